From an optimization exercise on the open Yosys and OpenROAD flow, aimed at small area; shortcuts taken in it are not production practice.
The RTL was checked by simulation tests, not by an equivalence proof against the original design.
Order is by start time. A run may have started before the one above it ended, and the first run may already hold edits.
The series may have gaps, and a smaller design here may also do less where the tests do not look.
Power is estimated from default activity; no workload was simulated.

===== config.mk =====
export PLATFORM = sky130hd
export DESIGN_NAME = ALU
export DESIGN_NICKNAME = ALU
export VERILOG_FILES = /design/flow/design.v
export SDC_FILE = /design/flow/constraint.sdc
export NUM_CORES = 4
export LEC_CHECK = 0
export CAP_MARGIN = 20
export CORE_MARGIN = 2
export CORE_UTILIZATION = 40
export SLEW_MARGIN = 20

===== constraint.sdc =====
create_clock -name core_clock -period 6.0 [get_ports {clk}]
set_input_delay 1.2000 -clock core_clock [delete_from_list [all_inputs] [get_ports {clk}]]
set_output_delay 1.2000 -clock core_clock [all_outputs]
set_load 0.01 [all_outputs]

===== design.v =====
module DFlipFlop(data,clk,q);
input data,clk;
output reg  q;
always@ (posedge clk)
begin
	q <= data;
end
endmodule  
module DFlipFlop2(DATA,clk,OUT);
input[1:0] DATA;
input clk;
output[1:0] OUT;
reg[1:0] OUT;
always @(posedge clk)
begin
	OUT <= DATA;
end
endmodule  
module DFlipFlop2IN(data1,data2,clk,out1,out2);
input data1, data2, clk;
output reg out1, out2;
always @(posedge clk)
begin
	out1 <= data1;
	out2 <= data2;
end
endmodule  
module DFlipFlop3(DATA,clk,OUT);
input[2:0] DATA;
input clk;
output[2:0] OUT;
reg[2:0] OUT;
always @(posedge clk)
begin
	OUT <= DATA;
end
endmodule  
module DFlipFlop4(DATA,clk,OUT);
input[3:0] DATA;
input clk;
output[3:0] OUT;
reg[3:0] OUT;
always @(posedge clk)
begin
	OUT <= DATA;
end
endmodule  
module DFlipFlop4IN(DATA1,DATA2,clk,OUT);
input[1:0] DATA1;
input[1:0] DATA2;
input clk;
output[3:0] OUT;
reg[3:0] OUT;
always @(posedge clk)
begin
	OUT[3:2] <= DATA1;
	OUT[1:0] <= DATA2;
end
endmodule  
module DFlipFlop5(DATA,clk,OUT);
input[4:0] DATA;
input clk;
output[4:0] OUT;
reg[4:0] OUT;
always @(posedge clk)
begin
	OUT <= DATA;
end
endmodule  
module DFlipFlop8IN(DATA1,DATA2,clk,OUT);
input[3:0] DATA1;
input[3:0] DATA2;
input clk;
output[7:0] OUT;
reg[7:0] OUT;
always @(posedge clk)
begin
	OUT[7:4] <= DATA1;
	OUT[3:0] <= DATA2;
end
endmodule  
module DFlipFlop8(DATA,clk,OUT);
input[7:0] DATA;
input clk;
output[7:0] OUT;
reg[7:0] OUT;
always @(posedge clk)
begin
	OUT <= DATA;
end
endmodule  
module DFlipFlop12(DATA,clk,OUT);
input[11:0] DATA;
input clk;
output[11:0] OUT;
reg[11:0] OUT;
always @(posedge clk)
begin
	OUT <= DATA;
end
endmodule  
module DFlipFlop14(DATA,clk,OUT);
input[13:0] DATA;
input clk;
output[13:0] OUT;
reg[13:0] OUT;
always @(posedge clk)
begin
	OUT <= DATA;
end
endmodule  
module DFlipFlop15(DATA,clk,OUT);
input[14:0] DATA;
input clk;
output[14:0] OUT;
reg[14:0] OUT;
always @(posedge clk)
begin
	OUT <= DATA;
end
endmodule  
module DFlipFlop16(DATA,clk,OUT);
input[15:0] DATA;
input clk;
output[15:0] OUT;
reg[15:0] OUT;
always @(posedge clk)
begin
	OUT <= DATA;
end
endmodule  
module DFlipFlop16IN(DATA1,DATA2,clk,OUT);
input[7:0] DATA1;
input[7:0] DATA2;
input clk;
output[15:0] OUT;
reg[15:0] OUT;
always @(posedge clk)
begin
	OUT[15:8] <= DATA1;
	OUT[7:0] <= DATA2;
end
endmodule  
module DFlipFlop23(DATA,clk, OUT);
input [22:0] DATA;
input clk;
output[22:0] OUT;
reg[22:0] OUT;
always @(posedge clk)
begin
	OUT <= DATA;
end
endmodule  
module DFlipFlop24(DATA,clk, OUT);
input [23:0] DATA;
input clk;
output[23:0] OUT;
reg[23:0] OUT;
always @(posedge clk)
begin
	OUT <= DATA;
end
endmodule  
module DFlipFlop32IN(DATA1,DATA2,clk,OUT);
input [15:0] DATA1;
input [15:0] DATA2;
input clk;
output[31:0] OUT;
reg[31:0] OUT;
always @(posedge clk)
begin
	OUT[31:16] <= DATA1;
	OUT[15:0]  <= DATA2;
end
endmodule  
module DFlipFlop32(DATA,clk, OUT);
input [31:0] DATA;
input clk;
output[31:0] OUT;
reg[31:0] OUT;
always @(posedge clk)
begin
	OUT <= DATA;
end
endmodule  
module DFlipFlop63bit(DATA,clk,OUT);
input[62:0] DATA;
input clk;
output[62:0] OUT;
reg[62:0] OUT;
always@ (posedge clk)
begin
	OUT <= DATA;
end
endmodule  
module DFlipFlop64(DATA,clk,OUT);
input[63:0] DATA;
input clk;
output[63:0] OUT;
reg[63:0] OUT;
always@ (posedge clk)
begin
	OUT <= DATA;
end
endmodule  
module delay10_1bit_DFF(in,clk,out);
	input in,clk;
	output out;
	wire level1_FF_OUT;
	DFlipFlop DFF_layer1(in,clk,level1_FF_OUT);
	wire level2_FF_OUT;
	DFlipFlop DFF_layer2(level1_FF_OUT,clk,level2_FF_OUT);
	wire level3_FF_OUT;
	DFlipFlop DFF_layer3(level2_FF_OUT,clk,level3_FF_OUT);
	wire level4_FF_OUT;
	DFlipFlop DFF_layer4(level3_FF_OUT,clk,level4_FF_OUT);
	wire level5_FF_OUT;
	DFlipFlop DFF_layer5(level4_FF_OUT,clk,level5_FF_OUT);
	wire level6_FF_OUT;
	DFlipFlop DFF_layer6(level5_FF_OUT,clk,level6_FF_OUT);
	wire level7_FF_OUT;
	DFlipFlop DFF_layer7(level6_FF_OUT,clk,level7_FF_OUT);
	wire level8_FF_OUT;
	DFlipFlop DFF_layer8(level7_FF_OUT,clk,level8_FF_OUT);
	wire level9_FF_OUT;
	DFlipFlop DFF_layer9(level8_FF_OUT,clk,level9_FF_OUT);
	wire level10_FF_OUT;
	DFlipFlop DFF_layer10(level9_FF_OUT,clk,out);
endmodule
module MUX_2x1(A,select,out);
	input[1:0] A;
	input select;
	output out;
	assign out=A[0]&(~select)|A[1]&select;
endmodule
module MUX2x1(data0,data1,select,out);
	input data0,data1,select;
	output out;
	assign out = data0 & (~select) | data1 & select;
endmodule  
module MUX8bit_2x1(DATA0,DATA1,select,OUT);
	input[7:0] DATA0, DATA1;
	input select;
	output[7:0] OUT;
	MUX2x1 MUX0(DATA0[0],DATA1[0],select,OUT[0]);
	MUX2x1 MUX1(DATA0[1],DATA1[1],select,OUT[1]);
	MUX2x1 MUX2(DATA0[2],DATA1[2],select,OUT[2]);
	MUX2x1 MUX3(DATA0[3],DATA1[3],select,OUT[3]);
	MUX2x1 MUX4(DATA0[4],DATA1[4],select,OUT[4]);
	MUX2x1 MUX5(DATA0[5],DATA1[5],select,OUT[5]);
	MUX2x1 MUX6(DATA0[6],DATA1[6],select,OUT[6]);
	MUX2x1 MUX7(DATA0[7],DATA1[7],select,OUT[7]);
endmodule  
module MUX24bit_2x1(DATA0,DATA1,select,OUT);
	input[23:0] DATA0,DATA1;
	input select;
	output[23:0] OUT;
	MUX2x1 MUX0(DATA0[0],DATA1[0],select,OUT[0]);
	MUX2x1 MUX1(DATA0[1],DATA1[1],select,OUT[1]);
	MUX2x1 MUX2(DATA0[2],DATA1[2],select,OUT[2]);
	MUX2x1 MUX3(DATA0[3],DATA1[3],select,OUT[3]);
	MUX2x1 MUX4(DATA0[4],DATA1[4],select,OUT[4]);
	MUX2x1 MUX5(DATA0[5],DATA1[5],select,OUT[5]);
	MUX2x1 MUX6(DATA0[6],DATA1[6],select,OUT[6]);
	MUX2x1 MUX7(DATA0[7],DATA1[7],select,OUT[7]);
	MUX2x1 MUX8(DATA0[8],DATA1[8],select,OUT[8]);
	MUX2x1 MUX9(DATA0[9],DATA1[9],select,OUT[9]);
	MUX2x1 MUX10(DATA0[10],DATA1[10],select,OUT[10]);
	MUX2x1 MUX11(DATA0[11],DATA1[11],select,OUT[11]);
	MUX2x1 MUX12(DATA0[12],DATA1[12],select,OUT[12]);
	MUX2x1 MUX13(DATA0[13],DATA1[13],select,OUT[13]);
	MUX2x1 MUX14(DATA0[14],DATA1[14],select,OUT[14]);
	MUX2x1 MUX15(DATA0[15],DATA1[15],select,OUT[15]);
	MUX2x1 MUX16(DATA0[16],DATA1[16],select,OUT[16]);
	MUX2x1 MUX17(DATA0[17],DATA1[17],select,OUT[17]);
	MUX2x1 MUX18(DATA0[18],DATA1[18],select,OUT[18]);
	MUX2x1 MUX19(DATA0[19],DATA1[19],select,OUT[19]);
	MUX2x1 MUX20(DATA0[20],DATA1[20],select,OUT[20]);
	MUX2x1 MUX21(DATA0[21],DATA1[21],select,OUT[21]);
	MUX2x1 MUX22(DATA0[22],DATA1[22],select,OUT[22]);
	MUX2x1 MUX23(DATA0[23],DATA1[23],select,OUT[23]);
endmodule  
module MUX32bit_2x1(DATA0,DATA1,select,OUT);
	input[31:0] DATA0,DATA1;
	input select;
	output[31:0] OUT;
	MUX2x1 MUX0(DATA0[0],DATA1[0],select,OUT[0]);
	MUX2x1 MUX1(DATA0[1],DATA1[1],select,OUT[1]);
	MUX2x1 MUX2(DATA0[2],DATA1[2],select,OUT[2]);
	MUX2x1 MUX3(DATA0[3],DATA1[3],select,OUT[3]);
	MUX2x1 MUX4(DATA0[4],DATA1[4],select,OUT[4]);
	MUX2x1 MUX5(DATA0[5],DATA1[5],select,OUT[5]);
	MUX2x1 MUX6(DATA0[6],DATA1[6],select,OUT[6]);
	MUX2x1 MUX7(DATA0[7],DATA1[7],select,OUT[7]);
	MUX2x1 MUX8(DATA0[8],DATA1[8],select,OUT[8]);
	MUX2x1 MUX9(DATA0[9],DATA1[9],select,OUT[9]);
	MUX2x1 MUX10(DATA0[10],DATA1[10],select,OUT[10]);
	MUX2x1 MUX11(DATA0[11],DATA1[11],select,OUT[11]);
	MUX2x1 MUX12(DATA0[12],DATA1[12],select,OUT[12]);
	MUX2x1 MUX13(DATA0[13],DATA1[13],select,OUT[13]);
	MUX2x1 MUX14(DATA0[14],DATA1[14],select,OUT[14]);
	MUX2x1 MUX15(DATA0[15],DATA1[15],select,OUT[15]);
	MUX2x1 MUX16(DATA0[16],DATA1[16],select,OUT[16]);
	MUX2x1 MUX17(DATA0[17],DATA1[17],select,OUT[17]);
	MUX2x1 MUX18(DATA0[18],DATA1[18],select,OUT[18]);
	MUX2x1 MUX19(DATA0[19],DATA1[19],select,OUT[19]);
	MUX2x1 MUX20(DATA0[20],DATA1[20],select,OUT[20]);
	MUX2x1 MUX21(DATA0[21],DATA1[21],select,OUT[21]);
	MUX2x1 MUX22(DATA0[22],DATA1[22],select,OUT[22]);
	MUX2x1 MUX23(DATA0[23],DATA1[23],select,OUT[23]);
	MUX2x1 MUX24(DATA0[24],DATA1[24],select,OUT[24]);
	MUX2x1 MUX25(DATA0[25],DATA1[25],select,OUT[25]);
	MUX2x1 MUX26(DATA0[26],DATA1[26],select,OUT[26]);
	MUX2x1 MUX27(DATA0[27],DATA1[27],select,OUT[27]);
	MUX2x1 MUX28(DATA0[28],DATA1[28],select,OUT[28]);
	MUX2x1 MUX29(DATA0[29],DATA1[29],select,OUT[29]);
	MUX2x1 MUX30(DATA0[30],DATA1[30],select,OUT[30]);
	MUX2x1 MUX31(DATA0[31],DATA1[31],select,OUT[31]);
endmodule  
module MUX_24bitShifter(DATA,shift,OUT);
	input[23:0] DATA;
	input shift;
	output[23:0] OUT;
	MUX2x1 MUX0(DATA[0],DATA[1],shift,OUT[0]);
	MUX2x1 MUX1(DATA[1],DATA[2],shift,OUT[1]);
	MUX2x1 MUX2(DATA[2],DATA[3],shift,OUT[2]);
	MUX2x1 MUX3(DATA[3],DATA[4],shift,OUT[3]);
	MUX2x1 MUX4(DATA[4],DATA[5],shift,OUT[4]);
	MUX2x1 MUX5(DATA[5],DATA[6],shift,OUT[5]);
	MUX2x1 MUX6(DATA[6],DATA[7],shift,OUT[6]);
	MUX2x1 MUX7(DATA[7],DATA[8],shift,OUT[7]);
	MUX2x1 MUX8(DATA[8],DATA[9],shift,OUT[8]);
	MUX2x1 MUX9(DATA[9],DATA[10],shift,OUT[9]);
	MUX2x1 MUX10(DATA[10],DATA[11],shift,OUT[10]);
	MUX2x1 MUX11(DATA[11],DATA[12],shift,OUT[11]);
	MUX2x1 MUX12(DATA[12],DATA[13],shift,OUT[12]);
	MUX2x1 MUX13(DATA[13],DATA[14],shift,OUT[13]);
	MUX2x1 MUX14(DATA[14],DATA[15],shift,OUT[14]);
	MUX2x1 MUX15(DATA[15],DATA[16],shift,OUT[15]);
	MUX2x1 MUX16(DATA[16],DATA[17],shift,OUT[16]);
	MUX2x1 MUX17(DATA[17],DATA[18],shift,OUT[17]);
	MUX2x1 MUX18(DATA[18],DATA[19],shift,OUT[18]);
	MUX2x1 MUX19(DATA[19],DATA[20],shift,OUT[19]);
	MUX2x1 MUX20(DATA[20],DATA[21],shift,OUT[20]);
	MUX2x1 MUX21(DATA[21],DATA[22],shift,OUT[21]);
	MUX2x1 MUX22(DATA[22],DATA[23],shift,OUT[22]);
	MUX2x1 MUX23(DATA[23],0,shift,OUT[23]);
endmodule
module MUX2x1_DFF(data0,data1,select,out,clk);
	input data0,data1,select,clk;
	output out;
	wire mux_out;
	assign mux_out = data0 & (~select) | data1 & select;
	DFlipFlop DFF(mux_out,clk,out);
endmodule  
module MUX4x1(data0,data1,data2,data3,SELECT,out,clk);
	input data0,data1,data2,data3,clk;
	input[1:0] SELECT;
	output out;
	wire level1_MUX0_out,level1_MUX1_out;
	MUX2x1 level1_MUX0(data0,data1,SELECT[0],level1_MUX0_out);
	MUX2x1 level1_MUX1(data2,data3,SELECT[0],level1_MUX1_out);
	MUX2x1 level2_MUX(level1_MUX0_out,level1_MUX1_out,SELECT[1],out);
endmodule  
module MUX64bit_4x1(DATA0,DATA1,DATA2,DATA3,SELECT,OUT,clk);
	input[63:0] DATA0,DATA1,DATA2,DATA3;
	input[1:0] SELECT;
	input clk;
	output[63:0] OUT;
	MUX4x1 MUX0(DATA0[0],DATA1[0],DATA2[0],DATA3[0],SELECT,OUT[0],clk);
	MUX4x1 MUX1(DATA0[1],DATA1[1],DATA2[1],DATA3[1],SELECT,OUT[1],clk);
	MUX4x1 MUX2(DATA0[2],DATA1[2],DATA2[2],DATA3[2],SELECT,OUT[2],clk);
	MUX4x1 MUX3(DATA0[3],DATA1[3],DATA2[3],DATA3[3],SELECT,OUT[3],clk);
	MUX4x1 MUX4(DATA0[4],DATA1[4],DATA2[4],DATA3[4],SELECT,OUT[4],clk);
	MUX4x1 MUX5(DATA0[5],DATA1[5],DATA2[5],DATA3[5],SELECT,OUT[5],clk);
	MUX4x1 MUX6(DATA0[6],DATA1[6],DATA2[6],DATA3[6],SELECT,OUT[6],clk);
	MUX4x1 MUX7(DATA0[7],DATA1[7],DATA2[7],DATA3[7],SELECT,OUT[7],clk);
	MUX4x1 MUX8(DATA0[8],DATA1[8],DATA2[8],DATA3[8],SELECT,OUT[8],clk);
	MUX4x1 MUX9(DATA0[9],DATA1[9],DATA2[9],DATA3[9],SELECT,OUT[9],clk);
	MUX4x1 MUX10(DATA0[10],DATA1[10],DATA2[10],DATA3[10],SELECT,OUT[10],clk);
	MUX4x1 MUX11(DATA0[11],DATA1[11],DATA2[11],DATA3[11],SELECT,OUT[11],clk);
	MUX4x1 MUX12(DATA0[12],DATA1[12],DATA2[12],DATA3[12],SELECT,OUT[12],clk);
	MUX4x1 MUX13(DATA0[13],DATA1[13],DATA2[13],DATA3[13],SELECT,OUT[13],clk);
	MUX4x1 MUX14(DATA0[14],DATA1[14],DATA2[14],DATA3[14],SELECT,OUT[14],clk);
	MUX4x1 MUX15(DATA0[15],DATA1[15],DATA2[15],DATA3[15],SELECT,OUT[15],clk);
	MUX4x1 MUX16(DATA0[16],DATA1[16],DATA2[16],DATA3[16],SELECT,OUT[16],clk);
	MUX4x1 MUX17(DATA0[17],DATA1[17],DATA2[17],DATA3[17],SELECT,OUT[17],clk);
	MUX4x1 MUX18(DATA0[18],DATA1[18],DATA2[18],DATA3[18],SELECT,OUT[18],clk);
	MUX4x1 MUX19(DATA0[19],DATA1[19],DATA2[19],DATA3[19],SELECT,OUT[19],clk);
	MUX4x1 MUX20(DATA0[20],DATA1[20],DATA2[20],DATA3[20],SELECT,OUT[20],clk);
	MUX4x1 MUX21(DATA0[21],DATA1[21],DATA2[21],DATA3[21],SELECT,OUT[21],clk);
	MUX4x1 MUX22(DATA0[22],DATA1[22],DATA2[22],DATA3[22],SELECT,OUT[22],clk);
	MUX4x1 MUX23(DATA0[23],DATA1[23],DATA2[23],DATA3[23],SELECT,OUT[23],clk);
	MUX4x1 MUX24(DATA0[24],DATA1[24],DATA2[24],DATA3[24],SELECT,OUT[24],clk);
	MUX4x1 MUX25(DATA0[25],DATA1[25],DATA2[25],DATA3[25],SELECT,OUT[25],clk);
	MUX4x1 MUX26(DATA0[26],DATA1[26],DATA2[26],DATA3[26],SELECT,OUT[26],clk);
	MUX4x1 MUX27(DATA0[27],DATA1[27],DATA2[27],DATA3[27],SELECT,OUT[27],clk);
	MUX4x1 MUX28(DATA0[28],DATA1[28],DATA2[28],DATA3[28],SELECT,OUT[28],clk);
	MUX4x1 MUX29(DATA0[29],DATA1[29],DATA2[29],DATA3[29],SELECT,OUT[29],clk);
	MUX4x1 MUX30(DATA0[30],DATA1[30],DATA2[30],DATA3[30],SELECT,OUT[30],clk);
	MUX4x1 MUX31(DATA0[31],DATA1[31],DATA2[31],DATA3[31],SELECT,OUT[31],clk);
	MUX4x1 MUX32(DATA0[32],DATA1[32],DATA2[32],DATA3[32],SELECT,OUT[32],clk);
	MUX4x1 MUX33(DATA0[33],DATA1[33],DATA2[33],DATA3[33],SELECT,OUT[33],clk);
	MUX4x1 MUX34(DATA0[34],DATA1[34],DATA2[34],DATA3[34],SELECT,OUT[34],clk);
	MUX4x1 MUX35(DATA0[35],DATA1[35],DATA2[35],DATA3[35],SELECT,OUT[35],clk);
	MUX4x1 MUX36(DATA0[36],DATA1[36],DATA2[36],DATA3[36],SELECT,OUT[36],clk);
	MUX4x1 MUX37(DATA0[37],DATA1[37],DATA2[37],DATA3[37],SELECT,OUT[37],clk);
	MUX4x1 MUX38(DATA0[38],DATA1[38],DATA2[38],DATA3[38],SELECT,OUT[38],clk);
	MUX4x1 MUX39(DATA0[39],DATA1[39],DATA2[39],DATA3[39],SELECT,OUT[39],clk);
	MUX4x1 MUX40(DATA0[40],DATA1[40],DATA2[40],DATA3[40],SELECT,OUT[40],clk);
	MUX4x1 MUX41(DATA0[41],DATA1[41],DATA2[41],DATA3[41],SELECT,OUT[41],clk);
	MUX4x1 MUX42(DATA0[42],DATA1[42],DATA2[42],DATA3[42],SELECT,OUT[42],clk);
	MUX4x1 MUX43(DATA0[43],DATA1[43],DATA2[43],DATA3[43],SELECT,OUT[43],clk);
	MUX4x1 MUX44(DATA0[44],DATA1[44],DATA2[44],DATA3[44],SELECT,OUT[44],clk);
	MUX4x1 MUX45(DATA0[45],DATA1[45],DATA2[45],DATA3[45],SELECT,OUT[45],clk);
	MUX4x1 MUX46(DATA0[46],DATA1[46],DATA2[46],DATA3[46],SELECT,OUT[46],clk);
	MUX4x1 MUX47(DATA0[47],DATA1[47],DATA2[47],DATA3[47],SELECT,OUT[47],clk);
	MUX4x1 MUX48(DATA0[48],DATA1[48],DATA2[48],DATA3[48],SELECT,OUT[48],clk);
	MUX4x1 MUX49(DATA0[49],DATA1[49],DATA2[49],DATA3[49],SELECT,OUT[49],clk);
	MUX4x1 MUX50(DATA0[50],DATA1[50],DATA2[50],DATA3[50],SELECT,OUT[50],clk);
	MUX4x1 MUX51(DATA0[51],DATA1[51],DATA2[51],DATA3[51],SELECT,OUT[51],clk);
	MUX4x1 MUX52(DATA0[52],DATA1[52],DATA2[52],DATA3[52],SELECT,OUT[52],clk);
	MUX4x1 MUX53(DATA0[53],DATA1[53],DATA2[53],DATA3[53],SELECT,OUT[53],clk);
	MUX4x1 MUX54(DATA0[54],DATA1[54],DATA2[54],DATA3[54],SELECT,OUT[54],clk);
	MUX4x1 MUX55(DATA0[55],DATA1[55],DATA2[55],DATA3[55],SELECT,OUT[55],clk);
	MUX4x1 MUX56(DATA0[56],DATA1[56],DATA2[56],DATA3[56],SELECT,OUT[56],clk);
	MUX4x1 MUX57(DATA0[57],DATA1[57],DATA2[57],DATA3[57],SELECT,OUT[57],clk);
	MUX4x1 MUX58(DATA0[58],DATA1[58],DATA2[58],DATA3[58],SELECT,OUT[58],clk);
	MUX4x1 MUX59(DATA0[59],DATA1[59],DATA2[59],DATA3[59],SELECT,OUT[59],clk);
	MUX4x1 MUX60(DATA0[60],DATA1[60],DATA2[60],DATA3[60],SELECT,OUT[60],clk);
	MUX4x1 MUX61(DATA0[61],DATA1[61],DATA2[61],DATA3[61],SELECT,OUT[61],clk);
	MUX4x1 MUX62(DATA0[62],DATA1[62],DATA2[62],DATA3[62],SELECT,OUT[62],clk);
	MUX4x1 MUX63(DATA0[63],DATA1[63],DATA2[63],DATA3[63],SELECT,OUT[63],clk);
endmodule  
module MUX64bit_16x1(DATA0,DATA1,DATA2,DATA3,DATA4,DATA5,DATA6,DATA7,DATA8,DATA9,DATA10,DATA11,DATA12,DATA13,DATA14,DATA15,SELECT,OUT,clk);
	input[63:0] DATA0,DATA1,DATA2,DATA3,DATA4,DATA5,DATA6,DATA7,DATA8,DATA9,DATA10,DATA11,DATA12,DATA13,DATA14,DATA15;
	input[3:0] SELECT;
	input clk;
	output[63:0] OUT;
	wire[63:0] LEVEL1_MUX0_OUT,LEVEL1_MUX1_OUT,LEVEL1_MUX2_OUT,LEVEL1_MUX3_OUT;
  	MUX64bit_4x1 level1_MUX0(DATA0,DATA1,DATA2,DATA3,SELECT[1:0],LEVEL1_MUX0_OUT,clk);
	MUX64bit_4x1 level1_MUX1(DATA4,DATA5,DATA6,DATA7,SELECT[1:0],LEVEL1_MUX1_OUT,clk);
	MUX64bit_4x1 level1_MUX2(DATA8,DATA9,DATA10,DATA11,SELECT[1:0],LEVEL1_MUX2_OUT,clk);
	MUX64bit_4x1 level1_MUX3(DATA12,DATA13,DATA14,DATA15,SELECT[1:0],LEVEL1_MUX3_OUT,clk);
	wire[63:0] LEVEL1_MUX0_FFOUT,LEVEL1_MUX1_FFOUT,LEVEL1_MUX2_FFOUT,LEVEL1_MUX3_FFOUT;
	DFlipFlop64 MUX0_outFF(LEVEL1_MUX0_OUT,clk,LEVEL1_MUX0_FFOUT);
	DFlipFlop64 MUX1_outFF(LEVEL1_MUX1_OUT,clk,LEVEL1_MUX1_FFOUT);
	DFlipFlop64 MUX2_outFF(LEVEL1_MUX2_OUT,clk,LEVEL1_MUX2_FFOUT);
	DFlipFlop64 MUX3_outFF(LEVEL1_MUX3_OUT,clk,LEVEL1_MUX3_FFOUT);
	wire[1:0] LEVEL1_SELECT_FFOUT;
	DFlipFlop2 level1_SELECT_FF(SELECT[3:2],clk,LEVEL1_SELECT_FFOUT);
	MUX64bit_4x1 level2_MUX(LEVEL1_MUX0_FFOUT,LEVEL1_MUX1_FFOUT,LEVEL1_MUX2_FFOUT,LEVEL1_MUX3_FFOUT,LEVEL1_SELECT_FFOUT,OUT,clk);
endmodule  
module blackBox(gL,aL,gR,gOut);
input gL,aL,gR;
output gOut;
assign gOut = gL | (aL&gR);
endmodule
module whiteBox(gL,aL,gR,aR,gOut,aOut);
input gL,aL,gR,aR;
output gOut,aOut;
assign gOut = gL | (aL&gR);
assign aOut = aL&aR;
endmodule
module prefixAdder(X,Y,cin,cout,SUM,clk);
input[31:0] X,Y;
input cin,clk;
output[31:0] SUM;
output cout;
wire[31:0] P,G,A;
assign P = X^Y;
assign G = X&Y;
assign A = P|G;
wire[31:0] carry;
assign carry[0]=cin;
wire[14:0] level01_FFIN_gOutL1;
wire[14:0] level01_FFIN_aOutL1;
blackBox level1_01(G[0],A[0],carry[0],carry[1]);
whiteBox level1_02(G[2],A[2],G[1],A[1],level01_FFIN_gOutL1[0],level01_FFIN_aOutL1[0]);
whiteBox level1_03(G[4],A[4],G[3],A[3],level01_FFIN_gOutL1[1],level01_FFIN_aOutL1[1]);
whiteBox level1_04(G[6],A[6],G[5],A[5],level01_FFIN_gOutL1[2],level01_FFIN_aOutL1[2]);
whiteBox level1_05(G[8],A[8],G[7],A[7],level01_FFIN_gOutL1[3],level01_FFIN_aOutL1[3]);
whiteBox level1_06(G[10],A[10],G[9],A[9],level01_FFIN_gOutL1[4],level01_FFIN_aOutL1[4]);
whiteBox level1_07(G[12],A[12],G[11],A[11],level01_FFIN_gOutL1[5],level01_FFIN_aOutL1[5]);
whiteBox level1_08(G[14],A[14],G[13],A[13],level01_FFIN_gOutL1[6],level01_FFIN_aOutL1[6]);
whiteBox level1_09(G[16],A[16],G[15],A[15],level01_FFIN_gOutL1[7],level01_FFIN_aOutL1[7]);
whiteBox level1_10(G[18],A[18],G[17],A[17],level01_FFIN_gOutL1[8],level01_FFIN_aOutL1[8]);
whiteBox level1_11(G[20],A[20],G[19],A[19],level01_FFIN_gOutL1[9],level01_FFIN_aOutL1[9]);
whiteBox level1_12(G[22],A[22],G[21],A[21],level01_FFIN_gOutL1[10],level01_FFIN_aOutL1[10]);
whiteBox level1_13(G[24],A[24],G[23],A[23],level01_FFIN_gOutL1[11],level01_FFIN_aOutL1[11]);
whiteBox level1_14(G[26],A[26],G[25],A[25],level01_FFIN_gOutL1[12],level01_FFIN_aOutL1[12]);
whiteBox level1_15(G[28],A[28],G[27],A[27],level01_FFIN_gOutL1[13],level01_FFIN_aOutL1[13]);
whiteBox level1_16(G[30],A[30],G[29],A[29],level01_FFIN_gOutL1[14],level01_FFIN_aOutL1[14]);
wire[31:0] level01_PFF_OUT;
DFlipFlop32 layer01_P_FF(P,clk,level01_PFF_OUT);
wire[1:0] level_01_carryFF_OUT;
DFlipFlop2IN layer01_CARRY_FF(carry[1],carry[0],clk,level_01_carryFF_OUT[1],level_01_carryFF_OUT[0]);
wire[31:0] level01_FFOUT_G;
DFlipFlop32 layer01_G_FF(G[31:0],clk,level01_FFOUT_G);
wire[31:0] level01_FFOUT_A;
DFlipFlop32 layer01_A_FF(A[31:0],clk,level01_FFOUT_A);
wire[14:0] level01_FFOUT_gOutL1;
wire[14:0] level01_FFOUT_aOutL1;
DFlipFlop15 layer01_gOutL1_FF(level01_FFIN_gOutL1[14:0],clk,level01_FFOUT_gOutL1[14:0]);
DFlipFlop15 layer01_aOutL1_FF(level01_FFIN_aOutL1[14:0],clk,level01_FFOUT_aOutL1[14:0]);
wire[13:0] level02_FFIN_gOutL2;
wire[13:0] level02_FFIN_aOutL2;
blackBox level2_01(level01_FFOUT_G[1],level01_FFOUT_A[1],level_01_carryFF_OUT[1],carry[2]);
blackBox level2_02(level01_FFOUT_gOutL1[0],level01_FFOUT_aOutL1[0],level_01_carryFF_OUT[1],carry[3]);
whiteBox level2_03(level01_FFOUT_G[5],level01_FFOUT_A[5],level01_FFOUT_gOutL1[1],level01_FFOUT_aOutL1[1],level02_FFIN_gOutL2[0],level02_FFIN_aOutL2[0]);
whiteBox level2_04(level01_FFOUT_gOutL1[2],level01_FFOUT_aOutL1[2],level01_FFOUT_gOutL1[1],level01_FFOUT_aOutL1[1],level02_FFIN_gOutL2[1],level02_FFIN_aOutL2[1]);
whiteBox level2_05(level01_FFOUT_G[9],level01_FFOUT_A[9],level01_FFOUT_gOutL1[3],level01_FFOUT_aOutL1[3],level02_FFIN_gOutL2[2],level02_FFIN_aOutL2[2]);
whiteBox level2_06(level01_FFOUT_gOutL1[4],level01_FFOUT_aOutL1[4],level01_FFOUT_gOutL1[3],level01_FFOUT_aOutL1[3],level02_FFIN_gOutL2[3],level02_FFIN_aOutL2[3]);
whiteBox level2_07(level01_FFOUT_G[13],level01_FFOUT_A[13],level01_FFOUT_gOutL1[5],level01_FFOUT_aOutL1[5],level02_FFIN_gOutL2[4],level02_FFIN_aOutL2[4]);
whiteBox level2_08(level01_FFOUT_gOutL1[6],level01_FFOUT_aOutL1[6],level01_FFOUT_gOutL1[5],level01_FFOUT_aOutL1[5],level02_FFIN_gOutL2[5],level02_FFIN_aOutL2[5]);
whiteBox level2_09(level01_FFOUT_G[17],level01_FFOUT_A[17],level01_FFOUT_gOutL1[7],level01_FFOUT_aOutL1[7],level02_FFIN_gOutL2[6],level02_FFIN_aOutL2[6]);
whiteBox level2_10(level01_FFOUT_gOutL1[8],level01_FFOUT_aOutL1[8],level01_FFOUT_gOutL1[7],level01_FFOUT_aOutL1[7],level02_FFIN_gOutL2[7],level02_FFIN_aOutL2[7]);
whiteBox level2_11(level01_FFOUT_G[21],level01_FFOUT_A[21],level01_FFOUT_gOutL1[9],level01_FFOUT_aOutL1[9],level02_FFIN_gOutL2[8],level02_FFIN_aOutL2[8]);
whiteBox level2_12(level01_FFOUT_gOutL1[10],level01_FFOUT_aOutL1[10],level01_FFOUT_gOutL1[9],level01_FFOUT_aOutL1[9],level02_FFIN_gOutL2[9],level02_FFIN_aOutL2[9]);
whiteBox level2_13(level01_FFOUT_G[25],level01_FFOUT_A[25],level01_FFOUT_gOutL1[11],level01_FFOUT_aOutL1[11],level02_FFIN_gOutL2[10],level02_FFIN_aOutL2[10]);
whiteBox level2_14(level01_FFOUT_gOutL1[12],level01_FFOUT_aOutL1[12],level01_FFOUT_gOutL1[11],level01_FFOUT_aOutL1[11],level02_FFIN_gOutL2[11],level02_FFIN_aOutL2[11]);
whiteBox level2_15(level01_FFOUT_G[29],level01_FFOUT_A[29],level01_FFOUT_gOutL1[13],level01_FFOUT_aOutL1[13],level02_FFIN_gOutL2[12],level02_FFIN_aOutL2[12]);
whiteBox level2_16(level01_FFOUT_gOutL1[14],level01_FFOUT_aOutL1[14],level01_FFOUT_gOutL1[13],level01_FFOUT_aOutL1[13],level02_FFIN_gOutL2[13],level02_FFIN_aOutL2[13]);
wire[31:0] level02_PFF_OUT;
DFlipFlop32 layer02_P_FF(level01_PFF_OUT,clk,level02_PFF_OUT);
wire[3:0] level_02_carryFF_OUT;
DFlipFlop4IN layer02_CARRY_FF(carry[3:2],level_01_carryFF_OUT[1:0],clk,level_02_carryFF_OUT[3:0]);
wire[31:0] level02_FFOUT_G;
DFlipFlop32 layer02_G_FF(level01_FFOUT_G,clk,level02_FFOUT_G);
wire[31:0] level02_FFOUT_A;
DFlipFlop32 layer02_A_FF(level01_FFOUT_A,clk,level02_FFOUT_A);
wire[14:0] level02_FFOUT_gOutL1;
wire[14:0] level02_FFOUT_aOutL1;
DFlipFlop15 layer02_gOutL1_FF(level01_FFOUT_gOutL1[14:0],clk,level02_FFOUT_gOutL1[14:0]);
DFlipFlop15 layer02_aOutL1_FF(level01_FFOUT_aOutL1[14:0],clk,level02_FFOUT_aOutL1[14:0]);
wire[13:0] level02_FFOUT_gOutL2;
wire[13:0] level02_FFOUT_aOutL2;
DFlipFlop14 layer02_gOutL2_FF(level02_FFIN_gOutL2[13:0],clk,level02_FFOUT_gOutL2[13:0]);
DFlipFlop14 layer02_aOutL2_FF(level02_FFIN_aOutL2[13:0],clk,level02_FFOUT_aOutL2[13:0]);
wire[11:0] level03_FFIN_gOutL3;
wire[11:0] level03_FFIN_aOutL3;
blackBox level3_01(level02_FFOUT_G[3],level02_FFOUT_A[3],level_02_carryFF_OUT[3],carry[4]);
blackBox level3_02(level02_FFOUT_gOutL1[1],level02_FFOUT_aOutL1[1],level_02_carryFF_OUT[3],carry[5]);
blackBox level3_03(level02_FFOUT_gOutL2[0],level02_FFOUT_aOutL2[0],level_02_carryFF_OUT[3],carry[6]);
blackBox level3_04(level02_FFOUT_gOutL2[1],level02_FFOUT_aOutL2[1],level_02_carryFF_OUT[3],carry[7]);
whiteBox level3_05(level02_FFOUT_G[11],level02_FFOUT_A[11],level02_FFOUT_gOutL2[3],level02_FFOUT_aOutL2[3],level03_FFIN_gOutL3[0],level03_FFIN_aOutL3[0]);
whiteBox level3_06(level02_FFOUT_gOutL1[5],level02_FFOUT_aOutL1[5],level02_FFOUT_gOutL2[3],level02_FFOUT_aOutL2[3],level03_FFIN_gOutL3[1],level03_FFIN_aOutL3[1]);
whiteBox level3_07(level02_FFOUT_gOutL2[4],level02_FFOUT_aOutL2[4],level02_FFOUT_gOutL2[3],level02_FFOUT_aOutL2[3],level03_FFIN_gOutL3[2],level03_FFIN_aOutL3[2]);
whiteBox level3_08(level02_FFOUT_gOutL2[5],level02_FFOUT_aOutL2[5],level02_FFOUT_gOutL2[3],level02_FFOUT_aOutL2[3],level03_FFIN_gOutL3[3],level03_FFIN_aOutL3[3]);
whiteBox level3_09(level02_FFOUT_G[19],level02_FFOUT_A[19],level02_FFOUT_gOutL2[7],level02_FFOUT_aOutL2[7],level03_FFIN_gOutL3[4],level03_FFIN_aOutL3[4]);
whiteBox level3_10(level02_FFOUT_gOutL1[9],level02_FFOUT_aOutL1[9],level02_FFOUT_gOutL2[7],level02_FFOUT_aOutL2[7],level03_FFIN_gOutL3[5],level03_FFIN_aOutL3[5]);
whiteBox level3_11(level02_FFOUT_gOutL2[8],level02_FFOUT_aOutL2[8],level02_FFOUT_gOutL2[7],level02_FFOUT_aOutL2[7],level03_FFIN_gOutL3[6],level03_FFIN_aOutL3[6]);
whiteBox level3_12(level02_FFOUT_gOutL2[9],level02_FFOUT_aOutL2[9],level02_FFOUT_gOutL2[7],level02_FFOUT_aOutL2[7],level03_FFIN_gOutL3[7],level03_FFIN_aOutL3[7]);
whiteBox level3_13(level02_FFOUT_G[27],level02_FFOUT_A[27],level02_FFOUT_gOutL2[11],level02_FFOUT_aOutL2[11],level03_FFIN_gOutL3[8],level03_FFIN_aOutL3[8]);
whiteBox level3_14(level02_FFOUT_gOutL1[13],level02_FFOUT_aOutL1[13],level02_FFOUT_gOutL2[11],level02_FFOUT_aOutL2[11],level03_FFIN_gOutL3[9],level03_FFIN_aOutL3[9]);
whiteBox level3_15(level02_FFOUT_gOutL2[12],level02_FFOUT_aOutL2[12],level02_FFOUT_gOutL2[11],level02_FFOUT_aOutL2[11],level03_FFIN_gOutL3[10],level03_FFIN_aOutL3[10]);
whiteBox level3_16(level02_FFOUT_gOutL2[13],level02_FFOUT_aOutL2[13],level02_FFOUT_gOutL2[11],level02_FFOUT_aOutL2[11],level03_FFIN_gOutL3[11],level03_FFIN_aOutL3[11]);
wire[31:0] level03_PFF_OUT;
DFlipFlop32 layer03_P_FF(level02_PFF_OUT,clk,level03_PFF_OUT);
wire[7:0] level_03_carryFF_OUT;
DFlipFlop8IN layer03_CARRY_FF(carry[7:4],level_02_carryFF_OUT[3:0],clk,level_03_carryFF_OUT[7:0]);
wire[31:0] level03_FFOUT_G;
DFlipFlop32 layer03_G_FF(level02_FFOUT_G,clk,level03_FFOUT_G);
wire[31:0] level03_FFOUT_A;
DFlipFlop32 layer03_A_FF(level02_FFOUT_A,clk,level03_FFOUT_A);
wire[14:0] level03_FFOUT_gOutL1;
wire[14:0] level03_FFOUT_aOutL1;
DFlipFlop15 layer03_gOutL1_FF(level02_FFOUT_gOutL1[14:0],clk,level03_FFOUT_gOutL1[14:0]);
DFlipFlop15 layer03_aOutL1_FF(level02_FFOUT_aOutL1[14:0],clk,level03_FFOUT_aOutL1[14:0]);
wire[13:0] level03_FFOUT_gOutL2;
wire[13:0] level03_FFOUT_aOutL2;
DFlipFlop14 layer03_gOutL2_FF(level02_FFOUT_gOutL2[13:0],clk,level03_FFOUT_gOutL2[13:0]);
DFlipFlop14 layer03_aOutL2_FF(level02_FFOUT_aOutL2[13:0],clk,level03_FFOUT_aOutL2[13:0]);
wire[11:0] level03_FFOUT_gOutL3;
wire[11:0] level03_FFOUT_aOutL3;
DFlipFlop12 layer03_gOutL3_FF(level03_FFIN_gOutL3[11:0],clk,level03_FFOUT_gOutL3[11:0]);
DFlipFlop12 layer03_aOutL3_FF(level03_FFIN_aOutL3[11:0],clk,level03_FFOUT_aOutL3[11:0]);
wire[7:0] level04_FFIN_gOutL4;
wire[7:0] level04_FFIN_aOutL4;
blackBox level4_01(level03_FFOUT_G[7],level03_FFOUT_A[7],level_03_carryFF_OUT[7],carry[8]);
blackBox level4_02(level03_FFOUT_gOutL1[3],level03_FFOUT_aOutL1[3],level_03_carryFF_OUT[7],carry[9]);
blackBox level4_03(level03_FFOUT_gOutL2[2],level03_FFOUT_aOutL2[2],level_03_carryFF_OUT[7],carry[10]);
blackBox level4_04(level03_FFOUT_gOutL2[3],level03_FFOUT_aOutL2[3],level_03_carryFF_OUT[7],carry[11]);
blackBox level4_05(level03_FFOUT_gOutL3[0],level03_FFOUT_aOutL3[0],level_03_carryFF_OUT[7],carry[12]);
blackBox level4_06(level03_FFOUT_gOutL3[1],level03_FFOUT_aOutL3[1],level_03_carryFF_OUT[7],carry[13]);
blackBox level4_07(level03_FFOUT_gOutL3[2],level03_FFOUT_aOutL3[2],level_03_carryFF_OUT[7],carry[14]);
blackBox level4_08(level03_FFOUT_gOutL3[3],level03_FFOUT_aOutL3[3],level_03_carryFF_OUT[7],carry[15]);
whiteBox level4_09(level03_FFOUT_G[23],level03_FFOUT_A[23],level03_FFOUT_gOutL3[7],level03_FFOUT_aOutL3[7],level04_FFIN_gOutL4[0],level04_FFIN_aOutL4[0]);
whiteBox level4_10(level03_FFOUT_gOutL1[11],level03_FFOUT_aOutL1[11],level03_FFOUT_gOutL3[7],level03_FFOUT_aOutL3[7],level04_FFIN_gOutL4[1],level04_FFIN_aOutL4[1]);
whiteBox level4_11(level03_FFOUT_gOutL2[10],level03_FFOUT_aOutL2[10],level03_FFOUT_gOutL3[7],level03_FFOUT_aOutL3[7],level04_FFIN_gOutL4[2],level04_FFIN_aOutL4[2]);
whiteBox level4_12(level03_FFOUT_gOutL2[11],level03_FFOUT_aOutL2[11],level03_FFOUT_gOutL3[7],level03_FFOUT_aOutL3[7],level04_FFIN_gOutL4[3],level04_FFIN_aOutL4[3]);
whiteBox level4_13(level03_FFOUT_gOutL3[8],level03_FFOUT_aOutL3[8],level03_FFOUT_gOutL3[7],level03_FFOUT_aOutL3[7],level04_FFIN_gOutL4[4],level04_FFIN_aOutL4[4]);
whiteBox level4_14(level03_FFOUT_gOutL3[9],level03_FFOUT_aOutL3[9],level03_FFOUT_gOutL3[7],level03_FFOUT_aOutL3[7],level04_FFIN_gOutL4[5],level04_FFIN_aOutL4[5]);
whiteBox level4_15(level03_FFOUT_gOutL3[10],level03_FFOUT_aOutL3[10],level03_FFOUT_gOutL3[7],level03_FFOUT_aOutL3[7],level04_FFIN_gOutL4[6],level04_FFIN_aOutL4[6]);
whiteBox level4_16(level03_FFOUT_gOutL3[11],level03_FFOUT_aOutL3[11],level03_FFOUT_gOutL3[7],level03_FFOUT_aOutL3[7],level04_FFIN_gOutL4[7],level04_FFIN_aOutL4[7]);
wire[31:0] level04_PFF_OUT;
DFlipFlop32 layer04_P_FF(level03_PFF_OUT,clk,level04_PFF_OUT);
wire[15:0] level_04_carryFF_OUT;
DFlipFlop16IN layer04_CARRY_FF(carry[15:8],level_03_carryFF_OUT[7:0],clk,level_04_carryFF_OUT[15:0]);
wire[31:0] level04_FFOUT_G;
DFlipFlop32 layer04_G_FF(level03_FFOUT_G,clk,level04_FFOUT_G);
wire[31:0] level04_FFOUT_A;
DFlipFlop32 layer04_A_FF(level03_FFOUT_A,clk,level04_FFOUT_A);
wire[14:0] level04_FFOUT_gOutL1;
wire[14:0] level04_FFOUT_aOutL1;
DFlipFlop15 layer04_gOutL1_FF(level03_FFOUT_gOutL1[14:0],clk,level04_FFOUT_gOutL1[14:0]);
DFlipFlop15 layer04_aOutL1_FF(level03_FFOUT_aOutL1[14:0],clk,level04_FFOUT_aOutL1[14:0]);
wire[13:0] level04_FFOUT_gOutL2;
wire[13:0] level04_FFOUT_aOutL2;
DFlipFlop14 layer04_gOutL2_FF(level03_FFOUT_gOutL2[13:0],clk,level04_FFOUT_gOutL2[13:0]);
DFlipFlop14 layer04_aOutL2_FF(level03_FFOUT_aOutL2[13:0],clk,level04_FFOUT_aOutL2[13:0]);
wire[11:0] level04_FFOUT_gOutL3;
wire[11:0] level04_FFOUT_aOutL3;
DFlipFlop12 layer04_gOutL3_FF(level03_FFOUT_gOutL3[11:0],clk,level04_FFOUT_gOutL3[11:0]);
DFlipFlop12 layer04_aOutL3_FF(level03_FFOUT_aOutL3[11:0],clk,level04_FFOUT_aOutL3[11:0]);
wire[7:0] level04_FFOUT_gOutL4;
wire[7:0] level04_FFOUT_aOutL4;
DFlipFlop8 layer04_gOutL4_FF(level04_FFIN_gOutL4[7:0],clk,level04_FFOUT_gOutL4[7:0]);
DFlipFlop8 layer04_aOutL4_FF(level04_FFIN_aOutL4[7:0],clk,level04_FFOUT_aOutL4[7:0]);
blackBox level5_01(level04_FFOUT_G[15],level04_FFOUT_A[15],level_04_carryFF_OUT[15],carry[16]);
blackBox level5_02(level04_FFOUT_gOutL1[7],level04_FFOUT_aOutL1[7],level_04_carryFF_OUT[15],carry[17]);
blackBox level5_03(level04_FFOUT_gOutL2[6],level04_FFOUT_aOutL2[6],level_04_carryFF_OUT[15],carry[18]);
blackBox level5_04(level04_FFOUT_gOutL2[7],level04_FFOUT_aOutL2[7],level_04_carryFF_OUT[15],carry[19]);
blackBox level5_05(level04_FFOUT_gOutL3[4],level04_FFOUT_aOutL3[4],level_04_carryFF_OUT[15],carry[20]);
blackBox level5_06(level04_FFOUT_gOutL3[5],level04_FFOUT_aOutL3[5],level_04_carryFF_OUT[15],carry[21]);
blackBox level5_07(level04_FFOUT_gOutL3[6],level04_FFOUT_aOutL3[6],level_04_carryFF_OUT[15],carry[22]);
blackBox level5_08(level04_FFOUT_gOutL3[7],level04_FFOUT_aOutL3[7],level_04_carryFF_OUT[15],carry[23]);
blackBox level5_09(level04_FFOUT_gOutL4[0],level04_FFOUT_aOutL4[0],level_04_carryFF_OUT[15],carry[24]);
blackBox level5_10(level04_FFOUT_gOutL4[1],level04_FFOUT_aOutL4[1],level_04_carryFF_OUT[15],carry[25]);
blackBox level5_11(level04_FFOUT_gOutL4[2],level04_FFOUT_aOutL4[2],level_04_carryFF_OUT[15],carry[26]);
blackBox level5_12(level04_FFOUT_gOutL4[3],level04_FFOUT_aOutL4[3],level_04_carryFF_OUT[15],carry[27]);
blackBox level5_13(level04_FFOUT_gOutL4[4],level04_FFOUT_aOutL4[4],level_04_carryFF_OUT[15],carry[28]);
blackBox level5_14(level04_FFOUT_gOutL4[5],level04_FFOUT_aOutL4[5],level_04_carryFF_OUT[15],carry[29]);
blackBox level5_15(level04_FFOUT_gOutL4[6],level04_FFOUT_aOutL4[6],level_04_carryFF_OUT[15],carry[30]);
blackBox level5_16(level04_FFOUT_gOutL4[7],level04_FFOUT_aOutL4[7],level_04_carryFF_OUT[15],carry[31]);
wire[31:0] level_05_carry_OUT;
assign level_05_carry_OUT[31:16]= carry[31:16];
assign level_05_carry_OUT[15:0] = level_04_carryFF_OUT[15:0];
blackBox carry_out(level04_FFOUT_G[31],level04_FFOUT_A[31],carry[31],cout);
assign SUM = level04_PFF_OUT^level_05_carry_OUT;
endmodule
module prefixAdder8bit(X,Y,cin,cout,SUM,clk);
	input[7:0] X,Y;
	input cin,clk;
	output[7:0] SUM;
	output cout;
	wire[7:0] P,G,A;
	assign P = X ^ Y;
	assign G = X & Y;
	assign A = X | Y;
	wire[7:0] carry;
	assign carry[0]=cin;
	wire[2:0] level01_FFIN_gOutL1,level01_FFIN_aOutL1;
	blackBox level1_01(G[0],A[0],carry[0],carry[1]);
	whiteBox level1_02(G[2],A[2],G[1],A[1],level01_FFIN_gOutL1[0],level01_FFIN_aOutL1[0]);
	whiteBox level1_03(G[4],A[4],G[3],A[3],level01_FFIN_gOutL1[1],level01_FFIN_aOutL1[1]);
	whiteBox level1_04(G[6],A[6],G[5],A[5],level01_FFIN_gOutL1[2],level01_FFIN_aOutL1[2]);
	wire[7:0] level01_FFOUT_P, level01_FFOUT_G, level01_FFOUT_A;
	DFlipFlop8 level01_P_FF(P,clk,level01_FFOUT_P);
	DFlipFlop8 level01_G_FF(G,clk,level01_FFOUT_G);
	DFlipFlop8 level01_A_FF(A,clk,level01_FFOUT_A);
	wire[1:0] level_01_carryFF_OUT;
	DFlipFlop2IN layer01_CARRY_FF(carry[1],carry[0],clk,level_01_carryFF_OUT[1],level_01_carryFF_OUT[0]);
	wire[2:0] level01_FFOUT_gOutL1, level01_FFOUT_aOutL1;
	DFlipFlop3 layer01_gOutL1_FF(level01_FFIN_gOutL1,clk,level01_FFOUT_gOutL1);
	DFlipFlop3 layer01_aOutL1_FF(level01_FFIN_aOutL1,clk,level01_FFOUT_aOutL1);
	wire[1:0] level02_FFIN_gOutL2, level02_FFIN_aOutL2;
	blackBox level2_01(level01_FFOUT_G[1],level01_FFOUT_A[1],level_01_carryFF_OUT[1],carry[2]);
	blackBox level2_02(level01_FFOUT_gOutL1[0],level01_FFOUT_aOutL1[0],level_01_carryFF_OUT[1],carry[3]);
	whiteBox level2_03(level01_FFOUT_G[5],level01_FFOUT_A[5],level01_FFOUT_gOutL1[1],level01_FFOUT_aOutL1[1],level02_FFIN_gOutL2[0],level02_FFIN_aOutL2[0]);
	whiteBox level2_04(level01_FFOUT_gOutL1[2],level01_FFOUT_aOutL1[2],level01_FFOUT_gOutL1[1],level01_FFOUT_aOutL1[1],level02_FFIN_gOutL2[1],level02_FFIN_aOutL2[1]);
	wire[7:0] level02_FFOUT_P, level02_FFOUT_G, level02_FFOUT_A;
	DFlipFlop8 level02_P_FF(level01_FFOUT_P,clk,level02_FFOUT_P);
	DFlipFlop8 level02_G_FF(level01_FFOUT_G,clk,level02_FFOUT_G);
	DFlipFlop8 level02_A_FF(level01_FFOUT_A,clk,level02_FFOUT_A);
	wire[3:0] level_02_carryFF_OUT;
	DFlipFlop4IN layer02_CARRY_FF(carry[3:2],level_01_carryFF_OUT[1:0],clk,level_02_carryFF_OUT[3:0]);
	wire[2:0] level02_FFOUT_gOutL1, level02_FFOUT_aOutL1;
	DFlipFlop3 layer02_gOutL1_FF(level01_FFOUT_gOutL1,clk,level02_FFOUT_gOutL1);
	DFlipFlop3 layer02_aOutL1_FF(level01_FFOUT_aOutL1,clk,level02_FFOUT_aOutL1);
	wire[1:0] level02_FFOUT_gOutL2, level02_FFOUT_aOutL2;
	DFlipFlop2 layer02_gOutL2_FF(level02_FFIN_gOutL2,clk,level02_FFOUT_gOutL2);
	DFlipFlop2 layer02_aOutL2_FF(level02_FFIN_aOutL2,clk,level02_FFOUT_aOutL2);
	blackBox level3_01(level02_FFOUT_G[3],level02_FFOUT_A[3],level_02_carryFF_OUT[3],carry[4]);
	blackBox level3_02(level02_FFOUT_gOutL1[1],level02_FFOUT_aOutL1[1],level_02_carryFF_OUT[3],carry[5]);
	blackBox level3_03(level02_FFOUT_gOutL2[0],level02_FFOUT_aOutL2[0],level_02_carryFF_OUT[3],carry[6]);
	blackBox level3_04(level02_FFOUT_gOutL2[1],level02_FFOUT_aOutL2[1],level_02_carryFF_OUT[3],carry[7]);
	wire[7:0] level_03_carry_OUT;
	assign level_03_carry_OUT[7:4]=carry[7:4];
	assign level_03_carry_OUT[3:0]=level_02_carryFF_OUT;
	blackBox carry_out(level02_FFOUT_G[7],level02_FFOUT_A[7],carry[7],cout);
	assign SUM = level_03_carry_OUT ^ level02_FFOUT_P;
endmodule  
module prefixAdder64(A,B,cin,cout,SUM,clk);
	input[63:0] A,B;
	input cin,clk;
	output[63:0] SUM;
	output cout;
	wire PA32_LSB_cout;
	wire[31:0] PA32_LSB_SUM;
	prefixAdder PA32_LSB(A[31:0],B[31:0],cin,PA32_LSB_cout,PA32_LSB_SUM,clk);
	wire PA32_MSB_cout0,PA32_MSB_cout1;
	wire[31:0] PA32_MSB_SUM0;
	wire[31:0] PA32_MSB_SUM1;
	prefixAdder PA32_MSB_0(A[63:32],B[63:32],0,PA32_MSB_cout0,PA32_MSB_SUM0,clk);
	prefixAdder PA32_MSB_1(A[63:32],B[63:32],1,PA32_MSB_cout1,PA32_MSB_SUM1,clk);
	wire[31:0] LSB_SUM_OUT,MSB_SUM0_OUT,MSB_SUM1_OUT;
	DFlipFlop32 SUM_LSB_FF(PA32_LSB_SUM,clk,LSB_SUM_OUT);
	DFlipFlop32 SUM_MSB_FF0(PA32_MSB_SUM0,clk,MSB_SUM0_OUT);
	DFlipFlop32 SUM_MSB_FF1(PA32_MSB_SUM1,clk,MSB_SUM1_OUT);
	wire LSB_cout_OUT,MSB_cout0_OUT,MSB_cout1_OUT;
	DFlipFlop cout_LSB_FF(PA32_LSB_cout,clk,LSB_cout_OUT);
	DFlipFlop cout_MSB0_FF(PA32_MSB_cout0,clk,MSB_cout0_OUT);
	DFlipFlop cout_MSB1_FF(PA32_MSB_cout1,clk,MSB_cout1_OUT);
	assign SUM[31:0] = LSB_SUM_OUT;
	MUX32bit_2x1 SUM_SELECT(MSB_SUM0_OUT,MSB_SUM1_OUT,LSB_cout_OUT,SUM[63:32]);
	MUX2x1 cout_Select(MSB_cout0_OUT,MSB_cout1_OUT,LSB_cout_OUT,cout);
endmodule  
module fullAdder(a,b,cin,sum,cout);
	input a, b, cin;
	output cout, sum;
	assign sum = a^b^cin;
	assign cout= (a&b) | (b&cin) | (cin&a);
endmodule  
module CSA63bit(A,B,C,SUM,CARRY);
	input[62:0] A,B,C;
	output[62:0] SUM,CARRY;
	assign CARRY[0]=0;
	fullAdder FA0(A[0],B[0],C[0],SUM[0],CARRY[1]);
	fullAdder FA1(A[1],B[1],C[1],SUM[1],CARRY[2]);
	fullAdder FA2(A[2],B[2],C[2],SUM[2],CARRY[3]);
	fullAdder FA3(A[3],B[3],C[3],SUM[3],CARRY[4]);
	fullAdder FA4(A[4],B[4],C[4],SUM[4],CARRY[5]);
	fullAdder FA5(A[5],B[5],C[5],SUM[5],CARRY[6]);
	fullAdder FA6(A[6],B[6],C[6],SUM[6],CARRY[7]);
	fullAdder FA7(A[7],B[7],C[7],SUM[7],CARRY[8]);
	fullAdder FA8(A[8],B[8],C[8],SUM[8],CARRY[9]);
	fullAdder FA9(A[9],B[9],C[9],SUM[9],CARRY[10]);
	fullAdder FA10(A[10],B[10],C[10],SUM[10],CARRY[11]);
	fullAdder FA11(A[11],B[11],C[11],SUM[11],CARRY[12]);
	fullAdder FA12(A[12],B[12],C[12],SUM[12],CARRY[13]);
	fullAdder FA13(A[13],B[13],C[13],SUM[13],CARRY[14]);
	fullAdder FA14(A[14],B[14],C[14],SUM[14],CARRY[15]);
	fullAdder FA15(A[15],B[15],C[15],SUM[15],CARRY[16]);
	fullAdder FA16(A[16],B[16],C[16],SUM[16],CARRY[17]);
	fullAdder FA17(A[17],B[17],C[17],SUM[17],CARRY[18]);
	fullAdder FA18(A[18],B[18],C[18],SUM[18],CARRY[19]);
	fullAdder FA19(A[19],B[19],C[19],SUM[19],CARRY[20]);
	fullAdder FA20(A[20],B[20],C[20],SUM[20],CARRY[21]);
	fullAdder FA21(A[21],B[21],C[21],SUM[21],CARRY[22]);
	fullAdder FA22(A[22],B[22],C[22],SUM[22],CARRY[23]);
	fullAdder FA23(A[23],B[23],C[23],SUM[23],CARRY[24]);
	fullAdder FA24(A[24],B[24],C[24],SUM[24],CARRY[25]);
	fullAdder FA25(A[25],B[25],C[25],SUM[25],CARRY[26]);
	fullAdder FA26(A[26],B[26],C[26],SUM[26],CARRY[27]);
	fullAdder FA27(A[27],B[27],C[27],SUM[27],CARRY[28]);
	fullAdder FA28(A[28],B[28],C[28],SUM[28],CARRY[29]);
	fullAdder FA29(A[29],B[29],C[29],SUM[29],CARRY[30]);
	fullAdder FA30(A[30],B[30],C[30],SUM[30],CARRY[31]);
	fullAdder FA31(A[31],B[31],C[31],SUM[31],CARRY[32]);
	fullAdder FA32(A[32],B[32],C[32],SUM[32],CARRY[33]);
	fullAdder FA33(A[33],B[33],C[33],SUM[33],CARRY[34]);
	fullAdder FA34(A[34],B[34],C[34],SUM[34],CARRY[35]);
	fullAdder FA35(A[35],B[35],C[35],SUM[35],CARRY[36]);
	fullAdder FA36(A[36],B[36],C[36],SUM[36],CARRY[37]);
	fullAdder FA37(A[37],B[37],C[37],SUM[37],CARRY[38]);
	fullAdder FA38(A[38],B[38],C[38],SUM[38],CARRY[39]);
	fullAdder FA39(A[39],B[39],C[39],SUM[39],CARRY[40]);
	fullAdder FA40(A[40],B[40],C[40],SUM[40],CARRY[41]);
	fullAdder FA41(A[41],B[41],C[41],SUM[41],CARRY[42]);
	fullAdder FA42(A[42],B[42],C[42],SUM[42],CARRY[43]);
	fullAdder FA43(A[43],B[43],C[43],SUM[43],CARRY[44]);
	fullAdder FA44(A[44],B[44],C[44],SUM[44],CARRY[45]);
	fullAdder FA45(A[45],B[45],C[45],SUM[45],CARRY[46]);
	fullAdder FA46(A[46],B[46],C[46],SUM[46],CARRY[47]);
	fullAdder FA47(A[47],B[47],C[47],SUM[47],CARRY[48]);
	fullAdder FA48(A[48],B[48],C[48],SUM[48],CARRY[49]);
	fullAdder FA49(A[49],B[49],C[49],SUM[49],CARRY[50]);
	fullAdder FA50(A[50],B[50],C[50],SUM[50],CARRY[51]);
	fullAdder FA51(A[51],B[51],C[51],SUM[51],CARRY[52]);
	fullAdder FA52(A[52],B[52],C[52],SUM[52],CARRY[53]);
	fullAdder FA53(A[53],B[53],C[53],SUM[53],CARRY[54]);
	fullAdder FA54(A[54],B[54],C[54],SUM[54],CARRY[55]);
	fullAdder FA55(A[55],B[55],C[55],SUM[55],CARRY[56]);
	fullAdder FA56(A[56],B[56],C[56],SUM[56],CARRY[57]);
	fullAdder FA57(A[57],B[57],C[57],SUM[57],CARRY[58]);
	fullAdder FA58(A[58],B[58],C[58],SUM[58],CARRY[59]);
	fullAdder FA59(A[59],B[59],C[59],SUM[59],CARRY[60]);
	fullAdder FA60(A[60],B[60],C[60],SUM[60],CARRY[61]);
	fullAdder FA61(A[61],B[61],C[61],SUM[61],CARRY[62]);
	wire temp;
	fullAdder FA62(A[62],B[62],C[62],SUM[62],temp);
endmodule  
module partialSum(A,b,OUT);
	input[31:0] A;
	input b;
	output[31:0] OUT;
	assign OUT[0] = A[0]&b;
	assign OUT[1] = A[1]&b;
	assign OUT[2] = A[2]&b;
	assign OUT[3] = A[3]&b;
	assign OUT[4] = A[4]&b;
	assign OUT[5] = A[5]&b;
	assign OUT[6] = A[6]&b;
	assign OUT[7] = A[7]&b;
	assign OUT[8] = A[8]&b;
	assign OUT[9] = A[9]&b;
	assign OUT[10] = A[10]&b;
	assign OUT[11] = A[11]&b;
	assign OUT[12] = A[12]&b;
	assign OUT[13] = A[13]&b;
	assign OUT[14] = A[14]&b;
	assign OUT[15] = A[15]&b;
	assign OUT[16] = A[16]&b;
	assign OUT[17] = A[17]&b;
	assign OUT[18] = A[18]&b;
	assign OUT[19] = A[19]&b;
	assign OUT[20] = A[20]&b;
	assign OUT[21] = A[21]&b;
	assign OUT[22] = A[22]&b;
	assign OUT[23] = A[23]&b;
	assign OUT[24] = A[24]&b;
	assign OUT[25] = A[25]&b;
	assign OUT[26] = A[26]&b;
	assign OUT[27] = A[27]&b;
	assign OUT[28] = A[28]&b;
	assign OUT[29] = A[29]&b;
	assign OUT[30] = A[30]&b;
	assign OUT[31] = A[31]&b;
endmodule  
module wallaceMultiplier(A,B,OUT,clk);
	input[31:0] A,B;
	input clk;
	output[63:0] OUT;
	wire[62:0] level1_partial_sum[0:31];
	assign level1_partial_sum[0][62:32]=31'b0;
	assign level1_partial_sum[1][0]=0;
	assign level1_partial_sum[1][62:33]=30'b0;
	assign level1_partial_sum[2][1:0]=2'b0;
	assign level1_partial_sum[2][62:34]=29'b0;
	assign level1_partial_sum[3][2:0]=3'b0;
	assign level1_partial_sum[3][62:35]=28'b0;
	assign level1_partial_sum[4][3:0]=4'b0;
	assign level1_partial_sum[4][62:36]=27'b0;
	assign level1_partial_sum[5][4:0]=5'b0;
	assign level1_partial_sum[5][62:37]=26'b0;
	assign level1_partial_sum[6][5:0]=6'b0;
	assign level1_partial_sum[6][62:38]=25'b0;
	assign level1_partial_sum[7][6:0]=7'b0;
	assign level1_partial_sum[7][62:39]=24'b0;
	assign level1_partial_sum[8][7:0]=8'b0;
	assign level1_partial_sum[8][62:40]=23'b0;
	assign level1_partial_sum[9][8:0]=9'b0;
	assign level1_partial_sum[9][62:41]=22'b0;
	assign level1_partial_sum[10][9:0]=10'b0;
	assign level1_partial_sum[10][62:42]=21'b0;
	assign level1_partial_sum[11][10:0]=11'b0;
	assign level1_partial_sum[11][62:43]=20'b0;
	assign level1_partial_sum[12][11:0]=12'b0;
	assign level1_partial_sum[12][62:44]=19'b0;
	assign level1_partial_sum[13][12:0]=13'b0;
	assign level1_partial_sum[13][62:45]=18'b0;
	assign level1_partial_sum[14][13:0]=14'b0;
	assign level1_partial_sum[14][62:46]=17'b0;
	assign level1_partial_sum[15][14:0]=15'b0;
	assign level1_partial_sum[15][62:47]=16'b0;
	assign level1_partial_sum[16][15:0]=16'b0;
	assign level1_partial_sum[16][62:48]=15'b0;
	assign level1_partial_sum[17][16:0]=17'b0;
	assign level1_partial_sum[17][62:49]=14'b0;
	assign level1_partial_sum[18][17:0]=18'b0;
	assign level1_partial_sum[18][62:50]=13'b0;
	assign level1_partial_sum[19][18:0]=19'b0;
	assign level1_partial_sum[19][62:51]=12'b0;
	assign level1_partial_sum[20][19:0]=20'b0;
	assign level1_partial_sum[20][62:52]=11'b0;
	assign level1_partial_sum[21][20:0]=21'b0;
	assign level1_partial_sum[21][62:53]=10'b0;
	assign level1_partial_sum[22][21:0]=22'b0;
	assign level1_partial_sum[22][62:54]=9'b0;
	assign level1_partial_sum[23][22:0]=23'b0;
	assign level1_partial_sum[23][62:55]=8'b0;
	assign level1_partial_sum[24][23:0]=24'b0;
	assign level1_partial_sum[24][62:56]=7'b0;
	assign level1_partial_sum[25][24:0]=25'b0;
	assign level1_partial_sum[25][62:57]=6'b0;
	assign level1_partial_sum[26][25:0]=26'b0;
	assign level1_partial_sum[26][62:58]=5'b0;
	assign level1_partial_sum[27][26:0]=27'b0;
	assign level1_partial_sum[27][62:59]=4'b0;
	assign level1_partial_sum[28][27:0]=28'b0;
	assign level1_partial_sum[28][62:60]=3'b0;
	assign level1_partial_sum[29][28:0]=29'b0;
	assign level1_partial_sum[29][62:61]=2'b0;
	assign level1_partial_sum[30][29:0]=30'b0;
	assign level1_partial_sum[30][62]=1'b0;
	assign level1_partial_sum[31][30:0]=31'b0;
	partialSum level1_PS0(A,B[0],level1_partial_sum[0][31:0]);
	partialSum level1_PS1(A,B[1],level1_partial_sum[1][32:1]);
	partialSum level1_PS2(A,B[2],level1_partial_sum[2][33:2]);
	partialSum level1_PS3(A,B[3],level1_partial_sum[3][34:3]);
	partialSum level1_PS4(A,B[4],level1_partial_sum[4][35:4]);
	partialSum level1_PS5(A,B[5],level1_partial_sum[5][36:5]);
	partialSum level1_PS6(A,B[6],level1_partial_sum[6][37:6]);
	partialSum level1_PS7(A,B[7],level1_partial_sum[7][38:7]);
	partialSum level1_PS8(A,B[8],level1_partial_sum[8][39:8]);
	partialSum level1_PS9(A,B[9],level1_partial_sum[9][40:9]);
	partialSum level1_PS10(A,B[10],level1_partial_sum[10][41:10]);
	partialSum level1_PS11(A,B[11],level1_partial_sum[11][42:11]);
	partialSum level1_PS12(A,B[12],level1_partial_sum[12][43:12]);
	partialSum level1_PS13(A,B[13],level1_partial_sum[13][44:13]);
	partialSum level1_PS14(A,B[14],level1_partial_sum[14][45:14]);
	partialSum level1_PS15(A,B[15],level1_partial_sum[15][46:15]);
	partialSum level1_PS16(A,B[16],level1_partial_sum[16][47:16]);
	partialSum level1_PS17(A,B[17],level1_partial_sum[17][48:17]);
	partialSum level1_PS18(A,B[18],level1_partial_sum[18][49:18]);
	partialSum level1_PS19(A,B[19],level1_partial_sum[19][50:19]);
	partialSum level1_PS20(A,B[20],level1_partial_sum[20][51:20]);
	partialSum level1_PS21(A,B[21],level1_partial_sum[21][52:21]);
	partialSum level1_PS22(A,B[22],level1_partial_sum[22][53:22]);
	partialSum level1_PS23(A,B[23],level1_partial_sum[23][54:23]);
	partialSum level1_PS24(A,B[24],level1_partial_sum[24][55:24]);
	partialSum level1_PS25(A,B[25],level1_partial_sum[25][56:25]);
	partialSum level1_PS26(A,B[26],level1_partial_sum[26][57:26]);
	partialSum level1_PS27(A,B[27],level1_partial_sum[27][58:27]);
	partialSum level1_PS28(A,B[28],level1_partial_sum[28][59:28]);
	partialSum level1_PS29(A,B[29],level1_partial_sum[29][60:29]);
	partialSum level1_PS30(A,B[30],level1_partial_sum[30][61:30]);
	partialSum level1_PS31(A,B[31],level1_partial_sum[31][62:31]);
	wire[62:0] level1_PS_FFIN[0:21];
	CSA63bit CSA_level1_0(level1_partial_sum[0],level1_partial_sum[1],level1_partial_sum[2],level1_PS_FFIN[0],level1_PS_FFIN[1]);
	CSA63bit CSA_level1_1(level1_partial_sum[3],level1_partial_sum[4],level1_partial_sum[5],level1_PS_FFIN[2],level1_PS_FFIN[3]);
	CSA63bit CSA_level1_2(level1_partial_sum[6],level1_partial_sum[7],level1_partial_sum[8],level1_PS_FFIN[4],level1_PS_FFIN[5]);
	CSA63bit CSA_level1_3(level1_partial_sum[9],level1_partial_sum[10],level1_partial_sum[11],level1_PS_FFIN[6],level1_PS_FFIN[7]);
	CSA63bit CSA_level1_4(level1_partial_sum[12],level1_partial_sum[13],level1_partial_sum[14],level1_PS_FFIN[8],level1_PS_FFIN[9]);
	CSA63bit CSA_level1_5(level1_partial_sum[15],level1_partial_sum[16],level1_partial_sum[17],level1_PS_FFIN[10],level1_PS_FFIN[11]);
	CSA63bit CSA_level1_6(level1_partial_sum[18],level1_partial_sum[19],level1_partial_sum[20],level1_PS_FFIN[12],level1_PS_FFIN[13]);
	CSA63bit CSA_level1_7(level1_partial_sum[21],level1_partial_sum[22],level1_partial_sum[23],level1_PS_FFIN[14],level1_PS_FFIN[15]);
	CSA63bit CSA_level1_8(level1_partial_sum[24],level1_partial_sum[25],level1_partial_sum[26],level1_PS_FFIN[16],level1_PS_FFIN[17]);
	CSA63bit CSA_level1_9(level1_partial_sum[27],level1_partial_sum[28],level1_partial_sum[29],level1_PS_FFIN[18],level1_PS_FFIN[19]);
	assign level1_PS_FFIN[20] = level1_partial_sum[30];
	assign level1_PS_FFIN[21] = level1_partial_sum[31];
	wire[62:0] level1_PS_FFOUT[0:21];
	DFlipFlop63bit level1_PSFF0(level1_PS_FFIN[0],clk,level1_PS_FFOUT[0]);
	DFlipFlop63bit level1_PSFF1(level1_PS_FFIN[1],clk,level1_PS_FFOUT[1]);
	DFlipFlop63bit level1_PSFF2(level1_PS_FFIN[2],clk,level1_PS_FFOUT[2]);
	DFlipFlop63bit level1_PSFF3(level1_PS_FFIN[3],clk,level1_PS_FFOUT[3]);
	DFlipFlop63bit level1_PSFF4(level1_PS_FFIN[4],clk,level1_PS_FFOUT[4]);
	DFlipFlop63bit level1_PSFF5(level1_PS_FFIN[5],clk,level1_PS_FFOUT[5]);
	DFlipFlop63bit level1_PSFF6(level1_PS_FFIN[6],clk,level1_PS_FFOUT[6]);
	DFlipFlop63bit level1_PSFF7(level1_PS_FFIN[7],clk,level1_PS_FFOUT[7]);
	DFlipFlop63bit level1_PSFF8(level1_PS_FFIN[8],clk,level1_PS_FFOUT[8]);
	DFlipFlop63bit level1_PSFF9(level1_PS_FFIN[9],clk,level1_PS_FFOUT[9]);
	DFlipFlop63bit level1_PSFF10(level1_PS_FFIN[10],clk,level1_PS_FFOUT[10]);
	DFlipFlop63bit level1_PSFF11(level1_PS_FFIN[11],clk,level1_PS_FFOUT[11]);
	DFlipFlop63bit level1_PSFF12(level1_PS_FFIN[12],clk,level1_PS_FFOUT[12]);
	DFlipFlop63bit level1_PSFF13(level1_PS_FFIN[13],clk,level1_PS_FFOUT[13]);
	DFlipFlop63bit level1_PSFF14(level1_PS_FFIN[14],clk,level1_PS_FFOUT[14]);
	DFlipFlop63bit level1_PSFF15(level1_PS_FFIN[15],clk,level1_PS_FFOUT[15]);
	DFlipFlop63bit level1_PSFF16(level1_PS_FFIN[16],clk,level1_PS_FFOUT[16]);
	DFlipFlop63bit level1_PSFF17(level1_PS_FFIN[17],clk,level1_PS_FFOUT[17]);
	DFlipFlop63bit level1_PSFF18(level1_PS_FFIN[18],clk,level1_PS_FFOUT[18]);
	DFlipFlop63bit level1_PSFF19(level1_PS_FFIN[19],clk,level1_PS_FFOUT[19]);
	DFlipFlop63bit level1_PSFF20(level1_PS_FFIN[20],clk,level1_PS_FFOUT[20]);
	DFlipFlop63bit level1_PSFF21(level1_PS_FFIN[21],clk,level1_PS_FFOUT[21]);
	wire[62:0] level2_partial_sum[0:14];
	CSA63bit CSA_level2_0(level1_PS_FFOUT[0],level1_PS_FFOUT[1],level1_PS_FFOUT[2],level2_partial_sum[0],level2_partial_sum[1]);
	CSA63bit CSA_level2_1(level1_PS_FFOUT[3],level1_PS_FFOUT[4],level1_PS_FFOUT[5],level2_partial_sum[2],level2_partial_sum[3]);
	CSA63bit CSA_level2_2(level1_PS_FFOUT[6],level1_PS_FFOUT[7],level1_PS_FFOUT[8],level2_partial_sum[4],level2_partial_sum[5]);
	CSA63bit CSA_level2_3(level1_PS_FFOUT[9],level1_PS_FFOUT[10],level1_PS_FFOUT[11],level2_partial_sum[6],level2_partial_sum[7]);
	CSA63bit CSA_level2_4(level1_PS_FFOUT[12],level1_PS_FFOUT[13],level1_PS_FFOUT[14],level2_partial_sum[8],level2_partial_sum[9]);
	CSA63bit CSA_level2_5(level1_PS_FFOUT[15],level1_PS_FFOUT[16],level1_PS_FFOUT[17],level2_partial_sum[10],level2_partial_sum[11]);
	CSA63bit CSA_level2_6(level1_PS_FFOUT[18],level1_PS_FFOUT[19],level1_PS_FFOUT[20],level2_partial_sum[12],level2_partial_sum[13]);
	assign level2_partial_sum[14] = level1_PS_FFOUT[21];
	wire[62:0] level3_partial_sum[0:9];
	CSA63bit CSA_level3_0(level2_partial_sum[0],level2_partial_sum[1],level2_partial_sum[2],level3_partial_sum[0],level3_partial_sum[1]);
	CSA63bit CSA_level3_1(level2_partial_sum[3],level2_partial_sum[4],level2_partial_sum[5],level3_partial_sum[2],level3_partial_sum[3]);
	CSA63bit CSA_level3_2(level2_partial_sum[6],level2_partial_sum[7],level2_partial_sum[8],level3_partial_sum[4],level3_partial_sum[5]);
	CSA63bit CSA_level3_3(level2_partial_sum[9],level2_partial_sum[10],level2_partial_sum[11],level3_partial_sum[6],level3_partial_sum[7]);
	CSA63bit CSA_level3_4(level2_partial_sum[12],level2_partial_sum[13],level2_partial_sum[14],level3_partial_sum[8],level3_partial_sum[9]);
	wire[62:0] level3_PS_FFOUT[0:9];
	DFlipFlop63bit level3_PSFF0(level3_partial_sum[0],clk,level3_PS_FFOUT[0]);
	DFlipFlop63bit level3_PSFF1(level3_partial_sum[1],clk,level3_PS_FFOUT[1]);
	DFlipFlop63bit level3_PSFF2(level3_partial_sum[2],clk,level3_PS_FFOUT[2]);
	DFlipFlop63bit level3_PSFF3(level3_partial_sum[3],clk,level3_PS_FFOUT[3]);
	DFlipFlop63bit level3_PSFF4(level3_partial_sum[4],clk,level3_PS_FFOUT[4]);
	DFlipFlop63bit level3_PSFF5(level3_partial_sum[5],clk,level3_PS_FFOUT[5]);
	DFlipFlop63bit level3_PSFF6(level3_partial_sum[6],clk,level3_PS_FFOUT[6]);
	DFlipFlop63bit level3_PSFF7(level3_partial_sum[7],clk,level3_PS_FFOUT[7]);
	DFlipFlop63bit level3_PSFF8(level3_partial_sum[8],clk,level3_PS_FFOUT[8]);
	DFlipFlop63bit level3_PSFF9(level3_partial_sum[9],clk,level3_PS_FFOUT[9]);
	wire[62:0] level4_partial_sum[0:6];
	CSA63bit CSA_level4_0(level3_PS_FFOUT[0],level3_PS_FFOUT[1],level3_PS_FFOUT[2],level4_partial_sum[0],level4_partial_sum[1]);
	CSA63bit CSA_level4_1(level3_PS_FFOUT[3],level3_PS_FFOUT[4],level3_PS_FFOUT[5],level4_partial_sum[2],level4_partial_sum[3]);
	CSA63bit CSA_level4_2(level3_PS_FFOUT[6],level3_PS_FFOUT[7],level3_PS_FFOUT[8],level4_partial_sum[4],level4_partial_sum[5]);
	assign level4_partial_sum[6] = level3_PS_FFOUT[9];
	wire[62:0] level5_partial_sum[0:4];
	CSA63bit CSA_level5_0(level4_partial_sum[0],level4_partial_sum[1],level4_partial_sum[2],level5_partial_sum[0],level5_partial_sum[1]);
	CSA63bit CSA_level5_1(level4_partial_sum[3],level4_partial_sum[4],level4_partial_sum[5],level5_partial_sum[2],level5_partial_sum[3]);
	assign level5_partial_sum[4] = level4_partial_sum[6];
	wire[62:0] level5_PS_FFOUT[0:4];
	DFlipFlop63bit level5_PSFF0(level5_partial_sum[0],clk,level5_PS_FFOUT[0]);
	DFlipFlop63bit level5_PSFF1(level5_partial_sum[1],clk,level5_PS_FFOUT[1]);
	DFlipFlop63bit level5_PSFF2(level5_partial_sum[2],clk,level5_PS_FFOUT[2]);
	DFlipFlop63bit level5_PSFF3(level5_partial_sum[3],clk,level5_PS_FFOUT[3]);
	DFlipFlop63bit level5_PSFF4(level5_partial_sum[4],clk,level5_PS_FFOUT[4]);
	wire[62:0] level6_partial_sum[0:3];
	CSA63bit CSA_level6_0(level5_PS_FFOUT[0],level5_PS_FFOUT[1],level5_PS_FFOUT[2],level6_partial_sum[0],level6_partial_sum[1]);
	assign level6_partial_sum[2] = level5_PS_FFOUT[3];
	assign level6_partial_sum[3] = level5_PS_FFOUT[4];
	wire[62:0] level7_partial_sum[0:2];
	CSA63bit CSA_level7_0(level6_partial_sum[0],level6_partial_sum[1],level6_partial_sum[2],level7_partial_sum[0],level7_partial_sum[1]);
	assign level7_partial_sum[2] = level6_partial_sum[3];
	wire[62:0] level7_PS_FFOUT[0:2];
	DFlipFlop63bit level7_PSFF0(level7_partial_sum[0],clk,level7_PS_FFOUT[0]);
	DFlipFlop63bit level7_PSFF1(level7_partial_sum[1],clk,level7_PS_FFOUT[1]);
	DFlipFlop63bit level7_PSFF2(level7_partial_sum[2],clk,level7_PS_FFOUT[2]);
	wire[62:0] level8_partial_sum[0:1];
	CSA63bit CSA_level8_0(level7_PS_FFOUT[0],level7_PS_FFOUT[1],level7_PS_FFOUT[2],level8_partial_sum[0],level8_partial_sum[1]);
	wire[63:0] partial_sumA,partial_sumB;
	assign partial_sumA[62:0] = level8_partial_sum[0];
	assign partial_sumB[62:0] = level8_partial_sum[1];
	assign partial_sumA[63] = 0;
	assign partial_sumB[63] = 0;
	wire temp_cout;
	prefixAdder64 PS_finalFF(partial_sumA,partial_sumB,0,temp_cout,OUT,clk);
endmodule  
module Adder_Subtractor(A,B,cin,neg_b,cout,SUM,clk);
	input[31:0] A,B;
	input cin,neg_b,clk;
	output cout;
	output[31:0] SUM;
	wire[31:0] PA_B_IN;
	assign PA_B_IN[0] = B[0] ^ neg_b;
	assign PA_B_IN[1] = B[1] ^ neg_b;
	assign PA_B_IN[2] = B[2] ^ neg_b;
	assign PA_B_IN[3] = B[3] ^ neg_b;
	assign PA_B_IN[4] = B[4] ^ neg_b;
	assign PA_B_IN[5] = B[5] ^ neg_b;
	assign PA_B_IN[6] = B[6] ^ neg_b;
	assign PA_B_IN[7] = B[7] ^ neg_b;
	assign PA_B_IN[8] = B[8] ^ neg_b;
	assign PA_B_IN[9] = B[9] ^ neg_b;
	assign PA_B_IN[10] = B[10] ^ neg_b;
	assign PA_B_IN[11] = B[11] ^ neg_b;
	assign PA_B_IN[12] = B[12] ^ neg_b;
	assign PA_B_IN[13] = B[13] ^ neg_b;
	assign PA_B_IN[14] = B[14] ^ neg_b;
	assign PA_B_IN[15] = B[15] ^ neg_b;
	assign PA_B_IN[16] = B[16] ^ neg_b;
	assign PA_B_IN[17] = B[17] ^ neg_b;
	assign PA_B_IN[18] = B[18] ^ neg_b;
	assign PA_B_IN[19] = B[19] ^ neg_b;
	assign PA_B_IN[20] = B[20] ^ neg_b;
	assign PA_B_IN[21] = B[21] ^ neg_b;
	assign PA_B_IN[22] = B[22] ^ neg_b;
	assign PA_B_IN[23] = B[23] ^ neg_b;
	assign PA_B_IN[24] = B[24] ^ neg_b;
	assign PA_B_IN[25] = B[25] ^ neg_b;
	assign PA_B_IN[26] = B[26] ^ neg_b;
	assign PA_B_IN[27] = B[27] ^ neg_b;
	assign PA_B_IN[28] = B[28] ^ neg_b;
	assign PA_B_IN[29] = B[29] ^ neg_b;
	assign PA_B_IN[30] = B[30] ^ neg_b;
	assign PA_B_IN[31] = B[31] ^ neg_b;
	prefixAdder adder_sub(A,PA_B_IN,cin,cout,SUM,clk);
endmodule  
module priorityEncoder32x5
	(
		IN,  
		OUT,input_valid,	 
		clk
	);
	input[31:0] IN;
	input clk;
	output[4:0] OUT;
	output input_valid;
	wire[15:0] level1_out, level1_FFOUT;
	assign level1_out[0] = IN[0] | IN[1];
	assign level1_out[1] = IN[2] | IN[3];
	assign level1_out[2] = IN[4] | IN[5];
	assign level1_out[3] = IN[6] | IN[7];
	assign level1_out[4] = IN[8] | IN[9];
	assign level1_out[5] = IN[10] | IN[11];
	assign level1_out[6] = IN[12] | IN[13];
	assign level1_out[7] = IN[14] | IN[15];
	assign level1_out[8] = IN[16] | IN[17];
	assign level1_out[9] = IN[18] | IN[19];
	assign level1_out[10] = IN[20] | IN[21];
	assign level1_out[11] = IN[22] | IN[23];
	assign level1_out[12] = IN[24] | IN[25];
	assign level1_out[13] = IN[26] | IN[27];
	assign level1_out[14] = IN[28] | IN[29];
	assign level1_out[15] = IN[30] | IN[31];
	wire[7:0] level2_out, level2_FFOUT;
	assign level2_out[0] = level1_out[0] | level1_out[1];
	assign level2_out[1] = level1_out[2] | level1_out[3];
	assign level2_out[2] = level1_out[4] | level1_out[5];
	assign level2_out[3] = level1_out[6] | level1_out[7];
	assign level2_out[4] = level1_out[8] | level1_out[9];
	assign level2_out[5] = level1_out[10] | level1_out[11];
	assign level2_out[6] = level1_out[12] | level1_out[13];
	assign level2_out[7] = level1_out[14] | level1_out[15];
	wire[3:0] level3_out, level3_FFOUT;
	assign level3_out[0] = level2_out[0] | level2_out[1];
	assign level3_out[1] = level2_out[2] | level2_out[3];
	assign level3_out[2] = level2_out[4] | level2_out[5];
	assign level3_out[3] = level2_out[6] | level2_out[7];
	wire[1:0] level4_out, level4_FFOUT;
	assign level4_out[0] = level3_out[0] | level3_out[1];
	assign level4_out[1] = level3_out[2] | level3_out[3];
	wire[31:0] IN_FFOUT;
	DFlipFlop32 IN_FF(IN,clk,IN_FFOUT);
	DFlipFlop16 level1_FF(level1_out,clk,level1_FFOUT);
	DFlipFlop8 level2_FF(level2_out,clk,level2_FFOUT);
	DFlipFlop4 level3_FF(level3_out,clk,level3_FFOUT);
	DFlipFlop2 level4_FF(level4_out,clk,level4_FFOUT);
	assign input_valid = level4_FFOUT[0] | level4_FFOUT[1];
	assign OUT[4] = ~level4_FFOUT[0] & level4_FFOUT[1];
	assign OUT[3] = (~level3_FFOUT[0] & level3_FFOUT[1]) | (~level4_FFOUT[0] & (~level3_FFOUT[2] & level3_FFOUT[3]));
	assign OUT[2] = (~level2_FFOUT[0] & level2_FFOUT[1]) | (~level3_FFOUT[0] & (~level2_FFOUT[2] & level2_FFOUT[3]))
					| (~level4_FFOUT[0] & ((~level2_FFOUT[4] & level2_FFOUT[5]) | (~level3_FFOUT[2] & ~level2_FFOUT[6] & level2_FFOUT[7])));
	assign OUT[1] = ~level1_FFOUT[0]&level1_FFOUT[1] | ~level2_FFOUT[0]&~level1_FFOUT[2]&level1_FFOUT[3] | 
					~level3_FFOUT[0]&(~level1_FFOUT[4]&level1_FFOUT[5] | ~level2_FFOUT[2]&~level1_FFOUT[6]&level1_FFOUT[7]) |
					~level4_FFOUT[0]&(~level1_FFOUT[8]&level1_FFOUT[9] | ~level2_FFOUT[4]&~level1_FFOUT[10]&level1_FFOUT[11] | 
						~level3_FFOUT[2]&(~level1_FFOUT[12]&level1_FFOUT[13] | ~level2_FFOUT[6]&~level1_FFOUT[14]&level1_FFOUT[15]));
	assign OUT[0] = ~IN_FFOUT[0]&IN_FFOUT[1] | ~level1_FFOUT[0]&~IN_FFOUT[2]&IN_FFOUT[3] | ~level2_FFOUT[0]&(~IN_FFOUT[4]&IN_FFOUT[5] | ~level1_FFOUT[2]&~IN_FFOUT[6]&IN_FFOUT[7]) |
					~level3_FFOUT[0]&(~IN_FFOUT[8]&IN_FFOUT[9] | ~level1_FFOUT[4]&~IN_FFOUT[10]&IN_FFOUT[11] | ~level2_FFOUT[2]&(~IN_FFOUT[12]&IN_FFOUT[13] | ~level1_FFOUT[6]&~IN_FFOUT[14]&IN_FFOUT[15]))
					| ~level4_FFOUT[0]&(~IN_FFOUT[16]&IN_FFOUT[17] | ~level1_FFOUT[8]&~IN_FFOUT[18]&IN_FFOUT[19] | ~level2_FFOUT[4]&(~IN_FFOUT[20]&IN_FFOUT[21] | ~level1_FFOUT[10]&~IN_FFOUT[22]&IN_FFOUT[23]) | 
						~level3_FFOUT[2]&(~IN_FFOUT[24]&IN_FFOUT[25] | ~level1_FFOUT[12]&~IN_FFOUT[26]&IN_FFOUT[27] | ~level2_FFOUT[6]&(~IN_FFOUT[28])&IN_FFOUT[29] | ~level1_FFOUT[14]&~IN_FFOUT[30]&IN_FFOUT[31])); 
endmodule  
module barrelShifterRotator(DATA,AMOUNT,left,rotate,arithmetic,clk,OUT);
	input[31:0] DATA;
	input[4:0] AMOUNT;
	input left,rotate,arithmetic,clk;
	output[31:0] OUT;
	wire[31:0] REV_DATA;
	MUX2x1_DFF DATA_REV31(DATA[31],DATA[0],left,REV_DATA[31],clk);
	MUX2x1_DFF DATA_REV30(DATA[30],DATA[1],left,REV_DATA[30],clk);
	MUX2x1_DFF DATA_REV29(DATA[29],DATA[2],left,REV_DATA[29],clk);
	MUX2x1_DFF DATA_REV28(DATA[28],DATA[3],left,REV_DATA[28],clk);
	MUX2x1_DFF DATA_REV27(DATA[27],DATA[4],left,REV_DATA[27],clk);
	MUX2x1_DFF DATA_REV26(DATA[26],DATA[5],left,REV_DATA[26],clk);
	MUX2x1_DFF DATA_REV25(DATA[25],DATA[6],left,REV_DATA[25],clk);
	MUX2x1_DFF DATA_REV24(DATA[24],DATA[7],left,REV_DATA[24],clk);
	MUX2x1_DFF DATA_REV23(DATA[23],DATA[8],left,REV_DATA[23],clk);
	MUX2x1_DFF DATA_REV22(DATA[22],DATA[9],left,REV_DATA[22],clk);
	MUX2x1_DFF DATA_REV21(DATA[21],DATA[10],left,REV_DATA[21],clk);
	MUX2x1_DFF DATA_REV20(DATA[20],DATA[11],left,REV_DATA[20],clk);
	MUX2x1_DFF DATA_REV19(DATA[19],DATA[12],left,REV_DATA[19],clk);
	MUX2x1_DFF DATA_REV18(DATA[18],DATA[13],left,REV_DATA[18],clk);
	MUX2x1_DFF DATA_REV17(DATA[17],DATA[14],left,REV_DATA[17],clk);
	MUX2x1_DFF DATA_REV16(DATA[16],DATA[15],left,REV_DATA[16],clk);
	MUX2x1_DFF DATA_REV15(DATA[15],DATA[16],left,REV_DATA[15],clk);
	MUX2x1_DFF DATA_REV14(DATA[14],DATA[17],left,REV_DATA[14],clk);
	MUX2x1_DFF DATA_REV13(DATA[13],DATA[18],left,REV_DATA[13],clk);
	MUX2x1_DFF DATA_REV12(DATA[12],DATA[19],left,REV_DATA[12],clk);
	MUX2x1_DFF DATA_REV11(DATA[11],DATA[20],left,REV_DATA[11],clk);
	MUX2x1_DFF DATA_REV10(DATA[10],DATA[21],left,REV_DATA[10],clk);
	MUX2x1_DFF DATA_REV9(DATA[9],DATA[22],left,REV_DATA[9],clk);
	MUX2x1_DFF DATA_REV8(DATA[8],DATA[23],left,REV_DATA[8],clk);
	MUX2x1_DFF DATA_REV7(DATA[7],DATA[24],left,REV_DATA[7],clk);
	MUX2x1_DFF DATA_REV6(DATA[6],DATA[25],left,REV_DATA[6],clk);
	MUX2x1_DFF DATA_REV5(DATA[5],DATA[26],left,REV_DATA[5],clk);
	MUX2x1_DFF DATA_REV4(DATA[4],DATA[27],left,REV_DATA[4],clk);
	MUX2x1_DFF DATA_REV3(DATA[3],DATA[28],left,REV_DATA[3],clk);
	MUX2x1_DFF DATA_REV2(DATA[2],DATA[29],left,REV_DATA[2],clk);
	MUX2x1_DFF DATA_REV1(DATA[1],DATA[30],left,REV_DATA[1],clk);
	MUX2x1_DFF DATA_REV0(DATA[0],DATA[31],left,REV_DATA[0],clk);
	wire sra,REV_level_sOUT;
	assign sra= ~rotate & ~left & arithmetic;
	MUX2x1_DFF REV_level_S(0,DATA[31],sra,REV_level_sOUT,clk);
	wire REV_level_leftOUT,REV_level_rotateOUT,REV_level_arithOUT;
	DFlipFlop REV_level_left(left,clk,REV_level_leftOUT);
	DFlipFlop REV_level_rotate(rotate,clk,REV_level_rotateOUT);
	DFlipFlop REV_level_arith(arithmetic,clk,REV_level_arithOUT);
	wire[4:0] REV_level_amountOUT;
	DFlipFlop5 REV_level_AMOUNTFF(AMOUNT,clk,REV_level_amountOUT);
	wire level1_rotated16OUT[15:0];
	MUX2x1 STAGE1_ROTATE_31(REV_level_sOUT,REV_DATA[15],REV_level_rotateOUT,level1_rotated16OUT[15]);
	MUX2x1 STAGE1_ROTATE_30(REV_level_sOUT,REV_DATA[14],REV_level_rotateOUT,level1_rotated16OUT[14]);
	MUX2x1 STAGE1_ROTATE_29(REV_level_sOUT,REV_DATA[13],REV_level_rotateOUT,level1_rotated16OUT[13]);
	MUX2x1 STAGE1_ROTATE_28(REV_level_sOUT,REV_DATA[12],REV_level_rotateOUT,level1_rotated16OUT[12]);
	MUX2x1 STAGE1_ROTATE_27(REV_level_sOUT,REV_DATA[11],REV_level_rotateOUT,level1_rotated16OUT[11]);
	MUX2x1 STAGE1_ROTATE_26(REV_level_sOUT,REV_DATA[10],REV_level_rotateOUT,level1_rotated16OUT[10]);
	MUX2x1 STAGE1_ROTATE_25(REV_level_sOUT,REV_DATA[9],REV_level_rotateOUT,level1_rotated16OUT[9]);
	MUX2x1 STAGE1_ROTATE_24(REV_level_sOUT,REV_DATA[8],REV_level_rotateOUT,level1_rotated16OUT[8]);
	MUX2x1 STAGE1_ROTATE_23(REV_level_sOUT,REV_DATA[7],REV_level_rotateOUT,level1_rotated16OUT[7]);
	MUX2x1 STAGE1_ROTATE_22(REV_level_sOUT,REV_DATA[6],REV_level_rotateOUT,level1_rotated16OUT[6]);
	MUX2x1 STAGE1_ROTATE_21(REV_level_sOUT,REV_DATA[5],REV_level_rotateOUT,level1_rotated16OUT[5]);
	MUX2x1 STAGE1_ROTATE_20(REV_level_sOUT,REV_DATA[4],REV_level_rotateOUT,level1_rotated16OUT[4]);
	MUX2x1 STAGE1_ROTATE_19(REV_level_sOUT,REV_DATA[3],REV_level_rotateOUT,level1_rotated16OUT[3]);
	MUX2x1 STAGE1_ROTATE_18(REV_level_sOUT,REV_DATA[2],REV_level_rotateOUT,level1_rotated16OUT[2]);
	MUX2x1 STAGE1_ROTATE_17(REV_level_sOUT,REV_DATA[1],REV_level_rotateOUT,level1_rotated16OUT[1]);
	MUX2x1 STAGE1_ROTATE_16(REV_level_sOUT,REV_DATA[0],REV_level_rotateOUT,level1_rotated16OUT[0]);
	wire[31:0] level1_dataOUT;
	MUX2x1_DFF level1_dataOUT31(REV_DATA[31],level1_rotated16OUT[15],REV_level_amountOUT[4],level1_dataOUT[31],clk);
	MUX2x1_DFF level1_dataOUT30(REV_DATA[30],level1_rotated16OUT[14],REV_level_amountOUT[4],level1_dataOUT[30],clk);
	MUX2x1_DFF level1_dataOUT29(REV_DATA[29],level1_rotated16OUT[13],REV_level_amountOUT[4],level1_dataOUT[29],clk);
	MUX2x1_DFF level1_dataOUT28(REV_DATA[28],level1_rotated16OUT[12],REV_level_amountOUT[4],level1_dataOUT[28],clk);
	MUX2x1_DFF level1_dataOUT27(REV_DATA[27],level1_rotated16OUT[11],REV_level_amountOUT[4],level1_dataOUT[27],clk);
	MUX2x1_DFF level1_dataOUT26(REV_DATA[26],level1_rotated16OUT[10],REV_level_amountOUT[4],level1_dataOUT[26],clk);
	MUX2x1_DFF level1_dataOUT25(REV_DATA[25],level1_rotated16OUT[9],REV_level_amountOUT[4],level1_dataOUT[25],clk);
	MUX2x1_DFF level1_dataOUT24(REV_DATA[24],level1_rotated16OUT[8],REV_level_amountOUT[4],level1_dataOUT[24],clk);
	MUX2x1_DFF level1_dataOUT23(REV_DATA[23],level1_rotated16OUT[7],REV_level_amountOUT[4],level1_dataOUT[23],clk);
	MUX2x1_DFF level1_dataOUT22(REV_DATA[22],level1_rotated16OUT[6],REV_level_amountOUT[4],level1_dataOUT[22],clk);
	MUX2x1_DFF level1_dataOUT21(REV_DATA[21],level1_rotated16OUT[5],REV_level_amountOUT[4],level1_dataOUT[21],clk);
	MUX2x1_DFF level1_dataOUT20(REV_DATA[20],level1_rotated16OUT[4],REV_level_amountOUT[4],level1_dataOUT[20],clk);
	MUX2x1_DFF level1_dataOUT19(REV_DATA[19],level1_rotated16OUT[3],REV_level_amountOUT[4],level1_dataOUT[19],clk);
	MUX2x1_DFF level1_dataOUT18(REV_DATA[18],level1_rotated16OUT[2],REV_level_amountOUT[4],level1_dataOUT[18],clk);
	MUX2x1_DFF level1_dataOUT17(REV_DATA[17],level1_rotated16OUT[1],REV_level_amountOUT[4],level1_dataOUT[17],clk);
	MUX2x1_DFF level1_dataOUT16(REV_DATA[16],level1_rotated16OUT[0],REV_level_amountOUT[4],level1_dataOUT[16],clk);
	MUX2x1_DFF level1_dataOUT15(REV_DATA[15],REV_DATA[31],REV_level_amountOUT[4],level1_dataOUT[15],clk);
	MUX2x1_DFF level1_dataOUT14(REV_DATA[14],REV_DATA[30],REV_level_amountOUT[4],level1_dataOUT[14],clk);
	MUX2x1_DFF level1_dataOUT13(REV_DATA[13],REV_DATA[29],REV_level_amountOUT[4],level1_dataOUT[13],clk);
	MUX2x1_DFF level1_dataOUT12(REV_DATA[12],REV_DATA[28],REV_level_amountOUT[4],level1_dataOUT[12],clk);
	MUX2x1_DFF level1_dataOUT11(REV_DATA[11],REV_DATA[27],REV_level_amountOUT[4],level1_dataOUT[11],clk);
	MUX2x1_DFF level1_dataOUT10(REV_DATA[10],REV_DATA[26],REV_level_amountOUT[4],level1_dataOUT[10],clk);
	MUX2x1_DFF level1_dataOUT9(REV_DATA[9],REV_DATA[25],REV_level_amountOUT[4],level1_dataOUT[9],clk);
	MUX2x1_DFF level1_dataOUT8(REV_DATA[8],REV_DATA[24],REV_level_amountOUT[4],level1_dataOUT[8],clk);
	MUX2x1_DFF level1_dataOUT7(REV_DATA[7],REV_DATA[23],REV_level_amountOUT[4],level1_dataOUT[7],clk);
	MUX2x1_DFF level1_dataOUT6(REV_DATA[6],REV_DATA[22],REV_level_amountOUT[4],level1_dataOUT[6],clk);
	MUX2x1_DFF level1_dataOUT5(REV_DATA[5],REV_DATA[21],REV_level_amountOUT[4],level1_dataOUT[5],clk);
	MUX2x1_DFF level1_dataOUT4(REV_DATA[4],REV_DATA[20],REV_level_amountOUT[4],level1_dataOUT[4],clk);
	MUX2x1_DFF level1_dataOUT3(REV_DATA[3],REV_DATA[19],REV_level_amountOUT[4],level1_dataOUT[3],clk);
	MUX2x1_DFF level1_dataOUT2(REV_DATA[2],REV_DATA[18],REV_level_amountOUT[4],level1_dataOUT[2],clk);
	MUX2x1_DFF level1_dataOUT1(REV_DATA[1],REV_DATA[17],REV_level_amountOUT[4],level1_dataOUT[1],clk);
	MUX2x1_DFF level1_dataOUT0(REV_DATA[0],REV_DATA[16],REV_level_amountOUT[4],level1_dataOUT[0],clk);
	wire level1_leftOUT,level1_rotateOUT,level1_arithOUT;
	DFlipFlop level1_left(REV_level_leftOUT,clk,level1_leftOUT);
	DFlipFlop level1_rotate(REV_level_rotateOUT,clk,level1_rotateOUT);
	DFlipFlop level1_arith(REV_level_arithOUT,clk,level1_arithOUT);
	wire[4:0] level1_amountOUT;
	DFlipFlop5 level1_AMOUNTFF(REV_level_amountOUT,clk,level1_amountOUT);
	wire level1_sLeftOUT;
	DFlipFlop level1_sLeftOUTFF(REV_DATA[0],clk,level1_sLeftOUT);
	wire level1_sOUT;
	DFlipFlop level1_sOutFF(REV_level_sOUT,clk,level1_sOUT);
	wire[7:0] level2_rotated8OUT;
	MUX2x1 STAGE2_ROTATE_31(level1_sOUT,level1_dataOUT[7],level1_rotateOUT,level2_rotated8OUT[7]);
	MUX2x1 STAGE2_ROTATE_30(level1_sOUT,level1_dataOUT[6],level1_rotateOUT,level2_rotated8OUT[6]);
	MUX2x1 STAGE2_ROTATE_29(level1_sOUT,level1_dataOUT[5],level1_rotateOUT,level2_rotated8OUT[5]);
	MUX2x1 STAGE2_ROTATE_28(level1_sOUT,level1_dataOUT[4],level1_rotateOUT,level2_rotated8OUT[4]);
	MUX2x1 STAGE2_ROTATE_27(level1_sOUT,level1_dataOUT[3],level1_rotateOUT,level2_rotated8OUT[3]);
	MUX2x1 STAGE2_ROTATE_26(level1_sOUT,level1_dataOUT[2],level1_rotateOUT,level2_rotated8OUT[2]);
	MUX2x1 STAGE2_ROTATE_25(level1_sOUT,level1_dataOUT[1],level1_rotateOUT,level2_rotated8OUT[1]);
	MUX2x1 STAGE2_ROTATE_24(level1_sOUT,level1_dataOUT[0],level1_rotateOUT,level2_rotated8OUT[0]);
	wire[31:0] level2_dataOUT;
	MUX2x1_DFF level2_dataOUT31(level1_dataOUT[31],level2_rotated8OUT[7],level1_amountOUT[3],level2_dataOUT[31],clk);
	MUX2x1_DFF level2_dataOUT30(level1_dataOUT[30],level2_rotated8OUT[6],level1_amountOUT[3],level2_dataOUT[30],clk);
	MUX2x1_DFF level2_dataOUT29(level1_dataOUT[29],level2_rotated8OUT[5],level1_amountOUT[3],level2_dataOUT[29],clk);
	MUX2x1_DFF level2_dataOUT28(level1_dataOUT[28],level2_rotated8OUT[4],level1_amountOUT[3],level2_dataOUT[28],clk);
	MUX2x1_DFF level2_dataOUT27(level1_dataOUT[27],level2_rotated8OUT[3],level1_amountOUT[3],level2_dataOUT[27],clk);
	MUX2x1_DFF level2_dataOUT26(level1_dataOUT[26],level2_rotated8OUT[2],level1_amountOUT[3],level2_dataOUT[26],clk);
	MUX2x1_DFF level2_dataOUT25(level1_dataOUT[25],level2_rotated8OUT[1],level1_amountOUT[3],level2_dataOUT[25],clk);
	MUX2x1_DFF level2_dataOUT24(level1_dataOUT[24],level2_rotated8OUT[0],level1_amountOUT[3],level2_dataOUT[24],clk);
	MUX2x1_DFF level2_dataOUT23(level1_dataOUT[23],level1_dataOUT[31],level1_amountOUT[3],level2_dataOUT[23],clk);
	MUX2x1_DFF level2_dataOUT22(level1_dataOUT[22],level1_dataOUT[30],level1_amountOUT[3],level2_dataOUT[22],clk);
	MUX2x1_DFF level2_dataOUT21(level1_dataOUT[21],level1_dataOUT[29],level1_amountOUT[3],level2_dataOUT[21],clk);
	MUX2x1_DFF level2_dataOUT20(level1_dataOUT[20],level1_dataOUT[28],level1_amountOUT[3],level2_dataOUT[20],clk);
	MUX2x1_DFF level2_dataOUT19(level1_dataOUT[19],level1_dataOUT[27],level1_amountOUT[3],level2_dataOUT[19],clk);
	MUX2x1_DFF level2_dataOUT18(level1_dataOUT[18],level1_dataOUT[26],level1_amountOUT[3],level2_dataOUT[18],clk);
	MUX2x1_DFF level2_dataOUT17(level1_dataOUT[17],level1_dataOUT[25],level1_amountOUT[3],level2_dataOUT[17],clk);
	MUX2x1_DFF level2_dataOUT16(level1_dataOUT[16],level1_dataOUT[24],level1_amountOUT[3],level2_dataOUT[16],clk);
	MUX2x1_DFF level2_dataOUT15(level1_dataOUT[15],level1_dataOUT[23],level1_amountOUT[3],level2_dataOUT[15],clk);
	MUX2x1_DFF level2_dataOUT14(level1_dataOUT[14],level1_dataOUT[22],level1_amountOUT[3],level2_dataOUT[14],clk);
	MUX2x1_DFF level2_dataOUT13(level1_dataOUT[13],level1_dataOUT[21],level1_amountOUT[3],level2_dataOUT[13],clk);
	MUX2x1_DFF level2_dataOUT12(level1_dataOUT[12],level1_dataOUT[20],level1_amountOUT[3],level2_dataOUT[12],clk);
	MUX2x1_DFF level2_dataOUT11(level1_dataOUT[11],level1_dataOUT[19],level1_amountOUT[3],level2_dataOUT[11],clk);
	MUX2x1_DFF level2_dataOUT10(level1_dataOUT[10],level1_dataOUT[18],level1_amountOUT[3],level2_dataOUT[10],clk);
	MUX2x1_DFF level2_dataOUT9(level1_dataOUT[9],level1_dataOUT[17],level1_amountOUT[3],level2_dataOUT[9],clk);
	MUX2x1_DFF level2_dataOUT8(level1_dataOUT[8],level1_dataOUT[16],level1_amountOUT[3],level2_dataOUT[8],clk);
	MUX2x1_DFF level2_dataOUT7(level1_dataOUT[7],level1_dataOUT[15],level1_amountOUT[3],level2_dataOUT[7],clk);
	MUX2x1_DFF level2_dataOUT6(level1_dataOUT[6],level1_dataOUT[14],level1_amountOUT[3],level2_dataOUT[6],clk);
	MUX2x1_DFF level2_dataOUT5(level1_dataOUT[5],level1_dataOUT[13],level1_amountOUT[3],level2_dataOUT[5],clk);
	MUX2x1_DFF level2_dataOUT4(level1_dataOUT[4],level1_dataOUT[12],level1_amountOUT[3],level2_dataOUT[4],clk);
	MUX2x1_DFF level2_dataOUT3(level1_dataOUT[3],level1_dataOUT[11],level1_amountOUT[3],level2_dataOUT[3],clk);
	MUX2x1_DFF level2_dataOUT2(level1_dataOUT[2],level1_dataOUT[10],level1_amountOUT[3],level2_dataOUT[2],clk);
	MUX2x1_DFF level2_dataOUT1(level1_dataOUT[1],level1_dataOUT[9],level1_amountOUT[3],level2_dataOUT[1],clk);
	MUX2x1_DFF level2_dataOUT0(level1_dataOUT[0],level1_dataOUT[8],level1_amountOUT[3],level2_dataOUT[0],clk);
	wire level2_leftOUT,level2_rotateOUT,level2_arithOUT;
	DFlipFlop level2_left(level1_leftOUT,clk,level2_leftOUT);
	DFlipFlop level2_rotate(level1_rotateOUT,clk,level2_rotateOUT);
	DFlipFlop level2_arith(level1_arithOUT,clk,level2_arithOUT);
	wire[4:0] level2_amountOUT;
	DFlipFlop5 level2_AMOUNTFF(level1_amountOUT,clk,level2_amountOUT);
	wire level2_sLeftOUT;
	DFlipFlop level2_sLeftOUTFF(level1_sLeftOUT,clk,level2_sLeftOUT);
	wire level2_sOUT;
	DFlipFlop level2_sOutFF(level1_sOUT,clk,level2_sOUT);
	wire[3:0] level3_rotated4OUT;
	MUX2x1 STAGE3_ROTATE_31(level2_sOUT,level2_dataOUT[3],level2_rotateOUT,level3_rotated4OUT[3]);
	MUX2x1 STAGE3_ROTATE_30(level2_sOUT,level2_dataOUT[2],level2_rotateOUT,level3_rotated4OUT[2]);
	MUX2x1 STAGE3_ROTATE_29(level2_sOUT,level2_dataOUT[1],level2_rotateOUT,level3_rotated4OUT[1]);
	MUX2x1 STAGE3_ROTATE_28(level2_sOUT,level2_dataOUT[0],level2_rotateOUT,level3_rotated4OUT[0]);
	wire[31:0] level3_dataOUT;
	MUX2x1_DFF level3_dataOUT31(level2_dataOUT[31],level3_rotated4OUT[3],level2_amountOUT[2],level3_dataOUT[31],clk);
	MUX2x1_DFF level3_dataOUT30(level2_dataOUT[30],level3_rotated4OUT[2],level2_amountOUT[2],level3_dataOUT[30],clk);
	MUX2x1_DFF level3_dataOUT29(level2_dataOUT[29],level3_rotated4OUT[1],level2_amountOUT[2],level3_dataOUT[29],clk);
	MUX2x1_DFF level3_dataOUT28(level2_dataOUT[28],level3_rotated4OUT[0],level2_amountOUT[2],level3_dataOUT[28],clk);
	MUX2x1_DFF level3_dataOUT27(level2_dataOUT[27],level2_dataOUT[31],level2_amountOUT[2],level3_dataOUT[27],clk);
	MUX2x1_DFF level3_dataOUT26(level2_dataOUT[26],level2_dataOUT[30],level2_amountOUT[2],level3_dataOUT[26],clk);
	MUX2x1_DFF level3_dataOUT25(level2_dataOUT[25],level2_dataOUT[29],level2_amountOUT[2],level3_dataOUT[25],clk);
	MUX2x1_DFF level3_dataOUT24(level2_dataOUT[24],level2_dataOUT[28],level2_amountOUT[2],level3_dataOUT[24],clk);
	MUX2x1_DFF level3_dataOUT23(level2_dataOUT[23],level2_dataOUT[27],level2_amountOUT[2],level3_dataOUT[23],clk);
	MUX2x1_DFF level3_dataOUT22(level2_dataOUT[22],level2_dataOUT[26],level2_amountOUT[2],level3_dataOUT[22],clk);
	MUX2x1_DFF level3_dataOUT21(level2_dataOUT[21],level2_dataOUT[25],level2_amountOUT[2],level3_dataOUT[21],clk);
	MUX2x1_DFF level3_dataOUT20(level2_dataOUT[20],level2_dataOUT[24],level2_amountOUT[2],level3_dataOUT[20],clk);
	MUX2x1_DFF level3_dataOUT19(level2_dataOUT[19],level2_dataOUT[23],level2_amountOUT[2],level3_dataOUT[19],clk);
	MUX2x1_DFF level3_dataOUT18(level2_dataOUT[18],level2_dataOUT[22],level2_amountOUT[2],level3_dataOUT[18],clk);
	MUX2x1_DFF level3_dataOUT17(level2_dataOUT[17],level2_dataOUT[21],level2_amountOUT[2],level3_dataOUT[17],clk);
	MUX2x1_DFF level3_dataOUT16(level2_dataOUT[16],level2_dataOUT[20],level2_amountOUT[2],level3_dataOUT[16],clk);
	MUX2x1_DFF level3_dataOUT15(level2_dataOUT[15],level2_dataOUT[19],level2_amountOUT[2],level3_dataOUT[15],clk);
	MUX2x1_DFF level3_dataOUT14(level2_dataOUT[14],level2_dataOUT[18],level2_amountOUT[2],level3_dataOUT[14],clk);
	MUX2x1_DFF level3_dataOUT13(level2_dataOUT[13],level2_dataOUT[17],level2_amountOUT[2],level3_dataOUT[13],clk);
	MUX2x1_DFF level3_dataOUT12(level2_dataOUT[12],level2_dataOUT[16],level2_amountOUT[2],level3_dataOUT[12],clk);
	MUX2x1_DFF level3_dataOUT11(level2_dataOUT[11],level2_dataOUT[15],level2_amountOUT[2],level3_dataOUT[11],clk);
	MUX2x1_DFF level3_dataOUT10(level2_dataOUT[10],level2_dataOUT[14],level2_amountOUT[2],level3_dataOUT[10],clk);
	MUX2x1_DFF level3_dataOUT9(level2_dataOUT[9],level2_dataOUT[13],level2_amountOUT[2],level3_dataOUT[9],clk);
	MUX2x1_DFF level3_dataOUT8(level2_dataOUT[8],level2_dataOUT[12],level2_amountOUT[2],level3_dataOUT[8],clk);
	MUX2x1_DFF level3_dataOUT7(level2_dataOUT[7],level2_dataOUT[11],level2_amountOUT[2],level3_dataOUT[7],clk);
	MUX2x1_DFF level3_dataOUT6(level2_dataOUT[6],level2_dataOUT[10],level2_amountOUT[2],level3_dataOUT[6],clk);
	MUX2x1_DFF level3_dataOUT5(level2_dataOUT[5],level2_dataOUT[9],level2_amountOUT[2],level3_dataOUT[5],clk);
	MUX2x1_DFF level3_dataOUT4(level2_dataOUT[4],level2_dataOUT[8],level2_amountOUT[2],level3_dataOUT[4],clk);
	MUX2x1_DFF level3_dataOUT3(level2_dataOUT[3],level2_dataOUT[7],level2_amountOUT[2],level3_dataOUT[3],clk);
	MUX2x1_DFF level3_dataOUT2(level2_dataOUT[2],level2_dataOUT[6],level2_amountOUT[2],level3_dataOUT[2],clk);
	MUX2x1_DFF level3_dataOUT1(level2_dataOUT[1],level2_dataOUT[5],level2_amountOUT[2],level3_dataOUT[1],clk);
	MUX2x1_DFF level3_dataOUT0(level2_dataOUT[0],level2_dataOUT[4],level2_amountOUT[2],level3_dataOUT[0],clk);
	wire level3_leftOUT,level3_rotateOUT,level3_arithOUT;
	DFlipFlop level3_left(level2_leftOUT,clk,level3_leftOUT);
	DFlipFlop level3_rotate(level2_rotateOUT,clk,level3_rotateOUT);
	DFlipFlop level3_arith(level2_arithOUT,clk,level3_arithOUT);
	wire[4:0] level3_amountOUT;
	DFlipFlop5 level3_AMOUNTFF(level2_amountOUT,clk,level3_amountOUT);
	wire level3_sLeftOUT;
	DFlipFlop level3_sLeftOUTFF(level2_sLeftOUT,clk,level3_sLeftOUT);
	wire level3_sOUT;
	DFlipFlop level3_sOutFF(level2_sOUT,clk,level3_sOUT);
	wire[1:0] level4_rotated2OUT;
	MUX2x1 STAGE4_ROTATE_31(level3_sOUT,level3_dataOUT[1],level3_rotateOUT,level4_rotated2OUT[1]);
	MUX2x1 STAGE4_ROTATE_30(level3_sOUT,level3_dataOUT[0],level3_rotateOUT,level4_rotated2OUT[0]);
	wire[31:0] level4_dataOUT;
  	MUX2x1_DFF level4_dataOUT31(level3_dataOUT[31],level4_rotated2OUT[1],level3_amountOUT[1],level4_dataOUT[31],clk);
  	MUX2x1_DFF level4_dataOUT30(level3_dataOUT[30],level4_rotated2OUT[0],level3_amountOUT[1],level4_dataOUT[30],clk);
	MUX2x1_DFF level4_dataOUT29(level3_dataOUT[29],level3_dataOUT[31],level3_amountOUT[1],level4_dataOUT[29],clk);
	MUX2x1_DFF level4_dataOUT28(level3_dataOUT[28],level3_dataOUT[30],level3_amountOUT[1],level4_dataOUT[28],clk);
	MUX2x1_DFF level4_dataOUT27(level3_dataOUT[27],level3_dataOUT[29],level3_amountOUT[1],level4_dataOUT[27],clk);
	MUX2x1_DFF level4_dataOUT26(level3_dataOUT[26],level3_dataOUT[28],level3_amountOUT[1],level4_dataOUT[26],clk);
	MUX2x1_DFF level4_dataOUT25(level3_dataOUT[25],level3_dataOUT[27],level3_amountOUT[1],level4_dataOUT[25],clk);
	MUX2x1_DFF level4_dataOUT24(level3_dataOUT[24],level3_dataOUT[26],level3_amountOUT[1],level4_dataOUT[24],clk);
	MUX2x1_DFF level4_dataOUT23(level3_dataOUT[23],level3_dataOUT[25],level3_amountOUT[1],level4_dataOUT[23],clk);
	MUX2x1_DFF level4_dataOUT22(level3_dataOUT[22],level3_dataOUT[24],level3_amountOUT[1],level4_dataOUT[22],clk);
	MUX2x1_DFF level4_dataOUT21(level3_dataOUT[21],level3_dataOUT[23],level3_amountOUT[1],level4_dataOUT[21],clk);
	MUX2x1_DFF level4_dataOUT20(level3_dataOUT[20],level3_dataOUT[22],level3_amountOUT[1],level4_dataOUT[20],clk);
	MUX2x1_DFF level4_dataOUT19(level3_dataOUT[19],level3_dataOUT[21],level3_amountOUT[1],level4_dataOUT[19],clk);
	MUX2x1_DFF level4_dataOUT18(level3_dataOUT[18],level3_dataOUT[20],level3_amountOUT[1],level4_dataOUT[18],clk);
	MUX2x1_DFF level4_dataOUT17(level3_dataOUT[17],level3_dataOUT[19],level3_amountOUT[1],level4_dataOUT[17],clk);
	MUX2x1_DFF level4_dataOUT16(level3_dataOUT[16],level3_dataOUT[18],level3_amountOUT[1],level4_dataOUT[16],clk);
	MUX2x1_DFF level4_dataOUT15(level3_dataOUT[15],level3_dataOUT[17],level3_amountOUT[1],level4_dataOUT[15],clk);
	MUX2x1_DFF level4_dataOUT14(level3_dataOUT[14],level3_dataOUT[16],level3_amountOUT[1],level4_dataOUT[14],clk);
	MUX2x1_DFF level4_dataOUT13(level3_dataOUT[13],level3_dataOUT[15],level3_amountOUT[1],level4_dataOUT[13],clk);
	MUX2x1_DFF level4_dataOUT12(level3_dataOUT[12],level3_dataOUT[14],level3_amountOUT[1],level4_dataOUT[12],clk);
	MUX2x1_DFF level4_dataOUT11(level3_dataOUT[11],level3_dataOUT[13],level3_amountOUT[1],level4_dataOUT[11],clk);
	MUX2x1_DFF level4_dataOUT10(level3_dataOUT[10],level3_dataOUT[12],level3_amountOUT[1],level4_dataOUT[10],clk);
	MUX2x1_DFF level4_dataOUT9(level3_dataOUT[9],level3_dataOUT[11],level3_amountOUT[1],level4_dataOUT[9],clk);
	MUX2x1_DFF level4_dataOUT8(level3_dataOUT[8],level3_dataOUT[10],level3_amountOUT[1],level4_dataOUT[8],clk);
	MUX2x1_DFF level4_dataOUT7(level3_dataOUT[7],level3_dataOUT[9],level3_amountOUT[1],level4_dataOUT[7],clk);
	MUX2x1_DFF level4_dataOUT6(level3_dataOUT[6],level3_dataOUT[8],level3_amountOUT[1],level4_dataOUT[6],clk);
	MUX2x1_DFF level4_dataOUT5(level3_dataOUT[5],level3_dataOUT[7],level3_amountOUT[1],level4_dataOUT[5],clk);
	MUX2x1_DFF level4_dataOUT4(level3_dataOUT[4],level3_dataOUT[6],level3_amountOUT[1],level4_dataOUT[4],clk);
	MUX2x1_DFF level4_dataOUT3(level3_dataOUT[3],level3_dataOUT[5],level3_amountOUT[1],level4_dataOUT[3],clk);
	MUX2x1_DFF level4_dataOUT2(level3_dataOUT[2],level3_dataOUT[4],level3_amountOUT[1],level4_dataOUT[2],clk);
	MUX2x1_DFF level4_dataOUT1(level3_dataOUT[1],level3_dataOUT[3],level3_amountOUT[1],level4_dataOUT[1],clk);
	MUX2x1_DFF level4_dataOUT0(level3_dataOUT[0],level3_dataOUT[2],level3_amountOUT[1],level4_dataOUT[0],clk);
	wire level4_leftOUT,level4_rotateOUT,level4_arithOUT;
	DFlipFlop level4_left(level3_leftOUT,clk,level4_leftOUT);
	DFlipFlop level4_rotate(level3_rotateOUT,clk,level4_rotateOUT);
	DFlipFlop level4_arith(level3_arithOUT,clk,level4_arithOUT);
	wire[4:0] level4_amountOUT;
	DFlipFlop5 level4_AMOUNTFF(level3_amountOUT,clk,level4_amountOUT);
	wire level4_sLeftOUT;
	DFlipFlop level4_sLeftOUTFF(level3_sLeftOUT,clk,level4_sLeftOUT);
	wire level4_sOUT;
	DFlipFlop level4_sOutFF(level3_sOUT,clk,level4_sOUT);
	wire sla;
	assign sla = ~level4_rotateOUT & level4_leftOUT & level4_arithOUT;
	wire level5_rotated1OUT;
	MUX2x1 STAGE5_ROTATE_31(level4_sOUT,level4_dataOUT[0],level4_rotateOUT,level5_rotated1OUT);
	wire[31:0] level5_dataOUT;
	wire level5_dataOUT_L0;
  	MUX2x1_DFF level5_dataOUT31(level4_dataOUT[31],level5_rotated1OUT,level4_amountOUT[0],level5_dataOUT[31],clk);
	MUX2x1_DFF level5_dataOUT30(level4_dataOUT[30],level4_dataOUT[31],level4_amountOUT[0],level5_dataOUT[30],clk);
	MUX2x1_DFF level5_dataOUT29(level4_dataOUT[29],level4_dataOUT[30],level4_amountOUT[0],level5_dataOUT[29],clk);
	MUX2x1_DFF level5_dataOUT28(level4_dataOUT[28],level4_dataOUT[29],level4_amountOUT[0],level5_dataOUT[28],clk);
	MUX2x1_DFF level5_dataOUT27(level4_dataOUT[27],level4_dataOUT[28],level4_amountOUT[0],level5_dataOUT[27],clk);
	MUX2x1_DFF level5_dataOUT26(level4_dataOUT[26],level4_dataOUT[27],level4_amountOUT[0],level5_dataOUT[26],clk);
	MUX2x1_DFF level5_dataOUT25(level4_dataOUT[25],level4_dataOUT[26],level4_amountOUT[0],level5_dataOUT[25],clk);
	MUX2x1_DFF level5_dataOUT24(level4_dataOUT[24],level4_dataOUT[25],level4_amountOUT[0],level5_dataOUT[24],clk);
	MUX2x1_DFF level5_dataOUT23(level4_dataOUT[23],level4_dataOUT[24],level4_amountOUT[0],level5_dataOUT[23],clk);
	MUX2x1_DFF level5_dataOUT22(level4_dataOUT[22],level4_dataOUT[23],level4_amountOUT[0],level5_dataOUT[22],clk);
	MUX2x1_DFF level5_dataOUT21(level4_dataOUT[21],level4_dataOUT[22],level4_amountOUT[0],level5_dataOUT[21],clk);
	MUX2x1_DFF level5_dataOUT20(level4_dataOUT[20],level4_dataOUT[21],level4_amountOUT[0],level5_dataOUT[20],clk);
	MUX2x1_DFF level5_dataOUT19(level4_dataOUT[19],level4_dataOUT[20],level4_amountOUT[0],level5_dataOUT[19],clk);
	MUX2x1_DFF level5_dataOUT18(level4_dataOUT[18],level4_dataOUT[19],level4_amountOUT[0],level5_dataOUT[18],clk);
	MUX2x1_DFF level5_dataOUT17(level4_dataOUT[17],level4_dataOUT[18],level4_amountOUT[0],level5_dataOUT[17],clk);
	MUX2x1_DFF level5_dataOUT16(level4_dataOUT[16],level4_dataOUT[17],level4_amountOUT[0],level5_dataOUT[16],clk);
	MUX2x1_DFF level5_dataOUT15(level4_dataOUT[15],level4_dataOUT[16],level4_amountOUT[0],level5_dataOUT[15],clk);
	MUX2x1_DFF level5_dataOUT14(level4_dataOUT[14],level4_dataOUT[15],level4_amountOUT[0],level5_dataOUT[14],clk);
	MUX2x1_DFF level5_dataOUT13(level4_dataOUT[13],level4_dataOUT[14],level4_amountOUT[0],level5_dataOUT[13],clk);
	MUX2x1_DFF level5_dataOUT12(level4_dataOUT[12],level4_dataOUT[13],level4_amountOUT[0],level5_dataOUT[12],clk);
	MUX2x1_DFF level5_dataOUT11(level4_dataOUT[11],level4_dataOUT[12],level4_amountOUT[0],level5_dataOUT[11],clk);
	MUX2x1_DFF level5_dataOUT10(level4_dataOUT[10],level4_dataOUT[11],level4_amountOUT[0],level5_dataOUT[10],clk);
	MUX2x1_DFF level5_dataOUT9(level4_dataOUT[9],level4_dataOUT[10],level4_amountOUT[0],level5_dataOUT[9],clk);
	MUX2x1_DFF level5_dataOUT8(level4_dataOUT[8],level4_dataOUT[9],level4_amountOUT[0],level5_dataOUT[8],clk);
	MUX2x1_DFF level5_dataOUT7(level4_dataOUT[7],level4_dataOUT[8],level4_amountOUT[0],level5_dataOUT[7],clk);
	MUX2x1_DFF level5_dataOUT6(level4_dataOUT[6],level4_dataOUT[7],level4_amountOUT[0],level5_dataOUT[6],clk);
	MUX2x1_DFF level5_dataOUT5(level4_dataOUT[5],level4_dataOUT[6],level4_amountOUT[0],level5_dataOUT[5],clk);
	MUX2x1_DFF level5_dataOUT4(level4_dataOUT[4],level4_dataOUT[5],level4_amountOUT[0],level5_dataOUT[4],clk);
	MUX2x1_DFF level5_dataOUT3(level4_dataOUT[3],level4_dataOUT[4],level4_amountOUT[0],level5_dataOUT[3],clk);
	MUX2x1_DFF level5_dataOUT2(level4_dataOUT[2],level4_dataOUT[3],level4_amountOUT[0],level5_dataOUT[2],clk);
	MUX2x1_DFF level5_dataOUT1(level4_dataOUT[1],level4_dataOUT[2],level4_amountOUT[0],level5_dataOUT[1],clk);
	MUX2x1 level5_dataOUTL0_FF(level4_dataOUT[0],level4_dataOUT[1],level4_amountOUT[0],level5_dataOUT_L0);
	MUX2x1_DFF level5_dataOUT0(level5_dataOUT_L0,level4_sLeftOUT,sla,level5_dataOUT[0],clk);
	wire level5_leftOUT;
	DFlipFlop level5_left(level4_leftOUT,clk,level5_leftOUT);
	wire[31:0] level_RE_REVERSEOUT;
	MUX2x1 level_RE_REVERSE31(level5_dataOUT[31],level5_dataOUT[0],level5_leftOUT,level_RE_REVERSEOUT[31]);
	MUX2x1 level_RE_REVERSE30(level5_dataOUT[30],level5_dataOUT[1],level5_leftOUT,level_RE_REVERSEOUT[30]);
	MUX2x1 level_RE_REVERSE29(level5_dataOUT[29],level5_dataOUT[2],level5_leftOUT,level_RE_REVERSEOUT[29]);
	MUX2x1 level_RE_REVERSE28(level5_dataOUT[28],level5_dataOUT[3],level5_leftOUT,level_RE_REVERSEOUT[28]);
	MUX2x1 level_RE_REVERSE27(level5_dataOUT[27],level5_dataOUT[4],level5_leftOUT,level_RE_REVERSEOUT[27]);
	MUX2x1 level_RE_REVERSE26(level5_dataOUT[26],level5_dataOUT[5],level5_leftOUT,level_RE_REVERSEOUT[26]);
	MUX2x1 level_RE_REVERSE25(level5_dataOUT[25],level5_dataOUT[6],level5_leftOUT,level_RE_REVERSEOUT[25]);
	MUX2x1 level_RE_REVERSE24(level5_dataOUT[24],level5_dataOUT[7],level5_leftOUT,level_RE_REVERSEOUT[24]);
	MUX2x1 level_RE_REVERSE23(level5_dataOUT[23],level5_dataOUT[8],level5_leftOUT,level_RE_REVERSEOUT[23]);
	MUX2x1 level_RE_REVERSE22(level5_dataOUT[22],level5_dataOUT[9],level5_leftOUT,level_RE_REVERSEOUT[22]);
	MUX2x1 level_RE_REVERSE21(level5_dataOUT[21],level5_dataOUT[10],level5_leftOUT,level_RE_REVERSEOUT[21]);
	MUX2x1 level_RE_REVERSE20(level5_dataOUT[20],level5_dataOUT[11],level5_leftOUT,level_RE_REVERSEOUT[20]);
	MUX2x1 level_RE_REVERSE19(level5_dataOUT[19],level5_dataOUT[12],level5_leftOUT,level_RE_REVERSEOUT[19]);
	MUX2x1 level_RE_REVERSE18(level5_dataOUT[18],level5_dataOUT[13],level5_leftOUT,level_RE_REVERSEOUT[18]);
	MUX2x1 level_RE_REVERSE17(level5_dataOUT[17],level5_dataOUT[14],level5_leftOUT,level_RE_REVERSEOUT[17]);
	MUX2x1 level_RE_REVERSE16(level5_dataOUT[16],level5_dataOUT[15],level5_leftOUT,level_RE_REVERSEOUT[16]);
	MUX2x1 level_RE_REVERSE15(level5_dataOUT[15],level5_dataOUT[16],level5_leftOUT,level_RE_REVERSEOUT[15]);
	MUX2x1 level_RE_REVERSE14(level5_dataOUT[14],level5_dataOUT[17],level5_leftOUT,level_RE_REVERSEOUT[14]);
	MUX2x1 level_RE_REVERSE13(level5_dataOUT[13],level5_dataOUT[18],level5_leftOUT,level_RE_REVERSEOUT[13]);
	MUX2x1 level_RE_REVERSE12(level5_dataOUT[12],level5_dataOUT[19],level5_leftOUT,level_RE_REVERSEOUT[12]);
	MUX2x1 level_RE_REVERSE11(level5_dataOUT[11],level5_dataOUT[20],level5_leftOUT,level_RE_REVERSEOUT[11]);
	MUX2x1 level_RE_REVERSE10(level5_dataOUT[10],level5_dataOUT[21],level5_leftOUT,level_RE_REVERSEOUT[10]);
	MUX2x1 level_RE_REVERSE9(level5_dataOUT[9],level5_dataOUT[22],level5_leftOUT,level_RE_REVERSEOUT[9]);
	MUX2x1 level_RE_REVERSE8(level5_dataOUT[8],level5_dataOUT[23],level5_leftOUT,level_RE_REVERSEOUT[8]);
	MUX2x1 level_RE_REVERSE7(level5_dataOUT[7],level5_dataOUT[24],level5_leftOUT,level_RE_REVERSEOUT[7]);
	MUX2x1 level_RE_REVERSE6(level5_dataOUT[6],level5_dataOUT[25],level5_leftOUT,level_RE_REVERSEOUT[6]);
	MUX2x1 level_RE_REVERSE5(level5_dataOUT[5],level5_dataOUT[26],level5_leftOUT,level_RE_REVERSEOUT[5]);
	MUX2x1 level_RE_REVERSE4(level5_dataOUT[4],level5_dataOUT[27],level5_leftOUT,level_RE_REVERSEOUT[4]);
	MUX2x1 level_RE_REVERSE3(level5_dataOUT[3],level5_dataOUT[28],level5_leftOUT,level_RE_REVERSEOUT[3]);
	MUX2x1 level_RE_REVERSE2(level5_dataOUT[2],level5_dataOUT[29],level5_leftOUT,level_RE_REVERSEOUT[2]);
	MUX2x1 level_RE_REVERSE1(level5_dataOUT[1],level5_dataOUT[30],level5_leftOUT,level_RE_REVERSEOUT[1]);
	MUX2x1 level_RE_REVERSE0(level5_dataOUT[0],level5_dataOUT[31],level5_leftOUT,level_RE_REVERSEOUT[0]);
	assign OUT = level_RE_REVERSEOUT;
endmodule  
module comparator_swap(A,B,OUT_EXPLARGE,OUT_EXPSMALL,clk);
	input[31:0] A,B;
	input clk;
	output[31:0] OUT_EXPLARGE,OUT_EXPSMALL;
	wire[7:0] EXPONENT_SUB_DIFF;
	wire PA_cout_FFIN;
	prefixAdder8bit PA_exp_diff(A[30:23],~B[30:23],1,PA_cout_FFIN,EXPONENT_SUB_DIFF,clk);
	wire PA_cout_FFOUT;
	DFlipFlop exp_cout_FF(PA_cout_FFIN,clk,PA_cout_FFOUT);
	wire[31:0] level1_A_FFOUT,level1_B_FFOUT;
	DFlipFlop32 level1_A_FF(A,clk,level1_A_FFOUT);
	DFlipFlop32 level1_B_FF(B,clk,level1_B_FFOUT);
	wire[31:0] level2_A_FFOUT,level2_B_FFOUT;
	DFlipFlop32 level2_A_FF(level1_A_FFOUT,clk,level2_A_FFOUT);
	DFlipFlop32 level2_B_FF(level1_B_FFOUT,clk,level2_B_FFOUT);
	wire[31:0] level3_A_FFOUT,level3_B_FFOUT;
	DFlipFlop32 level3_A_FF(level2_A_FFOUT,clk,level3_A_FFOUT);
	DFlipFlop32 level3_B_FF(level2_B_FFOUT,clk,level3_B_FFOUT);
	MUX32bit_2x1 MUX_EXPLARGE(level3_A_FFOUT,level3_B_FFOUT,~PA_cout_FFOUT,OUT_EXPLARGE);
	MUX32bit_2x1 MUX_EXPSMALL(level3_A_FFOUT,level3_B_FFOUT,PA_cout_FFOUT,OUT_EXPSMALL);
endmodule  
module exponent_balance(FP_EXPLARGE,FP_EXPSMALL,OUT_A_SIGN,OUT_A_MANTISSA,OUT_B_SIGN,OUT_B_MANTISSA,OUT_EXPONENT,clk);
	input[31:0] FP_EXPLARGE,FP_EXPSMALL;
	input clk;
	output OUT_A_SIGN, OUT_B_SIGN;
	output[23:0] OUT_A_MANTISSA, OUT_B_MANTISSA;
	output[7:0] OUT_EXPONENT;
	wire[7:0] EXPONENT_LARGE, EXPONENT_SMALL;
	assign EXPONENT_LARGE = FP_EXPLARGE[30:23];
	assign EXPONENT_SMALL = FP_EXPSMALL[30:23];
	wire exp_PA_cout;
	wire[7:0] EXP_PA_DIFF;
	prefixAdder8bit PA_exp_diff(EXPONENT_LARGE,~EXPONENT_SMALL,1,exp_PA_cout,EXP_PA_DIFF,clk);
	wire[7:0] EXP_DIFF_FFOUT;
	DFlipFlop8 EXP_DIFF_DFF(EXP_PA_DIFF,clk,EXP_DIFF_FFOUT);
	wire level1_FPA_sign, level1_FPB_sign;
	wire[22:0] level1_FPA_mantissa,level1_FPB_mantissa;
	wire[7:0] level1_FP_exponent;  
	DFlipFlop2IN level1_sign_FF(FP_EXPLARGE[31],FP_EXPSMALL[31],clk,level1_FPA_sign,level1_FPB_sign);
	DFlipFlop23 level1_mantissaA_FF(FP_EXPLARGE[22:0],clk,level1_FPA_mantissa);
	DFlipFlop23 level1_mantissaB_FF(FP_EXPSMALL[22:0],clk,level1_FPB_mantissa);
	DFlipFlop8 level1_exponent_FF(EXPONENT_LARGE,clk,level1_FP_exponent);
	wire level2_FPA_sign, level2_FPB_sign;
	wire[22:0] level2_FPA_mantissa,level2_FPB_mantissa;
	wire[7:0] level2_FP_exponent;  
	DFlipFlop2IN level2_sign_FF(level1_FPA_sign,level1_FPB_sign,clk,level2_FPA_sign,level2_FPB_sign);
	DFlipFlop23 level2_mantissaA_FF(level1_FPA_mantissa,clk,level2_FPA_mantissa);
	DFlipFlop23 level2_mantissaB_FF(level1_FPB_mantissa,clk,level2_FPB_mantissa);
	DFlipFlop8 level2_exponent_FF(level1_FP_exponent,clk,level2_FP_exponent);
	wire level3_FPA_sign, level3_FPB_sign;
	wire[22:0] level3_FPA_mantissa,level3_FPB_mantissa;
	wire[7:0] level3_FP_exponent;  
	DFlipFlop2IN level3_sign_FF(level2_FPA_sign,level2_FPB_sign,clk,level3_FPA_sign,level3_FPB_sign);
	DFlipFlop23 level3_mantissaA_FF(level2_FPA_mantissa,clk,level3_FPA_mantissa);
	DFlipFlop23 level3_mantissaB_FF(level2_FPB_mantissa,clk,level3_FPB_mantissa);
	DFlipFlop8 level3_exponent_FF(level2_FP_exponent,clk,level3_FP_exponent);
	wire is_greater_31=EXP_DIFF_FFOUT[7]|EXP_DIFF_FFOUT[6]|EXP_DIFF_FFOUT[5];
	wire[4:0] shiftAmount;
	assign shiftAmount[0] = EXP_DIFF_FFOUT[0] | is_greater_31;
	assign shiftAmount[1] = EXP_DIFF_FFOUT[1] | is_greater_31;
	assign shiftAmount[2] = EXP_DIFF_FFOUT[2] | is_greater_31;
	assign shiftAmount[3] = EXP_DIFF_FFOUT[3] | is_greater_31;
	assign shiftAmount[4] = EXP_DIFF_FFOUT[4] | is_greater_31;
	wire[31:0] shiftData;
	assign shiftData[31]=1;
	assign shiftData[30:8]=level3_FPB_mantissa;
	assign shiftData[7:0]=8'd0;
	wire[31:0] MANTISSA_SHIFTEDB_FFIN;
	wire[23:0] MANTISSA_SHIFTEDB_FFOUT;
	barrelShifterRotator BSA(shiftData,shiftAmount,0,0,0,clk,MANTISSA_SHIFTEDB_FFIN);
	DFlipFlop24 shifted_EXP_FF(MANTISSA_SHIFTEDB_FFIN[31:8],clk,MANTISSA_SHIFTEDB_FFOUT);
	wire level4_FPA_sign, level4_FPB_sign;
	wire[22:0] level4_FPA_mantissa;
	wire[7:0] level4_FP_exponent;
	DFlipFlop2IN level4_sign_FF(level3_FPA_sign,level3_FPB_sign,clk,level4_FPA_sign,level4_FPB_sign);
	DFlipFlop23 level4_mantissaA_FF(level3_FPA_mantissa,clk,level4_FPA_mantissa);
	DFlipFlop8 level4_exponent_FF(level3_FP_exponent,clk,level4_FP_exponent);
	wire level5_FPA_sign, level5_FPB_sign;
	wire[22:0] level5_FPA_mantissa;
	wire[7:0] level5_FP_exponent;
	DFlipFlop2IN level5_sign_FF(level4_FPA_sign,level4_FPB_sign,clk,level5_FPA_sign,level5_FPB_sign);
	DFlipFlop23 level5_mantissaA_FF(level4_FPA_mantissa,clk,level5_FPA_mantissa);
	DFlipFlop8 level5_exponent_FF(level4_FP_exponent,clk,level5_FP_exponent);
	wire level6_FPA_sign, level6_FPB_sign;
	wire[22:0] level6_FPA_mantissa;
	wire[7:0] level6_FP_exponent;
	DFlipFlop2IN level6_sign_FF(level5_FPA_sign,level5_FPB_sign,clk,level6_FPA_sign,level6_FPB_sign);
	DFlipFlop23 level6_mantissaA_FF(level5_FPA_mantissa,clk,level6_FPA_mantissa);
	DFlipFlop8 level6_exponent_FF(level5_FP_exponent,clk,level6_FP_exponent);
	wire level7_FPA_sign, level7_FPB_sign;
	wire[22:0] level7_FPA_mantissa;
	wire[7:0] level7_FP_exponent;
	DFlipFlop2IN level7_sign_FF(level6_FPA_sign,level6_FPB_sign,clk,level7_FPA_sign,level7_FPB_sign);
	DFlipFlop23 level7_mantissaA_FF(level6_FPA_mantissa,clk,level7_FPA_mantissa);
	DFlipFlop8 level7_exponent_FF(level6_FP_exponent,clk,level7_FP_exponent);
	wire level8_FPA_sign, level8_FPB_sign;
	wire[22:0] level8_FPA_mantissa;
	wire[7:0] level8_FP_exponent;
	DFlipFlop2IN level8_sign_FF(level7_FPA_sign,level7_FPB_sign,clk,level8_FPA_sign,level8_FPB_sign);
	DFlipFlop23 level8_mantissaA_FF(level7_FPA_mantissa,clk,level8_FPA_mantissa);
	DFlipFlop8 level8_exponent_FF(level7_FP_exponent,clk,level8_FP_exponent);
	wire level9_FPA_sign, level9_FPB_sign;
	wire[22:0] level9_FPA_mantissa;
	wire[7:0] level9_FP_exponent;
	DFlipFlop2IN level9_sign_FF(level8_FPA_sign,level8_FPB_sign,clk,level9_FPA_sign,level9_FPB_sign);
	DFlipFlop23 level9_mantissaA_FF(level8_FPA_mantissa,clk,level9_FPA_mantissa);
	DFlipFlop8 level9_exponent_FF(level8_FP_exponent,clk,level9_FP_exponent);
	wire level10_FPA_sign, level10_FPB_sign;
	wire[22:0] level10_FPA_mantissa;
	wire[7:0] level10_FP_exponent;
	DFlipFlop2IN level10_sign_FF(level9_FPA_sign,level9_FPB_sign,clk,level10_FPA_sign,level10_FPB_sign);
	DFlipFlop23 level10_mantissaA_FF(level9_FPA_mantissa,clk,level10_FPA_mantissa);
	DFlipFlop8 level10_exponent_FF(level9_FP_exponent,clk,level10_FP_exponent);
	assign OUT_A_SIGN = level10_FPA_sign;
	assign OUT_B_SIGN = level10_FPB_sign;
	assign OUT_A_MANTISSA[23]=1;
	assign OUT_A_MANTISSA[22:0]=level10_FPA_mantissa;
	assign OUT_B_MANTISSA=MANTISSA_SHIFTEDB_FFOUT;
	assign OUT_EXPONENT=level10_FP_exponent;
endmodule  
module FP_SS_Adder
	(
		SIGN_A,MANTISSA_A,SIGN_B,MANTISSA_B,EXPONENT, 	 
		SUM,
		clk  
	);
	input SIGN_A, SIGN_B, clk;
	input[23:0] MANTISSA_A, MANTISSA_B;
	input[7:0] EXPONENT;
	output[31:0] SUM;
	wire[31:0] PA_IN_MANTISSA, PA_IN_MANTISSB;
	assign PA_IN_MANTISSA[23:0] = MANTISSA_A;
	assign PA_IN_MANTISSA[31:24] = 8'd0;
	assign PA_IN_MANTISSB[23:0] = MANTISSA_B;
	assign PA_IN_MANTISSB[31:24] = 8'd0;
	wire pa_mantissa_cout;
	wire mantissa_cout_ffout;
	wire[31:0] MANTISSA_SUM;
	wire[23:0] MANTISSA_SUM_FFOUT;
	prefixAdder PA_MANTISSA_SUM(PA_IN_MANTISSA,PA_IN_MANTISSB,0,pa_mantissa_cout,MANTISSA_SUM,clk);
	DFlipFlop MANTISSA_COUT_FF(MANTISSA_SUM[24],clk,mantissa_cout_ffout);
	DFlipFlop24 MANTISSA_SUM_FF(MANTISSA_SUM[23:0],clk,MANTISSA_SUM_FFOUT);
	wire[7:0] EXP_PLUS_1;
	wire EXP_PLUS_1_cout;
	prefixAdder8bit EXP_PLUS_1PA(EXPONENT,8'd1,0,EXP_PLUS_1_cout,EXP_PLUS_1,clk);
	wire[7:0] level3_EXP_PLUS1;
	DFlipFlop8 level3_EXP_PLUS_1FF(EXP_PLUS_1,clk,level3_EXP_PLUS1);
	wire[7:0] level4_EXP_PLUS1;
	DFlipFlop8 level4_EXP_PLUS_1FF(level3_EXP_PLUS1,clk,level4_EXP_PLUS1);
	wire[7:0] level5_EXP_PLUS1;
	DFlipFlop8 level5_EXP_PLUS_1FF(level4_EXP_PLUS1,clk,level5_EXP_PLUS1);
	wire[7:0] level1_EXP;
	wire level1_SIGN;
	DFlipFlop8 level1_EXP_FF(EXPONENT,clk,level1_EXP);
	DFlipFlop level1_SIGN_FF(SIGN_A,clk,level1_SIGN);
	wire[7:0] level2_EXP;
	wire level2_SIGN;
	DFlipFlop8 level2_EXP_FF(level1_EXP,clk,level2_EXP);
	DFlipFlop level2_SIGN_FF(level1_SIGN,clk,level2_SIGN);
	wire[7:0] level3_EXP;
	wire level3_SIGN;
	DFlipFlop8 level3_EXP_FF(level2_EXP,clk,level3_EXP);
	DFlipFlop level3_SIGN_FF(level2_SIGN,clk,level3_SIGN);
	wire[7:0] level4_EXP;
	wire level4_SIGN;
	DFlipFlop8 level4_EXP_FF(level3_EXP,clk,level4_EXP);
	DFlipFlop level4_SIGN_FF(level3_SIGN,clk,level4_SIGN);
	wire[7:0] level5_EXP;
	wire level5_SIGN;
	DFlipFlop8 level5_EXP_FF(level4_EXP,clk,level5_EXP);
	DFlipFlop level5_SIGN_FF(level4_SIGN,clk,level5_SIGN);
	wire[23:0] SHIFTED_MANTISSA;
	MUX_24bitShifter MUX_MANTISSA_NORM(MANTISSA_SUM_FFOUT,mantissa_cout_ffout,SHIFTED_MANTISSA);
	assign SUM[22:0] = SHIFTED_MANTISSA[22:0];
	assign SUM[31] = level5_SIGN;
	MUX8bit_2x1 EXP_MUX(level5_EXP,level5_EXP_PLUS1,mantissa_cout_ffout,SUM[30:23]);
endmodule  
module FF_DS_Adder
	(
		SIGN_A,MANTISSA_A,SIGN_B,MANTISSA_B,EXPONENT, 	 
		SUM,	 
		clk
	);
	input SIGN_A,SIGN_B,clk;
	input[23:0] MANTISSA_A,MANTISSA_B;
	input[7:0] EXPONENT;
	output[31:0] SUM;
	wire[31:0] PA_IN_MANTISSA, PA_IN_MANTISSB;
	assign PA_IN_MANTISSA[23:0] = MANTISSA_A;
	assign PA_IN_MANTISSA[31:24]= 8'd0;
	assign PA_IN_MANTISSB[23:0] = MANTISSA_B;
	assign PA_IN_MANTISSB[31:24]= 8'd0;
	wire AgB_cout;
	wire[31:0] MANTISSA_DIFF;
	prefixAdder PA_MANTISSA_COMP(PA_IN_MANTISSA,~PA_IN_MANTISSB,1,AgB_cout,MANTISSA_DIFF,clk);
	wire AgB_cout_FFOUT;
	DFlipFlop AgB_FF(AgB_cout,clk,AgB_cout_FFOUT);
	wire[23:0] level1_MANTISSA,level1_MANTISSB;
	wire level1_SIGNA,level1_SIGNB;
	wire[7:0] level1_EXPONENT;
	DFlipFlop24 level1_MANTISSA_FF(MANTISSA_A,clk,level1_MANTISSA);
	DFlipFlop24 level1_MANTISSB_FF(MANTISSA_B,clk,level1_MANTISSB);
	DFlipFlop2IN level1_SIGN_FF(SIGN_A,SIGN_B,clk,level1_SIGNA,level1_SIGNB);
	DFlipFlop8 level1_EXPONENT_FF(EXPONENT,clk,level1_EXPONENT);
	wire[23:0] level2_MANTISSA,level2_MANTISSB;
	wire level2_SIGNA,level2_SIGNB;
	wire[7:0] level2_EXPONENT;
	DFlipFlop24 level2_MANTISSA_FF(level1_MANTISSA,clk,level2_MANTISSA);
	DFlipFlop24 level2_MANTISSB_FF(level1_MANTISSB,clk,level2_MANTISSB);
	DFlipFlop2IN level2_SIGN_FF(level1_SIGNA,level1_SIGNB,clk,level2_SIGNA,level2_SIGNB);
	DFlipFlop8 level2_EXPONENT_FF(level1_EXPONENT,clk,level2_EXPONENT);
	wire[23:0] level3_MANTISSA,level3_MANTISSB;
	wire level3_SIGNA,level3_SIGNB;
	wire[7:0] level3_EXPONENT;
	DFlipFlop24 level3_MANTISSA_FF(level2_MANTISSA,clk,level3_MANTISSA);
	DFlipFlop24 level3_MANTISSB_FF(level2_MANTISSB,clk,level3_MANTISSB);
	DFlipFlop2IN level3_SIGN_FF(level2_SIGNA,level2_SIGNB,clk,level3_SIGNA,level3_SIGNB);
	DFlipFlop8 level3_EXPONENT_FF(level2_EXPONENT,clk,level3_EXPONENT);
	wire[23:0] level4_MANTISSA,level4_MANTISSB;
	wire level4_SIGNA,level4_SIGNB;
	wire[7:0] level4_EXPONENT;
	DFlipFlop24 level4_MANTISSA_FF(level3_MANTISSA,clk,level4_MANTISSA);
	DFlipFlop24 level4_MANTISSB_FF(level3_MANTISSB,clk,level4_MANTISSB);
	DFlipFlop2IN level4_SIGN_FF(level3_SIGNA,level3_SIGNB,clk,level4_SIGNA,level4_SIGNB);
	DFlipFlop8 level4_EXPONENT_FF(level3_EXPONENT,clk,level4_EXPONENT);
	wire[23:0] level5_MANTISSA,level5_MANTISSB;
	wire level5_SIGNA,level5_SIGNB;
	wire[7:0] level5_EXPONENT;
	DFlipFlop24 level5_MANTISSA_FF(level4_MANTISSA,clk,level5_MANTISSA);
	DFlipFlop24 level5_MANTISSB_FF(level4_MANTISSB,clk,level5_MANTISSB);
	DFlipFlop2IN level5_SIGN_FF(level4_SIGNA,level4_SIGNB,clk,level5_SIGNA,level5_SIGNB);
	DFlipFlop8 level5_EXPONENT_FF(level4_EXPONENT,clk,level5_EXPONENT);
	wire SWAP_SIGN;
	MUX2x1 MUX_SIGN(level5_SIGNB,level5_SIGNA,AgB_cout_FFOUT,SWAP_SIGN);
	wire SIGN_FFOUT;
	DFlipFlop SIGN_FF(SWAP_SIGN,clk,SIGN_FFOUT);
	wire[23:0] SWAP_MANTISSA, SWAP_MANTISSB;
	MUX24bit_2x1 MUX_MANTISSA(level5_MANTISSB,level5_MANTISSA,AgB_cout_FFOUT,SWAP_MANTISSA);
	MUX24bit_2x1 MUX_MANTISSB(level5_MANTISSA,level5_MANTISSB,AgB_cout_FFOUT,SWAP_MANTISSB);
	wire[23:0] MANTISSA_FFOUT, MANTISSB_FFOUT;
	DFlipFlop24 SWAP_MANTISSA_FF(SWAP_MANTISSA,clk,MANTISSA_FFOUT);
	DFlipFlop24 SWAP_MANTISSB_FF(SWAP_MANTISSB,clk,MANTISSB_FFOUT);
	wire[7:0] level6_EXPONENT;
	DFlipFlop8 SWAP_EXPONENT_FF(level5_EXPONENT,clk,level6_EXPONENT);
	wire[31:0] PA1_MANTISSA_IN, PA1_MANTISSB_IN, PA1_MANTISSA_DIFF;
	assign PA1_MANTISSA_IN[7:0] = 8'd0;
	assign PA1_MANTISSA_IN[31:8]  = MANTISSA_FFOUT;
	assign PA1_MANTISSB_IN[7:0] = 8'd0;
	assign PA1_MANTISSB_IN[31:8]  = MANTISSB_FFOUT;
	wire AgB_cout_PA1;
	prefixAdder PA_MANTISSA_DIFF(PA1_MANTISSA_IN,~PA1_MANTISSB_IN,1,AgB_cout_PA1,PA1_MANTISSA_DIFF,clk);
	wire[31:0] MANTISSA_DIFF_FFOUT;
	DFlipFlop32 MANTISSA_DIFF_FF(PA1_MANTISSA_DIFF,clk,MANTISSA_DIFF_FFOUT);
	wire[31:0] level12_MANTISSA_DIFF;
	DFlipFlop32 level12_MANTISSA_FF(MANTISSA_DIFF_FFOUT,clk,level12_MANTISSA_DIFF);
	wire[31:0] level13_MANTISSA_DIFF;
	DFlipFlop32 level13_MANTISSA_FF(level12_MANTISSA_DIFF,clk,level13_MANTISSA_DIFF);
	wire[31:0] MANTISSA_PE_IN;
	assign MANTISSA_PE_IN[0]=MANTISSA_DIFF_FFOUT[31];
	assign MANTISSA_PE_IN[1]=MANTISSA_DIFF_FFOUT[30];
	assign MANTISSA_PE_IN[2]=MANTISSA_DIFF_FFOUT[29];
	assign MANTISSA_PE_IN[3]=MANTISSA_DIFF_FFOUT[28];
	assign MANTISSA_PE_IN[4]=MANTISSA_DIFF_FFOUT[27];
	assign MANTISSA_PE_IN[5]=MANTISSA_DIFF_FFOUT[26];
	assign MANTISSA_PE_IN[6]=MANTISSA_DIFF_FFOUT[25];
	assign MANTISSA_PE_IN[7]=MANTISSA_DIFF_FFOUT[24];
	assign MANTISSA_PE_IN[8]=MANTISSA_DIFF_FFOUT[23];
	assign MANTISSA_PE_IN[9]=MANTISSA_DIFF_FFOUT[22];
	assign MANTISSA_PE_IN[10]=MANTISSA_DIFF_FFOUT[21];
	assign MANTISSA_PE_IN[11]=MANTISSA_DIFF_FFOUT[20];
	assign MANTISSA_PE_IN[12]=MANTISSA_DIFF_FFOUT[19];
	assign MANTISSA_PE_IN[13]=MANTISSA_DIFF_FFOUT[18];
	assign MANTISSA_PE_IN[14]=MANTISSA_DIFF_FFOUT[17];
	assign MANTISSA_PE_IN[15]=MANTISSA_DIFF_FFOUT[16];
	assign MANTISSA_PE_IN[16]=MANTISSA_DIFF_FFOUT[15];
	assign MANTISSA_PE_IN[17]=MANTISSA_DIFF_FFOUT[14];
	assign MANTISSA_PE_IN[18]=MANTISSA_DIFF_FFOUT[13];
	assign MANTISSA_PE_IN[19]=MANTISSA_DIFF_FFOUT[12];
	assign MANTISSA_PE_IN[20]=MANTISSA_DIFF_FFOUT[11];
	assign MANTISSA_PE_IN[21]=MANTISSA_DIFF_FFOUT[10];
	assign MANTISSA_PE_IN[22]=MANTISSA_DIFF_FFOUT[9];
	assign MANTISSA_PE_IN[23]=MANTISSA_DIFF_FFOUT[8];
	assign MANTISSA_PE_IN[24]=MANTISSA_DIFF_FFOUT[7];
	assign MANTISSA_PE_IN[25]=MANTISSA_DIFF_FFOUT[6];
	assign MANTISSA_PE_IN[26]=MANTISSA_DIFF_FFOUT[5];
	assign MANTISSA_PE_IN[27]=MANTISSA_DIFF_FFOUT[4];
	assign MANTISSA_PE_IN[28]=MANTISSA_DIFF_FFOUT[3];
	assign MANTISSA_PE_IN[29]=MANTISSA_DIFF_FFOUT[2];
	assign MANTISSA_PE_IN[30]=MANTISSA_DIFF_FFOUT[1];
	assign MANTISSA_PE_IN[31]=MANTISSA_DIFF_FFOUT[0];
	wire[4:0] MANTISSA_NORMALISER;
	wire PEinput_valid;
	priorityEncoder32x5 PE_MANTISSA_DIFF(MANTISSA_PE_IN,MANTISSA_NORMALISER,PEinput_valid,clk);
	wire[4:0] MANTISSA_NORM_FFOUT;
	DFlipFlop5 MANTISSA_NORM_FF(MANTISSA_NORMALISER,clk,MANTISSA_NORM_FFOUT);
	wire level7_SIGN;
	wire[7:0] level7_EXPONENT;
	DFlipFlop level7_SIGN_FF(SIGN_FFOUT,clk,level7_SIGN);
	DFlipFlop8 level7_EXPONENT_FF(level6_EXPONENT,clk,level7_EXPONENT);
	wire level8_SIGN;
	wire[7:0] level8_EXPONENT;
	DFlipFlop level8_SIGN_FF(level7_SIGN,clk,level8_SIGN);
	DFlipFlop8 level8_EXPONENT_FF(level7_EXPONENT,clk,level8_EXPONENT);
	wire level9_SIGN;
	wire[7:0] level9_EXPONENT;
	DFlipFlop level9_SIGN_FF(level8_SIGN,clk,level9_SIGN);
	DFlipFlop8 level9_EXPONENT_FF(level8_EXPONENT,clk,level9_EXPONENT);
	wire level10_SIGN;
	wire[7:0] level10_EXPONENT;
	DFlipFlop level10_SIGN_FF(level9_SIGN,clk,level10_SIGN);
	DFlipFlop8 level10_EXPONENT_FF(level9_EXPONENT,clk,level10_EXPONENT);
	wire level11_SIGN;
	wire[7:0] level11_EXPONENT;
	DFlipFlop level11_SIGN_FF(level10_SIGN,clk,level11_SIGN);
	DFlipFlop8 level11_EXPONENT_FF(level10_EXPONENT,clk,level11_EXPONENT);
	wire level12_SIGN;
	wire[7:0] level12_EXPONENT;
	DFlipFlop level12_SIGN_FF(level11_SIGN,clk,level12_SIGN);
	DFlipFlop8 level12_EXPONENT_FF(level11_EXPONENT,clk,level12_EXPONENT);
	wire level13_SIGN;
	wire[7:0] level13_EXPONENT;
	DFlipFlop level13_SIGN_FF(level12_SIGN,clk,level13_SIGN);
	DFlipFlop8 level13_EXPONENT_FF(level12_EXPONENT,clk,level13_EXPONENT);
	wire level14_SIGN;
	DFlipFlop level14_SIGN_FF(level13_SIGN,clk,level14_SIGN);
	wire level15_SIGN;
	DFlipFlop level15_SIGN_FF(level14_SIGN,clk,level15_SIGN);
	wire level16_SIGN;
	DFlipFlop level16_SIGN_FF(level15_SIGN,clk,level16_SIGN);
	wire level17_SIGN;
	DFlipFlop level17_SIGN_FF(level16_SIGN,clk,level17_SIGN);
	wire level18_SIGN;
	DFlipFlop level18_SIGN_FF(level17_SIGN,clk,level18_SIGN);
	wire level19_SIGN;
	DFlipFlop level19_SIGN_FF(level18_SIGN,clk,level19_SIGN);
	wire[31:0] SHIFTED_MANTISSA, SHIFT_MANTISSA_FFOUT;
	barrelShifterRotator BS_MANTISSA_SHIFT(level13_MANTISSA_DIFF,MANTISSA_NORM_FFOUT,1,0,0,clk,SHIFTED_MANTISSA);
	wire[7:0] MANTISSA_NORM;
	assign MANTISSA_NORM[4:0]=MANTISSA_NORM_FFOUT;
	assign MANTISSA_NORM[7:5]=3'd0;
	wire[7:0] NORMALISED_EXPONENT;
	wire exponent_norm_cout;
	prefixAdder8bit PA_EXP_NORM(level13_EXPONENT,~MANTISSA_NORM,1,exponent_norm_cout,NORMALISED_EXPONENT,clk);
	wire[7:0] level16_exponent;
	DFlipFlop8 level16_exponentFF(NORMALISED_EXPONENT,clk,level16_exponent);
	wire[7:0] level17_exponent;
	DFlipFlop8 level17_exponentFF(level16_exponent,clk,level17_exponent);
	wire[7:0] level18_exponent;
	DFlipFlop8 level18_exponentFF(level17_exponent,clk,level18_exponent);
	wire[7:0] level19_exponent;
	DFlipFlop8 level19_exponentFF(level18_exponent,clk,level19_exponent);
	assign SUM[31]=level19_SIGN;
	assign SUM[30:23]=level19_exponent;
	assign SUM[22:0]=SHIFTED_MANTISSA[30:8];
endmodule  
module FPA(A,B,SUM,clk);
	input[31:0] A,B;
	input clk;
	output[31:0] SUM;
	wire[31:0] OUT_EXPLARGE,OUT_EXPSMALL;
	comparator_swap comp_swap(A,B,OUT_EXPLARGE,OUT_EXPSMALL,clk);
	wire[31:0] OUT_LARGE_FFOUT, OUT_SMALL_FFOUT;
	DFlipFlop32 OUT_LARGE_FF(OUT_EXPLARGE,clk,OUT_LARGE_FFOUT);
	DFlipFlop32 OUT_SMALL_FF(OUT_EXPSMALL,clk,OUT_SMALL_FFOUT);
	wire OUT_A_SIGN, OUT_B_SIGN;
	wire[23:0] OUT_A_MANTISSA, OUT_B_MANTISSA;
	wire[7:0] OUT_EXPONENT;
	exponent_balance exp_balance(OUT_LARGE_FFOUT,OUT_SMALL_FFOUT,OUT_A_SIGN,OUT_A_MANTISSA,OUT_B_SIGN,OUT_B_MANTISSA,OUT_EXPONENT,clk);
	wire SIGNA_FFOUT,SIGNB_FFOUT;
	wire[23:0] MANTISSA_FFOUT, MANTISSB_FFOUT;
	wire[7:0] EXPONENT_FFOUT;
	DFlipFlop2IN SIGN_FF(OUT_A_SIGN,OUT_B_SIGN,clk,SIGNA_FFOUT,SIGNB_FFOUT);
	DFlipFlop24 MANTISSA_FF(OUT_A_MANTISSA,clk,MANTISSA_FFOUT);
	DFlipFlop24 MANTISSB_FF(OUT_B_MANTISSA,clk,MANTISSB_FFOUT);
	DFlipFlop8 EXPONENT_FF(OUT_EXPONENT,clk,EXPONENT_FFOUT);
	wire[31:0] SUM_SS;
	FP_SS_Adder FPSSAdder(SIGNA_FFOUT,MANTISSA_FFOUT,SIGNB_FFOUT,MANTISSB_FFOUT,EXPONENT_FFOUT,SUM_SS,clk);
	wire[31:0] SUM_SS_FFOUT;
	DFlipFlop32 SUM_SS_FF(SUM_SS,clk,SUM_SS_FFOUT);
	wire[31:0] SUM_DS;
	FF_DS_Adder FPDSAdder(SIGNA_FFOUT,MANTISSA_FFOUT,SIGNB_FFOUT,MANTISSB_FFOUT,EXPONENT_FFOUT,SUM_DS,clk);
	wire[31:0] SUM_DS_FFOUT;
	DFlipFlop32 SUM_DS_FF(SUM_DS,clk,SUM_DS_FFOUT);
	wire sign_xor = SIGNA_FFOUT^SIGNB_FFOUT;
	wire level16_signXOR;
	DFlipFlop level16_signXOR_FF(sign_xor,clk,level16_signXOR);
	wire level17_signXOR;
	DFlipFlop level17_signXOR_FF(level16_signXOR,clk,level17_signXOR);
	wire level18_signXOR;
	DFlipFlop level18_signXOR_FF(level17_signXOR,clk,level18_signXOR);
	wire level19_signXOR;
	DFlipFlop level19_signXOR_FF(level18_signXOR,clk,level19_signXOR);
	wire level20_signXOR;
	DFlipFlop level20_signXOR_FF(level19_signXOR,clk,level20_signXOR);
	wire level21_signXOR;
	DFlipFlop level21_signXOR_FF(level20_signXOR,clk,level21_signXOR);
	wire level22_signXOR;
	DFlipFlop level22_signXOR_FF(level21_signXOR,clk,level22_signXOR);
	wire level23_signXOR;
	DFlipFlop level23_signXOR_FF(level22_signXOR,clk,level23_signXOR);
	wire level24_signXOR;
	DFlipFlop level24_signXOR_FF(level23_signXOR,clk,level24_signXOR);
	wire level25_signXOR;
	DFlipFlop level25_signXOR_FF(level24_signXOR,clk,level25_signXOR);
	wire level26_signXOR;
	DFlipFlop level26_signXOR_FF(level25_signXOR,clk,level26_signXOR);
	wire level27_signXOR;
	DFlipFlop level27_signXOR_FF(level26_signXOR,clk,level27_signXOR);
	wire level28_signXOR;
	DFlipFlop level28_signXOR_FF(level27_signXOR,clk,level28_signXOR);
	wire level29_signXOR;
	DFlipFlop level29_signXOR_FF(level28_signXOR,clk,level29_signXOR);
	wire level30_signXOR;
	DFlipFlop level30_signXOR_FF(level29_signXOR,clk,level30_signXOR);
	wire level31_signXOR;
	DFlipFlop level31_signXOR_FF(level30_signXOR,clk,level31_signXOR);
	wire level32_signXOR;
	DFlipFlop level32_signXOR_FF(level31_signXOR,clk,level32_signXOR);
	wire level33_signXOR;
	DFlipFlop level33_signXOR_FF(level32_signXOR,clk,level33_signXOR);
	wire level34_signXOR;
	DFlipFlop level34_signXOR_FF(level33_signXOR,clk,level34_signXOR);
	wire level35_signXOR;
	DFlipFlop level35_signXOR_FF(level34_signXOR,clk,level35_signXOR);
	wire[31:0] level22_SUM_SS;
	DFlipFlop32 level22_SUMSS_FF(SUM_SS_FFOUT,clk,level22_SUM_SS);
	wire[31:0] level23_SUM_SS;
	DFlipFlop32 level23_SUMSS_FF(level22_SUM_SS,clk,level23_SUM_SS);
	wire[31:0] level24_SUM_SS;
	DFlipFlop32 level24_SUMSS_FF(level23_SUM_SS,clk,level24_SUM_SS);
	wire[31:0] level25_SUM_SS;
	DFlipFlop32 level25_SUMSS_FF(level24_SUM_SS,clk,level25_SUM_SS);
	wire[31:0] level26_SUM_SS;
	DFlipFlop32 level26_SUMSS_FF(level25_SUM_SS,clk,level26_SUM_SS);
	wire[31:0] level27_SUM_SS;
	DFlipFlop32 level27_SUMSS_FF(level26_SUM_SS,clk,level27_SUM_SS);
	wire[31:0] level28_SUM_SS;
	DFlipFlop32 level28_SUMSS_FF(level27_SUM_SS,clk,level28_SUM_SS);
	wire[31:0] level29_SUM_SS;
	DFlipFlop32 level29_SUMSS_FF(level28_SUM_SS,clk,level29_SUM_SS);
	wire[31:0] level30_SUM_SS;
	DFlipFlop32 level30_SUMSS_FF(level29_SUM_SS,clk,level30_SUM_SS);
	wire[31:0] level31_SUM_SS;
	DFlipFlop32 level31_SUMSS_FF(level30_SUM_SS,clk,level31_SUM_SS);
	wire[31:0] level32_SUM_SS;
	DFlipFlop32 level32_SUMSS_FF(level31_SUM_SS,clk,level32_SUM_SS);
	wire[31:0] level33_SUM_SS;
	DFlipFlop32 level33_SUMSS_FF(level32_SUM_SS,clk,level33_SUM_SS);
	wire[31:0] level34_SUM_SS;
	DFlipFlop32 level34_SUMSS_FF(level33_SUM_SS,clk,level34_SUM_SS);
	wire[31:0] level35_SUM_SS;
	DFlipFlop32 level35_SUMSS_FF(level34_SUM_SS,clk,level35_SUM_SS);
	MUX32bit_2x1 MUX_SUM(level35_SUM_SS,SUM_DS_FFOUT,level35_signXOR,SUM);
endmodule  
module FPM(A,B,SUM,clk);
	input[31:0] A,B;
	input clk;
	output[31:0] SUM;
	wire exponentSUM_PA_cout;
	wire[7:0] exponent_SUM_FFIN;
	prefixAdder8bit exponentSUM_PA8(A[30:23],B[30:23],0,exponentSUM_PA_cout,exponent_SUM_FFIN,clk);
	wire[7:0] exponent_SUM_FFOUT;
	DFlipFlop8 exponentSUM_FF(exponent_SUM_FFIN,clk,exponent_SUM_FFOUT);
	wire exp_normalise_cout0, exp_normalise_cout1;
	wire[7:0] exp_normalise0__FFIN, exp_normalise1__FFIN;
	prefixAdder8bit exp_normalisePA_case0(exponent_SUM_FFOUT,8'b10000001,0,exp_normalise_cout0,exp_normalise0__FFIN,clk);
	prefixAdder8bit exp_normalisePA_case1(exponent_SUM_FFOUT,8'b10000001,1,exp_normalise_cout1,exp_normalise1__FFIN,clk);
	wire[7:0] exp_normalise0__FF0OUT, exp_normalise1__FF0OUT;
	DFlipFlop8 expSUM_norm_FF0_level0(exp_normalise0__FFIN,clk,exp_normalise0__FF0OUT);
	DFlipFlop8 expSUM_norm_FF1_level0(exp_normalise1__FFIN,clk,exp_normalise1__FF0OUT);
	wire[7:0] exp_normalise0__FF1OUT, exp_normalise1__FF1OUT;
	DFlipFlop8 expSUM_norm_FF0_level1(exp_normalise0__FF0OUT,clk,exp_normalise0__FF1OUT);
	DFlipFlop8 expSUM_norm_FF1_level1(exp_normalise1__FF0OUT,clk,exp_normalise1__FF1OUT);
	wire[7:0] exp_normalise0__FF2OUT, exp_normalise1__FF2OUT;
	DFlipFlop8 expSUM_norm_FF0_level2(exp_normalise0__FF1OUT,clk,exp_normalise0__FF2OUT);
	DFlipFlop8 expSUM_norm_FF1_level2(exp_normalise1__FF1OUT,clk,exp_normalise1__FF2OUT);
	wire[7:0] exp_normalise0__FF3OUT, exp_normalise1__FF3OUT;
	DFlipFlop8 expSUM_norm_FF0_level3(exp_normalise0__FF2OUT,clk,exp_normalise0__FF3OUT);
	DFlipFlop8 expSUM_norm_FF1_level3(exp_normalise1__FF2OUT,clk,exp_normalise1__FF3OUT);
	wire[7:0] exp_normalise0__FFOUT, exp_normalise1__FFOUT;
	DFlipFlop8 expSUM_norm_FF0(exp_normalise0__FF3OUT,clk,exp_normalise0__FFOUT);
	DFlipFlop8 expSUM_norm_FF1(exp_normalise1__FF3OUT,clk,exp_normalise1__FFOUT);
	wire[31:0] mantissa_A, mantissa_B;
	assign mantissa_A[22:0] = A[22:0];
	assign mantissa_B[22:0] = B[22:0];
	assign mantissa_A[23]=1;
	assign mantissa_B[23]=1;
	assign mantissa_A[31:24] = 8'd0;
	assign mantissa_B[31:24] = 8'd0;
	wire[63:0] mantissa_product_FFIN, mantissa_product_FFOUT;
	wallaceMultiplier mantissas_WM(mantissa_A,mantissa_B,mantissa_product_FFIN,clk);
	DFlipFlop64 mantissa_product_FF(mantissa_product_FFIN,clk,mantissa_product_FFOUT);
	MUX8bit_2x1 MUX_exp_norm(exp_normalise0__FFOUT, exp_normalise1__FFOUT, mantissa_product_FFOUT[47],SUM[30:23]);
	wire[23:0] mantissa_pro_shifted;
	MUX_24bitShifter mantissa_shifter(mantissa_product_FFOUT[46:23],mantissa_product_FFOUT[47],mantissa_pro_shifted);
	assign SUM[22:0] = mantissa_pro_shifted[22:0];
	assign SUM_sign = A[31] ^ B[31];
	delay10_1bit_DFF sign_delay_FFs(SUM_sign,clk,SUM[31]);
endmodule  
module ALU
	(
		A,B,OP_SELECT,
		OUT,
		clk	
	);
	input[31:0] A,B;
	input clk;
	input[3:0] OP_SELECT;
	output[63:0] OUT;
	assign cin = (~OP_SELECT[1]&OP_SELECT[0]) | (OP_SELECT[2]&OP_SELECT[0]) | (~OP_SELECT[3]&OP_SELECT[1]&~OP_SELECT[0]);
	assign neg_b = OP_SELECT[1];
	wire[31:0] SUM;
	Adder_Subtractor add_sub(A,B,cin,neg_b,cout,SUM,clk);
	wire level5_cout;
	wire[31:0] level5_SUM;
	DFlipFlop level5_cout_FF(cout,clk,level5_cout);
	DFlipFlop32 level5_SUM_FF(SUM,clk,level5_SUM);
	wire level6_cout;
	wire[31:0] level6_SUM;
	DFlipFlop level6_cout_FF(level5_cout,clk,level6_cout);
	DFlipFlop32 level6_SUM_FF(level5_SUM,clk,level6_SUM);
	wire level7_cout;
	wire[31:0] level7_SUM;
	DFlipFlop level7_cout_FF(level6_cout,clk,level7_cout);
	DFlipFlop32 level7_SUM_FF(level6_SUM,clk,level7_SUM);
	wire level8_cout;
	wire[31:0] level8_SUM;
	DFlipFlop level8_cout_FF(level7_cout,clk,level8_cout);
	DFlipFlop32 level8_SUM_FF(level7_SUM,clk,level8_SUM);
	wire level9_cout;
	wire[31:0] level9_SUM;
	DFlipFlop level9_cout_FF(level8_cout,clk,level9_cout);
	DFlipFlop32 level9_SUM_FF(level8_SUM,clk,level9_SUM);
	wire level10_cout;
	wire[31:0] level10_SUM;
	DFlipFlop level10_cout_FF(level9_cout,clk,level10_cout);
	DFlipFlop32 level10_SUM_FF(level9_SUM,clk,level10_SUM);
	wire level11_cout;
	wire[31:0] level11_SUM;
	DFlipFlop level11_cout_FF(level10_cout,clk,level11_cout);
	DFlipFlop32 level11_SUM_FF(level10_SUM,clk,level11_SUM);
	wire level12_cout;
	wire[31:0] level12_SUM;
	DFlipFlop level12_cout_FF(level11_cout,clk,level12_cout);
	DFlipFlop32 level12_SUM_FF(level11_SUM,clk,level12_SUM);
	wire level13_cout;
	wire[31:0] level13_SUM;
	DFlipFlop level13_cout_FF(level12_cout,clk,level13_cout);
	DFlipFlop32 level13_SUM_FF(level12_SUM,clk,level13_SUM);
	wire level14_cout;
	wire[31:0] level14_SUM;
	DFlipFlop level14_cout_FF(level13_cout,clk,level14_cout);
	DFlipFlop32 level14_SUM_FF(level13_SUM,clk,level14_SUM);
	wire level15_cout;
	wire[31:0] level15_SUM;
	DFlipFlop level15_cout_FF(level14_cout,clk,level15_cout);
	DFlipFlop32 level15_SUM_FF(level14_SUM,clk,level15_SUM);
	wire level16_cout;
	wire[31:0] level16_SUM;
	DFlipFlop level16_cout_FF(level15_cout,clk,level16_cout);
	DFlipFlop32 level16_SUM_FF(level15_SUM,clk,level16_SUM);
	wire level17_cout;
	wire[31:0] level17_SUM;
	DFlipFlop level17_cout_FF(level16_cout,clk,level17_cout);
	DFlipFlop32 level17_SUM_FF(level16_SUM,clk,level17_SUM);
	wire level18_cout;
	wire[31:0] level18_SUM;
	DFlipFlop level18_cout_FF(level17_cout,clk,level18_cout);
	DFlipFlop32 level18_SUM_FF(level17_SUM,clk,level18_SUM);
	wire level19_cout;
	wire[31:0] level19_SUM;
	DFlipFlop level19_cout_FF(level18_cout,clk,level19_cout);
	DFlipFlop32 level19_SUM_FF(level18_SUM,clk,level19_SUM);
	wire level20_cout;
	wire[31:0] level20_SUM;
	DFlipFlop level20_cout_FF(level19_cout,clk,level20_cout);
	DFlipFlop32 level20_SUM_FF(level19_SUM,clk,level20_SUM);
	wire level21_cout;
	wire[31:0] level21_SUM;
	DFlipFlop level21_cout_FF(level20_cout,clk,level21_cout);
	DFlipFlop32 level21_SUM_FF(level20_SUM,clk,level21_SUM);
	wire level22_cout;
	wire[31:0] level22_SUM;
	DFlipFlop level22_cout_FF(level21_cout,clk,level22_cout);
	DFlipFlop32 level22_SUM_FF(level21_SUM,clk,level22_SUM);
	wire level23_cout;
	wire[31:0] level23_SUM;
	DFlipFlop level23_cout_FF(level22_cout,clk,level23_cout);
	DFlipFlop32 level23_SUM_FF(level22_SUM,clk,level23_SUM);
	wire level24_cout;
	wire[31:0] level24_SUM;
	DFlipFlop level24_cout_FF(level23_cout,clk,level24_cout);
	DFlipFlop32 level24_SUM_FF(level23_SUM,clk,level24_SUM);
	wire level25_cout;
	wire[31:0] level25_SUM;
	DFlipFlop level25_cout_FF(level24_cout,clk,level25_cout);
	DFlipFlop32 level25_SUM_FF(level24_SUM,clk,level25_SUM);
	wire level26_cout;
	wire[31:0] level26_SUM;
	DFlipFlop level26_cout_FF(level25_cout,clk,level26_cout);
	DFlipFlop32 level26_SUM_FF(level25_SUM,clk,level26_SUM);
	wire level27_cout;
	wire[31:0] level27_SUM;
	DFlipFlop level27_cout_FF(level26_cout,clk,level27_cout);
	DFlipFlop32 level27_SUM_FF(level26_SUM,clk,level27_SUM);
	wire level28_cout;
	wire[31:0] level28_SUM;
	DFlipFlop level28_cout_FF(level27_cout,clk,level28_cout);
	DFlipFlop32 level28_SUM_FF(level27_SUM,clk,level28_SUM);
	wire level29_cout;
	wire[31:0] level29_SUM;
	DFlipFlop level29_cout_FF(level28_cout,clk,level29_cout);
	DFlipFlop32 level29_SUM_FF(level28_SUM,clk,level29_SUM);
	wire level30_cout;
	wire[31:0] level30_SUM;
	DFlipFlop level30_cout_FF(level29_cout,clk,level30_cout);
	DFlipFlop32 level30_SUM_FF(level29_SUM,clk,level30_SUM);
	wire level31_cout;
	wire[31:0] level31_SUM;
	DFlipFlop level31_cout_FF(level30_cout,clk,level31_cout);
	DFlipFlop32 level31_SUM_FF(level30_SUM,clk,level31_SUM);
	wire level32_cout;
	wire[31:0] level32_SUM;
	DFlipFlop level32_cout_FF(level31_cout,clk,level32_cout);
	DFlipFlop32 level32_SUM_FF(level31_SUM,clk,level32_SUM);
	wire level33_cout;
	wire[31:0] level33_SUM;
	DFlipFlop level33_cout_FF(level32_cout,clk,level33_cout);
	DFlipFlop32 level33_SUM_FF(level32_SUM,clk,level33_SUM);
	wire level34_cout;
	wire[31:0] level34_SUM;
	DFlipFlop level34_cout_FF(level33_cout,clk,level34_cout);
	DFlipFlop32 level34_SUM_FF(level33_SUM,clk,level34_SUM);
	wire level35_cout;
	wire[31:0] level35_SUM;
	DFlipFlop level35_cout_FF(level34_cout,clk,level35_cout);
	DFlipFlop32 level35_SUM_FF(level34_SUM,clk,level35_SUM);
	wire level36_cout;
	wire[31:0] level36_SUM;
	DFlipFlop level36_cout_FF(level35_cout,clk,level36_cout);
	DFlipFlop32 level36_SUM_FF(level35_SUM,clk,level36_SUM);
	wire[63:0] PRODUCT;
	wallaceMultiplier WMultiplier(A,B,PRODUCT,clk);
	wire[63:0] level10_PRODUCT;
	DFlipFlop64 level10_PRODUCT_FF(PRODUCT,clk,level10_PRODUCT);
	wire[63:0] level11_PRODUCT;
	DFlipFlop64 level11_PRODUCT_FF(level10_PRODUCT,clk,level11_PRODUCT);
	wire[63:0] level12_PRODUCT;
	DFlipFlop64 level12_PRODUCT_FF(level11_PRODUCT,clk,level12_PRODUCT);
	wire[63:0] level13_PRODUCT;
	DFlipFlop64 level13_PRODUCT_FF(level12_PRODUCT,clk,level13_PRODUCT);
	wire[63:0] level14_PRODUCT;
	DFlipFlop64 level14_PRODUCT_FF(level13_PRODUCT,clk,level14_PRODUCT);
	wire[63:0] level15_PRODUCT;
	DFlipFlop64 level15_PRODUCT_FF(level14_PRODUCT,clk,level15_PRODUCT);
	wire[63:0] level16_PRODUCT;
	DFlipFlop64 level16_PRODUCT_FF(level15_PRODUCT,clk,level16_PRODUCT);
	wire[63:0] level17_PRODUCT;
	DFlipFlop64 level17_PRODUCT_FF(level16_PRODUCT,clk,level17_PRODUCT);
	wire[63:0] level18_PRODUCT;
	DFlipFlop64 level18_PRODUCT_FF(level17_PRODUCT,clk,level18_PRODUCT);
	wire[63:0] level19_PRODUCT;
	DFlipFlop64 level19_PRODUCT_FF(level18_PRODUCT,clk,level19_PRODUCT);
	wire[63:0] level20_PRODUCT;
	DFlipFlop64 level20_PRODUCT_FF(level19_PRODUCT,clk,level20_PRODUCT);
	wire[63:0] level21_PRODUCT;
	DFlipFlop64 level21_PRODUCT_FF(level20_PRODUCT,clk,level21_PRODUCT);
	wire[63:0] level22_PRODUCT;
	DFlipFlop64 level22_PRODUCT_FF(level21_PRODUCT,clk,level22_PRODUCT);
	wire[63:0] level23_PRODUCT;
	DFlipFlop64 level23_PRODUCT_FF(level22_PRODUCT,clk,level23_PRODUCT);
	wire[63:0] level24_PRODUCT;
	DFlipFlop64 level24_PRODUCT_FF(level23_PRODUCT,clk,level24_PRODUCT);
	wire[63:0] level25_PRODUCT;
	DFlipFlop64 level25_PRODUCT_FF(level24_PRODUCT,clk,level25_PRODUCT);
	wire[63:0] level26_PRODUCT;
	DFlipFlop64 level26_PRODUCT_FF(level25_PRODUCT,clk,level26_PRODUCT);
	wire[63:0] level27_PRODUCT;
	DFlipFlop64 level27_PRODUCT_FF(level26_PRODUCT,clk,level27_PRODUCT);
	wire[63:0] level28_PRODUCT;
	DFlipFlop64 level28_PRODUCT_FF(level27_PRODUCT,clk,level28_PRODUCT);
	wire[63:0] level29_PRODUCT;
	DFlipFlop64 level29_PRODUCT_FF(level28_PRODUCT,clk,level29_PRODUCT);
	wire[63:0] level30_PRODUCT;
	DFlipFlop64 level30_PRODUCT_FF(level29_PRODUCT,clk,level30_PRODUCT);
	wire[63:0] level31_PRODUCT;
	DFlipFlop64 level31_PRODUCT_FF(level30_PRODUCT,clk,level31_PRODUCT);
	wire[63:0] level32_PRODUCT;
	DFlipFlop64 level32_PRODUCT_FF(level31_PRODUCT,clk,level32_PRODUCT);
	wire[63:0] level33_PRODUCT;
	DFlipFlop64 level33_PRODUCT_FF(level32_PRODUCT,clk,level33_PRODUCT);
	wire[63:0] level34_PRODUCT;
	DFlipFlop64 level34_PRODUCT_FF(level33_PRODUCT,clk,level34_PRODUCT);
	wire[63:0] level35_PRODUCT;
	DFlipFlop64 level35_PRODUCT_FF(level34_PRODUCT,clk,level35_PRODUCT);
	wire[63:0] level36_PRODUCT;
	DFlipFlop64 level36_PRODUCT_FF(level35_PRODUCT,clk,level36_PRODUCT);
	wire[31:0] FPA_B_IN;
	assign FPA_B_IN[31] = B[31] ^ neg_b;
	assign FPA_B_IN[30:0] = B[30:0];
	wire[31:0] FPA_SUM, FPA_SUM_FFOUT;
	FPA fpa(A,FPA_B_IN,FPA_SUM,clk);
	DFlipFlop32 FPA_SUM_FF(FPA_SUM,clk,FPA_SUM_FFOUT);
	wire[31:0] FPM_PRODUCT;
	FPM fpm(A,B,FPM_PRODUCT,clk);
	wire[31:0] level11_FPM_PRO;
	DFlipFlop32 level11_FPMPRO_FF(FPM_PRODUCT,clk,level11_FPM_PRO);
	wire[31:0] level12_FPM_PRO;
	DFlipFlop32 level12_FPMPRO_FF(level11_FPM_PRO,clk,level12_FPM_PRO);
	wire[31:0] level13_FPM_PRO;
	DFlipFlop32 level13_FPMPRO_FF(level12_FPM_PRO,clk,level13_FPM_PRO);
	wire[31:0] level14_FPM_PRO;
	DFlipFlop32 level14_FPMPRO_FF(level13_FPM_PRO,clk,level14_FPM_PRO);
	wire[31:0] level15_FPM_PRO;
	DFlipFlop32 level15_FPMPRO_FF(level14_FPM_PRO,clk,level15_FPM_PRO);
	wire[31:0] level16_FPM_PRO;
	DFlipFlop32 level16_FPMPRO_FF(level15_FPM_PRO,clk,level16_FPM_PRO);
	wire[31:0] level17_FPM_PRO;
	DFlipFlop32 level17_FPMPRO_FF(level16_FPM_PRO,clk,level17_FPM_PRO);
	wire[31:0] level18_FPM_PRO;
	DFlipFlop32 level18_FPMPRO_FF(level17_FPM_PRO,clk,level18_FPM_PRO);
	wire[31:0] level19_FPM_PRO;
	DFlipFlop32 level19_FPMPRO_FF(level18_FPM_PRO,clk,level19_FPM_PRO);
	wire[31:0] level20_FPM_PRO;
	DFlipFlop32 level20_FPMPRO_FF(level19_FPM_PRO,clk,level20_FPM_PRO);
	wire[31:0] level21_FPM_PRO;
	DFlipFlop32 level21_FPMPRO_FF(level20_FPM_PRO,clk,level21_FPM_PRO);
	wire[31:0] level22_FPM_PRO;
	DFlipFlop32 level22_FPMPRO_FF(level21_FPM_PRO,clk,level22_FPM_PRO);
	wire[31:0] level23_FPM_PRO;
	DFlipFlop32 level23_FPMPRO_FF(level22_FPM_PRO,clk,level23_FPM_PRO);
	wire[31:0] level24_FPM_PRO;
	DFlipFlop32 level24_FPMPRO_FF(level23_FPM_PRO,clk,level24_FPM_PRO);
	wire[31:0] level25_FPM_PRO;
	DFlipFlop32 level25_FPMPRO_FF(level24_FPM_PRO,clk,level25_FPM_PRO);
	wire[31:0] level26_FPM_PRO;
	DFlipFlop32 level26_FPMPRO_FF(level25_FPM_PRO,clk,level26_FPM_PRO);
	wire[31:0] level27_FPM_PRO;
	DFlipFlop32 level27_FPMPRO_FF(level26_FPM_PRO,clk,level27_FPM_PRO);
	wire[31:0] level28_FPM_PRO;
	DFlipFlop32 level28_FPMPRO_FF(level27_FPM_PRO,clk,level28_FPM_PRO);
	wire[31:0] level29_FPM_PRO;
	DFlipFlop32 level29_FPMPRO_FF(level28_FPM_PRO,clk,level29_FPM_PRO);
	wire[31:0] level30_FPM_PRO;
	DFlipFlop32 level30_FPMPRO_FF(level29_FPM_PRO,clk,level30_FPM_PRO);
	wire[31:0] level31_FPM_PRO;
	DFlipFlop32 level31_FPMPRO_FF(level30_FPM_PRO,clk,level31_FPM_PRO);
	wire[31:0] level32_FPM_PRO;
	DFlipFlop32 level32_FPMPRO_FF(level31_FPM_PRO,clk,level32_FPM_PRO);
	wire[31:0] level33_FPM_PRO;
	DFlipFlop32 level33_FPMPRO_FF(level32_FPM_PRO,clk,level33_FPM_PRO);
	wire[31:0] level34_FPM_PRO;
	DFlipFlop32 level34_FPMPRO_FF(level33_FPM_PRO,clk,level34_FPM_PRO);
	wire[31:0] level35_FPM_PRO;
	DFlipFlop32 level35_FPMPRO_FF(level34_FPM_PRO,clk,level35_FPM_PRO);
	wire[31:0] level36_FPM_PRO;
	DFlipFlop32 level36_FPMPRO_FF(level35_FPM_PRO,clk,level36_FPM_PRO);
	wire[31:0] AND, OR, XOR, NAND, NOR, XNOR;
	assign AND  = A &  B;
	assign OR   = A |  B;
	assign XOR  = A ^  B;
	assign NAND = ~(A & B);
	assign NOR  = ~(A | B);
	assign XNOR = A ^~ B;
	wire[31:0] level1_AND,level1_OR,level1_XOR,level1_NAND,level1_NOR,level1_XNOR;
	DFlipFlop32 level1_AND_FF(AND,clk,level1_AND);
	DFlipFlop32 level1_OR_FF(OR,clk,level1_OR);
	DFlipFlop32 level1_XOR_FF(XOR,clk,level1_XOR);
	DFlipFlop32 level1_NAND_FF(NAND,clk,level1_NAND);
	DFlipFlop32 level1_NOR_FF(NOR,clk,level1_NOR);
	DFlipFlop32 level1_XNOR_FF(XNOR,clk,level1_XNOR);
	wire[31:0] level2_AND,level2_OR,level2_XOR,level2_NAND,level2_NOR,level2_XNOR;
	DFlipFlop32 level2_AND_FF(level1_AND,clk,level2_AND);
	DFlipFlop32 level2_OR_FF(level1_OR,clk,level2_OR);
	DFlipFlop32 level2_XOR_FF(level1_XOR,clk,level2_XOR);
	DFlipFlop32 level2_NAND_FF(level1_NAND,clk,level2_NAND);
	DFlipFlop32 level2_NOR_FF(level1_NOR,clk,level2_NOR);
	DFlipFlop32 level2_XNOR_FF(level1_XNOR,clk,level2_XNOR);
	wire[31:0] level3_AND,level3_OR,level3_XOR,level3_NAND,level3_NOR,level3_XNOR;
	DFlipFlop32 level3_AND_FF(level2_AND,clk,level3_AND);
	DFlipFlop32 level3_OR_FF(level2_OR,clk,level3_OR);
	DFlipFlop32 level3_XOR_FF(level2_XOR,clk,level3_XOR);
	DFlipFlop32 level3_NAND_FF(level2_NAND,clk,level3_NAND);
	DFlipFlop32 level3_NOR_FF(level2_NOR,clk,level3_NOR);
	DFlipFlop32 level3_XNOR_FF(level2_XNOR,clk,level3_XNOR);
	wire[31:0] level4_AND,level4_OR,level4_XOR,level4_NAND,level4_NOR,level4_XNOR;
	DFlipFlop32 level4_AND_FF(level3_AND,clk,level4_AND);
	DFlipFlop32 level4_OR_FF(level3_OR,clk,level4_OR);
	DFlipFlop32 level4_XOR_FF(level3_XOR,clk,level4_XOR);
	DFlipFlop32 level4_NAND_FF(level3_NAND,clk,level4_NAND);
	DFlipFlop32 level4_NOR_FF(level3_NOR,clk,level4_NOR);
	DFlipFlop32 level4_XNOR_FF(level3_XNOR,clk,level4_XNOR);
	wire[31:0] level5_AND,level5_OR,level5_XOR,level5_NAND,level5_NOR,level5_XNOR;
	DFlipFlop32 level5_AND_FF(level4_AND,clk,level5_AND);
	DFlipFlop32 level5_OR_FF(level4_OR,clk,level5_OR);
	DFlipFlop32 level5_XOR_FF(level4_XOR,clk,level5_XOR);
	DFlipFlop32 level5_NAND_FF(level4_NAND,clk,level5_NAND);
	DFlipFlop32 level5_NOR_FF(level4_NOR,clk,level5_NOR);
	DFlipFlop32 level5_XNOR_FF(level4_XNOR,clk,level5_XNOR);
	wire[31:0] level6_AND,level6_OR,level6_XOR,level6_NAND,level6_NOR,level6_XNOR;
	DFlipFlop32 level6_AND_FF(level5_AND,clk,level6_AND);
	DFlipFlop32 level6_OR_FF(level5_OR,clk,level6_OR);
	DFlipFlop32 level6_XOR_FF(level5_XOR,clk,level6_XOR);
	DFlipFlop32 level6_NAND_FF(level5_NAND,clk,level6_NAND);
	DFlipFlop32 level6_NOR_FF(level5_NOR,clk,level6_NOR);
	DFlipFlop32 level6_XNOR_FF(level5_XNOR,clk,level6_XNOR);
	wire[31:0] level7_AND,level7_OR,level7_XOR,level7_NAND,level7_NOR,level7_XNOR;
	DFlipFlop32 level7_AND_FF(level6_AND,clk,level7_AND);
	DFlipFlop32 level7_OR_FF(level6_OR,clk,level7_OR);
	DFlipFlop32 level7_XOR_FF(level6_XOR,clk,level7_XOR);
	DFlipFlop32 level7_NAND_FF(level6_NAND,clk,level7_NAND);
	DFlipFlop32 level7_NOR_FF(level6_NOR,clk,level7_NOR);
	DFlipFlop32 level7_XNOR_FF(level6_XNOR,clk,level7_XNOR);
	wire[31:0] level8_AND,level8_OR,level8_XOR,level8_NAND,level8_NOR,level8_XNOR;
	DFlipFlop32 level8_AND_FF(level7_AND,clk,level8_AND);
	DFlipFlop32 level8_OR_FF(level7_OR,clk,level8_OR);
	DFlipFlop32 level8_XOR_FF(level7_XOR,clk,level8_XOR);
	DFlipFlop32 level8_NAND_FF(level7_NAND,clk,level8_NAND);
	DFlipFlop32 level8_NOR_FF(level7_NOR,clk,level8_NOR);
	DFlipFlop32 level8_XNOR_FF(level7_XNOR,clk,level8_XNOR);
	wire[31:0] level9_AND,level9_OR,level9_XOR,level9_NAND,level9_NOR,level9_XNOR;
	DFlipFlop32 level9_AND_FF(level8_AND,clk,level9_AND);
	DFlipFlop32 level9_OR_FF(level8_OR,clk,level9_OR);
	DFlipFlop32 level9_XOR_FF(level8_XOR,clk,level9_XOR);
	DFlipFlop32 level9_NAND_FF(level8_NAND,clk,level9_NAND);
	DFlipFlop32 level9_NOR_FF(level8_NOR,clk,level9_NOR);
	DFlipFlop32 level9_XNOR_FF(level8_XNOR,clk,level9_XNOR);
	wire[31:0] level10_AND,level10_OR,level10_XOR,level10_NAND,level10_NOR,level10_XNOR;
	DFlipFlop32 level10_AND_FF(level9_AND,clk,level10_AND);
	DFlipFlop32 level10_OR_FF(level9_OR,clk,level10_OR);
	DFlipFlop32 level10_XOR_FF(level9_XOR,clk,level10_XOR);
	DFlipFlop32 level10_NAND_FF(level9_NAND,clk,level10_NAND);
	DFlipFlop32 level10_NOR_FF(level9_NOR,clk,level10_NOR);
	DFlipFlop32 level10_XNOR_FF(level9_XNOR,clk,level10_XNOR);
	wire[31:0] level11_AND,level11_OR,level11_XOR,level11_NAND,level11_NOR,level11_XNOR;
	DFlipFlop32 level11_AND_FF(level10_AND,clk,level11_AND);
	DFlipFlop32 level11_OR_FF(level10_OR,clk,level11_OR);
	DFlipFlop32 level11_XOR_FF(level10_XOR,clk,level11_XOR);
	DFlipFlop32 level11_NAND_FF(level10_NAND,clk,level11_NAND);
	DFlipFlop32 level11_NOR_FF(level10_NOR,clk,level11_NOR);
	DFlipFlop32 level11_XNOR_FF(level10_XNOR,clk,level11_XNOR);
	wire[31:0] level12_AND,level12_OR,level12_XOR,level12_NAND,level12_NOR,level12_XNOR;
	DFlipFlop32 level12_AND_FF(level11_AND,clk,level12_AND);
	DFlipFlop32 level12_OR_FF(level11_OR,clk,level12_OR);
	DFlipFlop32 level12_XOR_FF(level11_XOR,clk,level12_XOR);
	DFlipFlop32 level12_NAND_FF(level11_NAND,clk,level12_NAND);
	DFlipFlop32 level12_NOR_FF(level11_NOR,clk,level12_NOR);
	DFlipFlop32 level12_XNOR_FF(level11_XNOR,clk,level12_XNOR);
	wire[31:0] level13_AND,level13_OR,level13_XOR,level13_NAND,level13_NOR,level13_XNOR;
	DFlipFlop32 level13_AND_FF(level12_AND,clk,level13_AND);
	DFlipFlop32 level13_OR_FF(level12_OR,clk,level13_OR);
	DFlipFlop32 level13_XOR_FF(level12_XOR,clk,level13_XOR);
	DFlipFlop32 level13_NAND_FF(level12_NAND,clk,level13_NAND);
	DFlipFlop32 level13_NOR_FF(level12_NOR,clk,level13_NOR);
	DFlipFlop32 level13_XNOR_FF(level12_XNOR,clk,level13_XNOR);
	wire[31:0] level14_AND,level14_OR,level14_XOR,level14_NAND,level14_NOR,level14_XNOR;
	DFlipFlop32 level14_AND_FF(level13_AND,clk,level14_AND);
	DFlipFlop32 level14_OR_FF(level13_OR,clk,level14_OR);
	DFlipFlop32 level14_XOR_FF(level13_XOR,clk,level14_XOR);
	DFlipFlop32 level14_NAND_FF(level13_NAND,clk,level14_NAND);
	DFlipFlop32 level14_NOR_FF(level13_NOR,clk,level14_NOR);
	DFlipFlop32 level14_XNOR_FF(level13_XNOR,clk,level14_XNOR);
	wire[31:0] level15_AND,level15_OR,level15_XOR,level15_NAND,level15_NOR,level15_XNOR;
	DFlipFlop32 level15_AND_FF(level14_AND,clk,level15_AND);
	DFlipFlop32 level15_OR_FF(level14_OR,clk,level15_OR);
	DFlipFlop32 level15_XOR_FF(level14_XOR,clk,level15_XOR);
	DFlipFlop32 level15_NAND_FF(level14_NAND,clk,level15_NAND);
	DFlipFlop32 level15_NOR_FF(level14_NOR,clk,level15_NOR);
	DFlipFlop32 level15_XNOR_FF(level14_XNOR,clk,level15_XNOR);
	wire[31:0] level16_AND,level16_OR,level16_XOR,level16_NAND,level16_NOR,level16_XNOR;
	DFlipFlop32 level16_AND_FF(level15_AND,clk,level16_AND);
	DFlipFlop32 level16_OR_FF(level15_OR,clk,level16_OR);
	DFlipFlop32 level16_XOR_FF(level15_XOR,clk,level16_XOR);
	DFlipFlop32 level16_NAND_FF(level15_NAND,clk,level16_NAND);
	DFlipFlop32 level16_NOR_FF(level15_NOR,clk,level16_NOR);
	DFlipFlop32 level16_XNOR_FF(level15_XNOR,clk,level16_XNOR);
	wire[31:0] level17_AND,level17_OR,level17_XOR,level17_NAND,level17_NOR,level17_XNOR;
	DFlipFlop32 level17_AND_FF(level16_AND,clk,level17_AND);
	DFlipFlop32 level17_OR_FF(level16_OR,clk,level17_OR);
	DFlipFlop32 level17_XOR_FF(level16_XOR,clk,level17_XOR);
	DFlipFlop32 level17_NAND_FF(level16_NAND,clk,level17_NAND);
	DFlipFlop32 level17_NOR_FF(level16_NOR,clk,level17_NOR);
	DFlipFlop32 level17_XNOR_FF(level16_XNOR,clk,level17_XNOR);
	wire[31:0] level18_AND,level18_OR,level18_XOR,level18_NAND,level18_NOR,level18_XNOR;
	DFlipFlop32 level18_AND_FF(level17_AND,clk,level18_AND);
	DFlipFlop32 level18_OR_FF(level17_OR,clk,level18_OR);
	DFlipFlop32 level18_XOR_FF(level17_XOR,clk,level18_XOR);
	DFlipFlop32 level18_NAND_FF(level17_NAND,clk,level18_NAND);
	DFlipFlop32 level18_NOR_FF(level17_NOR,clk,level18_NOR);
	DFlipFlop32 level18_XNOR_FF(level17_XNOR,clk,level18_XNOR);
	wire[31:0] level19_AND,level19_OR,level19_XOR,level19_NAND,level19_NOR,level19_XNOR;
	DFlipFlop32 level19_AND_FF(level18_AND,clk,level19_AND);
	DFlipFlop32 level19_OR_FF(level18_OR,clk,level19_OR);
	DFlipFlop32 level19_XOR_FF(level18_XOR,clk,level19_XOR);
	DFlipFlop32 level19_NAND_FF(level18_NAND,clk,level19_NAND);
	DFlipFlop32 level19_NOR_FF(level18_NOR,clk,level19_NOR);
	DFlipFlop32 level19_XNOR_FF(level18_XNOR,clk,level19_XNOR);
	wire[31:0] level20_AND,level20_OR,level20_XOR,level20_NAND,level20_NOR,level20_XNOR;
	DFlipFlop32 level20_AND_FF(level19_AND,clk,level20_AND);
	DFlipFlop32 level20_OR_FF(level19_OR,clk,level20_OR);
	DFlipFlop32 level20_XOR_FF(level19_XOR,clk,level20_XOR);
	DFlipFlop32 level20_NAND_FF(level19_NAND,clk,level20_NAND);
	DFlipFlop32 level20_NOR_FF(level19_NOR,clk,level20_NOR);
	DFlipFlop32 level20_XNOR_FF(level19_XNOR,clk,level20_XNOR);
	wire[31:0] level21_AND,level21_OR,level21_XOR,level21_NAND,level21_NOR,level21_XNOR;
	DFlipFlop32 level21_AND_FF(level20_AND,clk,level21_AND);
	DFlipFlop32 level21_OR_FF(level20_OR,clk,level21_OR);
	DFlipFlop32 level21_XOR_FF(level20_XOR,clk,level21_XOR);
	DFlipFlop32 level21_NAND_FF(level20_NAND,clk,level21_NAND);
	DFlipFlop32 level21_NOR_FF(level20_NOR,clk,level21_NOR);
	DFlipFlop32 level21_XNOR_FF(level20_XNOR,clk,level21_XNOR);
	wire[31:0] level22_AND,level22_OR,level22_XOR,level22_NAND,level22_NOR,level22_XNOR;
	DFlipFlop32 level22_AND_FF(level21_AND,clk,level22_AND);
	DFlipFlop32 level22_OR_FF(level21_OR,clk,level22_OR);
	DFlipFlop32 level22_XOR_FF(level21_XOR,clk,level22_XOR);
	DFlipFlop32 level22_NAND_FF(level21_NAND,clk,level22_NAND);
	DFlipFlop32 level22_NOR_FF(level21_NOR,clk,level22_NOR);
	DFlipFlop32 level22_XNOR_FF(level21_XNOR,clk,level22_XNOR);
	wire[31:0] level23_AND,level23_OR,level23_XOR,level23_NAND,level23_NOR,level23_XNOR;
	DFlipFlop32 level23_AND_FF(level22_AND,clk,level23_AND);
	DFlipFlop32 level23_OR_FF(level22_OR,clk,level23_OR);
	DFlipFlop32 level23_XOR_FF(level22_XOR,clk,level23_XOR);
	DFlipFlop32 level23_NAND_FF(level22_NAND,clk,level23_NAND);
	DFlipFlop32 level23_NOR_FF(level22_NOR,clk,level23_NOR);
	DFlipFlop32 level23_XNOR_FF(level22_XNOR,clk,level23_XNOR);
	wire[31:0] level24_AND,level24_OR,level24_XOR,level24_NAND,level24_NOR,level24_XNOR;
	DFlipFlop32 level24_AND_FF(level23_AND,clk,level24_AND);
	DFlipFlop32 level24_OR_FF(level23_OR,clk,level24_OR);
	DFlipFlop32 level24_XOR_FF(level23_XOR,clk,level24_XOR);
	DFlipFlop32 level24_NAND_FF(level23_NAND,clk,level24_NAND);
	DFlipFlop32 level24_NOR_FF(level23_NOR,clk,level24_NOR);
	DFlipFlop32 level24_XNOR_FF(level23_XNOR,clk,level24_XNOR);
	wire[31:0] level25_AND,level25_OR,level25_XOR,level25_NAND,level25_NOR,level25_XNOR;
	DFlipFlop32 level25_AND_FF(level24_AND,clk,level25_AND);
	DFlipFlop32 level25_OR_FF(level24_OR,clk,level25_OR);
	DFlipFlop32 level25_XOR_FF(level24_XOR,clk,level25_XOR);
	DFlipFlop32 level25_NAND_FF(level24_NAND,clk,level25_NAND);
	DFlipFlop32 level25_NOR_FF(level24_NOR,clk,level25_NOR);
	DFlipFlop32 level25_XNOR_FF(level24_XNOR,clk,level25_XNOR);
	wire[31:0] level26_AND,level26_OR,level26_XOR,level26_NAND,level26_NOR,level26_XNOR;
	DFlipFlop32 level26_AND_FF(level25_AND,clk,level26_AND);
	DFlipFlop32 level26_OR_FF(level25_OR,clk,level26_OR);
	DFlipFlop32 level26_XOR_FF(level25_XOR,clk,level26_XOR);
	DFlipFlop32 level26_NAND_FF(level25_NAND,clk,level26_NAND);
	DFlipFlop32 level26_NOR_FF(level25_NOR,clk,level26_NOR);
	DFlipFlop32 level26_XNOR_FF(level25_XNOR,clk,level26_XNOR);
	wire[31:0] level27_AND,level27_OR,level27_XOR,level27_NAND,level27_NOR,level27_XNOR;
	DFlipFlop32 level27_AND_FF(level26_AND,clk,level27_AND);
	DFlipFlop32 level27_OR_FF(level26_OR,clk,level27_OR);
	DFlipFlop32 level27_XOR_FF(level26_XOR,clk,level27_XOR);
	DFlipFlop32 level27_NAND_FF(level26_NAND,clk,level27_NAND);
	DFlipFlop32 level27_NOR_FF(level26_NOR,clk,level27_NOR);
	DFlipFlop32 level27_XNOR_FF(level26_XNOR,clk,level27_XNOR);
	wire[31:0] level28_AND,level28_OR,level28_XOR,level28_NAND,level28_NOR,level28_XNOR;
	DFlipFlop32 level28_AND_FF(level27_AND,clk,level28_AND);
	DFlipFlop32 level28_OR_FF(level27_OR,clk,level28_OR);
	DFlipFlop32 level28_XOR_FF(level27_XOR,clk,level28_XOR);
	DFlipFlop32 level28_NAND_FF(level27_NAND,clk,level28_NAND);
	DFlipFlop32 level28_NOR_FF(level27_NOR,clk,level28_NOR);
	DFlipFlop32 level28_XNOR_FF(level27_XNOR,clk,level28_XNOR);
	wire[31:0] level29_AND,level29_OR,level29_XOR,level29_NAND,level29_NOR,level29_XNOR;
	DFlipFlop32 level29_AND_FF(level28_AND,clk,level29_AND);
	DFlipFlop32 level29_OR_FF(level28_OR,clk,level29_OR);
	DFlipFlop32 level29_XOR_FF(level28_XOR,clk,level29_XOR);
	DFlipFlop32 level29_NAND_FF(level28_NAND,clk,level29_NAND);
	DFlipFlop32 level29_NOR_FF(level28_NOR,clk,level29_NOR);
	DFlipFlop32 level29_XNOR_FF(level28_XNOR,clk,level29_XNOR);
	wire[31:0] level30_AND,level30_OR,level30_XOR,level30_NAND,level30_NOR,level30_XNOR;
	DFlipFlop32 level30_AND_FF(level29_AND,clk,level30_AND);
	DFlipFlop32 level30_OR_FF(level29_OR,clk,level30_OR);
	DFlipFlop32 level30_XOR_FF(level29_XOR,clk,level30_XOR);
	DFlipFlop32 level30_NAND_FF(level29_NAND,clk,level30_NAND);
	DFlipFlop32 level30_NOR_FF(level29_NOR,clk,level30_NOR);
	DFlipFlop32 level30_XNOR_FF(level29_XNOR,clk,level30_XNOR);
	wire[31:0] level31_AND,level31_OR,level31_XOR,level31_NAND,level31_NOR,level31_XNOR;
	DFlipFlop32 level31_AND_FF(level30_AND,clk,level31_AND);
	DFlipFlop32 level31_OR_FF(level30_OR,clk,level31_OR);
	DFlipFlop32 level31_XOR_FF(level30_XOR,clk,level31_XOR);
	DFlipFlop32 level31_NAND_FF(level30_NAND,clk,level31_NAND);
	DFlipFlop32 level31_NOR_FF(level30_NOR,clk,level31_NOR);
	DFlipFlop32 level31_XNOR_FF(level30_XNOR,clk,level31_XNOR);
	wire[31:0] level32_AND,level32_OR,level32_XOR,level32_NAND,level32_NOR,level32_XNOR;
	DFlipFlop32 level32_AND_FF(level31_AND,clk,level32_AND);
	DFlipFlop32 level32_OR_FF(level31_OR,clk,level32_OR);
	DFlipFlop32 level32_XOR_FF(level31_XOR,clk,level32_XOR);
	DFlipFlop32 level32_NAND_FF(level31_NAND,clk,level32_NAND);
	DFlipFlop32 level32_NOR_FF(level31_NOR,clk,level32_NOR);
	DFlipFlop32 level32_XNOR_FF(level31_XNOR,clk,level32_XNOR);
	wire[31:0] level33_AND,level33_OR,level33_XOR,level33_NAND,level33_NOR,level33_XNOR;
	DFlipFlop32 level33_AND_FF(level32_AND,clk,level33_AND);
	DFlipFlop32 level33_OR_FF(level32_OR,clk,level33_OR);
	DFlipFlop32 level33_XOR_FF(level32_XOR,clk,level33_XOR);
	DFlipFlop32 level33_NAND_FF(level32_NAND,clk,level33_NAND);
	DFlipFlop32 level33_NOR_FF(level32_NOR,clk,level33_NOR);
	DFlipFlop32 level33_XNOR_FF(level32_XNOR,clk,level33_XNOR);
	wire[31:0] level34_AND,level34_OR,level34_XOR,level34_NAND,level34_NOR,level34_XNOR;
	DFlipFlop32 level34_AND_FF(level33_AND,clk,level34_AND);
	DFlipFlop32 level34_OR_FF(level33_OR,clk,level34_OR);
	DFlipFlop32 level34_XOR_FF(level33_XOR,clk,level34_XOR);
	DFlipFlop32 level34_NAND_FF(level33_NAND,clk,level34_NAND);
	DFlipFlop32 level34_NOR_FF(level33_NOR,clk,level34_NOR);
	DFlipFlop32 level34_XNOR_FF(level33_XNOR,clk,level34_XNOR);
	wire[31:0] level35_AND,level35_OR,level35_XOR,level35_NAND,level35_NOR,level35_XNOR;
	DFlipFlop32 level35_AND_FF(level34_AND,clk,level35_AND);
	DFlipFlop32 level35_OR_FF(level34_OR,clk,level35_OR);
	DFlipFlop32 level35_XOR_FF(level34_XOR,clk,level35_XOR);
	DFlipFlop32 level35_NAND_FF(level34_NAND,clk,level35_NAND);
	DFlipFlop32 level35_NOR_FF(level34_NOR,clk,level35_NOR);
	DFlipFlop32 level35_XNOR_FF(level34_XNOR,clk,level35_XNOR);
	wire[31:0] level36_AND,level36_OR,level36_XOR,level36_NAND,level36_NOR,level36_XNOR;
	DFlipFlop32 level36_AND_FF(level35_AND,clk,level36_AND);
	DFlipFlop32 level36_OR_FF(level35_OR,clk,level36_OR);
	DFlipFlop32 level36_XOR_FF(level35_XOR,clk,level36_XOR);
	DFlipFlop32 level36_NAND_FF(level35_NAND,clk,level36_NAND);
	DFlipFlop32 level36_NOR_FF(level35_NOR,clk,level36_NOR);
	DFlipFlop32 level36_XNOR_FF(level35_XNOR,clk,level36_XNOR);
	wire[31:0] NOT_A, A_2COMPL;
	assign NOT_A = ~A;
	wire PA_2COMPL_cout;
	prefixAdder PA_2COMPLEMENT(NOT_A,32'd0,cin,PA_2COMPL_cout,A_2COMPL,clk);
	wire[31:0] LEVEL5_NOT_COMPL;
	DFlipFlop32 level5_NOT_FF(A_2COMPL,clk,LEVEL5_NOT_COMPL);
	wire[31:0] LEVEL6_NOT_COMPL;
	DFlipFlop32 level6_NOT_FF(LEVEL5_NOT_COMPL,clk,LEVEL6_NOT_COMPL);
	wire[31:0] LEVEL7_NOT_COMPL;
	DFlipFlop32 level7_NOT_FF(LEVEL6_NOT_COMPL,clk,LEVEL7_NOT_COMPL);
	wire[31:0] LEVEL8_NOT_COMPL;
	DFlipFlop32 level8_NOT_FF(LEVEL7_NOT_COMPL,clk,LEVEL8_NOT_COMPL);
	wire[31:0] LEVEL9_NOT_COMPL;
	DFlipFlop32 level9_NOT_FF(LEVEL8_NOT_COMPL,clk,LEVEL9_NOT_COMPL);
	wire[31:0] LEVEL10_NOT_COMPL;
	DFlipFlop32 level10_NOT_FF(LEVEL9_NOT_COMPL,clk,LEVEL10_NOT_COMPL);
	wire[31:0] LEVEL11_NOT_COMPL;
	DFlipFlop32 level11_NOT_FF(LEVEL10_NOT_COMPL,clk,LEVEL11_NOT_COMPL);
	wire[31:0] LEVEL12_NOT_COMPL;
	DFlipFlop32 level12_NOT_FF(LEVEL11_NOT_COMPL,clk,LEVEL12_NOT_COMPL);
	wire[31:0] LEVEL13_NOT_COMPL;
	DFlipFlop32 level13_NOT_FF(LEVEL12_NOT_COMPL,clk,LEVEL13_NOT_COMPL);
	wire[31:0] LEVEL14_NOT_COMPL;
	DFlipFlop32 level14_NOT_FF(LEVEL13_NOT_COMPL,clk,LEVEL14_NOT_COMPL);
	wire[31:0] LEVEL15_NOT_COMPL;
	DFlipFlop32 level15_NOT_FF(LEVEL14_NOT_COMPL,clk,LEVEL15_NOT_COMPL);
	wire[31:0] LEVEL16_NOT_COMPL;
	DFlipFlop32 level16_NOT_FF(LEVEL15_NOT_COMPL,clk,LEVEL16_NOT_COMPL);
	wire[31:0] LEVEL17_NOT_COMPL;
	DFlipFlop32 level17_NOT_FF(LEVEL16_NOT_COMPL,clk,LEVEL17_NOT_COMPL);
	wire[31:0] LEVEL18_NOT_COMPL;
	DFlipFlop32 level18_NOT_FF(LEVEL17_NOT_COMPL,clk,LEVEL18_NOT_COMPL);
	wire[31:0] LEVEL19_NOT_COMPL;
	DFlipFlop32 level19_NOT_FF(LEVEL18_NOT_COMPL,clk,LEVEL19_NOT_COMPL);
	wire[31:0] LEVEL20_NOT_COMPL;
	DFlipFlop32 level20_NOT_FF(LEVEL19_NOT_COMPL,clk,LEVEL20_NOT_COMPL);
	wire[31:0] LEVEL21_NOT_COMPL;
	DFlipFlop32 level21_NOT_FF(LEVEL20_NOT_COMPL,clk,LEVEL21_NOT_COMPL);
	wire[31:0] LEVEL22_NOT_COMPL;
	DFlipFlop32 level22_NOT_FF(LEVEL21_NOT_COMPL,clk,LEVEL22_NOT_COMPL);
	wire[31:0] LEVEL23_NOT_COMPL;
	DFlipFlop32 level23_NOT_FF(LEVEL22_NOT_COMPL,clk,LEVEL23_NOT_COMPL);
	wire[31:0] LEVEL24_NOT_COMPL;
	DFlipFlop32 level24_NOT_FF(LEVEL23_NOT_COMPL,clk,LEVEL24_NOT_COMPL);
	wire[31:0] LEVEL25_NOT_COMPL;
	DFlipFlop32 level25_NOT_FF(LEVEL24_NOT_COMPL,clk,LEVEL25_NOT_COMPL);
	wire[31:0] LEVEL26_NOT_COMPL;
	DFlipFlop32 level26_NOT_FF(LEVEL25_NOT_COMPL,clk,LEVEL26_NOT_COMPL);
	wire[31:0] LEVEL27_NOT_COMPL;
	DFlipFlop32 level27_NOT_FF(LEVEL26_NOT_COMPL,clk,LEVEL27_NOT_COMPL);
	wire[31:0] LEVEL28_NOT_COMPL;
	DFlipFlop32 level28_NOT_FF(LEVEL27_NOT_COMPL,clk,LEVEL28_NOT_COMPL);
	wire[31:0] LEVEL29_NOT_COMPL;
	DFlipFlop32 level29_NOT_FF(LEVEL28_NOT_COMPL,clk,LEVEL29_NOT_COMPL);
	wire[31:0] LEVEL30_NOT_COMPL;
	DFlipFlop32 level30_NOT_FF(LEVEL29_NOT_COMPL,clk,LEVEL30_NOT_COMPL);
	wire[31:0] LEVEL31_NOT_COMPL;
	DFlipFlop32 level31_NOT_FF(LEVEL30_NOT_COMPL,clk,LEVEL31_NOT_COMPL);
	wire[31:0] LEVEL32_NOT_COMPL;
	DFlipFlop32 level32_NOT_FF(LEVEL31_NOT_COMPL,clk,LEVEL32_NOT_COMPL);
	wire[31:0] LEVEL33_NOT_COMPL;
	DFlipFlop32 level33_NOT_FF(LEVEL32_NOT_COMPL,clk,LEVEL33_NOT_COMPL);
	wire[31:0] LEVEL34_NOT_COMPL;
	DFlipFlop32 level34_NOT_FF(LEVEL33_NOT_COMPL,clk,LEVEL34_NOT_COMPL);
	wire[31:0] LEVEL35_NOT_COMPL;
	DFlipFlop32 level35_NOT_FF(LEVEL34_NOT_COMPL,clk,LEVEL35_NOT_COMPL);
	wire[31:0] LEVEL36_NOT_COMPL;
	DFlipFlop32 level36_NOT_FF(LEVEL35_NOT_COMPL,clk,LEVEL36_NOT_COMPL);
	wire[3:0] level1_OP;
	DFlipFlop4 level1_OP_FF(OP_SELECT,clk,level1_OP);
	wire[3:0] level2_OP;
	DFlipFlop4 level2_OP_FF(level1_OP,clk,level2_OP);
	wire[3:0] level3_OP;
	DFlipFlop4 level3_OP_FF(level2_OP,clk,level3_OP);
	wire[3:0] level4_OP;
	DFlipFlop4 level4_OP_FF(level3_OP,clk,level4_OP);
	wire[3:0] level5_OP;
	DFlipFlop4 level5_OP_FF(level4_OP,clk,level5_OP);
	wire[3:0] level6_OP;
	DFlipFlop4 level6_OP_FF(level5_OP,clk,level6_OP);
	wire[3:0] level7_OP;
	DFlipFlop4 level7_OP_FF(level6_OP,clk,level7_OP);
	wire[3:0] level8_OP;
	DFlipFlop4 level8_OP_FF(level7_OP,clk,level8_OP);
	wire[3:0] level9_OP;
	DFlipFlop4 level9_OP_FF(level8_OP,clk,level9_OP);
	wire[3:0] level10_OP;
	DFlipFlop4 level10_OP_FF(level9_OP,clk,level10_OP);
	wire[3:0] level11_OP;
	DFlipFlop4 level11_OP_FF(level10_OP,clk,level11_OP);
	wire[3:0] level12_OP;
	DFlipFlop4 level12_OP_FF(level11_OP,clk,level12_OP);
	wire[3:0] level13_OP;
	DFlipFlop4 level13_OP_FF(level12_OP,clk,level13_OP);
	wire[3:0] level14_OP;
	DFlipFlop4 level14_OP_FF(level13_OP,clk,level14_OP);
	wire[3:0] level15_OP;
	DFlipFlop4 level15_OP_FF(level14_OP,clk,level15_OP);
	wire[3:0] level16_OP;
	DFlipFlop4 level16_OP_FF(level15_OP,clk,level16_OP);
	wire[3:0] level17_OP;
	DFlipFlop4 level17_OP_FF(level16_OP,clk,level17_OP);
	wire[3:0] level18_OP;
	DFlipFlop4 level18_OP_FF(level17_OP,clk,level18_OP);
	wire[3:0] level19_OP;
	DFlipFlop4 level19_OP_FF(level18_OP,clk,level19_OP);
	wire[3:0] level20_OP;
	DFlipFlop4 level20_OP_FF(level19_OP,clk,level20_OP);
	wire[3:0] level21_OP;
	DFlipFlop4 level21_OP_FF(level20_OP,clk,level21_OP);
	wire[3:0] level22_OP;
	DFlipFlop4 level22_OP_FF(level21_OP,clk,level22_OP);
	wire[3:0] level23_OP;
	DFlipFlop4 level23_OP_FF(level22_OP,clk,level23_OP);
	wire[3:0] level24_OP;
	DFlipFlop4 level24_OP_FF(level23_OP,clk,level24_OP);
	wire[3:0] level25_OP;
	DFlipFlop4 level25_OP_FF(level24_OP,clk,level25_OP);
	wire[3:0] level26_OP;
	DFlipFlop4 level26_OP_FF(level25_OP,clk,level26_OP);
	wire[3:0] level27_OP;
	DFlipFlop4 level27_OP_FF(level26_OP,clk,level27_OP);
	wire[3:0] level28_OP;
	DFlipFlop4 level28_OP_FF(level27_OP,clk,level28_OP);
	wire[3:0] level29_OP;
	DFlipFlop4 level29_OP_FF(level28_OP,clk,level29_OP);
	wire[3:0] level30_OP;
	DFlipFlop4 level30_OP_FF(level29_OP,clk,level30_OP);
	wire[3:0] level31_OP;
	DFlipFlop4 level31_OP_FF(level30_OP,clk,level31_OP);
	wire[3:0] level32_OP;
	DFlipFlop4 level32_OP_FF(level31_OP,clk,level32_OP);
	wire[3:0] level33_OP;
	DFlipFlop4 level33_OP_FF(level32_OP,clk,level33_OP);
	wire[3:0] level34_OP;
	DFlipFlop4 level34_OP_FF(level33_OP,clk,level34_OP);
	wire[3:0] level35_OP;
	DFlipFlop4 level35_OP_FF(level34_OP,clk,level35_OP);
	wire[3:0] level36_OP;
	DFlipFlop4 level36_OP_FF(level35_OP,clk,level36_OP);
	wire[63:0] MUX_IN_SUM;
	assign MUX_IN_SUM[31:0] = level36_SUM;
	assign MUX_IN_SUM[32]   = level36_cout;
	assign MUX_IN_SUM[63:33]= 31'd0;
	wire[63:0] MUX_IN_PRODUCT;
	assign MUX_IN_PRODUCT = level36_PRODUCT;
	wire[63:0] MUX_IN_FPADD;
	assign MUX_IN_FPADD[31:0]  = FPA_SUM_FFOUT;
	assign MUX_IN_FPADD[63:32] = 32'd0;
	wire[63:0] MUX_IN_FPMUL;
	assign MUX_IN_FPMUL[31:0]  = level36_FPM_PRO;
	assign MUX_IN_FPMUL[63:32] = 32'd0;
	wire[63:0] MUX_IN_AND,MUX_IN_OR,MUX_IN_XOR,MUX_IN_NAND,MUX_IN_NOR,MUX_IN_XNOR;
	assign MUX_IN_AND[31:0]  = level36_AND;
	assign MUX_IN_AND[63:32] = 32'd0;
	assign MUX_IN_OR[31:0]  = level36_OR;
	assign MUX_IN_OR[63:32] = 32'd0;
	assign MUX_IN_XOR[31:0]  = level36_XOR;
	assign MUX_IN_XOR[63:32] = 32'd0;
	assign MUX_IN_NAND[31:0]  = level36_NAND;
	assign MUX_IN_NAND[63:32] = 32'd0;
	assign MUX_IN_NOR[31:0]  = level36_NOR;
	assign MUX_IN_NOR[63:32] = 32'd0;
	assign MUX_IN_XNOR[31:0]  = level36_XNOR;
	assign MUX_IN_XNOR[63:32] = 32'd0;
	wire[63:0] MUX_IN_NOT;
	assign MUX_IN_NOT[31:0]  = LEVEL36_NOT_COMPL;
	assign MUX_IN_NOT[63:32] = 32'd0;
	MUX64bit_16x1 MUX_OP_SELECT(MUX_IN_SUM,MUX_IN_SUM,MUX_IN_SUM,MUX_IN_SUM,MUX_IN_PRODUCT,MUX_IN_FPADD,MUX_IN_FPADD,MUX_IN_FPMUL,MUX_IN_AND,MUX_IN_OR,MUX_IN_XOR,MUX_IN_NAND,MUX_IN_NOR,MUX_IN_XNOR,MUX_IN_NOT,MUX_IN_NOT,level36_OP,OUT,clk);
endmodule  

===== run.sh =====
#!/bin/bash
# synth_recipe.tcl (not shown) runs the flow's synth.tcl, then flattens the netlist and writes it again
# the make line also repeats each setting of config.mk as NAME=value (left out here)
make -C /OpenROAD-flow-scripts/flow DESIGN_CONFIG=/design/flow/config.mk WORK_HOME=/design/flow/orfs CLKGATE_MAP_FILE= SYNTH_SCRIPT=/design/flow/synth_recipe.tcl finish

==> results.cfg, run 1 <==
[timing]
finalSetupViolations = 0
fin_skew_ns = 0.129
slew_violations = 0
worst_pin_slew_ns = 1.11
finalSetupTns_ns = 0
final-hold-violation-count = 0
max_freq_mhz = 219
finalHoldWorstSlack_ns = 0.199
worst_slack_ns = 1.44
fin_crit_sh = 0.760
rsz0062_at_grt = no
relSlewSlack = 0.263
fin_crit_ns = 4.56

[cts]
post_cts_buffers = 0
cts_sinks = 18300
cts-root-buf = clkbuf_16
cts-hold-fix-buffers = 0
numCtsBuffers = 1689
cts_tree = built
clk_pin_slew_ns = 0.07
clk_path_buf_depth = 6
h-tree-depth = 7
cts_resized = 0
clk_latency_ns = 1.31

[grt]
antenna_found_initial = 151
grt_pass1_vias = 173000
grt_first_pass_wirelength_um = 1040000
grtUsageTotal = 0.126
grt_overflow = 0
grt_max_degree = 113

[synth]
syn-cell-area_mm2 = 0.430
yosys.area.top_type = dfxtp_1
syn_nets = 28400
ys_ff_latch = 18300
yosys-top-cells-area = dfxtp_1 (85%), fa_1 (5.0%), inv_1 (2.5%), ha_1 (2.1%), mux2_2 (1.1%)
syn-instance-count = 26500
yosysTopAreaCellShare = 0.850
ys.warnings.count = 46
async_reset_ff_frac = 0
ys.flop_type = dfxtp_1
yosysSeqAreaShare = 0.850
syn_avg_cell_area_um2 = 16.3
synth-edff-count = 0
synth.distinct_cells = 36

[placement]
post_dp_cell_area_mm2 = 0.449
post-place-ws_ns = 2.25
place_congestion = 0.846
hpwlAfterDp_um = 463000
portBuffers = 132

[floorplanning]
rows = 381
die_w_um = 1040
io_pins = 133
core_area_mm2 = 1.07
die-area_mm2 = 1.08
start_util = 0.401
die-height_um = 1040

[power]
peakVddDrop_mv = 0.313
power_density_mw_per_mm2 = 553
p_leak_nw = 221

[worst_setup_path]
worstSetupPathType = reg2out
crit_family = buffers and inverters
max_stage_delay_ns = 0.68
r2r_setup_slack_ns = 3.34
cp_slowest_cell = mux4_2
crit_path_end_kind = output port
critPathArrivalTime_ns = 3.36
crit_fanout = 33
start_kind = flop
path_cells = buf_4 -> mux4_2 -> clkdlybuf4s50_1
crit_buf_inv = 2
crit_required_ns = 4.80

[cells_and_area]
nNetsFinal = 29900
area_growth_pct = 17.4
final_layout_size_suffix_gt1_frac = 0.115
final_util = 0.470
fin_area_mm2 = 0.505

[routing]
drtAntennaViolNets = 0
vias = 166000
drtPass1Iterations = 7
first_iter_violations = 7319
vias_per_cell = 3.79
post_drt_wl_per_cell_um = 15.8
drc = 0
wl_um = 690000

[job]
cap_violations = 0

[outcome]
outcome = finished clean

[worst_hold_path]
hold_path_class = reg2reg
==> layout by cell type (no fill, tap or decap), drive strengths merged <==
cell           Yosys  routed
dfxtp          18300   18300
inv             2873    2916
clkbuf           265    2439
fa              1083    1083
nand2            902     902
ha               729     729
mux2             426     426
a21o             381     381
clkinv             0     317
and2             307     307
nor2             267     267
buf              155     170
xor2             157     157
xnor2            150     150
a21oi            144     144
bufinv             0     138
nor2b             98      98
clkdlybuf4s50      0      81
mux2i             65      65
mux4              64      64
clkinvlp           0      47
diode              0      45
o21ai             39      39
or2               35      35
a211oi            31      31
nand2b             6       6
nor3b              6       6
o21bai             3       3
a221o              2       2
nor3               1       1
o31a               1       1
o22ai              1       1
nor4b              1       1
a211o              1       1
==> flip-flops by register name, indices dropped and copies added, names as in the netlist, 64 cells and up <==
signal and cells:
level33_PRODUCT_FF.OUT 64, level35_PRODUCT_FF.OUT 64, MUX_OP_SELECT.MUX1_outFF.OUT 64, level31_PRODUCT_FF.OUT 64, level32_PRODUCT_FF.OUT 64, level30_PRODUCT_FF.OUT 64
level34_PRODUCT_FF.OUT 64
==> logic make-up after synthesis <==
family,count (synthesis),share of synthesized area
multiplexers,555,0.0160
flip-flops,18300,0.850
AO/OA/AOI/OAI,603,0.00947
XOR/XNOR,307,0.00625
AND/OR/NAND/NOR,1623,0.0168
adder cells (fa/ha/maj),1812,0.0716
buffers and inverters,3293,0.0296
==> report_power, final <==
group	leakage, nW	switching, mW	internal (mW)
Combinational	39.6	10.5	7.72
Clock	27.9	42.5	63.2
Sequential	153	8.40	147
==> worst paths after layout <==
check | end | cells after the start | from
worst min register to register | flop | 0 | WMultiplier.level7_PSFF0.OUT[3]
worst max register to register | MUX_OP_SELECT.MUX3_outFF.OUT[6] | 3 | level36_OP_FF.OUT[0]
worst min-delay path | flop | 0 | WMultiplier.level7_PSFF0.OUT[3]
worst max-delay path | OUT[14] | 3 | MUX_OP_SELECT.level1_SELECT_FF.OUT[0]
==> layout make-up <==
cell class | instances | area [um2]
fill | 91000 | 569000
sequential | 18300 | 366000
multi-input combinational | 4900 | 51700
clock buffer | 2439 | 49600
tap | 14400 | 18000
inverter | 2873 | 10800
clock inverter | 545 | 6980
timing repair buffer | 251 | 2070
antenna | 45 | 113
==> synth_stat cells, types with 6 or more instances <==
| cell type | instances |
|---|---|
| a211oi_1 | 31 |
| a21o_1 | 381 |
| a21oi_1 | 144 |
| and2_1 | 307 |
| buf_1 | 17 |
| buf_2 | 62 |
| buf_4 | 73 |
| clkbuf_1 | 265 |
| dfxtp_1 | 18300 |
| fa_1 | 1083 |
| ha_1 | 729 |
| inv_1 | 2872 |
| mux2_2 | 421 |
| mux2i_1 | 65 |
| mux4_2 | 64 |
| nand2_1 | 902 |
| nand2b_1 | 6 |
| nor2_1 | 267 |
| nor2b_1 | 98 |
| nor3b_1 | 6 |
| o21ai_0 | 39 |
| or2_1 | 12 |
| or2_2 | 20 |
| xnor2_1 | 150 |
| xor2_1 | 157 |
==> routing by layer <==
layer | up-vias | wire length, um | global-route usage
met5 | - | 70 | 0
met4 | 12 | 18100 | 0.0395
met2 | 3366 | 288000 | 0.188
li1 | 83000 | - | -
met3 | 1374 | 40700 | 0.0310
met1 | 77900 | 344000 | 0.182
==> stage by stage <==
step           power, mW  instances
2_1_floorplan        165      26500
3_3_place_gp         176      40700
3_5_place_dp         177      40700
4_1_cts              284      43700
5_1_grt              293      43700
6_report             280      43700
## Run 2: large edit since run 1, in outline
design.v: 2646 -> 2361 lines; modules unchanged: 0
  mul32_cs: new, 1687 lines, shown in part
  add64: new, 308 lines
  wallace_drop: new, 220 lines
  CSA63d: new, 9 lines
  FPA1: new, 13 lines
  FPA2: new, 15 lines
  FPM1: new, 5 lines
  FPM2: new, 7 lines
  ALU: edited, 687 -> 32 lines
  alu_stage1: new, 37 lines
  alu_stage2: new, 19 lines
  alu_core: new, 9 lines
  removed: DFlipFlop, DFlipFlop2, DFlipFlop2IN, DFlipFlop3, DFlipFlop4, DFlipFlop4IN, DFlipFlop5, DFlipFlop8IN, DFlipFlop8, DFlipFlop12, DFlipFlop14, DFlipFlop15, DFlipFlop16, DFlipFlop16IN, DFlipFlop23, DFlipFlop24, DFlipFlop32IN, DFlipFlop32, DFlipFlop63bit, DFlipFlop64, delay10_1bit_DFF, MUX_2x1, MUX2x1, MUX8bit_2x1, MUX24bit_2x1, MUX32bit_2x1, MUX_24bitShifter, MUX2x1_DFF, MUX4x1, MUX64bit_4x1 and 19 more
==> module mul32_cs as of run 2, first 33 of 1687 lines <==
module mul32_cs(input [31:0] A, input [31:0] B, output [63:0] RA, output [63:0] RB);
  wire one0 = B[0] ^ 1'b0;
  wire two0 = (B[1] & ~B[0] & ~1'b0) | (~B[1] & B[0] & 1'b0);
  wire neg0 = B[1];
  wire w0 = ((one0 & A[0]) | (two0 & 1'b0)) ^ neg0;
  wire w1 = ((one0 & A[1]) | (two0 & A[0])) ^ neg0;
  wire w2 = ((one0 & A[2]) | (two0 & A[1])) ^ neg0;
  wire w3 = ((one0 & A[3]) | (two0 & A[2])) ^ neg0;
  wire w4 = ((one0 & A[4]) | (two0 & A[3])) ^ neg0;
  wire w5 = ((one0 & A[5]) | (two0 & A[4])) ^ neg0;
  wire w6 = ((one0 & A[6]) | (two0 & A[5])) ^ neg0;
  wire w7 = ((one0 & A[7]) | (two0 & A[6])) ^ neg0;
  wire w8 = ((one0 & A[8]) | (two0 & A[7])) ^ neg0;
  wire w9 = ((one0 & A[9]) | (two0 & A[8])) ^ neg0;
  wire w10 = ((one0 & A[10]) | (two0 & A[9])) ^ neg0;
  wire w11 = ((one0 & A[11]) | (two0 & A[10])) ^ neg0;
  wire w12 = ((one0 & A[12]) | (two0 & A[11])) ^ neg0;
  wire w13 = ((one0 & A[13]) | (two0 & A[12])) ^ neg0;
  wire w14 = ((one0 & A[14]) | (two0 & A[13])) ^ neg0;
  wire w15 = ((one0 & A[15]) | (two0 & A[14])) ^ neg0;
  wire w16 = ((one0 & A[16]) | (two0 & A[15])) ^ neg0;
  wire w17 = ((one0 & A[17]) | (two0 & A[16])) ^ neg0;
  wire w18 = ((one0 & A[18]) | (two0 & A[17])) ^ neg0;
  wire w19 = ((one0 & A[19]) | (two0 & A[18])) ^ neg0;
  wire w20 = ((one0 & A[20]) | (two0 & A[19])) ^ neg0;
  wire w21 = ((one0 & A[21]) | (two0 & A[20])) ^ neg0;
  wire w22 = ((one0 & A[22]) | (two0 & A[21])) ^ neg0;
  wire w23 = ((one0 & A[23]) | (two0 & A[22])) ^ neg0;
  wire w24 = ((one0 & A[24]) | (two0 & A[23])) ^ neg0;
  wire w25 = ((one0 & A[25]) | (two0 & A[24])) ^ neg0;
  wire w26 = ((one0 & A[26]) | (two0 & A[25])) ^ neg0;
  wire w27 = ((one0 & A[27]) | (two0 & A[26])) ^ neg0;
  wire w28 = ((one0 & A[28]) | (two0 & A[27])) ^ neg0;
==> module add64 as of run 2 <==
module add64(input [63:0] A, input [63:0] B, output [63:0] S);
  wire [63:0] p = A ^ B;
  wire [63:0] g = A & B;
  wire G0 = g[1] | (p[1] & g[0]);
  wire P0 = p[1] & p[0];
  wire G1 = g[3] | (p[3] & g[2]);
  wire P1 = p[3] & p[2];
  wire G2 = g[5] | (p[5] & g[4]);
  wire P2 = p[5] & p[4];
  wire G3 = g[7] | (p[7] & g[6]);
  wire P3 = p[7] & p[6];
  wire G4 = g[9] | (p[9] & g[8]);
  wire P4 = p[9] & p[8];
  wire G5 = g[11] | (p[11] & g[10]);
  wire P5 = p[11] & p[10];
  wire G6 = g[13] | (p[13] & g[12]);
  wire P6 = p[13] & p[12];
  wire G7 = g[15] | (p[15] & g[14]);
  wire P7 = p[15] & p[14];
  wire G8 = g[17] | (p[17] & g[16]);
  wire P8 = p[17] & p[16];
  wire G9 = g[19] | (p[19] & g[18]);
  wire P9 = p[19] & p[18];
  wire G10 = g[21] | (p[21] & g[20]);
  wire P10 = p[21] & p[20];
  wire G11 = g[23] | (p[23] & g[22]);
  wire P11 = p[23] & p[22];
  wire G12 = g[25] | (p[25] & g[24]);
  wire P12 = p[25] & p[24];
  wire G13 = g[27] | (p[27] & g[26]);
  wire P13 = p[27] & p[26];
  wire G14 = g[29] | (p[29] & g[28]);
  wire P14 = p[29] & p[28];
  wire G15 = g[31] | (p[31] & g[30]);
  wire P15 = p[31] & p[30];
  wire G16 = g[33] | (p[33] & g[32]);
  wire P16 = p[33] & p[32];
  wire G17 = g[35] | (p[35] & g[34]);
  wire P17 = p[35] & p[34];
  wire G18 = g[37] | (p[37] & g[36]);
  wire P18 = p[37] & p[36];
  wire G19 = g[39] | (p[39] & g[38]);
  wire P19 = p[39] & p[38];
  wire G20 = g[41] | (p[41] & g[40]);
  wire P20 = p[41] & p[40];
  wire G21 = g[43] | (p[43] & g[42]);
  wire P21 = p[43] & p[42];
  wire G22 = g[45] | (p[45] & g[44]);
  wire P22 = p[45] & p[44];
  wire G23 = g[47] | (p[47] & g[46]);
  wire P23 = p[47] & p[46];
  wire G24 = g[49] | (p[49] & g[48]);
  wire P24 = p[49] & p[48];
  wire G25 = g[51] | (p[51] & g[50]);
  wire P25 = p[51] & p[50];
  wire G26 = g[53] | (p[53] & g[52]);
  wire P26 = p[53] & p[52];
  wire G27 = g[55] | (p[55] & g[54]);
  wire P27 = p[55] & p[54];
  wire G28 = g[57] | (p[57] & g[56]);
  wire P28 = p[57] & p[56];
  wire G29 = g[59] | (p[59] & g[58]);
  wire P29 = p[59] & p[58];
  wire G30 = g[61] | (p[61] & g[60]);
  wire P30 = p[61] & p[60];
  wire G31 = g[63] | (p[63] & g[62]);
  wire P31 = p[63] & p[62];
  wire G32 = G1 | (P1 & G0);
  wire P32 = P1 & P0;
  wire G33 = G3 | (P3 & G2);
  wire P33 = P3 & P2;
  wire G34 = G5 | (P5 & G4);
  wire P34 = P5 & P4;
  wire G35 = G7 | (P7 & G6);
  wire P35 = P7 & P6;
  wire G36 = G9 | (P9 & G8);
  wire P36 = P9 & P8;
  wire G37 = G11 | (P11 & G10);
  wire P37 = P11 & P10;
  wire G38 = G13 | (P13 & G12);
  wire P38 = P13 & P12;
  wire G39 = G15 | (P15 & G14);
  wire P39 = P15 & P14;
  wire G40 = G17 | (P17 & G16);
  wire P40 = P17 & P16;
  wire G41 = G19 | (P19 & G18);
  wire P41 = P19 & P18;
  wire G42 = G21 | (P21 & G20);
  wire P42 = P21 & P20;
  wire G43 = G23 | (P23 & G22);
  wire P43 = P23 & P22;
  wire G44 = G25 | (P25 & G24);
  wire P44 = P25 & P24;
  wire G45 = G27 | (P27 & G26);
  wire P45 = P27 & P26;
  wire G46 = G29 | (P29 & G28);
  wire P46 = P29 & P28;
  wire G47 = G31 | (P31 & G30);
  wire P47 = P31 & P30;
  wire G48 = G33 | (P33 & G32);
  wire P48 = P33 & P32;
  wire G49 = G35 | (P35 & G34);
  wire P49 = P35 & P34;
  wire G50 = G37 | (P37 & G36);
  wire P50 = P37 & P36;
  wire G51 = G39 | (P39 & G38);
  wire P51 = P39 & P38;
  wire G52 = G41 | (P41 & G40);
  wire P52 = P41 & P40;
  wire G53 = G43 | (P43 & G42);
  wire P53 = P43 & P42;
  wire G54 = G45 | (P45 & G44);
  wire P54 = P45 & P44;
  wire G55 = G47 | (P47 & G46);
  wire P55 = P47 & P46;
  wire G56 = G49 | (P49 & G48);
  wire P56 = P49 & P48;
  wire G57 = G51 | (P51 & G50);
  wire P57 = P51 & P50;
  wire G58 = G53 | (P53 & G52);
  wire P58 = P53 & P52;
  wire G59 = G55 | (P55 & G54);
  wire P59 = P55 & P54;
  wire G60 = G57 | (P57 & G56);
  wire P60 = P57 & P56;
  wire G61 = G59 | (P59 & G58);
  wire P61 = P59 & P58;
  wire G62 = G61 | (P61 & G60);
  wire P62 = P61 & P60;
  wire G63 = G58 | (P58 & G60);
  wire P63 = P58 & P60;
  wire G64 = G50 | (P50 & G56);
  wire P64 = P50 & P56;
  wire G65 = G52 | (P52 & G60);
  wire P65 = P52 & P60;
  wire G66 = G54 | (P54 & G63);
  wire P66 = P54 & P63;
  wire G67 = G34 | (P34 & G48);
  wire P67 = P34 & P48;
  wire G68 = G36 | (P36 & G56);
  wire P68 = P36 & P56;
  wire G69 = G38 | (P38 & G64);
  wire P69 = P38 & P64;
  wire G70 = G40 | (P40 & G60);
  wire P70 = P40 & P60;
  wire G71 = G42 | (P42 & G65);
  wire P71 = P42 & P65;
  wire G72 = G44 | (P44 & G63);
  wire P72 = P44 & P63;
  wire G73 = G46 | (P46 & G66);
  wire P73 = P46 & P66;
  wire G74 = G2 | (P2 & G32);
  wire P74 = P2 & P32;
  wire G75 = G4 | (P4 & G48);
  wire P75 = P4 & P48;
  wire G76 = G6 | (P6 & G67);
  wire P76 = P6 & P67;
  wire G77 = G8 | (P8 & G56);
  wire P77 = P8 & P56;
  wire G78 = G10 | (P10 & G68);
  wire P78 = P10 & P68;
  wire G79 = G12 | (P12 & G64);
  wire P79 = P12 & P64;
  wire G80 = G14 | (P14 & G69);
  wire P80 = P14 & P69;
  wire G81 = G16 | (P16 & G60);
  wire P81 = P16 & P60;
  wire G82 = G18 | (P18 & G70);
  wire P82 = P18 & P70;
  wire G83 = G20 | (P20 & G65);
  wire P83 = P20 & P65;
  wire G84 = G22 | (P22 & G71);
  wire P84 = P22 & P71;
  wire G85 = G24 | (P24 & G63);
  wire P85 = P24 & P63;
  wire G86 = G26 | (P26 & G72);
  wire P86 = P26 & P72;
  wire G87 = G28 | (P28 & G66);
  wire P87 = P28 & P66;
  wire G88 = G30 | (P30 & G73);
  wire P88 = P30 & P73;
  wire G89 = g[2] | (p[2] & G0);
  wire P89 = p[2] & P0;
  wire G90 = g[4] | (p[4] & G32);
  wire P90 = p[4] & P32;
  wire G91 = g[6] | (p[6] & G74);
  wire P91 = p[6] & P74;
  wire G92 = g[8] | (p[8] & G48);
  wire P92 = p[8] & P48;
  wire G93 = g[10] | (p[10] & G75);
  wire P93 = p[10] & P75;
  wire G94 = g[12] | (p[12] & G67);
  wire P94 = p[12] & P67;
  wire G95 = g[14] | (p[14] & G76);
  wire P95 = p[14] & P76;
  wire G96 = g[16] | (p[16] & G56);
  wire P96 = p[16] & P56;
  wire G97 = g[18] | (p[18] & G77);
  wire P97 = p[18] & P77;
  wire G98 = g[20] | (p[20] & G68);
  wire P98 = p[20] & P68;
  wire G99 = g[22] | (p[22] & G78);
  wire P99 = p[22] & P78;
  wire G100 = g[24] | (p[24] & G64);
  wire P100 = p[24] & P64;
  wire G101 = g[26] | (p[26] & G79);
  wire P101 = p[26] & P79;
  wire G102 = g[28] | (p[28] & G69);
  wire P102 = p[28] & P69;
  wire G103 = g[30] | (p[30] & G80);
  wire P103 = p[30] & P80;
  wire G104 = g[32] | (p[32] & G60);
  wire P104 = p[32] & P60;
  wire G105 = g[34] | (p[34] & G81);
  wire P105 = p[34] & P81;
  wire G106 = g[36] | (p[36] & G70);
  wire P106 = p[36] & P70;
  wire G107 = g[38] | (p[38] & G82);
  wire P107 = p[38] & P82;
  wire G108 = g[40] | (p[40] & G65);
  wire P108 = p[40] & P65;
  wire G109 = g[42] | (p[42] & G83);
  wire P109 = p[42] & P83;
  wire G110 = g[44] | (p[44] & G71);
  wire P110 = p[44] & P71;
  wire G111 = g[46] | (p[46] & G84);
  wire P111 = p[46] & P84;
  wire G112 = g[48] | (p[48] & G63);
  wire P112 = p[48] & P63;
  wire G113 = g[50] | (p[50] & G85);
  wire P113 = p[50] & P85;
  wire G114 = g[52] | (p[52] & G72);
  wire P114 = p[52] & P72;
  wire G115 = g[54] | (p[54] & G86);
  wire P115 = p[54] & P86;
  wire G116 = g[56] | (p[56] & G66);
  wire P116 = p[56] & P66;
  wire G117 = g[58] | (p[58] & G87);
  wire P117 = p[58] & P87;
  wire G118 = g[60] | (p[60] & G73);
  wire P118 = p[60] & P73;
  wire G119 = g[62] | (p[62] & G88);
  wire P119 = p[62] & P88;
  assign S[0] = p[0];
  assign S[1] = p[1] ^ g[0];
  assign S[2] = p[2] ^ G0;
  assign S[3] = p[3] ^ G89;
  assign S[4] = p[4] ^ G32;
  assign S[5] = p[5] ^ G90;
  assign S[6] = p[6] ^ G74;
  assign S[7] = p[7] ^ G91;
  assign S[8] = p[8] ^ G48;
  assign S[9] = p[9] ^ G92;
  assign S[10] = p[10] ^ G75;
  assign S[11] = p[11] ^ G93;
  assign S[12] = p[12] ^ G67;
  assign S[13] = p[13] ^ G94;
  assign S[14] = p[14] ^ G76;
  assign S[15] = p[15] ^ G95;
  assign S[16] = p[16] ^ G56;
  assign S[17] = p[17] ^ G96;
  assign S[18] = p[18] ^ G77;
  assign S[19] = p[19] ^ G97;
  assign S[20] = p[20] ^ G68;
  assign S[21] = p[21] ^ G98;
  assign S[22] = p[22] ^ G78;
  assign S[23] = p[23] ^ G99;
  assign S[24] = p[24] ^ G64;
  assign S[25] = p[25] ^ G100;
  assign S[26] = p[26] ^ G79;
  assign S[27] = p[27] ^ G101;
  assign S[28] = p[28] ^ G69;
  assign S[29] = p[29] ^ G102;
  assign S[30] = p[30] ^ G80;
  assign S[31] = p[31] ^ G103;
  assign S[32] = p[32] ^ G60;
  assign S[33] = p[33] ^ G104;
  assign S[34] = p[34] ^ G81;
  assign S[35] = p[35] ^ G105;
  assign S[36] = p[36] ^ G70;
  assign S[37] = p[37] ^ G106;
  assign S[38] = p[38] ^ G82;
  assign S[39] = p[39] ^ G107;
  assign S[40] = p[40] ^ G65;
  assign S[41] = p[41] ^ G108;
  assign S[42] = p[42] ^ G83;
  assign S[43] = p[43] ^ G109;
  assign S[44] = p[44] ^ G71;
  assign S[45] = p[45] ^ G110;
  assign S[46] = p[46] ^ G84;
  assign S[47] = p[47] ^ G111;
  assign S[48] = p[48] ^ G63;
  assign S[49] = p[49] ^ G112;
  assign S[50] = p[50] ^ G85;
  assign S[51] = p[51] ^ G113;
  assign S[52] = p[52] ^ G72;
  assign S[53] = p[53] ^ G114;
  assign S[54] = p[54] ^ G86;
  assign S[55] = p[55] ^ G115;
  assign S[56] = p[56] ^ G66;
  assign S[57] = p[57] ^ G116;
  assign S[58] = p[58] ^ G87;
  assign S[59] = p[59] ^ G117;
  assign S[60] = p[60] ^ G73;
  assign S[61] = p[61] ^ G118;
  assign S[62] = p[62] ^ G88;
  assign S[63] = p[63] ^ G119;
endmodule
==> module wallace_drop as of run 2 <==
module wallace_drop(A,B,D);
	input[31:0] A,B;
	output D;
	wire[62:0] level1_partial_sum[0:31];
	assign level1_partial_sum[0][62:32]=31'b0;
	assign level1_partial_sum[1][0]=0;
	assign level1_partial_sum[1][62:33]=30'b0;
	assign level1_partial_sum[2][1:0]=2'b0;
	assign level1_partial_sum[2][62:34]=29'b0;
	assign level1_partial_sum[3][2:0]=3'b0;
	assign level1_partial_sum[3][62:35]=28'b0;
	assign level1_partial_sum[4][3:0]=4'b0;
	assign level1_partial_sum[4][62:36]=27'b0;
	assign level1_partial_sum[5][4:0]=5'b0;
	assign level1_partial_sum[5][62:37]=26'b0;
	assign level1_partial_sum[6][5:0]=6'b0;
	assign level1_partial_sum[6][62:38]=25'b0;
	assign level1_partial_sum[7][6:0]=7'b0;
	assign level1_partial_sum[7][62:39]=24'b0;
	assign level1_partial_sum[8][7:0]=8'b0;
	assign level1_partial_sum[8][62:40]=23'b0;
	assign level1_partial_sum[9][8:0]=9'b0;
	assign level1_partial_sum[9][62:41]=22'b0;
	assign level1_partial_sum[10][9:0]=10'b0;
	assign level1_partial_sum[10][62:42]=21'b0;
	assign level1_partial_sum[11][10:0]=11'b0;
	assign level1_partial_sum[11][62:43]=20'b0;
	assign level1_partial_sum[12][11:0]=12'b0;
	assign level1_partial_sum[12][62:44]=19'b0;
	assign level1_partial_sum[13][12:0]=13'b0;
	assign level1_partial_sum[13][62:45]=18'b0;
	assign level1_partial_sum[14][13:0]=14'b0;
	assign level1_partial_sum[14][62:46]=17'b0;
	assign level1_partial_sum[15][14:0]=15'b0;
	assign level1_partial_sum[15][62:47]=16'b0;
	assign level1_partial_sum[16][15:0]=16'b0;
	assign level1_partial_sum[16][62:48]=15'b0;
	assign level1_partial_sum[17][16:0]=17'b0;
	assign level1_partial_sum[17][62:49]=14'b0;
	assign level1_partial_sum[18][17:0]=18'b0;
	assign level1_partial_sum[18][62:50]=13'b0;
	assign level1_partial_sum[19][18:0]=19'b0;
	assign level1_partial_sum[19][62:51]=12'b0;
	assign level1_partial_sum[20][19:0]=20'b0;
	assign level1_partial_sum[20][62:52]=11'b0;
	assign level1_partial_sum[21][20:0]=21'b0;
	assign level1_partial_sum[21][62:53]=10'b0;
	assign level1_partial_sum[22][21:0]=22'b0;
	assign level1_partial_sum[22][62:54]=9'b0;
	assign level1_partial_sum[23][22:0]=23'b0;
	assign level1_partial_sum[23][62:55]=8'b0;
	assign level1_partial_sum[24][23:0]=24'b0;
	assign level1_partial_sum[24][62:56]=7'b0;
	assign level1_partial_sum[25][24:0]=25'b0;
	assign level1_partial_sum[25][62:57]=6'b0;
	assign level1_partial_sum[26][25:0]=26'b0;
	assign level1_partial_sum[26][62:58]=5'b0;
	assign level1_partial_sum[27][26:0]=27'b0;
	assign level1_partial_sum[27][62:59]=4'b0;
	assign level1_partial_sum[28][27:0]=28'b0;
	assign level1_partial_sum[28][62:60]=3'b0;
	assign level1_partial_sum[29][28:0]=29'b0;
	assign level1_partial_sum[29][62:61]=2'b0;
	assign level1_partial_sum[30][29:0]=30'b0;
	assign level1_partial_sum[30][62]=1'b0;
	assign level1_partial_sum[31][30:0]=31'b0;
	assign level1_partial_sum[0][31:0] = A & {32{B[0]}};
	assign level1_partial_sum[1][32:1] = A & {32{B[1]}};
	assign level1_partial_sum[2][33:2] = A & {32{B[2]}};
	assign level1_partial_sum[3][34:3] = A & {32{B[3]}};
	assign level1_partial_sum[4][35:4] = A & {32{B[4]}};
	assign level1_partial_sum[5][36:5] = A & {32{B[5]}};
	assign level1_partial_sum[6][37:6] = A & {32{B[6]}};
	assign level1_partial_sum[7][38:7] = A & {32{B[7]}};
	assign level1_partial_sum[8][39:8] = A & {32{B[8]}};
	assign level1_partial_sum[9][40:9] = A & {32{B[9]}};
	assign level1_partial_sum[10][41:10] = A & {32{B[10]}};
	assign level1_partial_sum[11][42:11] = A & {32{B[11]}};
	assign level1_partial_sum[12][43:12] = A & {32{B[12]}};
	assign level1_partial_sum[13][44:13] = A & {32{B[13]}};
	assign level1_partial_sum[14][45:14] = A & {32{B[14]}};
	assign level1_partial_sum[15][46:15] = A & {32{B[15]}};
	assign level1_partial_sum[16][47:16] = A & {32{B[16]}};
	assign level1_partial_sum[17][48:17] = A & {32{B[17]}};
	assign level1_partial_sum[18][49:18] = A & {32{B[18]}};
	assign level1_partial_sum[19][50:19] = A & {32{B[19]}};
	assign level1_partial_sum[20][51:20] = A & {32{B[20]}};
	assign level1_partial_sum[21][52:21] = A & {32{B[21]}};
	assign level1_partial_sum[22][53:22] = A & {32{B[22]}};
	assign level1_partial_sum[23][54:23] = A & {32{B[23]}};
	assign level1_partial_sum[24][55:24] = A & {32{B[24]}};
	assign level1_partial_sum[25][56:25] = A & {32{B[25]}};
	assign level1_partial_sum[26][57:26] = A & {32{B[26]}};
	assign level1_partial_sum[27][58:27] = A & {32{B[27]}};
	assign level1_partial_sum[28][59:28] = A & {32{B[28]}};
	assign level1_partial_sum[29][60:29] = A & {32{B[29]}};
	assign level1_partial_sum[30][61:30] = A & {32{B[30]}};
	assign level1_partial_sum[31][62:31] = A & {32{B[31]}};
	wire[62:0] level1_PS_FFIN[0:21];
	wire drop_CSA_level1_0;
	CSA63d CSA_level1_0(level1_partial_sum[0],level1_partial_sum[1],level1_partial_sum[2],level1_PS_FFIN[0],level1_PS_FFIN[1],drop_CSA_level1_0);
	wire drop_CSA_level1_1;
	CSA63d CSA_level1_1(level1_partial_sum[3],level1_partial_sum[4],level1_partial_sum[5],level1_PS_FFIN[2],level1_PS_FFIN[3],drop_CSA_level1_1);
	wire drop_CSA_level1_2;
	CSA63d CSA_level1_2(level1_partial_sum[6],level1_partial_sum[7],level1_partial_sum[8],level1_PS_FFIN[4],level1_PS_FFIN[5],drop_CSA_level1_2);
	wire drop_CSA_level1_3;
	CSA63d CSA_level1_3(level1_partial_sum[9],level1_partial_sum[10],level1_partial_sum[11],level1_PS_FFIN[6],level1_PS_FFIN[7],drop_CSA_level1_3);
	wire drop_CSA_level1_4;
	CSA63d CSA_level1_4(level1_partial_sum[12],level1_partial_sum[13],level1_partial_sum[14],level1_PS_FFIN[8],level1_PS_FFIN[9],drop_CSA_level1_4);
	wire drop_CSA_level1_5;
	CSA63d CSA_level1_5(level1_partial_sum[15],level1_partial_sum[16],level1_partial_sum[17],level1_PS_FFIN[10],level1_PS_FFIN[11],drop_CSA_level1_5);
	wire drop_CSA_level1_6;
	CSA63d CSA_level1_6(level1_partial_sum[18],level1_partial_sum[19],level1_partial_sum[20],level1_PS_FFIN[12],level1_PS_FFIN[13],drop_CSA_level1_6);
	wire drop_CSA_level1_7;
	CSA63d CSA_level1_7(level1_partial_sum[21],level1_partial_sum[22],level1_partial_sum[23],level1_PS_FFIN[14],level1_PS_FFIN[15],drop_CSA_level1_7);
	wire drop_CSA_level1_8;
	CSA63d CSA_level1_8(level1_partial_sum[24],level1_partial_sum[25],level1_partial_sum[26],level1_PS_FFIN[16],level1_PS_FFIN[17],drop_CSA_level1_8);
	wire drop_CSA_level1_9;
	CSA63d CSA_level1_9(level1_partial_sum[27],level1_partial_sum[28],level1_partial_sum[29],level1_PS_FFIN[18],level1_PS_FFIN[19],drop_CSA_level1_9);
	assign level1_PS_FFIN[20] = level1_partial_sum[30];
	assign level1_PS_FFIN[21] = level1_partial_sum[31];
	wire[62:0] level1_PS_FFOUT[0:21];
	assign level1_PS_FFOUT[0] = level1_PS_FFIN[0];
	assign level1_PS_FFOUT[1] = level1_PS_FFIN[1];
	assign level1_PS_FFOUT[2] = level1_PS_FFIN[2];
	assign level1_PS_FFOUT[3] = level1_PS_FFIN[3];
	assign level1_PS_FFOUT[4] = level1_PS_FFIN[4];
	assign level1_PS_FFOUT[5] = level1_PS_FFIN[5];
	assign level1_PS_FFOUT[6] = level1_PS_FFIN[6];
	assign level1_PS_FFOUT[7] = level1_PS_FFIN[7];
	assign level1_PS_FFOUT[8] = level1_PS_FFIN[8];
	assign level1_PS_FFOUT[9] = level1_PS_FFIN[9];
	assign level1_PS_FFOUT[10] = level1_PS_FFIN[10];
	assign level1_PS_FFOUT[11] = level1_PS_FFIN[11];
	assign level1_PS_FFOUT[12] = level1_PS_FFIN[12];
	assign level1_PS_FFOUT[13] = level1_PS_FFIN[13];
	assign level1_PS_FFOUT[14] = level1_PS_FFIN[14];
	assign level1_PS_FFOUT[15] = level1_PS_FFIN[15];
	assign level1_PS_FFOUT[16] = level1_PS_FFIN[16];
	assign level1_PS_FFOUT[17] = level1_PS_FFIN[17];
	assign level1_PS_FFOUT[18] = level1_PS_FFIN[18];
	assign level1_PS_FFOUT[19] = level1_PS_FFIN[19];
	assign level1_PS_FFOUT[20] = level1_PS_FFIN[20];
	assign level1_PS_FFOUT[21] = level1_PS_FFIN[21];
	wire[62:0] level2_partial_sum[0:14];
	wire drop_CSA_level2_0;
	CSA63d CSA_level2_0(level1_PS_FFOUT[0],level1_PS_FFOUT[1],level1_PS_FFOUT[2],level2_partial_sum[0],level2_partial_sum[1],drop_CSA_level2_0);
	wire drop_CSA_level2_1;
	CSA63d CSA_level2_1(level1_PS_FFOUT[3],level1_PS_FFOUT[4],level1_PS_FFOUT[5],level2_partial_sum[2],level2_partial_sum[3],drop_CSA_level2_1);
	wire drop_CSA_level2_2;
	CSA63d CSA_level2_2(level1_PS_FFOUT[6],level1_PS_FFOUT[7],level1_PS_FFOUT[8],level2_partial_sum[4],level2_partial_sum[5],drop_CSA_level2_2);
	wire drop_CSA_level2_3;
	CSA63d CSA_level2_3(level1_PS_FFOUT[9],level1_PS_FFOUT[10],level1_PS_FFOUT[11],level2_partial_sum[6],level2_partial_sum[7],drop_CSA_level2_3);
	wire drop_CSA_level2_4;
	CSA63d CSA_level2_4(level1_PS_FFOUT[12],level1_PS_FFOUT[13],level1_PS_FFOUT[14],level2_partial_sum[8],level2_partial_sum[9],drop_CSA_level2_4);
	wire drop_CSA_level2_5;
	CSA63d CSA_level2_5(level1_PS_FFOUT[15],level1_PS_FFOUT[16],level1_PS_FFOUT[17],level2_partial_sum[10],level2_partial_sum[11],drop_CSA_level2_5);
	wire drop_CSA_level2_6;
	CSA63d CSA_level2_6(level1_PS_FFOUT[18],level1_PS_FFOUT[19],level1_PS_FFOUT[20],level2_partial_sum[12],level2_partial_sum[13],drop_CSA_level2_6);
	assign level2_partial_sum[14] = level1_PS_FFOUT[21];
	wire[62:0] level3_partial_sum[0:9];
	wire drop_CSA_level3_0;
	CSA63d CSA_level3_0(level2_partial_sum[0],level2_partial_sum[1],level2_partial_sum[2],level3_partial_sum[0],level3_partial_sum[1],drop_CSA_level3_0);
	wire drop_CSA_level3_1;
	CSA63d CSA_level3_1(level2_partial_sum[3],level2_partial_sum[4],level2_partial_sum[5],level3_partial_sum[2],level3_partial_sum[3],drop_CSA_level3_1);
	wire drop_CSA_level3_2;
	CSA63d CSA_level3_2(level2_partial_sum[6],level2_partial_sum[7],level2_partial_sum[8],level3_partial_sum[4],level3_partial_sum[5],drop_CSA_level3_2);
	wire drop_CSA_level3_3;
	CSA63d CSA_level3_3(level2_partial_sum[9],level2_partial_sum[10],level2_partial_sum[11],level3_partial_sum[6],level3_partial_sum[7],drop_CSA_level3_3);
	wire drop_CSA_level3_4;
	CSA63d CSA_level3_4(level2_partial_sum[12],level2_partial_sum[13],level2_partial_sum[14],level3_partial_sum[8],level3_partial_sum[9],drop_CSA_level3_4);
	wire[62:0] level3_PS_FFOUT[0:9];
	assign level3_PS_FFOUT[0] = level3_partial_sum[0];
	assign level3_PS_FFOUT[1] = level3_partial_sum[1];
	assign level3_PS_FFOUT[2] = level3_partial_sum[2];
	assign level3_PS_FFOUT[3] = level3_partial_sum[3];
	assign level3_PS_FFOUT[4] = level3_partial_sum[4];
	assign level3_PS_FFOUT[5] = level3_partial_sum[5];
	assign level3_PS_FFOUT[6] = level3_partial_sum[6];
	assign level3_PS_FFOUT[7] = level3_partial_sum[7];
	assign level3_PS_FFOUT[8] = level3_partial_sum[8];
	assign level3_PS_FFOUT[9] = level3_partial_sum[9];
	wire[62:0] level4_partial_sum[0:6];
	wire drop_CSA_level4_0;
	CSA63d CSA_level4_0(level3_PS_FFOUT[0],level3_PS_FFOUT[1],level3_PS_FFOUT[2],level4_partial_sum[0],level4_partial_sum[1],drop_CSA_level4_0);
	wire drop_CSA_level4_1;
	CSA63d CSA_level4_1(level3_PS_FFOUT[3],level3_PS_FFOUT[4],level3_PS_FFOUT[5],level4_partial_sum[2],level4_partial_sum[3],drop_CSA_level4_1);
	wire drop_CSA_level4_2;
	CSA63d CSA_level4_2(level3_PS_FFOUT[6],level3_PS_FFOUT[7],level3_PS_FFOUT[8],level4_partial_sum[4],level4_partial_sum[5],drop_CSA_level4_2);
	assign level4_partial_sum[6] = level3_PS_FFOUT[9];
	wire[62:0] level5_partial_sum[0:4];
	wire drop_CSA_level5_0;
	CSA63d CSA_level5_0(level4_partial_sum[0],level4_partial_sum[1],level4_partial_sum[2],level5_partial_sum[0],level5_partial_sum[1],drop_CSA_level5_0);
	wire drop_CSA_level5_1;
	CSA63d CSA_level5_1(level4_partial_sum[3],level4_partial_sum[4],level4_partial_sum[5],level5_partial_sum[2],level5_partial_sum[3],drop_CSA_level5_1);
	assign level5_partial_sum[4] = level4_partial_sum[6];
	wire[62:0] level5_PS_FFOUT[0:4];
	assign level5_PS_FFOUT[0] = level5_partial_sum[0];
	assign level5_PS_FFOUT[1] = level5_partial_sum[1];
	assign level5_PS_FFOUT[2] = level5_partial_sum[2];
	assign level5_PS_FFOUT[3] = level5_partial_sum[3];
	assign level5_PS_FFOUT[4] = level5_partial_sum[4];
	wire[62:0] level6_partial_sum[0:3];
	wire drop_CSA_level6_0;
	CSA63d CSA_level6_0(level5_PS_FFOUT[0],level5_PS_FFOUT[1],level5_PS_FFOUT[2],level6_partial_sum[0],level6_partial_sum[1],drop_CSA_level6_0);
	assign level6_partial_sum[2] = level5_PS_FFOUT[3];
	assign level6_partial_sum[3] = level5_PS_FFOUT[4];
	wire[62:0] level7_partial_sum[0:2];
	wire drop_CSA_level7_0;
	CSA63d CSA_level7_0(level6_partial_sum[0],level6_partial_sum[1],level6_partial_sum[2],level7_partial_sum[0],level7_partial_sum[1],drop_CSA_level7_0);
	assign level7_partial_sum[2] = level6_partial_sum[3];
	wire[62:0] level7_PS_FFOUT[0:2];
	assign level7_PS_FFOUT[0] = level7_partial_sum[0];
	assign level7_PS_FFOUT[1] = level7_partial_sum[1];
	assign level7_PS_FFOUT[2] = level7_partial_sum[2];
	wire[62:0] level8_partial_sum[0:1];
	wire drop_CSA_level8_0;
	CSA63d CSA_level8_0(level7_PS_FFOUT[0],level7_PS_FFOUT[1],level7_PS_FFOUT[2],level8_partial_sum[0],level8_partial_sum[1],drop_CSA_level8_0);
	assign D = |{drop_CSA_level1_0,drop_CSA_level1_1,drop_CSA_level1_2,drop_CSA_level1_3,drop_CSA_level1_4,drop_CSA_level1_5,drop_CSA_level1_6,drop_CSA_level1_7,drop_CSA_level1_8,drop_CSA_level1_9,drop_CSA_level2_0,drop_CSA_level2_1,drop_CSA_level2_2,drop_CSA_level2_3,drop_CSA_level2_4,drop_CSA_level2_5,drop_CSA_level2_6,drop_CSA_level3_0,drop_CSA_level3_1,drop_CSA_level3_2,drop_CSA_level3_3,drop_CSA_level3_4,drop_CSA_level4_0,drop_CSA_level4_1,drop_CSA_level4_2,drop_CSA_level5_0,drop_CSA_level5_1,drop_CSA_level6_0,drop_CSA_level7_0,drop_CSA_level8_0};
endmodule
==> module CSA63d as of run 2 <==
module CSA63d(A,B,C,SUM,CARRY,DROP);
	input[62:0] A,B,C;
	output[62:0] SUM,CARRY;
	output DROP;
	wire[62:0] M = (A&B)|(B&C)|(C&A);
	assign SUM = A^B^C;
	assign CARRY = {M[61:0],1'b0};
	assign DROP = M[62];
endmodule
==> module FPA1 as of run 2 <==
module FPA1(A, B, F);
	input  [31:0] A, B;
	output [33:0] F;
	wire swap = A[30:0] < B[30:0];
	wire [31:0] L = swap ? B : A;
	wire [22:0] sm = swap ? A[22:0] : B[22:0];
	wire [7:0] d = swap ? B[30:23] - A[30:23] : A[30:23] - B[30:23];
	wire sub = A[31] ^ B[31];
	wire [23:0] ma = {1'b1, L[22:0]};
	wire [23:0] mb = (|d[7:5] || (d[4] && d[3])) ? 24'd0 : ({1'b1, sm} >> d[4:0]);
	wire [24:0] r = {1'b0, ma} + {1'b0, mb ^ {24{sub}}} + {24'd0, sub};
	assign F = {L[31], L[30:23], r[24] & ~sub, r[23:0]};
endmodule
==> module FPA2 as of run 2 <==
module FPA2(F, SUM);
	input  [33:0] F;
	output [31:0] SUM;
	wire [24:0] v = F[24:0];
	reg [4:0] z;
	integer i;
	always @* begin
		z = 5'd1;
		for (i = 0; i < 25; i = i + 1)
			if (v[i]) z = 24 - i;
	end
	wire [24:0] n = v << z;
	wire [7:0] e = F[32:25] + 8'd1 - {3'd0, z};
	assign SUM = {F[33], e, n[23:1]};
endmodule
==> module FPM1 as of run 2 <==
module FPM1(A, B, E);
	input  [31:0] A, B;
	output [8:0]  E;
	assign E = {A[31] ^ B[31], A[30:23] + B[30:23] + 8'h81};
endmodule
==> module FPM2 as of run 2 <==
module FPM2(E, MP, PRODUCT);
	input  [8:0]  E;
	input  [47:0] MP;
	output [31:0] PRODUCT;
	wire [7:0] e = E[7:0] + {7'd0, MP[47]};
	assign PRODUCT = {E[8], e, MP[47] ? MP[46:24] : MP[45:23]};
endmodule
==> module ALU as of run 2 <==
module ALU(A, B, OP_SELECT, OUT, clk);
	input  [31:0] A, B;
	input  [3:0]  OP_SELECT;
	input         clk;
	output [63:0] OUT;
	localparam DEPTH = 35;
	reg [31:0] a, b;
	reg [3:0]  op;
	always @(posedge clk) begin
		a  <= A;
		b  <= B;
		op <= OP_SELECT;
	end
	wire [63:0] x1, y1;
	wire        d1;
	alu_stage1 s1(.a(a), .b(b), .op(op), .x(x1), .y(y1), .drop(d1));
	reg [63:0] x2, y2;
	reg        d2;
	reg [3:0]  op2;
	always @(posedge clk) begin
		x2  <= x1;
		y2  <= y1;
		d2  <= d1;
		op2 <= op;
	end
	wire [63:0] res;
	alu_stage2 s2(.x(x2), .y(y2), .drop(d2), .op(op2), .res(res));
	reg [64*DEPTH-1:0] pipe;
	always @(posedge clk)
		pipe <= {pipe[64*(DEPTH-1)-1:0], res};
	assign OUT = pipe[64*DEPTH-1:64*(DEPTH-1)];
endmodule
==> module alu_stage1 as of run 2 <==
module alu_stage1(a, b, op, x, y, drop);
	input  [31:0] a, b;
	input  [3:0]  op;
	output reg [63:0] x;
	output [63:0] y;
	output drop;
	wire cin   = (~op[1] & op[0]) | (op[2] & op[0]) | (~op[3] & op[1] & ~op[0]);
	wire neg_b = op[1];
	wire [31:0] ax = op[3] ? ~a : a;
	wire [31:0] bx = op[3] ? 32'd0 : (b ^ {32{neg_b}});
	wire [32:0] sum = {1'b0, ax} + {1'b0, bx} + {32'd0, cin};
	wire fpm = (op == 4'd7);
	wire [31:0] ma = fpm ? {8'd0, 1'b1, a[22:0]} : a;
	wire [31:0] mb = fpm ? {8'd0, 1'b1, b[22:0]} : b;
	wire [63:0] ra;
	mul32_cs mult(.A(ma), .B(mb), .RA(ra), .RB(y));
	wallace_drop wdrop(.A(a), .B(b), .D(drop));
	wire [33:0] fpa_f;
	wire [8:0]  fpm_e;
	FPA1 fpa(.A(a), .B({b[31] ^ neg_b, b[30:0]}), .F(fpa_f));
	FPM1 fpmul(.A(a), .B(b), .E(fpm_e));
	always @* begin
		case (op)
			4'd0, 4'd1, 4'd2, 4'd3: x = {31'd0, sum};
			4'd4:  x = ra;
			4'd5, 4'd6: x = {30'd0, fpa_f};
			4'd7:  x = {7'd0, fpm_e, ra[47:0]};
			4'd8:  x = {32'd0, a & b};
			4'd9:  x = {32'd0, a | b};
			4'd10: x = {32'd0, a ^ b};
			4'd11: x = {32'd0, ~(a & b)};
			4'd12: x = {32'd0, ~(a | b)};
			4'd13: x = {32'd0, ~(a ^ b)};
			default: x = {32'd0, sum[31:0]};
		endcase
	end
endmodule
==> module alu_stage2 as of run 2 <==
module alu_stage2(x, y, drop, op, res);
	input  [63:0] x, y;
	input         drop;
	input  [3:0]  op;
	output reg [63:0] res;
	wire [63:0] p;
	add64 final_add(.A(x), .B(y), .S(p));
	wire [31:0] fpa_sum, fpm_prod;
	FPA2 fpa(.F(x[33:0]), .SUM(fpa_sum));
	FPM2 fpmul(.E(x[56:48]), .MP(p[47:0]), .PRODUCT(fpm_prod));
	always @* begin
		case (op)
			4'd4:  res = {p[63] & ~drop, p[62:0]};
			4'd5, 4'd6: res = {32'd0, fpa_sum};
			4'd7:  res = {32'd0, fpm_prod};
			default: res = x;
		endcase
	end
endmodule
==> module alu_core as of run 2 <==
module alu_core(a, b, op, res);
	input  [31:0] a, b;
	input  [3:0]  op;
	output [63:0] res;
	wire [63:0] x, y;
	wire drop;
	alu_stage1 s1(.a(a), .b(b), .op(op), .x(x), .y(y), .drop(drop));
	alu_stage2 s2(.x(x), .y(y), .drop(drop), .op(op), .res(res));
endmodule
--- a/config.mk
+++ b/config.mk
@@ -5,6 +5,7 @@
 export SDC_FILE = /design/flow/constraint.sdc
 export NUM_CORES = 4
 export LEC_CHECK = 0
+export ABC_AREA = 1
 export CAP_MARGIN = 20
 export CORE_MARGIN = 2
 export CORE_UTILIZATION = 40
==> results.cfg, run 2 <==
[floorplanning]
io_pins = 133
start_util = 0.403
die_w_um = 467
die-height_um = 467
die-area_mm2 = 0.218
core_area_mm2 = 0.213
rows = 169

[cells_and_area]
top_regs = pipe: 2240 flops, x2: 64 flops, y2: 63 flops
final_cell_mix = dfxtp_1 (2439), nand2_1 (792), inv_1 (667)
final_layout_size_suffix_gt1_frac = 0.132
area_growth_pct = 18.3
fill_cells = 19200
fin_cells = 11200
nNetsFinal = 9001
largest_reg_flops = 2240
mostFrequentLayoutCell = dfxtp_1
regMostFlops = pipe

[worst_setup_path]
critPathArrivalTime_ns = 6.62
rr_startpoint = b[13]
reg2reg_depth = 16
crit_fanout = 19
crit_buf_inv = 5
max_stage_delay_ns = 0.69
crit_required_ns = 6.71
crit_path_end_kind = flop
worstSetupPathType = reg2reg
path_cells = buf_4 -> nor2_1 -> nor2_1 -> inv_1 -> buf_4 -> o22ai_1 -> xor2_1 -> fa_1 -> fa_1 -> fa_1 -> fa_1 -> inv_1 -> fa_1 -> a2111oi_1 -> buf_4 -> o211ai_1
r2r_setup_slack_ns = 0.09
start_kind = flop
reg2reg_to = x2[27]
crit_family = adder cells
critical_path_depth = 16
cp_slowest_cell = a2111oi_1
crit_top_cell = fa_1

[synth]
ys.warnings.count = 5
ys_ff_latch = 2440
syn-cell-area_mm2 = 0.0856
synth_xor_xnor_area_share = 0.0645
synthAdderAreaFrac = 0.159
syn_avg_cell_area_um2 = 11.3
yosys.area.top_type = dfxtp_1
synth-edff-count = 0
synth-compound-area-share = 0.0806
yosysSeqAreaShare = 0.571
yosys-top-cells-area = dfxtp_1 (57%), fa_1 (12%), xor2_1 (6.2%), ha_1 (4.3%), o22ai_1 (3.8%)
synth.distinct_cells = 63
ys.flop_type = dfxtp_1
async_reset_ff_frac = 0
synthTopCellsByCount = dfxtp_1 (2440), nand2_1 (794), inv_1 (671)
synthSimpleGateAreaFrac = 0.0718
yosysTopAreaCellShare = 0.571
synth_top_family_by_area = adder cells
syn-instance-count = 7594
syn_nets = 8455
synth_most_common_cell = dfxtp_1
muxShareOfSynthArea = 0.000468

[timing]
max_freq_mhz = 169
fin_crit_sh = 0.985
fin_skew_ns = 0.0865
relSlewSlack = 0.248
finalSetupViolations = 0
slew_violations = 0
rsz0062_at_grt = yes
fin_crit_ns = 5.91
worst_pin_slew_ns = 1.12
finalHoldWorstSlack_ns = 0.246
final-hold-violation-count = 0

[grt]
grt_first_pass_wirelength_um = 373000
grt_max_degree = 55
grt_pass1_vias = 56200
grt_overflow = 0
antenna_found_initial = 23
grtUsageTotal = 0.234

[worst_hold_path]
min_to = pipe[1269]
hold_path_class = reg2reg
whs_path_depth = 0
worstHoldStart = pipe[1205]

[power]
p_leak_nw = 44.5
power_density_mw_per_mm2 = 593
clkPwrFrac = 0.230
power_frac_comb = 0.380
power.total_mw = 60.0
p_int_mw = 38.4
peakVddDrop_mv = 0.856
seqPwrFrac = 0.389
power_switching_mw = 21.6
sw_frac_of_total = 0.360

[routing]
drc = 0
drtAntennaViolNets = 0
post_drt_wl_per_cell_um = 23.1
vias = 55800
vias_per_cell = 5.00
first_iter_violations = 4625
drtPass1Iterations = 8
wl_um = 257000

[placement]
portBuffers = 132
hpwlAfterDp_um = 191000
place_congestion = 1.01
dp.cells = 10700

[cts]
clk_latency_ns = 0.84
cts-hold-fix-buffers = 0
clk_path_buf_depth = 3
cts-root-buf = clkbuf_16
cts_sinks = 2440
numCtsBuffers = 218
h-tree-depth = 4
cts_tree = built
clk_pin_slew_ns = 0.06

[outcome]
outcome = finished clean

[job]
cap_violations = 0
## run 2: cell count changes after synthesis, sizes merged, moves of 99 or more
| cell | delta |
|---|---|
| nand3 | +274 |
| fa | -587 |
| and2 | -306 |
| xor2 | +450 |
| xnor2 | -127 |
| mux2 | -426 |
| a21o | -373 |
| inv | -2185 |
| o22ai | +514 |
| nand2 | -99 |
| o21ai | +199 |
| dfxtp | -15800 |
| ha | -433 |
## run 2: area by class of cell
type,instances,area [um2],share of cell area
Sequential cell,2440,48800,0.482
Multi-Input combinational cell,4025,32500,0.321
Clock buffer,312,6280,0.0620
Timing Repair Buffer,751,6200,0.0612
Tap cell,2821,3530,0.0348
Inverter,704,2640,0.0261
Clock inverter,95,1230,0.0121
Antenna cell,13,32.5,0.000321
## run 2: per-layer routing
layer / track usage / vias to the layer above / share of wire
met4: 0.134 / 12 / 0.064
met3: 0.0495 / 709 / 0.076
met5: 0 / - / 0.00029
li1: - / 25600 / -
met2: 0.377 / 2348 / 0.46
met1: 0.290 / 27100 / 0.40
## run 2: metrics by stage
step                      setup TNS [ns]   util  cell area, um2  setup WS (ns)
after floorplan                        0      -           85600          0.279
after global placement             -2.82  0.440           93500         -0.653
after detailed placement          -0.489  0.440           93500         -0.262
after CTS                              0  0.475          101000         0.0102
after global routing              -0.430  0.477          101000         -0.142
final                                  0  0.477          101000         0.0913
## run 2: cells by family (layout without fill, tap and decap cells)
logic type,count (synthesis),after routing
flip-flops,2440,2440
AND/OR/NAND/NOR,1471,1471
buffers and inverters,1129,1862
AO/OA/AOI/OAI,1128,1128
adder cells (fa/ha/maj),792,792
XOR/XNOR,630,630
multiplexers,4,4
other,0,13
## run 2: power by group through the flow
stage	Combinational, mW	Clock [mW]	Sequential, mW
2_1_floorplan	11.6	0	23.1
3_5_place_dp	22.1	0	23.8
6_report	22.8	13.8	23.4
3_3_place_gp	21.9	0	23.6
4_1_cts	22.2	14.3	23.5
5_1_grt	24.7	15.0	23.9
## run 2: worst max path at each step
stage                     slack (ns)  startpoint      to
after global placement         -0.65       op[1]  x2[27]
after detailed placement       -0.26       op[1]  x2[31]
after CTS                       0.01        b[1]  x2[10]
after floorplan                 0.28       op[2]  x2[30]
final                           0.09       b[13]  x2[27]
after global routing           -0.14       b[28]  x2[22]
## run 2: timing repair
action                     CTS  global route
setup endpoints to repair    5            22
gates resized for setup      7            55
setup buffers                0             2
pin swaps                    0             6
==> run 3: changes to the inputs <==
--- a/design.v
+++ b/design.v
@@ -2222,9 +2222,12 @@
 	assign CARRY = {M[61:0],1'b0};
 	assign DROP = M[62];
 endmodule
-module FPA1(A, B, F);
+module FPA1(A, B, FS, FE, MX, MY, FSUB);
 	input  [31:0] A, B;
-	output [33:0] F;
+	output FS;
+	output [7:0] FE;
+	output [24:0] MX, MY;
+	output FSUB;
 	wire swap = A[30:0] < B[30:0];
 	wire [31:0] L = swap ? B : A;
 	wire [22:0] sm = swap ? A[22:0] : B[22:0];
@@ -2232,13 +2235,19 @@
 	wire sub = A[31] ^ B[31];
 	wire [23:0] ma = {1'b1, L[22:0]};
 	wire [23:0] mb = (|d[7:5] || (d[4] && d[3])) ? 24'd0 : ({1'b1, sm} >> d[4:0]);
-	wire [24:0] r = {1'b0, ma} + {1'b0, mb ^ {24{sub}}} + {24'd0, sub};
-	assign F = {L[31], L[30:23], r[24] & ~sub, r[23:0]};
-endmodule
-module FPA2(F, SUM);
-	input  [33:0] F;
+	assign MX = {ma, sub};
+	assign MY = {mb ^ {24{sub}}, sub};
+	assign FS = L[31];
+	assign FE = L[30:23];
+	assign FSUB = sub;
+endmodule
+module FPA2(FS, FE, R, FSUB, SUM);
+	input  FS;
+	input  [7:0] FE;
+	input  [24:0] R;
+	input  FSUB;
 	output [31:0] SUM;
-	wire [24:0] v = F[24:0];
+	wire [24:0] v = {R[24] & ~FSUB, R[23:0]};
 	reg [4:0] z;
 	integer i;
 	always @* begin
@@ -2247,8 +2256,8 @@
 			if (v[i]) z = 24 - i;
 	end
 	wire [24:0] n = v << z;
-	wire [7:0] e = F[32:25] + 8'd1 - {3'd0, z};
-	assign SUM = {F[33], e, n[23:1]};
+	wire [7:0] e = FE + 8'd1 - {3'd0, z};
+	assign SUM = {FS, e, n[23:1]};
 endmodule
 module FPM1(A, B, E);
 	input  [31:0] A, B;
@@ -2298,28 +2307,28 @@
 	input  [31:0] a, b;
 	input  [3:0]  op;
 	output reg [63:0] x;
-	output [63:0] y;
+	output reg [63:0] y;
 	output drop;
 	wire cin   = (~op[1] & op[0]) | (op[2] & op[0]) | (~op[3] & op[1] & ~op[0]);
 	wire neg_b = op[1];
 	wire [31:0] ax = op[3] ? ~a : a;
 	wire [31:0] bx = op[3] ? 32'd0 : (b ^ {32{neg_b}});
-	wire [32:0] sum = {1'b0, ax} + {1'b0, bx} + {32'd0, cin};
 	wire fpm = (op == 4'd7);
 	wire [31:0] ma = fpm ? {8'd0, 1'b1, a[22:0]} : a;
 	wire [31:0] mb = fpm ? {8'd0, 1'b1, b[22:0]} : b;
-	wire [63:0] ra;
-	mul32_cs mult(.A(ma), .B(mb), .RA(ra), .RB(y));
+	wire [63:0] ra, rb;
+	mul32_cs mult(.A(ma), .B(mb), .RA(ra), .RB(rb));
 	wallace_drop wdrop(.A(a), .B(b), .D(drop));
-	wire [33:0] fpa_f;
+	wire fs, fsub;
+	wire [7:0] fe;
+	wire [24:0] fmx, fmy;
 	wire [8:0]  fpm_e;
-	FPA1 fpa(.A(a), .B({b[31] ^ neg_b, b[30:0]}), .F(fpa_f));
+	FPA1 fpa(.A(a), .B({b[31] ^ neg_b, b[30:0]}), .FS(fs), .FE(fe), .MX(fmx), .MY(fmy), .FSUB(fsub));
 	FPM1 fpmul(.A(a), .B(b), .E(fpm_e));
 	always @* begin
 		case (op)
-			4'd0, 4'd1, 4'd2, 4'd3: x = {31'd0, sum};
 			4'd4:  x = ra;
-			4'd5, 4'd6: x = {30'd0, fpa_f};
+			4'd5, 4'd6: x = {28'd0, fs, fe, fsub, 1'b0, fmx};
 			4'd7:  x = {7'd0, fpm_e, ra[47:0]};
 			4'd8:  x = {32'd0, a & b};
 			4'd9:  x = {32'd0, a | b};
@@ -2327,7 +2336,12 @@
 			4'd11: x = {32'd0, ~(a & b)};
 			4'd12: x = {32'd0, ~(a | b)};
 			4'd13: x = {32'd0, ~(a ^ b)};
-			default: x = {32'd0, sum[31:0]};
+			default: x = {31'd0, ax, cin};
+		endcase
+		case (op)
+			4'd4, 4'd7: y = rb;
+			4'd5, 4'd6: y = {39'd0, fmy};
+			default: y = {31'd0, bx, cin};
 		endcase
 	end
 endmodule
@@ -2339,13 +2353,15 @@
 	wire [63:0] p;
 	add64 final_add(.A(x), .B(y), .S(p));
 	wire [31:0] fpa_sum, fpm_prod;
-	FPA2 fpa(.F(x[33:0]), .SUM(fpa_sum));
+	FPA2 fpa(.FS(x[35]), .FE(x[34:27]), .FSUB(x[26]), .R(p[25:1]), .SUM(fpa_sum));
 	FPM2 fpmul(.E(x[56:48]), .MP(p[47:0]), .PRODUCT(fpm_prod));
 	always @* begin
 		case (op)
 			4'd4:  res = {p[63] & ~drop, p[62:0]};
 			4'd5, 4'd6: res = {32'd0, fpa_sum};
 			4'd7:  res = {32'd0, fpm_prod};
+			4'd0, 4'd1, 4'd2, 4'd3: res = {31'd0, p[33:1]};
+			4'd14, 4'd15: res = {32'd0, p[32:1]};
 			default: res = x;
 		endcase
 	end
==> results.cfg, run 3 <==
[outcome]
outcome = finished clean

[cts]
cts_sinks = 2441
clk_path_buf_depth = 3
cts_tree = built
cts-root-buf = clkbuf_16
clk_pin_slew_ns = 0.07
clk_latency_ns = 0.89
numCtsBuffers = 220
h-tree-depth = 4

[grt]
antenna_found_initial = 13
grt_max_degree = 38
grtUsageTotal = 0.217
grt_first_pass_wirelength_um = 340000
grt_pass1_vias = 52100
grt_overflow = 0

[cells_and_area]
largest_reg_flops = 2240
mostFrequentLayoutCell = dfxtp_1
fill_cells = 18700
final_cell_mix = dfxtp_1 (2439), nand2_1 (628), o22ai_1 (550)
multi_input_area_mm2 = 0.0306
final-seq-area_mm2 = 0.0489
top_regs = pipe: 2240 flops, x2: 64 flops, y2: 64 flops
final_layout_size_suffix_gt1_frac = 0.107
area_growth_pct = 16.1
nNetsFinal = 8146
regMostFlops = pipe

[worst_hold_path]
whs_path_depth = 0
hold_path_class = reg2reg
min_to = pipe[475]
worstHoldStart = pipe[411]

[power]
power_frac_comb = 0.355
p_leak_nw = 40.9
seqPwrFrac = 0.394
sw_frac_of_total = 0.338
peakVddDrop_mv = 0.346
clkPwrFrac = 0.251
power_switching_mw = 19.1
power_density_mw_per_mm2 = 584
p_int_mw = 37.4

[worst_setup_path]
reg2reg_to = x2[51]
rr_startpoint = op[2]
cp_slowest_cell = fa_1
crit_fanout = 15
crit_path_end_kind = flop
worstSetupPathType = reg2reg
reg2reg_depth = 19
start_kind = flop
path_cells = inv_1 -> nor2_1 -> inv_1 -> nor2_1 -> buf_4 -> nor2_1 -> inv_1 -> buf_4 -> buf_4 -> o22ai_1 -> xor2_1 -> fa_1 -> inv_1 -> fa_1 -> inv_1 -> fa_1 -> fa_1 -> fa_1 -> o32ai_1
crit_required_ns = 6.72
max_stage_delay_ns = 0.56
r2r_setup_slack_ns = 0.23
critPathArrivalTime_ns = 6.49

[routing]
vias = 52100
first_iter_violations = 4791
drtPass1Iterations = 7
wl_um = 232000
drtAntennaViolNets = 0
post_drt_wl_per_cell_um = 22.5
vias_per_cell = 5.05
drc = 0

[synth]
synth-edff-count = 0
synth_xor_xnor_area_share = 0.0617
synth_most_common_cell = dfxtp_1
synth.distinct_cells = 65
syn_avg_cell_area_um2 = 11.7
ys_ff_latch = 2441
muxShareOfSynthArea = 0.000120
syn-instance-count = 7107
async_reset_ff_frac = 0
ys.flop_type = dfxtp_1
yosys.area.top_type = dfxtp_1
synthAdderAreaFrac = 0.155
yosysSeqAreaShare = 0.587
syn_nets = 7911
yosysTopAreaCellShare = 0.587
synth-compound-area-share = 0.0816
synthTopCellsByCount = dfxtp_1 (2441), nand2_1 (630), o22ai_1 (550)
synth_top_family_by_area = adder cells
ys.warnings.count = 5
synthSimpleGateAreaFrac = 0.0670
yosys-top-cells-area = dfxtp_1 (59%), fa_1 (12%), xor2_1 (5.6%), o22ai_1 (4.1%), ha_1 (3.6%)
syn-cell-area_mm2 = 0.0833

[timing]
finalSetupViolations = 0
worst_pin_slew_ns = 1.06
worst_slack_ns = 0.234
slew_violations = 0
finalHoldWorstSlack_ns = 0.245
relSlewSlack = 0.284
rsz0062_at_grt = no
fin_crit_sh = 0.961
final-hold-violation-count = 0
fin_crit_ns = 5.77
finalSetupTns_ns = 0
max_freq_mhz = 173
fin_skew_ns = 0.132

[floorplanning]
die_w_um = 460
io_pins = 133
rows = 167
start_util = 0.402
die-height_um = 460
die-area_mm2 = 0.212
core_area_mm2 = 0.207

[placement]
place_congestion = 0.953
post-place-ws_ns = 0.179
hpwlAfterDp_um = 166000
portBuffers = 132

[job]
cap_violations = 0
run 3: power by group through the flow:
stage | Clock, mW | Combinational, mW | Sequential [mW]
2_1_floorplan | 0 | 12.2 | 22.1
3_3_place_gp | 0 | 19.4 | 22.6
3_5_place_dp | 0 | 19.6 | 22.7
4_1_cts | 14.7 | 19.7 | 22.4
5_1_grt | 15.3 | 22.0 | 22.8
6_report | 14.2 | 20.1 | 22.3
run 3: logic make-up (layout without fill, tap and decap cells):
family	count (synthesis)	in the layout
xor+xnor	587	587
mux	1	1
other cells	0	11
compound gates	1081	1081
buf+inv	956	1373
fa+ha+maj	735	735
simple gates	1306	1306
flops	2441	2441
run 3: area by class of cell:
class	instances	area share
multi-input cells	3710	0.316
diodes	11	0.000285
flip-flops and latches	2441	0.506
repair buffers	463	0.0421
clock inverters	80	0.0119
inverters	506	0.0198
well taps	2788	0.0361
clock buffers	324	0.0679
run 3: worst max-delay path: cells and delay by family (launching register included):
family | cells | cell delay, ns
fa+ha+maj | 5 | 2.41
flops | 1 | 0.49
buf+inv | 8 | 1.60
simple gates | 3 | 0.47
compound gates | 2 | 0.47
xor+xnor | 1 | 0.19
run 3: routing by layer:
| metal | up-vias | part of all wire | track usage |
|---|---|---|---|
| li1 | 23700 | - | - |
| met3 | 592 | 0.080 | 0.0465 |
| met5 | - | 0.00021 | 0 |
| met4 | 8 | 0.066 | 0.136 |
| met1 | 25400 | 0.40 | 0.271 |
| met2 | 2391 | 0.45 | 0.343 |
run 3: worst max path at each step:
stage                     start  endpoint  slack [ns]  cells after the start
after floorplan           x2[0]  pipe[30]        0.60                     38
after global placement    x2[0]  pipe[30]        0.17                     37
after detailed placement  op[2]    x2[30]        0.18                     22
after CTS                 op[2]    x2[30]        0.21                     22
after global routing      x2[0]  pipe[30]        0.02                     37
final                     op[2]    x2[51]        0.23                     19
run 3: timing repair:
item / CTS / global route
gates resized for setup: 0 / 10
hold buffers: 0 / 0
buffers inserted: 0 / 1
endpoints found under the setup margin: 0 / 7
hold endpoints to repair: 0 / 0
run 3: stage by stage:
step                      instance area [um2]  instances   util  total power [mW]
after detailed placement                88900       9907  0.429              42.3
after CTS                               96600      10300  0.466              56.8
after floorplan                         83300       7107      -              34.3
after global placement                  88800       9907  0.429              42.0
final                                   96700      10300  0.467              56.5
after global routing                    96700      10300  0.467              60.1
==> run 4: changes to the inputs <==
--- a/design.v
+++ b/design.v
@@ -2306,13 +2306,16 @@
 module alu_stage1(a, b, op, x, y, drop);
 	input  [31:0] a, b;
 	input  [3:0]  op;
-	output reg [63:0] x;
-	output reg [63:0] y;
+	output [63:0] x;
+	output [63:0] y;
 	output drop;
 	wire cin   = (~op[1] & op[0]) | (op[2] & op[0]) | (~op[3] & op[1] & ~op[0]);
 	wire neg_b = op[1];
-	wire [31:0] ax = op[3] ? ~a : a;
-	wire [31:0] bx = op[3] ? 32'd0 : (b ^ {32{neg_b}});
+	wire mulop = (op == 4'd4) | (op == 4'd7);
+	wire fpaop = (op == 4'd5) | (op == 4'd6);
+	wire nota  = op[3] & op[2] & op[1];   
+	wire [31:0] ax = nota ? ~a : a;
+	wire [31:0] bx = nota ? 32'd0 : (b ^ {32{neg_b & ~op[3]}});
 	wire fpm = (op == 4'd7);
 	wire [31:0] ma = fpm ? {8'd0, 1'b1, a[22:0]} : a;
 	wire [31:0] mb = fpm ? {8'd0, 1'b1, b[22:0]} : b;
@@ -2325,25 +2328,12 @@
 	wire [8:0]  fpm_e;
 	FPA1 fpa(.A(a), .B({b[31] ^ neg_b, b[30:0]}), .FS(fs), .FE(fe), .MX(fmx), .MY(fmy), .FSUB(fsub));
 	FPM1 fpmul(.A(a), .B(b), .E(fpm_e));
-	always @* begin
-		case (op)
-			4'd4:  x = ra;
-			4'd5, 4'd6: x = {28'd0, fs, fe, fsub, 1'b0, fmx};
-			4'd7:  x = {7'd0, fpm_e, ra[47:0]};
-			4'd8:  x = {32'd0, a & b};
-			4'd9:  x = {32'd0, a | b};
-			4'd10: x = {32'd0, a ^ b};
-			4'd11: x = {32'd0, ~(a & b)};
-			4'd12: x = {32'd0, ~(a | b)};
-			4'd13: x = {32'd0, ~(a ^ b)};
-			default: x = {31'd0, ax, cin};
-		endcase
-		case (op)
-			4'd4, 4'd7: y = rb;
-			4'd5, 4'd6: y = {39'd0, fmy};
-			default: y = {31'd0, bx, cin};
-		endcase
-	end
+	assign x = mulop ? {fpm ? {7'd0, fpm_e} : ra[63:48], ra[47:0]} :
+	           fpaop ? {28'd0, fs, fe, fsub, 1'b0, fmx} :
+	                   {31'd0, ax, cin};
+	assign y = mulop ? rb :
+	           fpaop ? {39'd0, fmy} :
+	                   {31'd0, bx, cin};
 endmodule
 module alu_stage2(x, y, drop, op, res);
 	input  [63:0] x, y;
@@ -2355,6 +2345,11 @@
 	wire [31:0] fpa_sum, fpm_prod;
 	FPA2 fpa(.FS(x[35]), .FE(x[34:27]), .FSUB(x[26]), .R(p[25:1]), .SUM(fpa_sum));
 	FPM2 fpmul(.E(x[56:48]), .MP(p[47:0]), .PRODUCT(fpm_prod));
+	wire [31:0] la = x[32:1], lb = y[32:1];
+	wire use_g = (op[2:0] == 3'd0) | (op[2:0] == 3'd1) | (op[2:0] == 3'd3) | (op[2:0] == 3'd4);
+	wire use_t = (op[2:0] == 3'd1) | (op[2:0] == 3'd2) | (op[2:0] == 3'd4) | (op[2:0] == 3'd5);
+	wire inv   = (op[2:0] == 3'd3) | (op[2:0] == 3'd4) | (op[2:0] == 3'd5);
+	wire [31:0] lres = (((la & lb) & {32{use_g}}) | ((la ^ lb) & {32{use_t}})) ^ {32{inv}};
 	always @* begin
 		case (op)
 			4'd4:  res = {p[63] & ~drop, p[62:0]};
@@ -2362,7 +2357,7 @@
 			4'd7:  res = {32'd0, fpm_prod};
 			4'd0, 4'd1, 4'd2, 4'd3: res = {31'd0, p[33:1]};
 			4'd14, 4'd15: res = {32'd0, p[32:1]};
-			default: res = x;
+			default: res = {32'd0, lres};
 		endcase
 	end
 endmodule
--- a/config.mk
+++ b/config.mk
@@ -8,5 +8,7 @@
 export ABC_AREA = 1
 export CAP_MARGIN = 20
 export CORE_MARGIN = 2
-export CORE_UTILIZATION = 40
+export CORE_UTILIZATION = 65
+export CTS_CLUSTER_DIAMETER = 100
+export CTS_CLUSTER_SIZE = 24
 export SLEW_MARGIN = 20
==> results.cfg, run 4 <==
[worst_setup_path]
critPathArrivalTime_ns = 6.36
rr_startpoint = b[15]
path_cells = buf_4 -> nor2_1 -> a21oi_4 -> buf_12 -> o22ai_1 -> xor2_1 -> fa_1 -> fa_1 -> fa_1 -> fa_1 -> fa_1 -> fa_1 -> o22ai_1
crit_path_end_kind = flop
reg2reg_depth = 13
crit_required_ns = 6.63
start_kind = flop
crit_fanout = 25
cp_slowest_cell = dfxtp_1
crit_top_cell = fa_1
r2r_setup_slack_ns = 0.28
reg2reg_to = y2[32]
max_stage_delay_ns = 0.96
worstSetupPathType = reg2reg

[power]
seqPwrFrac = 0.440
p_leak_nw = 38.3
power.total_mw = 50.8
power_frac_comb = 0.393
clkPwrFrac = 0.167
sw_frac_of_total = 0.369
power_switching_mw = 18.7
peakVddDrop_mv = 0.507
p_int_mw = 32.1
power_density_mw_per_mm2 = 570

[cells_and_area]
area_growth_pct = 8.51
fin_cells = 8733
largest_reg_flops = 2240
top_regs = pipe: 2240 flops, x2: 64 flops, y2: 64 flops
nNetsFinal = 7813
regMostFlops = pipe
final_cell_mix = dfxtp_1 (2441), xor2_1 (592), o22ai_1 (546)
fill_cells = 8558
mostFrequentLayoutCell = dfxtp_1
final_util = 0.710
final_layout_size_suffix_gt1_frac = 0.0707

[synth]
ys_ff_latch = 2441
muxShareOfSynthArea = 0
ys.warnings.count = 4
yosysSeqAreaShare = 0.596
yosysTopAreaCellShare = 0.596
synth_most_common_cell = dfxtp_1
syn_avg_cell_area_um2 = 11.7
synth-edff-count = 0
synthTopCellsByCount = dfxtp_1 (2441), xor2_1 (592), o22ai_1 (546)
synth_top_family_by_area = adder cells
synthSimpleGateAreaFrac = 0.0626
synthAdderAreaFrac = 0.149
yosys-top-cells-area = dfxtp_1 (60%), fa_1 (12%), xor2_1 (6.3%), o22ai_1 (4.2%), ha_1 (2.8%)
ys.flop_type = dfxtp_1
synth.distinct_cells = 55
synth-compound-area-share = 0.0769
synth_xor_xnor_area_share = 0.0654
async_reset_ff_frac = 0
yosys.area.top_type = dfxtp_1
syn_nets = 7737
syn-cell-area_mm2 = 0.0821
syn-instance-count = 6988

[grt]
grt_pass1_vias = 53600
grt_overflow = 0
grt_max_degree = 61
antenna_found_initial = 10
grt_first_pass_wirelength_um = 342000
grtUsageTotal = 0.359

[timing]
relSlewSlack = 0.213
finalHoldWorstSlack_ns = 0.306
fin_crit_sh = 0.954
finalSetupViolations = 0
max_freq_mhz = 175
worst_slack_ns = 0.275
slew_violations = 0
final-hold-violation-count = 0
worst_pin_slew_ns = 1.18
fin_skew_ns = 0.0411
fin_crit_ns = 5.72

[floorplanning]
die-height_um = 359
io_pins = 133
die-area_mm2 = 0.129
start_util = 0.654
die_w_um = 359
rows = 130
core_area_mm2 = 0.125

[routing]
wl_um = 232000
first_iter_violations = 6347
post_drt_wl_per_cell_um = 26.5
drc = 0
drtAntennaViolNets = 0
drtPass1Iterations = 12
vias_per_cell = 5.92
vias = 51700

[worst_hold_path]
min_to = pipe[1225]
whs_path_depth = 0
hold_path_class = reg2reg
worstHoldStart = pipe[1161]

[cts]
cts_tree = built
cts-hold-fix-buffers = 0
h-tree-depth = 3
clk_path_buf_depth = 3
cts-root-buf = clkbuf_16
clk_latency_ns = 0.78
clk_pin_slew_ns = 0.09
numCtsBuffers = 115
cts_sinks = 2441

[job]
cap_violations = 0

[placement]
portBuffers = 132
place_congestion = 1.06
hpwlAfterDp_um = 150000
dp.cells = 8594
post-place-ws_ns = 0.211

[outcome]
outcome = finished clean
## run 4: how the worst max path moves through the flow
| stage | startpoint | endpoint | slack [ns] |
|---|---|---|---|
| floorplan | x2[0] | pipe[30] | 0.64 |
| global placement | x2[0] | pipe[29] | 0.19 |
| detailed placement | x2[0] | pipe[29] | 0.21 |
| CTS | x2[0] | pipe[30] | 0.11 |
| global route | x2[0] | pipe[29] | -0.02 |
| finish | b[15] | y2[32] | 0.28 |
## run 4: cells by family (layout without fill, tap and decap cells)
logic type,Yosys count,in the layout
xor+xnor,613,613
compound gates,1041,1041
flops,2441,2441
simple gates,1197,1197
buf+inv,1016,1105
other cells,0,6
fa+ha+maj,680,680
## run 4: cell type report
class	instances	area (um2)	area share
antenna	6	15.0	0.000169
clock buffer	115	2880	0.0323
clock inverter	15	320	0.00360
inverter	582	2190	0.0246
multi-input combinational	3531	29200	0.328
sequential	2441	48900	0.549
tap	1650	2060	0.0232
timing repair buffer	393	3530	0.0397
## run 4: per-stage QoR
stage               setup TNS (ns)  cell area (um2)
floorplan                        0            82100
global placement                 0            85800
detailed placement               0            85800
CTS                              0            89000
global route               -0.0182            89000
finish                           0            89000
## run 4: metal layers
layer	global-route usage	share of wire	vias up	routed length, um
li1	-	-	22600	-
met1	0.438	0.36	24700	84400
met5	0	0.00029	-	66
met4	0.242	0.085	12	19700
met2	0.546	0.43	3266	101000
met3	0.117	0.12	1072	26800
## run 4: repair_timing
| action | in CTS | in global routing |
|---|---|---|
| resized for setup | 0 | 8 |
| buffers inserted | 0 | 3 |
| hold endpoints to repair | 0 | 0 |
| setup endpoints to repair | 0 | 5 |
## run 4: worst max-delay path: cells and delay by family (launching register included)
family	cells	cell delay, ns
AND/OR/NAND/NOR	1	0.11
buffers and inverters	2	0.61
adder cells (fa/ha/maj)	6	3.03
flip-flops	1	0.96
XOR/XNOR	1	0.28
AO/OA/AOI/OAI	3	0.53
## run 4: power by group through the flow
stage,Clock [mW],Combinational (mW),Sequential (mW)
after CTS,8.67,19.4,22.4
after global routing,9.19,21.9,22.7
after global placement,0,18.9,22.2
after detailed placement,0,19.2,22.5
after floorplan,0,12.9,21.7
final,8.50,19.9,22.3
==> run 5: changes to the inputs <==
==> flow/run.sh (new file) <==
#!/bin/bash
# The standard layout (standard.sh, unchanged synthesis), with two
# changes to how the layout is made:
#  - clock tree synthesis adds no dummy loads and clusters up to 24 sinks
#    per leaf buffer, so the clock tree uses fewer buffers;
#  - the port buffers are buf_2 cells instead of the resizer's pick.
# standard.sh's full output goes to standard.log in this folder; ORFS's own
# per-step logs are under orfs/logs/.
set -euo pipefail
export CTS_ARGS="-sink_clustering_enable -repair_clock_nets -dont_use_dummy_load -sink_clustering_size 24 -sink_clustering_max_diameter 100"
export BUFFER_PORTS_ARGS="-buffer_cell sky130_fd_sc_hd__buf_2"
bash standard.sh > standard.log 2>&1
==> standard.sh (new file) <==
#!/bin/bash
# synth_recipe.tcl (not shown) runs the flow's synth.tcl, then flattens the netlist and writes it again
# the make line also repeats each setting of config.mk as NAME=value (left out here)
make -C /OpenROAD-flow-scripts/flow DESIGN_CONFIG=/design/flow/config.mk WORK_HOME=/design/flow/orfs CLKGATE_MAP_FILE= SYNTH_SCRIPT=/design/flow/synth_recipe.tcl "${@:-finish}"
--- a/config.mk
+++ b/config.mk
@@ -9,6 +9,4 @@
 export CAP_MARGIN = 20
 export CORE_MARGIN = 2
 export CORE_UTILIZATION = 65
-export CTS_CLUSTER_DIAMETER = 100
-export CTS_CLUSTER_SIZE = 24
 export SLEW_MARGIN = 20
removed: run.sh
==> results.cfg, run 5 <==
[worst_setup_path]
crit_fanout = 14
crit_top_cell = fa_1
cp_slowest_cell = nor2_2
crit_buf_inv = 4
crit_required_ns = 6.59
max_stage_delay_ns = 0.86
critPathArrivalTime_ns = 6.37
crit_family = adder cells
crit_path_end_kind = flop
start_kind = flop
path_cells = nor2_1 -> inv_2 -> nor3_2 -> nor2_2 -> nand2_1 -> o22ai_1 -> inv_1 -> buf_4 -> o22ai_1 -> xor2_1 -> ha_1 -> fa_1 -> inv_1 -> fa_1 -> fa_1 -> fa_1 -> fa_1 -> nor2_1
worstSetupPathType = reg2reg

[routing]
wl_um = 230000
drtPass1Iterations = 7
post_drt_wl_per_cell_um = 26.3
vias_per_cell = 5.92
first_iter_violations = 6151
drc = 0
vias = 51700
drtAntennaViolNets = 1

[timing]
fin_crit_sh = 0.963
worst_pin_slew_ns = 1.14
worst_slack_ns = 0.221
max_freq_mhz = 173
final-hold-violation-count = 0
finalSetupViolations = 0
slew_violations = 0
fin_skew_ns = 0.0715
finalSetupTns_ns = 0
rsz0062_at_grt = no
relSlewSlack = 0.241
fin_crit_ns = 5.78

[cells_and_area]
largest_reg_flops = 2240
fin_area_mm2 = 0.0881
final_cell_mix = dfxtp_1 (2441), xor2_1 (592), o22ai_1 (546)
mostFrequentLayoutCell = dfxtp_1
area_growth_pct = 7.36
final_layout_size_suffix_gt1_frac = 0.0900
final_util = 0.702
nNetsFinal = 7837
regMostFlops = pipe
top_regs = pipe: 2240 flops, x2: 64 flops, y2: 64 flops

[synth]
yosys.area.top_type = dfxtp_1
ys.flop_type = dfxtp_1
synthAdderAreaFrac = 0.149
synthTopCellsByCount = dfxtp_1 (2441), xor2_1 (592), o22ai_1 (546)
synth_most_common_cell = dfxtp_1
syn_nets = 7737
yosysSeqAreaShare = 0.596
async_reset_ff_frac = 0
synth.distinct_cells = 55
muxShareOfSynthArea = 0
syn_avg_cell_area_um2 = 11.7
ys_ff_latch = 2441
synth_top_family_by_area = adder cells
ys.warnings.count = 4
synthSimpleGateAreaFrac = 0.0626
synth-compound-area-share = 0.0769
yosysTopAreaCellShare = 0.596
yosys-top-cells-area = dfxtp_1 (60%), fa_1 (12%), xor2_1 (6.3%), o22ai_1 (4.2%), ha_1 (2.8%)
synth-edff-count = 0
synth_xor_xnor_area_share = 0.0654
syn-cell-area_mm2 = 0.0821
syn-instance-count = 6988

[floorplanning]
die-area_mm2 = 0.129
die-height_um = 359
start_util = 0.654
io_pins = 133
rows = 130
die_w_um = 359
core_area_mm2 = 0.125

[cts]
cts-root-buf = clkbuf_16
cts_tree = built
clk_path_buf_depth = 3
post_cts_buffers = 0
clk_latency_ns = 0.74
h-tree-depth = 3
numCtsBuffers = 115
clk_pin_slew_ns = 0.09
cts-hold-fix-buffers = 0
cts_sinks = 2441

[grt]
grt_overflow = 0
grt_first_pass_wirelength_um = 339000
antenna_found_initial = 7
grtUsageTotal = 0.355
grt_max_degree = 63
grt_pass1_vias = 52700

[placement]
hpwlAfterDp_um = 156000
post_dp_cell_area_mm2 = 0.0852
post-place-ws_ns = 0.300
place_congestion = 1.05
portBuffers = 132

[worst_hold_path]
hold_path_class = reg2reg

[outcome]
outcome = complete, but fails checks
so_faults = antenna rules

[job]
cap_violations = 0

[power]
p_leak_nw = 38.3
power_density_mw_per_mm2 = 562
peakVddDrop_mv = 0.425
## run 5: cell count changes in the layout (fill, tap and decap cells not counted), sizes merged
cell           previous run  this run
buf                     261       417
clkdlybuf4s50           132         0
clkinv                   21        12
inv                     575       570
diode                     6         8
bufinv                    1         0
## run 5: worst register-to-register path, delay by kind of cell, from the launching register on
kind                       cells  cell delay (ns)
xor gates and xnor gates       1             0.40
and+or+nand+nor                5             1.25
adders and majority gates      6             2.51
DFF                            1             0.44
buffers and inverters          4             0.56
AOI/OAI and AO/OA              2             0.50
## run 5: power breakdown
| group | internal [mW] | switching, mW | leakage, nW |
|---|---|---|---|
| Clock | 3.40 | 4.71 | 1.42 |
| Sequential | 20.7 | 1.60 | 20.1 |
| Combinational | 7.43 | 11.6 | 16.8 |
## run 5: what timing repair did
action	4_1_cts	5_1_grt
setup endpoints to repair	0	3
hold endpoints to repair	0	0
resized for setup	0	3
## run 5: cell families (layout without fill, tap and decap cells)
kind of cell	after synthesis	count (layout)
flip-flops	2441	2441
AND/OR/NAND/NOR	1197	1197
AO/OA/AOI/OAI	1041	1041
buffers and inverters	1016	1114
adder cells (fa/ha/maj)	680	680
XOR/XNOR	613	613
other	0	8
## run 5: final timing paths
kind         startpoint         end  slack, ns  cells after the start
max               op[3]      y2[36]       0.22                     18
min          pipe[1792]  pipe[1856]       0.28                      0
max reg2reg       op[3]      y2[36]       0.22                     18
min reg2reg  pipe[1792]  pipe[1856]       0.28                      0
## run 5: final cells by class
| class | count | area (um2) |
|---|---|---|
| sequential | 2441 | 48900 |
| tap | 1650 | 2060 |
| antenna | 8 | 20.0 |
| multi-input combinational | 3531 | 29100 |
| timing repair buffer | 417 | 2930 |
| clock buffer | 115 | 2880 |
| inverter | 582 | 2190 |
| fill | 8520 | 37300 |
## run 5: routing by layer
layer,vias to the layer above,routed length [um],part of all wire,track usage
met5,-,13,0.000057,0
met4,2,19300,0.084,0.238
met3,919,26300,0.11,0.105
met2,3278,99200,0.43,0.534
met1,24900,85200,0.37,0.446
li1,22600,-,-,-
## run 5: per-stage QoR
step,power [mW],hold slack [ns],cells
2_1_floorplan,34.6,0.310,6988
3_3_place_gp,40.5,0.310,8621
3_5_place_dp,41.0,0.312,8621
4_1_cts,49.3,0.286,8736
5_1_grt,52.7,0.284,8736
6_report,49.5,0.280,8744
==> run 6: changes to the inputs <==
--- a/config.mk
+++ b/config.mk
@@ -8,5 +8,5 @@
 export ABC_AREA = 1
 export CAP_MARGIN = 20
 export CORE_MARGIN = 2
-export CORE_UTILIZATION = 65
+export CORE_UTILIZATION = 64
 export SLEW_MARGIN = 20
==> results.cfg, run 6 <==
[cells_and_area]
nNetsFinal = 7843
fin_area_mm2 = 0.0882
final_cell_mix = dfxtp_1 (2441), xor2_1 (592), o22ai_1 (546)
fill_cells = 8667
regMostFlops = pipe
mostFrequentLayoutCell = dfxtp_1
final_layout_size_suffix_gt1_frac = 0.0894
top_regs = pipe: 2240 flops, x2: 64 flops, y2: 64 flops
fin_cells = 8755
area_growth_pct = 7.49
largest_reg_flops = 2240

[synth]
yosys-top-cells-area = dfxtp_1 (60%), fa_1 (12%), xor2_1 (6.3%), o22ai_1 (4.2%), ha_1 (2.8%)
syn_avg_cell_area_um2 = 11.7
syn_nets = 7737
ys.warnings.count = 4
syn-cell-area_mm2 = 0.0821
yosysTopAreaCellShare = 0.596
synth-edff-count = 0
syn-instance-count = 6988
synth_most_common_cell = dfxtp_1
ys_ff_latch = 2441
synthTopCellsByCount = dfxtp_1 (2441), xor2_1 (592), o22ai_1 (546)
ys.flop_type = dfxtp_1
yosysSeqAreaShare = 0.596
yosys.area.top_type = dfxtp_1
async_reset_ff_frac = 0
synth.distinct_cells = 55

[placement]
dp.cells = 8637
place_congestion = 0.992
post-place-ws_ns = 0.106
post_dp_cell_area_mm2 = 0.0853
portBuffers = 132
hpwlAfterDp_um = 152000

[routing]
first_iter_violations = 5646
drc = 0
vias = 51000
post_drt_wl_per_cell_um = 25.6
vias_per_cell = 5.83
wl_um = 224000
drtPass1Iterations = 9
drtAntennaViolNets = 0

[grt]
antenna_found_initial = 5
grt_max_degree = 62
use_met3 = 0.0877
grt_pass1_vias = 53400
grt_overflow = 0
grt_first_pass_wirelength_um = 334000
grt.busiest_layer = met2
grtUsageTotal = 0.343
grt.met1_usage = 0.421
met2_usage = 0.535

[floorplanning]
io_pins = 133
die_w_um = 362
die-height_um = 362
die-area_mm2 = 0.131
start_util = 0.644
core_area_mm2 = 0.127
rows = 131

[timing]
finalSetupViolations = 0
finalHoldWorstSlack_ns = 0.242
max_freq_mhz = 174
worst_pin_slew_ns = 1.07
fin_crit_ns = 5.75
fin_crit_sh = 0.959
relSlewSlack = 0.285
fin_skew_ns = 0.148
worst_slack_ns = 0.246
final-hold-violation-count = 0
slew_violations = 0

[power]
power_density_mw_per_mm2 = 564
peakVddDrop_mv = 0.624
power.total_mw = 49.8
p_leak_nw = 38.4

[cts]
h-tree-depth = 3
clk_latency_ns = 0.78
cts_tree = built
clk_path_buf_depth = 3
cts-root-buf = clkbuf_16
cts_sinks = 2441
numCtsBuffers = 115
cts-hold-fix-buffers = 0
clk_pin_slew_ns = 0.09

[worst_setup_path]
rr_startpoint = op[1]
crit_required_ns = 6.54
critPathArrivalTime_ns = 6.30
crit_path_end_kind = flop
start_kind = flop
worstSetupPathType = reg2reg
reg2reg_depth = 19
reg2reg_to = y2[38]
r2r_setup_slack_ns = 0.25
crit_fanout = 21

[worst_hold_path]
min_to = pipe[736]
hold_path_class = reg2reg
whs_path_depth = 0
worstHoldStart = pipe[672]

[job]
cap_violations = 0

[outcome]
outcome = finished clean
-- run 6: area by class of cell --
type / count / area, um2 / area share
inverters: 582 / 2190 / 0.0248
well taps: 1662 / 2080 / 0.0236
repair buffers: 423 / 3030 / 0.0344
flip-flops and latches: 2441 / 48900 / 0.554
multi-input cells: 3531 / 29200 / 0.331
diodes: 1 / 2.50 / 0.0000284
clock buffers: 115 / 2880 / 0.0326
-- run 6: critical path: stages (launching register included) --
cell,delay [ns]
dfxtp_1,0.46
inv_1,0.11
nor2_1,0.18
inv_2,0.07
nor3_2,0.11
buf_4,0.31
inv_1,0.10
nand3_1,0.09
nand2_1,0.47
buf_4,0.45
o22ai_1,0.21
xor2_1,0.24
ha_1,0.20
inv_1,0.10
fa_1,0.51
fa_1,0.43
fa_1,0.53
fa_1,0.44
fa_1,0.49
nor2_1,0.04
-- run 6: report_power, final --
part           internal [mW]  switching (mW)
clock                   3.40            4.67
sequential              20.7            1.58
combinational           7.59            11.8
-- run 6: cell families (layout without fill, tap and decap cells) --
family	Yosys count	in the layout	share of synthesized area
other	0	1	0
DFF	2441	2441	0.596
adders and majority gates	680	680	0.149
xor gates and xnor gates	613	613	0.0654
buffers and inverters	1016	1120	0.0507
and+or+nand+nor	1197	1197	0.0626
AOI/OAI and AO/OA	1041	1041	0.0769
-- run 6: worst max-delay path by stage --
| stage | to | depth (start not counted) | slack (ns) | start |
|---|---|---|---|---|
| global route | pipe[30] | 30 | -0.03 | x2[0] |
| finish | y2[38] | 19 | 0.25 | op[1] |
| global placement | pipe[30] | 30 | 0.24 | x2[0] |
| detailed placement | pipe[30] | 30 | 0.11 | x2[0] |
| CTS | pipe[30] | 30 | 0.08 | x2[0] |
| floorplan | pipe[30] | 30 | 0.64 | x2[0] |
-- run 6: routing by layer --
metal	wire, um	vias up
met5	36	-
met4	18400	6
met3	22800	878
met2	100000	2946
met1	83100	24500
li1	-	22600
-- run 6: metrics by stage --
stage / util / setup TNS (ns)
after floorplan: - / 0
after global placement: 0.670 / 0
after detailed placement: 0.670 / 0
after CTS: 0.692 / 0
after global routing: 0.693 / -0.0498
final: 0.693 / 0
-- run 6: what timing repair did --
action | CTS | global route
setup buffers | 0 | 2
endpoints found under the setup margin | 0 | 13
gates resized for setup | 0 | 10
==> run 7: changes to the inputs <==
==> run.sh (new file) <==
#!/bin/bash
# synth_recipe.tcl (not shown) runs the flow's synth.tcl, then flattens the netlist and writes it again
# the make line also repeats each setting of config.mk as NAME=value (left out here)
make -C /OpenROAD-flow-scripts/flow DESIGN_CONFIG=/design/flow/config.mk WORK_HOME=/design/flow/orfs CLKGATE_MAP_FILE= SYNTH_SCRIPT=/design/flow/synth_recipe.tcl finish
--- a/config.mk
+++ b/config.mk
@@ -8,5 +8,7 @@
 export ABC_AREA = 1
 export CAP_MARGIN = 20
 export CORE_MARGIN = 2
-export CORE_UTILIZATION = 64
+export CORE_UTILIZATION = 65
+export CTS_CLUSTER_DIAMETER = 105
+export CTS_CLUSTER_SIZE = 27
 export SLEW_MARGIN = 20
removed: flow/run.sh
removed: standard.sh
==> results.cfg, run 7 <==
[timing]
slew_violations = 0
max_freq_mhz = 173
worst_slack_ns = 0.231
finalSetupViolations = 0
fin_crit_sh = 0.962
fin_skew_ns = 0.0473
finalSetupTns_ns = 0
worst_pin_slew_ns = 1.19
rsz0062_at_grt = no
final-hold-violation-count = 0
relSlewSlack = 0.203
finalHoldWorstSlack_ns = 0.304
fin_crit_ns = 5.77

[synth]
syn-instance-count = 6988
syn-cell-area_mm2 = 0.0821
synth-compound-area-share = 0.0769
synth_most_common_cell = dfxtp_1
ys_ff_latch = 2441
synthAdderAreaFrac = 0.149
yosysTopAreaCellShare = 0.596
synth_top_family_by_area = adder cells
synth.distinct_cells = 55
syn_avg_cell_area_um2 = 11.7
ys.warnings.count = 4
yosysSeqAreaShare = 0.596
synthSimpleGateAreaFrac = 0.0626
ys.flop_type = dfxtp_1
yosys-top-cells-area = dfxtp_1 (60%), fa_1 (12%), xor2_1 (6.3%), o22ai_1 (4.2%), ha_1 (2.8%)
async_reset_ff_frac = 0
synth_xor_xnor_area_share = 0.0654
synth-edff-count = 0
synthTopCellsByCount = dfxtp_1 (2441), xor2_1 (592), o22ai_1 (546)
muxShareOfSynthArea = 0
yosys.area.top_type = dfxtp_1
syn_nets = 7737

[worst_setup_path]
cp_slowest_cell = dfxtp_1
worstSetupPathType = reg2reg
critPathArrivalTime_ns = 6.37
max_stage_delay_ns = 1.04
crit_family = adder cells
crit_top_cell = fa_1
crit_buf_inv = 2
crit_fanout = 25
rr_startpoint = b[15]
reg2reg_to = y2[32]
start_kind = flop
path_cells = buf_4 -> nor2_1 -> a21oi_4 -> buf_12 -> o22ai_1 -> xor2_1 -> fa_1 -> fa_1 -> fa_1 -> fa_1 -> fa_1 -> fa_1 -> o22ai_1
reg2reg_depth = 13
r2r_setup_slack_ns = 0.23
crit_path_end_kind = flop
crit_required_ns = 6.61

[floorplanning]
die_w_um = 359
start_util = 0.654
rows = 130
core_area_mm2 = 0.125
die-area_mm2 = 0.129
io_pins = 133
die-height_um = 359

[cts]
clk_pin_slew_ns = 0.10
clk_path_buf_depth = 3
numCtsBuffers = 103
clk_latency_ns = 0.78
cts-root-buf = clkbuf_16
cts_tree = built
cts_sinks = 2441
h-tree-depth = 3

[power]
clkPwrFrac = 0.160
seqPwrFrac = 0.445
power_frac_comb = 0.395
peakVddDrop_mv = 0.522
p_int_mw = 31.7
power.total_mw = 50.2
power_switching_mw = 18.5
power_density_mw_per_mm2 = 565
sw_frac_of_total = 0.369
p_leak_nw = 38.2

[cells_and_area]
nNetsFinal = 7801
multi_input_area_mm2 = 0.0292
final_cell_mix = dfxtp_1 (2441), xor2_1 (592), o22ai_1 (546)
final-seq-area_mm2 = 0.0489
mostFrequentLayoutCell = dfxtp_1
fin_area_mm2 = 0.0887
regMostFlops = pipe
top_regs = pipe: 2240 flops, x2: 64 flops, y2: 64 flops
largest_reg_flops = 2240
final_layout_size_suffix_gt1_frac = 0.0687
fill_cells = 8554
area_growth_pct = 8.11

[grt]
grtUsageTotal = 0.355
grt_max_degree = 61
antenna_found_initial = 14
grt_first_pass_wirelength_um = 339000
grt_pass1_vias = 53200
grt_overflow = 0

[worst_hold_path]
min_to = pipe[2168]
whs_path_depth = 0
worstHoldStart = pipe[2104]
hold_path_class = reg2reg

[placement]
post-place-ws_ns = 0.211
place_congestion = 1.06
portBuffers = 132
hpwlAfterDp_um = 150000
post_dp_cell_area_mm2 = 0.0858

[routing]
vias_per_cell = 5.94
drtPass1Iterations = 9
post_drt_wl_per_cell_um = 26.3
drc = 0
first_iter_violations = 6198
wl_um = 229000
drtAntennaViolNets = 0
vias = 51800

[job]
cap_violations = 0

[outcome]
outcome = finished clean
## run 7: cell counts after synthesis
No cell type changed its count.
## run 7: timing repair
item | CTS | global route
endpoints found under the setup margin | 0 | 5
gates resized for setup | 0 | 8
hold buffers | 0 | 0
buffers inserted | 0 | 3
## run 7: how the worst max path moves through the flow
stage                     startpoint        to  slack, ns  cells after the start
after global routing           x2[0]  pipe[30]       0.03                     31
final                          b[15]    y2[32]       0.23                     13
after floorplan                x2[0]  pipe[30]       0.64                     30
after detailed placement       x2[0]  pipe[29]       0.21                     31
after CTS                      x2[0]  pipe[29]       0.18                     31
after global placement         x2[0]  pipe[29]       0.19                     31
## run 7: power by group through the flow
stage,sequential (mW),clock [mW],combinational [mW]
2_1_floorplan,21.7,0,12.9
4_1_cts,22.4,8.19,19.4
3_3_place_gp,22.2,0,18.9
5_1_grt,22.7,8.71,21.8
3_5_place_dp,22.5,0,19.2
6_report,22.3,8.02,19.8
## run 7: per-layer routing
| metal | vias to the layer above | track usage | share of wire |
|---|---|---|---|
| li1 | 22600 | - | - |
| met1 | 24900 | 0.436 | 0.37 |
| met2 | 3292 | 0.542 | 0.44 |
| met3 | 1049 | 0.110 | 0.11 |
| met4 | 10 | 0.237 | 0.082 |
| met5 | - | 0 | 0.00026 |
## run 7: cell type report
type,count,area share
timing repair buffer,393,0.0398
tap,1650,0.0233
clock buffer,104,0.0291
clock inverter,13,0.00339
multi-input combinational,3531,0.329
antenna,5,0.000141
inverter,582,0.0247
sequential,2441,0.551
## run 7: per-stage QoR
| stage | std cells | util |
|---|---|---|
| after floorplan | 6988 | - |
| after global placement | 8594 | 0.684 |
| after detailed placement | 8594 | 0.684 |
| after CTS | 8711 | 0.707 |
| after global routing | 8715 | 0.707 |
| final | 8719 | 0.707 |
## run 7: cells by family (layout without fill, tap and decap cells)
family	after synthesis	in the layout
compound gates	1041	1041
xor+xnor	613	613
fa+ha+maj	680	680
buf+inv	1016	1092
flops	2441	2441
other cells	0	5
simple gates	1197	1197
==> run 8: changes to the inputs <==
==> flow/run.sh (new file) <==
#!/bin/bash
# The standard layout (standard.sh, unchanged synthesis), with two
# changes to how the layout is made:
#  - clock tree synthesis adds no dummy loads and clusters up to 27 sinks
#    per leaf buffer, so the clock tree uses fewer buffers;
#  - the port buffers are buf_2 cells instead of the resizer's pick.
# standard.sh's full output goes to standard.log in this folder; ORFS's own
# per-step logs are under orfs/logs/.
set -euo pipefail
export CTS_ARGS="-sink_clustering_enable -repair_clock_nets -dont_use_dummy_load -sink_clustering_size 27 -sink_clustering_max_diameter 105"
export BUFFER_PORTS_ARGS="-buffer_cell sky130_fd_sc_hd__buf_2"
bash standard.sh > standard.log 2>&1
==> standard.sh (new file) <==
#!/bin/bash
# synth_recipe.tcl (not shown) runs the flow's synth.tcl, then flattens the netlist and writes it again
# the make line also repeats each setting of config.mk as NAME=value (left out here)
make -C /OpenROAD-flow-scripts/flow DESIGN_CONFIG=/design/flow/config.mk WORK_HOME=/design/flow/orfs CLKGATE_MAP_FILE= SYNTH_SCRIPT=/design/flow/synth_recipe.tcl "${@:-finish}"
--- a/config.mk
+++ b/config.mk
@@ -8,7 +8,5 @@
 export ABC_AREA = 1
 export CAP_MARGIN = 20
 export CORE_MARGIN = 2
-export CORE_UTILIZATION = 65
-export CTS_CLUSTER_DIAMETER = 105
-export CTS_CLUSTER_SIZE = 27
+export CORE_UTILIZATION = 64
 export SLEW_MARGIN = 20
removed: run.sh
==> results.cfg, run 8 <==
[worst_setup_path]
cp_slowest_cell = fa_1
critPathArrivalTime_ns = 6.33
worstSetupPathType = reg2reg
start_kind = flop
path_cells = inv_1 -> nor2_1 -> inv_2 -> nor3_2 -> buf_4 -> inv_1 -> nand3_1 -> nand2_1 -> buf_4 -> o22ai_1 -> xor2_1 -> ha_1 -> inv_1 -> fa_1 -> fa_1 -> fa_1 -> fa_1 -> fa_1 -> nor2_1
crit_buf_inv = 6
crit_fanout = 21
crit_path_end_kind = flop
crit_family = adder cells
max_stage_delay_ns = 0.53
crit_required_ns = 6.58
crit_top_cell = fa_1

[synth]
ys.warnings.count = 4
syn-instance-count = 6988
ys.flop_type = dfxtp_1
synth-edff-count = 0
synth_most_common_cell = dfxtp_1
synthTopCellsByCount = dfxtp_1 (2441), xor2_1 (592), o22ai_1 (546)
yosysTopAreaCellShare = 0.596
syn_nets = 7737
syn_avg_cell_area_um2 = 11.7
yosys.area.top_type = dfxtp_1
yosysSeqAreaShare = 0.596
yosys-top-cells-area = dfxtp_1 (60%), fa_1 (12%), xor2_1 (6.3%), o22ai_1 (4.2%), ha_1 (2.8%)
synth.distinct_cells = 55
syn-cell-area_mm2 = 0.0821
ys_ff_latch = 2441
async_reset_ff_frac = 0

[timing]
worst_pin_slew_ns = 1.07
finalSetupViolations = 0
fin_crit_ns = 5.76
slew_violations = 0
fin_crit_sh = 0.959
fin_skew_ns = 0.0862
relSlewSlack = 0.286
max_freq_mhz = 174
finalHoldWorstSlack_ns = 0.265
final-hold-violation-count = 0

[cells_and_area]
final-seq-area_mm2 = 0.0489
fill_cells = 8718
area_growth_pct = 7.14
largest_reg_flops = 2240
regMostFlops = pipe
final_util = 0.690
fin_cells = 8749
mostFrequentLayoutCell = dfxtp_1
final_layout_size_suffix_gt1_frac = 0.0879
multi_input_area_mm2 = 0.0292
nNetsFinal = 7831
top_regs = pipe: 2240 flops, x2: 64 flops, y2: 64 flops
final_cell_mix = dfxtp_1 (2441), xor2_1 (592), o22ai_1 (546)
fin_area_mm2 = 0.0879

[grt]
grt.busiest_layer = met2
antenna_found_initial = 6
grt_pass1_vias = 53200
use_met3 = 0.0864
grt_max_degree = 62
grt_overflow = 0
met2_usage = 0.539
grt.met1_usage = 0.426
grt_first_pass_wirelength_um = 334000
grtUsageTotal = 0.344

[routing]
vias_per_cell = 5.83
first_iter_violations = 5581
drtPass1Iterations = 7
vias = 51000
drc = 0
drtAntennaViolNets = 0
wl_um = 225000
post_drt_wl_per_cell_um = 25.7

[cts]
numCtsBuffers = 103
clk_pin_slew_ns = 0.11
cts_sinks = 2441
clk_path_buf_depth = 3
cts-root-buf = clkbuf_16
cts_tree = built
h-tree-depth = 3
clk_latency_ns = 0.76

[job]
cap_violations = 0

[power]
p_leak_nw = 38.2
power_density_mw_per_mm2 = 563
peakVddDrop_mv = 0.623

[placement]
post_dp_cell_area_mm2 = 0.0853
dp.cells = 8637
place_congestion = 0.992
portBuffers = 132
hpwlAfterDp_um = 152000

[floorplanning]
rows = 131
start_util = 0.644
die-area_mm2 = 0.131
io_pins = 133
die_w_um = 362
die-height_um = 362
core_area_mm2 = 0.127

[outcome]
outcome = finished clean

[worst_hold_path]
hold_path_class = reg2reg
-- run 8: cell counts after synthesis --
Identical to the previous run, type by type.
-- run 8: what timing repair did --
item	4_1_cts	5_1_grt
endpoints found under the setup margin	0	11
hold buffers	0	0
resized for setup	0	10
buffers inserted	0	2
-- run 8: cells by family after synthesis --
kind of cell / synth area share
buf+inv: 0.0507
flops: 0.596
simple gates: 0.0626
compound gates: 0.0769
xor+xnor: 0.0654
fa+ha+maj: 0.149
-- run 8: where the power goes --
group          total, mW  leakage [nW]  switching, mW  internal [mW]
Combinational       19.5          16.8           11.9           7.62
Clock               7.71          1.27           4.64           3.07
Sequential          22.3          20.1           1.59           20.7
Total               49.5          38.2           18.1           31.4
-- run 8: per-stage QoR --
step                total power [mW]  setup TNS (ns)  worst slack, ns
finish                          49.5               0            0.244
global route                    52.8         -0.0229          -0.0229
CTS                             49.4               0           0.0772
detailed placement              41.3               0            0.106
global placement                40.8               0            0.241
floorplan                       34.6               0            0.639
-- run 8: cell type report --
type / count / area share
tap: 1662 / 0.0237
timing repair buffer: 423 / 0.0345
antenna: 7 / 0.000199
sequential: 2441 / 0.556
inverter: 582 / 0.0249
multi-input combinational: 3531 / 0.332
clock buffer: 103 / 0.0293
-- run 8: final timing paths --
path | end | startpoint | slack [ns] | cells past startpoint
hold reg to reg | pipe[116] | pipe[52] | 0.27 | 0
setup reg to reg | y2[38] | op[1] | 0.24 | 19
setup / recovery | y2[38] | op[1] | 0.24 | 19
hold / removal | pipe[116] | pipe[52] | 0.27 | 0
-- run 8: metal layers --
| metal | part of all wire | up-vias |
|---|---|---|
| li1 | - | 22600 |
| met1 | 0.38 | 24600 |
| met2 | 0.45 | 2896 |
| met3 | 0.097 | 922 |
| met4 | 0.080 | 4 |
| met5 | 0.00012 | - |
==> run 9: changes to the inputs <==
==> flow/run.sh (replaced) <==
#!/bin/bash
# The standard layout (standard.sh, unchanged synthesis), with two
# changes to how the layout is made:
#  - clock tree synthesis adds no dummy loads and clusters up to 24 sinks
#    per leaf buffer, so the clock tree uses fewer buffers;
#  - the port buffers are buf_2 cells instead of the resizer's pick.
# standard.sh's full output goes to standard.log in this folder; ORFS's own
# per-step logs are under orfs/logs/.
set -euo pipefail
export CTS_ARGS="-sink_clustering_enable -repair_clock_nets -dont_use_dummy_load -sink_clustering_size 24 -sink_clustering_max_diameter 100"
export BUFFER_PORTS_ARGS="-buffer_cell sky130_fd_sc_hd__buf_2"
bash standard.sh > standard.log 2>&1
--- a/config.mk
+++ b/config.mk
@@ -8,5 +8,5 @@
 export ABC_AREA = 1
 export CAP_MARGIN = 20
 export CORE_MARGIN = 2
-export CORE_UTILIZATION = 64
+export CORE_UTILIZATION = 72
 export SLEW_MARGIN = 20
==> results.cfg, run 9 <==
[outcome]
outcome = did not finish
haltStage = global routing
error_line = [ERROR GRT-0232] Routing congestion too high. Check the congestion heatmap in the GUI.

[cts]
h-tree-depth = 3
cts_sinks = 2441
numCtsBuffers = 112
post_cts_buffers = 0
clk_path_buf_depth = 3
cts-root-buf = clkbuf_16

[floorplanning]
die_w_um = 342
start_util = 0.727
io_pins = 133
die-height_um = 342
rows = 123

[synth]
syn-instance-count = 6988
async_reset_ff_frac = 0
synthTopCellsByCount = dfxtp_1 (2441), xor2_1 (592), o22ai_1 (546)
yosys-top-cells-area = dfxtp_1 (60%), fa_1 (12%), xor2_1 (6.3%), o22ai_1 (4.2%), ha_1 (2.8%)
syn_nets = 7737
yosys.area.top_type = dfxtp_1
yosysSeqAreaShare = 0.596
yosysTopAreaCellShare = 0.596
ys.warnings.count = 4
syn_avg_cell_area_um2 = 11.7
syn-cell-area_mm2 = 0.0821
synth-edff-count = 0
synth.distinct_cells = 55
synth_most_common_cell = dfxtp_1
ys.flop_type = dfxtp_1
ys_ff_latch = 2441

[placement]
portBuffers = 132
post_dp_cell_area_mm2 = 0.0848
hpwlAfterDp_um = 168000
place_congestion = 1.03
post-place-ws_ns = -0.196
dp.cells = 8447

[grt]
grtUsageTotal = 0.665
antenna_found_initial = 64
grt_max_degree = 67
grt_overflow = 92

[timing]
worst_endpoint = y2[44]$_SDFF_PP0_/D
worstEpCategory = sequential cell input
-- run 9: worst max path at each step --
stage | startpoint | to
CTS | op[1] | y2[44]
detailed placement | x2[0] | pipe[29]
global placement | x2[0] | pipe[29]
floorplan | x2[0] | pipe[30]
-- run 9: logic make-up after synthesis --
kind of cell             count (synthesis)  share of synthesized area
flip-flops                            2441                      0.596
AND/OR/NAND/NOR                       1197                     0.0626
AO/OA/AOI/OAI                         1041                     0.0769
buffers and inverters                 1016                     0.0507
adder cells (fa/ha/maj)                680                      0.149
XOR/XNOR                               613                     0.0654
-- run 9: power groups by stage --
stage	Clock [mW]	Sequential, mW	Combinational (mW)
after CTS	8.23	22.7	20.3
after floorplan	0	21.7	12.9
after detailed placement	0	22.7	19.2
after global placement	0	22.2	18.1
-- run 9: per-layer routing --
layer,GRT usage,overflow
met3,0.529,12
met2,0.829,40
met4,0.563,29
met5,0.349,3
met1,0.682,8
-- run 9: what timing repair did --
| item | in CTS |
|---|---|
| pin swaps | 2 |
| gates resized for setup | 12 |
| hold buffers | 0 |
| endpoints found under the setup margin | 9 |
==> run 10: changes to the inputs <==
==> flow/run.sh (replaced) <==
#!/bin/bash
# The standard layout (standard.sh, unchanged synthesis), with two
# changes to how the layout is made:
#  - clock tree synthesis adds no dummy loads and clusters up to 29 sinks
#    per leaf buffer, so the clock tree uses fewer buffers;
#  - the port buffers are buf_2 cells instead of the resizer's pick.
# standard.sh's full output goes to standard.log in this folder; ORFS's own
# per-step logs are under orfs/logs/.
set -euo pipefail
export CTS_ARGS="-sink_clustering_enable -repair_clock_nets -dont_use_dummy_load -sink_clustering_size 29 -sink_clustering_max_diameter 110"
export BUFFER_PORTS_ARGS="-buffer_cell sky130_fd_sc_hd__buf_2"
bash standard.sh > standard.log 2>&1
--- a/config.mk
+++ b/config.mk
@@ -8,5 +8,5 @@
 export ABC_AREA = 1
 export CAP_MARGIN = 20
 export CORE_MARGIN = 2
-export CORE_UTILIZATION = 72
+export CORE_UTILIZATION = 64
 export SLEW_MARGIN = 20
==> results.cfg, run 10 <==
[timing]
finalSetupTns_ns = 0
max_freq_mhz = 173
worst_pin_slew_ns = 1.06
fin_skew_ns = 0.119
final-hold-violation-count = 0
fin_crit_ns = 5.78
relSlewSlack = 0.291
finalSetupViolations = 0
slew_violations = 0
worst_slack_ns = 0.222
fin_crit_sh = 0.963

[cts]
h-tree-depth = 3
clk_latency_ns = 0.75
cts_tree = built
cts_sinks = 2441
numCtsBuffers = 98
clk_pin_slew_ns = 0.10
cts-root-buf = clkbuf_16
clk_path_buf_depth = 3

[floorplanning]
die-height_um = 362
core_area_mm2 = 0.127
start_util = 0.644
die_w_um = 362
io_pins = 133
die-area_mm2 = 0.131
rows = 131

[cells_and_area]
top_regs = pipe: 2240 flops, x2: 64 flops, y2: 64 flops
regMostFlops = pipe
nNetsFinal = 7826
area_growth_pct = 6.97
final_layout_size_suffix_gt1_frac = 0.0872
largest_reg_flops = 2240
final_cell_mix = dfxtp_1 (2441), xor2_1 (592), o22ai_1 (546)
mostFrequentLayoutCell = dfxtp_1
final_util = 0.689

[synth]
yosys-top-cells-area = dfxtp_1 (60%), fa_1 (12%), xor2_1 (6.3%), o22ai_1 (4.2%), ha_1 (2.8%)
synth_most_common_cell = dfxtp_1
synth-edff-count = 0
syn-instance-count = 6988
synthTopCellsByCount = dfxtp_1 (2441), xor2_1 (592), o22ai_1 (546)
async_reset_ff_frac = 0
syn-cell-area_mm2 = 0.0821
syn_nets = 7737
ys.warnings.count = 4
yosys.area.top_type = dfxtp_1
ys.flop_type = dfxtp_1
yosysSeqAreaShare = 0.596
ys_ff_latch = 2441
synth.distinct_cells = 55
yosysTopAreaCellShare = 0.596
syn_avg_cell_area_um2 = 11.7

[placement]
portBuffers = 132
post-place-ws_ns = 0.106
hpwlAfterDp_um = 152000
place_congestion = 0.992

[grt]
grt_max_degree = 62
grt_first_pass_wirelength_um = 331000
grtUsageTotal = 0.341
grt_overflow = 0
grt_pass1_vias = 53000
antenna_found_initial = 12

[worst_setup_path]
start_kind = flop
crit_end = y2[34]
rr_startpoint = op[1]
crit_required_ns = 6.48
r2r_setup_slack_ns = 0.22
reg2reg_to = y2[34]
critPathArrivalTime_ns = 6.26
worstSetupPathType = reg2reg
crit_path_end_kind = flop
worstSetupStartpoint = op[1]
crit_fanout = 20
reg2reg_depth = 18

[routing]
post_drt_wl_per_cell_um = 25.5
drtPass1Iterations = 8
wl_um = 223000
drc = 0
vias_per_cell = 5.81
drtAntennaViolNets = 0
first_iter_violations = 5479
vias = 50800

[job]
cap_violations = 0

[power]
peakVddDrop_mv = 0.628
power.total_mw = 49.1
power_density_mw_per_mm2 = 560
p_leak_nw = 38.2

[worst_hold_path]
hold_path_class = reg2reg
whs_path_depth = 0
worstHoldStart = pipe[424]

[outcome]
outcome = finished clean
[run 10: cell counts after synthesis]
No cell type changed its count.
[run 10: worst min path at each step]
stage / endpoint / slack (ns)
finish: pipe[488] / 0.27
global route: pipe[488] / 0.28
CTS: pipe[488] / 0.26
detailed placement: pipe[1968] / 0.31
global placement: pipe[1282] / 0.31
floorplan: pipe[1000] / 0.31
[run 10: cells by family (layout without fill, tap and decap cells)]
group           after synthesis  after routing  synth area share
fa+ha+maj                   680            680             0.149
buf+inv                    1016           1103            0.0507
xor+xnor                    613            613            0.0654
flops                      2441           2441             0.596
other cells                   0              1                 0
simple gates               1197           1197            0.0626
compound gates             1041           1041            0.0769
[run 10: where the power goes]
| group | switching, mW | internal (mW) |
|---|---|---|
| Sequential | 1.56 | 20.7 |
| Clock | 4.58 | 2.93 |
| Combinational | 11.8 | 7.58 |
[run 10: final cells by class]
cell class,count,area [um2]
Antenna cell,1,2.50
Clock buffer,98,2450
Fill cell,8771,39600
Inverter,582,2190
Multi-Input combinational cell,3531,29200
Sequential cell,2441,48900
Tap cell,1662,2080
Timing Repair Buffer,423,3030
[run 10: critical path: stages, from the launching register on]
cell and delay [ns]:
dfxtp_1 0.47, inv_1 0.11, nor2_1 0.18, inv_2 0.07, nor3_2 0.12, buf_4 0.31
nor2_1 0.08, inv_1 0.56, o22ai_1 0.21, xor2_1 0.21, fa_1 0.59, inv_1 0.09
fa_1 0.50, inv_1 0.05, fa_1 0.41, fa_1 0.48, fa_1 0.52, fa_1 0.50
nor2_1 0.04
[run 10: metrics by stage]
| stage | cell area [um2] | instances | hold slack (ns) |
|---|---|---|---|
| 2_1_floorplan | 82100 | 6988 | 0.310 |
| 3_3_place_gp | 85300 | 8637 | 0.309 |
| 3_5_place_dp | 85300 | 8637 | 0.312 |
| 4_1_cts | 87700 | 8735 | 0.264 |
| 5_1_grt | 87800 | 8737 | 0.279 |
| 6_report | 87800 | 8738 | 0.275 |
[run 10: what timing repair did]
action	4_1_cts	5_1_grt
gates resized for setup	0	9
hold buffers	0	0
endpoints found under the setup margin	0	12
setup buffers	0	2
[run 10: per-layer routing]
layer	vias up	routed length (um)	track usage
met5	-	81	0
met4	14	17900	0.231
met3	847	22100	0.0887
met2	2845	99300	0.531
met1	24500	83500	0.418
li1	22600	-	-

==> static timing again, ports no longer ideal <==
In the flow no input, the clock included, has a driving cell. The finished layouts below were timed again as built, in two steps. Step 1: set_driving_cell puts a clkbuf_16 on clk and a buf_2 on each other input, an assumption about the parent block. Step 2, shift: input delay + t, output delay - t, t = (earliest + latest rising clock arrival at the registers) / 2. This alone moves slack from input paths to output paths. a / b / c = ideal / step 1 / step 2; a / b = the first two.
| run | shift t [ns] | setup WS [ns] | hold slack, ns | worst data-port slew with drivers (ns) | pins driven straight from the clock port |
|---|---|---|---|---|---|
| run 1 | 1.348 | 1.439 / 1.298 / 2.253 | 0.199 / 0.184 / 0.199 | 0.16 | 1 |
| run 2 | 0.898 | 0.091 / 0.091 / 0.091 | 0.246 / 0.246 / 0.246 | 0.09 | 1 |
| run 3 | 0.914 | 0.234 / 0.234 / 0.234 | 0.245 / 0.245 / 0.245 | 0.04 | 1 |
| run 4 | 0.843 | 0.275 / 0.275 / 0.275 | 0.306 / 0.306 / 0.306 | 0.07 | 1 |
| run 5 | 0.801 | 0.221 / 0.221 / 0.221 | 0.280 / 0.280 / 0.280 | 0.07 | 1 |
| run 6 | 0.787 | 0.246 / 0.246 / 0.246 | 0.242 / 0.242 / 0.242 | 0.06 | 1 |
| run 7 | 0.841 | 0.231 / 0.231 / 0.231 | 0.304 / 0.304 / 0.304 | 0.07 | 1 |
| run 8 | 0.803 | 0.244 / 0.244 / 0.244 | 0.265 / 0.265 / 0.265 | 0.06 | 1 |
| run 10 | 0.773 | 0.222 / 0.222 / 0.222 | 0.275 / 0.275 / 0.275 | 0.06 | 1 |
